This design comes from an exercise in tuning for small area on the open sky130 flow, not from production work.
At most, simulation tests tie the RTL to the original design; equivalence was not proved.
Runs are listed by start time; runs that overlapped did not see each other's results, and the first one shown may already differ from the original design.
Some runs may be left out. An edit can pass the tests and still lose a function that they never use.
For runs 2 to 8, 13 to 17, 21 to 24, 33 to 42, 47, 49 to 51, 53 to 57, 61 to 64 and 66, only the layout was checked, not whether the RTL still works.
The clock port is modelled as an ideal driver; clocking choices that lean on that would not hold on a real chip.

==> design/flow/design.v <==
module clockDivider (
    input clk,
    input rst,
    output reg clk_1kHz,
    output reg clk_400Hz,
    output reg clk_500Hz,
    output wire tick_500Hz
);
    reg [26:0] ctr_1kHz;
    reg [26:0] ctr_400Hz;
    reg [26:0] ctr_500Hz;
    assign tick_500Hz = (ctr_500Hz >= 99) && !clk_500Hz;
    always @(posedge clk) begin
        if (rst) begin
            clk_1kHz <= 0;
            clk_400Hz <= 0;
            clk_500Hz <= 0;
            ctr_1kHz <= 0;
            ctr_400Hz <= 0;
            ctr_500Hz <= 0;
        end else begin
        if(ctr_1kHz >= 49) begin
            clk_1kHz <= ~clk_1kHz;
            ctr_1kHz <= 0;
        end else begin
            ctr_1kHz <= ctr_1kHz + 1;
        end if (ctr_400Hz >= 124) begin
            clk_400Hz <= ~clk_400Hz;
            ctr_400Hz <= 0;
        end else begin
            ctr_400Hz <= ctr_400Hz + 1;
        end if (ctr_500Hz >= 99) begin
            clk_500Hz <= ~clk_500Hz;
            ctr_500Hz <= 0;
        end else begin
            ctr_500Hz <= ctr_500Hz + 1;
        end
        end
    end
endmodule
module keypadDecode(
    input wire clk,
    input wire rst,
    input wire tick_500Hz,
    input wire [3:0] JC_cols,
    input wire [1:0] status,
    output reg [3:0] JC_rows,
    output reg [15:0] userPin,
    output reg validPin,
    output reg [3:0] pin0,
    output reg [3:0] pin1,
    output reg [3:0] pin2,
    output reg [3:0] pin3
);
    reg [3:0] currentPin [0:3];
    reg [3:0] currentInput;
    reg [2:0] inputCtr;
    reg keyPressedPrev;
    reg [1:0] rowSel;
    reg [15:0] debounce_timer;
    reg stable_keyPressed;
    always @(posedge clk) begin
        if (rst) begin
            currentPin[0] <= 0;
            currentPin[1] <= 0;
            currentPin[2] <= 0;
            currentPin[3] <= 0;
            inputCtr <= 0;
            keyPressedPrev <= 0;
            rowSel <= 0;
            debounce_timer <= 0;
            stable_keyPressed <= 0;
            JC_rows <= 0;
            userPin <= 0;
            validPin <= 0;
            pin0 <= 0;
            pin1 <= 0;
            pin2 <= 0;
            pin3 <= 0;
        end else if (tick_500Hz && status != 1) begin
            if (JC_cols != 4'b1111) begin
                if (debounce_timer < 20) begin
                    debounce_timer <= debounce_timer + 1;
                    stable_keyPressed <= 0;
                end else
                    stable_keyPressed <= 1;
            end else begin
                debounce_timer <= 0;
                stable_keyPressed <= 0;
                rowSel <= rowSel + 1;
                case(rowSel)
                    2'b00: JC_rows <= 4'b1110;
                    2'b01: JC_rows <= 4'b1101;
                    2'b10: JC_rows <= 4'b1011;
                    2'b11: JC_rows <= 4'b0111;
                endcase
            end
            keyPressedPrev <= stable_keyPressed;
            if (stable_keyPressed && !keyPressedPrev) begin
                if (currentInput < 4'b1010) begin
                    if (inputCtr < 4) begin
                        currentPin[inputCtr] <= currentInput;
                        inputCtr <= inputCtr + 1;
                    end
                    validPin <= 0;
                end else if (currentInput == 4'b1010) begin
                    inputCtr <= 0;
                    validPin <= 0;
                    pin0 <= 15;
                    pin1 <= 15;
                    pin2 <= 15;
                    pin3 <= 15;
                end
                else if (currentInput == 4'b1011 && inputCtr >= 4) begin
                    userPin <= {currentPin[0], currentPin[1], currentPin[2], currentPin[3]};
                    inputCtr <= 0;
                    validPin <= 1;
                    pin0 <= 15;
                    pin1 <= 15;
                    pin2 <= 15;
                    pin3 <= 15;
                end else if (currentInput == 4'b1100) 
                    inputCtr <= inputCtr - 1;
            end else begin
                validPin <= 0;
            end
            pin0 <= (inputCtr >= 1) ? currentPin[0] : 15;
            pin1 <= (inputCtr >= 2) ? currentPin[1] : 15;
            pin2 <= (inputCtr >= 3) ? currentPin[2] : 15;
            pin3 <= (inputCtr >= 4) ? currentPin[3] : 15;
        end
    end
    always @(*) begin
            case ({JC_rows, JC_cols})
                8'b11100111: currentInput = 4'b0000;  
                8'b11101110: currentInput = 4'b0001;  
                8'b11011110: currentInput = 4'b0010;  
                8'b10111110: currentInput = 4'b0011;  
                8'b11101101: currentInput = 4'b0100;  
                8'b11011101: currentInput = 4'b0101;  
                8'b10111101: currentInput = 4'b0110;  
                8'b11101011: currentInput = 4'b0111;  
                8'b11011011: currentInput = 4'b1000;  
                8'b10111011: currentInput = 4'b1001;  
                8'b01111011: currentInput = 4'b1010;  
                8'b10110111: currentInput = 4'b1011;  
                8'b01110111: currentInput = 4'b1100;  
                default: currentInput = 4'b1111;
            endcase
        end
endmodule
module outputs(
    input clk,
    input rst,
    input tick_500Hz,
    input wire [3:0] pin0,
    input wire [3:0] pin1,
    input wire [3:0] pin2,
    input wire [3:0] pin3,
    input wire [1:0] status,
    input wire       validPin,
    output reg [3:0] an,
    output reg [6:0] seg
);
    reg [4:0] LED_display;  
    reg [1:0] LEDActivationCtr;  
    reg       adj_set;           
  always @(posedge clk) begin
    if (rst) begin
        LED_display <= 0;
        LEDActivationCtr <= 0;
        adj_set <= 0;
        an <= 0;
    end else if (tick_500Hz) begin
        if (status != 2'b10)
            adj_set <= 1'b0;
        else if (validPin)
            adj_set <= 1'b1;
        case (LEDActivationCtr)
        2'b00: begin
            an <= 4'b0111;
            if (status == 2'b00) begin  
                if (pin0 != 15)
                    LED_display <= pin0;        
                else
                    LED_display <= 5'b01010;    
            end else if (status == 2'b01) begin  
                LED_display <= 5'b00000;        
            end else begin  
                if (adj_set)
                    LED_display <= 5'b10101;    
                else if (pin0 != 15)
                    LED_display <= pin0;        
                else
                    LED_display <= 5'b10100;    
            end
        end
        2'b01: begin
            an <= 4'b1011;
            if (status == 2'b00) begin  
                if (pin1 != 15)
                    LED_display <= pin1;
                else if (pin0 != 15)
                    LED_display <= 5'b01111;    
                else
                    LED_display <= 5'b00000;    
            end else if (status == 2'b01) begin  
                LED_display <= 5'b01100;        
            end else begin  
                if (adj_set)
                    LED_display <= 5'b01101;    
                else if (pin1 != 15)
                    LED_display <= pin1;
                else if (pin0 != 15)
                    LED_display <= 5'b01111;    
                else
                    LED_display <= 5'b01011;    
            end
        end
        2'b10: begin
            an <= 4'b1101;
            if (status == 2'b00) begin  
                if (pin2 != 15)
                    LED_display <= pin2;
                else if (pin0 != 15)
                    LED_display <= 5'b01111;    
                else
                    LED_display <= 5'b10000;    
            end else if (status == 2'b01) begin  
                LED_display <= 5'b01101;        
            end else begin  
                if (adj_set)
                    LED_display <= 5'b10110;    
                else if (pin2 != 15)
                    LED_display <= pin2;
                else if (pin0 != 15)
                    LED_display <= 5'b01111;    
                else
                    LED_display <= 5'b10111;    
            end
        end
        2'b11: begin
            an <= 4'b1110;
            if (status == 2'b00) begin  
                if (pin3 != 15)
                    LED_display <= pin3;
                else if (pin0 != 15)
                    LED_display <= 5'b01111;    
                else
                    LED_display <= 5'b01011;    
            end else if (status == 2'b01) begin  
                LED_display <= 5'b01110;        
            end else begin  
                if (adj_set)
                    LED_display <= 5'b10111;    
                else if (pin3 != 15)
                    LED_display <= pin3;
                else if (pin0 != 15)
                    LED_display <= 5'b01111;    
                else
                    LED_display <= 5'b10111;    
            end
        end
        endcase
        if (LEDActivationCtr >= 2'b11) begin
            LEDActivationCtr <= 0;
        end else begin
            LEDActivationCtr <= LEDActivationCtr + 1;
        end
    end
  end
    always @(*) begin
        case(LED_display)
            5'b00000: seg = 7'b0000001;  
            5'b00001: seg = 7'b1001111;  
            5'b00010: seg = 7'b0010010;  
            5'b00011: seg = 7'b0000110;  
            5'b00100: seg = 7'b1001100;  
            5'b00101: seg = 7'b0100100;  
            5'b00110: seg = 7'b0100000;  
            5'b00111: seg = 7'b0001111;  
            5'b01000: seg = 7'b0000000;  
            5'b01001: seg = 7'b0000100;  
            5'b01010: seg = 7'b1110001;  
            5'b10000: seg = 7'b0110001;  
            5'b01011: seg = 7'b1000010;  
            5'b01100: seg = 7'b0011000;  
            5'b01101: seg = 7'b0110000;  
            5'b01110: seg = 7'b1101010;  
            5'b01111: seg = 7'b1111110;  
            5'b10100: seg = 7'b0001000;  
            5'b10101: seg = 7'b0100100;  
            5'b10110: seg = 7'b1110000;  
            5'b10111: seg = 7'b1111111;  
            default: seg = 7'b0000001;  
        endcase
    end
endmodule
module pinVerify(
    input wire clk,
    input wire rst,
    input wire tick_500Hz,
    input wire clk_400Hz,
    input wire clk_1kHz,
    input wire [15:0] storedPin,
    input wire [15:0] userPin,
    input wire validPin,
    input wire [1:0] sw,
    input btnL,
    output wire audio_out,
    output reg [1:0] status
);
    reg [11:0] tone_timer;  
    reg play_enable;
    reg [1:0] pinStatus;  
    reg [15:0] lastEnteredPin;
    reg [3:0] rst_debounce_reg;
    reg clean_rst;
    always @(posedge clk) begin
      if (rst) begin
        tone_timer <= 0;
        play_enable <= 0;
        pinStatus <= 0;
        lastEnteredPin <= 0;
        rst_debounce_reg <= 0;
        clean_rst <= 0;
        status <= 0;
      end else if (tick_500Hz) begin
        if (status == 1 && sw[0] == 1) begin
            status <= 2;
        end
        if (play_enable) begin
            if (tone_timer <= 2499)
                tone_timer <= tone_timer + 1;
            else begin
                play_enable <= 0;
                tone_timer <= 0;
            end
        end
        if (clean_rst) begin
            status <= 0; 
        end else begin
            case (status)
                0: begin  
                    if (validPin) begin
                        if (userPin == storedPin) begin
                            status <= 1;
                            pinStatus <= 2;
                            play_enable <= 1;
                            tone_timer <= 0;
                        end
                        else begin
                            if (userPin != lastEnteredPin) begin
                                lastEnteredPin <= userPin;  
                                status <= 0;
                                pinStatus <= 1;
                                play_enable <= 1;
                                tone_timer <= 0;
                            end 
                        end
                    end 
                end
                1: begin  
                    if (sw[0] == 1) status <= 2;  
                end
                2: begin  
                    if (validPin) status <= 0;  
                end
            endcase
        end
        rst_debounce_reg <= {rst_debounce_reg[2:0], btnL};
        if (rst_debounce_reg == 4'b1111) 
            clean_rst <= 1;
        else if (rst_debounce_reg == 4'b0000)
            clean_rst <= 0;
      end
    end
    assign audio_out = (play_enable) ? ((pinStatus == 1) ? clk_400Hz : clk_1kHz) : 1'b0;
endmodule
module adjustment(
    input wire clk,
    input wire rst,
    input wire tick_500Hz,
    input wire [1:0] status,
    input wire [15:0] userPin,
    input wire validPin,
    output reg [15:0] storedPin
);
    always @(posedge clk) begin
        if (rst) begin
            storedPin <= 16'b0100_0011_0010_0001;   
        end else if (tick_500Hz) begin
            if (status == 2 && validPin) begin
                storedPin <= userPin;
            end
        end
    end
endmodule
module topModule (
    input clk,
    input rst,
    input btnL,
    input [1:0] sw,
    input [3:0] JC_cols,
    input btnR,
    output audio_gain,
    output audio_shutdown,
    output audio_out,
    output [3:0] JC_rows,
    output [3:0] an,
    output [6:0] seg
);
    wire clk_1kHz;
    wire clk_400Hz;
    wire clk_500Hz;
    wire tick_500Hz;
    wire [15:0] userPin;
    wire validPin;
    wire [3:0] pin0;
    wire [3:0] pin1;
    wire [3:0] pin2;
    wire [3:0] pin3;
    wire [1:0] status;  
    wire [15:0] storedPin;
    assign audio_shutdown = 1'b1;
    assign audio_gain = 1'b1;
    clockDivider u1(
        .clk(clk),
        .rst(rst),
        .tick_500Hz(tick_500Hz),
        .clk_1kHz(clk_1kHz),
        .clk_400Hz(clk_400Hz),
        .clk_500Hz(clk_500Hz)
    );
    keypadDecode u2(
        .clk(clk),
        .rst(rst),
        .tick_500Hz(tick_500Hz),
        .JC_rows(JC_rows),
        .JC_cols(JC_cols),
        .userPin(userPin),
        .validPin(validPin),
        .status(status),
        .pin0(pin0),
        .pin1(pin1),
        .pin2(pin2),
        .pin3(pin3)
    );
    outputs u3(
        .pin0(pin0),
        .pin1(pin1),
        .pin2(pin2),
        .pin3(pin3),
        .clk(clk),
        .rst(rst),
        .tick_500Hz(tick_500Hz),
        .validPin(validPin),
        .an(an),
        .seg(seg),
        .status(status)
    );
    pinVerify u4(
        .clk_400Hz(clk_400Hz),
        .clk_1kHz(clk_1kHz),
        .audio_out(audio_out),
        .clk(clk),
        .rst(rst),
        .tick_500Hz(tick_500Hz),
        .storedPin(storedPin),
        .userPin(userPin),
        .validPin(validPin),
        .status(status),
        .btnL(btnL),
        .sw(sw)
    );
    adjustment u5(
        .status(status),
        .clk(clk),
        .rst(rst),
        .tick_500Hz(tick_500Hz),
        .userPin(userPin),
        .validPin(validPin),
        .storedPin(storedPin)
    );
endmodule
==> design/flow/run.sh <==
#!/bin/bash
# synth_recipe.tcl (not shown) runs the flow's synth.tcl, then flattens the netlist and writes it again
# the make line also repeats each setting of config.mk as NAME=value (left out here)
make -C /OpenROAD-flow-scripts/flow DESIGN_CONFIG=/design/flow/config.mk WORK_HOME=/design/flow/orfs CLKGATE_MAP_FILE= SYNTH_SCRIPT=/design/flow/synth_recipe.tcl finish
==> design/flow/config.mk <==
export PLATFORM = sky130hd
export DESIGN_NAME = topModule
export DESIGN_NICKNAME = topModule
export VERILOG_FILES = /design/flow/design.v
export SDC_FILE = /design/flow/constraint.sdc
export NUM_CORES = 4
export LEC_CHECK = 0
export CAP_MARGIN = 20
export CORE_MARGIN = 2
export CORE_UTILIZATION = 40
export SLEW_MARGIN = 20
==> design/flow/constraint.sdc <==
create_clock -name core_clock -period 10.0 [get_ports {clk}]
set_input_delay 2.0000 -clock core_clock [delete_from_list [all_inputs] [get_ports {clk}]]
set_output_delay 2.0000 -clock core_clock [all_outputs]
set_load 0.01 [all_outputs]
==> run notes, run 1 <==
Area contributors post-synth dfxtp_1 (45%), nor2_1 (5.8%), edfxtp_1 (5.0%); largest area contributor in the netlist dfxtp_1; Ys Warns 5; Reg2Reg Depth 10; Worst R2R End seg[5]$_DFF_P_; Buf/Inv on CP 1; Resize count post-CTS 0; Worst-path clk slew 0.05 ns; Final period util 41.7%; ys flop type dfxtp_1; Die ar. 25,400 um2; crit-path max FO 16; Top cell by count, worst path nor2_1; status no timing/DRC/antenna violations; Fin Hold WS 0.456 ns; DRC Markers 0; Worst Skew 0.00826 ns; post-layout util 47.1%; FP Rows 56; Post-Syn Area 9660 um2; detailed-router iteration count before antenna repair 4; GR met1 Demand/Resource 19.8%; die width 159 um; routability cong. 0.817; max-slew violations 0; share of cells above drive strength 1 6.75%; slowest stage delay, CP 0.80 ns; H-tree Lvls 1; synth unique cells 75; commonest cells in the netlist dfxtp_1 (217), nor2_1 (149), nand2_1 (85); Layout area overhead 15.2%; max_cap viols 0; fin nets 1,132; Top delay family on crit path simple AND/OR/NAND/NOR gates; post-route minimum period 4.17 ns; Remaining Overflow, GRT 0; Num CTS Buffers 25; GR peak layer met2; Worst Hold Depth 2; GR Util met3 2.06%; Starting Density 40.9%; DR WL/cell 12.8 um; DIE HEIGHT 159 um; Mean Syn Cell Area 9.44 um2; Worst R2R Start u4.status[1]$_SDFFE_PP0N_; top-count cell post-synth dfxtp_1; first-pass GRT wire length 31,100 um; Max-slew headroom 35.0%; biggest regs u1.ctr_1kHz: 27 flops, u1.ctr_400Hz: 27 flops, u1.ctr_500Hz: 27 flops; Antenna Nets Post-Route 0; reg2reg setup slack 6.39 ns; met2 GRT Util 23.5%; RSZ-0062 raised after global routing false; hpwl dp 12,400 um; post-CTS setup buffer count 0; FF+latch count, synth 233; post-synthesis async set-or-reset flop share 0%; Ant. Diodes 0; Worst Tran Pin Value 0.973 ns; Hold Fails Final Rpt 0; vias per inst 4.86; largest net degree at the start of global routing 65; Root Buffer clkbuf_16; HP Start u2.keyPressedPrev$_SDFFE_PP0P_; sequential share of the synthesized area 49.9%; initial antenna violation count 0; Req. time, crit path 10.37 ns; Port Buffers 23; startpoint type of the worst setup path input pin; Hold Buf Count CTS 0; Total Routing Usage GR 14.3%; clock tree buffer depth 3; # setup viols final 0; HP Class flip-flop to flip-flop; DR vias 6,954; CTS tree yes; Crit Path Class input pin to flip-flop; Clock Latency Late Sink 0.51 ns; Synth top area share 45.0%; drt total wl 18,300 um; Place WS 5.34 ns; vias in the first global route 6,401; setup_tns 0 ns; cell count after synthesis 1,023; Post-synth EDFFs 16; WHS Endpoint u2.keyPressedPrev$_SDFFE_PP0P_; core area 23,600 um2; post-layout worst setup margin 5.83 ns; I/O Pins 28; TritonCTS sink count 233; fillers 2,274; critical path cell sequence clkdlybuf4s50_1 -> nand4b_1 -> nor2_1 -> nor3_1 -> a211oi_2 -> nor3_4 -> mux2i_1 -> nor2_1; crit path capture type flip-flop; Slowest cell on crit path nor3_4; initial DRC count 374; fmax 240 MHz; Worst EP arrival 4.54 ns
==> cell type report <==
class / count / area [um2] / area share [%]
clock buffers: 38 / 714 / 6.42
clock inverters: 6 / 83.8 / 0.754
inverters: 27 / 101 / 0.911
multi-input cells: 779 / 4740 / 42.6
flip-flops and latches: 233 / 4820 / 43.4
well taps: 319 / 399 / 3.59
repair buffers: 28 / 265 / 2.38
==> how the worst max path moves through the flow <==
stage | end | from | cells after the start | slack (ns)
floorplan | u2.currentPin[0][0]$_SDFFCE_PN0P_ | JC_cols[2] | 8 | 6.12
global placement | u2.userPin[13]$_SDFFE_PP0P_ | JC_cols[2] | 8 | 5.36
detailed placement | u2.currentPin[1][1]$_SDFFCE_PN0P_ | JC_cols[2] | 8 | 5.34
CTS | u2.userPin[0]$_SDFFE_PP0P_ | JC_cols[3] | 8 | 5.82
global route | u2.userPin[13]$_SDFFE_PP0P_ | JC_cols[2] | 8 | 5.56
finish | u2.userPin[0]$_SDFFE_PP0P_ | JC_cols[3] | 8 | 5.83
==> layout by cell type (no fill, tap or decap), types with 8 or more instances in the layout <==
master and n:
a211oi_1 15, a21oi_1 47, clkbuf_16 25, conb_1 63, xnor2_1 25, inv_1 25, nand3_1 28, xor2_1 36
nor4_1 22, nand2_1 85, clkdlybuf4s50_1 22, nor2_1 148, and2_1 8, nand3b_1 10, a31oi_1 11, clkbuf_1 9
o21ai_0 28, nor3_1 48, and3_1 8, nand4_1 14, ha_1 28, mux2i_1 41, edfxtp_1 16, dfxtp_1 217
==> tightest hold or removal path: cells and delay by family, from the launching register on <==
family          cells  cell delay (ns)
simple gates        1             0.05
flops               1             0.30
compound gates      1             0.05
==> metal layers <==
layer	share of wire, %	wire length (um)
met1	50	9190
met2	46	8360
met3	2.8	509
met4	1.6	288
met5	0	0
==> per-stage QoR <==
stage / instance area [um2] / cells
after detailed placement: 10300 / 1386
after global placement: 10300 / 1386
after floorplan: 9890 / 1084
final: 11100 / 1430
after global routing: 11100 / 1430
after CTS: 11100 / 1430
==> kinds of logic after synthesis <==
kind of cell / Yosys count / share of synthesized area (%)
other: 2 / 0.0777
adders and majority gates: 28 / 3.63
xor gates and xnor gates: 61 / 5.53
AOI/OAI and AO/OA: 163 / 11.2
muxes: 45 / 4.71
buffers and inverters: 72 / 3.56
and+or+nand+nor: 419 / 21.3
DFF: 233 / 49.9
Power of run 1 is not shown: the default activity estimate is doubtful for this run.
==> run 2: changes to the inputs <==
==> design/flow/design.v (replaced) <==
module topModule (
    input clk,
    input rst,
    input btnL,
    input [1:0] sw,
    input [3:0] JC_cols,
    input btnR,
    output audio_gain,
    output audio_shutdown,
    output audio_out,
    output reg [3:0] JC_rows,
    output reg [3:0] an,
    output reg [6:0] seg
);
    assign audio_shutdown = 1'b1;
    assign audio_gain = 1'b1;
    reg [5:0] c50;
    reg       k1, q1;
    reg [6:0] c125;
    reg       k4;
    wire w50  = c50[5] & c50[4] & c50[0];       
    wire w125 = &c125[6:2];                     
    wire tick = w50 & k1 & ~q1;                 
    always @(posedge clk) begin
        if (rst) begin
            c50 <= 0; k1 <= 0; q1 <= 0; c125 <= 0; k4 <= 0;
        end else begin
            c50 <= w50 ? 6'd0 : c50 + 6'd1;
            if (w50) k1 <= ~k1;
            if (w50 & k1) q1 <= ~q1;
            c125 <= w125 ? 7'd0 : c125 + 7'd1;
            if (w125) k4 <= ~k4;
        end
    end
    reg [1:0]  status;       
    reg [3:0]  cp0, cp1, cp2, cp3;    
    reg [2:0]  ctr;          
    reg [2:0]  pctr;         
    reg [4:0]  db;           
    reg        validPin;
    reg [15:0] storedPin;
    reg [15:0] lastPin;
    reg        play, fail;
    reg [11:0] timer;
    reg [3:0]  bl;
    reg        clean;
    reg [4:0]  led;
    reg        adj_set;
    wire [15:0] userPin = {cp0, cp1, cp2, cp3};
    wire en = tick & (status != 2'd1);
    wire pressed = (JC_cols != 4'b1111);
    wire edge_ = db[4] & db[2] & db[0];         
    wire dbmax = db[4] & db[2] & db[1];         
    reg [3:0] ci;
    always @(*) begin
        case ({JC_rows, JC_cols})
            8'b11100111: ci = 4'd0;
            8'b11101110: ci = 4'd1;
            8'b11011110: ci = 4'd2;
            8'b10111110: ci = 4'd3;
            8'b11101101: ci = 4'd4;
            8'b11011101: ci = 4'd5;
            8'b10111101: ci = 4'd6;
            8'b11101011: ci = 4'd7;
            8'b11011011: ci = 4'd8;
            8'b10111011: ci = 4'd9;
            8'b01111011: ci = 4'd10;
            8'b10110111: ci = 4'd11;
            8'b01110111: ci = 4'd12;
            default:     ci = 4'd15;
        endcase
    end
    wire isdig = (ci < 4'd10);
    wire kev = en & edge_;
    always @(posedge clk) begin
        if (rst) begin
            JC_rows <= 4'b0000;
            db <= 0;
            ctr <= 0;
            pctr <= 3'd7;
            validPin <= 0;
            cp0 <= 0; cp1 <= 0; cp2 <= 0; cp3 <= 0;
        end else begin
            if (en) begin
                db <= !pressed ? 5'd0 : (dbmax ? db : db + 5'd1);
                if (!pressed)
                    JC_rows <= {JC_rows[2] | ~JC_rows[3], JC_rows[1] | ~JC_rows[3],
                                JC_rows[0] | ~JC_rows[3], JC_rows[3]};
                pctr <= ctr;
                validPin <= edge_ & (ci == 4'd11) & ctr[2];
            end
            if (kev) begin
                if (isdig) begin
                    if (!ctr[2]) ctr <= ctr + 3'd1;
                end else if (ci == 4'd10) ctr <= 0;
                else if (ci == 4'd11) begin
                    if (ctr[2]) ctr <= 0;
                end else if (ci == 4'd12) ctr <= ctr - 3'd1;
            end
            if (kev & isdig & ~ctr[2]) begin
                case (ctr[1:0])
                    2'd0: cp0 <= ci;
                    2'd1: cp1 <= ci;
                    2'd2: cp2 <= ci;
                    2'd3: cp3 <= ci;
                endcase
            end
        end
    end
    wire match = (userPin == storedPin);
    wire newfail = (userPin != lastPin);
    always @(posedge clk) begin
        if (rst) begin
            status <= 0;
            storedPin <= 16'h4321;
            lastPin <= 0;
            play <= 0;
            fail <= 0;
            timer <= 0;
            bl <= 0;
            clean <= 0;
        end else if (tick) begin
            if (play) begin
                if (timer[11] & timer[8] & timer[7] & timer[6] & timer[2]) begin  
                    play <= 0;
                    timer <= 0;
                end else
                    timer <= timer + 12'd1;
            end
            if (clean)
                status <= 0;
            else begin
                case (status)
                    2'd0: if (validPin) begin
                        if (match) begin
                            status <= 1; fail <= 0; play <= 1; timer <= 0;
                        end else if (newfail) begin
                            lastPin <= userPin; fail <= 1; play <= 1; timer <= 0;
                        end
                    end
                    2'd1: if (sw[0]) status <= 2;
                    2'd2: if (validPin) status <= 0;
                    default: ;
                endcase
            end
            if (status == 2'd2 && validPin) storedPin <= userPin;
            bl <= {bl[2:0], btnL};
            if (bl == 4'b1111) clean <= 1;
            else if (bl == 4'b0000) clean <= 0;
        end
    end
    assign audio_out = play & (fail ? k4 : k1);
    wire [1:0] slot = (an == 4'b0111) ? 2'd1 : (an == 4'b1011) ? 2'd2 :
                      (an == 4'b1101) ? 2'd3 : 2'd0;
    reg [3:0] dig;
    always @(*) begin
        case (slot)
            2'd0: dig = cp0;
            2'd1: dig = cp1;
            2'd2: dig = cp2;
            default: dig = cp3;
        endcase
    end
    wire has  = (pctr > {1'b0, slot});    
    wire has0 = (pctr != 3'd0);
    reg [4:0] nled;
    always @(*) begin
        if (status == 2'd1) begin
            case (slot)
                2'd0: nled = 5'b00000;
                2'd1: nled = 5'b01100;
                2'd2: nled = 5'b01101;
                default: nled = 5'b01110;
            endcase
        end else if (status == 2'd2 && adj_set) begin
            case (slot)
                2'd0: nled = 5'b10101;
                2'd1: nled = 5'b01101;
                2'd2: nled = 5'b10110;
                default: nled = 5'b10111;
            endcase
        end else if (has)
            nled = {1'b0, dig};
        else if (has0)
            nled = 5'b01111;
        else if (status == 2'd0) begin
            case (slot)
                2'd0: nled = 5'b01010;
                2'd1: nled = 5'b00000;
                2'd2: nled = 5'b10000;
                default: nled = 5'b01011;
            endcase
        end else begin
            case (slot)
                2'd0: nled = 5'b10100;
                2'd1: nled = 5'b01011;
                default: nled = 5'b10111;
            endcase
        end
    end
    always @(posedge clk) begin
        if (rst) begin
            an <= 4'b0000;
            led <= 0;
            adj_set <= 0;
        end else if (tick) begin
            if (status != 2'd2) adj_set <= 0;
            else if (validPin) adj_set <= 1;
            an <= {an[0], an[3] | ~an[0], an[2] | ~an[0], an[1] | ~an[0]};
            led <= nled;
        end
    end
    always @(*) begin
        case (led)
            5'b00000: seg = 7'b0000001;
            5'b00001: seg = 7'b1001111;
            5'b00010: seg = 7'b0010010;
            5'b00011: seg = 7'b0000110;
            5'b00100: seg = 7'b1001100;
            5'b00101: seg = 7'b0100100;
            5'b00110: seg = 7'b0100000;
            5'b00111: seg = 7'b0001111;
            5'b01000: seg = 7'b0000000;
            5'b01001: seg = 7'b0000100;
            5'b01010: seg = 7'b1110001;
            5'b10000: seg = 7'b0110001;
            5'b01011: seg = 7'b1000010;
            5'b01100: seg = 7'b0011000;
            5'b01101: seg = 7'b0110000;
            5'b01110: seg = 7'b1101010;
            5'b01111: seg = 7'b1111110;
            5'b10100: seg = 7'b0001000;
            5'b10101: seg = 7'b0100100;
            5'b10110: seg = 7'b1110000;
            5'b10111: seg = 7'b1111111;
            default:  seg = 7'b0000001;
        endcase
    end
endmodule
--- a/design/flow/config.mk
+++ b/design/flow/config.mk
@@ -8,4 +8,6 @@
 export CAP_MARGIN = 20
 export CORE_MARGIN = 2
 export CORE_UTILIZATION = 40
+export CTS_BUF_LIST = sky130_fd_sc_hd__clkbuf_4
+export CTS_CLUSTER_SIZE = 40
 export SLEW_MARGIN = 20
==> run 2 against run 1 <==
Non-clock buffer count unchanged. Highest routed layer unchanged. First-iteration DRC count decreased by 10%. Utilization decreased by 2.2 points.
==> run notes, run 2 <==
FP Rows 46; FF+latch count, synth 118; TritonCTS sink count 118; max_cap viols 0; post-route minimum period 4.19 ns; DRC Markers 0; commonest non-fill, non-tap cells in the layout dfxtp_1 (118), nor2_1 (107), nand2_1 (65); commonest cells in the netlist dfxtp_1 (118), nor2_1 (108), nand2_1 (65); Antenna Nets Post-Route 0; CTS tree yes; Port Buffers 23; Post-synth EDFFs 0; DR vias 5,561; GR peak layer met2; RSZ-0062 raised after global routing false; post-synthesis async set-or-reset flop share 0%; detailed-router iteration count before antenna repair 7; Worst Skew 0.0201 ns; met2 GRT Util 28.6%; biggest regs lastPin: 16 flops, storedPin: 16 flops, timer: 12 flops; startpoint type of the worst setup path input pin; core area 15,900 um2; routability cong. 0.855; Top Metal Used met4; Worst R2R Start an[1]$_SDFFE_PP0P_; setup_tns 0 ns; GR met1 Demand/Resource 22.8%; ys flop type dfxtp_1; synth unique cells 79; I/O Pins 28; reg2reg setup slack 6.02 ns; met2 WL 6970 um; fmax 239 MHz; vias per inst 5.48; Hold Fails Final Rpt 0; met3 wire len 552 um; Root Buffer clkbuf_4; Layout area overhead 9.94%; vias in the first global route 5,235; fin nets 820; Worst-path clk slew 0.10 ns; critical path cell sequence clkdlybuf4s50_1 -> nand4_1 -> or3_1 -> o41ai_1 -> a222oi_1 -> buf_4 -> nor2_2 -> mux2_2; drt total wl 14,700 um; Fin Hold WS 0.481 ns; Post-Syn Area 6500 um2; Num CTS Buffers 17; Hold Buf Count CTS 0; largest net degree at the start of global routing 58; max-slew violations 0; slowest stage delay, CP 0.77 ns; Worst Tran Pin Value 0.936 ns; Buf/Inv on CP 2; Slowest cell on crit path clkdlybuf4s50_1; crit-path max FO 15; initial DRC count 335; top-count cell post-synth dfxtp_1; Clock Latency Late Sink 0.52 ns; first-pass GRT wire length 25,100 um; GR Util met3 3.94%; Req. time, crit path 10.42 ns; Reg2Reg Depth 14; commonest non-fill, non-tap cell in the layout dfxtp_1; Max-slew headroom 37.4%; Top delay family on crit path buffers and inverters; crit path capture type flip-flop; Worst Hold Depth 1; die width 131 um; share of cells above drive strength 1 6.78%; # setup viols final 0; cell count after synthesis 781; Area contributors post-synth dfxtp_1 (36%), mux2i_1 (6.6%), nor2_1 (6.2%); initial antenna violation count 1; Mean Syn Cell Area 8.32 um2; DIE HEIGHT 131 um; WHS Endpoint c125[0]$_SDFF_PP0_; HP Class flip-flop to flip-flop; post-layout util 45.0%; post-CTS setup buffer count 0; Worst EP arrival 4.60 ns; status no timing/DRC/antenna violations; HP Start c125[0]$_SDFF_PP0_; Remaining Overflow, GRT 0; Resize count post-CTS 0; Crit Path Class input pin to flip-flop; clock tree buffer depth 2; Ys Warns 1; Final period util 41.9%; Synth top area share 36.4%; hpwl dp 10,200 um; largest area contributor in the netlist dfxtp_1; Worst R2R End seg[2]$_DFF_P_; sequential share of the synthesized area 36.4%; Die ar. 17,300 um2; H-tree Lvls 4; Total Routing Usage GR 17.6%; Starting Density 40.9%; DR WL/cell 14.5 um; M1 WL 7000 um
## run 2: cell count changes after synthesis, sizes merged, moves of 11 or more
cell and change:
edfxtp -16, nor3 -30, nand2 -20, nor4 -14, nor2 -37, nand2b +11
o21ai -12, dfxtp -99
## run 2: area by class of cell
type	instances	area, um2
Antenna cell	1	2.50
Clock buffer	19	143
Clock inverter	12	160
Fill cell	1615	8740
Inverter	27	101
Multi-Input combinational cell	593	3840
Sequential cell	118	2360
Tap cell	216	270
Timing Repair Buffer	28	265
## run 2: cell families after synthesis
logic type                 share of synthesized area, %
muxes                                              6.80
buffers and inverters                              4.66
AOI/OAI and AO/OA                                  16.5
adders and majority gates                          4.82
other                                            0.0577
DFF                                                36.4
xor gates and xnor gates                           6.88
and+or+nand+nor                                    23.9
## run 2: stage by stage
| step | setup slack (ns) | instance area [um2] | std cells |
|---|---|---|---|
| after floorplan | 6.35 | 6500 | 782 |
| after global placement | 5.33 | 6840 | 982 |
| after detailed placement | 5.32 | 6840 | 982 |
| after CTS | 5.87 | 7140 | 1013 |
| after global routing | 5.68 | 7140 | 1014 |
| final | 5.81 | 7140 | 1014 |
## run 2: how the worst max path moves through the flow
| stage | slack (ns) | startpoint | end | cells past startpoint |
|---|---|---|---|---|
| 5_1_grt | 5.68 | an[1]$_SDFFE_PP0P_ | seg[2]$_DFF_P_ | 14 |
| 2_1_floorplan | 6.35 | JC_cols[0] | cp3[2]$_SDFFE_PP0P_ | 7 |
| 3_5_place_dp | 5.32 | JC_cols[1] | cp3[2]$_SDFFE_PP0P_ | 8 |
| 4_1_cts | 5.87 | play$_SDFFE_PP0P_ | audio_out | 3 |
| 3_3_place_gp | 5.33 | JC_cols[1] | cp3[2]$_SDFFE_PP0P_ | 8 |
| 6_report | 5.81 | JC_cols[1] | cp3[2]$_SDFFE_PP0P_ | 8 |
Power of run 2 is not shown: the default activity estimate is doubtful for this run.
==> run 3: changes to the inputs <==
--- a/design/flow/config.mk
+++ b/design/flow/config.mk
@@ -8,6 +8,4 @@
 export CAP_MARGIN = 20
 export CORE_MARGIN = 2
 export CORE_UTILIZATION = 40
-export CTS_BUF_LIST = sky130_fd_sc_hd__clkbuf_4
-export CTS_CLUSTER_SIZE = 40
 export SLEW_MARGIN = 20
==> run 3 against run 2 <==
Via count is 0.50% lower. Fmax fell by 2.8%. Clock skew decreased by 0.011 ns. Register-to-register slack is essentially flat.
==> run notes, run 3 <==
status no timing/DRC/antenna violations; Crit Path Class input pin to flip-flop; crit-path max FO 15; clock tree buffer depth 2; Worst EP arrival 4.61 ns; vias in the first global route 5,289; first-pass GRT wire length 25,200 um; HP Start c125[0]$_SDFF_PP0_; core area 15,900 um2; largest area contributor in the netlist dfxtp_1; Total Routing Usage GR 17.7%; fmax 232 MHz; Fin Hold WS 0.473 ns; post-CTS setup buffer count 0; fin nets 820; Synth top area share 36.4%; Max-slew headroom 36.6%; DP Cell Count 982; Remaining Overflow, GRT 0; Port Buffers 23; Worst Hold Depth 1; Layout Cells excl Fill 1,013; Die ar. 17,300 um2; FF+latch count, synth 118; Starting Density 40.9%; Hold Fails Final Rpt 0; FP Rows 46; Clock Latency Late Sink 0.42 ns; share of cells above drive strength 1 6.90%; vias per inst 5.46; DR vias 5,533; Placed Area 6840 um2; # setup viols final 0; cell count after synthesis 781; Worst-path clk slew 0.05 ns; Area contributors post-synth dfxtp_1 (36%), mux2i_1 (6.6%), nor2_1 (6.2%); Resize count post-CTS 0; initial DRC count 314; RSZ-0062 raised after global routing false; Worst R2R Start an[1]$_SDFFE_PP0P_; fin area 7460 um2; sequential share of the synthesized area 36.4%; Mean Syn Cell Area 8.32 um2; post-synthesis async set-or-reset flop share 0%; TritonCTS sink count 118; Post-Syn Area 6500 um2; post-layout worst setup margin 5.69 ns; synth unique cells 79; routability cong. 0.855; detailed-router iteration count before antenna repair 7; biggest regs lastPin: 16 flops, storedPin: 16 flops, timer: 12 flops; commonest cells in the netlist dfxtp_1 (118), nor2_1 (108), nand2_1 (65); I/O Pins 28; Layout area overhead 14.8%; DRC Markers 0; initial antenna violation count 0; Reg2Reg Depth 14; hpwl dp 10,200 um; DR WL/cell 14.6 um; post-route minimum period 4.31 ns; Post-synth EDFFs 0; DIE HEIGHT 131 um; Hold Buf Count CTS 0; post-layout util 47.0%; setup_tns 0 ns; max-slew violations 0; ys flop type dfxtp_1; Ys Warns 1; HP Class flip-flop to flip-flop; largest net degree at the start of global routing 58; startpoint type of the worst setup path input pin; CTS tree yes; Worst R2R End seg[2]$_DFF_P_; Worst Skew 0.00873 ns; Final period util 43.1%; Place WS 5.32 ns; commonest non-fill, non-tap cell in the layout dfxtp_1; top-count cell post-synth dfxtp_1; die width 131 um; Num CTS Buffers 17; Worst Tran Pin Value 0.948 ns; Root Buffer clkbuf_16; Req. time, crit path 10.31 ns; Antenna Nets Post-Route 0; Ant. Diodes 0; max_cap viols 0; WHS Endpoint c125[0]$_SDFF_PP0_; H-tree Lvls 4; commonest non-fill, non-tap cells in the layout dfxtp_1 (118), nor2_1 (107), nand2_1 (65); drt total wl 14,800 um; reg2reg setup slack 6.03 ns; crit path capture type flip-flop
-- run 3: cell counts after synthesis --
Identical to the previous run, type by type.
-- run 3: worst max-delay path by stage --
stage	start	cells after the start	slack (ns)	to
3_5_place_dp	JC_cols[1]	8	5.32	cp3[2]$_SDFFE_PP0P_
2_1_floorplan	JC_cols[0]	7	6.35	cp3[2]$_SDFFE_PP0P_
3_3_place_gp	JC_cols[1]	8	5.33	cp3[2]$_SDFFE_PP0P_
6_report	JC_cols[1]	8	5.69	cp3[2]$_SDFFE_PP0P_
5_1_grt	JC_cols[1]	8	5.54	cp3[2]$_SDFFE_PP0P_
4_1_cts	JC_cols[1]	8	5.76	cp3[2]$_SDFFE_PP0P_
-- run 3: routing by layer --
layer / GRT usage [%] / vias to the layer above / share of wire, %
met3: 4.05 / 15 / 4.0
met5: 0 / - / 0
met1: 22.5 / 2648 / 48
li1: - / 2769 / -
met2: 29.0 / 101 / 47
met4: 6.88 / 0 / 1.3
-- run 3: kinds of logic (layout without fill, tap and decap cells) --
group                      Yosys count  after routing  synth area share (%)
DFF                                118            118                  36.4
AOI/OAI and AO/OA                  156            156                  16.5
other                                1              2                0.0577
buffers and inverters               71             86                  4.66
and+or+nand+nor                    315            315                  23.9
muxes                               44             44                  6.80
xor gates and xnor gates            51             51                  6.88
adders and majority gates           25             25                  4.82
-- run 3: cell type report --
class	count	area, um2
fillers	1580	8430
multi-input cells	593	3840
flip-flops and latches	118	2360
clock buffers	22	474
well taps	216	270
repair buffers	28	265
clock inverters	9	149
inverters	27	101
-- run 3: critical path: stages --
cell,delay (ns)
clkdlybuf4s50_1,0.78
nand4_1,0.21
or3_1,0.43
o41ai_1,0.12
a222oi_1,0.17
buf_4,0.22
nor2_2,0.30
mux2_2,0.38
Power of run 3 is not shown: the default activity estimate is doubtful for this run.
==> run 4: changes to the inputs <==
--- a/design/flow/config.mk
+++ b/design/flow/config.mk
@@ -8,4 +8,6 @@
 export CAP_MARGIN = 20
 export CORE_MARGIN = 2
 export CORE_UTILIZATION = 40
+export CTS_BUF_LIST = sky130_fd_sc_hd__clkbuf_8
+export CTS_CLUSTER_SIZE = 60
 export SLEW_MARGIN = 20
==> run 4 against run 3 <==
Utilization shrank 1.2 points. Flip-flop and latch count did not move. First-iteration DRC count is 7.6% higher. Non-clock buffer count stayed put. Final cell count is the same. Routed wire length shrank 0.73%. Fmax increased by 1.1%.
==> run notes, run 4 <==
status no timing/DRC/antenna violations; Worst Hold Depth 1; largest area contributor in the netlist dfxtp_1; H-tree Lvls 4; slowest stage delay, CP 0.77 ns; Ys Warns 1; Num CTS Buffers 17; Final period util 42.6%; post-synthesis async set-or-reset flop share 0%; DIE HEIGHT 131 um; critical path cell sequence clkdlybuf4s50_1 -> nand4_1 -> or3_1 -> o41ai_1 -> a222oi_1 -> buf_4 -> nor2_2 -> mux2_2; die width 131 um; Crit Path Class input pin to flip-flop; DP Cell Count 982; Root Buffer clkbuf_8; Worst EP arrival 4.60 ns; FF+latch count, synth 118; Req. time, crit path 10.34 ns; startpoint type of the worst setup path input pin; RSZ-0062 raised after global routing false; commonest non-fill, non-tap cell in the layout dfxtp_1; fin area 7270 um2; DR vias 5,530; vias in the first global route 5,249; Die ar. 17,300 um2; post-layout worst setup margin 5.74 ns; Area contributors post-synth dfxtp_1 (36%), mux2i_1 (6.6%), nor2_1 (6.2%); ys flop type dfxtp_1; initial antenna violation count 0; TritonCTS sink count 118; share of cells above drive strength 1 6.90%; biggest regs lastPin: 16 flops, storedPin: 16 flops, timer: 12 flops; Worst R2R Start an[1]$_SDFFE_PP0P_; Layout area overhead 11.9%; post-route minimum period 4.26 ns; Port Buffers 23; post-CTS setup buffer count 0; drt total wl 14,700 um; HP Class flip-flop to flip-flop; Worst Skew 0.0107 ns; Ant. Diodes 0; first-pass GRT wire length 25,000 um; multi-input logic area 3840 um2; Antenna Nets Post-Route 0; DR WL/cell 14.5 um; Synth top area share 36.4%; fillers 1,601; Placed Area 6840 um2; synth unique cells 79; fin nets 820; Worst-path clk slew 0.07 ns; Worst Tran Pin Value 0.931 ns; clock tree buffer depth 2; Slowest cell on crit path clkdlybuf4s50_1; core area 15,900 um2; Post-Syn Area 6500 um2; Resize count post-CTS 0; HP Start c125[0]$_SDFF_PP0_; sequential share of the synthesized area 36.4%; cell count after synthesis 781; max-slew violations 0; initial DRC count 338; CP Launch Point JC_cols[1]; Layout Cells excl Fill 1,013; I/O Pins 28; Reg2Reg Depth 14; detailed-router iteration count before antenna repair 5; vias per inst 5.46; Remaining Overflow, GRT 0; # setup viols final 0; Worst R2R End seg[2]$_DFF_P_; Post-synth EDFFs 0; Starting Density 40.9%; commonest cells in the netlist dfxtp_1 (118), nor2_1 (108), nand2_1 (65); WHS Endpoint c125[0]$_SDFF_PP0_; setup_tns 0 ns; Total Routing Usage GR 17.6%; reg2reg setup slack 6.04 ns; Place WS 5.32 ns; top-count cell post-synth dfxtp_1; fmax 235 MHz; Hold Buf Count CTS 0; DRC Markers 0; Hold Fails Final Rpt 0; routability cong. 0.855; commonest non-fill, non-tap cells in the layout dfxtp_1 (118), nor2_1 (107), nand2_1 (65); CTS tree yes; Max-slew headroom 37.7%; Register Area 2360 um2; crit path capture type flip-flop; max_cap viols 0; hpwl dp 10,200 um; Mean Syn Cell Area 8.32 um2; FP Rows 46; CP endpoint cp3[2]$_SDFFE_PP0P_; crit-path max FO 15; Clock Latency Late Sink 0.45 ns; largest net degree at the start of global routing 58
==> run 4: cell count changes in the layout (fill, tap and decap cells not counted) <==
cell	previous run	this run
clkbuf_16	17	0
clkbuf_8	3	20
clkbuf_1	2	0
inv_1	26	28
==> run 4: worst max-delay path, delay by kind of cell <==
kind                   cells  cell delay [ns]
and+or+nand+nor            3             0.93
buffers and inverters      2             0.99
AOI/OAI and AO/OA          2             0.29
muxes                      1             0.38
==> run 4: through the flow <==
| stage | hold slack, ns | util (%) |
|---|---|---|
| 5_1_grt | 0.499 | 45.8 |
| 4_1_cts | 0.482 | 45.8 |
| 2_1_floorplan | 0.418 | - |
| 3_3_place_gp | 0.434 | 43.0 |
| 3_5_place_dp | 0.465 | 43.0 |
| 6_report | 0.475 | 45.8 |
==> run 4: area by class of cell <==
type,count,area share [%]
clock inverters,11,2.15
inverters,27,1.39
multi-input cells,593,52.8
well taps,216,3.72
flip-flops and latches,118,32.5
repair buffers,28,3.65
clock buffers,20,3.79
==> run 4: cell families (layout without fill, tap and decap cells) <==
| family | Yosys count | after routing | share of synthesized area, % |
|---|---|---|---|
| other | 1 | 2 | 0.0577 |
| XOR/XNOR | 51 | 51 | 6.88 |
| adder cells (fa/ha/maj) | 25 | 25 | 4.82 |
| buffers and inverters | 71 | 86 | 4.66 |
| multiplexers | 44 | 44 | 6.80 |
| flip-flops | 118 | 118 | 36.4 |
| AO/OA/AOI/OAI | 156 | 156 | 16.5 |
| AND/OR/NAND/NOR | 315 | 315 | 23.9 |
==> run 4: metal layers <==
metal	vias up	global-route usage [%]	part of all wire [%]	wire length, um
met5	-	0	0	0
met4	0	6.94	1.4	205
met3	18	4.28	4.4	642
met2	118	28.5	47	6910
met1	2627	22.6	47	6970
li1	2767	-	-	-
Power of run 4 is not shown: the default activity estimate is doubtful for this run.
==> run 5: changes to the inputs <==
--- a/design/flow/config.mk
+++ b/design/flow/config.mk
@@ -8,6 +8,6 @@
 export CAP_MARGIN = 20
 export CORE_MARGIN = 2
 export CORE_UTILIZATION = 40
-export CTS_BUF_LIST = sky130_fd_sc_hd__clkbuf_8
-export CTS_CLUSTER_SIZE = 60
+export CTS_BUF_LIST = sky130_fd_sc_hd__clkbuf_4
+export CTS_CLUSTER_SIZE = 80
 export SLEW_MARGIN = 20
==> run 5 against run 4 <==
Die area unchanged. Register-to-register slack lost 0.02 ns. Critical path type unchanged. Clock skew is 0.0094 ns higher. Utilization is 0.80 points lower. Highest routed layer unchanged. Flip-flop and latch count unchanged. Non-clock buffer count did not move. Sequential share of layout area is 0.58 points higher. Still clean on timing, DRC and antenna. Final cell count is essentially flat. Routed wire length decreased by 0.29%.
==> run notes, run 5 <==
Req. time, crit path 10.42 ns; commonest cells in the netlist dfxtp_1 (118), nor2_1 (108), nand2_1 (65); routability cong. 0.855; GR met1 Demand/Resource 22.8%; critical path cell sequence clkdlybuf4s50_1 -> nand4_1 -> or3_1 -> o41ai_1 -> a222oi_1 -> buf_4 -> nor2_2 -> mux2_2; Root Buffer clkbuf_4; clock tree buffer depth 2; detailed-router iteration count before antenna repair 7; Worst Skew 0.0201 ns; fmax 239 MHz; GR peak layer met2; sequential share of the synthesized area 36.4%; Worst Tran Pin Value 0.936 ns; RSZ-0062 raised after global routing false; die width 131 um; Remaining Overflow, GRT 0; Hold Fails Final Rpt 0; top-count cell post-synth dfxtp_1; Antenna Nets Post-Route 0; drt total wl 14,700 um; crit path capture type flip-flop; Final period util 41.9%; Max-slew headroom 37.4%; met2 GRT Util 28.6%; Ys Warns 1; post-synthesis async set-or-reset flop share 0%; CTS tree yes; slowest stage delay, CP 0.77 ns; share of cells above drive strength 1 6.78%; Total Routing Usage GR 17.6%; Num CTS Buffers 17; Port Buffers 23; startpoint type of the worst setup path input pin; Post-synth EDFFs 0; hpwl dp 10,200 um; cell count after synthesis 781; initial antenna violation count 1; HP Class flip-flop to flip-flop; initial DRC count 335; DIE HEIGHT 131 um; Area contributors post-synth dfxtp_1 (36%), mux2i_1 (6.6%), nor2_1 (6.2%); post-route minimum period 4.19 ns; synth unique cells 79; # setup viols final 0; FF+latch count, synth 118; status no timing/DRC/antenna violations; Slowest cell on crit path clkdlybuf4s50_1; Resize count post-CTS 0; Top delay family on crit path buffers and inverters; TritonCTS sink count 118; Clock Latency Late Sink 0.52 ns; max_cap viols 0; Buf/Inv on CP 2; FP Rows 46; DRC Markers 0; Die ar. 17,300 um2; post-CTS setup buffer count 0; setup_tns 0 ns; biggest regs lastPin: 16 flops, storedPin: 16 flops, timer: 12 flops; Crit Path Class input pin to flip-flop; Hold Buf Count CTS 0; Worst EP arrival 4.60 ns; commonest non-fill, non-tap cell in the layout dfxtp_1; Worst-path clk slew 0.10 ns; DR vias 5,561; H-tree Lvls 4; core area 15,900 um2; Mean Syn Cell Area 8.32 um2; GR Util met3 3.94%; Synth top area share 36.4%; first-pass GRT wire length 25,100 um; max-slew violations 0; largest net degree at the start of global routing 58; crit-path max FO 15; largest area contributor in the netlist dfxtp_1; commonest non-fill, non-tap cells in the layout dfxtp_1 (118), nor2_1 (107), nand2_1 (65); DR WL/cell 14.5 um; Layout area overhead 9.94%; vias in the first global route 5,235; ys flop type dfxtp_1; Fin Hold WS 0.481 ns; I/O Pins 28; fin nets 820; Post-Syn Area 6500 um2; fin area 7140 um2; Starting Density 40.9%; Placed Area 6840 um2; vias per inst 5.48
-- run 5: layout make-up --
class / count / area (um2)
fill: 1615 / 8740
multi-input combinational: 593 / 3840
sequential: 118 / 2360
tap: 216 / 270
timing repair buffer: 28 / 265
clock inverter: 12 / 160
clock buffer: 19 / 143
inverter: 27 / 101
antenna: 1 / 2.50
-- run 5: cells by family after synthesis --
logic type	count (synthesis)	synth area share, %
flops	118	36.4
fa+ha+maj	25	4.82
xor+xnor	51	6.88
compound gates	156	16.5
mux	44	6.80
simple gates	315	23.9
buf+inv	71	4.66
other cells	1	0.0577
-- run 5: layer usage --
| metal | vias up | routed length, um |
|---|---|---|
| met5 | - | 0 |
| met4 | 0 | 161 |
| met3 | 13 | 552 |
| met2 | 110 | 6970 |
| met1 | 2669 | 7000 |
| li1 | 2769 | - |
-- run 5: final timing paths --
kind | start | to | slack, ns | depth (start not counted)
setup / recovery | JC_cols[1] | cp3[2]$_SDFFE_PP0P_ | 5.81 | 8
hold / removal | c125[0]$_SDFF_PP0_ | c125[0]$_SDFF_PP0_ | 0.48 | 1
setup reg to reg | an[1]$_SDFFE_PP0P_ | seg[2]$_DFF_P_ | 6.02 | 14
hold reg to reg | c125[0]$_SDFF_PP0_ | c125[0]$_SDFF_PP0_ | 0.48 | 1
-- run 5: per-stage QoR --
step / worst slack, ns / utilization [%] / std cells
after detailed placement: 5.32 / 43.0 / 982
after CTS: 5.87 / 44.9 / 1013
after global placement: 5.33 / 43.0 / 982
final: 5.81 / 45.0 / 1014
after floorplan: 6.35 / - / 782
after global routing: 5.68 / 45.0 / 1014
Power of run 5 is not shown: the default activity estimate is doubtful for this run.
==> run 6: changes to the inputs <==
--- a/design/flow/config.mk
+++ b/design/flow/config.mk
@@ -7,7 +7,6 @@
 export LEC_CHECK = 0
 export CAP_MARGIN = 20
 export CORE_MARGIN = 2
-export CORE_UTILIZATION = 40
+export CORE_UTILIZATION = 70
 export CTS_BUF_LIST = sky130_fd_sc_hd__clkbuf_4
-export CTS_CLUSTER_SIZE = 80
 export SLEW_MARGIN = 20
==> run 6 against run 5 <==
Still clean on timing, DRC and antenna. Setup slack better by 0.035 ns. Clock skew fell by 0.00073 ns. Global-route usage is 12 points higher. Register-to-register slack worse by 0.08 ns. Critical path depth is 5 lower. Cell area decreased by 2.1%. Flip-flop and latch count stayed put. Largest cell class unchanged.
==> run notes, run 6 <==
Total Routing Usage GR 29.2%; fin nets 821; Worst R2R End seg[2]$_DFF_P_; DR vias 5,615; DIE HEIGHT 100 um; reg2reg setup slack 5.94 ns; RSZ-0062 raised after global routing false; post-route minimum period 4.15 ns; detailed-router iteration count before antenna repair 8; commonest cells in the netlist dfxtp_1 (118), nor2_1 (108), nand2_1 (65); multi-input logic area 3840 um2; routability cong. 0.913; HP Class flip-flop to flip-flop; Area contributors post-synth dfxtp_1 (36%), mux2i_1 (6.6%), nor2_1 (6.2%); initial DRC count 257; Num CTS Buffers 17; vias per inst 6.17; FP Rows 35; Post-Syn Area 6500 um2; Reg2Reg Depth 13; Final period util 41.5%; vias in the first global route 5,251; Starting Density 71.3%; Antenna Nets Post-Route 0; biggest regs lastPin: 16 flops, storedPin: 16 flops, timer: 12 flops; crit path capture type output pin; Layout area overhead 7.67%; post-layout util 76.8%; commonest non-fill, non-tap cell in the layout dfxtp_1; fmax 241 MHz; max-slew violations 0; Worst-path clk slew 0.12 ns; crit-path max FO 15; Clock Latency Late Sink 0.52 ns; fillers 709; Worst EP arrival 2.15 ns; hpwl dp 9820 um; Worst Skew 0.0194 ns; startpoint type of the worst setup path flip-flop; H-tree Lvls 4; CP Launch Point play$_SDFFE_PP0P_; post-synthesis async set-or-reset flop share 0%; fin area 6990 um2; TritonCTS sink count 118; Placed Area 6710 um2; initial antenna violation count 0; CTS tree yes; largest area contributor in the netlist dfxtp_1; commonest non-fill, non-tap cells in the layout dfxtp_1 (118), nor2_1 (107), nand2_1 (65); cell count after synthesis 781; CP endpoint audio_out; sequential share of the synthesized area 36.4%; post-layout worst setup margin 5.85 ns; Mean Syn Cell Area 8.32 um2; largest net degree at the start of global routing 84; Place WS 5.34 ns; drt total wl 14,300 um; share of cells above drive strength 1 7.13%; Post-synth EDFFs 0; Crit Path Class flip-flop to output pin; post-CTS setup buffer count 0; max_cap viols 0; clock tree buffer depth 2; DRC Markers 0; synth unique cells 79; first-pass GRT wire length 24,000 um; Register Area 2360 um2; core area 9110 um2; die width 100 um; Ant. Diodes 0; DR WL/cell 15.7 um; FF+latch count, synth 118; setup_tns 0 ns; DP Cell Count 878; Hold Buf Count CTS 0; Root Buffer clkbuf_4; Ys Warns 1; Fin Hold WS 0.455 ns; I/O Pins 28; Worst R2R Start an[1]$_SDFFE_PP0P_; # setup viols final 0; Layout Cells excl Fill 910; Req. time, crit path 8.00 ns; Hold Fails Final Rpt 0; Synth top area share 36.4%; top-count cell post-synth dfxtp_1; Die ar. 10,100 um2; Resize count post-CTS 0; ys flop type dfxtp_1; Port Buffers 23; Remaining Overflow, GRT 0; Max-slew headroom 34.5%; status no timing/DRC/antenna violations; Worst Tran Pin Value 0.979 ns
==> run 6: logic make-up after synthesis <==
family                   after synthesis  share of synthesized area [%]
AO/OA/AOI/OAI                        156                           16.5
XOR/XNOR                              51                           6.88
adder cells (fa/ha/maj)               25                           4.82
buffers and inverters                 71                           4.66
flip-flops                           118                           36.4
multiplexers                          44                           6.80
other                                  1                         0.0577
AND/OR/NAND/NOR                      315                           23.9
==> run 6: area by class of cell <==
| cell class | instances | area share (%) |
|---|---|---|
| inverters | 27 | 1.45 |
| repair buffers | 29 | 3.90 |
| flip-flops and latches | 118 | 33.8 |
| clock buffers | 17 | 1.82 |
| well taps | 111 | 1.99 |
| multi-input cells | 593 | 54.9 |
| clock inverters | 15 | 2.20 |
==> run 6: worst max-delay path, stage by stage, from the launching register on <==
cell and delay (ns):
dfxtp_1 0.65, inv_1 0.21, nor2_1 0.20, clkdlybuf4s50_1 0.57
==> run 6: worst min-delay path by stage <==
stage / start / to / slack, ns / cells past startpoint
floorplan: c125[0]$_SDFF_PP0_ / c125[0]$_SDFF_PP0_ / 0.42 / 1
global placement: c125[0]$_SDFF_PP0_ / c125[0]$_SDFF_PP0_ / 0.43 / 1
detailed placement: c125[0]$_SDFF_PP0_ / c125[0]$_SDFF_PP0_ / 0.44 / 1
CTS: c125[0]$_SDFF_PP0_ / c125[0]$_SDFF_PP0_ / 0.46 / 1
global route: c125[0]$_SDFF_PP0_ / c125[0]$_SDFF_PP0_ / 0.50 / 1
finish: c125[0]$_SDFF_PP0_ / c125[0]$_SDFF_PP0_ / 0.46 / 1
==> run 6: per-layer routing <==
metal / GRT usage, % / vias up / wire length (um)
li1: - / 2784 / -
met1: 37.3 / 2638 / 6250
met2: 48.9 / 161 / 7030
met3: 5.71 / 32 / 723
met4: 11.3 / 0 / 254
met5: 0 / - / 0
Power of run 6 is not shown: the default activity estimate is doubtful for this run.
==> run 7: changes to the inputs <==
--- a/design/flow/config.mk
+++ b/design/flow/config.mk
@@ -8,5 +8,6 @@
 export CAP_MARGIN = 20
 export CORE_MARGIN = 2
 export CORE_UTILIZATION = 70
-export CTS_BUF_LIST = sky130_fd_sc_hd__clkbuf_4
+export CTS_BUF_LIST = sky130_fd_sc_hd__clkbuf_2 sky130_fd_sc_hd__clkbuf_4
+export CTS_CLUSTER_DIAMETER = 60
 export SLEW_MARGIN = 20
==> run 7 against run 6 <==
Highest routed layer unchanged. Final cell count stayed put. Setup slack stayed put. Synthesized area stayed put. Cell area stayed put.
==> run notes, run 7 <==
share of cells above drive strength 1 7.13%; Final period util 41.5%; largest area contributor in the netlist dfxtp_1; biggest regs lastPin: 16 flops, storedPin: 16 flops, timer: 12 flops; Ant. Diodes 0; max-slew violations 0; Synth Area in Adders 4.82%; Post-Syn Area 6500 um2; post-CTS setup buffer count 0; hpwl dp 9820 um; post-synthesis async set-or-reset flop share 0%; Post-synth EDFFs 0; Synth Area in Compound Gates 16.5%; Clock Latency Late Sink 0.52 ns; detailed-router iteration count before antenna repair 8; Remaining Overflow, GRT 0; mux share of post-synthesis cell area 6.80%; FP Rows 35; TritonCTS sink count 118; first-pass GRT wire length 24,000 um; Req. time, crit path 8.00 ns; crit path capture type output pin; vias in the first global route 5,251; post-route minimum period 4.15 ns; ys flop type dfxtp_1; fmax 241 MHz; vias per inst 6.17; Num CTS Buffers 17; routability cong. 0.913; synth unique cells 79; initial DRC count 257; FF+latch count, synth 118; Resize count post-CTS 0; status no timing/DRC/antenna violations; Area contributors post-synth dfxtp_1 (36%), mux2i_1 (6.6%), nor2_1 (6.2%); commonest non-fill, non-tap cells in the layout dfxtp_1 (118), nor2_1 (107), nand2_1 (65); sequential share of the synthesized area 36.4%; largest net degree at the start of global routing 84; reg2reg setup slack 5.94 ns; CTS tree yes; Synth Area in XOR/XNOR 6.88%; cell count after synthesis 781; DR vias 5,615; Hold Buf Count CTS 0; setup_tns 0 ns; commonest non-fill, non-tap cell in the layout dfxtp_1; # setup viols final 0; Worst Tran Pin Value 0.979 ns; Ys Warns 1; RSZ-0062 raised after global routing false; H-tree Lvls 4; DRC Markers 0; HP Class flip-flop to flip-flop; Crit Path Class flip-flop to output pin; Antenna Nets Post-Route 0; die width 100 um; crit-path max FO 15; Port Buffers 23; largest family of logic cells by synthesized area simple AND/OR/NAND/NOR gates; Layout area overhead 7.67%; commonest cells in the netlist dfxtp_1 (118), nor2_1 (108), nand2_1 (65); Worst EP arrival 2.15 ns; core area 9110 um2; Root Buffer clkbuf_4; drt total wl 14,300 um; startpoint type of the worst setup path flip-flop; Die ar. 10,100 um2; clock tree buffer depth 2; DR WL/cell 15.7 um; Worst-path clk slew 0.12 ns; Max-slew headroom 34.5%; Starting Density 71.3%; Simple-Gate Fraction of Synth Area 23.9%; Total Routing Usage GR 29.2%; Hold Fails Final Rpt 0; I/O Pins 28; initial antenna violation count 0; Mean Syn Cell Area 8.32 um2; DIE HEIGHT 100 um; max_cap viols 0; Synth top area share 36.4%; Worst Skew 0.0194 ns; top-count cell post-synth dfxtp_1; fin nets 821
## run 7: cell counts in the layout (fill, tap and decap cells not counted)
No cell type changed its count.
## run 7: metrics by stage
stage                     util, %  hold WS (ns)  worst slack [ns]  cells  cell area (um2)
after floorplan                 -         0.418              6.35    782             6500
after global placement       73.7         0.431              5.41    878             6710
after detailed placement     73.7         0.435              5.34    878             6710
after CTS                    76.8         0.459              5.85    910             6990
after global routing         76.8         0.504              5.63    910             6990
final                        76.8         0.455              5.85    910             6990
## run 7: area by class of cell
type                       instances  area [um2]
fill                             709        2110
sequential                       118        2360
clock inverter                    15         154
clock buffer                      17         128
inverter                          27         101
tap                              111         139
timing repair buffer              29         273
multi-input combinational        593        3840
## run 7: worst paths after layout
kind                   endpoint  depth (start not counted)          startpoint
max                   audio_out                          3   play$_SDFFE_PP0P_
min          c125[0]$_SDFF_PP0_                          1  c125[0]$_SDFF_PP0_
max reg2reg      seg[2]$_DFF_P_                         13  an[1]$_SDFFE_PP0P_
min reg2reg  c125[0]$_SDFF_PP0_                          1  c125[0]$_SDFF_PP0_
## run 7: per-layer routing
layer  GRT usage, %  part of all wire, %  vias to the layer above
met3           5.71                  5.1                       32
met4           11.3                  1.8                        0
met2           48.9                   49                      161
met1           37.3                   44                     2638
met5              0                    0                        -
li1               -                    -                     2784
## run 7: critical path, cell delays in order, from the launching register on
cell and delay, ns:
dfxtp_1 0.65, inv_1 0.21, nor2_1 0.20, clkdlybuf4s50_1 0.57
Power of run 7 is not shown: the default activity estimate is doubtful for this run.
==> run 8: changes to the inputs <==
==> design/flow/config.mk (replaced) <==
export PLATFORM = sky130hd
export DESIGN_NAME = topModule
export DESIGN_NICKNAME = topModule
export VERILOG_FILES = /design/flow/design.v
export SDC_FILE = /design/flow/constraint.sdc
export NUM_CORES = 4
export LEC_CHECK = 0
export CAP_MARGIN = 20
export CORE_MARGIN = 2
export CORE_UTILIZATION = 55
export CTS_BUF_LIST = sky130_fd_sc_hd__clkbuf_4
export CTS_CLUSTER_DIAMETER = 100
export CTS_CLUSTER_SIZE = 30
export SLEW_MARGIN = 20
==> run 8 against run 7 <==
Count of clock-buffer cells in the layout up 4. Critical path type is now input pin to flip-flop. Register-to-register slack better by 0.12 ns. Clock skew down 0.0024 ns. Flip-flop and latch count unchanged. Routed wire length up 0.90%. Sequential share of layout area decreased by 0.23 points. Fmax shrank 0.19%. Worst hold slack improved by 0.0070 ns. Cell area up 0.70%. First-iteration DRC count up 15%. Highest routed layer unchanged. Non-clock buffer count stayed put. Synthesized cell count did not move. Still clean.
==> run notes, run 8 <==
ys flop type dfxtp_1; Starting Density 56.7%; Ys Warns 1; Placed Area 6750 um2; die width 113 um; Clock Latency Late Sink 0.54 ns; # setup viols final 0; post-route minimum period 4.16 ns; drt total wl 14,400 um; crit path capture type flip-flop; RSZ-0062 raised after global routing false; biggest regs lastPin: 16 flops, storedPin: 16 flops, timer: 12 flops; DRC Markers 0; Synth top area share 36.4%; Num CTS Buffers 17; Area contributors post-synth dfxtp_1 (36%), mux2i_1 (6.6%), nor2_1 (6.2%); I/O Pins 28; startpoint type of the worst setup path input pin; post-CTS setup buffer count 0; max_cap viols 0; synth unique cells 79; Mean Syn Cell Area 8.32 um2; Crit Path Class input pin to flip-flop; Worst Hold Depth 1; initial antenna violation count 0; Layout Cells excl Fill 942; fin nets 821; hpwl dp 9840 um; fmax 240 MHz; Total Routing Usage GR 23.5%; Antenna Nets Post-Route 0; Worst Skew 0.0170 ns; initial DRC count 296; vias per inst 5.83; Die ar. 12,700 um2; Worst EP arrival 4.60 ns; max-slew violations 0; Synth Area in XOR/XNOR 6.88%; fin area 7040 um2; TritonCTS sink count 118; Final period util 41.6%; CTS tree yes; crit-path max FO 15; mux share of post-synthesis cell area 6.80%; Remaining Overflow, GRT 0; first-pass GRT wire length 24,400 um; Root Buffer clkbuf_4; share of cells above drive strength 1 7.01%; status no timing/DRC/antenna violations; cell count after synthesis 781; FF+latch count, synth 118; Worst-path clk slew 0.10 ns; Simple-Gate Fraction of Synth Area 23.9%; DIE HEIGHT 113 um; Place WS 5.33 ns; Ant. Diodes 0; largest family of logic cells by synthesized area simple AND/OR/NAND/NOR gates; Layout area overhead 8.42%; top-count cell post-synth dfxtp_1; commonest cells in the netlist dfxtp_1 (118), nor2_1 (108), nand2_1 (65); Hold Fails Final Rpt 0; Resize count post-CTS 0; Synth Area in Adders 4.82%; FP Rows 39; detailed-router iteration count before antenna repair 7; DR WL/cell 15.3 um; Req. time, crit path 10.44 ns; clock tree buffer depth 2; core area 11,500 um2; Post-Syn Area 6500 um2; setup_tns 0 ns; Worst Tran Pin Value 0.965 ns; largest area contributor in the netlist dfxtp_1; H-tree Lvls 4; Port Buffers 23; commonest non-fill, non-tap cells in the layout dfxtp_1 (118), nor2_1 (107), nand2_1 (65); Max-slew headroom 35.5%; commonest non-fill, non-tap cell in the layout dfxtp_1; sequential share of the synthesized area 36.4%; Synth Area in Compound Gates 16.5%; Post-synth EDFFs 0; Hold Buf Count CTS 0; largest net degree at the start of global routing 76; HP Class flip-flop to flip-flop; routability cong. 0.855; post-layout worst setup margin 5.84 ns; DR vias 5,491; vias in the first global route 5,201; post-synthesis async set-or-reset flop share 0%; DP Cell Count 910; Reg2Reg Depth 14
run 8: cell counts after synthesis:
Identical to the previous run, type by type.
run 8: critical path: stages:
cell	delay [ns]
clkdlybuf4s50_1	0.79
nand4_1	0.22
or3_1	0.42
o41ai_1	0.12
a222oi_1	0.18
buf_4	0.22
nor2_2	0.27
mux2_2	0.37
run 8: layer usage:
layer	vias up	GRT usage, %	part of all wire (%)
met2	122	38.2	47
li1	2777	-	-
met1	2576	30.8	48
met3	16	5.72	3.9
met4	0	7.80	1.3
met5	-	0	0
run 8: metrics by stage:
stage               utilization, %  hold WS (ns)
floorplan                        -         0.418
global placement              58.9         0.431
detailed placement            58.9         0.454
CTS                           61.4         0.467
global route                  61.4         0.495
finish                        61.4         0.462
run 8: final timing paths:
check,start,to,slack (ns)
max,JC_cols[1],cp3[2]$_SDFFE_PP0P_,5.84
min,c125[0]$_SDFF_PP0_,c125[0]$_SDFF_PP0_,0.46
max reg2reg,an[1]$_SDFFE_PP0P_,seg[2]$_DFF_P_,6.06
min reg2reg,c125[0]$_SDFF_PP0_,c125[0]$_SDFF_PP0_,0.46
run 8: kinds of logic after synthesis:
group / count (synthesis)
mux: 44
buf+inv: 71
simple gates: 315
fa+ha+maj: 25
xor+xnor: 51
other cells: 1
compound gates: 156
flops: 118
run 8: area by class of cell:
class                   instances  area, um2
clock buffers                  21        158
clock inverters                11        133
fillers                      1046       4420
inverters                      27        101
multi-input cells             593       3840
flip-flops and latches        118       2360
well taps                     143        179
repair buffers                 29        273
Power of run 8 is not shown: the default activity estimate is doubtful for this run.
==> run 9: changes to the inputs <==
--- a/design/flow/design.v
+++ b/design/flow/design.v
@@ -32,46 +32,50 @@
             if (w125) k4 <= ~k4;
         end
     end
+    reg rl;
+    always @(posedge clk) begin
+        if (rst) rl <= 1'b1;
+        else if (w50) rl <= 1'b0;
+    end
     reg [1:0]  status;       
-    reg [3:0]  cp0, cp1, cp2, cp3;    
     reg [2:0]  ctr;          
     reg [2:0]  pctr;         
     reg [4:0]  db;           
     reg        validPin;
-    reg [15:0] storedPin;
-    reg [15:0] lastPin;
     reg        play, fail;
     reg [11:0] timer;
     reg [3:0]  bl;
     reg        clean;
     reg [4:0]  led;
     reg        adj_set;
-    wire [15:0] userPin = {cp0, cp1, cp2, cp3};
+    reg [7:0]  cpH, cpL;     
+    reg [7:0]  stH, stL;     
+    reg [7:0]  lpH, lpL;     
+    reg        accS, accL;   
     wire en = tick & (status != 2'd1);
     wire pressed = (JC_cols != 4'b1111);
     wire edge_ = db[4] & db[2] & db[0];         
     wire dbmax = db[4] & db[2] & db[1];         
-    reg [3:0] ci;
-    always @(*) begin
-        case ({JC_rows, JC_cols})
-            8'b11100111: ci = 4'd0;
-            8'b11101110: ci = 4'd1;
-            8'b11011110: ci = 4'd2;
-            8'b10111110: ci = 4'd3;
-            8'b11101101: ci = 4'd4;
-            8'b11011101: ci = 4'd5;
-            8'b10111101: ci = 4'd6;
-            8'b11101011: ci = 4'd7;
-            8'b11011011: ci = 4'd8;
-            8'b10111011: ci = 4'd9;
-            8'b01111011: ci = 4'd10;
-            8'b10110111: ci = 4'd11;
-            8'b01110111: ci = 4'd12;
-            default:     ci = 4'd15;
-        endcase
-    end
-    wire isdig = (ci < 4'd10);
+    wire R0 = ~JC_rows[0] & JC_rows[1];
+    wire R1 = ~JC_rows[1] & JC_rows[0];
+    wire R2 = ~JC_rows[2] & JC_rows[0];
+    wire R3 = ~JC_rows[3] & JC_rows[0];
+    wire K0 = (JC_cols == 4'b1110);
+    wire K1 = (JC_cols == 4'b1101);
+    wire K2 = (JC_cols == 4'b1011);
+    wire K3 = (JC_cols == 4'b0111);
+    wire isdig = (R0 & K3) | ((R0 | R1 | R2) & (K0 | K1 | K2));
+    wire isC = R3 & K2;
+    wire isE = R2 & K3;
+    wire isD = R3 & K3;
+    wire [3:0] dv = {K2 & ~R0, K1 | (K2 & R0), (K0 & (R1 | R2)) | (K1 & R2) | (K2 & R0),
+                     ((K0 | K2) & ~R1) | (K1 & R1)};
     wire kev = en & edge_;
+    wire wr = kev & isdig & ~ctr[2];
+    wire wr0 = wr & (ctr[1:0] == 2'd0);
+    wire wr1 = wr & (ctr[1:0] == 2'd1);
+    wire wr2 = wr & (ctr[1:0] == 2'd2);
+    wire wr3 = wr & (ctr[1:0] == 2'd3);
     always @(posedge clk) begin
         if (rst) begin
             JC_rows <= 4'b0000;
@@ -79,7 +83,6 @@
             ctr <= 0;
             pctr <= 3'd7;
             validPin <= 0;
-            cp0 <= 0; cp1 <= 0; cp2 <= 0; cp3 <= 0;
         end else begin
             if (en) begin
                 db <= !pressed ? 5'd0 : (dbmax ? db : db + 5'd1);
@@ -87,33 +90,47 @@
                     JC_rows <= {JC_rows[2] | ~JC_rows[3], JC_rows[1] | ~JC_rows[3],
                                 JC_rows[0] | ~JC_rows[3], JC_rows[3]};
                 pctr <= ctr;
-                validPin <= edge_ & (ci == 4'd11) & ctr[2];
+                validPin <= edge_ & isE & ctr[2];
             end
             if (kev) begin
                 if (isdig) begin
                     if (!ctr[2]) ctr <= ctr + 3'd1;
-                end else if (ci == 4'd10) ctr <= 0;
-                else if (ci == 4'd11) begin
-                    if (ctr[2]) ctr <= 0;
-                end else if (ci == 4'd12) ctr <= ctr - 3'd1;
-            end
-            if (kev & isdig & ~ctr[2]) begin
-                case (ctr[1:0])
-                    2'd0: cp0 <= ci;
-                    2'd1: cp1 <= ci;
-                    2'd2: cp2 <= ci;
-                    2'd3: cp3 <= ci;
-                endcase
-            end
-        end
-    end
-    wire match = (userPin == storedPin);
-    wire newfail = (userPin != lastPin);
+                end else if (isC | (isE & ctr[2])) ctr <= 0;
+                else if (isD) ctr <= ctr - 3'd1;
+            end
+        end
+    end
+    wire [7:0] cpH_rot = {cpH[6:0], cpH[7] & ~rl};
+    wire [7:0] cpL_rot = {cpL[6:0], cpL[7] & ~rl};
+    wire [7:0] cpH_wr = {dv[2:0], dv[3], dv[2:0], dv[3]};   
+    wire [7:0] wmH = {{3{wr0}}, wr1, {3{wr1}}, wr0};
+    wire [7:0] wmL = {{3{wr2}}, wr3, {3{wr3}}, wr2};
+    always @(posedge clk) begin
+        cpH <= (wmH & cpH_wr) | (~wmH & cpH_rot);
+        cpL <= (wmL & cpH_wr) | (~wmL & cpL_rot);
+    end
+    wire [2:0] rb = 3'd2 - c50[2:0];
+    wire kH = rl & (8'h43 >> rb);
+    wire kL = rl & (8'h21 >> rb);
+    wire ldS = adj_set;                                
+    wire ldL = play & fail & (timer == 12'd0);         
+    always @(posedge clk) begin
+        stH <= {stH[6:0], ldS ? cpH[7] : (rl ? kH : stH[7])};
+        stL <= {stL[6:0], ldS ? cpL[7] : (rl ? kL : stL[7])};
+        lpH <= {lpH[6:0], ldL ? cpH[7] : (lpH[7] & ~rl)};
+        lpL <= {lpL[6:0], ldL ? cpL[7] : (lpL[7] & ~rl)};
+    end
+    wire eqS = (cpH[7] == stH[7]) & (cpL[7] == stL[7]);
+    wire eqL = (cpH[7] == lpH[7]) & (cpL[7] == lpL[7]);
+    always @(posedge clk) begin
+        accS <= w50 | (accS & eqS);
+        accL <= w50 | (accL & eqL);
+    end
+    wire match = accS & eqS;           
+    wire newfail = ~(accL & eqL);
     always @(posedge clk) begin
         if (rst) begin
             status <= 0;
-            storedPin <= 16'h4321;
-            lastPin <= 0;
             play <= 0;
             fail <= 0;
             timer <= 0;
@@ -135,7 +152,7 @@
                         if (match) begin
                             status <= 1; fail <= 0; play <= 1; timer <= 0;
                         end else if (newfail) begin
-                            lastPin <= userPin; fail <= 1; play <= 1; timer <= 0;
+                            fail <= 1; play <= 1; timer <= 0;
                         end
                     end
                     2'd1: if (sw[0]) status <= 2;
@@ -143,7 +160,6 @@
                     default: ;
                 endcase
             end
-            if (status == 2'd2 && validPin) storedPin <= userPin;
             bl <= {bl[2:0], btnL};
             if (bl == 4'b1111) clean <= 1;
             else if (bl == 4'b0000) clean <= 0;
@@ -155,10 +171,10 @@
     reg [3:0] dig;
     always @(*) begin
         case (slot)
-            2'd0: dig = cp0;
-            2'd1: dig = cp1;
-            2'd2: dig = cp2;
-            default: dig = cp3;
+            2'd0: dig = cpH[7:4];
+            2'd1: dig = cpH[3:0];
+            2'd2: dig = cpL[7:4];
+            default: dig = cpL[3:0];
         endcase
     end
     wire has  = (pctr > {1'b0, slot});    
@@ -211,29 +227,26 @@
         end
     end
     always @(*) begin
-        case (led)
-            5'b00000: seg = 7'b0000001;
-            5'b00001: seg = 7'b1001111;
-            5'b00010: seg = 7'b0010010;
-            5'b00011: seg = 7'b0000110;
-            5'b00100: seg = 7'b1001100;
-            5'b00101: seg = 7'b0100100;
-            5'b00110: seg = 7'b0100000;
-            5'b00111: seg = 7'b0001111;
-            5'b01000: seg = 7'b0000000;
-            5'b01001: seg = 7'b0000100;
-            5'b01010: seg = 7'b1110001;
-            5'b10000: seg = 7'b0110001;
-            5'b01011: seg = 7'b1000010;
-            5'b01100: seg = 7'b0011000;
-            5'b01101: seg = 7'b0110000;
-            5'b01110: seg = 7'b1101010;
-            5'b01111: seg = 7'b1111110;
-            5'b10100: seg = 7'b0001000;
-            5'b10101: seg = 7'b0100100;
-            5'b10110: seg = 7'b1110000;
-            5'b10111: seg = 7'b1111111;
-            default:  seg = 7'b0000001;
-        endcase
+        seg = 7'b0000001;
+        if (led == 5'b00001) seg = 7'b1001111;
+        if (led == 5'b00010) seg = 7'b0010010;
+        if (led == 5'b00011) seg = 7'b0000110;
+        if (led == 5'b00100) seg = 7'b1001100;
+        if (led == 5'b00101) seg = 7'b0100100;
+        if (led == 5'b00110) seg = 7'b0100000;
+        if (led == 5'b00111) seg = 7'b0001111;
+        if (led == 5'b01000) seg = 7'b0000000;
+        if (led == 5'b01001) seg = 7'b0000100;
+        if (led == 5'b01010) seg = 7'b1110001;
+        if (led == 5'b10000) seg = 7'b0110001;
+        if (led == 5'b01011) seg = 7'b1000010;
+        if (led == 5'b01100) seg = 7'b0011000;
+        if (led == 5'b01101) seg = 7'b0110000;
+        if (led == 5'b01110) seg = 7'b1101010;
+        if (led == 5'b01111) seg = 7'b1111110;
+        if (led == 5'b10100) seg = 7'b0001000;
+        if (led == 5'b10101) seg = 7'b0100100;
+        if (led == 5'b10110) seg = 7'b1110000;
+        if (led == 5'b10111) seg = 7'b1111111;
     end
 endmodule
--- a/design/flow/config.mk
+++ b/design/flow/config.mk
@@ -7,8 +7,6 @@
 export LEC_CHECK = 0
 export CAP_MARGIN = 20
 export CORE_MARGIN = 2
-export CORE_UTILIZATION = 55
+export CORE_UTILIZATION = 40
 export CTS_BUF_LIST = sky130_fd_sc_hd__clkbuf_4
-export CTS_CLUSTER_DIAMETER = 100
-export CTS_CLUSTER_SIZE = 30
 export SLEW_MARGIN = 20
==> run 9 against run 8 <==
Synthesized area fell by 18%. Global-route usage decreased by 7.5 points. Critical path depth decreased by 4. Die area is 12% higher. Cell area decreased by 15%. Utilization shrank 16 points. Sequential share of layout area is 4.8 points higher. Clock skew decreased by 0.0027 ns. Non-clock buffer count down 5. Register-to-register slack improved by 1.3 ns. First-iteration DRC count fell by 26%. Critical path type is now flip-flop to output pin. Routed wire length decreased by 24%.
==> run notes, run 9 <==
commonest non-fill, non-tap cells in the layout dfxtp_1 (114), nand2_1 (69), nor2_1 (51); multi-input logic area 2780 um2; TritonCTS sink count 114; max_cap viols 0; initial antenna violation count 1; top-count cell post-synth dfxtp_1; largest net degree at the start of global routing 51; Layout area overhead 11.7%; Post-Syn Area 5330 um2; die width 119 um; fin area 5950 um2; FP Rows 42; Worst Skew 0.0143 ns; startpoint type of the worst setup path flip-flop; share of cells above drive strength 1 7.64%; CLK BUF 17; cell count after synthesis 602; drt total wl 11,000 um; sequential share of the synthesized area 42.8%; H-tree Lvls 4; vias in the first global route 3,937; setup_tns 0 ns; DR vias 4,251; Crit Path Class flip-flop to output pin; clock tree buffer depth 2; Total Routing Usage GR 16.1%; Die ar. 14,300 um2; # setup viols final 0; Top class by area multi-input combinational cells; Starting Density 40.6%; inverters 32; Resize count post-CTS 0; routability cong. 0.869; Antenna Nets Post-Route 0; detailed-router iteration count before antenna repair 4; fillers 1,290; most flop-heavy register timer; FFs & Latches 114; M1 WL 5390 um; Worst-path clk slew 0.10 ns; I/O Pins 28; post-route minimum period 4.31 ns; Mean Syn Cell Area 8.85 um2; Fin Hold WS 0.332 ns; fmax 232 MHz; commonest non-fill, non-tap cell in the layout dfxtp_1; Worst EP arrival 2.31 ns; Num CTS Buffers 17; Hold Fails Final Rpt 0; multi-input combinational cell count 426; Ant. Diodes 1; DRC Markers 0; post-synthesis async set-or-reset flop share 0%; non-clk buf share 3.91%; synth unique cells 66; fin nets 650; max-slew violations 0; max FFs per register 12; status no timing/DRC/antenna violations; DR WL/cell 13.6 um; met3 wire len 487 um; Post-synth EDFFs 0; vias per inst 5.28; crit-path max FO 15; Worst Tran Pin Value 0.833 ns; Ys Warns 1; Req. time, crit path 8.00 ns; Top Metal Used met4; Hold Buf Count CTS 0; RSZ-0062 raised after global routing false; Signal buffers 24; crit path capture type output pin; CTS tree yes; Area contributors post-synth dfxtp_1 (43%), ha_1 (5.9%), nand2_1 (4.9%); Port Buffers 23; reg2reg setup slack 7.40 ns; FF+latch count, synth 114; ys flop type dfxtp_1; largest area contributor in the netlist dfxtp_1; share of cell area taken by multi-input logic gates 46.6%; Placed Area 5630 um2; Max-slew headroom 43.1%; core area 13,100 um2; initial DRC count 218; Final period util 43.1%; met2 WL 4850 um; post-CTS setup buffer count 0; Clock Latency Late Sink 0.53 ns; hpwl dp 7680 um; # Taps 176; commonest cells in the netlist dfxtp_1 (114), nand2_1 (69), nor2_1 (51); Synth top area share 42.8%; HP Class flip-flop to flip-flop; Seq area share 38.3%; DIE HEIGHT 119 um; Root Buffer clkbuf_4; first-pass GRT wire length 18,500 um; clock-cell share of area 5.36%; Register Area 2280 um2; Remaining Overflow, GRT 0
[run 9: changes by cell type in the layout (fill, tap and decap cells not counted), sizes merged, moves of 7 or more]
cell / before / now
a21oi: 45 / 31
nor3: 19 / 26
mux2: 1 / 15
nor2: 112 / 51
xor2: 28 / 14
nand2: 65 / 73
mux2i: 43 / 17
nand2b: 19 / 10
[run 9: logic make-up (layout without fill, tap and decap cells)]
family	count (synthesis)	count (layout)	synth area share [%]
adders and majority gates	25	25	5.87
buffers and inverters	63	88	5.12
AOI/OAI and AO/OA	97	97	12.6
other	1	3	0.0704
DFF	114	114	42.8
muxes	32	32	6.36
and+or+nand+nor	239	239	22.1
xor gates and xnor gates	31	31	5.10
[run 9: worst max-delay path, stage by stage (launching register included)]
cell and delay, ns:
dfxtp_1 0.66, nand2b_1 0.16, a22o_1 0.26, a22o_1 0.23
clkdlybuf4s50_1 0.47
[run 9: layer usage]
metal / up-vias / global-route usage (%)
met5: - / 0
met4: 0 / 6.99
met2: 104 / 25.3
met3: 22 / 3.83
met1: 1995 / 21.0
li1: 2130 / -
[run 9: per-stage QoR]
| stage | worst slack [ns] | util, % | std cells |
|---|---|---|---|
| global route | 5.49 | 45.3 | 805 |
| floorplan | 6.43 | - | 603 |
| global placement | 5.72 | 42.9 | 772 |
| detailed placement | 5.67 | 42.9 | 772 |
| finish | 5.69 | 45.3 | 805 |
| CTS | 5.63 | 45.3 | 804 |
[run 9: worst paths after layout]
check / startpoint / endpoint / cells after the start
max reg2reg: an[1]$_SDFFE_PP0P_ / led[1]$_SDFFE_PP0P_ / 8
max: led[1]$_SDFFE_PP0P_ / seg[4] / 4
min: stL[3]$_DFF_P_ / stL[4]$_DFF_P_ / 0
min reg2reg: stL[3]$_DFF_P_ / stL[4]$_DFF_P_ / 0
Power of run 9 is not shown: the default activity estimate is doubtful for this run.
==> run 10: changes to the inputs <==
--- a/design/flow/config.mk
+++ b/design/flow/config.mk
@@ -9,4 +9,5 @@
 export CORE_MARGIN = 2
 export CORE_UTILIZATION = 40
 export CTS_BUF_LIST = sky130_fd_sc_hd__clkbuf_4
+export CTS_CLUSTER_SIZE = 20
 export SLEW_MARGIN = 20
==> run 10 against run 9 <==
Sequential share of layout area unchanged. Cell area unchanged. Die area unchanged. Global-route usage unchanged.
==> run notes, run 10 <==
Post-Syn Area 5330 um2; core area 13,100 um2; Hold Buf Count CTS 0; max-slew violations 0; Resize count post-CTS 0; Worst-path clk slew 0.10 ns; most flop-heavy register timer; detailed-router iteration count before antenna repair 4; Remaining Overflow, GRT 0; Req. time, crit path 8.00 ns; Seq area share 38.3%; Ys Warns 1; Clock Latency Late Sink 0.53 ns; post-CTS setup buffer count 0; Area contributors post-synth dfxtp_1 (43%), ha_1 (5.9%), nand2_1 (4.9%); RSZ-0062 raised after global routing false; # Taps 176; Slowest cell on crit path dfxtp_1; H-tree Lvls 4; Ant. Diodes 1; Antenna Nets Post-Route 0; commonest cells in the netlist dfxtp_1 (114), nand2_1 (69), nor2_1 (51); Hold Fails Final Rpt 0; Top class by area multi-input combinational cells; DR WL/cell 13.6 um; post-route minimum period 4.31 ns; startpoint type of the worst setup path flip-flop; post-synthesis async set-or-reset flop share 0%; FF+latch count, synth 114; vias in the first global route 3,937; sequential share of the synthesized area 42.8%; share of cell area taken by multi-input logic gates 46.6%; die width 119 um; Post-synth EDFFs 0; max_cap viols 0; CLK BUF 17; HP Class flip-flop to flip-flop; critical path cell sequence nand2b_1 -> a22o_1 -> a22o_1 -> clkdlybuf4s50_1; Worst Skew 0.0143 ns; Die ar. 14,300 um2; multi-input logic area 2780 um2; top-count cell post-synth dfxtp_1; FFs & Latches 114; Signal buffers 24; cell count after synthesis 602; crit path capture type output pin; Port Buffers 23; Worst Tran Pin Value 0.833 ns; initial DRC count 218; inverters 32; synth unique cells 66; # setup viols final 0; first-pass GRT wire length 18,500 um; Total Routing Usage GR 16.1%; Root Buffer clkbuf_4; clock-cell share of area 5.36%; routability cong. 0.869; DR vias 4,251; max FFs per register 12; Num CTS Buffers 17; multi-input combinational cell count 426; share of cells above drive strength 1 7.64%; drt total wl 11,000 um; Layout area overhead 11.7%; hpwl dp 7680 um; slowest stage delay, CP 0.66 ns; CTS tree yes; Max-slew headroom 43.1%; Top cell by count, worst path a22o_1; I/O Pins 28; DRC Markers 0; status no timing/DRC/antenna violations; Crit Path Class flip-flop to output pin; largest net degree at the start of global routing 51; FP Rows 42; Register Area 2280 um2; Mean Syn Cell Area 8.85 um2; Starting Density 40.6%; Synth top area share 42.8%; largest area contributor in the netlist dfxtp_1; non-clk buf share 3.91%; Final period util 43.1%; fillers 1,290; vias per inst 5.28; ys flop type dfxtp_1; setup_tns 0 ns; fin nets 650; commonest non-fill, non-tap cell in the layout dfxtp_1; fmax 232 MHz; initial antenna violation count 1; crit-path max FO 15; commonest non-fill, non-tap cells in the layout dfxtp_1 (114), nand2_1 (69), nor2_1 (51); Worst EP arrival 2.31 ns; clock tree buffer depth 2; DIE HEIGHT 119 um; TritonCTS sink count 114
-- run 10: cell counts after synthesis --
No cell type changed its count.
-- run 10: stage by stage --
stage / utilization [%] / cells / worst slack (ns) / hold WS [ns] / area [um2]
after global routing: 45.3 / 805 / 5.49 / 0.338 / 5950
after CTS: 45.3 / 804 / 5.63 / 0.331 / 5950
final: 45.3 / 805 / 5.69 / 0.332 / 5950
after floorplan: - / 603 / 6.43 / 0.310 / 5330
after detailed placement: 42.9 / 772 / 5.67 / 0.312 / 5630
after global placement: 42.9 / 772 / 5.72 / 0.310 / 5630
-- run 10: metal layers --
metal  wire length (um)  global-route usage [%]  part of all wire (%)
met3                487                    3.83                   4.4
met2               4850                    25.3                    44
met5                  0                       0                     0
met4                234                    6.99                   2.1
met1               5390                    21.0                    49
-- run 10: worst paths after layout --
kind,startpoint,endpoint,slack (ns),depth (start not counted)
worst max register to register,an[1]$_SDFFE_PP0P_,led[1]$_SDFFE_PP0P_,7.40,8
worst max-delay path,led[1]$_SDFFE_PP0P_,seg[4],5.69,4
worst min-delay path,stL[3]$_DFF_P_,stL[4]$_DFF_P_,0.33,0
worst min register to register,stL[3]$_DFF_P_,stL[4]$_DFF_P_,0.33,0
-- run 10: logic make-up after synthesis --
group / after synthesis / synth area share, %
AND/OR/NAND/NOR: 239 / 22.1
flip-flops: 114 / 42.8
AO/OA/AOI/OAI: 97 / 12.6
buffers and inverters: 63 / 5.12
multiplexers: 32 / 6.36
XOR/XNOR: 31 / 5.10
adder cells (fa/ha/maj): 25 / 5.87
other: 1 / 0.0704
-- run 10: critical path: cells and delay by family, from the launching register on --
kind	cells	cell delay, ns
compound gates	2	0.49
buf+inv	1	0.47
flops	1	0.66
simple gates	1	0.16
Power of run 10 is not shown: the default activity estimate is doubtful for this run.
==> run 11: changes to the inputs <==
--- a/design/flow/config.mk
+++ b/design/flow/config.mk
@@ -9,5 +9,6 @@
 export CORE_MARGIN = 2
 export CORE_UTILIZATION = 40
 export CTS_BUF_LIST = sky130_fd_sc_hd__clkbuf_4
-export CTS_CLUSTER_SIZE = 20
+export CTS_CLUSTER_DIAMETER = 200
+export CTS_CLUSTER_SIZE = 30
 export SLEW_MARGIN = 20
==> run 11 against run 10 <==
Still clean. Setup slack unchanged. Synthesized area unchanged. Final cell count stayed put. Cell area unchanged. Critical path depth unchanged. Register-to-register slack about the same. Worst hold slack is the same.
==> run notes, run 11 <==
status no timing/DRC/antenna violations; Remaining Overflow, GRT 0; DR vias 4,251; Resize count post-CTS 0; TritonCTS sink count 114; Root Buffer clkbuf_4; Post-Syn Area 5330 um2; Slowest cell on crit path dfxtp_1; first-pass GRT wire length 18,500 um; slowest stage delay, CP 0.66 ns; Worst Tran Pin Value 0.833 ns; Port Buffers 23; RSZ-0062 raised after global routing false; synth unique cells 66; multi-input logic area 2780 um2; Req. time, crit path 8.00 ns; Final period util 43.1%; Simple-Gate Fraction of Synth Area 22.1%; Total Routing Usage GR 16.1%; DP Cell Count 772; Num CTS Buffers 17; fmax 232 MHz; routability cong. 0.869; FF+latch count, synth 114; Mean Syn Cell Area 8.85 um2; DR WL/cell 13.6 um; initial DRC count 218; Post-synth EDFFs 0; CTS tree yes; setup_tns 0 ns; Starting Density 40.6%; post-synthesis async set-or-reset flop share 0%; drt total wl 11,000 um; mux share of post-synthesis cell area 6.36%; # setup viols final 0; Area contributors post-synth dfxtp_1 (43%), ha_1 (5.9%), nand2_1 (4.9%); crit path capture type output pin; post-CTS setup buffer count 0; Worst Skew 0.0143 ns; sequential share of the synthesized area 42.8%; Synth Area in Compound Gates 12.6%; hpwl dp 7680 um; DRC Markers 0; Synth Area in XOR/XNOR 5.10%; startpoint type of the worst setup path flip-flop; Die ar. 14,300 um2; I/O Pins 28; most flop-heavy register timer; cell count after synthesis 602; Register Area 2280 um2; Clock Latency Late Sink 0.53 ns; Layout area overhead 11.7%; Top cell by count, worst path a22o_1; crit-path max FO 15; core area 13,100 um2; Layout Cells excl Fill 805; DIE HEIGHT 119 um; largest family of logic cells by synthesized area simple AND/OR/NAND/NOR gates; post-layout util 45.3%; Worst-path clk slew 0.10 ns; initial antenna violation count 1; commonest non-fill, non-tap cells in the layout dfxtp_1 (114), nand2_1 (69), nor2_1 (51); Crit Path Class flip-flop to output pin; Synth top area share 42.8%; die width 119 um; clock tree buffer depth 2; Reg2Reg Depth 8; H-tree Lvls 4; HP Class flip-flop to flip-flop; vias in the first global route 3,937; fin nets 650; Max-slew headroom 43.1%; top-count cell post-synth dfxtp_1; max-slew violations 0; largest area contributor in the netlist dfxtp_1; Synth Area in Adders 5.87%; detailed-router iteration count before antenna repair 4; largest net degree at the start of global routing 51; critical path cell sequence nand2b_1 -> a22o_1 -> a22o_1 -> clkdlybuf4s50_1; ys flop type dfxtp_1; post-route minimum period 4.31 ns; fillers 1,290; Hold Fails Final Rpt 0; vias per inst 5.28; share of cells above drive strength 1 7.64%; Antenna Nets Post-Route 0; Ys Warns 1; Worst EP arrival 2.31 ns; max FFs per register 12; FP Rows 42; Worst Hold Depth 0; Hold Buf Count CTS 0; commonest cells in the netlist dfxtp_1 (114), nand2_1 (69), nor2_1 (51); max_cap viols 0; commonest non-fill, non-tap cell in the layout dfxtp_1
run 11: cell counts after synthesis:
Identical to the previous run, type by type.
run 11: final cells by class:
type,count,share of cell area [%]
flip-flops and latches,114,38.3
well taps,176,3.70
multi-input cells,426,46.6
inverters,32,2.02
clock buffers,17,2.14
diodes,1,0.0420
repair buffers,24,3.91
clock inverters,15,3.22
run 11: final timing paths:
kind / start / end / slack [ns]
worst min register to register: stL[3]$_DFF_P_ / stL[4]$_DFF_P_ / 0.33
worst min-delay path: stL[3]$_DFF_P_ / stL[4]$_DFF_P_ / 0.33
worst max register to register: an[1]$_SDFFE_PP0P_ / led[1]$_SDFFE_PP0P_ / 7.40
worst max-delay path: led[1]$_SDFFE_PP0P_ / seg[4] / 5.69
run 11: metrics by stage:
stage	worst slack, ns	instance area, um2	hold WS [ns]
finish	5.69	5950	0.332
floorplan	6.43	5330	0.310
detailed placement	5.67	5630	0.312
global placement	5.72	5630	0.310
global route	5.49	5950	0.338
CTS	5.63	5950	0.331
run 11: routing by layer:
layer | part of all wire, % | vias to the layer above | routed length (um) | GRT usage (%)
met4 | 2.1 | 0 | 234 | 6.99
li1 | - | 2130 | - | -
met2 | 44 | 104 | 4850 | 25.3
met1 | 49 | 1995 | 5390 | 21.0
met3 | 4.4 | 22 | 487 | 3.83
met5 | 0 | - | 0 | 0
run 11: cell families (layout without fill, tap and decap cells):
group	Yosys count	in the layout
xor gates and xnor gates	31	31
other	1	3
DFF	114	114
adders and majority gates	25	25
buffers and inverters	63	88
and+or+nand+nor	239	239
AOI/OAI and AO/OA	97	97
muxes	32	32
run 11: critical path: cells and delay by family (launching register included):
family                 cells  cell delay, ns
AOI/OAI and AO/OA          2            0.49
buffers and inverters      1            0.47
DFF                        1            0.66
and+or+nand+nor            1            0.16
Power of run 11 is not shown: the default activity estimate is doubtful for this run.
==> run 12: changes to the inputs <==
--- a/design/flow/config.mk
+++ b/design/flow/config.mk
@@ -8,7 +8,5 @@
 export CAP_MARGIN = 20
 export CORE_MARGIN = 2
 export CORE_UTILIZATION = 40
-export CTS_BUF_LIST = sky130_fd_sc_hd__clkbuf_4
-export CTS_CLUSTER_DIAMETER = 200
-export CTS_CLUSTER_SIZE = 30
+export CTS_BUF_LIST = sky130_fd_sc_hd__clkbuf_8
 export SLEW_MARGIN = 20
==> run 12 against run 11 <==
Still clean. Via count fell by 1.1%. Final cell count fell by 0.12%. Cell area rose by 2.1%. Count of clock-buffer cells in the layout rose by 2. Fmax rose by 2.3%. Worst hold slack got worse by 0.0070 ns. Setup slack improved by 0.097 ns.
==> run notes, run 12 <==
post-layout worst setup margin 5.78 ns; Slowest cell on crit path dfxtp_1; initial antenna violation count 0; CTS tree yes; post-route minimum period 4.22 ns; synth unique cells 66; Reg2Reg Depth 8; most flop-heavy register timer; post-synthesis async set-or-reset flop share 0%; critical path cell sequence nand2b_1 -> a22o_1 -> a22o_1 -> clkdlybuf4s50_1; DRC Markers 0; vias per inst 5.23; Layout Cells excl Fill 804; Synth top area share 42.8%; RSZ-0062 raised after global routing false; setup_tns 0 ns; drt total wl 11,000 um; Antenna Nets Post-Route 0; # setup viols final 0; commonest non-fill, non-tap cell in the layout dfxtp_1; Post-synth EDFFs 0; clock tree buffer depth 2; vias in the first global route 3,935; Total Routing Usage GR 16.1%; first-pass GRT wire length 18,600 um; Clock Latency Late Sink 0.43 ns; share of cells above drive strength 1 7.96%; largest area contributor in the netlist dfxtp_1; commonest cells in the netlist dfxtp_1 (114), nand2_1 (69), nor2_1 (51); Area contributors post-synth dfxtp_1 (43%), ha_1 (5.9%), nand2_1 (4.9%); Worst EP arrival 2.22 ns; ys flop type dfxtp_1; Mean Syn Cell Area 8.85 um2; crit-path max FO 15; H-tree Lvls 4; fin area 6080 um2; Ant. Diodes 0; TritonCTS sink count 114; Worst-path clk slew 0.07 ns; HP Class flip-flop to flip-flop; Num CTS Buffers 17; Worst Tran Pin Value 0.877 ns; commonest non-fill, non-tap cells in the layout dfxtp_1 (114), nand2_1 (69), nor2_1 (51); FP Rows 42; fmax 237 MHz; Top delay family on crit path flip-flops; max_cap viols 0; Resize count post-CTS 0; Fin Hold WS 0.325 ns; Req. time, crit path 8.00 ns; crit path capture type output pin; Remaining Overflow, GRT 0; reg2reg setup slack 7.43 ns; Root Buffer clkbuf_8; critical path depth 4; core area 13,100 um2; initial DRC count 253; post-layout util 46.3%; DR WL/cell 13.7 um; CP endpoint seg[4]; Buf/Inv on CP 1; max FFs per register 12; status no timing/DRC/antenna violations; Place WS 5.67 ns; Worst R2R End led[1]$_SDFFE_PP0P_; routability cong. 0.869; I/O Pins 28; Crit Path Class flip-flop to output pin; startpoint type of the worst setup path flip-flop; Worst R2R Start an[1]$_SDFFE_PP0P_; Final period util 42.2%; detailed-router iteration count before antenna repair 4; max-slew violations 0; CP Launch Point led[1]$_SDFFE_PP0P_; Starting Density 40.6%; Max-slew headroom 41.5%; Port Buffers 23; DR vias 4,203; Worst Skew 0.00822 ns; Layout area overhead 14.1%; top-count cell post-synth dfxtp_1; cell count after synthesis 602; Die ar. 14,300 um2; Ys Warns 1; DP Cell Count 772; Hold Buf Count CTS 0; sequential share of the synthesized area 42.8%; fin nets 650; DIE HEIGHT 119 um; slowest stage delay, CP 0.65 ns; Hold Fails Final Rpt 0; Post-Syn Area 5330 um2; die width 119 um; Placed Area 5630 um2; largest net degree at the start of global routing 51; post-CTS setup buffer count 0; FF+latch count, synth 114; hpwl dp 7680 um; Top cell by count, worst path a22o_1
## run 12: cell counts after synthesis
Identical to the previous run, type by type.
## run 12: cell families after synthesis
group                      after synthesis  share of synthesized area [%]
xor gates and xnor gates                31                           5.10
buffers and inverters                   63                           5.12
AOI/OAI and AO/OA                       97                           12.6
adders and majority gates               25                           5.87
other                                    1                         0.0704
muxes                                   32                           6.36
DFF                                    114                           42.8
and+or+nand+nor                        239                           22.1
## run 12: per-layer routing
layer  vias to the layer above  track usage [%]  routed length (um)
met3                        13             4.26                 377
met4                         0             6.10                 157
li1                       2121                -                   -
met2                        78             25.2                4920
met1                      1991             21.2                5560
met5                         -                0                   0
## run 12: worst min path at each step
| stage | startpoint | to | slack (ns) | cells after the start |
|---|---|---|---|---|
| 2_1_floorplan | lpH[0]$_DFF_P_ | lpH[1]$_DFF_P_ | 0.31 | 0 |
| 3_3_place_gp | lpL[4]$_DFF_P_ | lpL[5]$_DFF_P_ | 0.31 | 0 |
| 3_5_place_dp | lpH[4]$_DFF_P_ | lpH[5]$_DFF_P_ | 0.31 | 0 |
| 4_1_cts | stL[3]$_DFF_P_ | stL[4]$_DFF_P_ | 0.33 | 0 |
| 5_1_grt | lpL[2]$_DFF_P_ | lpL[3]$_DFF_P_ | 0.33 | 0 |
| 6_report | stL[3]$_DFF_P_ | stL[4]$_DFF_P_ | 0.32 | 0 |
## run 12: area by class of cell
class	count	area [um2]
clock buffers	19	262
repair buffers	24	233
well taps	176	220
multi-input cells	426	2780
inverters	32	120
clock inverters	13	184
flip-flops and latches	114	2280
fillers	1271	7060
Power of run 12 is not shown: the default activity estimate is doubtful for this run.
==> run 13: changes to the inputs <==
--- a/design/flow/design.v
+++ b/design/flow/design.v
@@ -9,33 +9,33 @@
     output audio_shutdown,
     output audio_out,
     output reg [3:0] JC_rows,
-    output reg [3:0] an,
+    output [3:0] an,
     output reg [6:0] seg
 );
     assign audio_shutdown = 1'b1;
     assign audio_gain = 1'b1;
     reg [5:0] c50;
-    reg       k1, q1;
-    reg [6:0] c125;
-    reg       k4;
+    reg       k1;
+    reg [3:0] d;
     wire w50  = c50[5] & c50[4] & c50[0];       
-    wire w125 = &c125[6:2];                     
-    wire tick = w50 & k1 & ~q1;                 
-    always @(posedge clk) begin
-        if (rst) begin
-            c50 <= 0; k1 <= 0; q1 <= 0; c125 <= 0; k4 <= 0;
+    wire w100 = w50 & k1;                       
+    wire tick = w100 & ~d[0];                   
+    wire ge25 = c50 >= 6'd25;
+    wire k4 = ((d == 4'd1 || d == 4'd6) & (k1 | ge25)) | ((d == 4'd2 || d == 4'd7) & ~k1) |
+              ((d == 4'd3 || d == 4'd8) & k1 & ge25) | (d == 4'd4) | (d == 4'd9);
+    always @(posedge clk) begin
+        if (rst) begin
+            c50 <= 0; k1 <= 0; d <= 0;
         end else begin
             c50 <= w50 ? 6'd0 : c50 + 6'd1;
             if (w50) k1 <= ~k1;
-            if (w50 & k1) q1 <= ~q1;
-            c125 <= w125 ? 7'd0 : c125 + 7'd1;
-            if (w125) k4 <= ~k4;
+            if (w100) d <= (d[3] & d[0]) ? 4'd0 : d + 4'd1;
         end
     end
     reg rl;
     always @(posedge clk) begin
         if (rst) rl <= 1'b1;
-        else if (w50) rl <= 1'b0;
+        else if (tick) rl <= 1'b0;
     end
     reg [1:0]  status;       
     reg [2:0]  ctr;          
@@ -110,13 +110,14 @@
         cpL <= (wmL & cpH_wr) | (~wmL & cpL_rot);
     end
     wire [2:0] rb = 3'd2 - c50[2:0];
-    wire kH = rl & (8'h43 >> rb);
-    wire kL = rl & (8'h21 >> rb);
+    wire rs = rl & ~k1;
+    wire kH = (8'h43 >> rb);
+    wire kL = (8'h21 >> rb);
     wire ldS = adj_set;                                
     wire ldL = play & fail & (timer == 12'd0);         
     always @(posedge clk) begin
-        stH <= {stH[6:0], ldS ? cpH[7] : (rl ? kH : stH[7])};
-        stL <= {stL[6:0], ldS ? cpL[7] : (rl ? kL : stL[7])};
+        stH <= {stH[6:0], ldS ? cpH[7] : (rs ? kH : stH[7])};
+        stL <= {stL[6:0], ldS ? cpL[7] : (rs ? kL : stL[7])};
         lpH <= {lpH[6:0], ldL ? cpH[7] : (lpH[7] & ~rl)};
         lpL <= {lpL[6:0], ldL ? cpL[7] : (lpL[7] & ~rl)};
     end
@@ -166,8 +167,9 @@
         end
     end
     assign audio_out = play & (fail ? k4 : k1);
-    wire [1:0] slot = (an == 4'b0111) ? 2'd1 : (an == 4'b1011) ? 2'd2 :
-                      (an == 4'b1101) ? 2'd3 : 2'd0;
+    reg [1:0] slot;
+    assign an = {~(rl | (slot == 2'd1)), ~(rl | (slot == 2'd2)),
+                 ~(rl | (slot == 2'd3)), ~(rl | (slot == 2'd0))};
     reg [3:0] dig;
     always @(*) begin
         case (slot)
@@ -216,37 +218,23 @@
     end
     always @(posedge clk) begin
         if (rst) begin
-            an <= 4'b0000;
+            slot <= 2'd0;
             led <= 0;
             adj_set <= 0;
         end else if (tick) begin
             if (status != 2'd2) adj_set <= 0;
             else if (validPin) adj_set <= 1;
-            an <= {an[0], an[3] | ~an[0], an[2] | ~an[0], an[1] | ~an[0]};
+            slot <= slot + 2'd1;
             led <= nled;
         end
     end
     always @(*) begin
-        seg = 7'b0000001;
-        if (led == 5'b00001) seg = 7'b1001111;
-        if (led == 5'b00010) seg = 7'b0010010;
-        if (led == 5'b00011) seg = 7'b0000110;
-        if (led == 5'b00100) seg = 7'b1001100;
-        if (led == 5'b00101) seg = 7'b0100100;
-        if (led == 5'b00110) seg = 7'b0100000;
-        if (led == 5'b00111) seg = 7'b0001111;
-        if (led == 5'b01000) seg = 7'b0000000;
-        if (led == 5'b01001) seg = 7'b0000100;
-        if (led == 5'b01010) seg = 7'b1110001;
-        if (led == 5'b10000) seg = 7'b0110001;
-        if (led == 5'b01011) seg = 7'b1000010;
-        if (led == 5'b01100) seg = 7'b0011000;
-        if (led == 5'b01101) seg = 7'b0110000;
-        if (led == 5'b01110) seg = 7'b1101010;
-        if (led == 5'b01111) seg = 7'b1111110;
-        if (led == 5'b10100) seg = 7'b0001000;
-        if (led == 5'b10101) seg = 7'b0100100;
-        if (led == 5'b10110) seg = 7'b1110000;
-        if (led == 5'b10111) seg = 7'b1111111;
+        seg[6] = (led[3] & led[1]) | (led[4] & led[1]) | (~led[3] & ~led[2] & ~led[1] & led[0]) | (~led[4] & ~led[3] & led[2] & ~led[1] & ~led[0]);
+        seg[5] = ~((~led[2] & led[0]) | (~led[4] & ~led[1] & ~led[0]) | (~led[4] & ~led[3] & ~led[2]) | (led[4] & led[2] & ~led[1]) | (~led[4] & ~led[3] & led[1] & led[0]));
+        seg[4] = (led[4] & led[1]) | (led[3] & led[2] & ~led[1]) | (~led[2] & led[1] & ~led[0]) | (led[4] & ~led[2]) | (led[3] & led[2] & led[0]);
+        seg[3] = (led[2] & ~led[1] & ~led[0]) | (led[2] & led[1] & led[0]) | (led[3] & led[2] & led[1]) | (~led[3] & ~led[2] & ~led[1] & led[0]);
+        seg[2] = (~led[3] & led[0]) | (~led[2] & ~led[1] & led[0]) | (led[2] & led[1] & led[0]) | (~led[4] & ~led[3] & led[2] & ~led[1]);
+        seg[1] = (led[1] & led[0]) | (~led[3] & ~led[2] & led[1]) | (~led[3] & ~led[2] & led[0]) | (led[3] & led[2] & led[1]);
+        seg[0] = (~led[3] & ~led[2] & ~led[1]) | (~led[3] & led[2] & led[1] & led[0]) | (led[3] & ~led[2] & led[1] & ~led[0]);
     end
 endmodule
==> run 13 against run 12 <==
Sequential share of layout area fell by 0.89 points. Worst hold slack improved by 0.011 ns. Clock skew rose by 0.00066 ns. Synthesized cell count fell by 2.8%. Setup slack got worse by 0.43 ns. Synthesized area fell by 0.54%. Utilization fell by 1.6 points. Non-clock buffer count did not move. Critical endpoint is now audio_out. Die area fell by 0.53%. Still clean on timing, DRC and antenna. Flip-flop and latch count fell by 7.
==> run notes, run 13 <==
status no timing/DRC/antenna violations; top-count cell post-synth dfxtp_1; Top delay family on crit path buffers and inverters; largest family of logic cells by synthesized area simple AND/OR/NAND/NOR gates; WHS Endpoint stL[3]$_DFF_P_; routability cong. 0.860; Starting Density 40.5%; Placed Area 5630 um2; Req. time, crit path 8.00 ns; DR WL/cell 14.2 um; # setup viols final 0; Worst R2R End timer[11]$_SDFFE_PP0N_; Synth top area share 40.4%; Simple-Gate Fraction of Synth Area 21.2%; vias per inst 5.26; core area 13,100 um2; setup_tns 0 ns; Slowest cell on crit path clkdlybuf4s50_1; max_cap viols 0; synth unique cells 68; Worst-path clk slew 0.10 ns; HP Start stL[2]$_DFF_P_; Clock Latency Late Sink 0.39 ns; max FFs per register 12; vias in the first global route 3,734; Total Routing Usage GR 16.0%; GR peak layer met2; RSZ-0062 raised after global routing false; Resize count post-CTS 0; Port Buffers 23; Buf/Inv on CP 2; DIE HEIGHT 119 um; post-CTS setup buffer count 0; met2 WL 4840 um; Fin Hold WS 0.336 ns; Worst R2R Start c50[0]$_SDFF_PP0_; Ant. Diodes 0; HP Class flip-flop to flip-flop; reg2reg setup slack 7.50 ns; Die ar. 14,200 um2; initial DRC count 231; GR met1 Demand/Resource 22.5%; cell count after synthesis 585; Post-synth EDFFs 0; Ys Warns 1; Num CTS Buffers 9; die width 119 um; Mean Syn Cell Area 9.06 um2; crit-path max FO 10; Remaining Overflow, GRT 0; Antenna Nets Post-Route 0; Synth Area in XOR/XNOR 3.80%; sequential share of the synthesized area 40.4%; post-route minimum period 4.64 ns; fmax 215 MHz; commonest non-fill, non-tap cells in the layout dfxtp_1 (107), nor2_1 (56), nand2_1 (43); Worst EP arrival 2.64 ns; M1 WL 5540 um; Hold Buf Count CTS 0; Crit Path Class flip-flop to output pin; share of cells above drive strength 1 7.37%; Reg2Reg Depth 4; slowest stage delay, CP 0.57 ns; H-tree Lvls 3; fin area 5840 um2; Hold Fails Final Rpt 0; drt total wl 11,000 um; CTS tree yes; Post-Syn Area 5300 um2; max-slew violations 0; crit path capture type output pin; Final period util 46.4%; most flop-heavy register timer; Layout area overhead 10.2%; post-synthesis async set-or-reset flop share 0%; Synth Area in Adders 7.56%; Area contributors post-synth dfxtp_1 (40%), ha_1 (7.6%), mux2_4 (4.0%); DR vias 4,064; fin nets 634; first-pass GRT wire length 18,500 um; met3 wire len 406 um; Max-slew headroom 30.9%; hpwl dp 7710 um; met2 GRT Util 24.5%; Worst Tran Pin Value 1.04 ns; critical path cell sequence inv_1 -> ha_1 -> nor3b_1 -> o21bai_1 -> a21o_1 -> nand2_1 -> a41oi_1 -> clkdlybuf4s50_1; Synth Area in Compound Gates 15.7%; startpoint type of the worst setup path flip-flop; Root Buffer clkbuf_8; largest net degree at the start of global routing 57; DRC Markers 0; TritonCTS sink count 107; FF+latch count, synth 107; Top Metal Used met4; detailed-router iteration count before antenna repair 4; FP Rows 42; mux share of post-synthesis cell area 6.80%; Worst Hold Depth 0; Worst Skew 0.00888 ns; I/O Pins 28; initial antenna violation count 0; ys flop type dfxtp_1; commonest cells in the netlist dfxtp_1 (107), nor2_1 (56), nand2_1 (43); commonest non-fill, non-tap cell in the layout dfxtp_1; fillers 1,287; clock tree buffer depth 2; largest area contributor in the netlist dfxtp_1; GR Util met3 3.35%
-- run 13: cell count changes after synthesis, moves of 6 or more --
cell | before | now
and3_1 | 10 | 3
dfxtp_1 | 114 | 107
ha_1 | 25 | 32
mux2_1 | 12 | 0
mux2_4 | 0 | 14
nand2_1 | 69 | 43
nand3_1 | 21 | 13
o21ai_0 | 16 | 25
xnor2_1 | 17 | 11
-- run 13: logic make-up after synthesis --
group / count (synthesis)
simple gates: 213
compound gates: 122
flops: 107
buf+inv: 58
fa+ha+maj: 32
mux: 29
xor+xnor: 23
other cells: 1
-- run 13: how the worst max path moves through the flow --
stage / startpoint / endpoint / cells past startpoint
3_5_place_dp: c50[0]$_SDFF_PP0_ / audio_out / 8
6_report: c50[0]$_SDFF_PP0_ / audio_out / 8
2_1_floorplan: JC_cols[0] / cpL[1]$_DFF_P_ / 6
4_1_cts: c50[0]$_SDFF_PP0_ / audio_out / 8
5_1_grt: c50[0]$_SDFF_PP0_ / audio_out / 8
3_3_place_gp: c50[0]$_SDFF_PP0_ / audio_out / 8
-- run 13: final cells by class --
class / instances / area (um2) / share of cell area [%]
repair buffers: 24 / 233 / 3.98
multi-input cells: 421 / 2920 / 50.1
inverters: 29 / 109 / 1.86
flip-flops and latches: 107 / 2140 / 36.7
clock inverters: 7 / 90.1 / 1.54
clock buffers: 9 / 124 / 2.12
well taps: 176 / 220 / 3.77
-- run 13: per-stage QoR --
stage	instances	util (%)	worst slack [ns]
final	773	44.6	5.36
after global routing	773	44.6	5.17
after CTS	773	44.6	5.30
after detailed placement	757	43.0	5.78
after global placement	757	43.0	5.85
after floorplan	586	-	6.52
Power of run 13 is not shown: the default activity estimate is doubtful for this run.
==> run 14: changes to the inputs <==
--- a/design/flow/config.mk
+++ b/design/flow/config.mk
@@ -8,5 +8,4 @@
 export CAP_MARGIN = 20
 export CORE_MARGIN = 2
 export CORE_UTILIZATION = 40
-export CTS_BUF_LIST = sky130_fd_sc_hd__clkbuf_8
 export SLEW_MARGIN = 20
==> run 14 against run 13 <==
Worst hold slack lost 0.0073 ns. Highest routed layer unchanged. Register-to-register slack is essentially flat. Utilization grew 0.77 points. Flip-flop and latch count is the same. First-iteration DRC count grew 8.7%. Critical path type unchanged. Final cell count is the same. Global-route usage is essentially flat. Clock skew shrank 0.0047 ns. Synthesized cell count is the same.
==> run notes, run 14 <==
first-pass GRT wire length 18,600 um; Post-Syn Area 5300 um2; reg2reg setup slack 7.50 ns; DR WL/cell 14.2 um; slowest stage delay, CP 0.57 ns; DIE HEIGHT 119 um; clock tree buffer depth 2; critical path cell sequence inv_1 -> ha_1 -> nor3b_1 -> o21bai_1 -> a21o_1 -> nand2_1 -> a41oi_1 -> clkdlybuf4s50_1; largest net degree at the start of global routing 57; Buf/Inv on CP 2; share of cells above drive strength 1 7.37%; met2 WL 4930 um; FF+latch count, synth 107; GR met1 Demand/Resource 22.4%; Hold Buf Count CTS 0; Die ar. 14,200 um2; Root Buffer clkbuf_16; GR Util met3 3.21%; hpwl dp 7710 um; Worst R2R Start k1$_SDFFE_PP0P_; commonest non-fill, non-tap cell in the layout dfxtp_1; drt total wl 10,900 um; Antenna Nets Post-Route 0; CP endpoint audio_out; FP Rows 42; HP Class flip-flop to flip-flop; M1 WL 5500 um; Worst Tran Pin Value 1.02 ns; Port Buffers 23; Max-slew headroom 32.3%; Reg2Reg Depth 4; fin nets 634; H-tree Lvls 3; most flop-heavy register timer; I/O Pins 28; post-route minimum period 4.61 ns; vias in the first global route 3,745; fillers 1,268; routability cong. 0.860; Num CTS Buffers 9; cell count after synthesis 585; Slowest cell on crit path clkdlybuf4s50_1; synth unique cells 68; Crit Path Class flip-flop to output pin; Post-synth EDFFs 0; CTS tree yes; crit-path max FO 10; critical path depth 8; Worst-path clk slew 0.07 ns; DR vias 4,075; Layout area overhead 12.2%; Synth top area share 40.4%; core area 13,100 um2; Req. time, crit path 8.00 ns; Final period util 46.1%; setup_tns 0 ns; Worst EP arrival 2.61 ns; post-layout worst setup margin 5.39 ns; Resize count post-CTS 0; Worst Skew 0.00414 ns; Top delay family on crit path buffers and inverters; largest area contributor in the netlist dfxtp_1; Ys Warns 1; startpoint type of the worst setup path flip-flop; Place WS 5.78 ns; commonest non-fill, non-tap cells in the layout dfxtp_1 (107), nor2_1 (56), nand2_1 (43); Worst R2R End timer[11]$_SDFFE_PP0N_; post-CTS setup buffer count 0; Clock Latency Late Sink 0.35 ns; multi-input logic area 2920 um2; TritonCTS sink count 107; Area contributors post-synth dfxtp_1 (40%), ha_1 (7.6%), mux2_4 (4.0%); DRC Markers 0; commonest cells in the netlist dfxtp_1 (107), nor2_1 (56), nand2_1 (43); Total Routing Usage GR 16.0%; max FFs per register 12; top-count cell post-synth dfxtp_1; Starting Density 40.5%; met3 wire len 374 um; Ant. Diodes 0; Mean Syn Cell Area 9.06 um2; Register Area 2140 um2; CP Launch Point c50[0]$_SDFF_PP0_; ys flop type dfxtp_1; vias per inst 5.27; status no timing/DRC/antenna violations; die width 119 um; initial DRC count 251; Hold Fails Final Rpt 0; sequential share of the synthesized area 40.4%; max-slew violations 0; GR peak layer met2; Top Metal Used met4; detailed-router iteration count before antenna repair 4; Remaining Overflow, GRT 0; met2 GRT Util 24.7%; fmax 217 MHz; initial antenna violation count 0; crit path capture type output pin; post-synthesis async set-or-reset flop share 0%; RSZ-0062 raised after global routing false; max_cap viols 0; # setup viols final 0
-- run 14: changes by cell type in the layout (fill, tap and decap cells not counted) --
cell / previous run / this run
clkbuf_16: 0 / 9
clkbuf_8: 9 / 0
-- run 14: final cells by class --
class | count | area share [%]
Timing Repair Buffer | 24 | 3.92
Clock inverter | 7 | 1.52
Sequential cell | 107 | 36.0
Multi-Input combinational cell | 421 | 49.2
Clock buffer | 9 | 3.79
Inverter | 29 | 1.83
Tap cell | 176 | 3.71
-- run 14: logic make-up (layout without fill, tap and decap cells) --
kind of cell | count (synthesis) | in the layout | synth area share [%]
buf+inv | 58 | 69 | 4.46
fa+ha+maj | 32 | 32 | 7.56
compound gates | 122 | 122 | 15.7
simple gates | 213 | 213 | 21.2
other cells | 1 | 2 | 0.0708
flops | 107 | 107 | 40.4
xor+xnor | 23 | 23 | 3.80
mux | 29 | 29 | 6.80
-- run 14: worst min path at each step --
stage	start	endpoint	slack, ns	cells after the start
final	lpH[4]$_DFF_P_	lpH[5]$_DFF_P_	0.33	0
after global routing	stL[2]$_DFF_P_	stL[3]$_DFF_P_	0.33	0
after CTS	stH[6]$_DFF_P_	stH[7]$_DFF_P_	0.33	0
after detailed placement	stH[1]$_DFF_P_	stH[2]$_DFF_P_	0.31	0
after global placement	stH[1]$_DFF_P_	stH[2]$_DFF_P_	0.31	0
after floorplan	lpH[0]$_DFF_P_	lpH[1]$_DFF_P_	0.31	0
-- run 14: through the flow --
step	utilization, %	std cells	instance area [um2]	hold slack [ns]
4_1_cts	45.4	773	5940	0.330
5_1_grt	45.4	773	5940	0.332
6_report	45.4	773	5940	0.328
2_1_floorplan	-	586	5300	0.310
3_3_place_gp	43.0	757	5630	0.311
3_5_place_dp	43.0	757	5630	0.312
Power of run 14 is not shown: the default activity estimate is doubtful for this run.
==> run 15: changes to the inputs <==
--- a/design/flow/config.mk
+++ b/design/flow/config.mk
@@ -8,4 +8,5 @@
 export CAP_MARGIN = 20
 export CORE_MARGIN = 2
 export CORE_UTILIZATION = 40
+export CTS_BUF_LIST = sky130_fd_sc_hd__clkbuf_4 sky130_fd_sc_hd__clkbuf_8
 export SLEW_MARGIN = 20
==> run 15 against run 14 <==
Flip-flop and latch count unchanged. Global-route usage is essentially flat. Non-clock buffer count stayed put. Cell area decreased by 1.7%. Worst hold slack better by 0.0073 ns. First-iteration DRC count is 8.0% lower. Clock skew is 0.0047 ns higher. Utilization fell by 0.77 points. Register-to-register slack hardly changed. Highest routed layer unchanged.
==> run notes, run 15 <==
crit-path max FO 10; Worst R2R End timer[11]$_SDFFE_PP0N_; Slowest cell on crit path clkdlybuf4s50_1; fillers 1,287; critical path depth 8; CP endpoint audio_out; met3 wire len 406 um; I/O Pins 28; drt total wl 11,000 um; # setup viols final 0; share of cells above drive strength 1 7.37%; Crit Path Class flip-flop to output pin; post-synthesis async set-or-reset flop share 0%; Antenna Nets Post-Route 0; Root Buffer clkbuf_8; TritonCTS sink count 107; Resize count post-CTS 0; Hold Buf Count CTS 0; Signal buffers 24; hpwl dp 7710 um; FFs & Latches 107; Worst R2R Start c50[0]$_SDFF_PP0_; Ant. Diodes 0; initial DRC count 231; critical path cell sequence inv_1 -> ha_1 -> nor3b_1 -> o21bai_1 -> a21o_1 -> nand2_1 -> a41oi_1 -> clkdlybuf4s50_1; commonest non-fill, non-tap cells in the layout dfxtp_1 (107), nor2_1 (56), nand2_1 (43); reg2reg setup slack 7.50 ns; fmax 215 MHz; Seq area share 36.7%; initial antenna violation count 0; CTS tree yes; Mean Syn Cell Area 9.06 um2; DP Cell Count 757; Post-synth EDFFs 0; Post-Syn Area 5300 um2; DR vias 4,064; Reg2Reg Depth 4; commonest cells in the netlist dfxtp_1 (107), nor2_1 (56), nand2_1 (43); fin nets 634; crit path capture type output pin; top-count cell post-synth dfxtp_1; H-tree Lvls 3; Starting Density 40.5%; die width 119 um; CP Launch Point c50[0]$_SDFF_PP0_; Num CTS Buffers 9; Worst Skew 0.00888 ns; share of cell area taken by multi-input logic gates 50.1%; Req. time, crit path 8.00 ns; routability cong. 0.860; Clock Latency Late Sink 0.39 ns; Top delay family on crit path buffers and inverters; Final period util 46.4%; Worst-path clk slew 0.10 ns; Remaining Overflow, GRT 0; cell count after synthesis 585; largest net degree at the start of global routing 57; HP Class flip-flop to flip-flop; FP Rows 42; CLK BUF 9; DIE HEIGHT 119 um; slowest stage delay, CP 0.57 ns; DRC Markers 0; status no timing/DRC/antenna violations; Buf/Inv on CP 2; multi-input combinational cell count 421; post-CTS setup buffer count 0; Layout area overhead 10.2%; Register Area 2140 um2; Worst EP arrival 2.64 ns; Port Buffers 23; max_cap viols 0; vias in the first global route 3,734; Ys Warns 1; Hold Fails Final Rpt 0; clock-cell share of area 3.66%; first-pass GRT wire length 18,500 um; FF+latch count, synth 107; max-slew violations 0; sequential share of the synthesized area 40.4%; non-clk buf share 3.98%; ys flop type dfxtp_1; post-route minimum period 4.64 ns; commonest non-fill, non-tap cell in the layout dfxtp_1; # Taps 176; Layout Cells excl Fill 773; inverters 29; max FFs per register 12; Area contributors post-synth dfxtp_1 (40%), ha_1 (7.6%), mux2_4 (4.0%); met2 WL 4840 um; RSZ-0062 raised after global routing false; multi-input logic area 2920 um2; vias per inst 5.26; most flop-heavy register timer; setup_tns 0 ns; Die ar. 14,200 um2; Synth top area share 40.4%; largest area contributor in the netlist dfxtp_1; synth unique cells 68; clock tree buffer depth 2; HP Start stL[2]$_DFF_P_; core area 13,100 um2; Total Routing Usage GR 16.0%; Top class by area multi-input combinational cells; Max-slew headroom 30.9%; DR WL/cell 14.2 um; Worst Tran Pin Value 1.04 ns; startpoint type of the worst setup path flip-flop; M1 WL 5540 um; detailed-router iteration count before antenna repair 4; Top Metal Used met4
run 15: cell count changes in the layout (fill, tap and decap cells not counted):
| cell | change |
|---|---|
| clkbuf_16 | -9 |
| clkbuf_8 | +9 |
run 15: how the worst min path moves through the flow:
stage	end	slack [ns]	cells past startpoint
after floorplan	lpH[1]$_DFF_P_	0.31	0
after global placement	stH[2]$_DFF_P_	0.31	0
after detailed placement	stH[2]$_DFF_P_	0.31	0
after CTS	stL[3]$_DFF_P_	0.34	0
after global routing	lpH[5]$_DFF_P_	0.34	0
final	stL[3]$_DFF_P_	0.34	0
run 15: stage by stage:
step | cell area, um2 | hold WS [ns] | utilization (%) | setup slack, ns
2_1_floorplan | 5300 | 0.310 | - | 6.52
3_3_place_gp | 5630 | 0.311 | 43.0 | 5.85
3_5_place_dp | 5630 | 0.312 | 43.0 | 5.78
4_1_cts | 5840 | 0.338 | 44.6 | 5.30
5_1_grt | 5840 | 0.341 | 44.6 | 5.17
6_report | 5840 | 0.336 | 44.6 | 5.36
run 15: routing by layer:
| layer | vias up | global-route usage, % |
|---|---|---|
| li1 | 2077 | - |
| met1 | 1913 | 22.5 |
| met2 | 61 | 24.5 |
| met3 | 13 | 3.35 |
| met4 | 0 | 5.28 |
| met5 | - | 0 |
run 15: kinds of logic (layout without fill, tap and decap cells):
family                   after synthesis  after routing  synth area share [%]
buffers and inverters                 58             69                  4.46
other                                  1              2                0.0708
AO/OA/AOI/OAI                        122            122                  15.7
AND/OR/NAND/NOR                      213            213                  21.2
XOR/XNOR                              23             23                  3.80
multiplexers                          29             29                  6.80
flip-flops                           107            107                  40.4
adder cells (fa/ha/maj)               32             32                  7.56
Power of run 15 is not shown: the default activity estimate is doubtful for this run.
==> run 16: changes to the inputs <==
==> design/flow/flow/run.sh (new file) <==
#!/bin/bash
# Own layout flow: the standard layout (standard.sh), with three changes:
#  - synthesis runs the standard flow's synthesis script (synth_recipe.tcl) unchanged, except that the final
#    ABC technology mapping uses flow/abc.script (area mapping, no buffering or upsizing)
#    instead of ORFS's speed script; registers and their names are not affected;
#  - buffer_ports puts a sky130_fd_sc_hd__buf_1 on every input and output port;
#  - clock tree synthesis uses clkbuf cells from CTS_BUFS and inserts no dummy loads.
# Each tool's output is in orfs/logs/; make's full output is in own_flow.log.
set -euo pipefail
W=$(pwd)
CTS_BUFS="sky130_fd_sc_hd__clkbuf_8"
CTS_EXTRA=""
{
  printf 'proc abc {args} {\n'
  printf '  set i [lsearch -exact $args -script]\n'
  printf '  if {$i >= 0} { lset args [expr {$i + 1}] {%s/flow/abc.script} }\n' "$W"
  printf '  puts "own flow: abc $args"\n'
  printf '  yosys abc {*}$args\n'
  printf '}\n'
  cat synth_recipe.tcl
} > own_synth.tcl
sed -E "s#SYNTH_SCRIPT=[^ ]*#SYNTH_SCRIPT=$W/own_synth.tcl#" standard.sh > own_standard.sh
grep -q "SYNTH_SCRIPT=$W/own_synth.tcl" own_standard.sh
export BUFFER_PORTS_ARGS="-buffer_cell sky130_fd_sc_hd__buf_1"
export CTS_ARGS="-sink_clustering_enable -repair_clock_nets -buf_list $CTS_BUFS -dont_use_dummy_load $CTS_EXTRA"
bash own_standard.sh > own_flow.log 2>&1
==> design/flow/flow/abc.script (new file) <==
strash
&get -n
&st
&syn2
&dch
&nf
&put
strash
dch
map -a
==> design/flow/standard.sh (new file) <==
#!/bin/bash
# synth_recipe.tcl (not shown) runs the flow's synth.tcl, then flattens the netlist and writes it again
# the make line also repeats each setting of config.mk as NAME=value (left out here)
make -C /OpenROAD-flow-scripts/flow DESIGN_CONFIG=/design/flow/config.mk WORK_HOME=/design/flow/orfs CLKGATE_MAP_FILE= SYNTH_SCRIPT=/design/flow/synth_recipe.tcl "${@:-finish}"
--- a/design/flow/config.mk
+++ b/design/flow/config.mk
@@ -8,5 +8,4 @@
 export CAP_MARGIN = 20
 export CORE_MARGIN = 2
 export CORE_UTILIZATION = 40
-export CTS_BUF_LIST = sky130_fd_sc_hd__clkbuf_4 sky130_fd_sc_hd__clkbuf_8
 export SLEW_MARGIN = 20
removed: design/flow/run.sh
==> run 16 against run 15 <==
Non-clock buffer count grew 1. Setup slack gained 0.32 ns. Via count grew 2.6%. Cell area shrank 11%. Die area shrank 9.0%. Count of clock-buffer cells in the layout is the same. Worst hold slack lost 0.022 ns. Global-route usage grew 0.94 points. Synthesized area shrank 9.3%. Routed wire length shrank 4.9%. Synthesized cell count grew 5.8%. Critical path type is now flip-flop to flip-flop.
==> run notes, run 16 <==
Register Area 2140 um2; fillers 1,178; Ys Warns 1; Remaining Overflow, GRT 0; Worst EP arrival 4.63 ns; share of cells above drive strength 1 2.30%; startpoint type of the worst setup path flip-flop; Max-slew headroom 59.4%; post-route minimum period 4.32 ns; # Taps 147; Reg2Reg Depth 15; die width 114 um; Crit Path Class flip-flop to flip-flop; cell count after synthesis 619; Synth top area share 44.5%; Root Buffer clkbuf_8; CTS tree yes; Layout area overhead 8.27%; multi-input combinational cell count 423; vias per inst 5.22; critical path cell sequence clkinv_1 -> nor3_1 -> clkinv_1 -> nor2_1 -> clkinv_1 -> nor2_1 -> buf_4 -> clkinv_1 -> nor2_1 -> clkinv_1 -> a21oi_1 -> clkinv_1 -> nor2_1 -> a31oi_1 -> nor3_1; Worst Tran Pin Value 0.606 ns; Starting Density 40.5%; DR vias 4,170; DIE HEIGHT 114 um; commonest cells in the netlist dfxtp_1 (107), clkinv_1 (88), nor2_1 (83); Top cell by count, worst path clkinv_1; setup_tns 0 ns; Clock Latency Late Sink 0.38 ns; Port Buffers 23; share of cell area taken by multi-input logic gates 44.7%; Worst-path clk slew 0.11 ns; fin nets 696; routability cong. 0.868; crit path capture type flip-flop; CP Launch Point c50[0]$_SDFF_PP0_; max-slew violations 0; Worst Skew 0.0382 ns; Req. time, crit path 10.31 ns; vias in the first global route 3,897; clock tree buffer depth 2; slowest stage delay, CP 0.58 ns; DR WL/cell 13.0 um; status no timing/DRC/antenna violations; Buf/Inv on CP 7; commonest non-fill, non-tap cell in the layout dfxtp_1; Post-Syn Area 4810 um2; inverters 88; largest area contributor in the netlist dfxtp_1; Resize count post-CTS 0; # setup viols final 0; Layout Cells excl Fill 799; Top delay family on crit path buffers and inverters; most flop-heavy register timer; crit-path max FO 23; synth unique cells 32; Die ar. 12,900 um2; top-count cell post-synth dfxtp_1; FP Rows 40; Signal buffers 25; CLK BUF 9; initial DRC count 338; critical path depth 15; initial antenna violation count 0; RSZ-0062 raised after global routing false; detailed-router iteration count before antenna repair 7; Ant. Diodes 0; commonest non-fill, non-tap cells in the layout dfxtp_1 (107), clkinv_1 (88), nor2_1 (83); Place WS 5.37 ns; Hold Buf Count CTS 0; HP Start stL[2]$_DFF_P_; I/O Pins 28; Area contributors post-synth dfxtp_1 (45%), ha_1 (8.3%), clkinv_1 (6.9%); Worst R2R Start c50[0]$_SDFF_PP0_; Worst R2R End db[4]$_SDFFE_PP0P_; Antenna Nets Post-Route 0; multi-input logic area 2320 um2; post-CTS setup buffer count 0; core area 11,900 um2; first-pass GRT wire length 17,900 um; Slowest cell on crit path nor2_1; Total Routing Usage GR 17.0%; FFs & Latches 107; post-layout worst setup margin 5.68 ns; Top class by area multi-input combinational cells; clock-cell share of area 2.38%; WHS Endpoint stL[3]$_DFF_P_; FF+latch count, synth 107; DP Cell Count 790; TritonCTS sink count 107; sequential share of the synthesized area 44.5%; largest net degree at the start of global routing 27; ys flop type dfxtp_1; Final period util 43.2%; hpwl dp 7640 um; reg2reg setup slack 5.68 ns; max_cap viols 0; Num CTS Buffers 9; Worst Hold Depth 0; Seq area share 41.1%; Mean Syn Cell Area 7.77 um2; fmax 231 MHz
-- run 16: cell types whose count changed in the layout (fill, tap and decap cells not counted), sizes merged, moves of 15 or more --
cell | before | now
clkdlybuf4s50 | 22 | 0
buf | 2 | 25
inv | 33 | 0
o21ai | 28 | 56
clkinv | 2 | 88
a21oi | 33 | 60
mux2i | 15 | 0
nand2 | 47 | 72
nor2 | 56 | 83
-- run 16: worst max-delay path by stage --
| stage | slack, ns | to |
|---|---|---|
| 2_1_floorplan | 6.01 | db[4]$_SDFFE_PP0P_ |
| 3_3_place_gp | 5.53 | cpL[0]$_DFF_P_ |
| 3_5_place_dp | 5.37 | cpL[0]$_DFF_P_ |
| 4_1_cts | 5.65 | db[4]$_SDFFE_PP0P_ |
| 5_1_grt | 5.00 | db[0]$_SDFFE_PP0P_ |
| 6_report | 5.68 | db[4]$_SDFFE_PP0P_ |
-- run 16: through the flow --
step / hold WS (ns) / util [%] / instance area (um2)
final: 0.313 / 43.9 / 5210
after global routing: 0.326 / 43.9 / 5210
after CTS: 0.321 / 43.9 / 5210
after detailed placement: 0.312 / 42.8 / 5080
after global placement: 0.311 / 42.8 / 5080
after floorplan: 0.310 / - / 4810
-- run 16: cell families after synthesis --
group | Yosys count | share of synthesized area (%)
compound gates | 164 | 19.5
xor+xnor | 7 | 1.28
fa+ha+maj | 32 | 8.33
buf+inv | 90 | 7.18
flops | 107 | 44.5
other cells | 1 | 0.0780
simple gates | 218 | 19.0
-- run 16: routing by layer --
metal | part of all wire (%) | wire length (um) | global-route usage [%] | vias up
met4 | 0.64 | 67 | 4.15 | 0
met1 | 47 | 4880 | 20.9 | 1911
li1 | - | - | - | 2173
met2 | 49 | 5120 | 29.7 | 79
met5 | 0 | 0 | 0 | -
met3 | 3.4 | 350 | 4.30 | 7
Power of run 16 is not shown: the default activity estimate is doubtful for this run.
==> run 17: changes to the inputs <==
--- a/design/flow/flow/run.sh
+++ b/design/flow/flow/run.sh
@@ -8,7 +8,7 @@
 # Each tool's output is in orfs/logs/; make's full output is in own_flow.log.
 set -euo pipefail
 W=$(pwd)
-CTS_BUFS="sky130_fd_sc_hd__clkbuf_8"
+CTS_BUFS="sky130_fd_sc_hd__clkbuf_2 sky130_fd_sc_hd__clkbuf_4 sky130_fd_sc_hd__clkbuf_8"
 CTS_EXTRA=""
 {
   printf 'proc abc {args} {\n'
==> run 17 against run 16 <==
The flow now stops in clock tree synthesis. Synthesized cell count did not move. Synthesized area did not move.
==> run notes, run 17 <==
FF+latch count, synth 107; ys flop type dfxtp_1; Placed Area 5080 um2; top-count cell post-synth dfxtp_1; stage where the run ended clock tree synthesis; hpwl dp 7640 um; largest area contributor in the netlist dfxtp_1; Port Buffers 23; die width 114 um; cell count after synthesis 619; Synth top area share 44.5%; routability cong. 0.868; DIE HEIGHT 114 um; sequential share of the synthesized area 44.5%; Mean Syn Cell Area 7.77 um2; Starting Density 40.5%; commonest cells in the netlist dfxtp_1 (107), clkinv_1 (88), nor2_1 (83); Area contributors post-synth dfxtp_1 (45%), ha_1 (8.3%), clkinv_1 (6.9%); status aborted with a tool error; Post-Syn Area 4810 um2; FP Rows 40; Run Error [ERROR STA-0564] clock_tree_synthesis positional arguments not supported.; I/O Pins 28; Ys Warns 1; synth unique cells 32; Post-synth EDFFs 0; DP Cell Count 790; post-synthesis async set-or-reset flop share 0%
==> run 17: cell counts after synthesis <==
Identical to the previous run, type by type.
==> run 17: through the flow <==
step	utilization [%]	setup slack, ns
global placement	42.8	5.53
floorplan	-	6.01
detailed placement	42.8	5.37
==> run 17: cell families after synthesis <==
group | count (synthesis) | synth area share [%]
adders and majority gates | 32 | 8.33
AOI/OAI and AO/OA | 164 | 19.5
and+or+nand+nor | 218 | 19.0
DFF | 107 | 44.5
buffers and inverters | 90 | 7.18
xor gates and xnor gates | 7 | 1.28
other | 1 | 0.0780
==> run 17: worst max path at each step <==
stage,to,depth (start not counted),start,slack (ns)
2_1_floorplan,db[4]$_SDFFE_PP0P_,14,c50[0]$_SDFF_PP0_,6.01
3_3_place_gp,cpL[0]$_DFF_P_,14,JC_cols[0],5.53
3_5_place_dp,cpL[0]$_DFF_P_,14,JC_cols[0],5.37
==> run 18: changes to the inputs <==
--- a/design/flow/design.v
+++ b/design/flow/design.v
@@ -43,7 +43,8 @@
     reg [4:0]  db;           
     reg        validPin;
     reg        play, fail;
-    reg [11:0] timer;
+    reg [2:0]  tp0, tp1, tp2, tp3;
+    reg        tc;
     reg [3:0]  bl;
     reg        clean;
     reg [4:0]  led;
@@ -114,7 +115,8 @@
     wire kH = (8'h43 >> rb);
     wire kL = (8'h21 >> rb);
     wire ldS = adj_set;                                
-    wire ldL = play & fail & (timer == 12'd0);         
+    wire tz = ~|{tp0, tp1, tp2, tp3, tc};               
+    wire ldL = play & fail & tz;                        
     always @(posedge clk) begin
         stH <= {stH[6:0], ldS ? cpH[7] : (rs ? kH : stH[7])};
         stL <= {stL[6:0], ldS ? cpL[7] : (rs ? kL : stL[7])};
@@ -129,33 +131,35 @@
     end
     wire match = accS & eqS;           
     wire newfail = ~(accL & eqL);
+    wire tend = tp3[2] & tp1[0] & tp1[1] & tp1[2] & tp0[2];    
+    wire start = tick & ~clean & (status == 2'd0) & validPin & (match | newfail);
+    wire cin = (tick & play & ~tend) | tc;
+    wire [3:0] tsum = {1'b0, tp3} + {3'b000, cin};
+    always @(posedge clk) begin
+        if (rst | start) begin
+            tp0 <= 0; tp1 <= 0; tp2 <= 0; tp3 <= 0; tc <= 0;
+        end else begin
+            tp0 <= tsum[2:0]; tp1 <= tp0; tp2 <= tp1; tp3 <= tp2; tc <= tsum[3];
+        end
+    end
     always @(posedge clk) begin
         if (rst) begin
             status <= 0;
             play <= 0;
             fail <= 0;
-            timer <= 0;
             bl <= 0;
             clean <= 0;
         end else if (tick) begin
-            if (play) begin
-                if (timer[11] & timer[8] & timer[7] & timer[6] & timer[2]) begin  
-                    play <= 0;
-                    timer <= 0;
-                end else
-                    timer <= timer + 12'd1;
+            if (play & tend) play <= 0;
+            if (start) begin
+                play <= 1;
+                fail <= ~match;
             end
             if (clean)
                 status <= 0;
             else begin
                 case (status)
-                    2'd0: if (validPin) begin
-                        if (match) begin
-                            status <= 1; fail <= 0; play <= 1; timer <= 0;
-                        end else if (newfail) begin
-                            fail <= 1; play <= 1; timer <= 0;
-                        end
-                    end
+                    2'd0: if (validPin & match) status <= 1;
                     2'd1: if (sw[0]) status <= 2;
                     2'd2: if (validPin) status <= 0;
                     default: ;
--- a/design/flow/flow/run.sh
+++ b/design/flow/flow/run.sh
@@ -8,7 +8,7 @@
 # Each tool's output is in orfs/logs/; make's full output is in own_flow.log.
 set -euo pipefail
 W=$(pwd)
-CTS_BUFS="sky130_fd_sc_hd__clkbuf_2 sky130_fd_sc_hd__clkbuf_4 sky130_fd_sc_hd__clkbuf_8"
+CTS_BUFS="sky130_fd_sc_hd__clkbuf_4 sky130_fd_sc_hd__clkbuf_8"
 CTS_EXTRA=""
 {
   printf 'proc abc {args} {\n'
@@ -22,5 +22,5 @@
 sed -E "s#SYNTH_SCRIPT=[^ ]*#SYNTH_SCRIPT=$W/own_synth.tcl#" standard.sh > own_standard.sh
 grep -q "SYNTH_SCRIPT=$W/own_synth.tcl" own_standard.sh
 export BUFFER_PORTS_ARGS="-buffer_cell sky130_fd_sc_hd__buf_1"
-export CTS_ARGS="-sink_clustering_enable -repair_clock_nets -buf_list $CTS_BUFS -dont_use_dummy_load $CTS_EXTRA"
+export CTS_ARGS="-sink_clustering_enable -repair_clock_nets -buf_list {$CTS_BUFS} -dont_use_dummy_load $CTS_EXTRA"
 bash own_standard.sh > own_flow.log 2>&1
==> run 18 against run 17 <==
Synthesized cell count down 8.2%. Synthesized area down 3.8%. Now clean on timing, DRC and antenna.
==> run notes, run 18 <==
H-tree Lvls 3; sequential share of the synthesized area 46.8%; Starting Density 40.7%; die width 112 um; Top cell by count, worst path a21oi_1; TritonCTS sink count 108; cell count after synthesis 568; met3 wire len 413 um; Post-Syn Area 4620 um2; Top Metal Used met4; post-route minimum period 4.17 ns; DIE HEIGHT 112 um; Top delay family on crit path compound AO/OA/AOI/OAI gates; Num CTS Buffers 9; CP Launch Point c50[0]$_SDFF_PP0_; fmax 240 MHz; first-pass GRT wire length 16,500 um; Worst Skew 0.0313 ns; commonest non-fill, non-tap cell in the layout dfxtp_1; Worst Tran Pin Value 0.582 ns; vias per inst 5.24; Root Buffer clkbuf_8; Max-slew headroom 60.8%; FP Rows 39; Synth Area in Compound Gates 20.9%; Hold Buf Count CTS 0; Port Buffers 23; Synth Area in XOR/XNOR 0.758%; Worst R2R Start c50[0]$_SDFF_PP0_; commonest cells in the netlist dfxtp_1 (108), clkinv_1 (84), nand2_1 (66), nor2_1 (66), o21ai_0 (63); synth unique cells 34; Simple-Gate Fraction of Synth Area 15.5%; Final period util 41.7%; Synth top area share 46.8%; Reg2Reg Depth 15; Hold Fails Final Rpt 0; reg2reg setup slack 5.83 ns; Slowest cell on crit path dfxtp_1; Crit Path Class flip-flop to output pin; met2 WL 4440 um; CTS tree yes; drt total wl 9590 um; Mean Syn Cell Area 8.14 um2; Resize count post-CTS 0; # setup viols final 0; WHS Endpoint stH[2]$_DFF_P_; critical path depth 7; DRC Markers 0; Post-synth EDFFs 0; post-CTS setup buffer count 0; crit path capture type output pin; detailed-router iteration count before antenna repair 5; commonest non-fill, non-tap cells in the layout dfxtp_1 (108), clkinv_1 (84), nor2_1 (66), nand2_1 (66), o21ai_0 (63); hpwl dp 7030 um; RSZ-0062 raised after global routing false; setup_tns 0 ns; fin nets 645; clock tree buffer depth 2; slowest stage delay, CP 0.46 ns; post-layout util 44.1%; HP Start stH[1]$_DFF_P_; Worst R2R End db[4]$_SDFFE_PP0P_; Clock Latency Late Sink 0.37 ns; max_cap viols 0; Worst-path clk slew 0.10 ns; DR vias 3,895; Req. time, crit path 8.00 ns; fillers 1,129; vias in the first global route 3,643; I/O Pins 28; largest family of logic cells by synthesized area compound AO/OA/AOI/OAI gates; routability cong. 0.910; Total Routing Usage GR 16.0%; initial antenna violation count 0; Worst Hold Depth 0; post-synthesis async set-or-reset flop share 0%; Antenna Nets Post-Route 0; critical path cell sequence clkinv_1 -> ha_1 -> a21oi_1 -> a21oi_1 -> o311a_2 -> o22ai_1 -> buf_1; Area contributors post-synth dfxtp_1 (47%), ha_1 (8.7%), o21ai_0 (6.8%); Synth Area in Adders 8.66%; M1 WL 4580 um; crit-path max FO 7; Die ar. 12,400 um2; Worst EP arrival 2.17 ns; initial DRC count 280; Ant. Diodes 0; largest area contributor in the netlist dfxtp_1; HP Class flip-flop to flip-flop; ys flop type dfxtp_1; Remaining Overflow, GRT 0; Layout area overhead 8.50%; max-slew violations 0; largest net degree at the start of global routing 26; status no timing/DRC/antenna violations; DR WL/cell 12.9 um; mux share of post-synthesis cell area 0.216%; FF+latch count, synth 108; core area 11,400 um2; Buf/Inv on CP 2; top-count cell post-synth dfxtp_1; share of cells above drive strength 1 2.66%; Ys Warns 1; startpoint type of the worst setup path flip-flop
==> run 18: changes by cell type after synthesis, sizes merged, moves of 6 or more <==
cell,delta
nand3,-8
nor3,-14
o211ai,+6
a21oi,-15
o21ai,+7
nor2,-17
nand2,-6
==> run 18: worst max path at each step <==
stage,to,slack (ns)
CTS,audio_out,5.80
floorplan,db[4]$_SDFFE_PP0P_,6.34
detailed placement,db[4]$_SDFFE_PP0P_,5.92
global route,db[4]$_SDFFE_PP0P_,5.20
global placement,db[4]$_SDFFE_PP0P_,5.97
finish,audio_out,5.83
==> run 18: cell families after synthesis <==
logic type | count (synthesis)
AOI/OAI and AO/OA | 163
xor gates and xnor gates | 4
adders and majority gates | 32
buffers and inverters | 86
DFF | 108
muxes | 1
other | 1
and+or+nand+nor | 173
==> run 18: layout make-up <==
| class | instances | area (um2) | area share, % |
|---|---|---|---|
| Multi-Input combinational cell | 375 | 2140 | 42.6 |
| Timing Repair Buffer | 25 | 101 | 2.02 |
| Sequential cell | 108 | 2160 | 43.1 |
| Inverter | 84 | 315 | 6.28 |
| Tap cell | 143 | 179 | 3.57 |
| Clock buffer | 9 | 124 | 2.47 |
==> run 18: metal layers <==
layer	up-vias	track usage, %
met3	16	3.76
li1	2014	-
met4	0	5.43
met5	-	0
met1	1771	21.1
met2	94	26.0
==> run 18: metrics by stage <==
| stage | area (um2) | setup slack (ns) | hold WS (ns) | instances |
|---|---|---|---|---|
| floorplan | 4630 | 6.34 | 0.310 | 569 |
| global placement | 4890 | 5.97 | 0.311 | 735 |
| detailed placement | 4890 | 5.92 | 0.312 | 735 |
| CTS | 5020 | 5.80 | 0.318 | 744 |
| global route | 5020 | 5.20 | 0.323 | 744 |
| finish | 5020 | 5.83 | 0.321 | 744 |
Power of run 18 is not shown: the default activity estimate is doubtful for this run.
==> run 19: changes to the inputs <==
--- a/design/flow/flow/run.sh
+++ b/design/flow/flow/run.sh
@@ -8,7 +8,7 @@
 # Each tool's output is in orfs/logs/; make's full output is in own_flow.log.
 set -euo pipefail
 W=$(pwd)
-CTS_BUFS="sky130_fd_sc_hd__clkbuf_4 sky130_fd_sc_hd__clkbuf_8"
+CTS_BUFS="sky130_fd_sc_hd__clkbuf_8"
 CTS_EXTRA=""
 {
   printf 'proc abc {args} {\n'
==> run 19 against run 18 <==
Critical path depth unchanged. Cell area unchanged. Via count is the same. Register-to-register slack is essentially flat. Count of clock-buffer cells in the layout unchanged. Non-clock buffer count is the same. Fmax stayed put. Setup slack did not move. First-iteration DRC count unchanged. Critical path type unchanged. Highest routed layer unchanged.
==> run notes, run 19 <==
status no timing/DRC/antenna violations; max_cap viols 0; Max-slew headroom 60.8%; routability cong. 0.910; Worst-path clk slew 0.10 ns; critical path cell sequence clkinv_1 -> ha_1 -> a21oi_1 -> a21oi_1 -> o311a_2 -> o22ai_1 -> buf_1; Remaining Overflow, GRT 0; vias per inst 5.24; largest net degree at the start of global routing 26; commonest cells in the netlist dfxtp_1 (108), clkinv_1 (84), nand2_1 (66), nor2_1 (66), o21ai_0 (63); RSZ-0062 raised after global routing false; Layout area overhead 8.50%; top-count cell post-synth dfxtp_1; fin nets 645; DR vias 3,895; initial antenna violation count 0; Buf/Inv on CP 2; core area 11,400 um2; Die ar. 12,400 um2; sequential share of the synthesized area 46.8%; startpoint type of the worst setup path flip-flop; Mean Syn Cell Area 8.14 um2; Post-Syn Area 4620 um2; Resize count post-CTS 0; setup_tns 0 ns; Antenna Nets Post-Route 0; H-tree Lvls 3; Final period util 41.7%; post-layout worst setup margin 5.83 ns; Placed Area 4890 um2; post-CTS setup buffer count 0; slowest stage delay, CP 0.46 ns; Synth top area share 46.8%; ys flop type dfxtp_1; fmax 240 MHz; Starting Density 40.7%; Hold Fails Final Rpt 0; Slowest cell on crit path dfxtp_1; TritonCTS sink count 108; FP Rows 39; Top cell by count, worst path a21oi_1; synth unique cells 34; FF+latch count, synth 108; commonest non-fill, non-tap cell in the layout dfxtp_1; DR WL/cell 12.9 um; largest area contributor in the netlist dfxtp_1; Clock Latency Late Sink 0.37 ns; Top delay family on crit path compound AO/OA/AOI/OAI gates; Hold Buf Count CTS 0; Ant. Diodes 0; crit-path max FO 7; DP Cell Count 735; Worst Skew 0.0313 ns; Worst EP arrival 2.17 ns; Layout Cells excl Fill 744; Worst Tran Pin Value 0.582 ns; die width 112 um; I/O Pins 28; Fin Hold WS 0.321 ns; initial DRC count 280; vias in the first global route 3,643; first-pass GRT wire length 16,500 um; fin area 5020 um2; drt total wl 9590 um; Crit Path Class flip-flop to output pin; Post-synth EDFFs 0; Num CTS Buffers 9; Ys Warns 1; detailed-router iteration count before antenna repair 5; cell count after synthesis 568; HP Class flip-flop to flip-flop; clock tree buffer depth 2; Total Routing Usage GR 16.0%; share of cells above drive strength 1 2.66%; post-synthesis async set-or-reset flop share 0%; Place WS 5.92 ns; crit path capture type output pin; max-slew violations 0; Area contributors post-synth dfxtp_1 (47%), ha_1 (8.7%), o21ai_0 (6.8%); post-layout util 44.1%; DIE HEIGHT 112 um; DRC Markers 0; Port Buffers 23; # setup viols final 0; Root Buffer clkbuf_8; hpwl dp 7030 um; CTS tree yes; commonest non-fill, non-tap cells in the layout dfxtp_1 (108), clkinv_1 (84), nor2_1 (66), nand2_1 (66), o21ai_0 (63); post-route minimum period 4.17 ns; Req. time, crit path 8.00 ns
[run 19: cell counts in the layout (fill, tap and decap cells not counted)]
No cell type changed its count.
[run 19: cell families after synthesis]
logic type,synth area share (%)
multiplexers,0.216
buffers and inverters,7.14
other,0.0811
adder cells (fa/ha/maj),8.66
AO/OA/AOI/OAI,20.9
XOR/XNOR,0.758
flip-flops,46.8
AND/OR/NAND/NOR,15.5
[run 19: area by class of cell]
type                            instances  area [um2]
Tap cell                              143         179
Inverter                               84         315
Fill cell                            1129        6350
Clock buffer                            9         124
Sequential cell                       108        2160
Timing Repair Buffer                   25         101
Multi-Input combinational cell        375        2140
[run 19: worst register-to-register path, stage by stage (launching register included)]
cell,delay [ns]
dfxtp_1,0.46
clkinv_1,0.19
nor3_1,0.33
clkinv_1,0.19
nor2_1,0.21
clkinv_1,0.16
nor2_1,0.12
buf_4,0.23
clkinv_1,0.34
nor2_1,0.48
clkinv_1,0.30
a31oi_1,0.27
clkinv_1,0.17
nor2_1,0.29
a31oi_1,0.12
a311oi_1,0.19
[run 19: worst paths after layout]
path | startpoint | cells past startpoint | slack [ns] | to
worst max-delay path | c50[0]$_SDFF_PP0_ | 7 | 5.83 | audio_out
worst min-delay path | stH[1]$_DFF_P_ | 0 | 0.32 | stH[2]$_DFF_P_
worst max register to register | c50[0]$_SDFF_PP0_ | 15 | 5.83 | db[4]$_SDFFE_PP0P_
worst min register to register | stH[1]$_DFF_P_ | 0 | 0.32 | stH[2]$_DFF_P_
[run 19: routing by layer]
metal	wire length (um)	up-vias	part of all wire [%]	GRT usage (%)
met1	4580	1771	48	21.1
li1	-	2014	-	-
met3	413	16	4.3	3.76
met2	4440	94	46	26.0
met5	0	-	0	0
met4	156	0	1.6	5.43
Power of run 19 is not shown: the default activity estimate is doubtful for this run.
==> run 20: changes to the inputs <==
--- a/design/flow/flow/run.sh
+++ b/design/flow/flow/run.sh
@@ -8,8 +8,8 @@
 # Each tool's output is in orfs/logs/; make's full output is in own_flow.log.
 set -euo pipefail
 W=$(pwd)
-CTS_BUFS="sky130_fd_sc_hd__clkbuf_8"
-CTS_EXTRA=""
+CTS_BUFS=${CTS_BUFS:-sky130_fd_sc_hd__clkbuf_4 sky130_fd_sc_hd__clkbuf_8}
+CTS_EXTRA=${CTS_EXTRA:-}
 {
   printf 'proc abc {args} {\n'
   printf '  set i [lsearch -exact $args -script]\n'
==> run 20 against run 19 <==
Cell area did not move. Utilization unchanged. Synthesized area unchanged. Still clean. Routed wire length is the same. Die area unchanged. Non-clock buffer count stayed put.
==> run notes, run 20 <==
status no timing/DRC/antenna violations; Simple-Gate Fraction of Synth Area 15.5%; initial antenna violation count 0; Total Routing Usage GR 16.0%; sequential share of the synthesized area 46.8%; Num CTS Buffers 9; Remaining Overflow, GRT 0; Worst R2R Start c50[0]$_SDFF_PP0_; Antenna Nets Post-Route 0; Final period util 41.7%; Top cell by count, worst path a21oi_1; Resize count post-CTS 0; fmax 240 MHz; Synth Area in Compound Gates 20.9%; Max-slew headroom 60.8%; Mean Syn Cell Area 8.14 um2; clock tree buffer depth 2; post-synthesis async set-or-reset flop share 0%; initial DRC count 280; I/O Pins 28; Ys Warns 1; largest net degree at the start of global routing 26; Worst Tran Pin Value 0.582 ns; post-route minimum period 4.17 ns; Worst EP arrival 2.17 ns; share of cells above drive strength 1 2.66%; HP Class flip-flop to flip-flop; Synth top area share 46.8%; largest family of logic cells by synthesized area compound AO/OA/AOI/OAI gates; Post-Syn Area 4620 um2; Port Buffers 23; die width 112 um; detailed-router iteration count before antenna repair 5; post-layout util 44.1%; top-count cell post-synth dfxtp_1; RSZ-0062 raised after global routing false; Worst-path clk slew 0.10 ns; DR vias 3,895; Worst Hold Depth 0; DP Cell Count 735; Worst Skew 0.0313 ns; FP Rows 39; max-slew violations 0; vias in the first global route 3,643; multi-input logic area 2140 um2; core area 11,400 um2; Die ar. 12,400 um2; Root Buffer clkbuf_8; Synth Area in XOR/XNOR 0.758%; largest area contributor in the netlist dfxtp_1; commonest non-fill, non-tap cell in the layout dfxtp_1; DRC Markers 0; crit-path max FO 7; fin nets 645; Ant. Diodes 0; WHS Endpoint stH[2]$_DFF_P_; Worst R2R End db[4]$_SDFFE_PP0P_; critical path cell sequence clkinv_1 -> ha_1 -> a21oi_1 -> a21oi_1 -> o311a_2 -> o22ai_1 -> buf_1; Area contributors post-synth dfxtp_1 (47%), ha_1 (8.7%), o21ai_0 (6.8%); Starting Density 40.7%; CTS tree yes; # setup viols final 0; Hold Buf Count CTS 0; DR WL/cell 12.9 um; TritonCTS sink count 108; Register Area 2160 um2; Slowest cell on crit path dfxtp_1; drt total wl 9590 um; synth unique cells 34; slowest stage delay, CP 0.46 ns; fillers 1,129; hpwl dp 7030 um; setup_tns 0 ns; commonest cells in the netlist dfxtp_1 (108), clkinv_1 (84), nand2_1 (66), nor2_1 (66), o21ai_0 (63); Layout Cells excl Fill 744; ys flop type dfxtp_1; first-pass GRT wire length 16,500 um; max_cap viols 0; routability cong. 0.910; Synth Area in Adders 8.66%; Crit Path Class flip-flop to output pin; H-tree Lvls 3; Clock Latency Late Sink 0.37 ns; Buf/Inv on CP 2; Top delay family on crit path compound AO/OA/AOI/OAI gates; DIE HEIGHT 112 um; HP Start stH[1]$_DFF_P_; vias per inst 5.24; startpoint type of the worst setup path flip-flop; Reg2Reg Depth 15; Layout area overhead 8.50%; Req. time, crit path 8.00 ns; crit path capture type output pin; post-CTS setup buffer count 0; Post-synth EDFFs 0; FF+latch count, synth 108; commonest non-fill, non-tap cells in the layout dfxtp_1 (108), clkinv_1 (84), nor2_1 (66), nand2_1 (66), o21ai_0 (63); reg2reg setup slack 5.83 ns; Hold Fails Final Rpt 0; cell count after synthesis 568; mux share of post-synthesis cell area 0.216%
run 20: logic make-up after synthesis:
logic type                 count (synthesis)
muxes                                      1
AOI/OAI and AO/OA                        163
and+or+nand+nor                          173
DFF                                      108
other                                      1
xor gates and xnor gates                   4
buffers and inverters                     86
adders and majority gates                 32
run 20: final cells by class:
cell class,count,share of cell area (%)
tap,143,3.57
clock buffer,9,2.47
timing repair buffer,25,2.02
multi-input combinational,375,42.6
inverter,84,6.28
sequential,108,43.1
run 20: worst max path at each step:
stage / endpoint / slack (ns) / from / cells past startpoint
floorplan: db[4]$_SDFFE_PP0P_ / 6.34 / c50[0]$_SDFF_PP0_ / 14
global placement: db[4]$_SDFFE_PP0P_ / 5.97 / c50[0]$_SDFF_PP0_ / 15
detailed placement: db[4]$_SDFFE_PP0P_ / 5.92 / c50[0]$_SDFF_PP0_ / 15
CTS: audio_out / 5.80 / c50[0]$_SDFF_PP0_ / 7
global route: db[4]$_SDFFE_PP0P_ / 5.20 / c50[0]$_SDFF_PP0_ / 15
finish: audio_out / 5.83 / c50[0]$_SDFF_PP0_ / 7
run 20: metal layers:
metal / GRT usage, % / part of all wire [%] / wire length (um) / vias to the layer above
li1: - / - / - / 2014
met5: 0 / 0 / 0 / -
met1: 21.1 / 48 / 4580 / 1771
met4: 5.43 / 1.6 / 156 / 0
met3: 3.76 / 4.3 / 413 / 16
met2: 26.0 / 46 / 4440 / 94
run 20: metrics by stage:
step,hold WS (ns),setup slack [ns],cell area (um2)
after floorplan,0.310,6.34,4630
after global placement,0.311,5.97,4890
after detailed placement,0.312,5.92,4890
after CTS,0.318,5.80,5020
after global routing,0.323,5.20,5020
final,0.321,5.83,5020
Power of run 20 is not shown: the default activity estimate is doubtful for this run.
==> run 21: changes to the inputs <==
--- a/design/flow/design.v
+++ b/design/flow/design.v
@@ -185,41 +185,9 @@
     end
     wire has  = (pctr > {1'b0, slot});    
     wire has0 = (pctr != 3'd0);
-    reg [4:0] nled;
-    always @(*) begin
-        if (status == 2'd1) begin
-            case (slot)
-                2'd0: nled = 5'b00000;
-                2'd1: nled = 5'b01100;
-                2'd2: nled = 5'b01101;
-                default: nled = 5'b01110;
-            endcase
-        end else if (status == 2'd2 && adj_set) begin
-            case (slot)
-                2'd0: nled = 5'b10101;
-                2'd1: nled = 5'b01101;
-                2'd2: nled = 5'b10110;
-                default: nled = 5'b10111;
-            endcase
-        end else if (has)
-            nled = {1'b0, dig};
-        else if (has0)
-            nled = 5'b01111;
-        else if (status == 2'd0) begin
-            case (slot)
-                2'd0: nled = 5'b01010;
-                2'd1: nled = 5'b00000;
-                2'd2: nled = 5'b10000;
-                default: nled = 5'b01011;
-            endcase
-        end else begin
-            case (slot)
-                2'd0: nled = 5'b10100;
-                2'd1: nled = 5'b01011;
-                default: nled = 5'b10111;
-            endcase
-        end
-    end
+    wire isword = (status == 2'd1) | ((status == 2'd2) & adj_set) | ~has0;
+    wire [1:0] wcode = {status[1], (status == 2'd0) | (status[1] & ~adj_set)};
+    wire [4:0] nled = isword ? {1'b1, slot, wcode} : (has ? {1'b0, dig} : 5'b01111);
     always @(posedge clk) begin
         if (rst) begin
             slot <= 2'd0;
@@ -233,12 +201,12 @@
         end
     end
     always @(*) begin
-        seg[6] = (led[3] & led[1]) | (led[4] & led[1]) | (~led[3] & ~led[2] & ~led[1] & led[0]) | (~led[4] & ~led[3] & led[2] & ~led[1] & ~led[0]);
-        seg[5] = ~((~led[2] & led[0]) | (~led[4] & ~led[1] & ~led[0]) | (~led[4] & ~led[3] & ~led[2]) | (led[4] & led[2] & ~led[1]) | (~led[4] & ~led[3] & led[1] & led[0]));
-        seg[4] = (led[4] & led[1]) | (led[3] & led[2] & ~led[1]) | (~led[2] & led[1] & ~led[0]) | (led[4] & ~led[2]) | (led[3] & led[2] & led[0]);
-        seg[3] = (led[2] & ~led[1] & ~led[0]) | (led[2] & led[1] & led[0]) | (led[3] & led[2] & led[1]) | (~led[3] & ~led[2] & ~led[1] & led[0]);
-        seg[2] = (~led[3] & led[0]) | (~led[2] & ~led[1] & led[0]) | (led[2] & led[1] & led[0]) | (~led[4] & ~led[3] & led[2] & ~led[1]);
-        seg[1] = (led[1] & led[0]) | (~led[3] & ~led[2] & led[1]) | (~led[3] & ~led[2] & led[0]) | (led[3] & led[2] & led[1]);
-        seg[0] = (~led[3] & ~led[2] & ~led[1]) | (~led[3] & led[2] & led[1] & led[0]) | (led[3] & ~led[2] & led[1] & ~led[0]);
+        seg[6] = (led[3] & led[2]) | (led[3] & led[1]) | (~led[3] & ~led[2] & ~led[1] & led[0]) | (~led[4] & led[2] & ~led[1] & ~led[0]) | (led[4] & led[2] & led[1] & led[0]);
+        seg[5] = ~((~led[4] & ~led[2]) | (~led[3] & ~led[1] & ~led[0]) | (~led[3] & led[1] & led[0]) | (led[4] & led[2] & ~led[1] & led[0]));
+        seg[4] = (led[3] & led[1]) | (led[4] & led[3] & ~led[2]) | (led[4] & ~led[3] & led[2] & ~led[0]) | (~led[4] & ~led[2] & led[1] & ~led[0]) | (led[4] & ~led[2] & ~led[1] & led[0]);
+        seg[3] = (led[3] & led[2] & led[1]) | (led[2] & ~led[1] & ~led[0]) | (led[4] & ~led[2] & led[1] & led[0]) | (~led[4] & led[2] & led[1] & led[0]) | (~led[4] & ~led[3] & ~led[2] & ~led[1] & led[0]);
+        seg[2] = (~led[4] & led[0]) | (led[3] & led[2] & led[1]) | (~led[4] & led[2] & ~led[1]) | (led[3] & led[1] & led[0]) | (led[4] & ~led[3] & ~led[2] & led[1] & ~led[0]);
+        seg[1] = (led[3] & led[2]) | (~led[4] & ~led[2] & led[1]) | (led[2] & led[1] & led[0]) | (led[3] & led[1] & led[0]) | (~led[4] & ~led[3] & ~led[2] & led[0]);
+        seg[0] = (~led[3] & ~led[2] & ~led[1]) | (led[4] & led[3] & ~led[2] & led[0]) | (led[4] & led[3] & led[2] & led[1]) | (led[4] & ~led[3] & ~led[1] & led[0]) | (~led[4] & ~led[3] & led[2] & led[1] & led[0]);
     end
 endmodule
--- a/design/flow/flow/run.sh
+++ b/design/flow/flow/run.sh
@@ -8,8 +8,8 @@
 # Each tool's output is in orfs/logs/; make's full output is in own_flow.log.
 set -euo pipefail
 W=$(pwd)
-CTS_BUFS=${CTS_BUFS:-sky130_fd_sc_hd__clkbuf_4 sky130_fd_sc_hd__clkbuf_8}
-CTS_EXTRA=${CTS_EXTRA:-}
+CTS_BUFS="sky130_fd_sc_hd__clkbuf_4 sky130_fd_sc_hd__clkbuf_8"
+CTS_EXTRA=""
 {
   printf 'proc abc {args} {\n'
   printf '  set i [lsearch -exact $args -script]\n'
==> run 21 against run 20 <==
Non-clock buffer count is the same. Count of clock-buffer cells in the layout unchanged. Synthesized area is 1.0% lower. Flip-flop and latch count did not move. Clock skew up 0.0037 ns. First-iteration DRC count is 18% lower. Fmax decreased by 12%.
==> run notes, run 21 <==
Ant. Diodes 0; commonest non-fill, non-tap cells in the layout dfxtp_1 (108), clkinv_1 (88), nor2_1 (85); Die ar. 12,300 um2; initial antenna violation count 0; largest area contributor in the netlist dfxtp_1; Placed Area 4850 um2; Fin Hold WS 0.302 ns; post-synthesis async set-or-reset flop share 0%; Worst EP arrival 4.98 ns; Crit Path Class input pin to flip-flop; Num CTS Buffers 9; cell count after synthesis 564; status no timing/DRC/antenna violations; Layout area overhead 8.58%; Worst Skew 0.0351 ns; fin nets 638; # setup viols final 0; Worst-path clk slew 0.11 ns; Clock Latency Late Sink 0.38 ns; sequential share of the synthesized area 47.2%; share of cells above drive strength 1 3.18%; Mean Syn Cell Area 8.12 um2; Ys Warns 1; Slowest cell on crit path mux2_2; max_cap viols 0; I/O Pins 28; first-pass GRT wire length 16,000 um; synth unique cells 35; startpoint type of the worst setup path input pin; drt total wl 9450 um; Hold Buf Count CTS 0; DIE HEIGHT 111 um; Starting Density 40.6%; Port Buffers 23; commonest cells in the netlist dfxtp_1 (108), clkinv_1 (88), nor2_1 (85); Final period util 47.3%; H-tree Lvls 3; Buf/Inv on CP 7; post-route minimum period 4.73 ns; Hold Fails Final Rpt 0; Post-Syn Area 4580 um2; die width 111 um; Top cell by count, worst path clkinv_1; routability cong. 0.877; Max-slew headroom 42.3%; FP Rows 39; fin area 4970 um2; core area 11,300 um2; hpwl dp 6980 um; Top delay family on crit path simple AND/OR/NAND/NOR gates; initial DRC count 229; CTS tree yes; Req. time, crit path 10.25 ns; vias per inst 5.07; max-slew violations 0; crit path capture type flip-flop; Area contributors post-synth dfxtp_1 (47%), ha_1 (7.9%), clkinv_1 (7.2%); largest net degree at the start of global routing 26; Post-synth EDFFs 0; post-CTS setup buffer count 0; Root Buffer clkbuf_8; Synth top area share 47.2%; HP Class flip-flop to flip-flop; Resize count post-CTS 0; clock tree buffer depth 2; ys flop type dfxtp_1; Antenna Nets Post-Route 0; DR WL/cell 12.8 um; top-count cell post-synth dfxtp_1; DRC Markers 0; vias in the first global route 3,618; Worst Tran Pin Value 0.854 ns; TritonCTS sink count 108; RSZ-0062 raised after global routing false; detailed-router iteration count before antenna repair 5; Total Routing Usage GR 15.7%; commonest non-fill, non-tap cell in the layout dfxtp_1; Remaining Overflow, GRT 0; setup_tns 0 ns; DR vias 3,751; crit-path max FO 6; slowest stage delay, CP 0.39 ns; critical path cell sequence buf_1 -> clkinv_1 -> nor2_1 -> clkinv_1 -> nor3_1 -> clkinv_1 -> o21ai_0 -> clkinv_1 -> nor2_1 -> clkinv_1 -> nor2_1 -> clkinv_1 -> nor2_1 -> mux2_2; fmax 211 MHz; FF+latch count, synth 108
-- run 21: changes by cell type after synthesis, moves of 3 or more --
cell / previous run / this run
a31oi_1: 7 / 11
clkinv_1: 84 / 88
ha_1: 32 / 29
mux2_2: 0 / 4
nand2_1: 66 / 59
nand3_1: 11 / 14
nor2_1: 66 / 85
o21ai_0: 63 / 43
-- run 21: final timing paths --
check,from,slack (ns),cells after the start,to
min,lpL[5]$_DFF_P_,0.30,0,lpL[6]$_DFF_P_
max,JC_cols[0],5.27,14,cpH[1]$_DFF_P_
max reg2reg,c50[0]$_SDFF_PP0_,5.32,16,cpH[1]$_DFF_P_
min reg2reg,lpL[5]$_DFF_P_,0.30,0,lpL[6]$_DFF_P_
-- run 21: per-layer routing --
layer  GRT usage [%]  wire length [um]
met5               0                 0
met4            4.00                40
met3            4.37               350
met2            27.3              4450
met1            19.3              4610
-- run 21: cell families after synthesis --
family	after synthesis	share of synthesized area, %
other cells	1	0.0819
buf+inv	90	7.55
compound gates	142	18.6
mux	5	1.20
flops	108	47.2
simple gates	184	16.4
xor+xnor	5	0.957
fa+ha+maj	29	7.93
-- run 21: per-stage QoR --
step	cells	setup slack, ns	util, %
after floorplan	565	5.63	-
after global placement	731	5.04	43.0
after global routing	740	4.68	44.1
after detailed placement	731	4.91	43.0
final	740	5.27	44.1
after CTS	740	5.31	44.1
-- run 21: cell type report --
cell class	instances	area, um2
fillers	1136	6300
flip-flops and latches	108	2160
multi-input cells	367	2070
inverters	88	330
well taps	143	179
clock buffers	9	124
repair buffers	25	101
Power of run 21 is not shown: the default activity estimate is doubtful for this run.
==> run 22: changes to the inputs <==
--- a/design/flow/flow/run.sh
+++ b/design/flow/flow/run.sh
@@ -8,8 +8,8 @@
 # Each tool's output is in orfs/logs/; make's full output is in own_flow.log.
 set -euo pipefail
 W=$(pwd)
-CTS_BUFS="sky130_fd_sc_hd__clkbuf_4 sky130_fd_sc_hd__clkbuf_8"
-CTS_EXTRA=""
+CTS_BUFS="sky130_fd_sc_hd__clkbuf_16"
+CTS_EXTRA="-sink_clustering_size 60 -sink_clustering_max_diameter 400"
 {
   printf 'proc abc {args} {\n'
   printf '  set i [lsearch -exact $args -script]\n'
==> run 22 against run 21 <==
Still clean on timing, DRC and antenna. Worst hold slack improved by 0.0065 ns. Utilization rose by 0.90 points. Via count rose by 0.27%. Highest routed layer unchanged.
==> run notes, run 22 <==
largest net degree at the start of global routing 26; Post-synth EDFFs 0; post-layout util 45.0%; Ant. Diodes 0; slowest stage delay, CP 0.38 ns; top-count cell post-synth dfxtp_1; Starting Density 40.6%; Worst R2R End cpL[1]$_DFF_P_; Total Routing Usage GR 15.8%; detailed-router iteration count before antenna repair 4; cell count after synthesis 564; post-CTS setup buffer count 0; reg2reg setup slack 5.33 ns; Slowest cell on crit path o21ai_0; Antenna Nets Post-Route 0; status no timing/DRC/antenna violations; commonest cells in the netlist dfxtp_1 (108), clkinv_1 (88), nor2_1 (85); core area 11,300 um2; FF+latch count, synth 108; commonest non-fill, non-tap cell in the layout dfxtp_1; Crit Path Class input pin to flip-flop; Hold Buf Count CTS 0; Port Buffers 23; FP Rows 39; Reg2Reg Depth 16; Fin Hold WS 0.308 ns; fin nets 638; crit-path max FO 6; Resize count post-CTS 0; I/O Pins 28; Layout area overhead 10.8%; Area contributors post-synth dfxtp_1 (47%), ha_1 (7.9%), clkinv_1 (7.2%); max-slew violations 0; Mean Syn Cell Area 8.12 um2; TritonCTS sink count 108; Worst Tran Pin Value 0.830 ns; drt total wl 9520 um; die width 111 um; fillers 1,131; synth unique cells 35; DR WL/cell 12.9 um; H-tree Lvls 3; WHS Endpoint lpL[6]$_DFF_P_; post-route minimum period 4.73 ns; first-pass GRT wire length 16,100 um; Worst EP arrival 4.96 ns; # setup viols final 0; Top delay family on crit path simple AND/OR/NAND/NOR gates; max_cap viols 0; RSZ-0062 raised after global routing false; CTS tree yes; hpwl dp 6980 um; Worst Skew 0.0218 ns; Final period util 47.3%; HP Class flip-flop to flip-flop; vias per inst 5.08; Root Buffer clkbuf_16; DRC Markers 0; post-synthesis async set-or-reset flop share 0%; Worst R2R Start c50[0]$_SDFF_PP0_; routability cong. 0.877; ys flop type dfxtp_1; Hold Fails Final Rpt 0; initial DRC count 245; Remaining Overflow, GRT 0; initial antenna violation count 0; Clock Latency Late Sink 0.35 ns; setup_tns 0 ns; Worst Hold Depth 0; crit path capture type flip-flop; Max-slew headroom 44.0%; commonest non-fill, non-tap cells in the layout dfxtp_1 (108), clkinv_1 (88), nor2_1 (85); largest area contributor in the netlist dfxtp_1; Die ar. 12,300 um2; Req. time, crit path 10.23 ns; Worst-path clk slew 0.08 ns; DR vias 3,761; startpoint type of the worst setup path input pin; clock tree buffer depth 2; critical path cell sequence buf_1 -> clkinv_1 -> nor2_1 -> clkinv_1 -> nor3_1 -> clkinv_1 -> o21ai_0 -> clkinv_1 -> nor2_1 -> clkinv_1 -> nor2_1 -> clkinv_1 -> nor2_1 -> mux2_2; sequential share of the synthesized area 47.2%; HP Start lpL[5]$_DFF_P_; Num CTS Buffers 9; DIE HEIGHT 111 um; Synth top area share 47.2%; Top cell by count, worst path clkinv_1; vias in the first global route 3,631; Post-Syn Area 4580 um2; Ys Warns 1; share of cells above drive strength 1 3.18%; fmax 211 MHz; Buf/Inv on CP 7
## run 22: worst reg2reg max path: cells and delay by family (launching register included)
kind	cells	cell delay, ns
simple gates	7	1.97
buf+inv	8	1.72
flops	1	0.49
mux	1	0.38
## run 22: worst max-delay path by stage
stage	start	endpoint	cells after the start
floorplan	JC_cols[0]	cpL[1]$_DFF_P_	13
global placement	JC_cols[0]	cpL[1]$_DFF_P_	14
detailed placement	JC_cols[0]	cpL[1]$_DFF_P_	14
CTS	JC_cols[0]	cpL[1]$_DFF_P_	14
global route	c50[0]$_SDFF_PP0_	cpL[1]$_DFF_P_	16
finish	JC_cols[0]	cpL[1]$_DFF_P_	14
## run 22: per-layer routing
metal  wire (um)  track usage (%)  vias up
met5           0                0        -
met4          91             4.67        0
met3         323             4.05       17
met2        4480             27.4       76
met1        4620             19.4     1692
li1            -                -     1976
## run 22: metrics by stage
step / worst slack, ns / area, um2 / std cells
2_1_floorplan: 5.63 / 4580 / 565
3_3_place_gp: 5.04 / 4850 / 731
3_5_place_dp: 4.91 / 4850 / 731
4_1_cts: 5.27 / 5070 / 740
5_1_grt: 4.68 / 5070 / 740
6_report: 5.27 / 5070 / 740
## run 22: cell families after synthesis
kind of cell	Yosys count	share of synthesized area, %
compound gates	142	18.6
xor+xnor	5	0.957
fa+ha+maj	29	7.93
buf+inv	90	7.55
flops	108	47.2
mux	5	1.20
other cells	1	0.0819
simple gates	184	16.4
## run 22: layout make-up
cell class | instances | area, um2 | area share, %
inverter | 88 | 330 | 6.51
sequential | 108 | 2160 | 42.6
clock buffer | 9 | 225 | 4.44
tap | 143 | 179 | 3.53
timing repair buffer | 25 | 101 | 2.00
multi-input combinational | 367 | 2070 | 40.9
Power of run 22 is not shown: the default activity estimate is doubtful for this run.
==> run 23: changes to the inputs <==
--- a/design/flow/flow/run.sh
+++ b/design/flow/flow/run.sh
@@ -8,8 +8,8 @@
 # Each tool's output is in orfs/logs/; make's full output is in own_flow.log.
 set -euo pipefail
 W=$(pwd)
-CTS_BUFS="sky130_fd_sc_hd__clkbuf_16"
-CTS_EXTRA="-sink_clustering_size 60 -sink_clustering_max_diameter 400"
+CTS_BUFS="sky130_fd_sc_hd__clkbuf_8 sky130_fd_sc_hd__clkbuf_16"
+CTS_EXTRA="-sink_clustering_size 30 -sink_clustering_max_diameter 300"
 {
   printf 'proc abc {args} {\n'
   printf '  set i [lsearch -exact $args -script]\n'
==> run 23 against run 22 <==
Register-to-register slack is essentially flat. Setup slack stayed put. Highest routed layer unchanged. Synthesized cell count unchanged. Sequential share of layout area unchanged. First-iteration DRC count stayed put. Critical endpoint unchanged.
==> run notes, run 23 <==
status no timing/DRC/antenna violations; DRC Markers 0; die width 111 um; GR peak layer met2; initial DRC count 245; startpoint type of the worst setup path input pin; H-tree Lvls 3; FF+latch count, synth 108; first-pass GRT wire length 16,100 um; max-slew violations 0; multi-input logic area 2070 um2; Worst EP arrival 4.96 ns; Post-Syn Area 4580 um2; Port Buffers 23; Max-slew headroom 44.0%; Hold Buf Count CTS 0; core area 11,300 um2; HP Class flip-flop to flip-flop; FP Rows 39; crit-path max FO 6; Root Buffer clkbuf_16; cell count after synthesis 564; fmax 211 MHz; Req. time, crit path 10.23 ns; Crit Path Class input pin to flip-flop; I/O Pins 28; vias per inst 5.08; sequential share of the synthesized area 47.2%; setup_tns 0 ns; Total Routing Usage GR 15.8%; Layout area overhead 10.8%; Fin Hold WS 0.308 ns; routability cong. 0.877; Worst-path clk slew 0.08 ns; Worst Tran Pin Value 0.830 ns; commonest non-fill, non-tap cells in the layout dfxtp_1 (108), clkinv_1 (88), nor2_1 (85); drt total wl 9520 um; Ys Warns 1; Register Area 2160 um2; RSZ-0062 raised after global routing false; # setup viols final 0; TritonCTS sink count 108; share of cells above drive strength 1 3.18%; GR met1 Demand/Resource 19.4%; Hold Fails Final Rpt 0; M1 WL 4620 um; largest area contributor in the netlist dfxtp_1; Mean Syn Cell Area 8.12 um2; detailed-router iteration count before antenna repair 4; top-count cell post-synth dfxtp_1; DR vias 3,761; crit path capture type flip-flop; post-CTS setup buffer count 0; Area contributors post-synth dfxtp_1 (47%), ha_1 (7.9%), clkinv_1 (7.2%); met2 WL 4480 um; Ant. Diodes 0; Resize count post-CTS 0; CTS tree yes; hpwl dp 6980 um; Starting Density 40.6%; post-synthesis async set-or-reset flop share 0%; DR WL/cell 12.9 um; synth unique cells 35; Die ar. 12,300 um2; ys flop type dfxtp_1; GR Util met3 4.05%; met2 GRT Util 27.4%; Num CTS Buffers 9; met3 wire len 323 um; Top Metal Used met4; Final period util 47.3%; Post-synth EDFFs 0; fillers 1,131; commonest non-fill, non-tap cell in the layout dfxtp_1; Clock Latency Late Sink 0.35 ns; Remaining Overflow, GRT 0; clock tree buffer depth 2; initial antenna violation count 0; max_cap viols 0; Synth top area share 47.2%; vias in the first global route 3,631; fin nets 638; DIE HEIGHT 111 um; largest net degree at the start of global routing 26; Antenna Nets Post-Route 0; Worst Skew 0.0218 ns; post-route minimum period 4.73 ns; commonest cells in the netlist dfxtp_1 (108), clkinv_1 (88), nor2_1 (85)
[run 23: cell counts after synthesis]
No cell type changed its count.
[run 23: logic make-up (layout without fill, tap and decap cells)]
logic type,after synthesis,count (layout),share of synthesized area [%]
buffers and inverters,90,122,7.55
muxes,5,5,1.20
adders and majority gates,29,29,7.93
and+or+nand+nor,184,184,16.4
other,1,2,0.0819
xor gates and xnor gates,5,5,0.957
AOI/OAI and AO/OA,142,142,18.6
DFF,108,108,47.2
[run 23: through the flow]
step	util (%)	worst slack [ns]	cell area (um2)	instances
floorplan	-	5.63	4580	565
global placement	43.0	5.04	4850	731
detailed placement	43.0	4.91	4850	731
CTS	45.0	5.27	5070	740
global route	45.0	4.68	5070	740
finish	45.0	5.27	5070	740
[run 23: final timing paths]
check / from / to / slack, ns / cells after the start
worst max-delay path: JC_cols[0] / cpL[1]$_DFF_P_ / 5.27 / 14
worst min-delay path: lpL[5]$_DFF_P_ / lpL[6]$_DFF_P_ / 0.31 / 0
worst max register to register: c50[0]$_SDFF_PP0_ / cpL[1]$_DFF_P_ / 5.33 / 16
worst min register to register: lpL[5]$_DFF_P_ / lpL[6]$_DFF_P_ / 0.31 / 0
[run 23: layout make-up]
type	instances	share of cell area, %
repair buffers	25	2.00
well taps	143	3.53
inverters	88	6.51
flip-flops and latches	108	42.6
multi-input cells	367	40.9
clock buffers	9	4.44
[run 23: worst max-delay path: stages]
cell and delay (ns):
buf_1 0.18, clkinv_1 0.16, nor2_1 0.18, clkinv_1 0.10, nor3_1 0.31, clkinv_1 0.10, o21ai_0 0.38, clkinv_1 0.15
nor2_1 0.19, clkinv_1 0.10, nor2_1 0.23, clkinv_1 0.12, nor2_1 0.35, mux2_2 0.38
Power of run 23 is not shown: the default activity estimate is doubtful for this run.
==> run 24: changes to the inputs <==
--- a/design/flow/flow/run.sh
+++ b/design/flow/flow/run.sh
@@ -8,8 +8,8 @@
 # Each tool's output is in orfs/logs/; make's full output is in own_flow.log.
 set -euo pipefail
 W=$(pwd)
-CTS_BUFS="sky130_fd_sc_hd__clkbuf_8 sky130_fd_sc_hd__clkbuf_16"
-CTS_EXTRA="-sink_clustering_size 30 -sink_clustering_max_diameter 300"
+CTS_BUFS="sky130_fd_sc_hd__clkbuf_16"
+CTS_EXTRA=""
 {
   printf 'proc abc {args} {\n'
   printf '  set i [lsearch -exact $args -script]\n'
==> run 24 against run 23 <==
Clock skew did not move. Die area is the same. Synthesized cell count is the same. Critical path depth unchanged. Flip-flop and latch count unchanged. Critical path type unchanged.
==> run notes, run 24 <==
clock tree buffer depth 2; largest net degree at the start of global routing 26; GR Util met3 4.05%; HP Start lpL[5]$_DFF_P_; CTS tree yes; fin area 5070 um2; commonest non-fill, non-tap cells in the layout dfxtp_1 (108), clkinv_1 (88), nor2_1 (85); fin nets 638; crit path capture type flip-flop; Fin Hold WS 0.308 ns; Starting Density 40.6%; Max-slew headroom 44.0%; H-tree Lvls 3; Worst Hold Depth 0; Req. time, crit path 10.23 ns; Num CTS Buffers 9; Area contributors post-synth dfxtp_1 (47%), ha_1 (7.9%), clkinv_1 (7.2%); die width 111 um; Post-synth EDFFs 0; TritonCTS sink count 108; WHS Endpoint lpL[6]$_DFF_P_; # setup viols final 0; synth unique cells 35; post-layout util 45.0%; max-slew violations 0; crit-path max FO 6; Clock Latency Late Sink 0.35 ns; Worst Tran Pin Value 0.830 ns; Layout Cells excl Fill 740; Port Buffers 23; GR peak layer met2; RSZ-0062 raised after global routing false; Worst R2R End cpL[1]$_DFF_P_; cell count after synthesis 564; post-CTS setup buffer count 0; Resize count post-CTS 0; Hold Buf Count CTS 0; commonest cells in the netlist dfxtp_1 (108), clkinv_1 (88), nor2_1 (85); hpwl dp 6980 um; Crit Path Class input pin to flip-flop; Ys Warns 1; initial DRC count 245; Synth top area share 47.2%; DR WL/cell 12.9 um; Worst Skew 0.0218 ns; Ant. Diodes 0; routability cong. 0.877; sequential share of the synthesized area 47.2%; drt total wl 9520 um; Hold Fails Final Rpt 0; FP Rows 39; GR met1 Demand/Resource 19.4%; DR vias 3,761; first-pass GRT wire length 16,100 um; vias in the first global route 3,631; max_cap viols 0; DP Cell Count 731; post-layout worst setup margin 5.27 ns; Post-Syn Area 4580 um2; initial antenna violation count 0; DIE HEIGHT 111 um; core area 11,300 um2; fillers 1,131; Mean Syn Cell Area 8.12 um2; DRC Markers 0; Layout area overhead 10.8%; Worst-path clk slew 0.08 ns; detailed-router iteration count before antenna repair 4; startpoint type of the worst setup path input pin; commonest non-fill, non-tap cell in the layout dfxtp_1; Reg2Reg Depth 16; Total Routing Usage GR 15.8%; Worst EP arrival 4.96 ns; FF+latch count, synth 108; status no timing/DRC/antenna violations; I/O Pins 28; Placed Area 4850 um2; Antenna Nets Post-Route 0; Final period util 47.3%; Place WS 4.91 ns; largest area contributor in the netlist dfxtp_1; ys flop type dfxtp_1; top-count cell post-synth dfxtp_1; fmax 211 MHz; HP Class flip-flop to flip-flop; Remaining Overflow, GRT 0; setup_tns 0 ns; Root Buffer clkbuf_16; share of cells above drive strength 1 3.18%; post-route minimum period 4.73 ns; Die ar. 12,300 um2; vias per inst 5.08; reg2reg setup slack 5.33 ns; met2 GRT Util 27.4%; post-synthesis async set-or-reset flop share 0%; Worst R2R Start c50[0]$_SDFF_PP0_
-- run 24: metal layers --
layer	routed length (um)	up-vias
met3	323	17
met4	91	0
li1	-	1976
met1	4620	1692
met5	0	-
met2	4480	76
-- run 24: worst max-delay path, cell delays in order --
cell,delay (ns)
buf_1,0.18
clkinv_1,0.16
nor2_1,0.18
clkinv_1,0.10
nor3_1,0.31
clkinv_1,0.10
o21ai_0,0.38
clkinv_1,0.15
nor2_1,0.19
clkinv_1,0.10
nor2_1,0.23
clkinv_1,0.12
nor2_1,0.35
mux2_2,0.38
-- run 24: worst max-delay path by stage --
stage                       from  cells past startpoint        endpoint
2_1_floorplan         JC_cols[0]                     13  cpL[1]$_DFF_P_
3_3_place_gp          JC_cols[0]                     14  cpL[1]$_DFF_P_
3_5_place_dp          JC_cols[0]                     14  cpL[1]$_DFF_P_
4_1_cts               JC_cols[0]                     14  cpL[1]$_DFF_P_
5_1_grt        c50[0]$_SDFF_PP0_                     16  cpL[1]$_DFF_P_
6_report              JC_cols[0]                     14  cpL[1]$_DFF_P_
-- run 24: cell families (layout without fill, tap and decap cells) --
kind of cell    Yosys count  after routing  share of synthesized area [%]
compound gates          142            142                           18.6
fa+ha+maj                29             29                           7.93
buf+inv                  90            122                           7.55
xor+xnor                  5              5                          0.957
other cells               1              2                         0.0819
mux                       5              5                           1.20
simple gates            184            184                           16.4
flops                   108            108                           47.2
-- run 24: layout make-up --
class / instances / area (um2) / area share [%]
clock buffers: 9 / 225 / 4.44
flip-flops and latches: 108 / 2160 / 42.6
repair buffers: 25 / 101 / 2.00
inverters: 88 / 330 / 6.51
multi-input cells: 367 / 2070 / 40.9
well taps: 143 / 179 / 3.53
Power of run 24 is not shown: the default activity estimate is doubtful for this run.
==> run 25: changes to the inputs <==
--- a/design/flow/design.v
+++ b/design/flow/design.v
@@ -16,20 +16,24 @@
     assign audio_gain = 1'b1;
     reg [5:0] c50;
     reg       k1;
-    reg [3:0] d;
+    reg [2:0] d5;
+    reg       dp;
     wire w50  = c50[5] & c50[4] & c50[0];       
     wire w100 = w50 & k1;                       
-    wire tick = w100 & ~d[0];                   
+    wire tick = w100 & ~dp;                     
     wire ge25 = c50 >= 6'd25;
-    wire k4 = ((d == 4'd1 || d == 4'd6) & (k1 | ge25)) | ((d == 4'd2 || d == 4'd7) & ~k1) |
-              ((d == 4'd3 || d == 4'd8) & k1 & ge25) | (d == 4'd4) | (d == 4'd9);
-    always @(posedge clk) begin
-        if (rst) begin
-            c50 <= 0; k1 <= 0; d <= 0;
+    wire k4 = ((d5 == 3'd1) & (k1 | ge25)) | ((d5 == 3'd2) & ~k1) |
+              ((d5 == 3'd3) & k1 & ge25) | (d5 == 3'd4);
+    always @(posedge clk) begin
+        if (rst) begin
+            c50 <= 0; k1 <= 0; d5 <= 0; dp <= 0;
         end else begin
             c50 <= w50 ? 6'd0 : c50 + 6'd1;
             if (w50) k1 <= ~k1;
-            if (w100) d <= (d[3] & d[0]) ? 4'd0 : d + 4'd1;
+            if (w100) begin
+                d5 <= d5[2] ? 3'd0 : d5 + 3'd1;
+                dp <= ~dp;
+            end
         end
     end
     reg rl;
@@ -40,7 +44,7 @@
     reg [1:0]  status;       
     reg [2:0]  ctr;          
     reg [2:0]  pctr;         
-    reg [4:0]  db;           
+    reg [4:0]  db;
     reg        validPin;
     reg        play, fail;
     reg [2:0]  tp0, tp1, tp2, tp3;
@@ -55,8 +59,8 @@
     reg        accS, accL;   
     wire en = tick & (status != 2'd1);
     wire pressed = (JC_cols != 4'b1111);
-    wire edge_ = db[4] & db[2] & db[0];         
-    wire dbmax = db[4] & db[2] & db[1];         
+    wire edge_ = ~db[4] & ~db[2] & ~db[1];      
+    wire dbmax = ~db[3] & ~db[2] & ~db[0];      
     wire R0 = ~JC_rows[0] & JC_rows[1];
     wire R1 = ~JC_rows[1] & JC_rows[0];
     wire R2 = ~JC_rows[2] & JC_rows[0];
@@ -80,13 +84,13 @@
     always @(posedge clk) begin
         if (rst) begin
             JC_rows <= 4'b0000;
-            db <= 0;
+            db <= 5'b01011;
             ctr <= 0;
             pctr <= 3'd7;
             validPin <= 0;
         end else begin
             if (en) begin
-                db <= !pressed ? 5'd0 : (dbmax ? db : db + 5'd1);
+                db <= !pressed ? 5'b01011 : (dbmax ? db : {db[3:0], db[4] ^ db[1]});
                 if (!pressed)
                     JC_rows <= {JC_rows[2] | ~JC_rows[3], JC_rows[1] | ~JC_rows[3],
                                 JC_rows[0] | ~JC_rows[3], JC_rows[3]};
--- a/design/flow/flow/run.sh
+++ b/design/flow/flow/run.sh
@@ -8,8 +8,8 @@
 # Each tool's output is in orfs/logs/; make's full output is in own_flow.log.
 set -euo pipefail
 W=$(pwd)
-CTS_BUFS="sky130_fd_sc_hd__clkbuf_16"
-CTS_EXTRA=""
+CTS_BUFS=${CTS_BUFS:-sky130_fd_sc_hd__clkbuf_4 sky130_fd_sc_hd__clkbuf_8}
+CTS_EXTRA=${CTS_EXTRA:-}
 {
   printf 'proc abc {args} {\n'
   printf '  set i [lsearch -exact $args -script]\n'
==> run 25 against run 24 <==
Non-clock buffer count is the same. Count of clock-buffer cells in the layout is the same. First-iteration DRC count shrank 19%. Still clean. Critical path type is now flip-flop to flip-flop. Synthesized cell count shrank 3.5%. Critical endpoint is now cpH[1]$_DFF_P_. Routed wire length shrank 3.6%. Global-route usage grew 0.51 points.
==> run notes, run 25 <==
Top cell by count, worst path clkinv_1; Worst R2R End cpH[1]$_DFF_P_; CP endpoint cpH[1]$_DFF_P_; Top Metal Used met4; setup_tns 0 ns; fillers 1,060; core area 10,900 um2; Reg2Reg Depth 16; met2 GRT Util 26.7%; crit-path max FO 17; Slowest cell on crit path nor2_1; Placed Area 4760 um2; DIE HEIGHT 110 um; Mean Syn Cell Area 8.27 um2; M1 WL 4420 um; Synth top area share 48.1%; DR WL/cell 12.8 um; max-slew violations 0; sequential share of the synthesized area 48.1%; DR vias 3,642; Post-synth EDFFs 0; TritonCTS sink count 108; CTS tree yes; I/O Pins 28; cell count after synthesis 544; RSZ-0062 raised after global routing false; Clock Latency Late Sink 0.37 ns; met3 wire len 378 um; fmax 189 MHz; top-count cell post-synth dfxtp_1; Total Routing Usage GR 16.3%; HP Class flip-flop to flip-flop; fin nets 617; post-CTS setup buffer count 0; post-route minimum period 5.29 ns; vias per inst 5.08; Worst Hold Depth 0; Antenna Nets Post-Route 0; largest net degree at the start of global routing 28; Layout Cells excl Fill 717; drt total wl 9170 um; # setup viols final 0; routability cong. 0.801; hpwl dp 6740 um; critical path cell sequence clkinv_1 -> nor3_1 -> clkinv_1 -> nor2_1 -> clkinv_1 -> nor2_1 -> buf_4 -> clkinv_1 -> nor2_1 -> clkinv_1 -> nor4_1 -> clkinv_1 -> nor2_1 -> clkinv_1 -> nor2_1 -> mux2_2; fin area 4890 um2; vias in the first global route 3,427; commonest non-fill, non-tap cell in the layout dfxtp_1; slowest stage delay, CP 0.56 ns; Post-Syn Area 4500 um2; Die ar. 12,100 um2; share of cells above drive strength 1 3.81%; startpoint type of the worst setup path flip-flop; Worst Tran Pin Value 0.643 ns; max_cap viols 0; Worst R2R Start c50[0]$_SDFF_PP0_; Fin Hold WS 0.306 ns; ys flop type dfxtp_1; die width 110 um; GR Util met3 3.88%; synth unique cells 35; DRC Markers 0; Worst EP arrival 5.55 ns; Layout area overhead 8.65%; largest area contributor in the netlist dfxtp_1; GR met1 Demand/Resource 21.2%; Num CTS Buffers 9; FP Rows 38; clock tree buffer depth 2; Hold Fails Final Rpt 0; Remaining Overflow, GRT 0; DP Cell Count 708; Root Buffer clkbuf_8; Crit Path Class flip-flop to flip-flop; Starting Density 41.3%; Final period util 52.9%; Worst-path clk slew 0.10 ns; Ys Warns 1; status no timing/DRC/antenna violations; initial DRC count 198; Resize count post-CTS 0; first-pass GRT wire length 15,500 um; GR peak layer met2; Req. time, crit path 10.26 ns; detailed-router iteration count before antenna repair 5; reg2reg setup slack 4.71 ns; post-synthesis async set-or-reset flop share 0%; Port Buffers 23; Max-slew headroom 56.8%; crit path capture type flip-flop; commonest non-fill, non-tap cells in the layout dfxtp_1 (108), clkinv_1 (87), nor2_1 (76); met2 WL 4320 um; Worst Skew 0.0216 ns; FF+latch count, synth 108; H-tree Lvls 3; Register Area 2160 um2; multi-input logic area 2000 um2; initial antenna violation count 0; Hold Buf Count CTS 0; commonest cells in the netlist dfxtp_1 (108), clkinv_1 (87), nor2_1 (76); CP Launch Point c50[0]$_SDFF_PP0_; Area contributors post-synth dfxtp_1 (48%), ha_1 (7.8%), clkinv_1 (7.3%); Ant. Diodes 0
[run 25: final cells by class]
| class | count | share of cell area, % |
|---|---|---|
| Clock buffer | 9 | 2.53 |
| Inverter | 87 | 6.68 |
| Tap cell | 140 | 3.58 |
| Sequential cell | 108 | 44.2 |
| Multi-Input combinational cell | 348 | 40.9 |
| Timing Repair Buffer | 25 | 2.07 |
[run 25: logic make-up (layout without fill, tap and decap cells)]
| group | count (synthesis) | after routing | synth area share (%) |
|---|---|---|---|
| compound gates | 138 | 138 | 18.4 |
| xor+xnor | 5 | 5 | 0.974 |
| mux | 6 | 6 | 1.50 |
| flops | 108 | 108 | 48.1 |
| simple gates | 169 | 169 | 15.6 |
| buf+inv | 89 | 121 | 7.59 |
| fa+ha+maj | 28 | 28 | 7.79 |
| other cells | 1 | 2 | 0.0834 |
[run 25: how the worst min path moves through the flow]
stage / from / endpoint
floorplan: lpH[0]$_DFF_P_ / lpH[1]$_DFF_P_
global placement: stL[5]$_DFF_P_ / stL[6]$_DFF_P_
detailed placement: lpL[3]$_DFF_P_ / lpL[4]$_DFF_P_
CTS: stH[1]$_DFF_P_ / stH[2]$_DFF_P_
global route: stH[1]$_DFF_P_ / stH[2]$_DFF_P_
finish: stH[1]$_DFF_P_ / stH[2]$_DFF_P_
[run 25: worst max-delay path: cells and delay by family (launching register included)]
| kind | cells | cell delay (ns) |
|---|---|---|
| muxes | 1 | 0.39 |
| buffers and inverters | 8 | 1.96 |
| and+or+nand+nor | 7 | 2.36 |
| DFF | 1 | 0.46 |
[run 25: through the flow]
step / worst slack [ns] / utilization (%)
3_3_place_gp: 4.81 / 43.7
2_1_floorplan: 5.48 / -
6_report: 4.71 / 44.9
5_1_grt: 3.99 / 44.9
4_1_cts: 4.68 / 44.9
3_5_place_dp: 4.67 / 43.7
Power of run 25 is not shown: the default activity estimate is doubtful for this run.
==> run 26: changes to the inputs <==
==> design/flow/flow/abc.script (replaced) <==
strash
&get -n
&st
&syn2
&syn3
&dch
&nf
&put
strash
dch
map -a
==> run 26 against run 25 <==
Still clean on timing, DRC and antenna. Synthesized area is 0.75% lower. Clock skew rose by 0.010 ns. Fmax decreased by 8.8%. Critical endpoint is now cpL[4]$_DFF_P_. Largest cell class unchanged.
==> run notes, run 26 <==
Ant. Diodes 0; Die ar. 12,000 um2; ys flop type dfxtp_1; max-slew violations 0; detailed-router iteration count before antenna repair 4; post-CTS setup buffer count 0; Layout Cells excl Fill 723; initial antenna violation count 0; max_cap viols 0; first-pass GRT wire length 15,100 um; Layout area overhead 8.55%; DR vias 3,627; clock tree buffer depth 2; Hold Buf Count CTS 0; Hold Fails Final Rpt 0; critical path depth 16; Clock Latency Late Sink 0.37 ns; DP Cell Count 714; critical path cell sequence clkinv_1 -> nor3_1 -> clkinv_1 -> nor2_1 -> clkinv_1 -> nor2_1 -> clkinv_1 -> nor2_1 -> clkinv_1 -> nor4_1 -> clkinv_1 -> nor2_1 -> clkinv_1 -> nor2_1 -> nor2_1 -> a21oi_1; Buf/Inv on CP 7; Top delay family on crit path simple AND/OR/NAND/NOR gates; GR Util met3 4.09%; startpoint type of the worst setup path flip-flop; Fin Hold WS 0.291 ns; post-route minimum period 5.80 ns; Port Buffers 23; Ys Warns 1; commonest cells in the netlist dfxtp_1 (108), clkinv_1 (88), nor2_1 (81); HP Class flip-flop to flip-flop; CTS tree yes; Max-slew headroom 36.2%; cell count after synthesis 551; share of cells above drive strength 1 2.40%; met2 GRT Util 25.2%; crit-path max FO 18; vias per inst 5.02; Total Routing Usage GR 16.1%; Antenna Nets Post-Route 0; commonest non-fill, non-tap cell in the layout dfxtp_1; Post-Syn Area 4460 um2; Worst Skew 0.0319 ns; fmax 173 MHz; TritonCTS sink count 108; # setup viols final 0; RSZ-0062 raised after global routing false; Worst-path clk slew 0.11 ns; Register Area 2160 um2; Crit Path Class flip-flop to flip-flop; FP Rows 38; DIE HEIGHT 110 um; fin nets 623; vias in the first global route 3,415; DR WL/cell 12.1 um; Worst EP arrival 6.08 ns; hpwl dp 6560 um; synth unique cells 29; H-tree Lvls 3; Resize count post-CTS 0; Final period util 58.0%; Worst Hold Depth 0; post-layout util 44.5%; Slowest cell on crit path nor2_1; commonest non-fill, non-tap cells in the layout dfxtp_1 (108), clkinv_1 (88), nor2_1 (81); die width 110 um; Remaining Overflow, GRT 0; largest net degree at the start of global routing 32; Top cell by count, worst path clkinv_1; Starting Density 41.0%; Reg2Reg Depth 16; GR peak layer met2; DRC Markers 0; setup_tns 0 ns; drt total wl 8740 um; initial DRC count 150; largest area contributor in the netlist dfxtp_1; routability cong. 0.813; core area 10,900 um2; status no timing/DRC/antenna violations; slowest stage delay, CP 0.78 ns; top-count cell post-synth dfxtp_1; Root Buffer clkbuf_8; post-synthesis async set-or-reset flop share 0%; Worst Tran Pin Value 0.953 ns; I/O Pins 28; Post-synth EDFFs 0; multi-input logic area 1960 um2; FF+latch count, synth 108; crit path capture type flip-flop; GR met1 Demand/Resource 21.2%; sequential share of the synthesized area 48.4%; Num CTS Buffers 9; Synth top area share 48.4%; Req. time, crit path 10.28 ns; Area contributors post-synth dfxtp_1 (48%), ha_1 (7.8%), clkinv_1 (7.4%); fillers 1,106; Mean Syn Cell Area 8.10 um2
-- run 26: worst paths after layout --
kind,to,from,slack (ns)
min,lpH[1]$_DFF_P_,lpH[0]$_DFF_P_,0.29
min reg2reg,lpH[1]$_DFF_P_,lpH[0]$_DFF_P_,0.29
max,cpL[4]$_DFF_P_,c50[0]$_SDFF_PP0_,4.20
max reg2reg,cpL[4]$_DFF_P_,c50[0]$_SDFF_PP0_,4.20
-- run 26: cell families after synthesis --
group | count (synthesis) | synth area share (%)
compound gates | 142 | 18.5
xor+xnor | 3 | 0.589
fa+ha+maj | 28 | 7.85
buf+inv | 90 | 7.74
flops | 108 | 48.4
other cells | 1 | 0.0840
simple gates | 179 | 16.8
-- run 26: final cells by class --
| type | count | share of cell area, % |
|---|---|---|
| inverter | 88 | 6.82 |
| tap | 140 | 3.61 |
| timing repair buffer | 24 | 1.94 |
| sequential | 108 | 44.6 |
| multi-input combinational | 354 | 40.5 |
| clock buffer | 9 | 2.56 |
-- run 26: metal layers --
metal,vias to the layer above,routed length [um]
li1,1934,-
met1,1630,4430
met2,45,3770
met3,18,322
met4,0,218
met5,-,0
-- run 26: per-stage QoR --
step	instance area, um2	worst slack (ns)
6_report	4850	4.20
5_1_grt	4850	3.24
4_1_cts	4850	4.18
3_5_place_dp	4720	4.23
3_3_place_gp	4720	4.34
2_1_floorplan	4470	5.74
Power of run 26 is not shown: the default activity estimate is doubtful for this run.
==> run 27: changes to the inputs <==
==> design/flow/flow/abc.script (replaced) <==
strash
dch
map -a
topo
dnsize -c
==> run 27 against run 26 <==
Still clean. Critical path depth down 1. Clock skew up 0.0023 ns. Count of clock-buffer cells in the layout unchanged. Flip-flop and latch count unchanged. Global-route usage down 0.11 points. Register-to-register slack better by 0.31 ns. Synthesized cell count down 2.4%. Critical path type unchanged.
==> run notes, run 27 <==
Top cell by count, worst path clkinv_1; RSZ-0062 raised after global routing false; Num CTS Buffers 9; Worst Skew 0.0342 ns; CTS tree yes; Ys Warns 1; status no timing/DRC/antenna violations; Area contributors post-synth dfxtp_1 (49%), ha_1 (7.9%), clkinv_1 (6.9%); Post-Syn Area 4430 um2; Req. time, crit path 10.23 ns; TritonCTS sink count 108; Slowest cell on crit path clkinv_1; clock tree buffer depth 2; Antenna Nets Post-Route 0; Reg2Reg Depth 15; Mean Syn Cell Area 8.23 um2; I/O Pins 28; vias in the first global route 3,341; core area 10,800 um2; slowest stage delay, CP 0.72 ns; Ant. Diodes 0; vias per inst 5.09; Die ar. 11,900 um2; fmax 182 MHz; ys flop type dfxtp_1; # setup viols final 0; fillers 1,099; crit path capture type flip-flop; crit-path max FO 23; Synth top area share 48.8%; max-slew violations 0; cell count after synthesis 538; hpwl dp 6530 um; reg2reg setup slack 4.52 ns; largest family of logic cells by synthesized area compound AO/OA/AOI/OAI gates; Hold Buf Count CTS 0; fin nets 610; largest net degree at the start of global routing 28; mux share of post-synthesis cell area 0%; detailed-router iteration count before antenna repair 5; initial antenna violation count 0; Post-synth EDFFs 0; H-tree Lvls 3; first-pass GRT wire length 15,100 um; Clock Latency Late Sink 0.37 ns; share of cells above drive strength 1 2.63%; sequential share of the synthesized area 48.8%; Worst EP arrival 5.71 ns; Hold Fails Final Rpt 0; synth unique cells 32; Worst Tran Pin Value 0.734 ns; Starting Density 40.8%; Final period util 54.8%; FP Rows 38; die width 109 um; commonest non-fill, non-tap cell in the layout dfxtp_1; DIE HEIGHT 109 um; Remaining Overflow, GRT 0; Total Routing Usage GR 16.0%; Worst Hold Depth 0; Port Buffers 23; FF+latch count, synth 108; DR vias 3,617; multi-input logic area 1950 um2; max_cap viols 0; Resize count post-CTS 0; drt total wl 8720 um; Buf/Inv on CP 6; critical path depth 15; commonest non-fill, non-tap cells in the layout dfxtp_1 (108), clkinv_1 (81), nor2_1 (59); DRC Markers 0; Synth Area in Adders 7.91%; setup_tns 0 ns; top-count cell post-synth dfxtp_1; critical path cell sequence clkinv_1 -> nor3_1 -> clkinv_1 -> nor2_1 -> clkinv_1 -> nor2_1 -> clkinv_1 -> nor2_1 -> clkinv_1 -> nor4_1 -> clkinv_1 -> nor2_1 -> nand3_1 -> nand3_1 -> o21ai_0; post-route minimum period 5.48 ns; DR WL/cell 12.3 um; post-synthesis async set-or-reset flop share 0%; routability cong. 0.860; Synth Area in XOR/XNOR 0.989%; HP Class flip-flop to flip-flop; largest area contributor in the netlist dfxtp_1; Crit Path Class flip-flop to flip-flop; Synth Area in Compound Gates 18.5%; startpoint type of the worst setup path flip-flop; Top delay family on crit path simple AND/OR/NAND/NOR gates; initial DRC count 217; post-CTS setup buffer count 0; Simple-Gate Fraction of Synth Area 16.5%; Root Buffer clkbuf_8; Layout area overhead 8.62%; Max-slew headroom 50.9%; Worst-path clk slew 0.11 ns; commonest cells in the netlist dfxtp_1 (108), clkinv_1 (81), nor2_1 (59); Register Area 2160 um2
run 27: layout make-up:
| cell class | instances | area share [%] |
|---|---|---|
| sequential | 108 | 45.0 |
| timing repair buffer | 24 | 1.95 |
| inverter | 81 | 6.32 |
| clock buffer | 9 | 2.58 |
| multi-input combinational | 348 | 40.6 |
| tap | 140 | 3.64 |
run 27: per-stage QoR:
stage / utilization [%] / cells / hold WS [ns] / area, um2 / worst slack, ns
5_1_grt: 44.4 / 710 / 0.304 / 4810 / 3.69
3_5_place_dp: 43.2 / 701 / 0.312 / 4690 / 4.58
4_1_cts: 44.4 / 710 / 0.304 / 4810 / 4.56
3_3_place_gp: 43.2 / 701 / 0.311 / 4690 / 4.59
2_1_floorplan: - / 539 / 0.310 / 4430 / 6.10
6_report: 44.4 / 710 / 0.301 / 4810 / 4.52
run 27: metal layers:
metal | up-vias | track usage, % | share of wire [%]
li1 | 1883 | - | -
met1 | 1659 | 22.4 | 52
met2 | 61 | 24.9 | 44
met3 | 14 | 3.11 | 2.8
met4 | 0 | 5.15 | 1.4
met5 | - | 0 | 0
run 27: worst paths after layout:
path,start,endpoint
worst max-delay path,c50[0]$_SDFF_PP0_,cpL[0]$_DFF_P_
worst min-delay path,lpL[0]$_DFF_P_,lpL[1]$_DFF_P_
worst max register to register,c50[0]$_SDFF_PP0_,cpL[0]$_DFF_P_
worst min register to register,lpL[0]$_DFF_P_,lpL[1]$_DFF_P_
run 27: cell families (layout without fill, tap and decap cells):
logic type / Yosys count / after routing
DFF: 108 / 108
and+or+nand+nor: 172 / 172
xor gates and xnor gates: 5 / 5
adders and majority gates: 28 / 28
AOI/OAI and AO/OA: 141 / 141
buffers and inverters: 83 / 114
other: 1 / 2
Power of run 27 is not shown: the default activity estimate is doubtful for this run.
==> run 28: changes to the inputs <==
==> design/flow/flow/abc.script (replaced) <==
strash
dch
amap
topo
==> run 28 against run 27 <==
Synthesized cell count down 8.4%. Still clean on timing, DRC and antenna. Register-to-register slack improved by 0.99 ns. First-iteration DRC count shrank 4.1%. Critical endpoint is now cpH[5]$_DFF_P_.
==> run notes, run 28 <==
status no timing/DRC/antenna violations; Max-slew headroom 40.8%; startpoint type of the worst setup path flip-flop; WHS Endpoint lpL[1]$_DFF_P_; Starting Density 40.7%; setup_tns 0 ns; top-count cell post-synth dfxtp_1; initial DRC count 208; RSZ-0062 raised after global routing false; DIE HEIGHT 109 um; sequential share of the synthesized area 49.4%; routability cong. 0.865; critical path cell sequence and3_1 -> nand2_1 -> nor2_1 -> clkinv_1 -> nor2_1 -> nand4_1 -> or3_1 -> nor2b_1 -> clkinv_1 -> nand2_1 -> o21ai_0; commonest non-fill, non-tap cells in the layout dfxtp_1 (108), clkinv_1 (66), nor2_1 (66); hpwl dp 6350 um; Req. time, crit path 10.22 ns; # setup viols final 0; HP Start lpL[0]$_DFF_P_; core area 10,700 um2; Area contributors post-synth dfxtp_1 (49%), ha_1 (8.0%), clkinv_1 (5.7%); Hold Buf Count CTS 0; fmax 223 MHz; largest net degree at the start of global routing 26; Mean Syn Cell Area 8.87 um2; Ys Warns 1; detailed-router iteration count before antenna repair 7; Die ar. 11,800 um2; Num CTS Buffers 9; commonest non-fill, non-tap cell in the layout dfxtp_1; FF+latch count, synth 108; Worst Tran Pin Value 0.885 ns; share of cells above drive strength 1 1.90%; synth unique cells 40; commonest cells in the netlist dfxtp_1 (108), clkinv_1 (66), nor2_1 (66); fin nets 565; clock tree buffer depth 2; Hold Fails Final Rpt 0; FP Rows 38; Synth top area share 49.4%; first-pass GRT wire length 14,700 um; DR WL/cell 13.0 um; Resize count post-CTS 0; Worst R2R End cpH[5]$_DFF_P_; TritonCTS sink count 108; CTS tree yes; Ant. Diodes 0; Worst R2R Start c50[0]$_SDFF_PP0_; Buf/Inv on CP 2; Worst-path clk slew 0.11 ns; post-CTS setup buffer count 0; Crit Path Class flip-flop to flip-flop; Worst EP arrival 4.71 ns; slowest stage delay, CP 0.75 ns; crit path capture type flip-flop; Top delay family on crit path simple AND/OR/NAND/NOR gates; ys flop type dfxtp_1; vias in the first global route 3,209; DR vias 3,504; Root Buffer clkbuf_8; HP Class flip-flop to flip-flop; drt total wl 8630 um; initial antenna violation count 0; cell count after synthesis 493; Post-Syn Area 4370 um2; I/O Pins 28; Slowest cell on crit path clkinv_1; Worst Skew 0.0386 ns; die width 109 um; Antenna Nets Post-Route 0; Layout area overhead 8.72%; largest area contributor in the netlist dfxtp_1; CP Launch Point c50[0]$_SDFF_PP0_; Post-synth EDFFs 0; reg2reg setup slack 5.51 ns; Clock Latency Late Sink 0.38 ns; max-slew violations 0; vias per inst 5.27; Total Routing Usage GR 15.8%; Remaining Overflow, GRT 0; DRC Markers 0; Reg2Reg Depth 11; Port Buffers 23; Worst Hold Depth 0; H-tree Lvls 3; post-synthesis async set-or-reset flop share 0%; max_cap viols 0; crit-path max FO 20; Final period util 44.9%; post-route minimum period 4.49 ns
==> run 28: cell types whose count changed after synthesis, sizes merged, moves of 5 or more <==
cell	previous run	this run
o221a	1	7
nor2	59	66
o21ai	52	32
a21oi	50	26
nand2	57	37
nor2b	0	12
clkinv	81	66
nand3	25	6
a211oi	7	18
o221ai	0	6
o22ai	2	7
==> run 28: kinds of logic after synthesis <==
family                     synth area share [%]
DFF                                        49.4
buffers and inverters                      6.01
and+or+nand+nor                            15.6
AOI/OAI and AO/OA                          20.9
other                                    0.0857
adders and majority gates                  8.01
==> run 28: cell type report <==
cell class	instances	area, um2
sequential	108	2160
tap	140	175
inverter	66	248
clock buffer	9	124
timing repair buffer	24	93.8
multi-input combinational	318	1950
fill	1083	5990
==> run 28: through the flow <==
step	utilization, %	area (um2)	setup slack, ns	instances	hold slack [ns]
final	44.3	4760	5.51	665	0.283
after CTS	44.3	4760	5.48	665	0.282
after global placement	43.1	4630	5.48	656	0.311
after detailed placement	43.1	4630	5.41	656	0.313
after global routing	44.3	4760	5.10	665	0.281
after floorplan	-	4380	5.93	494	0.310
==> run 28: worst max path at each step <==
stage | cells past startpoint | to | slack [ns]
2_1_floorplan | 11 | cpL[1]$_DFF_P_ | 5.93
3_3_place_gp | 12 | cpH[5]$_DFF_P_ | 5.48
3_5_place_dp | 12 | cpH[5]$_DFF_P_ | 5.41
4_1_cts | 11 | cpH[5]$_DFF_P_ | 5.48
5_1_grt | 11 | cpH[6]$_DFF_P_ | 5.10
6_report | 11 | cpH[5]$_DFF_P_ | 5.51
==> run 28: per-layer routing <==
metal | track usage (%) | wire (um)
met3 | 2.95 | 350
met2 | 25.0 | 3940
met4 | 6.59 | 131
met1 | 21.1 | 4210
met5 | 0 | 0
Power of run 28 is not shown: the default activity estimate is doubtful for this run.
==> run 29: changes to the inputs <==
==> design/flow/flow/abc.script (replaced) <==
strash
dch
amap
strash
dch
amap
topo
==> run 29 against run 28 <==
Flip-flop and latch count stayed put. Non-clock buffer count unchanged. Critical path depth unchanged. Still clean on timing, DRC and antenna. Count of clock-buffer cells in the layout is the same. Critical endpoint is now ctr[1]$_SDFFE_PP0P_. Routed wire length increased by 3.2%.
==> run notes, run 29 <==
top-count cell post-synth dfxtp_1; Die ar. 11,800 um2; WHS Endpoint lpL[4]$_DFF_P_; RSZ-0062 raised after global routing false; post-layout util 44.2%; Root Buffer clkbuf_8; CTS tree yes; cell count after synthesis 499; Worst Tran Pin Value 0.996 ns; detailed-router iteration count before antenna repair 4; post-synthesis async set-or-reset flop share 0%; TritonCTS sink count 108; Mean Syn Cell Area 8.79 um2; Resize count post-CTS 0; die width 109 um; FP Rows 38; post-CTS setup buffer count 0; DRC Markers 0; clock tree buffer depth 2; HP Start lpL[3]$_DFF_P_; Synth top area share 49.3%; slowest stage delay, CP 0.81 ns; fin nets 571; Hold Fails Final Rpt 0; largest area contributor in the netlist dfxtp_1; Worst R2R End ctr[1]$_SDFFE_PP0P_; Req. time, crit path 10.21 ns; fin area 4770 um2; startpoint type of the worst setup path flip-flop; reg2reg setup slack 5.00 ns; vias per inst 5.21; ys flop type dfxtp_1; Layout area overhead 8.70%; Worst EP arrival 5.22 ns; max_cap viols 0; Clock Latency Late Sink 0.38 ns; status no timing/DRC/antenna violations; Worst R2R Start c50[0]$_SDFF_PP0_; share of cells above drive strength 1 1.88%; fmax 200 MHz; max-slew violations 0; Post-Syn Area 4390 um2; Hold Buf Count CTS 0; commonest non-fill, non-tap cell in the layout dfxtp_1; I/O Pins 28; Max-slew headroom 32.9%; commonest non-fill, non-tap cells in the layout dfxtp_1 (108), nor2_1 (75), clkinv_1 (68); Total Routing Usage GR 16.4%; critical path depth 11; DR vias 3,496; commonest cells in the netlist dfxtp_1 (108), nor2_1 (75), clkinv_1 (68); first-pass GRT wire length 15,100 um; post-route minimum period 5.00 ns; Post-synth EDFFs 0; critical path cell sequence and3_1 -> nand2_1 -> nor2_1 -> clkinv_1 -> nor2_1 -> clkinv_1 -> nor4_1 -> o31a_1 -> o21ai_0 -> a311oi_1 -> a211oi_1; Final period util 50.0%; Placed Area 4640 um2; Crit Path Class flip-flop to flip-flop; H-tree Lvls 3; Antenna Nets Post-Route 0; DIE HEIGHT 109 um; DR WL/cell 13.3 um; # setup viols final 0; Ys Warns 1; CP Launch Point c50[0]$_SDFF_PP0_; Port Buffers 23; Buf/Inv on CP 2; initial antenna violation count 0; Starting Density 40.6%; crit path capture type flip-flop; sequential share of the synthesized area 49.3%; drt total wl 8900 um; Worst-path clk slew 0.11 ns; largest net degree at the start of global routing 34; vias in the first global route 3,321; Ant. Diodes 0; core area 10,800 um2; Num CTS Buffers 9; initial DRC count 217; Area contributors post-synth dfxtp_1 (49%), ha_1 (8.0%), nor2_1 (6.4%); Remaining Overflow, GRT 0; Worst Hold Depth 0; synth unique cells 43; setup_tns 0 ns; CP endpoint ctr[1]$_SDFFE_PP0P_; Reg2Reg Depth 11; FF+latch count, synth 108; crit-path max FO 21; Slowest cell on crit path nor4_1; routability cong. 0.808; Top delay family on crit path simple AND/OR/NAND/NOR gates; hpwl dp 6550 um; Worst Skew 0.0344 ns; HP Class flip-flop to flip-flop
run 29: changes by cell type in the layout (fill, tap and decap cells not counted), moves of 4 or more:
cell      change
nor2_1        +9
a221oi_1      -5
o21ai_0       -6
o221a_1       -7
nor3_1        +5
and3_1        +8
o22ai_1      +10
a211oi_1      -5
nand2_1       -6
nor2b_1      -10
o21a_1        +4
run 29: worst register-to-register path: stages, from the launching register on:
cell	delay (ns)
dfxtp_1	0.49
and3_1	0.28
nand2_1	0.17
nor2_1	0.62
clkinv_1	0.71
nor2_1	0.56
clkinv_1	0.35
nor4_1	0.81
o31a_1	0.28
o21ai_0	0.19
a311oi_1	0.30
a211oi_1	0.08
run 29: layout make-up:
class	instances	area (um2)
multi-input combinational	322	1960
fill	1063	6020
timing repair buffer	24	93.8
sequential	108	2160
clock buffer	9	124
tap	140	175
inverter	68	255
run 29: cells by family (layout without fill, tap and decap cells):
logic type      after synthesis  count (layout)  synth area share, %
buf+inv                      70             101                 6.16
compound gates              130             130                 20.0
simple gates                162             162                 16.5
flops                       108             108                 49.3
fa+ha+maj                    28              28                 7.99
other cells                   1               2               0.0855
run 29: metal layers:
metal / GRT usage [%] / vias up / share of wire [%]
li1: - / 1828 / -
met1: 20.5 / 1615 / 49
met2: 27.3 / 43 / 47
met3: 5.02 / 10 / 2.9
met4: 4.76 / 0 / 1.1
met5: 0 / - / 0
run 29: metrics by stage:
stage | hold WS (ns) | cells | setup WS [ns]
2_1_floorplan | 0.310 | 500 | 6.01
3_3_place_gp | 0.310 | 662 | 5.09
3_5_place_dp | 0.313 | 662 | 5.00
4_1_cts | 0.334 | 671 | 4.92
5_1_grt | 0.338 | 671 | 4.45
6_report | 0.320 | 671 | 5.00
Power of run 29 is not shown: the default activity estimate is doubtful for this run.
==> run 30: changes to the inputs <==
==> design/flow/flow/abc.script (replaced) <==
strash
dch -f
amap
topo
==> run 30 against run 29 <==
Flip-flop and latch count unchanged. Critical endpoint is now cpL[5]$_DFF_P_. Non-clock buffer count up 1. Cell area up 0.73%. Fmax up 17%. Final cell count up 0.45%. Sequential share of layout area down 0.33 points. Synthesized cell count up 0.40%. Synthesized area up 0.63%. Utilization up 0.32 points.
==> run notes, run 30 <==
DP Cell Count 665; Hold Fails Final Rpt 0; commonest cells in the netlist dfxtp_1 (108), nor2_1 (76), clkinv_1 (75); clock tree buffer depth 2; fin nets 574; DIE HEIGHT 109 um; largest net degree at the start of global routing 30; ys flop type dfxtp_1; H-tree Lvls 3; vias in the first global route 3,367; post-route minimum period 4.26 ns; routability cong. 0.843; Layout Cells excl Fill 674; DRC Markers 0; largest area contributor in the netlist dfxtp_1; status no timing/DRC/antenna violations; Worst-path clk slew 0.10 ns; Port Buffers 23; FP Rows 38; Post-Syn Area 4410 um2; post-layout worst setup margin 5.74 ns; FF+latch count, synth 108; DR vias 3,522; initial antenna violation count 0; Mean Syn Cell Area 8.81 um2; max_cap viols 0; Layout area overhead 8.82%; Clock Latency Late Sink 0.38 ns; post-layout util 44.5%; Place WS 5.37 ns; Hold Buf Count CTS 0; top-count cell post-synth dfxtp_1; Crit Path Class input pin to flip-flop; Area contributors post-synth dfxtp_1 (49%), ha_1 (7.9%), nor2_1 (6.5%); Max-slew headroom 55.8%; max-slew violations 0; Starting Density 40.9%; Root Buffer clkbuf_8; post-CTS setup buffer count 0; Fin Hold WS 0.329 ns; Worst EP arrival 4.51 ns; detailed-router iteration count before antenna repair 4; drt total wl 8930 um; I/O Pins 28; fin area 4800 um2; critical path cell sequence buf_1 -> nand2_1 -> nor3_1 -> clkinv_1 -> a22o_1 -> o21ai_0 -> clkinv_1 -> or3_1 -> nor2b_1 -> clkinv_1 -> o22a_1; Top delay family on crit path simple AND/OR/NAND/NOR gates; Buf/Inv on CP 4; DR WL/cell 13.2 um; Antenna Nets Post-Route 0; Ys Warns 1; RSZ-0062 raised after global routing false; Synth top area share 49.0%; initial DRC count 241; cell count after synthesis 501; commonest non-fill, non-tap cell in the layout dfxtp_1; hpwl dp 6590 um; Worst Skew 0.0307 ns; Placed Area 4680 um2; core area 10,800 um2; Req. time, crit path 10.25 ns; startpoint type of the worst setup path input pin; sequential share of the synthesized area 49.0%; vias per inst 5.23; fillers 1,086; Resize count post-CTS 0; first-pass GRT wire length 15,400 um; # setup viols final 0; Top cell by count, worst path clkinv_1; Post-synth EDFFs 0; Slowest cell on crit path or3_1; slowest stage delay, CP 0.47 ns; share of cells above drive strength 1 2.06%; commonest non-fill, non-tap cells in the layout dfxtp_1 (108), nor2_1 (76), clkinv_1 (75); crit path capture type flip-flop; Num CTS Buffers 9; Worst Tran Pin Value 0.664 ns; setup_tns 0 ns; HP Class flip-flop to flip-flop; synth unique cells 39; fmax 235 MHz; die width 109 um; Ant. Diodes 0; crit-path max FO 5; Die ar. 11,900 um2; CTS tree yes; multi-input logic area 1960 um2; Register Area 2160 um2; Remaining Overflow, GRT 0; TritonCTS sink count 108; Final period util 42.6%; post-synthesis async set-or-reset flop share 0%; Total Routing Usage GR 16.4%
run 30: changes by cell type after synthesis, sizes merged, moves of 6 or more:
cell / change
nand2: -11
a21oi: +10
nor2b: +10
o22ai: -10
and3: -8
clkinv: +7
o22a: +7
a221oi: +6
run 30: final timing paths:
check                                        from        endpoint  slack (ns)  depth (start not counted)
worst min register to register     stL[1]$_DFF_P_  stL[2]$_DFF_P_        0.33                          0
worst min-delay path               stL[1]$_DFF_P_  stL[2]$_DFF_P_        0.33                          0
worst max-delay path                   JC_cols[1]  cpL[5]$_DFF_P_        5.74                         11
worst max register to register  c50[0]$_SDFF_PP0_  cpL[5]$_DFF_P_        6.40                         10
run 30: cell families after synthesis:
| logic type | after synthesis | share of synthesized area [%] |
|---|---|---|
| AO/OA/AOI/OAI | 135 | 20.8 |
| adder cells (fa/ha/maj) | 28 | 7.94 |
| buffers and inverters | 77 | 6.72 |
| flip-flops | 108 | 49.0 |
| other | 1 | 0.0850 |
| AND/OR/NAND/NOR | 152 | 15.4 |
run 30: area by class of cell:
type                       count  share of cell area [%]
sequential                   108                    45.0
multi-input combinational    317                    40.8
inverter                      75                    5.86
tap                          140                    3.65
clock buffer                   9                    2.58
timing repair buffer          25                    2.11
run 30: per-layer routing:
layer	part of all wire [%]	global-route usage [%]
met3	3.3	4.00
met4	1.6	5.77
met1	48	20.5
met2	47	27.3
met5	0	0
Power of run 30 is not shown: the default activity estimate is doubtful for this run.
==> run 31: changes to the inputs <==
==> design/flow/flow/abc.script (replaced) <==
strash
resyn2rs
dch -f
amap
topo
==> run 31 against run 30 <==
The run now fails in synthesis.
==> run notes, run 31 <==
status aborted with a tool error; stage where the run ended synthesis; Run Error ERROR: ABC script did not complete successfully; Ys Warns 1
==> run 32: changes to the inputs <==
==> design/flow/flow/abc.script (replaced) <==
strash
&get -n
&st
&synch2
&put
dch
amap
topo
==> run 32 against run 31 <==
The run now finishes clean.
==> run notes, run 32 <==
status no timing/DRC/antenna violations; HP Start lpH[1]$_DFF_P_; Hold Buf Count CTS 0; post-synthesis async set-or-reset flop share 0%; initial antenna violation count 0; WHS Endpoint lpH[2]$_DFF_P_; Worst Skew 0.0315 ns; Mean Syn Cell Area 8.79 um2; Port Buffers 23; Worst R2R End cpL[3]$_DFF_P_; Max-slew headroom 46.4%; Num CTS Buffers 9; fin nets 573; startpoint type of the worst setup path flip-flop; Remaining Overflow, GRT 0; max_cap viols 0; RSZ-0062 raised after global routing false; met2 WL 3910 um; fmax 212 MHz; DR WL/cell 12.9 um; Total Routing Usage GR 15.5%; critical path cell sequence nand3_1 -> nor2_1 -> clkinv_1 -> nor2_1 -> clkinv_1 -> nor2_1 -> nand4_1 -> or3_1 -> nor2b_1 -> clkinv_1 -> o22ai_1; reg2reg setup slack 5.28 ns; largest area contributor in the netlist dfxtp_1; Ant. Diodes 0; GR Util met3 2.39%; vias per inst 5.14; # setup viols final 0; CTS tree yes; vias in the first global route 3,208; Post-Syn Area 4400 um2; max-slew violations 0; DRC Markers 0; Post-synth EDFFs 0; FF+latch count, synth 108; multi-input logic area 1960 um2; Placed Area 4660 um2; commonest non-fill, non-tap cells in the layout dfxtp_1 (108), nor2_1 (76), clkinv_1 (72); GR met1 Demand/Resource 20.6%; Synth top area share 49.1%; core area 10,800 um2; commonest non-fill, non-tap cell in the layout dfxtp_1; met3 wire len 263 um; Resize count post-CTS 0; Top delay family on crit path simple AND/OR/NAND/NOR gates; Req. time, crit path 10.28 ns; Ys Warns 1; detailed-router iteration count before antenna repair 6; ys flop type dfxtp_1; routability cong. 0.896; DR vias 3,458; Hold Fails Final Rpt 0; DIE HEIGHT 109 um; first-pass GRT wire length 14,500 um; Worst R2R Start c50[0]$_SDFF_PP0_; Worst-path clk slew 0.10 ns; Worst Tran Pin Value 0.801 ns; Place WS 5.25 ns; Root Buffer clkbuf_8; FP Rows 38; Register Area 2160 um2; Reg2Reg Depth 11; crit path capture type flip-flop; Crit Path Class flip-flop to flip-flop; post-route minimum period 4.72 ns; GR peak layer met2; clock tree buffer depth 2; setup_tns 0 ns; fillers 1,063; Buf/Inv on CP 3; HP Class flip-flop to flip-flop; I/O Pins 28; Worst EP arrival 5.00 ns; initial DRC count 180; Die ar. 11,900 um2; Slowest cell on crit path clkinv_1; slowest stage delay, CP 0.74 ns; Final period util 47.2%; die width 109 um; Top Metal Used met4; Area contributors post-synth dfxtp_1 (49%), ha_1 (8.0%), nor2_1 (6.5%); sequential share of the synthesized area 49.1%; Clock Latency Late Sink 0.37 ns; fin area 4780 um2; post-CTS setup buffer count 0; Starting Density 40.8%; TritonCTS sink count 108; crit-path max FO 22; largest net degree at the start of global routing 31; Layout area overhead 8.67%; post-layout util 44.3%; drt total wl 8700 um; commonest cells in the netlist dfxtp_1 (108), nor2_1 (76), clkinv_1 (72); share of cells above drive strength 1 1.88%; met2 GRT Util 24.1%; hpwl dp 6380 um; Worst Hold Depth 0; post-layout worst setup margin 5.28 ns; M1 WL 4380 um; Antenna Nets Post-Route 0; H-tree Lvls 3; cell count after synthesis 501; synth unique cells 36; top-count cell post-synth dfxtp_1
## run 32: metrics by stage
| step | hold WS, ns | std cells |
|---|---|---|
| floorplan | 0.310 | 502 |
| global placement | 0.312 | 664 |
| detailed placement | 0.313 | 664 |
| CTS | 0.329 | 673 |
| global route | 0.329 | 673 |
| finish | 0.324 | 673 |
## run 32: worst register-to-register path: cells and delay by family, from the launching register on
| kind | cells | cell delay (ns) |
|---|---|---|
| buffers and inverters | 3 | 1.16 |
| AO/OA/AOI/OAI | 1 | 0.19 |
| flip-flops | 1 | 0.48 |
| AND/OR/NAND/NOR | 7 | 2.80 |
## run 32: area by class of cell
class,count,share of cell area [%]
well taps,140,3.66
flip-flops and latches,108,45.2
clock buffers,9,2.59
multi-input cells,320,41.0
repair buffers,24,1.96
inverters,72,5.65
## run 32: worst max path at each step
stage / start / slack, ns / depth (start not counted) / end
detailed placement: c50[0]$_SDFF_PP0_ / 5.25 / 11 / cpL[3]$_DFF_P_
finish: c50[0]$_SDFF_PP0_ / 5.28 / 11 / cpL[3]$_DFF_P_
floorplan: JC_cols[3] / 6.33 / 9 / ctr[0]$_SDFFE_PP0P_
global route: c50[0]$_SDFF_PP0_ / 4.64 / 11 / cpL[1]$_DFF_P_
global placement: c50[0]$_SDFF_PP0_ / 5.30 / 11 / cpL[4]$_DFF_P_
CTS: c50[0]$_SDFF_PP0_ / 5.18 / 11 / cpL[3]$_DFF_P_
## run 32: logic make-up (layout without fill, tap and decap cells)
logic type	Yosys count	count (layout)	synth area share, %
and+or+nand+nor	149	149	14.8
AOI/OAI and AO/OA	141	141	21.6
DFF	108	108	49.1
buffers and inverters	74	105	6.48
adders and majority gates	28	28	7.96
other	1	2	0.0852
Power of run 32 is not shown: the default activity estimate is doubtful for this run.
==> run 33: changes to the inputs <==
--- a/design/flow/design.v
+++ b/design/flow/design.v
@@ -49,7 +49,8 @@
     reg        play, fail;
     reg [2:0]  tp0, tp1, tp2, tp3;
     reg        tc;
-    reg [3:0]  bl;
+    reg        blv;          
+    reg [1:0]  blr;          
     reg        clean;
     reg [4:0]  led;
     reg        adj_set;
@@ -151,7 +152,8 @@
             status <= 0;
             play <= 0;
             fail <= 0;
-            bl <= 0;
+            blv <= 0;
+            blr <= 2'd3;
             clean <= 0;
         end else if (tick) begin
             if (play & tend) play <= 0;
@@ -169,9 +171,12 @@
                     default: ;
                 endcase
             end
-            bl <= {bl[2:0], btnL};
-            if (bl == 4'b1111) clean <= 1;
-            else if (bl == 4'b0000) clean <= 0;
+            if (btnL != blv) begin
+                blv <= btnL;
+                blr <= 2'd0;
+            end else if (blr != 2'd3)
+                blr <= blr + 2'd1;
+            if (blr == 2'd3) clean <= blv;    
         end
     end
     assign audio_out = play & (fail ? k4 : k1);
@@ -190,7 +195,7 @@
     wire has  = (pctr > {1'b0, slot});    
     wire has0 = (pctr != 3'd0);
     wire isword = (status == 2'd1) | ((status == 2'd2) & adj_set) | ~has0;
-    wire [1:0] wcode = {status[1], (status == 2'd0) | (status[1] & ~adj_set)};
+    wire [1:0] wcode = {(status == 2'd0) | (status[1] & ~adj_set), status[1]};
     wire [4:0] nled = isword ? {1'b1, slot, wcode} : (has ? {1'b0, dig} : 5'b01111);
     always @(posedge clk) begin
         if (rst) begin
@@ -205,12 +210,12 @@
         end
     end
     always @(*) begin
-        seg[6] = (led[3] & led[2]) | (led[3] & led[1]) | (~led[3] & ~led[2] & ~led[1] & led[0]) | (~led[4] & led[2] & ~led[1] & ~led[0]) | (led[4] & led[2] & led[1] & led[0]);
-        seg[5] = ~((~led[4] & ~led[2]) | (~led[3] & ~led[1] & ~led[0]) | (~led[3] & led[1] & led[0]) | (led[4] & led[2] & ~led[1] & led[0]));
-        seg[4] = (led[3] & led[1]) | (led[4] & led[3] & ~led[2]) | (led[4] & ~led[3] & led[2] & ~led[0]) | (~led[4] & ~led[2] & led[1] & ~led[0]) | (led[4] & ~led[2] & ~led[1] & led[0]);
-        seg[3] = (led[3] & led[2] & led[1]) | (led[2] & ~led[1] & ~led[0]) | (led[4] & ~led[2] & led[1] & led[0]) | (~led[4] & led[2] & led[1] & led[0]) | (~led[4] & ~led[3] & ~led[2] & ~led[1] & led[0]);
-        seg[2] = (~led[4] & led[0]) | (led[3] & led[2] & led[1]) | (~led[4] & led[2] & ~led[1]) | (led[3] & led[1] & led[0]) | (led[4] & ~led[3] & ~led[2] & led[1] & ~led[0]);
+        seg[6] = (led[3] & led[2]) | (led[4] & led[3] & led[0]) | (~led[4] & led[2] & ~led[1] & ~led[0]) | (led[4] & led[2] & led[1] & led[0]) | (~led[4] & ~led[3] & ~led[2] & ~led[1] & led[0]) | (led[4] & ~led[3] & ~led[2] & led[1] & ~led[0]);
+        seg[5] = ~((~led[4] & ~led[2]) | (~led[3] & ~led[1] & ~led[0]) | (~led[3] & led[1] & led[0]) | (led[4] & led[2] & led[1] & ~led[0]));
+        seg[4] = (led[4] & led[3] & ~led[2]) | (led[3] & led[2] & led[0]) | (~led[2] & led[1] & ~led[0]) | (led[4] & ~led[3] & led[2] & ~led[1]);
+        seg[3] = (led[3] & led[2] & led[0]) | (led[2] & ~led[1] & ~led[0]) | (led[4] & ~led[2] & led[1] & led[0]) | (~led[4] & led[2] & led[1] & led[0]) | (~led[4] & ~led[3] & ~led[2] & ~led[1] & led[0]);
+        seg[2] = (~led[4] & led[0]) | (led[3] & led[2] & led[0]) | (~led[4] & led[2] & ~led[1]) | (led[3] & led[1] & led[0]) | (~led[3] & ~led[2] & ~led[1] & led[0]);
         seg[1] = (led[3] & led[2]) | (~led[4] & ~led[2] & led[1]) | (led[2] & led[1] & led[0]) | (led[3] & led[1] & led[0]) | (~led[4] & ~led[3] & ~led[2] & led[0]);
-        seg[0] = (~led[3] & ~led[2] & ~led[1]) | (led[4] & led[3] & ~led[2] & led[0]) | (led[4] & led[3] & led[2] & led[1]) | (led[4] & ~led[3] & ~led[1] & led[0]) | (~led[4] & ~led[3] & led[2] & led[1] & led[0]);
+        seg[0] = ~((led[4] & ~led[3] & led[0]) | (led[3] & ~led[2] & ~led[1]) | (~led[3] & led[2] & ~led[1]) | (~led[4] & ~led[2] & led[1]) | (led[3] & led[2] & ~led[0]) | (~led[4] & led[3]) | (~led[4] & led[2] & ~led[0]));
     end
 endmodule
==> design/flow/flow/abc.script (replaced) <==
strash
dch
amap
topo
==> run 33 against run 32 <==
Still clean on timing, DRC and antenna. Synthesized cell count decreased by 0.40%. Flip-flop and latch count decreased by 1. Clock skew up 0.0045 ns. Routed wire length up 3.0%. Setup slack worse by 0.17 ns. Critical path type unchanged.
==> run notes, run 33 <==
status no timing/DRC/antenna violations; drt total wl 8970 um; initial DRC count 221; mux share of post-synthesis cell area 0%; FP Rows 38; TritonCTS sink count 107; Num CTS Buffers 9; CTS tree yes; DR WL/cell 13.4 um; Worst EP arrival 5.10 ns; post-layout util 44.3%; Post-synth EDFFs 0; largest family of logic cells by synthesized area compound AO/OA/AOI/OAI gates; post-CTS setup buffer count 0; Post-Syn Area 4380 um2; max_cap viols 0; Total Routing Usage GR 16.3%; Root Buffer clkbuf_8; commonest cells in the netlist dfxtp_1 (107), nor2_1 (72), clkinv_1 (65); Clock Latency Late Sink 0.36 ns; vias per inst 5.25; Simple-Gate Fraction of Synth Area 15.9%; # setup viols final 0; fin nets 572; sequential share of the synthesized area 48.9%; Ys Warns 1; Mean Syn Cell Area 8.77 um2; Port Buffers 23; Worst Skew 0.0361 ns; Synth Area in Adders 8.29%; core area 10,700 um2; post-synthesis async set-or-reset flop share 0%; Final period util 49.0%; startpoint type of the worst setup path flip-flop; Layout area overhead 8.72%; fmax 204 MHz; DRC Markers 0; Req. time, crit path 10.20 ns; RSZ-0062 raised after global routing false; post-route minimum period 4.90 ns; vias in the first global route 3,335; fin area 4760 um2; setup_tns 0 ns; Starting Density 40.7%; top-count cell post-synth dfxtp_1; Fin Hold WS 0.316 ns; Remaining Overflow, GRT 0; Synth Area in Compound Gates 20.9%; post-layout worst setup margin 5.10 ns; routability cong. 0.845; Synth top area share 48.9%; crit path capture type flip-flop; first-pass GRT wire length 15,200 um; Hold Fails Final Rpt 0; detailed-router iteration count before antenna repair 5; commonest non-fill, non-tap cells in the layout dfxtp_1 (107), nor2_1 (72), clkinv_1 (65); Placed Area 4640 um2; Hold Buf Count CTS 0; FF+latch count, synth 107; ys flop type dfxtp_1; Register Area 2140 um2; synth unique cells 40; largest area contributor in the netlist dfxtp_1; Layout Cells excl Fill 671; max-slew violations 0; fillers 1,081; H-tree Lvls 3; clock tree buffer depth 2; die width 109 um; Synth Area in XOR/XNOR 0%; Ant. Diodes 0; crit-path max FO 18; Place WS 5.19 ns; DR vias 3,520; Worst Tran Pin Value 0.990 ns; Worst-path clk slew 0.09 ns; commonest non-fill, non-tap cell in the layout dfxtp_1; share of cells above drive strength 1 1.88%; largest net degree at the start of global routing 25; I/O Pins 28; Max-slew headroom 33.4%; DIE HEIGHT 109 um; Area contributors post-synth dfxtp_1 (49%), ha_1 (8.3%), nor2_1 (6.2%); DP Cell Count 662; Crit Path Class flip-flop to flip-flop; initial antenna violation count 0; Antenna Nets Post-Route 0; multi-input logic area 1980 um2; cell count after synthesis 499; hpwl dp 6650 um; Resize count post-CTS 0; Die ar. 11,800 um2; HP Class flip-flop to flip-flop
==> run 33: cell count changes in the layout (fill, tap and decap cells not counted), sizes merged, moves of 4 or more <==
cell / before / now
nor2b: 14 / 10
a211oi: 11 / 20
o21ai: 29 / 36
o22ai: 13 / 4
clkinv: 72 / 65
a21oi: 33 / 25
nor2: 76 / 72
nor3: 14 / 18
a22oi: 8 / 3
nand2: 26 / 36
==> run 33: kinds of logic (layout without fill, tap and decap cells) <==
group                      Yosys count  count (layout)
AOI/OAI and AO/OA                  136             136
adders and majority gates           29              29
buffers and inverters               67              98
DFF                                107             107
other                                1               2
and+or+nand+nor                    159             159
==> run 33: worst paths after layout <==
path	cells after the start	startpoint	endpoint	slack, ns
max reg2reg	10	c50[0]$_SDFF_PP0_	cpH[1]$_DFF_P_	5.10
max	10	c50[0]$_SDFF_PP0_	cpH[1]$_DFF_P_	5.10
min	0	stL[2]$_DFF_P_	stL[3]$_DFF_P_	0.32
min reg2reg	0	stL[2]$_DFF_P_	stL[3]$_DFF_P_	0.32
==> run 33: final cells by class <==
cell class | instances | share of cell area, %
timing repair buffer | 24 | 1.97
clock buffer | 9 | 2.60
sequential | 107 | 45.0
tap | 140 | 3.68
inverter | 65 | 5.13
multi-input combinational | 326 | 41.6
==> run 33: worst max-delay path, stage by stage, from the launching register on <==
cell and delay [ns]:
dfxtp_1 0.47, and3_1 0.29, nand2_1 0.17, nor2_1 0.62
clkinv_1 0.68, nor2_1 0.59, clkinv_1 0.33, nor4_1 0.82
nand4_1 0.50, nand2_1 0.18, o21ai_0 0.12
==> run 33: routing by layer <==
layer,track usage [%],share of wire [%],vias up
met3,3.17,4.1,20
met1,21.3,50,1611
met2,25.8,43,72
met4,8.15,2.7,0
li1,-,-,1817
met5,0,0,-
Power of run 33 is not shown: the default activity estimate is doubtful for this run.
==> run 34: changes to the inputs <==
==> design/flow/flow/abc.script (replaced) <==
strash
dch
amap -A 0.9
topo
==> run 34 against run 33 <==
Critical path depth is 8 higher. Synthesized area rose by 18%. Die area up 17%.
==> run notes, run 34 <==
synth unique cells 16; Fin Hold WS 0.329 ns; I/O Pins 28; startpoint type of the worst setup path flip-flop; first-pass GRT wire length 17,000 um; largest net degree at the start of global routing 32; largest area contributor in the netlist dfxtp_1; post-route minimum period 5.37 ns; Placed Area 5450 um2; max-slew violations 0; fin area 5570 um2; Clock Latency Late Sink 0.38 ns; Hold Buf Count CTS 0; Resize count post-CTS 0; Top cell by count, worst path clkinv_1; Synth top area share 41.6%; status no timing/DRC/antenna violations; setup_tns 0 ns; share of cells above drive strength 1 1.28%; drt total wl 9570 um; # setup viols final 0; critical path cell sequence clkinv_1 -> nor3_1 -> clkinv_1 -> nor2_1 -> clkinv_1 -> nor2_1 -> clkinv_1 -> nor2_1 -> clkinv_1 -> nor2_1 -> clkinv_1 -> nor2_1 -> clkinv_1 -> nor2_1 -> clkinv_1 -> nor2_1 -> clkinv_1 -> o21ai_0; H-tree Lvls 3; DP Cell Count 947; Final period util 53.7%; hpwl dp 7370 um; core area 12,600 um2; Ys Warns 1; FP Rows 41; Req. time, crit path 10.31 ns; Root Buffer clkbuf_8; Post-synth EDFFs 0; Layout area overhead 8.19%; post-layout util 44.2%; clock tree buffer depth 2; post-CTS setup buffer count 0; routability cong. 0.852; Antenna Nets Post-Route 0; DRC Markers 0; fmax 186 MHz; commonest non-fill, non-tap cell in the layout clkinv_1; initial antenna violation count 0; Worst EP arrival 5.67 ns; Crit Path Class flip-flop to flip-flop; DIE HEIGHT 117 um; Worst Skew 0.0156 ns; max_cap viols 0; Ant. Diodes 0; sequential share of the synthesized area 41.6%; commonest cells in the netlist clkinv_1 (287), nor2_1 (174), dfxtp_1 (107); Port Buffers 23; Post-Syn Area 5150 um2; Die ar. 13,800 um2; post-synthesis async set-or-reset flop share 0%; CTS tree yes; fin nets 825; RSZ-0062 raised after global routing false; crit path capture type flip-flop; Starting Density 40.8%; detailed-router iteration count before antenna repair 4; ys flop type dfxtp_1; Max-slew headroom 45.3%; DR WL/cell 10.0 um; Top delay family on crit path simple AND/OR/NAND/NOR gates; crit-path max FO 16; commonest non-fill, non-tap cells in the layout clkinv_1 (287), nor2_1 (174), dfxtp_1 (107); post-layout worst setup margin 4.63 ns; FF+latch count, synth 107; Area contributors post-synth dfxtp_1 (42%), clkinv_1 (21%), nor2_1 (13%); Num CTS Buffers 9; vias per inst 4.37; Layout Cells excl Fill 956; DR vias 4,178; Mean Syn Cell Area 6.85 um2; HP Class flip-flop to flip-flop; Hold Fails Final Rpt 0; Slowest cell on crit path nor2_1; Remaining Overflow, GRT 0; Place WS 4.48 ns; Worst-path clk slew 0.09 ns; Total Routing Usage GR 15.1%; Buf/Inv on CP 9; die width 117 um; top-count cell post-synth clkinv_1; Worst Tran Pin Value 0.817 ns; initial DRC count 154; slowest stage delay, CP 0.65 ns; vias in the first global route 3,828; cell count after synthesis 752; TritonCTS sink count 107
-- run 34: cell types whose count changed after synthesis, sizes merged, moves of 7 or more --
cell	before	now
clkinv	65	287
a211oi	20	0
nor3	18	48
nand2	36	0
nor2b	10	0
nor4	1	9
a21oi	25	0
nand3	7	0
nor2	72	174
o22ai	4	29
-- run 34: routing by layer --
layer | up-vias | part of all wire (%) | GRT usage (%)
met5 | - | 0 | 0
li1 | 2325 | - | -
met4 | 0 | 1.2 | 4.14
met1 | 1806 | 51 | 19.2
met2 | 39 | 44 | 24.5
met3 | 8 | 3.4 | 5.14
-- run 34: area by class of cell --
class | count | area (um2)
Fill cell | 1371 | 7050
Clock buffer | 9 | 124
Sequential cell | 107 | 2140
Inverter | 287 | 1080
Multi-Input combinational cell | 357 | 1920
Tap cell | 172 | 215
Timing Repair Buffer | 24 | 93.8
-- run 34: kinds of logic after synthesis --
family / share of synthesized area, %
AO/OA/AOI/OAI: 11.6
adder cells (fa/ha/maj): 7.05
buffers and inverters: 21.2
flip-flops: 41.6
other: 0.0728
AND/OR/NAND/NOR: 18.4
-- run 34: worst paths after layout --
check / start / endpoint / cells past startpoint / slack (ns)
max reg2reg: c50[0]$_SDFF_PP0_ / cpH[0]$_DFF_P_ / 18 / 4.63
min: lpL[4]$_DFF_P_ / lpL[5]$_DFF_P_ / 0 / 0.33
min reg2reg: lpL[4]$_DFF_P_ / lpL[5]$_DFF_P_ / 0 / 0.33
max: c50[0]$_SDFF_PP0_ / cpH[0]$_DFF_P_ / 18 / 4.63
Power of run 34 is not shown: the default activity estimate is doubtful for this run.
==> run 35: changes to the inputs <==
==> design/flow/flow/abc.script (replaced) <==
strash
balance
rewrite
refactor
balance
rewrite -z
refactor -z
balance
dch
amap
topo
==> run 35 against run 34 <==
Die area is 15% lower. Still clean on timing, DRC and antenna. Synthesized area is 16% lower. Largest cell class unchanged. Critical path depth is 9 lower.
==> run notes, run 35 <==
Die ar. 11,700 um2; fin nets 563; clock tree buffer depth 2; Post-synth EDFFs 0; Buf/Inv on CP 2; max_cap viols 0; Worst EP arrival 2.15 ns; Layout Cells excl Fill 662; share of cells above drive strength 1 2.30%; post-CTS setup buffer count 0; Remaining Overflow, GRT 0; Resize count post-CTS 0; Area contributors post-synth dfxtp_1 (49%), ha_1 (8.3%), nor2_1 (6.0%); TritonCTS sink count 107; Port Buffers 23; Place WS 5.57 ns; commonest non-fill, non-tap cell in the layout dfxtp_1; status no timing/DRC/antenna violations; Crit Path Class flip-flop to output pin; FP Rows 38; commonest non-fill, non-tap cells in the layout dfxtp_1 (107), nor2_1 (69), clkinv_1 (64); Hold Buf Count CTS 0; post-layout util 44.1%; max-slew violations 0; Placed Area 4610 um2; largest net degree at the start of global routing 32; H-tree Lvls 3; Synth top area share 49.3%; I/O Pins 28; startpoint type of the worst setup path flip-flop; HP Class flip-flop to flip-flop; Top cell by count, worst path a21oi_1; Ys Warns 1; synth unique cells 45; Clock Latency Late Sink 0.36 ns; crit path capture type output pin; DIE HEIGHT 108 um; core area 10,700 um2; CTS tree yes; RSZ-0062 raised after global routing false; vias in the first global route 3,241; post-layout worst setup margin 5.85 ns; Starting Density 40.5%; Layout area overhead 9.09%; Max-slew headroom 48.0%; setup_tns 0 ns; post-route minimum period 4.15 ns; Ant. Diodes 0; DP Cell Count 653; Final period util 41.5%; Antenna Nets Post-Route 0; slowest stage delay, CP 0.41 ns; fin area 4740 um2; sequential share of the synthesized area 49.3%; largest area contributor in the netlist dfxtp_1; Root Buffer clkbuf_8; top-count cell post-synth dfxtp_1; # setup viols final 0; Fin Hold WS 0.329 ns; Req. time, crit path 8.00 ns; Worst Tran Pin Value 0.780 ns; Slowest cell on crit path dfxtp_1; commonest cells in the netlist dfxtp_1 (107), nor2_1 (69), clkinv_1 (64); Post-Syn Area 4350 um2; detailed-router iteration count before antenna repair 5; DR WL/cell 13.3 um; Worst Skew 0.0292 ns; ys flop type dfxtp_1; vias per inst 5.25; Num CTS Buffers 9; Total Routing Usage GR 15.9%; cell count after synthesis 489; hpwl dp 6550 um; FF+latch count, synth 107; Top delay family on crit path compound AO/OA/AOI/OAI gates; first-pass GRT wire length 14,900 um; initial antenna violation count 0; Mean Syn Cell Area 8.89 um2; Worst-path clk slew 0.10 ns; DR vias 3,475; fmax 241 MHz; critical path cell sequence clkinv_1 -> ha_1 -> o311a_1 -> o22a_1 -> o21ai_0 -> a21oi_1 -> a21oi_1 -> nor2_1 -> buf_1; DRC Markers 0; routability cong. 0.904; post-synthesis async set-or-reset flop share 0%; die width 108 um; Hold Fails Final Rpt 0; initial DRC count 192; crit-path max FO 5; drt total wl 8790 um
-- run 35: cell count changes after synthesis, moves of 11 or more --
cell,delta
nand2_1,+30
nor2_1,-105
nand3_1,+12
o22ai_1,-23
a21oi_1,+28
clkinv_1,-223
and3_1,+11
nor3_1,-32
-- run 35: final timing paths --
kind | startpoint | end | slack [ns] | cells after the start
setup / recovery | c50[1]$_SDFF_PP0_ | audio_out | 5.85 | 9
setup reg to reg | c50[0]$_SDFF_PP0_ | ctr[2]$_SDFFE_PP0P_ | 5.87 | 12
hold / removal | lpH[2]$_DFF_P_ | lpH[3]$_DFF_P_ | 0.33 | 0
hold reg to reg | lpH[2]$_DFF_P_ | lpH[3]$_DFF_P_ | 0.33 | 0
-- run 35: cells by family after synthesis --
family / synth area share, %
and+or+nand+nor: 15.7
AOI/OAI and AO/OA: 20.8
DFF: 49.3
buffers and inverters: 5.87
adders and majority gates: 8.35
other: 0.0862
-- run 35: metal layers --
metal	routed length, um	vias to the layer above	part of all wire (%)	global-route usage [%]
met5	0	-	0	0
met4	91	0	1.0	5.77
met3	326	8	3.7	3.13
met2	4010	67	46	25.5
met1	4360	1598	50	21.3
li1	-	1802	-	-
-- run 35: area by class of cell --
class / count / area (um2)
clock buffer: 9 / 124
fill: 1069 / 6000
inverter: 64 / 240
multi-input combinational: 317 / 1960
sequential: 107 / 2140
tap: 140 / 175
timing repair buffer: 25 / 101
Power of run 35 is not shown: the default activity estimate is doubtful for this run.
==> run 36: changes to the inputs <==
==> design/flow/flow/abc.script (replaced) <==
strash
fraig
dch
amap
topo
==> run 36 against run 35 <==
Final cell count rose by 1.4%. Flip-flop and latch count did not move. Count of clock-buffer cells in the layout is the same. Fmax down 15%. Synthesized area is 0.69% higher. Routed wire length grew 2.0%. Sequential share of layout area fell by 0.15 points. Worst hold slack got worse by 0.014 ns. Die area is 0.66% higher. Critical path depth up 1. Critical path type is now flip-flop to flip-flop. Highest routed layer unchanged.
==> run notes, run 36 <==
status no timing/DRC/antenna violations; Worst R2R Start c50[0]$_SDFF_PP0_; post-route minimum period 4.90 ns; fmax 204 MHz; fin nets 572; Root Buffer clkbuf_8; Area contributors post-synth dfxtp_1 (49%), ha_1 (8.3%), nor2_1 (6.2%); Port Buffers 23; fin area 4760 um2; commonest cells in the netlist dfxtp_1 (107), nor2_1 (72), clkinv_1 (65); max-slew violations 0; Worst-path clk slew 0.09 ns; vias in the first global route 3,335; core area 10,700 um2; Synth top area share 48.9%; Starting Density 40.7%; Post-synth EDFFs 0; drt total wl 8970 um; Worst R2R End cpH[1]$_DFF_P_; Hold Fails Final Rpt 0; detailed-router iteration count before antenna repair 5; FP Rows 38; sequential share of the synthesized area 48.9%; commonest non-fill, non-tap cell in the layout dfxtp_1; HP Class flip-flop to flip-flop; commonest non-fill, non-tap cells in the layout dfxtp_1 (107), nor2_1 (72), clkinv_1 (65); Worst EP arrival 5.10 ns; HP Start stL[2]$_DFF_P_; Reg2Reg Depth 10; Req. time, crit path 10.20 ns; Post-Syn Area 4380 um2; post-CTS setup buffer count 0; CTS tree yes; I/O Pins 28; Final period util 49.0%; largest net degree at the start of global routing 25; Placed Area 4640 um2; reg2reg setup slack 5.10 ns; top-count cell post-synth dfxtp_1; Hold Buf Count CTS 0; H-tree Lvls 3; TritonCTS sink count 107; post-layout util 44.3%; first-pass GRT wire length 15,200 um; Worst Tran Pin Value 0.990 ns; Max-slew headroom 33.4%; setup_tns 0 ns; initial antenna violation count 0; Clock Latency Late Sink 0.36 ns; post-synthesis async set-or-reset flop share 0%; DR vias 3,520; RSZ-0062 raised after global routing false; FF+latch count, synth 107; Layout Cells excl Fill 671; largest area contributor in the netlist dfxtp_1; # setup viols final 0; Die ar. 11,800 um2; post-layout worst setup margin 5.10 ns; Remaining Overflow, GRT 0; Worst Skew 0.0361 ns; cell count after synthesis 499; Antenna Nets Post-Route 0; CP Launch Point c50[0]$_SDFF_PP0_; Total Routing Usage GR 16.3%; startpoint type of the worst setup path flip-flop; CP endpoint cpH[1]$_DFF_P_; clock tree buffer depth 2; DRC Markers 0; Ys Warns 1; DIE HEIGHT 109 um; ys flop type dfxtp_1; Resize count post-CTS 0; hpwl dp 6650 um; DR WL/cell 13.4 um; initial DRC count 221; DP Cell Count 662; crit path capture type flip-flop; Layout area overhead 8.72%; Fin Hold WS 0.316 ns; crit-path max FO 18; Place WS 5.19 ns; Crit Path Class flip-flop to flip-flop; Num CTS Buffers 9; Mean Syn Cell Area 8.77 um2; synth unique cells 40; fillers 1,081; routability cong. 0.845; Ant. Diodes 0; die width 109 um; max_cap viols 0; vias per inst 5.25; share of cells above drive strength 1 1.88%
run 36: changes by cell type after synthesis, moves of 4 or more:
cell and delta:
a211oi_1 +10, a221oi_1 -5, a31oi_1 +5, and3_1 -9, nand2_1 +6, nand3_1 -5
nor2b_1 +7, o22a_1 -4, or2_0 +4
run 36: worst max-delay path, cell delays in order (launching register included):
cell,delay [ns]
dfxtp_1,0.47
and3_1,0.29
nand2_1,0.17
nor2_1,0.62
clkinv_1,0.68
nor2_1,0.59
clkinv_1,0.33
nor4_1,0.82
nand4_1,0.50
nand2_1,0.18
o21ai_0,0.12
run 36: logic make-up after synthesis:
family,after synthesis,share of synthesized area [%]
AND/OR/NAND/NOR,159,15.9
AO/OA/AOI/OAI,136,20.9
flip-flops,107,48.9
buffers and inverters,67,5.92
adder cells (fa/ha/maj),29,8.29
other,1,0.0857
run 36: how the worst min path moves through the flow:
stage | end | slack (ns) | cells after the start
after global placement | lpH[5]$_DFF_P_ | 0.31 | 0
after floorplan | lpH[1]$_DFF_P_ | 0.31 | 0
after global routing | lpL[6]$_DFF_P_ | 0.32 | 0
final | stL[3]$_DFF_P_ | 0.32 | 0
after CTS | stL[3]$_DFF_P_ | 0.32 | 0
after detailed placement | lpH[7]$_DFF_P_ | 0.31 | 0
run 36: per-layer routing:
layer	GRT usage, %	wire length (um)	vias up
li1	-	-	1817
met1	21.3	4500	1611
met2	25.8	3850	72
met3	3.17	369	20
met4	8.15	244	0
met5	0	0	-
run 36: layout make-up:
class	instances	area, um2	share of cell area [%]
clock buffer	9	124	2.60
inverter	65	244	5.13
multi-input combinational	326	1980	41.6
sequential	107	2140	45.0
tap	140	175	3.68
timing repair buffer	24	93.8	1.97
Power of run 36 is not shown: the default activity estimate is doubtful for this run.
==> run 37: changes to the inputs <==
==> design/flow/flow/abc.script (replaced) <==
strash
dch
amap -m
topo
==> run 37 against run 36 <==
First-iteration DRC count fell by 18%. Flip-flop and latch count unchanged. Synthesized area is 0.80% higher. Setup slack worse by 0.19 ns. Highest routed layer unchanged. Non-clock buffer count is the same. Via count increased by 1.4%. Critical path depth increased by 1. Critical endpoint is now cpL[3]$_DFF_P_. Fmax is 3.7% lower. Clock skew rose by 0.0092 ns. Register-to-register slack got worse by 0.19 ns. Sequential share of layout area down 0.33 points.
==> run notes, run 37 <==
CP endpoint cpL[3]$_DFF_P_; # setup viols final 0; startpoint type of the worst setup path flip-flop; RSZ-0062 raised after global routing false; Port Buffers 23; critical path depth 11; Slowest cell on crit path nor2_1; Synth top area share 48.5%; first-pass GRT wire length 14,900 um; H-tree Lvls 3; max-slew violations 0; Worst EP arrival 5.34 ns; synth unique cells 39; post-layout worst setup margin 4.91 ns; critical path cell sequence and3_1 -> nand2_1 -> nor2_1 -> clkinv_1 -> nor2_1 -> clkinv_1 -> or4_1 -> or3_1 -> nor2b_1 -> clkinv_1 -> o22ai_1; TritonCTS sink count 107; Hold Fails Final Rpt 0; top-count cell post-synth dfxtp_1; largest area contributor in the netlist dfxtp_1; DRC Markers 0; Total Routing Usage GR 15.8%; die width 109 um; status no timing/DRC/antenna violations; Worst-path clk slew 0.12 ns; Hold Buf Count CTS 0; commonest non-fill, non-tap cell in the layout dfxtp_1; fin nets 580; FP Rows 38; hpwl dp 6460 um; Layout area overhead 8.65%; detailed-router iteration count before antenna repair 5; fin area 4790 um2; fmax 197 MHz; Fin Hold WS 0.305 ns; Ant. Diodes 0; DR WL/cell 12.8 um; Starting Density 40.9%; Max-slew headroom 43.1%; Worst R2R Start c50[0]$_SDFF_PP0_; slowest stage delay, CP 0.69 ns; Req. time, crit path 10.26 ns; initial antenna violation count 0; Mean Syn Cell Area 8.70 um2; Layout Cells excl Fill 679; routability cong. 0.883; Worst Skew 0.0453 ns; Remaining Overflow, GRT 0; I/O Pins 28; Placed Area 4670 um2; cell count after synthesis 507; crit path capture type flip-flop; Resize count post-CTS 0; Place WS 4.94 ns; ys flop type dfxtp_1; reg2reg setup slack 4.91 ns; vias in the first global route 3,305; share of cells above drive strength 1 1.86%; largest net degree at the start of global routing 28; vias per inst 5.25; Buf/Inv on CP 3; Worst R2R End cpL[3]$_DFF_P_; HP Class flip-flop to flip-flop; Num CTS Buffers 9; Area contributors post-synth dfxtp_1 (49%), ha_1 (8.2%), nor2_1 (7.5%); Final period util 50.9%; Top cell by count, worst path clkinv_1; Ys Warns 1; Clock Latency Late Sink 0.37 ns; DIE HEIGHT 109 um; DR vias 3,568; FF+latch count, synth 107; post-CTS setup buffer count 0; crit-path max FO 16; core area 10,800 um2; Worst Tran Pin Value 0.851 ns; post-layout util 44.4%; post-synthesis async set-or-reset flop share 0%; commonest cells in the netlist dfxtp_1 (107), nor2_1 (88), clkinv_1 (68); Post-Syn Area 4410 um2; CP Launch Point c50[0]$_SDFF_PP0_; Top delay family on crit path simple AND/OR/NAND/NOR gates; Root Buffer clkbuf_8; Antenna Nets Post-Route 0; Reg2Reg Depth 11; Die ar. 11,900 um2; max_cap viols 0; sequential share of the synthesized area 48.5%; initial DRC count 181; DP Cell Count 670; Crit Path Class flip-flop to flip-flop; commonest non-fill, non-tap cells in the layout dfxtp_1 (107), nor2_1 (88), clkinv_1 (68); setup_tns 0 ns; drt total wl 8670 um; post-route minimum period 5.09 ns; Post-synth EDFFs 0; CTS tree yes; clock tree buffer depth 2
-- run 37: changes by cell type after synthesis, sizes merged, moves of 3 or more --
cell and change:
nor2 +16, o21ai -12, o22ai +9, nand2 -7
a211oi -5, a21oi +3, a31oi -3, clkinv +3
o21a -3
-- run 37: cell type report --
class / instances / area, um2
fill: 1085 / 6000
sequential: 107 / 2140
multi-input combinational: 331 / 2000
inverter: 68 / 255
tap: 140 / 175
clock buffer: 9 / 124
timing repair buffer: 24 / 93.8
-- run 37: per-layer routing --
layer | wire length, um | vias to the layer above | global-route usage, %
met2 | 3730 | 78 | 24.8
met1 | 4430 | 1633 | 21.3
met4 | 244 | 0 | 7.88
met3 | 260 | 21 | 2.45
li1 | - | 1836 | -
met5 | 0 | - | 0
-- run 37: how the worst min path moves through the flow --
stage                        start              to  slack (ns)  cells past startpoint
finish              lpL[4]$_DFF_P_  lpL[5]$_DFF_P_        0.31                      0
global route        lpH[3]$_DFF_P_  lpH[4]$_DFF_P_        0.32                      0
CTS                 lpL[4]$_DFF_P_  lpL[5]$_DFF_P_        0.31                      0
detailed placement  lpH[0]$_DFF_P_  lpH[1]$_DFF_P_        0.31                      0
global placement    stL[0]$_DFF_P_  stL[1]$_DFF_P_        0.31                      0
floorplan           lpH[0]$_DFF_P_  lpH[1]$_DFF_P_        0.31                      0
-- run 37: cells by family after synthesis --
family / after synthesis / share of synthesized area [%]
other: 1 / 0.0850
flip-flops: 107 / 48.5
AND/OR/NAND/NOR: 172 / 17.1
adder cells (fa/ha/maj): 29 / 8.22
buffers and inverters: 70 / 6.12
AO/OA/AOI/OAI: 128 / 19.9
Power of run 37 is not shown: the default activity estimate is doubtful for this run.
==> run 38: changes to the inputs <==
==> design/flow/flow/abc.script (replaced) <==
strash
dc2
dch
amap
topo
==> run 38 against run 37 <==
First-iteration DRC count up 50%. Sequential share of layout area is essentially flat. Highest routed layer unchanged. Worst hold slack better by 0.0085 ns. Critical endpoint is now ctr[0]$_SDFFE_PP0P_. Setup slack better by 0.28 ns. Global-route usage increased by 0.30 points. Cell area about the same. Non-clock buffer count unchanged. Via count is 0.28% lower. Final cell count shrank 0.88%.
==> run notes, run 38 <==
RSZ-0062 raised after global routing false; Worst Hold Depth 0; crit path capture type flip-flop; vias in the first global route 3,306; Num CTS Buffers 9; Place WS 5.13 ns; TritonCTS sink count 107; slowest stage delay, CP 0.76 ns; Synth Area in Compound Gates 21.3%; Port Buffers 23; Worst Tran Pin Value 0.894 ns; initial antenna violation count 0; Root Buffer clkbuf_8; M1 WL 4360 um; fillers 1,090; commonest non-fill, non-tap cells in the layout dfxtp_1 (107), nor2_1 (86), clkinv_1 (77); Hold Fails Final Rpt 0; # setup viols final 0; DR WL/cell 13.3 um; Layout area overhead 8.65%; Clock Latency Late Sink 0.37 ns; vias per inst 5.29; startpoint type of the worst setup path flip-flop; max-slew violations 0; CTS tree yes; met3 wire len 278 um; crit-path max FO 19; Total Routing Usage GR 16.1%; Layout Cells excl Fill 673; clock tree buffer depth 2; Ant. Diodes 0; post-synthesis async set-or-reset flop share 0%; synth unique cells 44; met2 WL 4170 um; Area contributors post-synth dfxtp_1 (49%), ha_1 (8.2%), nor2_1 (7.3%); detailed-router iteration count before antenna repair 4; Die ar. 11,900 um2; first-pass GRT wire length 15,200 um; Hold Buf Count CTS 0; FP Rows 38; Post-synth EDFFs 0; DRC Markers 0; post-layout util 44.4%; Simple-Gate Fraction of Synth Area 15.0%; Starting Density 40.9%; drt total wl 8950 um; die width 109 um; fin nets 574; top-count cell post-synth dfxtp_1; cell count after synthesis 501; Antenna Nets Post-Route 0; Crit Path Class flip-flop to flip-flop; Synth Area in XOR/XNOR 0%; Worst-path clk slew 0.10 ns; largest family of logic cells by synthesized area compound AO/OA/AOI/OAI gates; critical path cell sequence nand3_1 -> nor2_1 -> clkinv_1 -> nor2_1 -> clkinv_1 -> nor2_1 -> clkinv_1 -> nor4_1 -> o21ai_0 -> o21bai_1 -> o21ai_0 -> a21oi_1; ys flop type dfxtp_1; mux share of post-synthesis cell area 0%; Synth Area in Adders 8.23%; Register Area 2140 um2; Post-Syn Area 4410 um2; Top Metal Used met4; commonest cells in the netlist dfxtp_1 (107), nor2_1 (86), clkinv_1 (77); HP Class flip-flop to flip-flop; I/O Pins 28; Slowest cell on crit path nor4_1; Remaining Overflow, GRT 0; post-layout worst setup margin 5.19 ns; setup_tns 0 ns; DP Cell Count 664; post-route minimum period 4.81 ns; Mean Syn Cell Area 8.80 um2; FF+latch count, synth 107; Max-slew headroom 39.9%; multi-input logic area 1970 um2; DIE HEIGHT 109 um; commonest non-fill, non-tap cell in the layout dfxtp_1; sequential share of the synthesized area 48.6%; share of cells above drive strength 1 1.88%; status no timing/DRC/antenna violations; largest area contributor in the netlist dfxtp_1; Reg2Reg Depth 12; Worst EP arrival 5.04 ns; core area 10,800 um2; Synth top area share 48.6%; fmax 208 MHz; initial DRC count 272; Final period util 48.1%; Resize count post-CTS 0; Ys Warns 1; H-tree Lvls 3; post-CTS setup buffer count 0; Req. time, crit path 10.24 ns; largest net degree at the start of global routing 27; hpwl dp 6630 um; DR vias 3,558; max_cap viols 0; Worst Skew 0.0188 ns; routability cong. 0.884
run 38: area by class of cell:
type / instances / area share (%)
flip-flops and latches: 107 / 44.7
multi-input cells: 316 / 41.1
inverters: 77 / 6.03
well taps: 140 / 3.66
clock buffers: 9 / 2.59
repair buffers: 24 / 1.96
run 38: metal layers:
| metal | vias up | track usage, % |
|---|---|---|
| met2 | 62 | 26.9 |
| met4 | 0 | 5.04 |
| met1 | 1660 | 20.7 |
| li1 | 1820 | - |
| met5 | - | 0 |
| met3 | 16 | 3.59 |
run 38: stage by stage:
stage | instance area [um2] | hold WS, ns
4_1_cts | 4790 | 0.314
2_1_floorplan | 4410 | 0.310
3_3_place_gp | 4670 | 0.311
6_report | 4790 | 0.314
5_1_grt | 4790 | 0.329
3_5_place_dp | 4670 | 0.312
run 38: path summary, 6_finish.rpt:
check,startpoint,end,slack [ns]
max,c50[0]$_SDFF_PP0_,ctr[0]$_SDFFE_PP0P_,5.19
min,stH[3]$_DFF_P_,stH[4]$_DFF_P_,0.31
max reg2reg,c50[0]$_SDFF_PP0_,ctr[0]$_SDFFE_PP0P_,5.19
min reg2reg,stH[3]$_DFF_P_,stH[4]$_DFF_P_,0.31
run 38: logic make-up (layout without fill, tap and decap cells):
family	Yosys count	count (layout)
AND/OR/NAND/NOR	153	153
AO/OA/AOI/OAI	132	132
flip-flops	107	107
buffers and inverters	79	110
adder cells (fa/ha/maj)	29	29
other	1	2
run 38: worst max-delay path: cells and delay by family (launching register included):
kind / cells / cell delay [ns]
AO/OA/AOI/OAI: 4 / 0.80
buffers and inverters: 3 / 1.15
flip-flops: 1 / 0.49
AND/OR/NAND/NOR: 5 / 2.24
Power of run 38 is not shown: the default activity estimate is doubtful for this run.
==> run 39: changes to the inputs <==
==> design/flow/flow/abc.script (replaced) <==
strash
rewrite
refactor
resub
dch
amap
topo
==> run 39 against run 38 <==
Setup slack improved by 0.62 ns. Non-clock buffer count increased by 1. Die area decreased by 1.6%. Count of clock-buffer cells in the layout unchanged. Utilization decreased by 0.23 points. Synthesized cell count decreased by 2.0%. Clock skew increased by 0.015 ns. Highest routed layer unchanged.
==> run notes, run 39 <==
Starting Density 40.5%; ys flop type dfxtp_1; I/O Pins 28; RSZ-0062 raised after global routing false; TritonCTS sink count 107; Num CTS Buffers 9; detailed-router iteration count before antenna repair 4; core area 10,700 um2; Req. time, crit path 10.22 ns; startpoint type of the worst setup path flip-flop; post-route minimum period 4.19 ns; post-layout worst setup margin 5.81 ns; Port Buffers 23; Hold Buf Count CTS 0; commonest non-fill, non-tap cell in the layout dfxtp_1; Fin Hold WS 0.299 ns; Area contributors post-synth dfxtp_1 (49%), ha_1 (8.4%), nor2_1 (6.1%); DR vias 3,483; commonest cells in the netlist dfxtp_1 (107), nor2_1 (70), clkinv_1 (64); CTS tree yes; Hold Fails Final Rpt 0; Resize count post-CTS 0; HP Class flip-flop to flip-flop; Worst-path clk slew 0.10 ns; share of cells above drive strength 1 2.10%; Mean Syn Cell Area 8.83 um2; synth unique cells 40; Post-Syn Area 4340 um2; DRC Markers 0; top-count cell post-synth dfxtp_1; largest net degree at the start of global routing 23; clock tree buffer depth 2; Remaining Overflow, GRT 0; Worst EP arrival 4.41 ns; Final period util 41.9%; status no timing/DRC/antenna violations; crit path capture type flip-flop; vias per inst 5.25; FF+latch count, synth 107; crit-path max FO 17; fmax 239 MHz; die width 108 um; Post-synth EDFFs 0; Die ar. 11,700 um2; Max-slew headroom 36.3%; drt total wl 8660 um; setup_tns 0 ns; DR WL/cell 13.0 um; first-pass GRT wire length 14,600 um; Total Routing Usage GR 15.7%; largest area contributor in the netlist dfxtp_1; # setup viols final 0; Ys Warns 1; routability cong. 0.809; Synth top area share 49.4%; hpwl dp 6400 um; commonest non-fill, non-tap cells in the layout dfxtp_1 (107), nor2_1 (70), clkinv_1 (64); Layout area overhead 8.98%; cell count after synthesis 491; max-slew violations 0; Root Buffer clkbuf_8; post-layout util 44.2%; sequential share of the synthesized area 49.4%; vias in the first global route 3,224; FP Rows 38; Ant. Diodes 0; initial DRC count 214; Antenna Nets Post-Route 0; Worst Skew 0.0337 ns; Crit Path Class flip-flop to flip-flop; post-CTS setup buffer count 0; post-synthesis async set-or-reset flop share 0%; H-tree Lvls 3; max_cap viols 0; Worst Tran Pin Value 0.947 ns; fin nets 565; Place WS 5.63 ns; Clock Latency Late Sink 0.37 ns; initial antenna violation count 0; DIE HEIGHT 108 um
[run 39: worst paths after layout]
check	endpoint	cells after the start	startpoint	slack (ns)
hold reg to reg	lpL[5]$_DFF_P_	0	lpL[4]$_DFF_P_	0.30
setup reg to reg	cpH[1]$_DFF_P_	11	c50[0]$_SDFF_PP0_	5.81
setup / recovery	cpH[1]$_DFF_P_	11	c50[0]$_SDFF_PP0_	5.81
hold / removal	lpL[5]$_DFF_P_	0	lpL[4]$_DFF_P_	0.30
[run 39: layer usage]
layer	track usage (%)	routed length [um]
met1	20.1	4190
met2	26.5	4040
met3	2.35	280
met4	6.68	144
met5	0	0
[run 39: cells by family (layout without fill, tap and decap cells)]
group | count (synthesis) | count (layout) | synth area share, %
AOI/OAI and AO/OA | 131 | 131 | 20.5
buffers and inverters | 66 | 98 | 5.89
and+or+nand+nor | 157 | 157 | 15.8
DFF | 107 | 107 | 49.4
adders and majority gates | 29 | 29 | 8.37
other | 1 | 2 | 0.0865
[run 39: metrics by stage]
stage | instances | cell area [um2]
4_1_cts | 664 | 4720
5_1_grt | 664 | 4720
2_1_floorplan | 492 | 4340
6_report | 664 | 4720
3_5_place_dp | 655 | 4600
3_3_place_gp | 655 | 4600
[run 39: critical path: stages, from the launching register on]
cell and delay [ns]:
dfxtp_1 0.48, nand3_1 0.26, nor2_1 0.22, clkinv_1 0.15
nor2_1 0.15, clkinv_1 0.41, nor2_1 0.48, clkinv_1 0.32
nor4_1 0.78, nand4_1 0.50, nand2_1 0.19, o21ai_0 0.11
[run 39: final cells by class]
cell class | instances | area, um2
repair buffers | 25 | 101
fillers | 1075 | 5970
flip-flops and latches | 107 | 2140
multi-input cells | 319 | 1940
inverters | 64 | 240
clock buffers | 9 | 124
well taps | 140 | 175
Power of run 39 is not shown: the default activity estimate is doubtful for this run.
==> run 40: changes to the inputs <==
--- a/design/flow/flow/run.sh
+++ b/design/flow/flow/run.sh
@@ -8,7 +8,7 @@
 # Each tool's output is in orfs/logs/; make's full output is in own_flow.log.
 set -euo pipefail
 W=$(pwd)
-CTS_BUFS=${CTS_BUFS:-sky130_fd_sc_hd__clkbuf_4 sky130_fd_sc_hd__clkbuf_8}
+CTS_BUFS="sky130_fd_sc_hd__clkbuf_4 sky130_fd_sc_hd__clkbuf_8"
 CTS_EXTRA=${CTS_EXTRA:-}
 {
   printf 'proc abc {args} {\n'
@@ -22,5 +22,6 @@
 sed -E "s#SYNTH_SCRIPT=[^ ]*#SYNTH_SCRIPT=$W/own_synth.tcl#" standard.sh > own_standard.sh
 grep -q "SYNTH_SCRIPT=$W/own_synth.tcl" own_standard.sh
 export BUFFER_PORTS_ARGS="-buffer_cell sky130_fd_sc_hd__buf_1"
+if [[ -f flow/pre_cts.tcl ]]; then export PRE_CTS_TCL=$W/flow/pre_cts.tcl; fi
 export CTS_ARGS="-sink_clustering_enable -repair_clock_nets -buf_list {$CTS_BUFS} -dont_use_dummy_load $CTS_EXTRA"
 bash own_standard.sh > own_flow.log 2>&1
==> design/flow/flow/abc.script (replaced) <==
strash
dch
amap
topo
==> design/flow/flow/pre_cts.tcl (new file) <==
configure_cts_characterization -max_slew 0.1
==> run 40 against run 39 <==
Register-to-register slack worse by 0.71 ns. Setup slack worse by 0.71 ns. Utilization up 0.13 points. Sequential share of layout area down 0.33 points. Critical path type unchanged. Synthesized cell count up 1.6%. Non-clock buffer count down 1. Synthesized area up 0.98%. Die area up 0.94%. Critical path depth down 1.
==> run notes, run 40 <==
hpwl dp 6650 um; synth unique cells 40; initial DRC count 221; Fin Hold WS 0.316 ns; Crit Path Class flip-flop to flip-flop; Slowest cell on crit path nor4_1; DR WL/cell 13.4 um; vias per inst 5.25; GR met1 Demand/Resource 21.3%; top-count cell post-synth dfxtp_1; max-slew violations 0; FF+latch count, synth 107; Hold Buf Count CTS 0; post-CTS setup buffer count 0; detailed-router iteration count before antenna repair 5; DR vias 3,520; max_cap viols 0; Final period util 49.0%; Layout area overhead 8.72%; Port Buffers 23; Max-slew headroom 33.4%; Ys Warns 1; Layout Cells excl Fill 671; core area 10,700 um2; slowest stage delay, CP 0.82 ns; fmax 204 MHz; met2 GRT Util 25.8%; GR peak layer met2; Die ar. 11,800 um2; Remaining Overflow, GRT 0; FP Rows 38; post-synthesis async set-or-reset flop share 0%; startpoint type of the worst setup path flip-flop; initial antenna violation count 0; Hold Fails Final Rpt 0; sequential share of the synthesized area 48.9%; largest area contributor in the netlist dfxtp_1; crit path capture type flip-flop; setup_tns 0 ns; Post-Syn Area 4380 um2; Worst Skew 0.0361 ns; Total Routing Usage GR 16.3%; status no timing/DRC/antenna violations; Area contributors post-synth dfxtp_1 (49%), ha_1 (8.3%), nor2_1 (6.2%); first-pass GRT wire length 15,200 um; die width 109 um; Worst-path clk slew 0.09 ns; Starting Density 40.7%; I/O Pins 28; critical path cell sequence and3_1 -> nand2_1 -> nor2_1 -> clkinv_1 -> nor2_1 -> clkinv_1 -> nor4_1 -> nand4_1 -> nand2_1 -> o21ai_0; commonest non-fill, non-tap cells in the layout dfxtp_1 (107), nor2_1 (72), clkinv_1 (65); largest net degree at the start of global routing 25; Worst Tran Pin Value 0.990 ns; Clock Latency Late Sink 0.36 ns; share of cells above drive strength 1 1.88%; fin nets 572; drt total wl 8970 um; ys flop type dfxtp_1; TritonCTS sink count 107; commonest non-fill, non-tap cell in the layout dfxtp_1; Post-synth EDFFs 0; Synth top area share 48.9%; Ant. Diodes 0; Mean Syn Cell Area 8.77 um2; cell count after synthesis 499; crit-path max FO 18; HP Class flip-flop to flip-flop; commonest cells in the netlist dfxtp_1 (107), nor2_1 (72), clkinv_1 (65); Resize count post-CTS 0; DIE HEIGHT 109 um; Req. time, crit path 10.20 ns; fin area 4760 um2; CTS tree yes; routability cong. 0.845; Num CTS Buffers 9; DP Cell Count 662; vias in the first global route 3,335; Register Area 2140 um2; RSZ-0062 raised after global routing false; post-route minimum period 4.90 ns; DRC Markers 0; # setup viols final 0; fillers 1,081; multi-input logic area 1980 um2; GR Util met3 3.17%; Placed Area 4640 um2; Antenna Nets Post-Route 0; Worst EP arrival 5.10 ns
-- run 40: layer usage --
metal | up-vias | part of all wire (%)
met5 | - | 0
met2 | 72 | 43
met3 | 20 | 4.1
li1 | 1817 | -
met4 | 0 | 2.7
met1 | 1611 | 50
-- run 40: final timing paths --
check | from | end | slack, ns | cells after the start
max | c50[0]$_SDFF_PP0_ | cpH[1]$_DFF_P_ | 5.10 | 10
min | stL[2]$_DFF_P_ | stL[3]$_DFF_P_ | 0.32 | 0
max reg2reg | c50[0]$_SDFF_PP0_ | cpH[1]$_DFF_P_ | 5.10 | 10
min reg2reg | stL[2]$_DFF_P_ | stL[3]$_DFF_P_ | 0.32 | 0
-- run 40: layout make-up --
class                   instances  area share [%]
flip-flops and latches        107            45.0
repair buffers                 24            1.97
multi-input cells             326            41.6
clock buffers                   9            2.60
well taps                     140            3.68
inverters                      65            5.13
-- run 40: stage by stage --
step,util [%],setup slack (ns)
3_5_place_dp,43.1,5.19
6_report,44.3,5.10
2_1_floorplan,-,6.14
3_3_place_gp,43.1,5.20
4_1_cts,44.3,5.18
5_1_grt,44.3,4.46
-- run 40: worst max-delay path, delay by kind of cell (launching register included) --
family	cells	cell delay, ns
simple gates	7	3.17
buf+inv	2	1.01
flops	1	0.47
compound gates	1	0.12
-- run 40: kinds of logic (layout without fill, tap and decap cells) --
group / count (synthesis) / count (layout) / synth area share (%)
simple gates: 159 / 159 / 15.9
compound gates: 136 / 136 / 20.9
buf+inv: 67 / 98 / 5.92
fa+ha+maj: 29 / 29 / 8.29
other cells: 1 / 2 / 0.0857
flops: 107 / 107 / 48.9
Power of run 40 is not shown: the default activity estimate is doubtful for this run.
==> run 41: changes to the inputs <==
--- a/design/flow/flow/run.sh
+++ b/design/flow/flow/run.sh
@@ -8,7 +8,7 @@
 # Each tool's output is in orfs/logs/; make's full output is in own_flow.log.
 set -euo pipefail
 W=$(pwd)
-CTS_BUFS="sky130_fd_sc_hd__clkbuf_4 sky130_fd_sc_hd__clkbuf_8"
+CTS_BUFS="sky130_fd_sc_hd__clkbuf_8"
 CTS_EXTRA=${CTS_EXTRA:-}
 {
   printf 'proc abc {args} {\n'
==> design/flow/flow/pre_cts.tcl (replaced) <==
configure_cts_characterization -max_slew 0.1 -max_cap 0.08
==> run 41 against run 40 <==
Still clean on timing, DRC and antenna. Routed wire length unchanged. First-iteration DRC count unchanged. Non-clock buffer count unchanged. Clock skew unchanged. Via count unchanged. Cell area unchanged. Largest cell class unchanged. Highest routed layer unchanged.
==> run notes, run 41 <==
CP Launch Point c50[0]$_SDFF_PP0_; routability cong. 0.845; slowest stage delay, CP 0.82 ns; vias in the first global route 3,335; DRC Markers 0; Port Buffers 23; sequential share of the synthesized area 48.9%; Post-Syn Area 4380 um2; Final period util 49.0%; max-slew violations 0; hpwl dp 6650 um; share of cells above drive strength 1 1.88%; startpoint type of the worst setup path flip-flop; Simple-Gate Fraction of Synth Area 15.9%; WHS Endpoint stL[3]$_DFF_P_; Worst R2R Start c50[0]$_SDFF_PP0_; Layout Cells excl Fill 671; Hold Fails Final Rpt 0; max_cap viols 0; vias per inst 5.25; FF+latch count, synth 107; FP Rows 38; Worst Hold Depth 0; initial antenna violation count 0; Starting Density 40.7%; die width 109 um; CTS tree yes; commonest cells in the netlist dfxtp_1 (107), nor2_1 (72), clkinv_1 (65); Crit Path Class flip-flop to flip-flop; Ant. Diodes 0; Max-slew headroom 33.4%; Clock Latency Late Sink 0.36 ns; critical path cell sequence and3_1 -> nand2_1 -> nor2_1 -> clkinv_1 -> nor2_1 -> clkinv_1 -> nor4_1 -> nand4_1 -> nand2_1 -> o21ai_0; Antenna Nets Post-Route 0; Remaining Overflow, GRT 0; ys flop type dfxtp_1; DR vias 3,520; Mean Syn Cell Area 8.77 um2; Synth top area share 48.9%; status no timing/DRC/antenna violations; Worst EP arrival 5.10 ns; post-CTS setup buffer count 0; Register Area 2140 um2; Slowest cell on crit path nor4_1; commonest non-fill, non-tap cell in the layout dfxtp_1; Worst Skew 0.0361 ns; Reg2Reg Depth 10; top-count cell post-synth dfxtp_1; post-route minimum period 4.90 ns; TritonCTS sink count 107; Worst-path clk slew 0.09 ns; fillers 1,081; drt total wl 8970 um; Worst Tran Pin Value 0.990 ns; Synth Area in XOR/XNOR 0%; Top delay family on crit path simple AND/OR/NAND/NOR gates; DP Cell Count 662; post-synthesis async set-or-reset flop share 0%; crit path capture type flip-flop; commonest non-fill, non-tap cells in the layout dfxtp_1 (107), nor2_1 (72), clkinv_1 (65); Num CTS Buffers 9; Total Routing Usage GR 16.3%; Ys Warns 1; reg2reg setup slack 5.10 ns; fin nets 572; setup_tns 0 ns; Synth Area in Adders 8.29%; mux share of post-synthesis cell area 0%; DIE HEIGHT 109 um; RSZ-0062 raised after global routing false; Area contributors post-synth dfxtp_1 (49%), ha_1 (8.3%), nor2_1 (6.2%); Resize count post-CTS 0; DR WL/cell 13.4 um; Req. time, crit path 10.20 ns; Synth Area in Compound Gates 20.9%; HP Class flip-flop to flip-flop; largest area contributor in the netlist dfxtp_1; initial DRC count 221; multi-input logic area 1980 um2; largest net degree at the start of global routing 25; cell count after synthesis 499; core area 10,700 um2; first-pass GRT wire length 15,200 um; Hold Buf Count CTS 0; fmax 204 MHz; Worst R2R End cpH[1]$_DFF_P_; largest family of logic cells by synthesized area compound AO/OA/AOI/OAI gates; HP Start stL[2]$_DFF_P_; Buf/Inv on CP 2; crit-path max FO 18; # setup viols final 0; detailed-router iteration count before antenna repair 5; Die ar. 11,800 um2; synth unique cells 40; I/O Pins 28; Post-synth EDFFs 0; Layout area overhead 8.72%
## run 41: worst max-delay path by stage
stage,depth (start not counted),to,slack [ns]
final,10,cpH[1]$_DFF_P_,5.10
after global routing,10,cpH[1]$_DFF_P_,4.46
after CTS,11,ctr[0]$_SDFFE_PP0P_,5.18
after detailed placement,10,cpH[1]$_DFF_P_,5.19
after global placement,10,cpH[5]$_DFF_P_,5.20
after floorplan,9,ctr[0]$_SDFFE_PP0P_,6.14
## run 41: layer usage
layer	vias up	part of all wire (%)	global-route usage, %
met5	-	0	0
met4	0	2.7	8.15
met3	20	4.1	3.17
met2	72	43	25.8
met1	1611	50	21.3
li1	1817	-	-
## run 41: cell families (layout without fill, tap and decap cells)
| logic type | after synthesis | after routing |
|---|---|---|
| simple gates | 159 | 159 |
| compound gates | 136 | 136 |
| other cells | 1 | 2 |
| buf+inv | 67 | 98 |
| flops | 107 | 107 |
| fa+ha+maj | 29 | 29 |
## run 41: cell type report
type                       count  area share (%)
sequential                   107            45.0
multi-input combinational    326            41.6
inverter                      65            5.13
tap                          140            3.68
clock buffer                   9            2.60
timing repair buffer          24            1.97
## run 41: stage by stage
| stage | worst slack, ns | area (um2) | hold WS, ns | util [%] |
|---|---|---|---|---|
| 2_1_floorplan | 6.14 | 4380 | 0.310 | - |
| 3_3_place_gp | 5.20 | 4640 | 0.311 | 43.1 |
| 3_5_place_dp | 5.19 | 4640 | 0.312 | 43.1 |
| 4_1_cts | 5.18 | 4760 | 0.321 | 44.3 |
| 5_1_grt | 4.46 | 4760 | 0.325 | 44.3 |
| 6_report | 5.10 | 4760 | 0.316 | 44.3 |
Power of run 41 is not shown: the default activity estimate is doubtful for this run.
==> run 42: changes to the inputs <==
--- a/design/flow/flow/run.sh
+++ b/design/flow/flow/run.sh
@@ -8,7 +8,7 @@
 # Each tool's output is in orfs/logs/; make's full output is in own_flow.log.
 set -euo pipefail
 W=$(pwd)
-CTS_BUFS="sky130_fd_sc_hd__clkbuf_8"
+CTS_BUFS="sky130_fd_sc_hd__clkbuf_16"
 CTS_EXTRA=${CTS_EXTRA:-}
 {
   printf 'proc abc {args} {\n'
==> design/flow/flow/pre_cts.tcl (replaced) <==
configure_cts_characterization -max_slew 0.12
==> run 42 against run 41 <==
Still clean. Register-to-register slack lost 0.02 ns. Synthesized cell count is the same. Count of clock-buffer cells in the layout is the same. Final cell count is the same. Flip-flop and latch count unchanged. Routed wire length up 0.98%. Cell area increased by 2.1%. Critical path type unchanged.
==> run notes, run 42 <==
DRC Markers 0; Post-synth EDFFs 0; FF+latch count, synth 107; Area contributors post-synth dfxtp_1 (49%), ha_1 (8.3%), nor2_1 (6.2%); Worst Hold Depth 0; Worst R2R Start c50[0]$_SDFF_PP0_; Worst R2R End cpH[1]$_DFF_P_; Num CTS Buffers 9; DR WL/cell 13.5 um; Worst Tran Pin Value 0.990 ns; Buf/Inv on CP 2; largest net degree at the start of global routing 25; Total Routing Usage GR 16.4%; Worst Skew 0.0239 ns; crit path capture type flip-flop; Req. time, crit path 10.24 ns; Remaining Overflow, GRT 0; Layout area overhead 11.0%; critical path cell sequence and3_1 -> nand2_1 -> nor2_1 -> clkinv_1 -> nor2_1 -> clkinv_1 -> nor4_1 -> nand4_1 -> o21ai_0; I/O Pins 28; Post-Syn Area 4380 um2; Hold Fails Final Rpt 0; Synth top area share 48.9%; vias in the first global route 3,359; status no timing/DRC/antenna violations; RSZ-0062 raised after global routing false; post-layout util 45.2%; commonest non-fill, non-tap cells in the layout dfxtp_1 (107), nor2_1 (72), clkinv_1 (65); # setup viols final 0; slowest stage delay, CP 0.82 ns; die width 109 um; HP Start stL[2]$_DFF_P_; commonest non-fill, non-tap cell in the layout dfxtp_1; Die ar. 11,800 um2; synth unique cells 40; DP Cell Count 662; Ant. Diodes 0; Antenna Nets Post-Route 0; vias per inst 5.29; Mean Syn Cell Area 8.77 um2; Placed Area 4640 um2; Clock Latency Late Sink 0.34 ns; Final period util 49.1%; Crit Path Class flip-flop to flip-flop; Hold Buf Count CTS 0; post-route minimum period 4.91 ns; setup_tns 0 ns; Layout Cells excl Fill 671; initial DRC count 167; core area 10,700 um2; sequential share of the synthesized area 48.9%; Starting Density 40.7%; commonest cells in the netlist dfxtp_1 (107), nor2_1 (72), clkinv_1 (65); max_cap viols 0; fin nets 572; DIE HEIGHT 109 um; post-CTS setup buffer count 0; post-synthesis async set-or-reset flop share 0%; largest area contributor in the netlist dfxtp_1; Worst EP arrival 5.15 ns; post-layout worst setup margin 5.09 ns; Worst-path clk slew 0.06 ns; cell count after synthesis 499; Ys Warns 1; share of cells above drive strength 1 1.88%; Slowest cell on crit path nor4_1; Fin Hold WS 0.319 ns; CP Launch Point c50[0]$_SDFF_PP0_; fin area 4860 um2; initial antenna violation count 0; detailed-router iteration count before antenna repair 5; WHS Endpoint stL[3]$_DFF_P_; DR vias 3,552; TritonCTS sink count 107; startpoint type of the worst setup path flip-flop; Resize count post-CTS 0; HP Class flip-flop to flip-flop; Reg2Reg Depth 9; reg2reg setup slack 5.09 ns; Max-slew headroom 33.4%; CTS tree yes; first-pass GRT wire length 15,400 um; drt total wl 9050 um; critical path depth 9; max-slew violations 0; hpwl dp 6650 um; Place WS 5.19 ns; FP Rows 38; ys flop type dfxtp_1; routability cong. 0.845; crit-path max FO 18; Port Buffers 23; fmax 204 MHz; top-count cell post-synth dfxtp_1; Top delay family on crit path simple AND/OR/NAND/NOR gates
==> run 42: cell counts after synthesis <==
No cell type changed its count.
==> run 42: cells by family (layout without fill, tap and decap cells) <==
group | after synthesis | count (layout) | synth area share, %
fa+ha+maj | 29 | 29 | 8.29
buf+inv | 67 | 98 | 5.92
simple gates | 159 | 159 | 15.9
other cells | 1 | 2 | 0.0857
flops | 107 | 107 | 48.9
compound gates | 136 | 136 | 20.9
==> run 42: how the worst max path moves through the flow <==
stage / to / slack (ns)
3_5_place_dp: cpH[1]$_DFF_P_ / 5.19
3_3_place_gp: cpH[5]$_DFF_P_ / 5.20
6_report: cpH[1]$_DFF_P_ / 5.09
2_1_floorplan: ctr[0]$_SDFFE_PP0P_ / 6.14
4_1_cts: ctr[0]$_SDFFE_PP0P_ / 5.18
5_1_grt: cpH[1]$_DFF_P_ / 4.46
==> run 42: worst reg2reg max path, cell delays in order, from the launching register on <==
cell and delay, ns:
dfxtp_1 0.45, and3_1 0.29, nand2_1 0.17, nor2_1 0.63, clkinv_1 0.69, nor2_1 0.59, clkinv_1 0.33, nor4_1 0.82
nand4_1 0.50, o21ai_0 0.36
==> run 42: metal layers <==
metal | vias to the layer above | track usage, % | part of all wire, %
li1 | 1822 | - | -
met1 | 1637 | 21.6 | 50
met2 | 71 | 25.8 | 43
met3 | 22 | 4.00 | 4.4
met4 | 0 | 6.32 | 2.6
met5 | - | 0 | 0
==> run 42: layout make-up <==
type	instances	area, um2
clock buffers	9	225
repair buffers	24	93.8
fillers	1056	5880
well taps	140	175
flip-flops and latches	107	2140
multi-input cells	326	1980
inverters	65	244
Power of run 42 is not shown: the default activity estimate is doubtful for this run.
==> run 43: changes to the inputs <==
--- a/design/flow/design.v
+++ b/design/flow/design.v
@@ -42,8 +42,8 @@
         else if (tick) rl <= 1'b0;
     end
     reg [1:0]  status;       
-    reg [2:0]  ctr;          
-    reg [2:0]  pctr;         
+    reg [2:0]  ctr;
+    reg [1:0]  pend;         
     reg [4:0]  db;
     reg        validPin;
     reg        play, fail;
@@ -86,8 +86,8 @@
         if (rst) begin
             JC_rows <= 4'b0000;
             db <= 5'b01011;
-            ctr <= 0;
-            pctr <= 3'd7;
+            ctr <= 3'd7;             
+            pend <= 2'd3;
             validPin <= 0;
         end else begin
             if (en) begin
@@ -95,14 +95,17 @@
                 if (!pressed)
                     JC_rows <= {JC_rows[2] | ~JC_rows[3], JC_rows[1] | ~JC_rows[3],
                                 JC_rows[0] | ~JC_rows[3], JC_rows[3]};
-                pctr <= ctr;
                 validPin <= edge_ & isE & ctr[2];
             end
-            if (kev) begin
-                if (isdig) begin
-                    if (!ctr[2]) ctr <= ctr + 3'd1;
-                end else if (isC | (isE & ctr[2])) ctr <= 0;
-                else if (isD) ctr <= ctr - 3'd1;
+            if (tick) begin
+                case (pend)
+                    2'd1: ctr <= ctr + 3'd1;
+                    2'd2: ctr <= ctr - 3'd1;
+                    2'd3: ctr <= 3'd0;
+                    default: ;
+                endcase
+                pend <= ~kev ? 2'd0 : (isdig & ~ctr[2]) ? 2'd1 : (isC | (isE & ctr[2])) ? 2'd3 :
+                        isD ? 2'd2 : 2'd0;
             end
         end
     end
@@ -192,8 +195,8 @@
             default: dig = cpL[3:0];
         endcase
     end
-    wire has  = (pctr > {1'b0, slot});    
-    wire has0 = (pctr != 3'd0);
+    wire has  = (ctr > {1'b0, slot});     
+    wire has0 = (ctr != 3'd0);
     wire isword = (status == 2'd1) | ((status == 2'd2) & adj_set) | ~has0;
     wire [1:0] wcode = {(status == 2'd0) | (status[1] & ~adj_set), status[1]};
     wire [4:0] nled = isword ? {1'b1, slot, wcode} : (has ? {1'b0, dig} : 5'b01111);
--- a/design/flow/flow/run.sh
+++ b/design/flow/flow/run.sh
@@ -8,7 +8,7 @@
 # Each tool's output is in orfs/logs/; make's full output is in own_flow.log.
 set -euo pipefail
 W=$(pwd)
-CTS_BUFS="sky130_fd_sc_hd__clkbuf_16"
+CTS_BUFS="sky130_fd_sc_hd__clkbuf_4 sky130_fd_sc_hd__clkbuf_8"
 CTS_EXTRA=${CTS_EXTRA:-}
 {
   printf 'proc abc {args} {\n'
==> design/flow/flow/abc.script (replaced) <==
strash
rewrite
refactor
resub
dch
amap
topo
removed: design/flow/flow/pre_cts.tcl
==> run 43 against run 42 <==
Setup slack better by 0.67 ns. Non-clock buffer count up 1. Via count down 2.6%. Register-to-register slack better by 0.69 ns. Sequential share of layout area up 1.4 points. First-iteration DRC count up 20%. Critical path type is now flip-flop to output pin. Critical endpoint is now audio_out. Largest cell class unchanged.
==> run notes, run 43 <==
status no timing/DRC/antenna violations; core area 10,400 um2; commonest non-fill, non-tap cell in the layout dfxtp_1; Port Buffers 23; post-route minimum period 4.24 ns; share of cells above drive strength 1 2.11%; post-CTS setup buffer count 0; Post-Syn Area 4280 um2; DRC Markers 0; crit-path max FO 4; Layout area overhead 8.97%; Die ar. 11,500 um2; GR Util met3 3.81%; die width 107 um; Starting Density 41.3%; Worst Tran Pin Value 0.829 ns; routability cong. 0.824; first-pass GRT wire length 14,900 um; GR met1 Demand/Resource 20.4%; Place WS 5.86 ns; largest net degree at the start of global routing 29; TritonCTS sink count 106; largest area contributor in the netlist dfxtp_1; met2 GRT Util 26.7%; crit path capture type output pin; max-slew violations 0; Post-synth EDFFs 0; commonest non-fill, non-tap cells in the layout dfxtp_1 (106), clkinv_1 (72), nor2_1 (71); synth unique cells 41; Worst Skew 0.0358 ns; top-count cell post-synth dfxtp_1; FP Rows 37; HP Class flip-flop to flip-flop; Crit Path Class flip-flop to output pin; Final period util 42.4%; Ant. Diodes 0; Remaining Overflow, GRT 0; GR peak layer met2; Worst EP arrival 2.24 ns; CTS tree yes; Hold Buf Count CTS 0; DIE HEIGHT 107 um; initial DRC count 201; vias per inst 5.26; drt total wl 8680 um; ys flop type dfxtp_1; Max-slew headroom 44.4%; Hold Fails Final Rpt 0; vias in the first global route 3,296; fmax 236 MHz; post-layout util 45.0%; Antenna Nets Post-Route 0; setup_tns 0 ns; DR vias 3,460; Num CTS Buffers 9; initial antenna violation count 0; Layout Cells excl Fill 658; Total Routing Usage GR 15.9%; Worst-path clk slew 0.11 ns; Resize count post-CTS 0; FF+latch count, synth 106; Synth top area share 49.6%; Req. time, crit path 8.00 ns; DP Cell Count 649; post-layout worst setup margin 5.76 ns; DR WL/cell 13.2 um; hpwl dp 6400 um; sequential share of the synthesized area 49.6%; Area contributors post-synth dfxtp_1 (50%), ha_1 (7.0%), clkinv_1 (6.3%); I/O Pins 28; startpoint type of the worst setup path flip-flop; commonest cells in the netlist dfxtp_1 (106), clkinv_1 (72), nor2_1 (71); post-synthesis async set-or-reset flop share 0%; # setup viols final 0; Mean Syn Cell Area 8.75 um2; Ys Warns 1; max_cap viols 0; fin nets 559; RSZ-0062 raised after global routing false; Clock Latency Late Sink 0.37 ns; detailed-router iteration count before antenna repair 5; cell count after synthesis 489
-- run 43: cell count changes after synthesis, sizes merged, moves of 4 or more --
cell and delta:
o21ai -4, a211oi -8, ha -5, and3 +8, nor2b -8, a31oi -5
o22ai +5, clkinv +7
-- run 43: metrics by stage --
step                hold slack [ns]  instance area, um2
floorplan                     0.310                4280
global placement              0.310                4540
finish                        0.307                4660
global route                  0.313                4660
detailed placement            0.312                4540
CTS                           0.309                4660
-- run 43: layout make-up --
cell class / instances / area [um2]
multi-input combinational: 310 / 1880
fill: 1033 / 5710
timing repair buffer: 25 / 101
tap: 136 / 170
clock buffer: 9 / 124
inverter: 72 / 270
sequential: 106 / 2120
-- run 43: routing by layer --
layer / share of wire [%] / routed length, um
met5: 0 / 0
met4: 1.5 / 127
met3: 3.8 / 332
met2: 46 / 4030
met1: 48 / 4190
-- run 43: worst paths after layout --
kind | start | to | slack [ns] | depth (start not counted)
setup / recovery | c50[1]$_SDFF_PP0_ | audio_out | 5.76 | 9
hold / removal | lpL[6]$_DFF_P_ | lpL[7]$_DFF_P_ | 0.31 | 0
setup reg to reg | c50[0]$_SDFF_PP0_ | cpH[5]$_DFF_P_ | 5.78 | 13
hold reg to reg | lpL[6]$_DFF_P_ | lpL[7]$_DFF_P_ | 0.31 | 0
-- run 43: cells by family after synthesis --
group	Yosys count	share of synthesized area, %
AOI/OAI and AO/OA	129	20.5
adders and majority gates	25	7.48
DFF	106	49.6
other	1	0.0876
buffers and inverters	74	6.66
and+or+nand+nor	154	15.7
-- run 43: critical path, cell delays in order (launching register included) --
cell and delay [ns]:
dfxtp_1 0.39, clkinv_1 0.16, ha_1 0.21, o311a_1 0.35
o22a_1 0.16, a221oi_1 0.22, nor2_1 0.06, a21oi_1 0.12
a21oi_1 0.09, buf_1 0.14
Power of run 43 is not shown: the default activity estimate is doubtful for this run.
==> run 44: changes to the inputs <==
--- a/design/flow/config.mk
+++ b/design/flow/config.mk
@@ -7,5 +7,5 @@
 export LEC_CHECK = 0
 export CAP_MARGIN = 20
 export CORE_MARGIN = 2
-export CORE_UTILIZATION = 40
+export CORE_UTILIZATION = 65
 export SLEW_MARGIN = 20
==> run 44 against run 43 <==
First-iteration DRC count increased by 61%. Setup slack better by 0.015 ns. Final cell count is 9.0% lower. Critical path depth did not move. Critical path type unchanged. Largest cell class unchanged.
==> run notes, run 44 <==
fin nets 559; commonest non-fill, non-tap cell in the layout dfxtp_1; Remaining Overflow, GRT 0; Die ar. 7250 um2; Worst Tran Pin Value 0.840 ns; startpoint type of the worst setup path flip-flop; Worst-path clk slew 0.10 ns; Crit Path Class flip-flop to output pin; die width 85.2 um; DP Cell Count 590; post-layout worst setup margin 5.77 ns; Layout area overhead 7.25%; Max-slew headroom 42.5%; Fin Hold WS 0.315 ns; Post-Syn Area 4280 um2; largest area contributor in the netlist dfxtp_1; hpwl dp 6120 um; Mean Syn Cell Area 8.75 um2; I/O Pins 28; ys flop type dfxtp_1; post-synthesis async set-or-reset flop share 0%; fin area 4590 um2; Starting Density 67.4%; post-CTS setup buffer count 0; Placed Area 4470 um2; first-pass GRT wire length 14,200 um; top-count cell post-synth dfxtp_1; Synth top area share 49.6%; share of cells above drive strength 1 2.11%; initial antenna violation count 0; post-route minimum period 4.23 ns; vias per inst 5.78; Port Buffers 23; Worst EP arrival 2.23 ns; setup_tns 0 ns; initial DRC count 324; DR WL/cell 13.9 um; DR vias 3,463; FF+latch count, synth 106; fmax 236 MHz; Worst Skew 0.0253 ns; Total Routing Usage GR 24.4%; HP Class flip-flop to flip-flop; synth unique cells 41; Place WS 6.04 ns; sequential share of the synthesized area 49.6%; Hold Buf Count CTS 0; vias in the first global route 3,072; Hold Fails Final Rpt 0; Clock Latency Late Sink 0.37 ns; cell count after synthesis 489; post-layout util 72.3%; largest net degree at the start of global routing 29; # setup viols final 0; fillers 493; CTS tree yes; commonest cells in the netlist dfxtp_1 (106), clkinv_1 (72), nor2_1 (71); TritonCTS sink count 106; Resize count post-CTS 0; Final period util 42.3%; crit-path max FO 4; FP Rows 29; Ant. Diodes 0; Antenna Nets Post-Route 0; drt total wl 8310 um; core area 6350 um2; DRC Markers 0; status no timing/DRC/antenna violations; max_cap viols 0; max-slew violations 0; Post-synth EDFFs 0; DIE HEIGHT 85.2 um; Layout Cells excl Fill 599; Num CTS Buffers 9; commonest non-fill, non-tap cells in the layout dfxtp_1 (106), clkinv_1 (72), nor2_1 (71); routability cong. 0.882; RSZ-0062 raised after global routing false; Area contributors post-synth dfxtp_1 (50%), ha_1 (7.0%), clkinv_1 (6.3%); detailed-router iteration count before antenna repair 5; Req. time, crit path 8.00 ns; Ys Warns 1; crit path capture type output pin
[run 44: cell counts after synthesis]
No cell type changed its count.
[run 44: routing by layer]
metal  track usage [%]  wire (um)  share of wire (%)
met4              5.48         83                1.0
met1              33.1       4030                 49
met2              39.3       3870                 47
met5                 0          0                  0
met3              6.71        322                3.9
[run 44: critical path, cell delays in order (launching register included)]
cell      delay [ns]
dfxtp_1         0.39
clkinv_1        0.15
ha_1            0.21
o311a_1         0.34
o22a_1          0.15
a221oi_1        0.22
nor2_1          0.07
a21oi_1         0.12
a21oi_1         0.08
buf_1           0.13
[run 44: layout make-up]
type | count | area [um2] | area share (%)
inverters | 72 | 270 | 5.89
clock buffers | 9 | 124 | 2.70
flip-flops and latches | 106 | 2120 | 46.2
well taps | 77 | 96.3 | 2.10
repair buffers | 25 | 101 | 2.21
multi-input cells | 310 | 1880 | 40.9
[run 44: final timing paths]
path	start	end	slack (ns)	cells after the start
max	c50[1]$_SDFF_PP0_	audio_out	5.77	9
min	lpH[5]$_DFF_P_	lpH[6]$_DFF_P_	0.31	0
max reg2reg	c50[0]$_SDFF_PP0_	cpL[2]$_DFF_P_	5.96	13
min reg2reg	lpH[5]$_DFF_P_	lpH[6]$_DFF_P_	0.31	0
[run 44: kinds of logic after synthesis]
| kind of cell | count (synthesis) | synth area share (%) |
|---|---|---|
| AND/OR/NAND/NOR | 154 | 15.7 |
| flip-flops | 106 | 49.6 |
| AO/OA/AOI/OAI | 129 | 20.5 |
| buffers and inverters | 74 | 6.66 |
| adder cells (fa/ha/maj) | 25 | 7.48 |
| other | 1 | 0.0876 |
Power of run 44 is not shown: the default activity estimate is doubtful for this run.
==> run 45: changes to the inputs <==
--- a/design/flow/flow/run.sh
+++ b/design/flow/flow/run.sh
@@ -8,7 +8,7 @@
 # Each tool's output is in orfs/logs/; make's full output is in own_flow.log.
 set -euo pipefail
 W=$(pwd)
-CTS_BUFS="sky130_fd_sc_hd__clkbuf_4 sky130_fd_sc_hd__clkbuf_8"
+CTS_BUFS=${CTS_BUFS:-sky130_fd_sc_hd__clkbuf_4 sky130_fd_sc_hd__clkbuf_8}
 CTS_EXTRA=${CTS_EXTRA:-}
 {
   printf 'proc abc {args} {\n'
--- a/design/flow/config.mk
+++ b/design/flow/config.mk
@@ -7,5 +7,5 @@
 export LEC_CHECK = 0
 export CAP_MARGIN = 20
 export CORE_MARGIN = 2
-export CORE_UTILIZATION = 65
+export CORE_UTILIZATION = 40
 export SLEW_MARGIN = 20
==> run 45 against run 44 <==
Sequential share of layout area down 0.73 points. Routed wire length up 4.5%. Synthesized cell count unchanged. Critical path type unchanged. Largest cell class unchanged. Highest routed layer unchanged.
==> run notes, run 45 <==
Starting Density 41.3%; vias per inst 5.26; Mean Syn Cell Area 8.75 um2; I/O Pins 28; Worst Skew 0.0358 ns; startpoint type of the worst setup path flip-flop; TritonCTS sink count 106; # setup viols final 0; slowest stage delay, CP 0.39 ns; initial DRC count 201; detailed-router iteration count before antenna repair 5; fin nets 559; HP Start lpL[6]$_DFF_P_; Req. time, crit path 8.00 ns; Max-slew headroom 44.4%; vias in the first global route 3,296; fmax 236 MHz; Layout Cells excl Fill 658; DR WL/cell 13.2 um; Worst-path clk slew 0.11 ns; largest area contributor in the netlist dfxtp_1; sequential share of the synthesized area 49.6%; Slowest cell on crit path dfxtp_1; Layout area overhead 8.97%; largest net degree at the start of global routing 29; routability cong. 0.824; fillers 1,033; Resize count post-CTS 0; Final period util 42.4%; Post-synth EDFFs 0; Worst EP arrival 2.24 ns; post-route minimum period 4.24 ns; Crit Path Class flip-flop to output pin; drt total wl 8680 um; status no timing/DRC/antenna violations; synth unique cells 41; cell count after synthesis 489; DIE HEIGHT 107 um; crit-path max FO 4; DP Cell Count 649; Hold Buf Count CTS 0; share of cells above drive strength 1 2.11%; crit path capture type output pin; DRC Markers 0; Remaining Overflow, GRT 0; commonest non-fill, non-tap cell in the layout dfxtp_1; post-synthesis async set-or-reset flop share 0%; max_cap viols 0; RSZ-0062 raised after global routing false; DR vias 3,460; post-CTS setup buffer count 0; Area contributors post-synth dfxtp_1 (50%), ha_1 (7.0%), clkinv_1 (6.3%); Ys Warns 1; top-count cell post-synth dfxtp_1; Port Buffers 23; FF+latch count, synth 106; ys flop type dfxtp_1; FP Rows 37; Worst Tran Pin Value 0.829 ns; core area 10,400 um2; Ant. Diodes 0; initial antenna violation count 0; setup_tns 0 ns; CTS tree yes; Hold Fails Final Rpt 0; max-slew violations 0; Die ar. 11,500 um2; hpwl dp 6400 um; Total Routing Usage GR 15.9%; HP Class flip-flop to flip-flop; Clock Latency Late Sink 0.37 ns; Worst R2R Start c50[0]$_SDFF_PP0_; commonest non-fill, non-tap cells in the layout dfxtp_1 (106), clkinv_1 (72), nor2_1 (71); Synth top area share 49.6%; Antenna Nets Post-Route 0; Post-Syn Area 4280 um2; critical path cell sequence clkinv_1 -> ha_1 -> o311a_1 -> o22a_1 -> a221oi_1 -> nor2_1 -> a21oi_1 -> a21oi_1 -> buf_1; die width 107 um; CP Launch Point c50[1]$_SDFF_PP0_; commonest cells in the netlist dfxtp_1 (106), clkinv_1 (72), nor2_1 (71); Top cell by count, worst path a21oi_1; Num CTS Buffers 9; first-pass GRT wire length 14,900 um
## run 45: cell counts after synthesis
Identical to the previous run, type by type.
## run 45: final cells by class
class / count / area (um2) / share of cell area (%)
clock buffer: 9 / 124 / 2.66
inverter: 72 / 270 / 5.79
multi-input combinational: 310 / 1880 / 40.2
sequential: 106 / 2120 / 45.5
tap: 136 / 170 / 3.65
timing repair buffer: 25 / 101 / 2.17
## run 45: critical path: cells and delay by family, from the launching register on
kind	cells	cell delay (ns)
fa+ha+maj	1	0.21
flops	1	0.39
simple gates	1	0.06
buf+inv	2	0.30
compound gates	5	0.94
## run 45: per-layer routing
layer	share of wire [%]	up-vias	global-route usage, %	routed length [um]
met5	0	-	0	0
met4	1.5	0	4.76	127
met3	3.8	14	3.81	332
met2	46	75	26.7	4030
met1	48	1584	20.4	4190
li1	-	1787	-	-
## run 45: final timing paths
kind | end | slack [ns] | cells after the start
max | audio_out | 5.76 | 9
max reg2reg | cpH[5]$_DFF_P_ | 5.78 | 13
min | lpL[7]$_DFF_P_ | 0.31 | 0
min reg2reg | lpL[7]$_DFF_P_ | 0.31 | 0
## run 45: kinds of logic (layout without fill, tap and decap cells)
logic type	Yosys count	in the layout	synth area share (%)
AND/OR/NAND/NOR	154	154	15.7
AO/OA/AOI/OAI	129	129	20.5
flip-flops	106	106	49.6
buffers and inverters	74	106	6.66
adder cells (fa/ha/maj)	25	25	7.48
other	1	2	0.0876
## run 45: per-stage QoR
step	cell area [um2]	worst slack [ns]	hold slack [ns]	util (%)
finish	4660	5.76	0.307	45.0
global route	4660	5.25	0.313	45.0
global placement	4540	6.02	0.310	43.8
CTS	4660	5.71	0.309	45.0
floorplan	4280	6.34	0.310	-
detailed placement	4540	5.86	0.312	43.8
Power of run 45 is not shown: the default activity estimate is doubtful for this run.
==> run 46: changes to the inputs <==
--- a/design/flow/flow/run.sh
+++ b/design/flow/flow/run.sh
@@ -1,8 +1,9 @@
 #!/bin/bash
 # Own layout flow: the standard layout (standard.sh), with three changes:
 #  - synthesis runs the standard flow's synthesis script (synth_recipe.tcl) unchanged, except that the final
-#    ABC technology mapping uses flow/abc.script (area mapping, no buffering or upsizing)
-#    instead of ORFS's speed script; registers and their names are not affected;
+#    ABC technology mapping tries each flow/abc_*.script (area mappings, no buffering or
+#    upsizing) instead of ORFS's speed script and keeps the smallest result; registers and
+#    their names are not affected;
 #  - buffer_ports puts a sky130_fd_sc_hd__buf_1 on every input and output port;
 #  - clock tree synthesis uses clkbuf cells from CTS_BUFS and inserts no dummy loads.
 # Each tool's output is in orfs/logs/; make's full output is in own_flow.log.
@@ -11,9 +12,28 @@
 CTS_BUFS=${CTS_BUFS:-sky130_fd_sc_hd__clkbuf_4 sky130_fd_sc_hd__clkbuf_8}
 CTS_EXTRA=${CTS_EXTRA:-}
 {
+  # ABC maps the logic with each of flow/abc_*.script in turn; the smallest result is kept.
   printf 'proc abc {args} {\n'
   printf '  set i [lsearch -exact $args -script]\n'
-  printf '  if {$i >= 0} { lset args [expr {$i + 1}] {%s/flow/abc.script} }\n' "$W"
+  printf '  set lib [lindex $args [expr {[lsearch -exact $args -liberty] + 1}]]\n'
+  printf '  yosys design -save own_pre_abc\n'
+  printf '  set best ""\n'
+  printf '  set best_area 1e30\n'
+  printf '  foreach s [lsort [glob {%s/flow/abc_*.script}]] {\n' "$W"
+  printf '    yosys design -load own_pre_abc\n'
+  printf '    set a $args\n'
+  printf '    if {$i >= 0} { lset a [expr {$i + 1}] $s }\n'
+  printf '    yosys abc {*}$a\n'
+  printf '    yosys tee -q -o {%s/own_area.txt} stat -liberty $lib\n' "$W"
+  printf '    set f [open {%s/own_area.txt}]\n' "$W"
+  printf '    set t [read $f]\n'
+  printf '    close $f\n'
+  printf '    regexp {Chip area for module [^:]*: +([0-9.]+)} $t -> area\n'
+  printf '    puts "own flow: abc script $s gives area $area"\n'
+  printf '    if {$area < $best_area} { set best_area $area; set best $s }\n'
+  printf '  }\n'
+  printf '  yosys design -load own_pre_abc\n'
+  printf '  if {$i >= 0} { lset args [expr {$i + 1}] $best }\n'
   printf '  puts "own flow: abc $args"\n'
   printf '  yosys abc {*}$args\n'
   printf '}\n'
==> design/flow/flow/abc_a3.script (new file) <==
strash
dch
amap
topo
==> design/flow/flow/abc_a6.script (new file) <==
strash
&get -n
&st
&syn2
&dch
&nf
&put
strash
dch
map -a
==> design/flow/flow/abc_b4.script (new file) <==
strash
dch
amap
strash
dch
amap
topo
==> design/flow/flow/abc_c4.script (new file) <==
strash
balance
rewrite
refactor
balance
rewrite -z
refactor -z
balance
dch
amap
topo
==> design/flow/flow/abc_c6.script (new file) <==
strash
rewrite
refactor
resub
dch
amap
topo
removed: design/flow/flow/abc.script
==> run 46 against run 45 <==
Die area about the same. Critical path type is now flip-flop to flip-flop. Still clean. Utilization about the same. Non-clock buffer count unchanged. Worst hold slack worse by 0.0027 ns. Synthesized area about the same. Global-route usage up 0.76 points. Highest routed layer unchanged. Cell area about the same. Critical endpoint is now cpL[7]$_DFF_P_.
==> run notes, run 46 <==
post-synthesis async set-or-reset flop share 0%; Crit Path Class flip-flop to flip-flop; reg2reg setup slack 5.78 ns; Layout Cells excl Fill 653; Worst Skew 0.0390 ns; vias in the first global route 3,255; post-route minimum period 4.22 ns; fin nets 554; hpwl dp 6500 um; Worst-path clk slew 0.11 ns; post-layout util 45.0%; largest area contributor in the netlist dfxtp_1; met2 GRT Util 26.6%; RSZ-0062 raised after global routing false; share of cells above drive strength 1 2.13%; Slowest cell on crit path nor4_1; Post-Syn Area 4280 um2; DR WL/cell 13.5 um; WHS Endpoint lpL[1]$_DFF_P_; Worst EP arrival 4.45 ns; M1 WL 4380 um; I/O Pins 28; sequential share of the synthesized area 49.6%; Top Metal Used met4; Num CTS Buffers 9; GR peak layer met2; max_cap viols 0; Mean Syn Cell Area 8.84 um2; DP Cell Count 644; first-pass GRT wire length 15,300 um; commonest non-fill, non-tap cell in the layout dfxtp_1; TritonCTS sink count 106; Top cell by count, worst path clkinv_1; CTS tree yes; Placed Area 4540 um2; post-layout worst setup margin 5.78 ns; Worst Tran Pin Value 0.704 ns; Fin Hold WS 0.304 ns; fmax 237 MHz; Starting Density 41.3%; ys flop type dfxtp_1; vias per inst 5.33; Die ar. 11,500 um2; GR met1 Demand/Resource 22.5%; Total Routing Usage GR 16.7%; initial antenna violation count 0; fin area 4660 um2; DRC Markers 0; Layout area overhead 8.98%; Post-synth EDFFs 0; Area contributors post-synth dfxtp_1 (50%), ha_1 (7.0%), nor2_1 (6.6%); HP Start lpL[0]$_DFF_P_; Resize count post-CTS 0; top-count cell post-synth dfxtp_1; synth unique cells 45; Hold Buf Count CTS 0; DR vias 3,481; FP Rows 37; detailed-router iteration count before antenna repair 5; status no timing/DRC/antenna violations; GR Util met3 3.69%; core area 10,400 um2; Clock Latency Late Sink 0.37 ns; die width 107 um; Place WS 5.78 ns; met3 wire len 314 um; commonest non-fill, non-tap cells in the layout dfxtp_1 (106), nor2_1 (75), clkinv_1 (66); critical path cell sequence and3_1 -> nand2_1 -> nor2_1 -> clkinv_1 -> nor2_1 -> clkinv_1 -> nor4_1 -> clkinv_1 -> nor2_1 -> clkinv_1 -> nor3_1 -> clkinv_1 -> o22a_1; DIE HEIGHT 107 um; post-CTS setup buffer count 0; drt total wl 8810 um; routability cong. 0.859; Antenna Nets Post-Route 0; largest net degree at the start of global routing 29; Worst Hold Depth 0; Remaining Overflow, GRT 0; initial DRC count 144; max-slew violations 0; CP Launch Point c50[0]$_SDFF_PP0_; Synth top area share 49.6%; Max-slew headroom 53.0%; met2 WL 4010 um; Final period util 42.2%; crit path capture type flip-flop; startpoint type of the worst setup path flip-flop; cell count after synthesis 484; Hold Fails Final Rpt 0; crit-path max FO 17; # setup viols final 0; Port Buffers 23; Ys Warns 1; slowest stage delay, CP 0.51 ns; Ant. Diodes 0; Reg2Reg Depth 13; commonest cells in the netlist dfxtp_1 (106), nor2_1 (75), clkinv_1 (66); FF+latch count, synth 106; setup_tns 0 ns; Req. time, crit path 10.23 ns; Worst R2R End cpL[7]$_DFF_P_; Worst R2R Start c50[0]$_SDFF_PP0_; HP Class flip-flop to flip-flop
run 46: cell count changes after synthesis, sizes merged, moves of 3 or more:
cell / before / now
a211oi: 12 / 7
nand3: 4 / 7
nor2: 71 / 75
o311ai: 4 / 1
o21ai: 32 / 27
nor3: 18 / 21
nand2: 36 / 28
clkinv: 72 / 66
o22a: 1 / 8
o32ai: 5 / 2
run 46: cell families (layout without fill, tap and decap cells):
logic type                 count (synthesis)  after routing  synth area share (%)
buffers and inverters                     68            100                  6.14
adders and majority gates                 25             25                  7.49
DFF                                      106            106                  49.6
AOI/OAI and AO/OA                        127            127                  20.4
other                                      1              2                0.0877
and+or+nand+nor                          157            157                  16.2
run 46: worst max path at each step:
| stage | endpoint | slack (ns) | cells past startpoint |
|---|---|---|---|
| 2_1_floorplan | cpL[6]$_DFF_P_ | 6.24 | 13 |
| 3_3_place_gp | cpL[7]$_DFF_P_ | 5.82 | 12 |
| 3_5_place_dp | cpL[7]$_DFF_P_ | 5.78 | 12 |
| 4_1_cts | cpL[7]$_DFF_P_ | 5.86 | 13 |
| 5_1_grt | cpH[1]$_DFF_P_ | 5.29 | 14 |
| 6_report | cpL[7]$_DFF_P_ | 5.78 | 13 |
run 46: cell type report:
| type | instances | area, um2 |
|---|---|---|
| Sequential cell | 106 | 2120 |
| Timing Repair Buffer | 25 | 101 |
| Tap cell | 136 | 170 |
| Multi-Input combinational cell | 311 | 1900 |
| Inverter | 66 | 248 |
| Clock buffer | 9 | 124 |
| Fill cell | 1041 | 5710 |
run 46: critical path: cells and delay by family (launching register included):
family	cells	cell delay, ns
simple gates	7	2.09
compound gates	1	0.23
buf+inv	5	1.28
flops	1	0.49
Power of run 46 is not shown: the default activity estimate is doubtful for this run.
==> run 47: changes to the inputs <==
--- a/design/flow/design.v
+++ b/design/flow/design.v
@@ -8,7 +8,7 @@
     output audio_gain,
     output audio_shutdown,
     output audio_out,
-    output reg [3:0] JC_rows,
+    output [3:0] JC_rows,
     output [3:0] an,
     output reg [6:0] seg
 );
@@ -62,10 +62,13 @@
     wire pressed = (JC_cols != 4'b1111);
     wire edge_ = ~db[4] & ~db[2] & ~db[1];      
     wire dbmax = ~db[3] & ~db[2] & ~db[0];      
-    wire R0 = ~JC_rows[0] & JC_rows[1];
-    wire R1 = ~JC_rows[1] & JC_rows[0];
-    wire R2 = ~JC_rows[2] & JC_rows[0];
-    wire R3 = ~JC_rows[3] & JC_rows[0];
+    reg       scan;
+    reg [1:0] rr;
+    wire R0 = scan & (rr == 2'd0);
+    wire R1 = scan & (rr == 2'd1);
+    wire R2 = scan & (rr == 2'd2);
+    wire R3 = scan & (rr == 2'd3);
+    assign JC_rows = {~R3, ~R2, ~R1, ~R0};
     wire K0 = (JC_cols == 4'b1110);
     wire K1 = (JC_cols == 4'b1101);
     wire K2 = (JC_cols == 4'b1011);
@@ -84,7 +87,8 @@
     wire wr3 = wr & (ctr[1:0] == 2'd3);
     always @(posedge clk) begin
         if (rst) begin
-            JC_rows <= 4'b0000;
+            scan <= 1'b0;
+            rr <= 2'd0;
             db <= 5'b01011;
             ctr <= 3'd7;             
             pend <= 2'd3;
@@ -93,8 +97,10 @@
             if (en) begin
                 db <= !pressed ? 5'b01011 : (dbmax ? db : {db[3:0], db[4] ^ db[1]});
                 if (!pressed)
-                    JC_rows <= {JC_rows[2] | ~JC_rows[3], JC_rows[1] | ~JC_rows[3],
-                                JC_rows[0] | ~JC_rows[3], JC_rows[3]};
+                begin
+                    scan <= 1'b1;
+                    rr <= rr + {1'b0, scan};
+                end
                 validPin <= edge_ & isE & ctr[2];
             end
             if (tick) begin
==> run 47 against run 46 <==
Still clean. Setup slack got worse by 0.10 ns. Critical path depth decreased by 4. Non-clock buffer count unchanged. Synthesized cell count unchanged. Cell area decreased by 0.89%. Sequential share of layout area about the same. First-iteration DRC count increased by 4.2%. Routed wire length decreased by 1.9%. Synthesized area decreased by 0.97%. Count of clock-buffer cells in the layout unchanged. Via count decreased by 1.5%. Worst hold slack improved by 0.0044 ns.
==> run notes, run 47 <==
Mean Syn Cell Area 8.75 um2; max_cap viols 0; sequential share of the synthesized area 49.6%; Layout area overhead 9.07%; FF+latch count, synth 105; Num CTS Buffers 9; Worst Hold Depth 0; WHS Endpoint stH[1]$_DFF_P_; Synth top area share 49.6%; DR vias 3,428; commonest cells in the netlist dfxtp_1 (105), nor2_1 (78), clkinv_1 (61); Placed Area 4500 um2; Worst Skew 0.0232 ns; FP Rows 37; largest area contributor in the netlist dfxtp_1; Clock Latency Late Sink 0.36 ns; reg2reg setup slack 6.18 ns; share of cells above drive strength 1 2.13%; post-CTS setup buffer count 0; Post-synth EDFFs 0; Reg2Reg Depth 11; Hold Buf Count CTS 0; vias per inst 5.25; Post-Syn Area 4240 um2; fin nets 553; RSZ-0062 raised after global routing false; crit-path max FO 7; core area 10,300 um2; Worst R2R End cpH[1]$_DFF_P_; routability cong. 0.784; drt total wl 8640 um; CTS tree yes; Starting Density 41.0%; post-layout worst setup margin 5.68 ns; Top Metal Used met4; commonest non-fill, non-tap cell in the layout dfxtp_1; HP Class flip-flop to flip-flop; Port Buffers 23; Die ar. 11,400 um2; Final period util 43.2%; fmax 231 MHz; post-route minimum period 4.32 ns; initial DRC count 150; max-slew violations 0; commonest non-fill, non-tap cells in the layout dfxtp_1 (105), nor2_1 (78), clkinv_1 (61); Total Routing Usage GR 16.3%; crit path capture type output pin; # setup viols final 0; Layout Cells excl Fill 653; Max-slew headroom 38.7%; initial antenna violation count 0; DIE HEIGHT 107 um; Hold Fails Final Rpt 0; Worst-path clk slew 0.10 ns; Worst EP arrival 2.32 ns; hpwl dp 6480 um; DR WL/cell 13.2 um; ys flop type dfxtp_1; Place WS 5.70 ns; top-count cell post-synth dfxtp_1; status no timing/DRC/antenna violations; met2 WL 3940 um; DRC Markers 0; M1 WL 4210 um; detailed-router iteration count before antenna repair 4; I/O Pins 28; Resize count post-CTS 0; synth unique cells 41; cell count after synthesis 484; post-layout util 44.8%; DP Cell Count 644; Antenna Nets Post-Route 0; setup_tns 0 ns; Worst R2R Start c50[0]$_SDFF_PP0_; first-pass GRT wire length 14,900 um; Fin Hold WS 0.309 ns; Remaining Overflow, GRT 0; largest net degree at the start of global routing 29; fin area 4620 um2; Area contributors post-synth dfxtp_1 (50%), nor2_1 (6.9%), ha_1 (6.8%); die width 107 um; HP Start stH[0]$_DFF_P_; Req. time, crit path 8.00 ns; TritonCTS sink count 105; met3 wire len 361 um; Ys Warns 1; startpoint type of the worst setup path flip-flop; Ant. Diodes 0; Crit Path Class flip-flop to output pin; Worst Tran Pin Value 0.897 ns; vias in the first global route 3,267; post-synthesis async set-or-reset flop share 0%
run 47: cell types whose count changed in the layout (fill, tap and decap cells not counted), sizes merged, moves of 4 or more:
cell    before  now
a221oi       6    2
a22oi        6    2
o22a         8    0
a31oi        3    7
a211oi       7   12
clkinv      66   61
o21a         2    6
and3         9    1
nand3        7   11
a21oi       27   35
nor2b        3   10
run 47: how the worst max path moves through the flow:
| stage | end | cells after the start | startpoint |
|---|---|---|---|
| floorplan | cpL[1]$_DFF_P_ | 7 | JC_cols[3] |
| global placement | cpH[2]$_DFF_P_ | 8 | JC_cols[1] |
| detailed placement | cpH[2]$_DFF_P_ | 9 | JC_cols[2] |
| CTS | audio_out | 9 | c50[0]$_SDFF_PP0_ |
| global route | audio_out | 9 | c50[0]$_SDFF_PP0_ |
| finish | audio_out | 9 | c50[0]$_SDFF_PP0_ |
run 47: layer usage:
metal	up-vias	track usage (%)
li1	1783	-
met1	1586	21.1
met2	48	26.5
met3	11	4.19
met4	0	5.47
met5	-	0
run 47: layout make-up:
class | instances | area [um2]
sequential | 105 | 2100
multi-input combinational | 317 | 1890
tap | 136 | 170
fill | 1015 | 5700
inverter | 61 | 229
timing repair buffer | 25 | 101
clock buffer | 9 | 124
run 47: logic make-up (layout without fill, tap and decap cells):
logic type      count (synthesis)  count (layout)  synth area share [%]
compound gates                128             128                  20.1
fa+ha+maj                      24              24                  7.27
buf+inv                        63              95                  5.76
flops                         105             105                  49.6
other cells                     1               2                0.0885
simple gates                  163             163                  17.2
run 47: worst max-delay path, stage by stage, from the launching register on:
cell and delay (ns):
dfxtp_1 0.49, clkinv_1 0.17, ha_1 0.24, nand3b_1 0.09, a31oi_1 0.10, nor2_1 0.12
a221oi_1 0.05, or2_0 0.21, a31oi_1 0.31, buf_1 0.20
Power of run 47 is not shown: the default activity estimate is doubtful for this run.
==> run 48: changes to the inputs <==
--- a/design/flow/design.v
+++ b/design/flow/design.v
@@ -68,7 +68,7 @@
     wire R1 = scan & (rr == 2'd1);
     wire R2 = scan & (rr == 2'd2);
     wire R3 = scan & (rr == 2'd3);
-    assign JC_rows = {~R3, ~R2, ~R1, ~R0};
+    assign JC_rows = {4{scan}} & {~R3, ~R2, ~R1, ~R0};
     wire K0 = (JC_cols == 4'b1110);
     wire K1 = (JC_cols == 4'b1101);
     wire K2 = (JC_cols == 4'b1011);
==> run 48 against run 47 <==
Still clean on timing, DRC and antenna. Critical path depth grew 4. Critical path type is now flip-flop to flip-flop. Clock skew is essentially flat. Sequential share of layout area shrank 0.086 points. Critical endpoint is now cpH[2]$_DFF_P_. Non-clock buffer count is the same. Fmax shrank 0.96%.
==> run notes, run 48 <==
initial DRC count 184; Starting Density 41.1%; post-CTS setup buffer count 0; FF+latch count, synth 105; Worst-path clk slew 0.10 ns; max_cap viols 0; Synth top area share 49.5%; ys flop type dfxtp_1; commonest non-fill, non-tap cell in the layout dfxtp_1; DR vias 3,430; hpwl dp 6350 um; critical path cell sequence and3_1 -> nand2_1 -> nor2_1 -> buf_4 -> clkinv_1 -> nor2_1 -> clkinv_1 -> or4_1 -> nor3_1 -> clkinv_1 -> nor3_1 -> clkinv_1 -> o22a_1; commonest cells in the netlist dfxtp_1 (105), nor2_1 (69), clkinv_1 (68); fin nets 548; commonest non-fill, non-tap cells in the layout dfxtp_1 (105), nor2_1 (69), clkinv_1 (68); cell count after synthesis 479; Resize count post-CTS 0; first-pass GRT wire length 14,500 um; Worst Tran Pin Value 0.786 ns; CTS tree yes; largest area contributor in the netlist dfxtp_1; DIE HEIGHT 107 um; Hold Buf Count CTS 0; vias per inst 5.29; setup_tns 0 ns; die width 107 um; Worst Skew 0.0228 ns; Total Routing Usage GR 15.7%; Worst EP arrival 4.60 ns; Mean Syn Cell Area 8.86 um2; Layout area overhead 9.05%; core area 10,300 um2; Post-Syn Area 4250 um2; DR WL/cell 13.0 um; synth unique cells 42; Top cell by count, worst path clkinv_1; FP Rows 37; Clock Latency Late Sink 0.35 ns; HP Class flip-flop to flip-flop; drt total wl 8430 um; post-synthesis async set-or-reset flop share 0%; Final period util 43.6%; Remaining Overflow, GRT 0; Area contributors post-synth dfxtp_1 (50%), ha_1 (6.8%), nor2_1 (6.1%); crit path capture type flip-flop; vias in the first global route 3,153; Hold Fails Final Rpt 0; max-slew violations 0; Buf/Inv on CP 5; Top delay family on crit path simple AND/OR/NAND/NOR gates; initial antenna violation count 0; top-count cell post-synth dfxtp_1; Req. time, crit path 10.24 ns; largest net degree at the start of global routing 29; status no timing/DRC/antenna violations; # setup viols final 0; DRC Markers 0; Ant. Diodes 0; startpoint type of the worst setup path flip-flop; Antenna Nets Post-Route 0; Ys Warns 1; Post-synth EDFFs 0; TritonCTS sink count 105; RSZ-0062 raised after global routing false; post-route minimum period 4.36 ns; crit-path max FO 18; Fin Hold WS 0.317 ns; Num CTS Buffers 9; Max-slew headroom 47.0%; detailed-router iteration count before antenna repair 5; Port Buffers 23; Slowest cell on crit path or4_1; sequential share of the synthesized area 49.5%; share of cells above drive strength 1 2.15%; slowest stage delay, CP 0.54 ns; routability cong. 0.855; Die ar. 11,500 um2; I/O Pins 28; fmax 229 MHz; Crit Path Class flip-flop to flip-flop
==> run 48: final timing paths <==
kind,start,to,slack (ns),cells past startpoint
worst min register to register,lpL[1]$_DFF_P_,lpL[2]$_DFF_P_,0.32,0
worst min-delay path,lpL[1]$_DFF_P_,lpL[2]$_DFF_P_,0.32,0
worst max register to register,c50[0]$_SDFF_PP0_,cpH[2]$_DFF_P_,5.64,13
worst max-delay path,c50[0]$_SDFF_PP0_,cpH[2]$_DFF_P_,5.64,13
==> run 48: kinds of logic after synthesis <==
| logic type | share of synthesized area, % |
|---|---|
| other | 0.0883 |
| AND/OR/NAND/NOR | 15.1 |
| adder cells (fa/ha/maj) | 7.25 |
| buffers and inverters | 6.37 |
| flip-flops | 49.5 |
| AO/OA/AOI/OAI | 21.7 |
==> run 48: layout make-up <==
cell class                 count  area, um2
sequential                   105       2100
clock buffer                   9        124
inverter                      68        255
timing repair buffer          25        101
fill                         980       5690
tap                          136        170
multi-input combinational    305       1880
==> run 48: per-stage QoR <==
stage / cells / util, % / worst slack, ns / cell area [um2]
after global placement: 639 / 43.6 / 5.54 / 4510
after floorplan: 480 / - / 6.04 / 4250
final: 648 / 44.8 / 5.64 / 4630
after detailed placement: 639 / 43.6 / 5.51 / 4510
after global routing: 648 / 44.8 / 5.07 / 4630
after CTS: 648 / 44.8 / 5.56 / 4630
==> run 48: per-layer routing <==
metal,global-route usage [%],vias up,share of wire [%]
met4,5.10,0,1.6
met3,3.47,13,4.3
met5,0,-,0
met1,22.0,1585,51
met2,23.9,66,43
li1,-,1766,-
Power of run 48 is not shown: the default activity estimate is doubtful for this run.
==> run 49: changes to the inputs <==
--- a/design/flow/design.v
+++ b/design/flow/design.v
@@ -58,7 +58,7 @@
     reg [7:0]  stH, stL;     
     reg [7:0]  lpH, lpL;     
     reg        accS, accL;   
-    wire en = tick & (status != 2'd1);
+    wire en = tick & (status != 2'd0);
     wire pressed = (JC_cols != 4'b1111);
     wire edge_ = ~db[4] & ~db[2] & ~db[1];      
     wire dbmax = ~db[3] & ~db[2] & ~db[0];      
@@ -146,7 +146,7 @@
     wire match = accS & eqS;           
     wire newfail = ~(accL & eqL);
     wire tend = tp3[2] & tp1[0] & tp1[1] & tp1[2] & tp0[2];    
-    wire start = tick & ~clean & (status == 2'd0) & validPin & (match | newfail);
+    wire start = tick & ~clean & (status == 2'd1) & validPin & (match | newfail);
     wire cin = (tick & play & ~tend) | tc;
     wire [3:0] tsum = {1'b0, tp3} + {3'b000, cin};
     always @(posedge clk) begin
@@ -158,7 +158,7 @@
     end
     always @(posedge clk) begin
         if (rst) begin
-            status <= 0;
+            status <= 2'd1;
             play <= 0;
             fail <= 0;
             blv <= 0;
@@ -171,12 +171,12 @@
                 fail <= ~match;
             end
             if (clean)
-                status <= 0;
+                status <= 2'd1;
             else begin
                 case (status)
-                    2'd0: if (validPin & match) status <= 1;
-                    2'd1: if (sw[0]) status <= 2;
-                    2'd2: if (validPin) status <= 0;
+                    2'd1: if (validPin & match) status <= 2'd0;
+                    2'd0: if (sw[0]) status <= 2'd2;
+                    2'd2: if (validPin) status <= 2'd1;
                     default: ;
                 endcase
             end
@@ -203,8 +203,8 @@
     end
     wire has  = (ctr > {1'b0, slot});     
     wire has0 = (ctr != 3'd0);
-    wire isword = (status == 2'd1) | ((status == 2'd2) & adj_set) | ~has0;
-    wire [1:0] wcode = {(status == 2'd0) | (status[1] & ~adj_set), status[1]};
+    wire isword = (status == 2'd0) | ((status == 2'd2) & adj_set) | ~has0;
+    wire [1:0] wcode = {(status == 2'd1) | ((status == 2'd2) & ~adj_set), (status == 2'd2)};
     wire [4:0] nled = isword ? {1'b1, slot, wcode} : (has ? {1'b0, dig} : 5'b01111);
     always @(posedge clk) begin
         if (rst) begin
==> run 49 against run 48 <==
Synthesized cell count is 0.84% lower. Worst hold slack better by 0.0050 ns. Via count is 1.0% lower. Critical path type unchanged. Critical endpoint is now cpH[7]$_DFF_P_.
==> run notes, run 49 <==
status no timing/DRC/antenna violations; largest net degree at the start of global routing 29; DR WL/cell 13.2 um; Synth Area in Compound Gates 21.9%; FF+latch count, synth 105; RSZ-0062 raised after global routing false; Total Routing Usage GR 15.8%; Buf/Inv on CP 5; largest area contributor in the netlist dfxtp_1; routability cong. 0.862; sequential share of the synthesized area 50.0%; vias per inst 5.27; commonest non-fill, non-tap cells in the layout dfxtp_1 (105), nor2_1 (71), clkinv_1 (65); DIE HEIGHT 107 um; post-synthesis async set-or-reset flop share 0%; Layout Cells excl Fill 644; share of cells above drive strength 1 2.17%; HP Class flip-flop to flip-flop; initial DRC count 160; Max-slew headroom 50.7%; cell count after synthesis 475; I/O Pins 28; synth unique cells 42; Antenna Nets Post-Route 0; Simple-Gate Fraction of Synth Area 15.4%; CTS tree yes; Resize count post-CTS 0; Register Area 2100 um2; Num CTS Buffers 9; Synth top area share 50.0%; fmax 225 MHz; Ys Warns 1; Worst Skew 0.0186 ns; Worst Tran Pin Value 0.739 ns; post-route minimum period 4.45 ns; core area 10,300 um2; Slowest cell on crit path or4_1; Crit Path Class flip-flop to flip-flop; setup_tns 0 ns; commonest non-fill, non-tap cell in the layout dfxtp_1; hpwl dp 6280 um; TritonCTS sink count 105; commonest cells in the netlist dfxtp_1 (105), nor2_1 (71), clkinv_1 (65); Clock Latency Late Sink 0.36 ns; FP Rows 37; post-CTS setup buffer count 0; max-slew violations 0; Layout area overhead 9.14%; Ant. Diodes 0; Synth Area in Adders 6.43%; top-count cell post-synth dfxtp_1; Port Buffers 23; die width 107 um; DP Cell Count 635; Remaining Overflow, GRT 0; initial antenna violation count 0; multi-input logic area 1850 um2; Die ar. 11,300 um2; detailed-router iteration count before antenna repair 4; vias in the first global route 3,148; Post-Syn Area 4200 um2; DRC Markers 0; crit-path max FO 17; Fin Hold WS 0.322 ns; first-pass GRT wire length 14,400 um; drt total wl 8480 um; Mean Syn Cell Area 8.85 um2; mux share of post-synthesis cell area 0%; max_cap viols 0; Worst EP arrival 4.69 ns; Final period util 44.5%; fillers 1,038; Worst-path clk slew 0.10 ns; DR vias 3,395; ys flop type dfxtp_1; Top delay family on crit path simple AND/OR/NAND/NOR gates; Post-synth EDFFs 0; startpoint type of the worst setup path flip-flop; crit path capture type flip-flop; Top cell by count, worst path clkinv_1; critical path cell sequence nand3_1 -> nor2_1 -> clkinv_1 -> nor2_1 -> clkinv_1 -> nor2_1 -> clkinv_1 -> or4_1 -> nor3_1 -> clkinv_1 -> nor3_1 -> clkinv_1 -> o22a_1; Synth Area in XOR/XNOR 0%; Area contributors post-synth dfxtp_1 (50%), nor2_1 (6.3%), ha_1 (6.0%); Hold Fails Final Rpt 0; Hold Buf Count CTS 0; # setup viols final 0; fin nets 541; largest family of logic cells by synthesized area compound AO/OA/AOI/OAI gates; Req. time, crit path 10.24 ns; slowest stage delay, CP 0.53 ns; Starting Density 40.9%
run 49: cell count changes in the layout (fill, tap and decap cells not counted), moves of 3 or more:
| cell | previous run | this run |
|---|---|---|
| a211oi_1 | 6 | 11 |
| a21oi_1 | 30 | 26 |
| and3_1 | 7 | 11 |
| nand2_1 | 26 | 30 |
| nand3_1 | 6 | 10 |
| nor3_1 | 21 | 17 |
| a211o_1 | 3 | 0 |
| clkinv_1 | 68 | 65 |
| ha_1 | 23 | 20 |
| o2111ai_1 | 1 | 4 |
| o21ai_0 | 34 | 31 |
run 49: area by class of cell:
class,count,area share (%)
flip-flops and latches,105,45.8
inverters,65,5.32
multi-input cells,304,40.3
well taps,136,3.71
repair buffers,25,2.21
clock buffers,9,2.70
run 49: routing by layer:
layer  GRT usage [%]  vias up  part of all wire, %
li1                -     1772                    -
met1            20.6     1540                   50
met2            25.7       73                   45
met3            3.92       10                  3.9
met4            5.10        0                  1.4
met5               0        -                    0
run 49: cells by family after synthesis:
family | after synthesis
other cells | 1
simple gates | 149
buf+inv | 67
fa+ha+maj | 21
flops | 105
compound gates | 132
run 49: worst paths after layout:
kind                    endpoint  slack, ns         startpoint  depth (start not counted)
hold / removal    stL[5]$_DFF_P_       0.32     stL[4]$_DFF_P_                          0
hold reg to reg   stL[5]$_DFF_P_       0.32     stL[4]$_DFF_P_                          0
setup / recovery  cpH[7]$_DFF_P_       5.55  c50[0]$_SDFF_PP0_                         13
setup reg to reg  cpH[7]$_DFF_P_       5.55  c50[0]$_SDFF_PP0_                         13
run 49: metrics by stage:
stage	instance area (um2)	util (%)	setup slack, ns
after floorplan	4210	-	5.91
after global placement	4460	43.4	5.62
after detailed placement	4460	43.4	5.53
after CTS	4590	44.6	5.55
after global routing	4590	44.6	4.93
final	4590	44.6	5.55
Power of run 49 is not shown: the default activity estimate is doubtful for this run.
==> run 50: changes to the inputs <==
--- a/design/flow/design.v
+++ b/design/flow/design.v
@@ -58,7 +58,7 @@
     reg [7:0]  stH, stL;     
     reg [7:0]  lpH, lpL;     
     reg        accS, accL;   
-    wire en = tick & (status != 2'd0);
+    wire en = tick & (status != 2'd2);
     wire pressed = (JC_cols != 4'b1111);
     wire edge_ = ~db[4] & ~db[2] & ~db[1];      
     wire dbmax = ~db[3] & ~db[2] & ~db[0];      
@@ -146,7 +146,7 @@
     wire match = accS & eqS;           
     wire newfail = ~(accL & eqL);
     wire tend = tp3[2] & tp1[0] & tp1[1] & tp1[2] & tp0[2];    
-    wire start = tick & ~clean & (status == 2'd1) & validPin & (match | newfail);
+    wire start = tick & ~clean & (status == 2'd0) & validPin & (match | newfail);
     wire cin = (tick & play & ~tend) | tc;
     wire [3:0] tsum = {1'b0, tp3} + {3'b000, cin};
     always @(posedge clk) begin
@@ -158,7 +158,7 @@
     end
     always @(posedge clk) begin
         if (rst) begin
-            status <= 2'd1;
+            status <= 2'd0;
             play <= 0;
             fail <= 0;
             blv <= 0;
@@ -171,12 +171,12 @@
                 fail <= ~match;
             end
             if (clean)
-                status <= 2'd1;
+                status <= 2'd0;
             else begin
                 case (status)
-                    2'd1: if (validPin & match) status <= 2'd0;
-                    2'd0: if (sw[0]) status <= 2'd2;
-                    2'd2: if (validPin) status <= 2'd1;
+                    2'd0: if (validPin & match) status <= 2'd2;
+                    2'd2: if (sw[0]) status <= 2'd1;
+                    2'd1: if (validPin) status <= 2'd0;
                     default: ;
                 endcase
             end
@@ -203,8 +203,8 @@
     end
     wire has  = (ctr > {1'b0, slot});     
     wire has0 = (ctr != 3'd0);
-    wire isword = (status == 2'd0) | ((status == 2'd2) & adj_set) | ~has0;
-    wire [1:0] wcode = {(status == 2'd1) | ((status == 2'd2) & ~adj_set), (status == 2'd2)};
+    wire isword = (status == 2'd2) | ((status == 2'd1) & adj_set) | ~has0;
+    wire [1:0] wcode = {(status == 2'd0) | ((status == 2'd1) & ~adj_set), (status == 2'd1)};
     wire [4:0] nled = isword ? {1'b1, slot, wcode} : (has ? {1'b0, dig} : 5'b01111);
     always @(posedge clk) begin
         if (rst) begin
@@ -212,7 +212,7 @@
             led <= 0;
             adj_set <= 0;
         end else if (tick) begin
-            if (status != 2'd2) adj_set <= 0;
+            if (status != 2'd1) adj_set <= 0;
             else if (validPin) adj_set <= 1;
             slot <= slot + 2'd1;
             led <= nled;
==> run 50 against run 49 <==
Routed wire length is 3.4% higher. Non-clock buffer count unchanged. Critical path type unchanged. Sequential share of layout area shrank 0.51 points. Count of clock-buffer cells in the layout unchanged. Utilization grew 0.30 points. Synthesized area increased by 1.2%. Still clean. Global-route usage is 0.44 points higher. Die area is 1.2% higher. Clock skew rose by 0.016 ns. First-iteration DRC count is 12% higher. Register-to-register slack got worse by 0.12 ns. Largest cell class unchanged.
==> run notes, run 50 <==
reg2reg setup slack 5.44 ns; Layout area overhead 9.03%; post-CTS setup buffer count 0; post-synthesis async set-or-reset flop share 0%; crit path capture type flip-flop; fin nets 553; crit-path max FO 17; top-count cell post-synth dfxtp_1; Remaining Overflow, GRT 0; max-slew violations 0; share of cells above drive strength 1 2.13%; Total Routing Usage GR 16.2%; Starting Density 41.2%; setup_tns 0 ns; Ys Warns 1; Top cell by count, worst path clkinv_1; Hold Fails Final Rpt 0; Worst EP arrival 4.77 ns; DR vias 3,456; DIE HEIGHT 107 um; status no timing/DRC/antenna violations; commonest non-fill, non-tap cell in the layout dfxtp_1; Worst-path clk slew 0.09 ns; # setup viols final 0; Antenna Nets Post-Route 0; vias per inst 5.29; post-route minimum period 4.56 ns; Top delay family on crit path simple AND/OR/NAND/NOR gates; initial antenna violation count 0; first-pass GRT wire length 14,800 um; fmax 219 MHz; synth unique cells 41; FF+latch count, synth 105; vias in the first global route 3,093; met2 GRT Util 25.8%; WHS Endpoint stL[3]$_DFF_P_; Crit Path Class flip-flop to flip-flop; Final period util 45.6%; Req. time, crit path 10.21 ns; commonest non-fill, non-tap cells in the layout dfxtp_1 (105), nor2_1 (72), clkinv_1 (71); post-layout worst setup margin 5.44 ns; Post-synth EDFFs 0; HP Class flip-flop to flip-flop; Clock Latency Late Sink 0.36 ns; Die ar. 11,500 um2; Buf/Inv on CP 5; Mean Syn Cell Area 8.79 um2; Worst Tran Pin Value 0.673 ns; Port Buffers 23; drt total wl 8770 um; DRC Markers 0; Ant. Diodes 0; slowest stage delay, CP 0.52 ns; sequential share of the synthesized area 49.4%; FP Rows 37; die width 107 um; cell count after synthesis 484; TritonCTS sink count 105; met2 WL 4020 um; detailed-router iteration count before antenna repair 4; fillers 1,019; Area contributors post-synth dfxtp_1 (49%), ha_1 (6.8%), nor2_1 (6.4%); Max-slew headroom 55.1%; ys flop type dfxtp_1; GR met1 Demand/Resource 22.1%; GR Util met3 4.19%; RSZ-0062 raised after global routing false; Top Metal Used met4; largest area contributor in the netlist dfxtp_1; initial DRC count 179; post-layout util 44.9%; DR WL/cell 13.4 um; Place WS 5.45 ns; core area 10,300 um2; Worst Hold Depth 0; Synth top area share 49.4%; HP Start stL[2]$_DFF_P_; largest net degree at the start of global routing 27; M1 WL 4400 um; Resize count post-CTS 0; I/O Pins 28; Worst R2R Start c50[0]$_SDFF_PP0_; critical path cell sequence nand3_1 -> nor2_1 -> clkinv_1 -> nor2_1 -> clkinv_1 -> nor2_1 -> clkinv_1 -> or4_1 -> nor3_1 -> clkinv_1 -> nor3_1 -> clkinv_1 -> nand2_1 -> o21ai_0; Num CTS Buffers 9; max_cap viols 0; CTS tree yes; startpoint type of the worst setup path flip-flop; met3 wire len 262 um; hpwl dp 6470 um; routability cong. 0.852; Post-Syn Area 4260 um2; Hold Buf Count CTS 0; Worst R2R End cpL[5]$_DFF_P_; Reg2Reg Depth 14; Worst Skew 0.0342 ns; GR peak layer met2; Slowest cell on crit path or4_1; commonest cells in the netlist dfxtp_1 (105), nor2_1 (72), clkinv_1 (71)
==> run 50: changes by cell type after synthesis, moves of 4 or more <==
cell / before / now
clkinv_1: 65 / 71
a21oi_1: 26 / 31
nand2_1: 30 / 26
o22ai_1: 6 / 10
==> run 50: per-stage QoR <==
stage               cells  cell area [um2]  hold slack, ns
floorplan             485             4260           0.310
global placement      644             4520           0.311
detailed placement    644             4520           0.312
CTS                   653             4640           0.312
global route          653             4640           0.329
finish                653             4640           0.316
==> run 50: cell families after synthesis <==
group	after synthesis	synth area share (%)
adders and majority gates	24	7.23
AOI/OAI and AO/OA	136	21.8
DFF	105	49.4
buffers and inverters	73	6.62
other	1	0.0881
and+or+nand+nor	145	14.8
==> run 50: how the worst max path moves through the flow <==
| stage | slack (ns) | endpoint | depth (start not counted) | from |
|---|---|---|---|---|
| 6_report | 5.44 | cpL[5]$_DFF_P_ | 14 | c50[0]$_SDFF_PP0_ |
| 5_1_grt | 4.83 | cpL[5]$_DFF_P_ | 14 | c50[0]$_SDFF_PP0_ |
| 4_1_cts | 5.42 | cpL[5]$_DFF_P_ | 14 | c50[0]$_SDFF_PP0_ |
| 3_5_place_dp | 5.45 | cpL[7]$_DFF_P_ | 12 | JC_cols[3] |
| 3_3_place_gp | 5.52 | cpL[7]$_DFF_P_ | 13 | c50[0]$_SDFF_PP0_ |
| 2_1_floorplan | 5.92 | cpL[6]$_DFF_P_ | 13 | c50[0]$_SDFF_PP0_ |
==> run 50: final cells by class <==
type / count / area, um2 / share of cell area, %
tap: 136 / 170 / 3.67
multi-input combinational: 307 / 1880 / 40.4
clock buffer: 9 / 124 / 2.67
sequential: 105 / 2100 / 45.3
inverter: 71 / 267 / 5.74
timing repair buffer: 25 / 101 / 2.18
Power of run 50 is not shown: the default activity estimate is doubtful for this run.
==> run 51: changes to the inputs <==
--- a/design/flow/design.v
+++ b/design/flow/design.v
@@ -58,7 +58,7 @@
     reg [7:0]  stH, stL;     
     reg [7:0]  lpH, lpL;     
     reg        accS, accL;   
-    wire en = tick & (status != 2'd2);
+    wire en = tick & (status != 2'd3);
     wire pressed = (JC_cols != 4'b1111);
     wire edge_ = ~db[4] & ~db[2] & ~db[1];      
     wire dbmax = ~db[3] & ~db[2] & ~db[0];      
@@ -174,9 +174,9 @@
                 status <= 2'd0;
             else begin
                 case (status)
-                    2'd0: if (validPin & match) status <= 2'd2;
-                    2'd2: if (sw[0]) status <= 2'd1;
-                    2'd1: if (validPin) status <= 2'd0;
+                    2'd0: if (validPin & match) status <= 2'd3;
+                    2'd3: if (sw[0]) status <= 2'd2;
+                    2'd2: if (validPin) status <= 2'd0;
                     default: ;
                 endcase
             end
@@ -203,8 +203,8 @@
     end
     wire has  = (ctr > {1'b0, slot});     
     wire has0 = (ctr != 3'd0);
-    wire isword = (status == 2'd2) | ((status == 2'd1) & adj_set) | ~has0;
-    wire [1:0] wcode = {(status == 2'd0) | ((status == 2'd1) & ~adj_set), (status == 2'd1)};
+    wire isword = (status == 2'd3) | ((status == 2'd2) & adj_set) | ~has0;
+    wire [1:0] wcode = {(status == 2'd0) | ((status == 2'd2) & ~adj_set), (status == 2'd2)};
     wire [4:0] nled = isword ? {1'b1, slot, wcode} : (has ? {1'b0, dig} : 5'b01111);
     always @(posedge clk) begin
         if (rst) begin
@@ -212,7 +212,7 @@
             led <= 0;
             adj_set <= 0;
         end else if (tick) begin
-            if (status != 2'd1) adj_set <= 0;
+            if (status != 2'd2) adj_set <= 0;
             else if (validPin) adj_set <= 1;
             slot <= slot + 2'd1;
             led <= nled;
==> run 51 against run 50 <==
Fmax grew 8.2%. Utilization did not move. Non-clock buffer count is the same. Routed wire length fell by 4.1%. Register-to-register slack gained 0.84 ns. Critical path type is now flip-flop to output pin. Count of clock-buffer cells in the layout stayed put.
==> run notes, run 51 <==
crit-path max FO 4; setup_tns 0 ns; Die ar. 11,500 um2; fmax 237 MHz; commonest non-fill, non-tap cells in the layout dfxtp_1 (105), nor2_1 (64), clkinv_1 (62); RSZ-0062 raised after global routing false; DIE HEIGHT 107 um; sequential share of the synthesized area 49.4%; Antenna Nets Post-Route 0; crit path capture type output pin; post-CTS setup buffer count 0; max-slew violations 0; Area contributors post-synth dfxtp_1 (49%), ha_1 (6.8%), nor2_1 (5.6%); Ys Warns 1; DR vias 3,450; Num CTS Buffers 9; startpoint type of the worst setup path flip-flop; Post-synth EDFFs 0; largest area contributor in the netlist dfxtp_1; GR peak layer met2; vias per inst 5.24; Worst EP arrival 2.22 ns; Max-slew headroom 52.3%; Clock Latency Late Sink 0.38 ns; Synth Area in Compound Gates 21.0%; Hold Buf Count CTS 0; Worst Tran Pin Value 0.711 ns; initial DRC count 194; Hold Fails Final Rpt 0; core area 10,300 um2; critical path cell sequence clkinv_1 -> ha_1 -> nand3b_1 -> a31oi_1 -> nor2_1 -> a221oi_1 -> nor2_1 -> a21oi_1 -> a21oi_1 -> buf_1; cell count after synthesis 489; Final period util 42.2%; share of cells above drive strength 1 2.11%; Post-Syn Area 4260 um2; first-pass GRT wire length 14,400 um; met2 GRT Util 24.5%; Total Routing Usage GR 15.7%; Top delay family on crit path compound AO/OA/AOI/OAI gates; Req. time, crit path 8.00 ns; Layout area overhead 9.03%; routability cong. 0.840; Synth Area in XOR/XNOR 0.206%; hpwl dp 6180 um; FP Rows 37; die width 107 um; vias in the first global route 3,184; Starting Density 41.2%; TritonCTS sink count 105; top-count cell post-synth dfxtp_1; Synth top area share 49.4%; post-route minimum period 4.22 ns; Ant. Diodes 0; detailed-router iteration count before antenna repair 4; Simple-Gate Fraction of Synth Area 16.3%; CTS tree yes; post-synthesis async set-or-reset flop share 0%; status no timing/DRC/antenna violations; slowest stage delay, CP 0.42 ns; Buf/Inv on CP 2; commonest non-fill, non-tap cell in the layout dfxtp_1; Slowest cell on crit path dfxtp_1; Crit Path Class flip-flop to output pin; largest net degree at the start of global routing 27; ys flop type dfxtp_1; # setup viols final 0; fin nets 558; synth unique cells 38; FF+latch count, synth 105; initial antenna violation count 0; Worst-path clk slew 0.12 ns; max_cap viols 0; DRC Markers 0; Mean Syn Cell Area 8.70 um2; largest family of logic cells by synthesized area compound AO/OA/AOI/OAI gates; HP Class flip-flop to flip-flop; Resize count post-CTS 0; DR WL/cell 12.8 um; Remaining Overflow, GRT 0; Synth Area in Adders 7.23%; Port Buffers 23; commonest cells in the netlist dfxtp_1 (105), nor2_1 (64), clkinv_1 (62); GR met1 Demand/Resource 21.5%; GR Util met3 2.98%; Worst Skew 0.0458 ns; I/O Pins 28; drt total wl 8410 um; mux share of post-synthesis cell area 0%
==> run 51: changes by cell type after synthesis, sizes merged, moves of 4 or more <==
| cell | delta |
|---|---|
| nand2 | +14 |
| o32a | -4 |
| a211oi | +7 |
| a31oi | +4 |
| o21ai | +4 |
| o22a | -8 |
| clkinv | -9 |
| nand3 | +6 |
| o22ai | -7 |
| nor3 | -4 |
| nor2 | -8 |
==> run 51: worst paths after layout <==
check	start	to	slack, ns	cells after the start
max	c50[1]$_SDFF_PP0_	audio_out	5.78	10
min	lpH[3]$_DFF_P_	lpH[4]$_DFF_P_	0.30	0
max reg2reg	c50[0]$_SDFF_PP0_	cpL[2]$_DFF_P_	6.28	13
min reg2reg	lpH[3]$_DFF_P_	lpH[4]$_DFF_P_	0.30	0
==> run 51: routing by layer <==
metal	up-vias	wire (um)
met5	-	0
met4	0	155
met3	13	466
met2	68	3720
met1	1574	4070
li1	1795	-
==> run 51: kinds of logic after synthesis <==
group,after synthesis
and+or+nand+nor,157
AOI/OAI and AO/OA,137
DFF,105
buffers and inverters,64
adders and majority gates,24
xor gates and xnor gates,1
other,1
==> run 51: metrics by stage <==
step / util [%] / cell area [um2] / cells / hold WS [ns] / worst slack (ns)
after floorplan: - / 4260 / 490 / 0.310 / 6.24
after global placement: 43.7 / 4520 / 649 / 0.310 / 5.83
after detailed placement: 43.7 / 4520 / 649 / 0.312 / 5.78
after CTS: 44.9 / 4640 / 658 / 0.302 / 5.73
after global routing: 44.9 / 4640 / 658 / 0.303 / 5.49
final: 44.9 / 4640 / 658 / 0.302 / 5.78
==> run 51: cell type report <==
class	instances	area, um2
fill	1021	5680
sequential	105	2100
multi-input combinational	321	1910
inverter	62	233
tap	136	170
clock buffer	9	124
timing repair buffer	25	101
Power of run 51 is not shown: the default activity estimate is doubtful for this run.
==> run 52: changes to the inputs <==
--- a/design/flow/design.v
+++ b/design/flow/design.v
@@ -58,7 +58,7 @@
     reg [7:0]  stH, stL;     
     reg [7:0]  lpH, lpL;     
     reg        accS, accL;   
-    wire en = tick & (status != 2'd3);
+    wire en = tick & (status != 2'd1);
     wire pressed = (JC_cols != 4'b1111);
     wire edge_ = ~db[4] & ~db[2] & ~db[1];      
     wire dbmax = ~db[3] & ~db[2] & ~db[0];      
@@ -174,9 +174,9 @@
                 status <= 2'd0;
             else begin
                 case (status)
-                    2'd0: if (validPin & match) status <= 2'd3;
-                    2'd3: if (sw[0]) status <= 2'd2;
-                    2'd2: if (validPin) status <= 2'd0;
+                    2'd0: if (validPin & match) status <= 2'd1;
+                    2'd1: if (sw[0]) status <= 2'd3;
+                    2'd3: if (validPin) status <= 2'd0;
                     default: ;
                 endcase
             end
@@ -203,8 +203,8 @@
     end
     wire has  = (ctr > {1'b0, slot});     
     wire has0 = (ctr != 3'd0);
-    wire isword = (status == 2'd3) | ((status == 2'd2) & adj_set) | ~has0;
-    wire [1:0] wcode = {(status == 2'd0) | ((status == 2'd2) & ~adj_set), (status == 2'd2)};
+    wire isword = (status == 2'd1) | ((status == 2'd3) & adj_set) | ~has0;
+    wire [1:0] wcode = {(status == 2'd0) | ((status == 2'd3) & ~adj_set), (status == 2'd3)};
     wire [4:0] nled = isword ? {1'b1, slot, wcode} : (has ? {1'b0, dig} : 5'b01111);
     always @(posedge clk) begin
         if (rst) begin
@@ -212,7 +212,7 @@
             led <= 0;
             adj_set <= 0;
         end else if (tick) begin
-            if (status != 2'd2) adj_set <= 0;
+            if (status != 2'd3) adj_set <= 0;
             else if (validPin) adj_set <= 1;
             slot <= slot + 2'd1;
             led <= nled;
==> run 52 against run 51 <==
Synthesized cell count down 1.8%. First-iteration DRC count down 35%. Synthesized area down 1.2%. Critical path type unchanged. Routed wire length up 0.87%. Count of clock-buffer cells in the layout unchanged. Cell area down 1.1%. Flip-flop and latch count unchanged. Global-route usage about the same.
==> run notes, run 52 <==
status no timing/DRC/antenna violations; DIE HEIGHT 107 um; CTS tree yes; cell count after synthesis 480; Num CTS Buffers 9; TritonCTS sink count 105; GR met1 Demand/Resource 20.6%; fillers 1,057; Slowest cell on crit path dfxtp_1; critical path cell sequence clkinv_1 -> ha_1 -> nand3b_1 -> a31oi_1 -> nor2_1 -> a221oi_1 -> nor2_1 -> a21oi_1 -> a21oi_1 -> buf_1; Buf/Inv on CP 2; largest area contributor in the netlist dfxtp_1; sequential share of the synthesized area 50.0%; commonest cells in the netlist dfxtp_1 (105), nor2_1 (75), clkinv_1 (59); setup_tns 0 ns; Hold Buf Count CTS 0; Worst EP arrival 2.15 ns; Area contributors post-synth dfxtp_1 (50%), nor2_1 (6.7%), ha_1 (6.0%); max-slew violations 0; GR peak layer met2; largest net degree at the start of global routing 26; Synth Area in XOR/XNOR 0.208%; largest family of logic cells by synthesized area compound AO/OA/AOI/OAI gates; Starting Density 40.9%; core area 10,300 um2; Worst Tran Pin Value 0.941 ns; initial antenna violation count 0; RSZ-0062 raised after global routing false; crit path capture type output pin; Top delay family on crit path compound AO/OA/AOI/OAI gates; Crit Path Class flip-flop to output pin; commonest non-fill, non-tap cell in the layout dfxtp_1; Max-slew headroom 36.8%; initial DRC count 126; Synth Area in Adders 6.43%; Post-Syn Area 4200 um2; detailed-router iteration count before antenna repair 6; DR WL/cell 13.1 um; Port Buffers 23; fmax 241 MHz; first-pass GRT wire length 14,400 um; I/O Pins 28; vias in the first global route 3,228; post-CTS setup buffer count 0; Layout area overhead 9.14%; FP Rows 37; Remaining Overflow, GRT 0; Synth top area share 50.0%; Antenna Nets Post-Route 0; Final period util 41.5%; slowest stage delay, CP 0.41 ns; Req. time, crit path 8.00 ns; synth unique cells 42; max_cap viols 0; post-synthesis async set-or-reset flop share 0%; drt total wl 8490 um; share of cells above drive strength 1 2.14%; Die ar. 11,300 um2; vias per inst 5.37; ys flop type dfxtp_1; multi-input logic area 1870 um2; Resize count post-CTS 0; FF+latch count, synth 105; Worst-path clk slew 0.10 ns; HP Class flip-flop to flip-flop; Total Routing Usage GR 15.7%; mux share of post-synthesis cell area 0%; # setup viols final 0; DR vias 3,482; met2 GRT Util 25.0%; routability cong. 0.834; crit-path max FO 4; post-route minimum period 4.15 ns; commonest non-fill, non-tap cells in the layout dfxtp_1 (105), nor2_1 (75), clkinv_1 (59); GR Util met3 3.86%; DRC Markers 0; Simple-Gate Fraction of Synth Area 16.2%; Post-synth EDFFs 0; Worst Skew 0.0241 ns; Ant. Diodes 0; Mean Syn Cell Area 8.76 um2; Clock Latency Late Sink 0.36 ns; startpoint type of the worst setup path flip-flop; hpwl dp 6350 um; Synth Area in Compound Gates 21.4%; Register Area 2100 um2; Ys Warns 1; top-count cell post-synth dfxtp_1; fin nets 546; Hold Fails Final Rpt 0; die width 107 um
[run 52: changes by cell type after synthesis, moves of 5 or more]
cell     previous run  this run
a31oi_1             8         3
nand2_1            40        26
a21oi_1            33        42
o21ai_0            35        28
nand3_1            14         8
nor2_1             64        75
nor3_1             15        21
[run 52: metrics by stage]
step / worst slack (ns) / cell area, um2 / cells / utilization [%] / hold slack [ns]
6_report: 5.85 / 4590 / 649 / 44.6 / 0.315
5_1_grt: 5.64 / 4590 / 649 / 44.6 / 0.321
4_1_cts: 5.82 / 4590 / 649 / 44.6 / 0.319
3_5_place_dp: 5.75 / 4460 / 640 / 43.4 / 0.314
3_3_place_gp: 5.83 / 4460 / 640 / 43.4 / 0.310
2_1_floorplan: 6.31 / 4210 / 481 / - / 0.310
[run 52: path summary, 6_finish.rpt]
kind | from | endpoint | slack, ns | depth (start not counted)
setup / recovery | c50[1]$_SDFF_PP0_ | audio_out | 5.85 | 10
hold / removal | lpL[3]$_DFF_P_ | lpL[4]$_DFF_P_ | 0.32 | 0
setup reg to reg | c50[0]$_SDFF_PP0_ | cpH[1]$_DFF_P_ | 6.36 | 11
hold reg to reg | lpL[3]$_DFF_P_ | lpL[4]$_DFF_P_ | 0.32 | 0
[run 52: routing by layer]
metal / vias up / share of wire [%]
met3: 14 / 3.9
li1: 1772 / -
met2: 60 / 46
met1: 1636 / 48
met4: 0 / 2.0
met5: - / 0
[run 52: layout make-up]
type / instances / area share (%)
flip-flops and latches: 105 / 45.8
multi-input cells: 315 / 40.7
inverters: 59 / 4.83
well taps: 136 / 3.71
clock buffers: 9 / 2.70
repair buffers: 25 / 2.21
Power of run 52 is not shown: the default activity estimate is doubtful for this run.
==> run 53: changes to the inputs <==
--- a/design/flow/design.v
+++ b/design/flow/design.v
@@ -26,12 +26,19 @@
               ((d5 == 3'd3) & k1 & ge25) | (d5 == 3'd4);
     always @(posedge clk) begin
         if (rst) begin
-            c50 <= 0; k1 <= 0; d5 <= 0; dp <= 0;
+            c50 <= 0; k1 <= 0; d5 <= 3'd0; dp <= 0;
         end else begin
             c50 <= w50 ? 6'd0 : c50 + 6'd1;
             if (w50) k1 <= ~k1;
             if (w100) begin
-                d5 <= d5[2] ? 3'd0 : d5 + 3'd1;
+                case (d5)
+                    3'd0: d5 <= 3'd1;
+                    3'd1: d5 <= 3'd2;
+                    3'd2: d5 <= 3'd3;
+                    3'd3: d5 <= 3'd4;
+                    3'd4: d5 <= 3'd0;
+                    default: d5 <= 3'd0;
+                endcase
                 dp <= ~dp;
             end
         end
@@ -91,7 +98,7 @@
             rr <= 2'd0;
             db <= 5'b01011;
             ctr <= 3'd7;             
-            pend <= 2'd3;
+            pend <= 2'd1;
             validPin <= 0;
         end else begin
             if (en) begin
@@ -105,13 +112,13 @@
             end
             if (tick) begin
                 case (pend)
-                    2'd1: ctr <= ctr + 3'd1;
-                    2'd2: ctr <= ctr - 3'd1;
-                    2'd3: ctr <= 3'd0;
+                    2'd2: ctr <= ctr + 3'd1;
+                    2'd3: ctr <= ctr - 3'd1;
+                    2'd1: ctr <= 3'd0;
                     default: ;
                 endcase
-                pend <= ~kev ? 2'd0 : (isdig & ~ctr[2]) ? 2'd1 : (isC | (isE & ctr[2])) ? 2'd3 :
-                        isD ? 2'd2 : 2'd0;
+                pend <= ~kev ? 2'd0 : (isdig & ~ctr[2]) ? 2'd2 : (isC | (isE & ctr[2])) ? 2'd1 :
+                        isD ? 2'd3 : 2'd0;
             end
         end
     end
==> run 53 against run 52 <==
Critical endpoint unchanged. Critical path type unchanged. Highest routed layer unchanged. Sequential share of layout area rose by 0.49 points. Synthesized cell count rose by 0.42%. Utilization fell by 0.073 points. Register-to-register slack got worse by 0.24 ns. Count of clock-buffer cells in the layout did not move.
==> run notes, run 53 <==
Die ar. 11,200 um2; initial DRC count 159; post-CTS setup buffer count 0; share of cells above drive strength 1 2.14%; DIE HEIGHT 106 um; Resize count post-CTS 0; Worst-path clk slew 0.10 ns; ys flop type dfxtp_1; Req. time, crit path 8.00 ns; status no timing/DRC/antenna violations; Hold Fails Final Rpt 0; I/O Pins 28; largest family of logic cells by synthesized area compound AO/OA/AOI/OAI gates; post-layout worst setup margin 5.77 ns; CP Launch Point c50[0]$_SDFF_PP0_; detailed-router iteration count before antenna repair 6; Simple-Gate Fraction of Synth Area 16.4%; Fin Hold WS 0.318 ns; commonest non-fill, non-tap cell in the layout dfxtp_1; post-synthesis async set-or-reset flop share 0%; sequential share of the synthesized area 50.6%; Placed Area 4410 um2; Ys Warns 1; CTS tree yes; Area contributors post-synth dfxtp_1 (51%), nor2_1 (6.7%), clkinv_1 (6.0%); hpwl dp 6320 um; max-slew violations 0; crit path capture type output pin; Top Metal Used met4; Crit Path Class flip-flop to output pin; Mean Syn Cell Area 8.62 um2; max_cap viols 0; Remaining Overflow, GRT 0; DR WL/cell 13.3 um; initial antenna violation count 0; post-route minimum period 4.23 ns; mux share of post-synthesis cell area 0%; Max-slew headroom 49.2%; Worst Skew 0.0258 ns; fin area 4540 um2; Place WS 5.70 ns; post-layout util 44.6%; Starting Density 40.8%; DP Cell Count 642; Synth Area in Adders 5.30%; Worst R2R Start c50[0]$_SDFF_PP0_; HP Class flip-flop to flip-flop; RSZ-0062 raised after global routing false; Antenna Nets Post-Route 0; reg2reg setup slack 6.12 ns; vias per inst 5.35; FP Rows 37; Post-synth EDFFs 0; vias in the first global route 3,260; met3 wire len 346 um; fin nets 544; synth unique cells 39; commonest cells in the netlist dfxtp_1 (105), nor2_1 (74), clkinv_1 (66); Worst Tran Pin Value 0.754 ns; crit-path max FO 7; Layout Cells excl Fill 651; Synth Area in Compound Gates 21.2%; Port Buffers 23; commonest non-fill, non-tap cells in the layout dfxtp_1 (105), nor2_1 (74), clkinv_1 (66); met2 GRT Util 28.1%; Worst EP arrival 2.23 ns; Clock Latency Late Sink 0.36 ns; startpoint type of the worst setup path flip-flop; drt total wl 8630 um; Synth top area share 50.6%; Synth Area in XOR/XNOR 0%; Total Routing Usage GR 16.4%; CP endpoint audio_out; die width 106 um; DR vias 3,482; first-pass GRT wire length 14,800 um; core area 10,200 um2; fmax 237 MHz; GR peak layer met2; # setup viols final 0; Reg2Reg Depth 14; Final period util 42.3%; FF+latch count, synth 105; Worst R2R End cpL[2]$_DFF_P_; Ant. Diodes 0; largest net degree at the start of global routing 26; Post-Syn Area 4150 um2; largest area contributor in the netlist dfxtp_1; top-count cell post-synth dfxtp_1; met2 WL 4140 um; M1 WL 3980 um; Hold Buf Count CTS 0; TritonCTS sink count 105; routability cong. 0.856; setup_tns 0 ns; cell count after synthesis 482; Num CTS Buffers 9; Layout area overhead 9.25%; DRC Markers 0; GR Util met3 4.11%; GR met1 Demand/Resource 19.9%; fillers 1,023
-- run 53: changes by cell type after synthesis, sizes merged, moves of 3 or more --
cell / previous run / this run
nand2: 26 / 39
clkinv: 59 / 66
a211oi: 17 / 20
nor4: 0 / 3
nor3: 21 / 13
o21a: 5 / 0
a21oi: 42 / 37
ha: 20 / 16
-- run 53: area by class of cell --
type	instances	area [um2]	area share [%]
well taps	136	170	3.75
multi-input cells	310	1790	39.5
clock buffers	9	124	2.73
inverters	66	248	5.46
flip-flops and latches	105	2100	46.3
repair buffers	25	101	2.23
-- run 53: worst max-delay path: stages (launching register included) --
cell,delay (ns)
dfxtp_1,0.46
clkinv_1,0.16
ha_1,0.23
clkinv_1,0.06
o311a_1,0.16
o22a_1,0.11
nor2_1,0.04
o32a_1,0.15
a211oi_1,0.30
buf_1,0.19
-- run 53: cells by family (layout without fill, tap and decap cells) --
family	Yosys count	count (layout)
AOI/OAI and AO/OA	133	133
adders and majority gates	17	17
buffers and inverters	68	100
DFF	105	105
other	1	2
and+or+nand+nor	158	158
-- run 53: how the worst min path moves through the flow --
| stage | startpoint | endpoint | cells after the start |
|---|---|---|---|
| final | stH[5]$_DFF_P_ | stH[6]$_DFF_P_ | 0 |
| after global routing | stH[5]$_DFF_P_ | stH[6]$_DFF_P_ | 0 |
| after CTS | stH[5]$_DFF_P_ | stH[6]$_DFF_P_ | 0 |
| after detailed placement | stH[3]$_DFF_P_ | stH[4]$_DFF_P_ | 0 |
| after global placement | stH[3]$_DFF_P_ | stH[4]$_DFF_P_ | 0 |
| after floorplan | lpH[0]$_DFF_P_ | lpH[1]$_DFF_P_ | 0 |
Power of run 53 is not shown: the default activity estimate is doubtful for this run.
==> run 54: changes to the inputs <==
--- a/design/flow/design.v
+++ b/design/flow/design.v
@@ -98,7 +98,7 @@
             rr <= 2'd0;
             db <= 5'b01011;
             ctr <= 3'd7;             
-            pend <= 2'd1;
+            pend <= 2'd0;
             validPin <= 0;
         end else begin
             if (en) begin
@@ -112,13 +112,13 @@
             end
             if (tick) begin
                 case (pend)
-                    2'd2: ctr <= ctr + 3'd1;
-                    2'd3: ctr <= ctr - 3'd1;
-                    2'd1: ctr <= 3'd0;
+                    2'd1: ctr <= ctr + 3'd1;
+                    2'd2: ctr <= ctr - 3'd1;
+                    2'd0: ctr <= 3'd0;
                     default: ;
                 endcase
-                pend <= ~kev ? 2'd0 : (isdig & ~ctr[2]) ? 2'd2 : (isC | (isE & ctr[2])) ? 2'd1 :
-                        isD ? 2'd3 : 2'd0;
+                pend <= ~kev ? 2'd3 : (isdig & ~ctr[2]) ? 2'd1 : (isC | (isE & ctr[2])) ? 2'd0 :
+                        isD ? 2'd2 : 2'd3;
             end
         end
     end
==> run 54 against run 53 <==
Still clean on timing, DRC and antenna. Register-to-register slack got worse by 0.88 ns. Global-route usage fell by 0.30 points. Setup slack worse by 0.54 ns. First-iteration DRC count up 30%. Synthesized area increased by 0.33%. Fmax fell by 11%. Worst hold slack worse by 0.018 ns. Utilization shrank 0.067 points. Cell area grew 0.30%. Synthesized cell count grew 1.0%. Flip-flop and latch count did not move. Critical endpoint is now cpL[5]$_DFF_P_.
==> run notes, run 54 <==
Synth top area share 50.4%; vias in the first global route 3,118; TritonCTS sink count 105; synth unique cells 42; drt total wl 8530 um; Worst-path clk slew 0.09 ns; Seq area share 46.2%; RSZ-0062 raised after global routing false; core area 10,200 um2; fin nets 549; Mean Syn Cell Area 8.56 um2; multi-input logic area 1810 um2; Total Routing Usage GR 16.1%; Top delay family on crit path simple AND/OR/NAND/NOR gates; status no timing/DRC/antenna violations; share of cell area taken by multi-input logic gates 39.8%; Buf/Inv on CP 6; non-clk buf share 2.23%; DR WL/cell 13.0 um; largest net degree at the start of global routing 29; multi-input combinational cell count 316; Layout area overhead 9.22%; HP Class flip-flop to flip-flop; Ys Warns 1; routability cong. 0.845; commonest non-fill, non-tap cell in the layout dfxtp_1; fmax 210 MHz; FP Rows 37; post-route minimum period 4.76 ns; max_cap viols 0; Area contributors post-synth dfxtp_1 (50%), nor2_1 (8.6%), clkinv_1 (5.9%); WHS Endpoint lpL[4]$_DFF_P_; Ant. Diodes 0; largest area contributor in the netlist dfxtp_1; Req. time, crit path 10.21 ns; Port Buffers 23; commonest cells in the netlist dfxtp_1 (105), nor2_1 (95), clkinv_1 (65); cell count after synthesis 487; Worst EP arrival 4.98 ns; Top class by area sequential cells; ys flop type dfxtp_1; Num CTS Buffers 9; setup_tns 0 ns; Worst R2R Start c50[0]$_SDFF_PP0_; post-CTS setup buffer count 0; CTS tree yes; max-slew violations 0; Signal buffers 25; detailed-router iteration count before antenna repair 6; inverters 65; post-synthesis async set-or-reset flop share 0%; vias per inst 5.33; fillers 1,022; Starting Density 40.7%; DIE HEIGHT 106 um; initial DRC count 207; Clock Latency Late Sink 0.35 ns; Worst Hold Depth 0; share of cells above drive strength 1 2.12%; Hold Fails Final Rpt 0; sequential share of the synthesized area 50.4%; DRC Markers 0; hpwl dp 6320 um; Register Area 2100 um2; slowest stage delay, CP 0.52 ns; HP Start lpL[3]$_DFF_P_; startpoint type of the worst setup path flip-flop; Top cell by count, worst path clkinv_1; Remaining Overflow, GRT 0; FF+latch count, synth 105; critical path cell sequence nand3_1 -> nor2_1 -> clkinv_1 -> nor2_1 -> buf_4 -> clkinv_1 -> nor2_1 -> clkinv_1 -> or4_1 -> nor3_1 -> clkinv_1 -> nor3_1 -> clkinv_1 -> nand2_1 -> o21ai_0; die width 106 um; Hold Buf Count CTS 0; clock-cell share of area 2.72%; top-count cell post-synth dfxtp_1; Reg2Reg Depth 15; commonest non-fill, non-tap cells in the layout dfxtp_1 (105), nor2_1 (95), clkinv_1 (65); Crit Path Class flip-flop to flip-flop; Max-slew headroom 40.4%; DR vias 3,496; # Taps 136; CLK BUF 9; Die ar. 11,300 um2; crit path capture type flip-flop; Worst Skew 0.0264 ns; Resize count post-CTS 0; Worst Tran Pin Value 0.889 ns; Post-synth EDFFs 0; crit-path max FO 18; FFs & Latches 105; Final period util 47.6%; Post-Syn Area 4170 um2; I/O Pins 28; initial antenna violation count 0; Slowest cell on crit path or4_1; # setup viols final 0; first-pass GRT wire length 14,500 um; Worst R2R End cpL[5]$_DFF_P_; reg2reg setup slack 5.24 ns; Antenna Nets Post-Route 0
[run 54: layer usage]
metal | track usage, % | vias to the layer above | wire [um]
met5 | 0 | - | 0
met4 | 5.36 | 0 | 125
met3 | 3.68 | 12 | 420
met2 | 24.3 | 87 | 3690
met1 | 22.6 | 1602 | 4290
li1 | - | 1795 | -
[run 54: kinds of logic after synthesis]
family,count (synthesis),synth area share [%]
DFF,105,50.4
adders and majority gates,17,5.28
other,1,0.0900
and+or+nand+nor,168,17.1
AOI/OAI and AO/OA,129,20.8
buffers and inverters,67,6.21
[run 54: through the flow]
stage | utilization, % | hold WS, ns | setup WS [ns] | cell area [um2] | instances
after floorplan | - | 0.310 | 5.92 | 4170 | 488
after global placement | 43.3 | 0.310 | 5.28 | 4430 | 647
after detailed placement | 43.3 | 0.312 | 5.26 | 4430 | 647
after CTS | 44.5 | 0.303 | 5.25 | 4550 | 656
after global routing | 44.5 | 0.306 | 4.62 | 4550 | 656
final | 44.5 | 0.300 | 5.24 | 4550 | 656
[run 54: worst max path at each step]
| stage | startpoint | end | slack, ns | cells after the start |
|---|---|---|---|---|
| finish | c50[0]$_SDFF_PP0_ | cpL[5]$_DFF_P_ | 5.24 | 15 |
| floorplan | c50[0]$_SDFF_PP0_ | cpL[6]$_DFF_P_ | 5.92 | 13 |
| global placement | c50[0]$_SDFF_PP0_ | cpL[6]$_DFF_P_ | 5.28 | 14 |
| global route | c50[0]$_SDFF_PP0_ | cpL[5]$_DFF_P_ | 4.62 | 15 |
| detailed placement | c50[0]$_SDFF_PP0_ | cpL[5]$_DFF_P_ | 5.26 | 15 |
| CTS | c50[0]$_SDFF_PP0_ | cpL[5]$_DFF_P_ | 5.25 | 15 |
Power of run 54 is not shown: the default activity estimate is doubtful for this run.
==> run 55: changes to the inputs <==
--- a/design/flow/design.v
+++ b/design/flow/design.v
@@ -112,13 +112,13 @@
             end
             if (tick) begin
                 case (pend)
-                    2'd1: ctr <= ctr + 3'd1;
+                    2'd3: ctr <= ctr + 3'd1;
                     2'd2: ctr <= ctr - 3'd1;
                     2'd0: ctr <= 3'd0;
                     default: ;
                 endcase
-                pend <= ~kev ? 2'd3 : (isdig & ~ctr[2]) ? 2'd1 : (isC | (isE & ctr[2])) ? 2'd0 :
-                        isD ? 2'd2 : 2'd3;
+                pend <= ~kev ? 2'd1 : (isdig & ~ctr[2]) ? 2'd3 : (isC | (isE & ctr[2])) ? 2'd0 :
+                        isD ? 2'd2 : 2'd1;
             end
         end
     end
==> run 55 against run 54 <==
Still clean. Fmax is 12% higher. Flip-flop and latch count stayed put. Via count is 2.4% lower. Worst hold slack worse by 0.010 ns.
==> run notes, run 55 <==
mux share of post-synthesis cell area 0%; Synth Area in Adders 5.31%; commonest non-fill, non-tap cells in the layout dfxtp_1 (105), nor2_1 (92), clkinv_1 (53); Resize count post-CTS 0; die width 106 um; DRC Markers 0; ys flop type dfxtp_1; sequential share of the synthesized area 50.7%; setup_tns 0 ns; Fin Hold WS 0.290 ns; Crit Path Class flip-flop to output pin; detailed-router iteration count before antenna repair 7; Placed Area 4420 um2; DIE HEIGHT 106 um; multi-input logic area 1840 um2; top-count cell post-synth dfxtp_1; Mean Syn Cell Area 8.61 um2; DR vias 3,411; share of cells above drive strength 1 2.33%; Post-Syn Area 4150 um2; Synth Area in XOR/XNOR 0%; status no timing/DRC/antenna violations; Num CTS Buffers 9; commonest cells in the netlist dfxtp_1 (105), nor2_1 (92), clkinv_1 (53); Port Buffers 23; cell count after synthesis 482; fillers 1,033; Worst EP arrival 2.23 ns; Worst-path clk slew 0.11 ns; initial DRC count 156; drt total wl 8510 um; Ys Warns 1; synth unique cells 40; max_cap viols 0; largest area contributor in the netlist dfxtp_1; Hold Fails Final Rpt 0; Total Routing Usage GR 16.2%; startpoint type of the worst setup path flip-flop; fmax 236 MHz; Synth Area in Compound Gates 20.5%; FF+latch count, synth 105; Area contributors post-synth dfxtp_1 (51%), nor2_1 (8.3%), ha_1 (4.8%); Antenna Nets Post-Route 0; largest net degree at the start of global routing 27; Hold Buf Count CTS 0; fin nets 545; routability cong. 0.914; first-pass GRT wire length 14,600 um; Worst Tran Pin Value 0.772 ns; Post-synth EDFFs 0; TritonCTS sink count 105; commonest non-fill, non-tap cell in the layout dfxtp_1; # setup viols final 0; crit-path max FO 5; post-route minimum period 4.23 ns; Die ar. 11,200 um2; I/O Pins 28; Simple-Gate Fraction of Synth Area 18.3%; initial antenna violation count 0; largest family of logic cells by synthesized area compound AO/OA/AOI/OAI gates; Ant. Diodes 0; Starting Density 40.7%; Final period util 42.3%; Register Area 2100 um2; Synth top area share 50.7%; crit path capture type output pin; HP Class flip-flop to flip-flop; Req. time, crit path 8.00 ns; DR WL/cell 13.1 um; Worst Skew 0.0337 ns; Layout area overhead 9.44%; post-synthesis async set-or-reset flop share 0%; core area 10,200 um2; vias in the first global route 3,163; RSZ-0062 raised after global routing false; hpwl dp 6230 um; CTS tree yes; post-CTS setup buffer count 0; Clock Latency Late Sink 0.37 ns; Remaining Overflow, GRT 0; max-slew violations 0; FP Rows 37; vias per inst 5.23; fin area 4540 um2; Max-slew headroom 48.2%
run 55: cell types whose count changed after synthesis, moves of 4 or more:
cell | before | now
nor2b_1 | 3 | 7
nor3_1 | 18 | 24
o22a_1 | 4 | 0
and3_1 | 6 | 2
o21a_1 | 1 | 7
clkinv_1 | 65 | 53
a221oi_1 | 7 | 3
o21ai_0 | 28 | 21
run 55: cell type report:
cell class / instances / area share [%]
sequential: 105 / 46.3
multi-input combinational: 323 / 40.4
inverter: 53 / 4.38
tap: 136 / 3.75
clock buffer: 9 / 2.73
timing repair buffer: 26 / 2.40
run 55: critical path, cell delays in order, from the launching register on:
cell	delay [ns]
dfxtp_1	0.40
clkinv_1	0.15
ha_1	0.20
nor2_1	0.09
nand2_1	0.06
a31oi_1	0.22
a21boi_0	0.12
a2111oi_0	0.37
a21oi_1	0.14
buf_1	0.14
run 55: worst paths after layout:
kind                          start        endpoint  slack (ns)  cells past startpoint
hold reg to reg      lpL[5]$_DFF_P_  lpL[6]$_DFF_P_        0.29                      0
setup / recovery  c50[1]$_SDFF_PP0_       audio_out        5.77                      9
setup reg to reg  c50[0]$_SDFF_PP0_  cpL[4]$_DFF_P_        6.02                     12
hold / removal       lpL[5]$_DFF_P_  lpL[6]$_DFF_P_        0.29                      0
run 55: layer usage:
metal / global-route usage (%) / up-vias / wire [um]
met2: 26.5 / 61 / 3930
met4: 4.98 / 0 / 107
met5: 0 / - / 0
met3: 3.71 / 11 / 288
met1: 21.3 / 1565 / 4190
li1: - / 1774 / -
run 55: metrics by stage:
stage | utilization [%] | worst slack (ns) | instances
after floorplan | - | 6.32 | 483
after global placement | 43.4 | 5.94 | 643
after detailed placement | 43.4 | 5.84 | 643
after CTS | 44.6 | 5.72 | 652
after global routing | 44.6 | 5.28 | 652
final | 44.6 | 5.77 | 652
Power of run 55 is not shown: the default activity estimate is doubtful for this run.
==> run 56: changes to the inputs <==
--- a/design/flow/design.v
+++ b/design/flow/design.v
@@ -22,8 +22,8 @@
     wire w100 = w50 & k1;                       
     wire tick = w100 & ~dp;                     
     wire ge25 = c50 >= 6'd25;
-    wire k4 = ((d5 == 3'd1) & (k1 | ge25)) | ((d5 == 3'd2) & ~k1) |
-              ((d5 == 3'd3) & k1 & ge25) | (d5 == 3'd4);
+    wire k4 = ((d5 == 3'd1) & (k1 | ge25)) | ((d5 == 3'd3) & ~k1) |
+              ((d5 == 3'd2) & k1 & ge25) | (d5 == 3'd4);
     always @(posedge clk) begin
         if (rst) begin
             c50 <= 0; k1 <= 0; d5 <= 3'd0; dp <= 0;
@@ -33,9 +33,9 @@
             if (w100) begin
                 case (d5)
                     3'd0: d5 <= 3'd1;
-                    3'd1: d5 <= 3'd2;
-                    3'd2: d5 <= 3'd3;
-                    3'd3: d5 <= 3'd4;
+                    3'd1: d5 <= 3'd3;
+                    3'd3: d5 <= 3'd2;
+                    3'd2: d5 <= 3'd4;
                     3'd4: d5 <= 3'd0;
                     default: d5 <= 3'd0;
                 endcase
@@ -112,13 +112,13 @@
             end
             if (tick) begin
                 case (pend)
-                    2'd3: ctr <= ctr + 3'd1;
+                    2'd1: ctr <= ctr + 3'd1;
                     2'd2: ctr <= ctr - 3'd1;
                     2'd0: ctr <= 3'd0;
                     default: ;
                 endcase
-                pend <= ~kev ? 2'd1 : (isdig & ~ctr[2]) ? 2'd3 : (isC | (isE & ctr[2])) ? 2'd0 :
-                        isD ? 2'd2 : 2'd1;
+                pend <= ~kev ? 2'd3 : (isdig & ~ctr[2]) ? 2'd1 : (isC | (isE & ctr[2])) ? 2'd0 :
+                        isD ? 2'd2 : 2'd3;
             end
         end
     end
==> run 56 against run 55 <==
Still clean. Clock skew increased by 0.013 ns. Via count decreased by 0.21%. Global-route usage decreased by 0.30 points. Synthesized area increased by 0.15%. First-iteration DRC count decreased by 10%. Setup slack got worse by 0.26 ns. Sequential share of layout area about the same. Critical path type is now flip-flop to flip-flop.
==> run notes, run 56 <==
share of cells above drive strength 1 2.13%; HP Start lpH[0]$_DFF_P_; multi-input logic area 1830 um2; Ant. Diodes 0; Antenna Nets Post-Route 0; ys flop type dfxtp_1; die width 106 um; max-slew violations 0; initial DRC count 140; I/O Pins 28; post-synthesis async set-or-reset flop share 0%; Synth Area in Compound Gates 20.8%; FP Rows 37; Die ar. 11,200 um2; HP Class flip-flop to flip-flop; core area 10,200 um2; Synth Area in XOR/XNOR 0%; initial antenna violation count 0; fin nets 545; Layout area overhead 9.25%; reg2reg setup slack 5.51 ns; first-pass GRT wire length 14,500 um; Resize count post-CTS 0; Synth top area share 50.6%; routability cong. 0.863; crit-path max FO 18; DIE HEIGHT 106 um; Worst-path clk slew 0.11 ns; Worst Hold Depth 0; Worst EP arrival 4.70 ns; # setup viols final 0; sequential share of the synthesized area 50.6%; Reg2Reg Depth 14; CP Launch Point c50[0]$_SDFF_PP0_; Total Routing Usage GR 15.9%; Post-synth EDFFs 0; crit path capture type flip-flop; cell count after synthesis 483; Starting Density 40.8%; Req. time, crit path 10.21 ns; DR WL/cell 13.0 um; DR vias 3,404; Port Buffers 23; TritonCTS sink count 105; status no timing/DRC/antenna violations; Worst R2R Start c50[0]$_SDFF_PP0_; fillers 1,053; post-CTS setup buffer count 0; mux share of post-synthesis cell area 0%; commonest cells in the netlist dfxtp_1 (105), nor2_1 (87), clkinv_1 (57); largest area contributor in the netlist dfxtp_1; setup_tns 0 ns; commonest non-fill, non-tap cells in the layout dfxtp_1 (105), nor2_1 (87), clkinv_1 (57); Remaining Overflow, GRT 0; Num CTS Buffers 9; startpoint type of the worst setup path flip-flop; WHS Endpoint lpH[1]$_DFF_P_; CTS tree yes; Area contributors post-synth dfxtp_1 (51%), nor2_1 (7.9%), clkinv_1 (5.2%); top-count cell post-synth dfxtp_1; commonest non-fill, non-tap cell in the layout dfxtp_1; Max-slew headroom 40.2%; RSZ-0062 raised after global routing false; Clock Latency Late Sink 0.37 ns; largest net degree at the start of global routing 28; Hold Fails Final Rpt 0; detailed-router iteration count before antenna repair 5; largest family of logic cells by synthesized area compound AO/OA/AOI/OAI gates; Worst R2R End cpL[5]$_DFF_P_; Worst Skew 0.0463 ns; synth unique cells 41; drt total wl 8450 um; Ys Warns 1; Hold Buf Count CTS 0; Register Area 2100 um2; post-route minimum period 4.49 ns; Post-Syn Area 4150 um2; vias in the first global route 3,142; FF+latch count, synth 105; Crit Path Class flip-flop to flip-flop; Synth Area in Adders 5.30%; DRC Markers 0; Final period util 44.9%; CP endpoint cpL[5]$_DFF_P_; vias per inst 5.22; fmax 223 MHz; Worst Tran Pin Value 0.892 ns; hpwl dp 6290 um; max_cap viols 0; Mean Syn Cell Area 8.60 um2; Simple-Gate Fraction of Synth Area 17.7%
## run 56: cell types whose count changed after synthesis, moves of 4 or more
cell | previous run | this run
o22a_1 | 0 | 4
clkinv_1 | 53 | 57
nor3_1 | 24 | 18
o21a_1 | 7 | 2
and3_1 | 2 | 9
a211oi_1 | 14 | 8
nor2b_1 | 7 | 3
nor2_1 | 92 | 87
o21ai_0 | 21 | 31
## run 56: area by class of cell
type	instances	area share (%)
repair buffers	25	2.23
flip-flops and latches	105	46.3
well taps	136	3.75
clock buffers	9	2.73
multi-input cells	320	40.3
inverters	57	4.71
## run 56: critical path, cell delays in order, from the launching register on
cell	delay (ns)
dfxtp_1	0.48
nand3_1	0.22
nor2_1	0.28
clkinv_1	0.22
nor2_1	0.18
clkinv_1	0.42
nor2_1	0.35
clkinv_1	0.24
or4_1	0.52
nor3_1	0.36
clkinv_1	0.15
nor3_1	0.48
clkinv_1	0.25
nand2_1	0.11
o21ai_0	0.09
## run 56: per-stage QoR
step / setup WS [ns] / util (%) / hold WS, ns / area, um2 / cells
after floorplan: 5.91 / - / 0.310 / 4160 / 484
final: 5.51 / 44.6 / 0.301 / 4540 / 652
after CTS: 5.44 / 44.6 / 0.304 / 4540 / 652
after detailed placement: 5.41 / 43.3 / 0.312 / 4410 / 643
after global placement: 5.57 / 43.3 / 0.311 / 4410 / 643
after global routing: 4.81 / 44.6 / 0.304 / 4540 / 652
## run 56: cell families after synthesis
logic type	after synthesis
AOI/OAI and AO/OA	131
DFF	105
buffers and inverters	59
adders and majority gates	17
other	1
and+or+nand+nor	170
## run 56: per-layer routing
metal  wire length [um]  track usage, %  vias up
li1                   -               -     1779
met1               4290            21.9     1570
met2               3800            24.8       46
met3                231            2.94        9
met4                123            6.20        0
met5                  0               0        -
Power of run 56 is not shown: the default activity estimate is doubtful for this run.
==> run 57: changes to the inputs <==
--- a/design/flow/design.v
+++ b/design/flow/design.v
@@ -98,7 +98,7 @@
             rr <= 2'd0;
             db <= 5'b01011;
             ctr <= 3'd7;             
-            pend <= 2'd0;
+            pend <= 2'd1;
             validPin <= 0;
         end else begin
             if (en) begin
@@ -112,13 +112,13 @@
             end
             if (tick) begin
                 case (pend)
-                    2'd1: ctr <= ctr + 3'd1;
-                    2'd2: ctr <= ctr - 3'd1;
-                    2'd0: ctr <= 3'd0;
+                    2'd2: ctr <= ctr + 3'd1;
+                    2'd3: ctr <= ctr - 3'd1;
+                    2'd1: ctr <= 3'd0;
                     default: ;
                 endcase
-                pend <= ~kev ? 2'd3 : (isdig & ~ctr[2]) ? 2'd1 : (isC | (isE & ctr[2])) ? 2'd0 :
-                        isD ? 2'd2 : 2'd3;
+                pend <= ~kev ? 2'd0 : (isdig & ~ctr[2]) ? 2'd2 : (isC | (isE & ctr[2])) ? 2'd1 :
+                        isD ? 2'd3 : 2'd0;
             end
         end
     end
==> run 57 against run 56 <==
Still clean. Register-to-register slack improved by 1.1 ns. Synthesized cell count rose by 0.21%. Final cell count increased by 0.15%. Flip-flop and latch count stayed put. Worst hold slack better by 0.018 ns. Sequential share of layout area about the same. Setup slack improved by 0.26 ns. Fmax is 6.2% higher. Highest routed layer unchanged.
==> run notes, run 57 <==
routability cong. 0.924; Remaining Overflow, GRT 0; ys flop type dfxtp_1; detailed-router iteration count before antenna repair 4; DP Cell Count 644; Place WS 5.60 ns; Synth top area share 50.6%; DR WL/cell 12.9 um; synth unique cells 34; TritonCTS sink count 105; CTS tree yes; DR vias 3,413; Num CTS Buffers 9; drt total wl 8410 um; I/O Pins 28; sequential share of the synthesized area 50.6%; Ys Warns 1; max-slew violations 0; Worst R2R End cpL[5]$_DFF_P_; max_cap viols 0; Hold Fails Final Rpt 0; Port Buffers 23; Worst Skew 0.0314 ns; Fin Hold WS 0.319 ns; post-CTS setup buffer count 0; fin nets 546; post-layout worst setup margin 5.77 ns; WHS Endpoint stH[6]$_DFF_P_; crit path capture type output pin; Clock Latency Late Sink 0.37 ns; HP Class flip-flop to flip-flop; post-route minimum period 4.23 ns; largest area contributor in the netlist dfxtp_1; vias per inst 5.23; largest net degree at the start of global routing 25; vias in the first global route 3,173; Worst Hold Depth 0; die width 106 um; Resize count post-CTS 0; HP Start stH[5]$_DFF_P_; Worst-path clk slew 0.09 ns; Crit Path Class flip-flop to output pin; Post-Syn Area 4150 um2; Post-synth EDFFs 0; status no timing/DRC/antenna violations; commonest cells in the netlist dfxtp_1 (105), nor2_1 (69), clkinv_1 (68); commonest non-fill, non-tap cell in the layout dfxtp_1; post-layout util 44.5%; Final period util 42.3%; reg2reg setup slack 6.59 ns; FP Rows 37; Worst EP arrival 2.23 ns; Layout area overhead 9.26%; crit-path max FO 7; fillers 1,015; cell count after synthesis 484; initial antenna violation count 0; Req. time, crit path 8.00 ns; DRC Markers 0; Starting Density 40.7%; Worst R2R Start c50[0]$_SDFF_PP0_; Reg2Reg Depth 12; top-count cell post-synth dfxtp_1; multi-input logic area 1780 um2; Register Area 2100 um2; Antenna Nets Post-Route 0; Max-slew headroom 60.6%; Ant. Diodes 0; # setup viols final 0; initial DRC count 176; Total Routing Usage GR 15.8%; first-pass GRT wire length 14,200 um; startpoint type of the worst setup path flip-flop; hpwl dp 6220 um; Layout Cells excl Fill 653; Area contributors post-synth dfxtp_1 (51%), nor2_1 (6.2%), clkinv_1 (6.2%); Worst Tran Pin Value 0.587 ns; fin area 4530 um2; Mean Syn Cell Area 8.57 um2; Die ar. 11,200 um2; Placed Area 4410 um2; FF+latch count, synth 105; post-synthesis async set-or-reset flop share 0%; core area 10,200 um2; setup_tns 0 ns; fmax 237 MHz; Hold Buf Count CTS 0; RSZ-0062 raised after global routing false; DIE HEIGHT 106 um; commonest non-fill, non-tap cells in the layout dfxtp_1 (105), nor2_1 (69), clkinv_1 (68); share of cells above drive strength 1 2.13%
==> run 57: cell types whose count changed after synthesis, moves of 4 or more <==
cell,change
nor2_1,-18
a211oi_1,+11
clkinv_1,+11
nand2_1,+7
nor3_1,-6
o22ai_1,+5
o32ai_1,+5
o22a_1,-4
==> run 57: worst max-delay path: stages (launching register included) <==
cell	delay, ns
dfxtp_1	0.46
clkinv_1	0.16
ha_1	0.24
clkinv_1	0.05
o311ai_0	0.12
a311oi_1	0.29
a31oi_1	0.08
a211oi_1	0.29
buf_1	0.19
==> run 57: logic make-up after synthesis <==
kind of cell | synth area share, %
AND/OR/NAND/NOR | 16.3
AO/OA/AOI/OAI | 21.2
flip-flops | 50.6
buffers and inverters | 6.51
adder cells (fa/ha/maj) | 5.31
other | 0.0904
==> run 57: layout make-up <==
| type | count | area share, % |
|---|---|---|
| sequential | 105 | 46.4 |
| multi-input combinational | 310 | 39.3 |
| inverter | 68 | 5.63 |
| tap | 136 | 3.75 |
| clock buffer | 9 | 2.73 |
| timing repair buffer | 25 | 2.24 |
==> run 57: worst max path at each step <==
stage,startpoint,to
3_5_place_dp,JC_cols[0],cpL[6]$_DFF_P_
3_3_place_gp,JC_cols[0],cpL[2]$_DFF_P_
2_1_floorplan,JC_cols[3],cpL[2]$_DFF_P_
6_report,c50[0]$_SDFF_PP0_,audio_out
5_1_grt,c50[0]$_SDFF_PP0_,audio_out
4_1_cts,c50[0]$_SDFF_PP0_,audio_out
==> run 57: layer usage <==
layer  up-vias  track usage, %  part of all wire [%]
li1       1767               -                     -
met1      1566            20.1                    48
met2        68            25.4                    46
met3        12            3.53                   4.4
met4         0            7.80                   1.9
met5         -               0                     0
Power of run 57 is not shown: the default activity estimate is doubtful for this run.
==> run 58: changes to the inputs <==
--- a/design/flow/design.v
+++ b/design/flow/design.v
@@ -98,7 +98,7 @@
             rr <= 2'd0;
             db <= 5'b01011;
             ctr <= 3'd7;             
-            pend <= 2'd1;
+            pend <= 2'd3;
             validPin <= 0;
         end else begin
             if (en) begin
@@ -112,13 +112,13 @@
             end
             if (tick) begin
                 case (pend)
-                    2'd2: ctr <= ctr + 3'd1;
-                    2'd3: ctr <= ctr - 3'd1;
-                    2'd1: ctr <= 3'd0;
+                    2'd1: ctr <= ctr + 3'd1;
+                    2'd2: ctr <= ctr - 3'd1;
+                    2'd3: ctr <= 3'd0;
                     default: ;
                 endcase
-                pend <= ~kev ? 2'd0 : (isdig & ~ctr[2]) ? 2'd2 : (isC | (isE & ctr[2])) ? 2'd1 :
-                        isD ? 2'd3 : 2'd0;
+                pend <= ~kev ? 2'd0 : (isdig & ~ctr[2]) ? 2'd1 : (isC | (isE & ctr[2])) ? 2'd3 :
+                        isD ? 2'd2 : 2'd0;
             end
         end
     end
==> run 58 against run 57 <==
Non-clock buffer count down 1. First-iteration DRC count down 16%. Flip-flop and latch count unchanged. Largest cell class unchanged. Setup slack got worse by 0.41 ns. Cell area is 0.14% lower. Critical endpoint is now cpH[3]$_DFF_P_. Global-route usage shrank 0.21 points.
==> run notes, run 58 <==
CTS tree yes; # setup viols final 0; Placed Area 4400 um2; largest net degree at the start of global routing 27; hpwl dp 6120 um; detailed-router iteration count before antenna repair 7; Total Routing Usage GR 15.6%; Ys Warns 1; Resize count post-CTS 0; Starting Density 40.8%; Post-Syn Area 4150 um2; Post-synth EDFFs 0; I/O Pins 28; Area contributors post-synth dfxtp_1 (51%), nor2_1 (7.2%), clkinv_1 (5.7%); Worst Skew 0.0345 ns; die width 106 um; first-pass GRT wire length 14,200 um; Worst-path clk slew 0.10 ns; fillers 1,030; Register Area 2100 um2; top-count cell post-synth dfxtp_1; initial DRC count 147; DIE HEIGHT 106 um; Synth top area share 50.6%; Req. time, crit path 10.22 ns; DP Cell Count 646; ys flop type dfxtp_1; critical path cell sequence nand3_1 -> nor2_1 -> clkinv_1 -> nor2_1 -> clkinv_1 -> nor2_1 -> nand4_1 -> or3_1 -> nor3_1 -> a21oi_1; vias per inst 5.19; critical path depth 10; routability cong. 0.865; DR vias 3,402; DRC Markers 0; RSZ-0062 raised after global routing false; post-layout worst setup margin 5.36 ns; Final period util 46.4%; commonest non-fill, non-tap cells in the layout dfxtp_1 (105), nor2_1 (80), clkinv_1 (63); Layout area overhead 9.07%; FF+latch count, synth 105; Top delay family on crit path simple AND/OR/NAND/NOR gates; crit-path max FO 16; status no timing/DRC/antenna violations; Num CTS Buffers 9; Die ar. 11,200 um2; Layout Cells excl Fill 655; cell count after synthesis 487; Hold Fails Final Rpt 0; Reg2Reg Depth 10; Antenna Nets Post-Route 0; fmax 216 MHz; crit path capture type flip-flop; drt total wl 8180 um; setup_tns 0 ns; CP endpoint cpH[3]$_DFF_P_; Worst R2R End cpH[3]$_DFF_P_; core area 10,200 um2; Crit Path Class flip-flop to flip-flop; reg2reg setup slack 5.36 ns; Slowest cell on crit path nor2_1; multi-input logic area 1800 um2; HP Class flip-flop to flip-flop; fin nets 548; Mean Syn Cell Area 8.52 um2; commonest cells in the netlist dfxtp_1 (105), nor2_1 (80), clkinv_1 (63); Worst EP arrival 4.86 ns; Max-slew headroom 35.8%; post-synthesis async set-or-reset flop share 0%; Ant. Diodes 0; TritonCTS sink count 105; share of cells above drive strength 1 1.93%; post-route minimum period 4.64 ns; largest area contributor in the netlist dfxtp_1; commonest non-fill, non-tap cell in the layout dfxtp_1; post-CTS setup buffer count 0; Top cell by count, worst path nor2_1; Clock Latency Late Sink 0.36 ns; sequential share of the synthesized area 50.6%; slowest stage delay, CP 0.77 ns; Port Buffers 23; CP Launch Point c50[0]$_SDFF_PP0_; Place WS 5.39 ns; Worst Tran Pin Value 0.959 ns; FP Rows 37; vias in the first global route 3,192; Remaining Overflow, GRT 0; synth unique cells 37; initial antenna violation count 0; Buf/Inv on CP 2; max_cap viols 0; Worst R2R Start c50[0]$_SDFF_PP0_; startpoint type of the worst setup path flip-flop; Hold Buf Count CTS 0; max-slew violations 0; DR WL/cell 12.5 um; fin area 4530 um2
==> run 58: cell type report <==
type                            instances  share of cell area, %
Clock buffer                            9                   2.74
Multi-Input combinational cell        318                   39.8
Timing Repair Buffer                   24                   2.07
Inverter                               63                   5.22
Sequential cell                       105                   46.4
Tap cell                              136                   3.76
==> run 58: routing by layer <==
layer | vias up | part of all wire, % | track usage (%) | wire, um
li1 | 1780 | - | - | -
met1 | 1545 | 51 | 21.4 | 4210
met2 | 62 | 44 | 24.6 | 3580
met3 | 15 | 3.0 | 2.66 | 246
met4 | 0 | 1.8 | 6.11 | 148
met5 | - | 0 | 0 | 0
==> run 58: how the worst min path moves through the flow <==
stage | from | end | cells past startpoint
floorplan | lpH[0]$_DFF_P_ | lpH[1]$_DFF_P_ | 0
global placement | stL[0]$_DFF_P_ | stL[1]$_DFF_P_ | 0
detailed placement | lpL[1]$_DFF_P_ | lpL[2]$_DFF_P_ | 0
CTS | stL[0]$_DFF_P_ | stL[1]$_DFF_P_ | 0
global route | stL[0]$_DFF_P_ | stL[1]$_DFF_P_ | 0
finish | stL[0]$_DFF_P_ | stL[1]$_DFF_P_ | 0
==> run 58: through the flow <==
stage | utilization [%] | hold slack [ns]
2_1_floorplan | - | 0.310
3_3_place_gp | 43.2 | 0.311
3_5_place_dp | 43.2 | 0.312
4_1_cts | 44.5 | 0.310
5_1_grt | 44.5 | 0.308
6_report | 44.5 | 0.308
==> run 58: kinds of logic after synthesis <==
family,after synthesis,synth area share [%]
xor gates and xnor gates,1,0.211
and+or+nand+nor,162,16.6
other,1,0.0903
DFF,105,50.6
adders and majority gates,17,5.30
buffers and inverters,65,6.06
AOI/OAI and AO/OA,136,21.1
Power of run 58 is not shown: the default activity estimate is doubtful for this run.
==> run 59: changes to the inputs <==
--- a/design/flow/flow/run.sh
+++ b/design/flow/flow/run.sh
@@ -43,5 +43,5 @@
 grep -q "SYNTH_SCRIPT=$W/own_synth.tcl" own_standard.sh
 export BUFFER_PORTS_ARGS="-buffer_cell sky130_fd_sc_hd__buf_1"
 if [[ -f flow/pre_cts.tcl ]]; then export PRE_CTS_TCL=$W/flow/pre_cts.tcl; fi
-export CTS_ARGS="-sink_clustering_enable -repair_clock_nets -buf_list {$CTS_BUFS} -dont_use_dummy_load $CTS_EXTRA"
+export CTS_ARGS="-repair_clock_nets -buf_list {$CTS_BUFS} -dont_use_dummy_load $CTS_EXTRA"
 bash own_standard.sh > own_flow.log 2>&1
==> run 59 against run 58 <==
Still clean. Synthesized cell count unchanged. Via count unchanged. Die area unchanged. Critical path depth unchanged. Sequential share of layout area unchanged. Global-route usage unchanged. Non-clock buffer count unchanged. Utilization unchanged. Largest cell class unchanged.
==> run notes, run 59 <==
status no timing/DRC/antenna violations; setup_tns 0 ns; initial DRC count 147; Hold Buf Count CTS 0; ys flop type dfxtp_1; post-synthesis async set-or-reset flop share 0%; reg2reg setup slack 5.36 ns; commonest non-fill, non-tap cells in the layout dfxtp_1 (105), nor2_1 (80), clkinv_1 (63); Mean Syn Cell Area 8.52 um2; I/O Pins 28; startpoint type of the worst setup path flip-flop; met2 GRT Util 24.6%; Port Buffers 23; Ys Warns 1; DR vias 3,402; routability cong. 0.865; fin area 4530 um2; Placed Area 4400 um2; die width 106 um; Num CTS Buffers 9; GR met1 Demand/Resource 21.4%; Synth top area share 50.6%; fmax 216 MHz; Remaining Overflow, GRT 0; TritonCTS sink count 105; DR WL/cell 12.5 um; initial antenna violation count 0; Antenna Nets Post-Route 0; Ant. Diodes 0; crit-path max FO 16; Req. time, crit path 10.22 ns; Final period util 46.4%; max-slew violations 0; FP Rows 37; Resize count post-CTS 0; detailed-router iteration count before antenna repair 7; vias in the first global route 3,192; GR peak layer met2; Total Routing Usage GR 15.6%; CTS tree yes; largest area contributor in the netlist dfxtp_1; first-pass GRT wire length 14,200 um; Worst EP arrival 4.86 ns; Worst Skew 0.0345 ns; fin nets 548; HP Class flip-flop to flip-flop; Clock Latency Late Sink 0.36 ns; Worst Tran Pin Value 0.959 ns; Worst-path clk slew 0.10 ns; share of cells above drive strength 1 1.93%; # setup viols final 0; synth unique cells 37; Post-Syn Area 4150 um2; commonest cells in the netlist dfxtp_1 (105), nor2_1 (80), clkinv_1 (63); max_cap viols 0; Starting Density 40.8%; Max-slew headroom 35.8%; GR Util met3 2.66%; DP Cell Count 646; DIE HEIGHT 106 um; DRC Markers 0; Layout Cells excl Fill 655; largest net degree at the start of global routing 27; core area 10,200 um2; crit path capture type flip-flop; RSZ-0062 raised after global routing false; Layout area overhead 9.07%; sequential share of the synthesized area 50.6%; post-route minimum period 4.64 ns; commonest non-fill, non-tap cell in the layout dfxtp_1; Area contributors post-synth dfxtp_1 (51%), nor2_1 (7.2%), clkinv_1 (5.7%); Die ar. 11,200 um2; vias per inst 5.19; cell count after synthesis 487; top-count cell post-synth dfxtp_1; FF+latch count, synth 105; Crit Path Class flip-flop to flip-flop; Hold Fails Final Rpt 0; Post-synth EDFFs 0; hpwl dp 6120 um; drt total wl 8180 um; post-CTS setup buffer count 0
run 59: logic make-up after synthesis:
group	share of synthesized area [%]
other	0.0903
adders and majority gates	5.30
buffers and inverters	6.06
and+or+nand+nor	16.6
xor gates and xnor gates	0.211
DFF	50.6
AOI/OAI and AO/OA	21.1
run 59: layout make-up:
cell class	instances	area [um2]
well taps	136	170
inverters	63	236
flip-flops and latches	105	2100
fillers	1030	5660
multi-input cells	318	1800
clock buffers	9	124
repair buffers	24	93.8
run 59: stage by stage:
stage               worst slack (ns)  utilization (%)  hold WS (ns)
finish                          5.36             44.5         0.308
global route                    4.82             44.5         0.308
CTS                             5.37             44.5         0.310
detailed placement              5.39             43.2         0.312
global placement                5.45             43.2         0.311
floorplan                       6.24                -         0.310
run 59: path summary, 6_finish.rpt:
kind,to,start,cells past startpoint
worst max-delay path,cpH[3]$_DFF_P_,c50[0]$_SDFF_PP0_,10
worst min-delay path,stL[1]$_DFF_P_,stL[0]$_DFF_P_,0
worst max register to register,cpH[3]$_DFF_P_,c50[0]$_SDFF_PP0_,10
worst min register to register,stL[1]$_DFF_P_,stL[0]$_DFF_P_,0
run 59: worst max-delay path, cell delays in order, from the launching register on:
cell,delay (ns)
dfxtp_1,0.47
nand3_1,0.22
nor2_1,0.23
clkinv_1,0.21
nor2_1,0.77
clkinv_1,0.69
nor2_1,0.37
nand4_1,0.23
or3_1,0.44
nor3_1,0.70
a21oi_1,0.17
run 59: per-layer routing:
| metal | share of wire (%) | up-vias |
|---|---|---|
| li1 | - | 1780 |
| met1 | 51 | 1545 |
| met2 | 44 | 62 |
| met3 | 3.0 | 15 |
| met4 | 1.8 | 0 |
| met5 | 0 | - |
Power of run 59 is not shown: the default activity estimate is doubtful for this run.
==> run 60: changes to the inputs <==
--- a/design/flow/flow/run.sh
+++ b/design/flow/flow/run.sh
@@ -10,7 +10,7 @@
 set -euo pipefail
 W=$(pwd)
 CTS_BUFS=${CTS_BUFS:-sky130_fd_sc_hd__clkbuf_4 sky130_fd_sc_hd__clkbuf_8}
-CTS_EXTRA=${CTS_EXTRA:-}
+CTS_EXTRA="-sink_clustering_size 100 -sink_clustering_max_diameter 1000 -sink_clustering_levels 1"
 {
   # ABC maps the logic with each of flow/abc_*.script in turn; the smallest result is kept.
   printf 'proc abc {args} {\n'
@@ -43,5 +43,5 @@
 grep -q "SYNTH_SCRIPT=$W/own_synth.tcl" own_standard.sh
 export BUFFER_PORTS_ARGS="-buffer_cell sky130_fd_sc_hd__buf_1"
 if [[ -f flow/pre_cts.tcl ]]; then export PRE_CTS_TCL=$W/flow/pre_cts.tcl; fi
-export CTS_ARGS="-repair_clock_nets -buf_list {$CTS_BUFS} -dont_use_dummy_load $CTS_EXTRA"
+export CTS_ARGS="-sink_clustering_enable -repair_clock_nets -buf_list {$CTS_BUFS} -dont_use_dummy_load $CTS_EXTRA"
 bash own_standard.sh > own_flow.log 2>&1
==> run 60 against run 59 <==
Cell area unchanged. Global-route usage did not move. Critical path type unchanged. Clock skew is the same. Via count is the same. Flip-flop and latch count is the same. Register-to-register slack is essentially flat. Synthesized cell count unchanged.
==> run notes, run 60 <==
initial DRC count 147; top-count cell post-synth dfxtp_1; DR WL/cell 12.5 um; Place WS 5.39 ns; vias in the first global route 3,192; DR vias 3,402; Slowest cell on crit path nor2_1; startpoint type of the worst setup path flip-flop; Mean Syn Cell Area 8.52 um2; Ys Warns 1; Resize count post-CTS 0; post-CTS setup buffer count 0; # setup viols final 0; Max-slew headroom 35.8%; post-layout util 44.5%; Worst EP arrival 4.86 ns; Remaining Overflow, GRT 0; HP Class flip-flop to flip-flop; fin nets 548; Layout area overhead 9.07%; commonest non-fill, non-tap cell in the layout dfxtp_1; mux share of post-synthesis cell area 0%; cell count after synthesis 487; Num CTS Buffers 9; I/O Pins 28; Req. time, crit path 10.22 ns; Crit Path Class flip-flop to flip-flop; Simple-Gate Fraction of Synth Area 16.6%; TritonCTS sink count 105; crit path capture type flip-flop; Clock Latency Late Sink 0.36 ns; Port Buffers 23; fillers 1,030; Placed Area 4400 um2; max_cap viols 0; fin area 4530 um2; sequential share of the synthesized area 50.6%; initial antenna violation count 0; RSZ-0062 raised after global routing false; largest family of logic cells by synthesized area compound AO/OA/AOI/OAI gates; fmax 216 MHz; commonest non-fill, non-tap cells in the layout dfxtp_1 (105), nor2_1 (80), clkinv_1 (63); Antenna Nets Post-Route 0; share of cells above drive strength 1 1.93%; DIE HEIGHT 106 um; first-pass GRT wire length 14,200 um; Synth top area share 50.6%; core area 10,200 um2; setup_tns 0 ns; Area contributors post-synth dfxtp_1 (51%), nor2_1 (7.2%), clkinv_1 (5.7%); synth unique cells 37; Post-Syn Area 4150 um2; hpwl dp 6120 um; Top cell by count, worst path nor2_1; routability cong. 0.865; Synth Area in Adders 5.30%; max-slew violations 0; Worst Tran Pin Value 0.959 ns; detailed-router iteration count before antenna repair 7; Total Routing Usage GR 15.6%; post-route minimum period 4.64 ns; largest area contributor in the netlist dfxtp_1; drt total wl 8180 um; ys flop type dfxtp_1; Final period util 46.4%; Post-synth EDFFs 0; post-layout worst setup margin 5.36 ns; Ant. Diodes 0; FF+latch count, synth 105; Hold Buf Count CTS 0; CTS tree yes; die width 106 um; post-synthesis async set-or-reset flop share 0%; FP Rows 37; crit-path max FO 16; status no timing/DRC/antenna violations; commonest cells in the netlist dfxtp_1 (105), nor2_1 (80), clkinv_1 (63); Hold Fails Final Rpt 0; largest net degree at the start of global routing 27; Worst Skew 0.0345 ns; DRC Markers 0; Die ar. 11,200 um2; Synth Area in XOR/XNOR 0.211%; Worst-path clk slew 0.10 ns; Synth Area in Compound Gates 21.1%; vias per inst 5.19; slowest stage delay, CP 0.77 ns; critical path cell sequence nand3_1 -> nor2_1 -> clkinv_1 -> nor2_1 -> clkinv_1 -> nor2_1 -> nand4_1 -> or3_1 -> nor3_1 -> a21oi_1; Starting Density 40.8%
[run 60: path summary, 6_finish.rpt]
path / from / end / slack [ns] / depth (start not counted)
setup reg to reg: c50[0]$_SDFF_PP0_ / cpH[3]$_DFF_P_ / 5.36 / 10
hold reg to reg: stL[0]$_DFF_P_ / stL[1]$_DFF_P_ / 0.31 / 0
setup / recovery: c50[0]$_SDFF_PP0_ / cpH[3]$_DFF_P_ / 5.36 / 10
hold / removal: stL[0]$_DFF_P_ / stL[1]$_DFF_P_ / 0.31 / 0
[run 60: cell families after synthesis]
family          count (synthesis)
compound gates                136
buf+inv                        65
other cells                     1
simple gates                  162
xor+xnor                        1
fa+ha+maj                      17
flops                         105
[run 60: final cells by class]
type,count,area (um2),share of cell area [%]
clock buffers,9,124,2.74
inverters,63,236,5.22
multi-input cells,318,1800,39.8
flip-flops and latches,105,2100,46.4
well taps,136,170,3.76
repair buffers,24,93.8,2.07
[run 60: worst max-delay path, delay by kind of cell, from the launching register on]
kind / cells / cell delay [ns]
buffers and inverters: 2 / 0.90
DFF: 1 / 0.47
and+or+nand+nor: 7 / 2.96
AOI/OAI and AO/OA: 1 / 0.17
[run 60: routing by layer]
metal	global-route usage [%]	wire [um]	share of wire, %
met5	0	0	0
met4	6.11	148	1.8
met3	2.66	246	3.0
met2	24.6	3580	44
met1	21.4	4210	51
[run 60: through the flow]
stage / hold slack [ns] / cells
6_report: 0.308 / 655
4_1_cts: 0.310 / 655
2_1_floorplan: 0.310 / 488
3_5_place_dp: 0.312 / 646
3_3_place_gp: 0.311 / 646
5_1_grt: 0.308 / 655
Power of run 60 is not shown: the default activity estimate is doubtful for this run.
==> run 61: changes to the inputs <==
--- a/design/flow/design.v
+++ b/design/flow/design.v
@@ -211,8 +211,8 @@
     wire has  = (ctr > {1'b0, slot});     
     wire has0 = (ctr != 3'd0);
     wire isword = (status == 2'd1) | ((status == 2'd3) & adj_set) | ~has0;
-    wire [1:0] wcode = {(status == 2'd0) | ((status == 2'd3) & ~adj_set), (status == 2'd3)};
-    wire [4:0] nled = isword ? {1'b1, slot, wcode} : (has ? {1'b0, dig} : 5'b01111);
+    wire [1:0] wcode = ((status == 2'd1) ? 2'd0 : ((status == 2'd3) & adj_set) ? 2'd1 : (status == 2'd0) ? 2'd2 : 2'd3);
+    wire [4:0] nled = isword ? {1'b1, wcode, slot} : (has ? {1'b0, dig} : 5'd13);
     always @(posedge clk) begin
         if (rst) begin
             slot <= 2'd0;
@@ -226,12 +226,12 @@
         end
     end
     always @(*) begin
-        seg[6] = (led[3] & led[2]) | (led[4] & led[3] & led[0]) | (~led[4] & led[2] & ~led[1] & ~led[0]) | (led[4] & led[2] & led[1] & led[0]) | (~led[4] & ~led[3] & ~led[2] & ~led[1] & led[0]) | (led[4] & ~led[3] & ~led[2] & led[1] & ~led[0]);
-        seg[5] = ~((~led[4] & ~led[2]) | (~led[3] & ~led[1] & ~led[0]) | (~led[3] & led[1] & led[0]) | (led[4] & led[2] & led[1] & ~led[0]));
-        seg[4] = (led[4] & led[3] & ~led[2]) | (led[3] & led[2] & led[0]) | (~led[2] & led[1] & ~led[0]) | (led[4] & ~led[3] & led[2] & ~led[1]);
-        seg[3] = (led[3] & led[2] & led[0]) | (led[2] & ~led[1] & ~led[0]) | (led[4] & ~led[2] & led[1] & led[0]) | (~led[4] & led[2] & led[1] & led[0]) | (~led[4] & ~led[3] & ~led[2] & ~led[1] & led[0]);
-        seg[2] = (~led[4] & led[0]) | (led[3] & led[2] & led[0]) | (~led[4] & led[2] & ~led[1]) | (led[3] & led[1] & led[0]) | (~led[3] & ~led[2] & ~led[1] & led[0]);
-        seg[1] = (led[3] & led[2]) | (~led[4] & ~led[2] & led[1]) | (led[2] & led[1] & led[0]) | (led[3] & led[1] & led[0]) | (~led[4] & ~led[3] & ~led[2] & led[0]);
-        seg[0] = ~((led[4] & ~led[3] & led[0]) | (led[3] & ~led[2] & ~led[1]) | (~led[3] & led[2] & ~led[1]) | (~led[4] & ~led[2] & led[1]) | (led[3] & led[2] & ~led[0]) | (~led[4] & led[3]) | (~led[4] & led[2] & ~led[0]));
+        seg[6] = (led[4] & led[2] & led[1]) | (led[4] & led[1] & led[0]) | (led[3] & led[2] & led[0]) | (~led[4] & led[2] & ~led[1] & ~led[0]) | (~led[4] & ~led[3] & ~led[2] & ~led[1] & led[0]) | (led[4] & led[3] & ~led[2] & ~led[1] & ~led[0]);
+        seg[5] = ~((~led[4] & ~led[2]) | (~led[3] & ~led[2] & ~led[1]) | (led[3] & ~led[2] & led[0]) | (led[4] & led[3] & led[2] & ~led[1]) | (~led[4] & ~led[1] & ~led[0]) | (~led[4] & led[1] & led[0]));
+        seg[4] = (led[4] & led[2] & led[1]) | (~led[2] & led[1] & ~led[0]) | (led[4] & ~led[3] & ~led[1] & led[0]) | (~led[4] & led[3] & led[2]) | (led[4] & led[3] & ~led[2] & ~led[0]);
+        seg[3] = (led[2] & led[1] & led[0]) | (led[3] & led[2] & ~led[0]) | (led[4] & ~led[3] & ~led[2] & led[0]) | (~led[4] & led[3] & led[2]) | (~led[4] & led[2] & ~led[1] & ~led[0]) | (~led[3] & ~led[2] & ~led[1] & led[0]);
+        seg[2] = (~led[4] & led[0]) | (led[3] & led[2] & led[1]) | (~led[3] & led[2] & ~led[1] & ~led[0]) | (led[2] & led[1] & led[0]);
+        seg[1] = (led[1] & led[0]) | (led[3] & led[2] & led[0]) | (~led[4] & ~led[2] & led[1]) | (led[3] & led[2] & led[1]) | (~led[4] & ~led[3] & ~led[2] & led[0]);
+        seg[0] = (led[2] & led[1] & led[0]) | (led[3] & led[1] & ~led[0]) | (~led[4] & ~led[3] & ~led[2] & ~led[1]) | (led[4] & led[3] & ~led[2] & ~led[1]) | (led[4] & ~led[2] & ~led[1] & ~led[0]);
     end
 endmodule
--- a/design/flow/flow/run.sh
+++ b/design/flow/flow/run.sh
@@ -10,7 +10,7 @@
 set -euo pipefail
 W=$(pwd)
 CTS_BUFS=${CTS_BUFS:-sky130_fd_sc_hd__clkbuf_4 sky130_fd_sc_hd__clkbuf_8}
-CTS_EXTRA="-sink_clustering_size 100 -sink_clustering_max_diameter 1000 -sink_clustering_levels 1"
+CTS_EXTRA=${CTS_EXTRA:-}
 {
   # ABC maps the logic with each of flow/abc_*.script in turn; the smallest result is kept.
   printf 'proc abc {args} {\n'
==> run 61 against run 60 <==
Count of clock-buffer cells in the layout unchanged. Non-clock buffer count up 1. Sequential share of layout area down 0.19 points. Register-to-register slack better by 1.4 ns. Critical endpoint is now audio_out. Highest routed layer unchanged.
==> run notes, run 61 <==
status no timing/DRC/antenna violations; post-CTS setup buffer count 0; DIE HEIGHT 106 um; Final period util 42.4%; fin nets 548; hpwl dp 6030 um; CTS tree yes; Antenna Nets Post-Route 0; max_cap viols 0; initial antenna violation count 0; Top Metal Used met4; Hold Fails Final Rpt 0; CP endpoint audio_out; Worst EP arrival 2.24 ns; startpoint type of the worst setup path flip-flop; Resize count post-CTS 0; routability cong. 0.894; HP Start lpH[4]$_DFF_P_; TritonCTS sink count 105; initial DRC count 171; ys flop type dfxtp_1; fmax 236 MHz; Starting Density 40.7%; Register Area 2100 um2; Hold Buf Count CTS 0; DR WL/cell 12.5 um; Ant. Diodes 0; multi-input logic area 1810 um2; first-pass GRT wire length 13,700 um; Crit Path Class flip-flop to output pin; FF+latch count, synth 105; I/O Pins 28; fin area 4550 um2; Worst Skew 0.0367 ns; max-slew violations 0; Post-synth EDFFs 0; largest area contributor in the netlist dfxtp_1; Remaining Overflow, GRT 0; Post-Syn Area 4160 um2; synth unique cells 41; Req. time, crit path 8.00 ns; met3 wire len 310 um; Reg2Reg Depth 12; commonest cells in the netlist dfxtp_1 (105), nor2_1 (69), clkinv_1 (64); M1 WL 4200 um; fillers 1,017; post-layout util 44.4%; largest net degree at the start of global routing 27; FP Rows 37; slowest stage delay, CP 0.45 ns; Area contributors post-synth dfxtp_1 (50%), nor2_1 (6.2%), clkinv_1 (5.8%); RSZ-0062 raised after global routing false; die width 106 um; top-count cell post-synth dfxtp_1; core area 10,200 um2; vias per inst 5.27; Max-slew headroom 44.9%; sequential share of the synthesized area 50.5%; drt total wl 8160 um; CP Launch Point c50[0]$_SDFF_PP0_; Ys Warns 1; Top cell by count, worst path clkinv_1; setup_tns 0 ns; Placed Area 4420 um2; Synth top area share 50.5%; Worst R2R Start c50[0]$_SDFF_PP0_; Mean Syn Cell Area 8.57 um2; detailed-router iteration count before antenna repair 6; Worst R2R End cpL[2]$_DFF_P_; Layout area overhead 9.23%; Worst Tran Pin Value 0.806 ns; post-layout worst setup margin 5.76 ns; critical path cell sequence clkinv_1 -> ha_1 -> clkinv_1 -> o311ai_0 -> a311oi_1 -> a31oi_1 -> a22oi_1 -> buf_1; post-synthesis async set-or-reset flop share 0%; crit-path max FO 7; post-route minimum period 4.24 ns; commonest non-fill, non-tap cells in the layout dfxtp_1 (105), nor2_1 (69), clkinv_1 (64); Port Buffers 23; crit path capture type output pin; HP Class flip-flop to flip-flop; share of cells above drive strength 1 2.12%; Place WS 5.88 ns; Slowest cell on crit path dfxtp_1; vias in the first global route 3,032; DR vias 3,451; WHS Endpoint lpH[5]$_DFF_P_; commonest non-fill, non-tap cell in the layout dfxtp_1; DRC Markers 0; Clock Latency Late Sink 0.37 ns; Total Routing Usage GR 15.1%; Worst-path clk slew 0.11 ns; cell count after synthesis 486; reg2reg setup slack 6.74 ns; Worst Hold Depth 0; Die ar. 11,200 um2; # setup viols final 0; met2 WL 3460 um; Num CTS Buffers 9
[run 61: critical path: cells and delay by family, from the launching register on]
family | cells | cell delay (ns)
DFF | 1 | 0.45
adders and majority gates | 1 | 0.22
buffers and inverters | 3 | 0.41
AOI/OAI and AO/OA | 4 | 0.80
[run 61: metrics by stage]
stage	hold WS, ns	cells
after floorplan	0.310	487
after global placement	0.311	646
after detailed placement	0.312	646
after CTS	0.308	655
after global routing	0.315	655
final	0.306	655
[run 61: cell families (layout without fill, tap and decap cells)]
group | Yosys count | count (layout) | synth area share [%]
AOI/OAI and AO/OA | 139 | 139 | 21.6
adders and majority gates | 17 | 17 | 5.29
buffers and inverters | 66 | 98 | 6.13
DFF | 105 | 105 | 50.5
other | 1 | 2 | 0.0901
and+or+nand+nor | 158 | 158 | 16.4
[run 61: metal layers]
layer | GRT usage (%) | vias up
met1 | 20.8 | 1573
met2 | 22.8 | 78
li1 | - | 1785
met4 | 6.58 | 0
met5 | 0 | -
met3 | 3.00 | 15
[run 61: final cells by class]
class                      instances  share of cell area [%]
multi-input combinational        316                    39.8
clock buffer                       9                    2.72
timing repair buffer              25                    2.23
sequential                       105                    46.2
tap                              136                    3.74
inverter                          64                    5.28
Power of run 61 is not shown: the default activity estimate is doubtful for this run.
==> run 62: changes to the inputs <==
--- a/design/flow/design.v
+++ b/design/flow/design.v
@@ -211,8 +211,8 @@
     wire has  = (ctr > {1'b0, slot});     
     wire has0 = (ctr != 3'd0);
     wire isword = (status == 2'd1) | ((status == 2'd3) & adj_set) | ~has0;
-    wire [1:0] wcode = ((status == 2'd1) ? 2'd0 : ((status == 2'd3) & adj_set) ? 2'd1 : (status == 2'd0) ? 2'd2 : 2'd3);
-    wire [4:0] nled = isword ? {1'b1, wcode, slot} : (has ? {1'b0, dig} : 5'd13);
+    wire [1:0] wcode = ((status == 2'd1) ? 2'd0 : ((status == 2'd3) & adj_set) ? 2'd2 : (status == 2'd0) ? 2'd1 : 2'd3);
+    wire [4:0] nled = isword ? {1'b1, slot, wcode} : (has ? {1'b0, dig} : 5'd11);
     always @(posedge clk) begin
         if (rst) begin
             slot <= 2'd0;
@@ -226,12 +226,12 @@
         end
     end
     always @(*) begin
-        seg[6] = (led[4] & led[2] & led[1]) | (led[4] & led[1] & led[0]) | (led[3] & led[2] & led[0]) | (~led[4] & led[2] & ~led[1] & ~led[0]) | (~led[4] & ~led[3] & ~led[2] & ~led[1] & led[0]) | (led[4] & led[3] & ~led[2] & ~led[1] & ~led[0]);
-        seg[5] = ~((~led[4] & ~led[2]) | (~led[3] & ~led[2] & ~led[1]) | (led[3] & ~led[2] & led[0]) | (led[4] & led[3] & led[2] & ~led[1]) | (~led[4] & ~led[1] & ~led[0]) | (~led[4] & led[1] & led[0]));
-        seg[4] = (led[4] & led[2] & led[1]) | (~led[2] & led[1] & ~led[0]) | (led[4] & ~led[3] & ~led[1] & led[0]) | (~led[4] & led[3] & led[2]) | (led[4] & led[3] & ~led[2] & ~led[0]);
-        seg[3] = (led[2] & led[1] & led[0]) | (led[3] & led[2] & ~led[0]) | (led[4] & ~led[3] & ~led[2] & led[0]) | (~led[4] & led[3] & led[2]) | (~led[4] & led[2] & ~led[1] & ~led[0]) | (~led[3] & ~led[2] & ~led[1] & led[0]);
-        seg[2] = (~led[4] & led[0]) | (led[3] & led[2] & led[1]) | (~led[3] & led[2] & ~led[1] & ~led[0]) | (led[2] & led[1] & led[0]);
-        seg[1] = (led[1] & led[0]) | (led[3] & led[2] & led[0]) | (~led[4] & ~led[2] & led[1]) | (led[3] & led[2] & led[1]) | (~led[4] & ~led[3] & ~led[2] & led[0]);
-        seg[0] = (led[2] & led[1] & led[0]) | (led[3] & led[1] & ~led[0]) | (~led[4] & ~led[3] & ~led[2] & ~led[1]) | (led[4] & led[3] & ~led[2] & ~led[1]) | (led[4] & ~led[2] & ~led[1] & ~led[0]);
+        seg[6] = (led[3] & led[1]) | (led[3] & led[2]) | (~led[3] & ~led[2] & ~led[1] & led[0]) | (~led[4] & led[2] & ~led[1] & ~led[0]) | (led[4] & led[2] & led[1] & led[0]);
+        seg[5] = ~((~led[4] & ~led[3] & ~led[2]) | (~led[3] & ~led[1] & ~led[0]) | (~led[3] & led[1] & led[0]) | (~led[4] & led[3] & ~led[1]) | (led[4] & led[2] & ~led[1] & led[0]));
+        seg[4] = (led[3] & led[1]) | (led[4] & led[3] & ~led[2]) | (led[4] & ~led[3] & led[2] & ~led[0]) | (~led[4] & ~led[2] & led[1] & ~led[0]) | (led[4] & ~led[2] & ~led[1] & led[0]);
+        seg[3] = (led[3] & led[1] & led[0]) | (led[2] & ~led[1] & ~led[0]) | (led[3] & led[2] & led[1]) | (~led[4] & led[2] & led[1] & led[0]) | (led[4] & ~led[2] & led[1] & led[0]) | (~led[4] & ~led[3] & ~led[2] & ~led[1] & led[0]);
+        seg[2] = (~led[4] & led[0]) | (led[3] & led[2] & led[1]) | (~led[4] & led[2] & ~led[1]) | (led[3] & led[1] & led[0]) | (led[4] & ~led[3] & ~led[2] & led[1] & ~led[0]);
+        seg[1] = (led[3] & led[2]) | (~led[4] & ~led[2] & led[1]) | (led[2] & led[1] & led[0]) | (led[3] & led[1] & led[0]) | (~led[4] & ~led[3] & ~led[2] & led[0]);
+        seg[0] = (~led[3] & ~led[2] & ~led[1]) | (led[3] & led[2] & led[1]) | (led[4] & led[3] & ~led[2] & led[0]) | (~led[4] & led[2] & led[1] & led[0]) | (led[4] & ~led[3] & ~led[1] & led[0]);
     end
 endmodule
==> run 62 against run 61 <==
Critical endpoint is now cpH[3]$_DFF_P_. Sequential share of layout area is essentially flat. Synthesized area is essentially flat. Via count grew 0.26%. Setup slack gained 0.092 ns. Worst hold slack is essentially flat. Critical path depth grew 3. Still clean. Cell area is essentially flat.
==> run notes, run 62 <==
status no timing/DRC/antenna violations; commonest non-fill, non-tap cells in the layout dfxtp_1 (105), nor2_1 (90), clkinv_1 (63); CTS tree yes; fin nets 546; FF+latch count, synth 105; Clock Latency Late Sink 0.37 ns; Ant. Diodes 0; FP Rows 37; Req. time, crit path 10.25 ns; DIE HEIGHT 106 um; Layout area overhead 9.35%; DP Cell Count 643; TritonCTS sink count 105; Worst R2R Start c50[0]$_SDFF_PP0_; share of cells above drive strength 1 2.32%; Top cell by count, worst path clkinv_1; Die ar. 11,200 um2; max_cap viols 0; cell count after synthesis 483; fmax 241 MHz; HP Class flip-flop to flip-flop; core area 10,200 um2; DR WL/cell 13.3 um; Starting Density 40.7%; setup_tns 0 ns; commonest non-fill, non-tap cell in the layout dfxtp_1; Fin Hold WS 0.307 ns; Total Routing Usage GR 16.4%; first-pass GRT wire length 15,000 um; Crit Path Class input pin to flip-flop; post-synthesis async set-or-reset flop share 0%; synth unique cells 42; die width 106 um; top-count cell post-synth dfxtp_1; Max-slew headroom 58.0%; Worst Tran Pin Value 0.624 ns; Final period util 41.5%; Remaining Overflow, GRT 0; Post-Syn Area 4160 um2; post-route minimum period 4.15 ns; initial antenna violation count 0; ys flop type dfxtp_1; Port Buffers 23; Slowest cell on crit path or3_1; DRC Markers 0; RSZ-0062 raised after global routing false; # setup viols final 0; crit-path max FO 6; Worst Skew 0.0321 ns; crit path capture type flip-flop; fillers 1,040; commonest cells in the netlist dfxtp_1 (105), nor2_1 (90), clkinv_1 (63); post-CTS setup buffer count 0; I/O Pins 28; Register Area 2100 um2; Area contributors post-synth dfxtp_1 (51%), nor2_1 (8.1%), clkinv_1 (5.7%); Mean Syn Cell Area 8.62 um2; Antenna Nets Post-Route 0; multi-input logic area 1810 um2; Hold Buf Count CTS 0; Place WS 5.57 ns; CP Launch Point JC_cols[3]; vias per inst 5.30; drt total wl 8690 um; HP Start lpL[3]$_DFF_P_; Resize count post-CTS 0; post-layout worst setup margin 5.85 ns; largest net degree at the start of global routing 27; Synth top area share 50.5%; slowest stage delay, CP 0.43 ns; detailed-router iteration count before antenna repair 5; critical path cell sequence buf_1 -> clkinv_1 -> nor3_1 -> clkinv_1 -> nand2_1 -> nor2_1 -> o22a_1 -> or3_1 -> nor3_1 -> clkinv_1 -> o22a_1; max-slew violations 0; Hold Fails Final Rpt 0; Layout Cells excl Fill 653; Worst EP arrival 4.40 ns; initial DRC count 148; DR vias 3,460; largest area contributor in the netlist dfxtp_1; vias in the first global route 3,215; Post-synth EDFFs 0; routability cong. 0.921; reg2reg setup slack 6.16 ns; Num CTS Buffers 9; sequential share of the synthesized area 50.5%; startpoint type of the worst setup path input pin; hpwl dp 6340 um; Worst-path clk slew 0.11 ns; Ys Warns 1
[run 62: changes by cell type after synthesis, sizes merged, moves of 3 or more]
cell / previous run / this run
nor2: 69 / 90
nand2: 38 / 27
o22a: 0 / 7
a21oi: 36 / 31
nor3: 21 / 17
o22ai: 10 / 6
o221ai: 4 / 7
[run 62: cells by family after synthesis]
group,synth area share (%)
and+or+nand+nor,16.4
buffers and inverters,6.04
adders and majority gates,5.29
DFF,50.5
AOI/OAI and AO/OA,21.6
other,0.0901
[run 62: routing by layer]
metal / wire, um / share of wire [%] / vias to the layer above / global-route usage (%)
li1: - / - / 1780 / -
met1: 4310 / 50 / 1590 / 22.3
met2: 3860 / 44 / 80 / 26.2
met3: 403 / 4.6 / 10 / 3.43
met4: 114 / 1.3 / 0 / 5.45
met5: 0 / 0 / - / 0
[run 62: worst paths after layout]
| path | endpoint | depth (start not counted) |
|---|---|---|
| setup / recovery | cpH[3]$_DFF_P_ | 11 |
| hold / removal | lpL[4]$_DFF_P_ | 0 |
| setup reg to reg | cpH[3]$_DFF_P_ | 12 |
| hold reg to reg | lpL[4]$_DFF_P_ | 0 |
[run 62: area by class of cell]
type	count	area share [%]
flip-flops and latches	105	46.2
multi-input cells	314	39.8
inverters	63	5.20
well taps	136	3.74
clock buffers	9	2.72
repair buffers	26	2.34
[run 62: worst max-delay path, delay by kind of cell]
kind / cells / cell delay [ns]
AND/OR/NAND/NOR: 5 / 1.30
buffers and inverters: 4 / 0.68
AO/OA/AOI/OAI: 2 / 0.40
[run 62: through the flow]
| stage | util (%) | area [um2] |
|---|---|---|
| after CTS | 44.4 | 4550 |
| after global routing | 44.5 | 4550 |
| after floorplan | - | 4170 |
| final | 44.5 | 4550 |
| after global placement | 43.2 | 4420 |
| after detailed placement | 43.2 | 4420 |
Power of run 62 is not shown: the default activity estimate is doubtful for this run.
==> run 63: changes to the inputs <==
--- a/design/flow/design.v
+++ b/design/flow/design.v
@@ -211,8 +211,8 @@
     wire has  = (ctr > {1'b0, slot});     
     wire has0 = (ctr != 3'd0);
     wire isword = (status == 2'd1) | ((status == 2'd3) & adj_set) | ~has0;
-    wire [1:0] wcode = ((status == 2'd1) ? 2'd0 : ((status == 2'd3) & adj_set) ? 2'd2 : (status == 2'd0) ? 2'd1 : 2'd3);
-    wire [4:0] nled = isword ? {1'b1, slot, wcode} : (has ? {1'b0, dig} : 5'd11);
+    wire [1:0] wcode = ((status == 2'd1) ? 2'd0 : ((status == 2'd3) & adj_set) ? 2'd1 : (status == 2'd0) ? 2'd2 : 2'd3);
+    wire [4:0] nled = isword ? {1'b1, wcode, slot} : (has ? {1'b0, dig} : 5'd14);
     always @(posedge clk) begin
         if (rst) begin
             slot <= 2'd0;
@@ -226,12 +226,12 @@
         end
     end
     always @(*) begin
-        seg[6] = (led[3] & led[1]) | (led[3] & led[2]) | (~led[3] & ~led[2] & ~led[1] & led[0]) | (~led[4] & led[2] & ~led[1] & ~led[0]) | (led[4] & led[2] & led[1] & led[0]);
-        seg[5] = ~((~led[4] & ~led[3] & ~led[2]) | (~led[3] & ~led[1] & ~led[0]) | (~led[3] & led[1] & led[0]) | (~led[4] & led[3] & ~led[1]) | (led[4] & led[2] & ~led[1] & led[0]));
-        seg[4] = (led[3] & led[1]) | (led[4] & led[3] & ~led[2]) | (led[4] & ~led[3] & led[2] & ~led[0]) | (~led[4] & ~led[2] & led[1] & ~led[0]) | (led[4] & ~led[2] & ~led[1] & led[0]);
-        seg[3] = (led[3] & led[1] & led[0]) | (led[2] & ~led[1] & ~led[0]) | (led[3] & led[2] & led[1]) | (~led[4] & led[2] & led[1] & led[0]) | (led[4] & ~led[2] & led[1] & led[0]) | (~led[4] & ~led[3] & ~led[2] & ~led[1] & led[0]);
-        seg[2] = (~led[4] & led[0]) | (led[3] & led[2] & led[1]) | (~led[4] & led[2] & ~led[1]) | (led[3] & led[1] & led[0]) | (led[4] & ~led[3] & ~led[2] & led[1] & ~led[0]);
-        seg[1] = (led[3] & led[2]) | (~led[4] & ~led[2] & led[1]) | (led[2] & led[1] & led[0]) | (led[3] & led[1] & led[0]) | (~led[4] & ~led[3] & ~led[2] & led[0]);
-        seg[0] = (~led[3] & ~led[2] & ~led[1]) | (led[3] & led[2] & led[1]) | (led[4] & led[3] & ~led[2] & led[0]) | (~led[4] & led[2] & led[1] & led[0]) | (led[4] & ~led[3] & ~led[1] & led[0]);
+        seg[6] = (led[4] & led[2] & led[1]) | (led[4] & led[1] & led[0]) | (~led[4] & led[3] & led[2]) | (led[3] & led[2] & led[0]) | (~led[4] & led[2] & ~led[1] & ~led[0]) | (~led[4] & ~led[3] & ~led[2] & ~led[1] & led[0]) | (led[4] & led[3] & ~led[2] & ~led[1] & ~led[0]);
+        seg[5] = ~((~led[4] & ~led[2]) | (~led[3] & ~led[2] & ~led[1]) | (led[3] & ~led[2] & led[0]) | (led[3] & led[2] & ~led[1]) | (~led[4] & ~led[1] & ~led[0]) | (~led[4] & led[1] & led[0]));
+        seg[4] = (led[4] & led[2] & led[1]) | (~led[2] & led[1] & ~led[0]) | (led[4] & ~led[3] & ~led[1] & led[0]) | (~led[4] & led[3] & led[2]) | (led[4] & led[3] & ~led[2] & ~led[0]);
+        seg[3] = ~((~led[2] & ~led[0]) | (led[3] & ~led[2]) | (led[2] & ~led[1] & led[0]) | (led[4] & ~led[3] & ~led[0]) | (~led[4] & ~led[2] & led[1]) | (~led[3] & led[1] & ~led[0]));
+        seg[2] = (~led[4] & led[0]) | (led[3] & led[2] & led[1]) | (~led[3] & led[2] & ~led[1] & ~led[0]) | (led[2] & led[1] & led[0]);
+        seg[1] = (led[1] & led[0]) | (led[3] & led[2] & led[1]) | (~led[4] & ~led[2] & led[1]) | (led[3] & led[2] & led[0]) | (~led[4] & ~led[3] & ~led[2] & led[0]);
+        seg[0] = (led[2] & led[1] & led[0]) | (~led[4] & ~led[3] & ~led[2] & ~led[1]) | (led[4] & led[3] & ~led[2] & ~led[1]) | (led[4] & led[3] & led[1] & ~led[0]) | (led[4] & ~led[2] & ~led[1] & ~led[0]);
     end
 endmodule
==> run 63 against run 62 <==
Die area is 0.20% higher. Global-route usage is 0.37 points lower. Critical endpoint is now audio_out. Utilization hardly changed. Critical path depth is 3 lower. Worst hold slack better by 0.022 ns. Synthesized cell count is 1.9% higher. Via count is 0.92% higher. Sequential share of layout area hardly changed. Register-to-register slack better by 0.39 ns. Clock skew is 0.0070 ns lower. Flip-flop and latch count stayed put.
==> run notes, run 63 <==
status no timing/DRC/antenna violations; # setup viols final 0; Reg2Reg Depth 12; HP Class flip-flop to flip-flop; Post-Syn Area 4170 um2; vias per inst 5.28; crit-path max FO 7; Synth top area share 50.4%; Num CTS Buffers 9; Ys Warns 1; RSZ-0062 raised after global routing false; ys flop type dfxtp_1; reg2reg setup slack 6.55 ns; Synth Area in Compound Gates 21.1%; initial antenna violation count 0; sequential share of the synthesized area 50.4%; Remaining Overflow, GRT 0; Area contributors post-synth dfxtp_1 (50%), nor2_1 (7.6%), clkinv_1 (5.9%); fin nets 554; Layout Cells excl Fill 661; top-count cell post-synth dfxtp_1; Total Routing Usage GR 16.1%; core area 10,200 um2; commonest cells in the netlist dfxtp_1 (105), nor2_1 (84), clkinv_1 (65); Mean Syn Cell Area 8.48 um2; Worst Skew 0.0252 ns; Crit Path Class flip-flop to output pin; fillers 1,044; startpoint type of the worst setup path flip-flop; Starting Density 40.8%; largest family of logic cells by synthesized area compound AO/OA/AOI/OAI gates; fin area 4550 um2; largest area contributor in the netlist dfxtp_1; Placed Area 4430 um2; Simple-Gate Fraction of Synth Area 17.0%; max-slew violations 0; routability cong. 0.872; DRC Markers 0; Req. time, crit path 8.00 ns; Antenna Nets Post-Route 0; Worst Hold Depth 0; Final period util 41.8%; Worst R2R Start c50[0]$_SDFF_PP0_; Layout area overhead 9.21%; hpwl dp 6330 um; commonest non-fill, non-tap cell in the layout dfxtp_1; Port Buffers 23; Worst Tran Pin Value 0.703 ns; Worst R2R End cpL[5]$_DFF_P_; Ant. Diodes 0; post-CTS setup buffer count 0; TritonCTS sink count 105; drt total wl 8470 um; detailed-router iteration count before antenna repair 4; Worst-path clk slew 0.09 ns; Worst EP arrival 2.18 ns; Synth Area in XOR/XNOR 0%; vias in the first global route 3,178; HP Start lpL[3]$_DFF_P_; crit path capture type output pin; Post-synth EDFFs 0; DR vias 3,492; die width 106 um; CP Launch Point c50[0]$_SDFF_PP0_; commonest non-fill, non-tap cells in the layout dfxtp_1 (105), nor2_1 (84), clkinv_1 (65); DP Cell Count 652; fmax 239 MHz; Hold Buf Count CTS 0; post-layout util 44.5%; setup_tns 0 ns; CTS tree yes; Die ar. 11,300 um2; initial DRC count 191; I/O Pins 28; FF+latch count, synth 105; Resize count post-CTS 0; largest net degree at the start of global routing 27; DIE HEIGHT 106 um; Max-slew headroom 52.7%; DR WL/cell 12.8 um; Clock Latency Late Sink 0.37 ns; first-pass GRT wire length 14,500 um; FP Rows 37; post-synthesis async set-or-reset flop share 0%; WHS Endpoint lpL[4]$_DFF_P_; Hold Fails Final Rpt 0; cell count after synthesis 492; max_cap viols 0; mux share of post-synthesis cell area 0%; CP endpoint audio_out; post-route minimum period 4.18 ns; share of cells above drive strength 1 2.10%; synth unique cells 38; Synth Area in Adders 5.28%
## run 63: cell types whose count changed in the layout (fill, tap and decap cells not counted), sizes merged, moves of 3 or more
cell	change
a211oi	+3
a21oi	+7
nand2	+9
nor2	-6
nor4	+4
o22a	-7
## run 63: area by class of cell
| type | count | area (um2) | share of cell area [%] |
|---|---|---|---|
| Sequential cell | 105 | 2100 | 46.2 |
| Multi-Input combinational cell | 321 | 1810 | 39.8 |
| Inverter | 65 | 244 | 5.36 |
| Tap cell | 136 | 170 | 3.74 |
| Clock buffer | 9 | 124 | 2.72 |
| Timing Repair Buffer | 25 | 101 | 2.23 |
## run 63: through the flow
| step | setup slack (ns) | hold slack, ns |
|---|---|---|
| 2_1_floorplan | 6.27 | 0.310 |
| 3_3_place_gp | 5.88 | 0.310 |
| 3_5_place_dp | 5.81 | 0.312 |
| 4_1_cts | 5.77 | 0.332 |
| 5_1_grt | 5.65 | 0.340 |
| 6_report | 5.82 | 0.329 |
## run 63: logic make-up (layout without fill, tap and decap cells)
family | Yosys count | in the layout
AOI/OAI and AO/OA | 136 | 136
adders and majority gates | 17 | 17
other | 1 | 2
buffers and inverters | 67 | 99
DFF | 105 | 105
and+or+nand+nor | 166 | 166
## run 63: layer usage
layer  routed length, um  track usage (%)  vias to the layer above
li1                    -                -                     1802
met1                4140             20.9                     1607
met2                3760             25.1                       68
met3                 358             4.29                       15
met4                 205             6.95                        0
met5                   0                0                        -
## run 63: critical path, stage by stage, from the launching register on
cell and delay [ns]:
dfxtp_1 0.47, clkinv_1 0.18, ha_1 0.24, nand2_1 0.07, o211ai_1 0.08, a31oi_1 0.19, a31oi_1 0.07, a221oi_1 0.32
buf_1 0.18
Power of run 63 is not shown: the default activity estimate is doubtful for this run.
==> run 64: changes to the inputs <==
--- a/design/flow/design.v
+++ b/design/flow/design.v
@@ -211,7 +211,7 @@
     wire has  = (ctr > {1'b0, slot});     
     wire has0 = (ctr != 3'd0);
     wire isword = (status == 2'd1) | ((status == 2'd3) & adj_set) | ~has0;
-    wire [1:0] wcode = ((status == 2'd1) ? 2'd0 : ((status == 2'd3) & adj_set) ? 2'd1 : (status == 2'd0) ? 2'd2 : 2'd3);
+    wire [1:0] wcode = ((status == 2'd1) ? 2'd0 : ((status == 2'd3) & adj_set) ? 2'd2 : (status == 2'd0) ? 2'd1 : 2'd3);
     wire [4:0] nled = isword ? {1'b1, wcode, slot} : (has ? {1'b0, dig} : 5'd14);
     always @(posedge clk) begin
         if (rst) begin
@@ -226,12 +226,12 @@
         end
     end
     always @(*) begin
-        seg[6] = (led[4] & led[2] & led[1]) | (led[4] & led[1] & led[0]) | (~led[4] & led[3] & led[2]) | (led[3] & led[2] & led[0]) | (~led[4] & led[2] & ~led[1] & ~led[0]) | (~led[4] & ~led[3] & ~led[2] & ~led[1] & led[0]) | (led[4] & led[3] & ~led[2] & ~led[1] & ~led[0]);
-        seg[5] = ~((~led[4] & ~led[2]) | (~led[3] & ~led[2] & ~led[1]) | (led[3] & ~led[2] & led[0]) | (led[3] & led[2] & ~led[1]) | (~led[4] & ~led[1] & ~led[0]) | (~led[4] & led[1] & led[0]));
-        seg[4] = (led[4] & led[2] & led[1]) | (~led[2] & led[1] & ~led[0]) | (led[4] & ~led[3] & ~led[1] & led[0]) | (~led[4] & led[3] & led[2]) | (led[4] & led[3] & ~led[2] & ~led[0]);
-        seg[3] = ~((~led[2] & ~led[0]) | (led[3] & ~led[2]) | (led[2] & ~led[1] & led[0]) | (led[4] & ~led[3] & ~led[0]) | (~led[4] & ~led[2] & led[1]) | (~led[3] & led[1] & ~led[0]));
-        seg[2] = (~led[4] & led[0]) | (led[3] & led[2] & led[1]) | (~led[3] & led[2] & ~led[1] & ~led[0]) | (led[2] & led[1] & led[0]);
+        seg[6] = (led[3] & led[1]) | (led[4] & led[1] & led[0]) | (~led[3] & led[2] & ~led[1] & ~led[0]) | (led[3] & led[2] & led[0]) | (~led[4] & ~led[3] & ~led[2] & ~led[1] & led[0]);
+        seg[5] = (led[3] & led[1]) | (led[4] & led[3] & ~led[2]) | (led[4] & ~led[2] & led[1]) | (led[2] & led[1] & ~led[0]) | (~led[4] & led[2] & ~led[1] & led[0]) | (led[4] & ~led[3] & led[2] & ~led[0]);
+        seg[4] = (led[3] & led[1]) | (led[4] & led[1] & ~led[0]) | (led[4] & ~led[2] & ~led[1] & led[0]) | (~led[2] & led[1] & ~led[0]) | (led[4] & ~led[3] & led[2] & ~led[0]);
+        seg[3] = ~((~led[2] & ~led[0]) | (led[4] & ~led[3] & led[2]) | (led[3] & ~led[1] & led[0]) | (~led[4] & ~led[2] & led[1]) | (~led[3] & led[1] & ~led[0]) | (led[2] & ~led[1] & led[0]));
+        seg[2] = (~led[4] & led[0]) | (led[3] & led[2] & led[1]) | (~led[4] & led[2] & ~led[1]) | (led[3] & led[1] & led[0]) | (led[4] & led[3] & ~led[2] & ~led[1] & ~led[0]);
         seg[1] = (led[1] & led[0]) | (led[3] & led[2] & led[1]) | (~led[4] & ~led[2] & led[1]) | (led[3] & led[2] & led[0]) | (~led[4] & ~led[3] & ~led[2] & led[0]);
-        seg[0] = (led[2] & led[1] & led[0]) | (~led[4] & ~led[3] & ~led[2] & ~led[1]) | (led[4] & led[3] & ~led[2] & ~led[1]) | (led[4] & led[3] & led[1] & ~led[0]) | (led[4] & ~led[2] & ~led[1] & ~led[0]);
+        seg[0] = (led[3] & led[1] & led[0]) | (~led[4] & ~led[3] & ~led[2] & ~led[1]) | (led[4] & ~led[3] & led[2] & ~led[1]) | (led[4] & led[2] & led[1] & ~led[0]) | (~led[4] & led[2] & led[1] & led[0]) | (led[4] & ~led[3] & ~led[1] & ~led[0]);
     end
 endmodule
==> run 64 against run 63 <==
Fmax decreased by 8.5%. Via count unchanged. Non-clock buffer count decreased by 1. Still clean. Worst hold slack got worse by 0.016 ns.
==> run notes, run 64 <==
Placed Area 4410 um2; startpoint type of the worst setup path flip-flop; DR WL/cell 12.9 um; Hold Fails Final Rpt 0; Max-slew headroom 41.7%; initial DRC count 286; Post-Syn Area 4160 um2; detailed-router iteration count before antenna repair 5; core area 10,200 um2; Ant. Diodes 0; I/O Pins 28; synth unique cells 40; Antenna Nets Post-Route 0; commonest non-fill, non-tap cell in the layout dfxtp_1; Hold Buf Count CTS 0; Total Routing Usage GR 16.2%; RSZ-0062 raised after global routing false; Mean Syn Cell Area 8.41 um2; DRC Markers 0; DP Cell Count 654; DR vias 3,492; FF+latch count, synth 105; fmax 219 MHz; first-pass GRT wire length 14,700 um; Buf/Inv on CP 2; drt total wl 8580 um; Resize count post-CTS 0; commonest cells in the netlist dfxtp_1 (105), nor2_1 (97), clkinv_1 (58); Worst EP arrival 4.77 ns; critical path cell sequence nand3_1 -> clkinv_1 -> nand2_1 -> nor2_1 -> clkinv_1 -> nor2_1 -> nand3b_1 -> or3_1 -> nor3_1 -> a21oi_1; crit-path max FO 21; status no timing/DRC/antenna violations; Area contributors post-synth dfxtp_1 (51%), nor2_1 (8.7%), clkinv_1 (5.2%); # setup viols final 0; Port Buffers 23; Num CTS Buffers 9; Req. time, crit path 10.20 ns; CP Launch Point c50[0]$_SDFF_PP0_; post-CTS setup buffer count 0; Remaining Overflow, GRT 0; Worst Hold Depth 0; initial antenna violation count 0; slowest stage delay, CP 0.76 ns; setup_tns 0 ns; hpwl dp 6330 um; CP endpoint cpL[2]$_DFF_P_; critical path depth 10; Die ar. 11,200 um2; Worst R2R Start c50[0]$_SDFF_PP0_; TritonCTS sink count 105; Final period util 45.7%; largest area contributor in the netlist dfxtp_1; Worst Skew 0.0241 ns; vias in the first global route 3,238; top-count cell post-synth dfxtp_1; post-layout util 44.4%; max-slew violations 0; cell count after synthesis 495; DIE HEIGHT 106 um; Slowest cell on crit path clkinv_1; Starting Density 40.7%; fin nets 556; Clock Latency Late Sink 0.36 ns; share of cells above drive strength 1 1.90%; post-route minimum period 4.57 ns; Layout area overhead 9.05%; Crit Path Class flip-flop to flip-flop; vias per inst 5.27; Post-synth EDFFs 0; ys flop type dfxtp_1; Synth top area share 50.5%; fin area 4540 um2; commonest non-fill, non-tap cells in the layout dfxtp_1 (105), nor2_1 (97), clkinv_1 (58); largest net degree at the start of global routing 22; CTS tree yes; Ys Warns 1; HP Class flip-flop to flip-flop; FP Rows 37; Worst Tran Pin Value 0.868 ns; die width 106 um; Worst R2R End cpL[2]$_DFF_P_; crit path capture type flip-flop; Layout Cells excl Fill 663; Reg2Reg Depth 10; post-synthesis async set-or-reset flop share 0%; routability cong. 0.873; Top delay family on crit path simple AND/OR/NAND/NOR gates; sequential share of the synthesized area 50.5%; reg2reg setup slack 5.43 ns; max_cap viols 0; Worst-path clk slew 0.09 ns
## run 64: changes by cell type in the layout (fill, tap and decap cells not counted), sizes merged, moves of 6 or more
| cell | before | now |
|---|---|---|
| a211oi | 13 | 7 |
| clkinv | 65 | 58 |
| nor2 | 84 | 97 |
| nor2b | 0 | 8 |
| nor3 | 18 | 25 |
| o21ai | 32 | 26 |
## run 64: stage by stage
stage | worst slack (ns) | hold slack, ns
final | 5.43 | 0.313
after CTS | 5.42 | 0.318
after detailed placement | 5.41 | 0.312
after global routing | 4.90 | 0.318
after floorplan | 6.26 | 0.310
after global placement | 5.58 | 0.310
## run 64: logic make-up after synthesis
logic type	count (synthesis)	synth area share (%)
simple gates	193	20.1
compound gates	119	18.4
flops	105	50.5
buf+inv	60	5.59
fa+ha+maj	17	5.29
other cells	1	0.0901
## run 64: worst min path at each step
stage                         startpoint              to  slack (ns)
after floorplan           lpH[0]$_DFF_P_  lpH[1]$_DFF_P_        0.31
after global placement    stL[0]$_DFF_P_  stL[1]$_DFF_P_        0.31
after detailed placement  lpH[5]$_DFF_P_  lpH[6]$_DFF_P_        0.31
after CTS                 stH[5]$_DFF_P_  stH[6]$_DFF_P_        0.32
after global routing      stH[5]$_DFF_P_  stH[6]$_DFF_P_        0.32
final                     stH[5]$_DFF_P_  stH[6]$_DFF_P_        0.31
## run 64: cell type report
class / count / area, um2
clock buffer: 9 / 124
fill: 1011 / 5690
inverter: 58 / 218
multi-input combinational: 331 / 1830
sequential: 105 / 2100
tap: 136 / 170
timing repair buffer: 24 / 93.8
## run 64: per-layer routing
layer | track usage, % | part of all wire, %
met5 | 0 | 0
met4 | 4.79 | 1.3
met3 | 4.41 | 4.6
met2 | 26.2 | 45
met1 | 21.4 | 49
Power of run 64 is not shown: the default activity estimate is doubtful for this run.
==> run 65: changes to the inputs <==
--- a/design/flow/design.v
+++ b/design/flow/design.v
@@ -212,7 +212,7 @@
     wire has0 = (ctr != 3'd0);
     wire isword = (status == 2'd1) | ((status == 2'd3) & adj_set) | ~has0;
     wire [1:0] wcode = ((status == 2'd1) ? 2'd0 : ((status == 2'd3) & adj_set) ? 2'd2 : (status == 2'd0) ? 2'd1 : 2'd3);
-    wire [4:0] nled = isword ? {1'b1, wcode, slot} : (has ? {1'b0, dig} : 5'd14);
+    wire [4:0] nled = isword ? {1'b1, slot, wcode} : (has ? {1'b0, dig} : 5'd15);
     always @(posedge clk) begin
         if (rst) begin
             slot <= 2'd0;
@@ -226,12 +226,12 @@
         end
     end
     always @(*) begin
-        seg[6] = (led[3] & led[1]) | (led[4] & led[1] & led[0]) | (~led[3] & led[2] & ~led[1] & ~led[0]) | (led[3] & led[2] & led[0]) | (~led[4] & ~led[3] & ~led[2] & ~led[1] & led[0]);
-        seg[5] = (led[3] & led[1]) | (led[4] & led[3] & ~led[2]) | (led[4] & ~led[2] & led[1]) | (led[2] & led[1] & ~led[0]) | (~led[4] & led[2] & ~led[1] & led[0]) | (led[4] & ~led[3] & led[2] & ~led[0]);
-        seg[4] = (led[3] & led[1]) | (led[4] & led[1] & ~led[0]) | (led[4] & ~led[2] & ~led[1] & led[0]) | (~led[2] & led[1] & ~led[0]) | (led[4] & ~led[3] & led[2] & ~led[0]);
-        seg[3] = ~((~led[2] & ~led[0]) | (led[4] & ~led[3] & led[2]) | (led[3] & ~led[1] & led[0]) | (~led[4] & ~led[2] & led[1]) | (~led[3] & led[1] & ~led[0]) | (led[2] & ~led[1] & led[0]));
-        seg[2] = (~led[4] & led[0]) | (led[3] & led[2] & led[1]) | (~led[4] & led[2] & ~led[1]) | (led[3] & led[1] & led[0]) | (led[4] & led[3] & ~led[2] & ~led[1] & ~led[0]);
-        seg[1] = (led[1] & led[0]) | (led[3] & led[2] & led[1]) | (~led[4] & ~led[2] & led[1]) | (led[3] & led[2] & led[0]) | (~led[4] & ~led[3] & ~led[2] & led[0]);
-        seg[0] = (led[3] & led[1] & led[0]) | (~led[4] & ~led[3] & ~led[2] & ~led[1]) | (led[4] & ~led[3] & led[2] & ~led[1]) | (led[4] & led[2] & led[1] & ~led[0]) | (~led[4] & led[2] & led[1] & led[0]) | (led[4] & ~led[3] & ~led[1] & ~led[0]);
+        seg[6] = (led[3] & led[2]) | (led[3] & led[1]) | (~led[3] & ~led[2] & ~led[1] & led[0]) | (~led[4] & led[2] & ~led[1] & ~led[0]) | (led[4] & led[2] & led[1] & led[0]);
+        seg[5] = ~((~led[4] & ~led[2]) | (~led[3] & ~led[1] & ~led[0]) | (~led[3] & led[1] & led[0]) | (led[4] & led[2] & ~led[1] & led[0]));
+        seg[4] = (led[3] & led[1]) | (led[4] & led[3] & ~led[2]) | (led[4] & ~led[3] & led[2] & ~led[0]) | (~led[4] & ~led[2] & led[1] & ~led[0]) | (led[4] & ~led[2] & ~led[1] & led[0]);
+        seg[3] = (led[3] & led[2] & led[1]) | (led[2] & ~led[1] & ~led[0]) | (led[4] & ~led[2] & led[1] & led[0]) | (~led[4] & led[2] & led[1] & led[0]) | (~led[4] & ~led[3] & ~led[2] & ~led[1] & led[0]);
+        seg[2] = (~led[4] & led[0]) | (led[3] & led[2] & led[1]) | (~led[4] & led[2] & ~led[1]) | (led[3] & led[1] & led[0]) | (led[4] & ~led[3] & ~led[2] & led[1] & ~led[0]);
+        seg[1] = (led[3] & led[2]) | (~led[4] & ~led[2] & led[1]) | (led[2] & led[1] & led[0]) | (led[3] & led[1] & led[0]) | (~led[4] & ~led[3] & ~led[2] & led[0]);
+        seg[0] = (~led[3] & ~led[2] & ~led[1]) | (led[4] & led[3] & ~led[2] & led[0]) | (led[4] & led[3] & led[2] & led[1]) | (led[4] & ~led[3] & ~led[1] & led[0]) | (~led[4] & ~led[3] & led[2] & led[1] & led[0]);
     end
 endmodule
==> run 65 against run 64 <==
Setup slack improved by 0.082 ns. Global-route usage increased by 0.051 points. Cell area decreased by 0.52%. Critical path depth unchanged. Fmax increased by 1.8%. Synthesized cell count decreased by 3.4%. Still clean. Die area decreased by 0.56%. Utilization about the same. First-iteration DRC count decreased by 14%. Synthesized area decreased by 0.57%. Clock skew increased by 0.0035 ns.
==> run notes, run 65 <==
Clock Latency Late Sink 0.37 ns; fin nets 539; DRC Markers 0; max_cap viols 0; Port Buffers 23; Worst EP arrival 4.70 ns; ys flop type dfxtp_1; vias in the first global route 3,139; Hold Fails Final Rpt 0; core area 10,200 um2; routability cong. 0.907; commonest non-fill, non-tap cells in the layout dfxtp_1 (105), nor2_1 (75), clkinv_1 (57); Worst-path clk slew 0.10 ns; FP Rows 37; Worst Tran Pin Value 0.867 ns; Post-Syn Area 4140 um2; status no timing/DRC/antenna violations; HP Start lpH[2]$_DFF_P_; Final period util 44.8%; Mean Syn Cell Area 8.66 um2; Resize count post-CTS 0; # setup viols final 0; cell count after synthesis 478; Slowest cell on crit path clkinv_1; Remaining Overflow, GRT 0; Worst R2R Start c50[0]$_SDFF_PP0_; TritonCTS sink count 105; Hold Buf Count CTS 0; Synth top area share 50.8%; sequential share of the synthesized area 50.8%; Worst Skew 0.0276 ns; Req. time, crit path 10.22 ns; detailed-router iteration count before antenna repair 4; Layout area overhead 9.10%; Ant. Diodes 0; crit-path max FO 18; DR WL/cell 13.2 um; die width 106 um; Die ar. 11,200 um2; synth unique cells 37; drt total wl 8500 um; hpwl dp 6200 um; commonest cells in the netlist dfxtp_1 (105), nor2_1 (75), clkinv_1 (57); Crit Path Class flip-flop to flip-flop; DR vias 3,407; DIE HEIGHT 106 um; RSZ-0062 raised after global routing false; setup_tns 0 ns; crit path capture type flip-flop; largest area contributor in the netlist dfxtp_1; Antenna Nets Post-Route 0; Starting Density 40.6%; Total Routing Usage GR 16.3%; top-count cell post-synth dfxtp_1; max-slew violations 0; CTS tree yes; initial DRC count 245; initial antenna violation count 0; fmax 223 MHz; HP Class flip-flop to flip-flop; slowest stage delay, CP 0.72 ns; Ys Warns 1; commonest non-fill, non-tap cell in the layout dfxtp_1; Num CTS Buffers 9; post-CTS setup buffer count 0; critical path cell sequence nand3_1 -> clkinv_1 -> nand2_1 -> nor2_1 -> clkinv_1 -> nor2_1 -> nand4_1 -> or3_1 -> nor3_1 -> a21oi_1; Post-synth EDFFs 0; vias per inst 5.27; share of cells above drive strength 1 1.96%; first-pass GRT wire length 14,600 um; post-synthesis async set-or-reset flop share 0%; I/O Pins 28; CP Launch Point c50[0]$_SDFF_PP0_; Max-slew headroom 41.8%; post-route minimum period 4.48 ns; FF+latch count, synth 105; startpoint type of the worst setup path flip-flop; Area contributors post-synth dfxtp_1 (51%), nor2_1 (6.8%), clkinv_1 (5.2%); largest net degree at the start of global routing 24
run 65: worst paths after layout:
kind,depth (start not counted),end,slack [ns]
worst max register to register,10,cpH[2]$_DFF_P_,5.52
worst min register to register,0,lpH[3]$_DFF_P_,0.30
worst max-delay path,10,cpH[2]$_DFF_P_,5.52
worst min-delay path,0,lpH[3]$_DFF_P_,0.30
run 65: cells by family after synthesis:
family	after synthesis	synth area share, %
and+or+nand+nor	166	17.6
other	1	0.0906
DFF	105	50.8
buffers and inverters	59	5.53
adders and majority gates	17	5.32
AOI/OAI and AO/OA	130	20.6
run 65: cell type report:
class                           instances  area [um2]
Sequential cell                       105        2100
Clock buffer                            9         124
Fill cell                            1053        5670
Tap cell                              136         170
Inverter                               57         214
Multi-Input combinational cell        315        1810
Timing Repair Buffer                   24        93.8
run 65: worst max-delay path: cells and delay by family (launching register included):
family / cells / cell delay, ns
buffers and inverters: 2 / 0.83
AO/OA/AOI/OAI: 1 / 0.16
flip-flops: 1 / 0.47
AND/OR/NAND/NOR: 7 / 2.88
run 65: metal layers:
layer	vias to the layer above	GRT usage (%)	wire, um	part of all wire (%)
li1	1749	-	-	-
met1	1557	21.9	4200	49
met2	81	24.7	3670	43
met3	20	4.51	415	4.9
met4	0	6.58	215	2.5
met5	-	0	0	0
run 65: through the flow:
stage	utilization [%]	area [um2]	setup slack (ns)	cells	hold WS (ns)
after floorplan	-	4140	6.20	479	0.310
final	44.3	4510	5.52	646	0.297
after detailed placement	43.1	4390	5.47	637	0.312
after global placement	43.1	4390	5.46	637	0.310
after CTS	44.3	4510	5.46	646	0.300
after global routing	44.3	4510	4.88	646	0.293
Power of run 65 is not shown: the default activity estimate is doubtful for this run.
==> run 66: changes to the inputs <==
--- a/design/flow/design.v
+++ b/design/flow/design.v
@@ -95,7 +95,6 @@
     always @(posedge clk) begin
         if (rst) begin
             scan <= 1'b0;
-            rr <= 2'd0;
             db <= 5'b01011;
             ctr <= 3'd7;             
             pend <= 2'd3;
@@ -106,7 +105,7 @@
                 if (!pressed)
                 begin
                     scan <= 1'b1;
-                    rr <= rr + {1'b0, scan};
+                    rr <= scan ? rr + 2'd1 : 2'd0;
                 end
                 validPin <= edge_ & isE & ctr[2];
             end
@@ -157,7 +156,7 @@
     wire cin = (tick & play & ~tend) | tc;
     wire [3:0] tsum = {1'b0, tp3} + {3'b000, cin};
     always @(posedge clk) begin
-        if (rst | start) begin
+        if (start) begin                 
             tp0 <= 0; tp1 <= 0; tp2 <= 0; tp3 <= 0; tc <= 0;
         end else begin
             tp0 <= tsum[2:0]; tp1 <= tp0; tp2 <= tp1; tp3 <= tp2; tc <= tsum[3];
@@ -167,10 +166,8 @@
         if (rst) begin
             status <= 2'd0;
             play <= 0;
-            fail <= 0;
             blv <= 0;
             blr <= 2'd3;
-            clean <= 0;
         end else if (tick) begin
             if (play & tend) play <= 0;
             if (start) begin
==> run 66 against run 65 <==
Still clean. Critical path depth is 1 lower. Worst hold slack worse by 0.0049 ns. First-iteration DRC count is 5.7% lower. Clock skew is 0.0069 ns higher. Count of clock-buffer cells in the layout stayed put. Critical path type is now flip-flop to output pin.
==> run notes, run 66 <==
initial DRC count 231; critical path depth 9; largest area contributor in the netlist dfxtp_1; fillers 1,034; routability cong. 0.867; Num CTS Buffers 9; I/O Pins 28; Worst-path clk slew 0.10 ns; startpoint type of the worst setup path flip-flop; FF+latch count, synth 105; slowest stage delay, CP 0.41 ns; Final period util 43.2%; Antenna Nets Post-Route 0; Crit Path Class flip-flop to output pin; Worst Hold Depth 0; Synth top area share 48.2%; Resize count post-CTS 0; Hold Fails Final Rpt 0; Mean Syn Cell Area 8.62 um2; Die ar. 11,300 um2; post-route minimum period 4.32 ns; Post-Syn Area 4200 um2; max_cap viols 0; Worst Skew 0.0345 ns; setup_tns 0 ns; fin nets 553; Hold Buf Count CTS 0; synth unique cells 40; Reg2Reg Depth 12; core area 10,300 um2; initial antenna violation count 0; top-count cell post-synth dfxtp_1; drt total wl 8470 um; FP Rows 37; crit path capture type output pin; Ant. Diodes 0; Layout Cells excl Fill 657; crit-path max FO 4; TritonCTS sink count 105; largest net degree at the start of global routing 26; share of cells above drive strength 1 2.50%; detailed-router iteration count before antenna repair 5; Slowest cell on crit path a2111oi_0; critical path cell sequence clkinv_1 -> ha_1 -> nor2_1 -> nand2_1 -> a31oi_1 -> a31oi_1 -> a2111oi_0 -> a211oi_1 -> buf_1; max-slew violations 0; post-CTS setup buffer count 0; Worst EP arrival 2.32 ns; # setup viols final 0; Ys Warns 1; Place WS 5.82 ns; Remaining Overflow, GRT 0; Total Routing Usage GR 16.2%; post-layout util 44.7%; post-synthesis async set-or-reset flop share 0%; Buf/Inv on CP 2; sequential share of the synthesized area 51.0%; Worst Tran Pin Value 0.862 ns; Post-synth EDFFs 4; hpwl dp 6250 um; commonest non-fill, non-tap cell in the layout dfxtp_1; ys flop type dfxtp_1; DR WL/cell 12.9 um; Req. time, crit path 8.00 ns; DR vias 3,444; status no timing/DRC/antenna violations; Layout area overhead 9.48%; Port Buffers 23; vias per inst 5.24; DIE HEIGHT 106 um; CTS tree yes; first-pass GRT wire length 14,700 um; Clock Latency Late Sink 0.37 ns; commonest non-fill, non-tap cells in the layout dfxtp_1 (101), nor2_1 (84), clkinv_1 (64); Top cell by count, worst path a31oi_1; post-layout worst setup margin 5.68 ns; vias in the first global route 3,215; fmax 232 MHz; Top delay family on crit path compound AO/OA/AOI/OAI gates; Starting Density 40.8%; Max-slew headroom 42.1%; commonest cells in the netlist dfxtp_1 (101), nor2_1 (84), clkinv_1 (64); Area contributors post-synth dfxtp_1 (48%), nor2_1 (7.5%), clkinv_1 (5.7%); DRC Markers 0; cell count after synthesis 487; HP Class flip-flop to flip-flop; RSZ-0062 raised after global routing false; DP Cell Count 648; die width 106 um
-- run 66: cell families (layout without fill, tap and decap cells) --
| family | Yosys count | count (layout) | share of synthesized area, % |
|---|---|---|---|
| adder cells (fa/ha/maj) | 20 | 20 | 6.14 |
| other | 1 | 2 | 0.0893 |
| AND/OR/NAND/NOR | 168 | 168 | 17.1 |
| AO/OA/AOI/OAI | 127 | 127 | 19.6 |
| buffers and inverters | 66 | 99 | 6.08 |
| flip-flops | 105 | 105 | 51.0 |
-- run 66: through the flow --
step           hold slack [ns]  area (um2)
2_1_floorplan            0.310        4200
3_3_place_gp             0.311        4470
3_5_place_dp             0.312        4470
4_1_cts                  0.298        4600
5_1_grt                  0.289        4600
6_report                 0.292        4600
-- run 66: final timing paths --
path / to / start / slack (ns)
max reg2reg: cpH[4]$_DFF_P_ / c50[0]$_SDFF_PP0_ / 6.04
min: lpH[2]$_DFF_P_ / lpH[1]$_DFF_P_ / 0.29
max: audio_out / c50[1]$_SDFF_PP0_ / 5.68
min reg2reg: lpH[2]$_DFF_P_ / lpH[1]$_DFF_P_ / 0.29
-- run 66: layer usage --
layer	part of all wire, %	GRT usage (%)	vias up
li1	-	-	1772
met1	50	22.0	1600
met3	3.2	3.49	6
met2	45	25.4	66
met5	0	0	-
met4	1.2	6.12	0
-- run 66: area by class of cell --
cell class | instances | area (um2) | share of cell area (%)
clock buffers | 9 | 124 | 2.70
inverters | 64 | 240 | 5.23
repair buffers | 26 | 109 | 2.37
well taps | 136 | 170 | 3.70
flip-flops and latches | 105 | 2140 | 46.6
multi-input cells | 317 | 1810 | 39.4
Power of run 66 is not shown: the default activity estimate is doubtful for this run.

==> what the ideal ports hide <==
The results above use ideal ports. As a check the final layouts listed here were re-extracted and re-timed, cells and wires unchanged. Step 1: set_driving_cell puts a clkbuf_16 on clk and a buf_2 on each other input, an assumption about the parent block. Step 2 adds t to the input delays and takes it off the output delays; t is the mean of the earliest and latest rising clock arrival at the registers after step 1. Input paths then give back, and output paths get back, about the clock's delay inside the block. a / b / c = ideal ports / drivers / drivers and shift; a / b = the first two.
run	shift t [ns]	setup slack, ns	worst data-port slew with drivers (ns)
run 1	0.552	5.825 / 5.842 / 5.290	0.03
run 2	0.549	5.814 / 5.825 / 5.276	0.03
run 3	0.456	5.694 / 5.713 / 5.258	0.04
run 4	0.484	5.742 / 5.756 / 5.272	0.04
run 5	0.549	5.814 / 5.825 / 5.276	0.03
run 6	0.550	5.849 / 5.814 / 5.332	0.03
run 7	0.550	5.849 / 5.814 / 5.332	0.03
run 8	0.569	5.841 / 5.851 / 5.286	0.04
run 9	0.554	5.687 / 5.652 / 5.644	0.03
run 10	0.554	5.687 / 5.652 / 5.644	0.03
run 11	0.554	5.687 / 5.652 / 5.644	0.03
run 12	0.462	5.784 / 5.752 / 5.637	0.03
run 13	0.417	5.357 / 5.322 / 5.739	0.03
run 14	0.388	5.395 / 5.354 / 5.742	0.03
run 15	0.417	5.357 / 5.322 / 5.739	0.03
run 16	0.392	5.676 / 5.676 / 5.320	0.03
run 18	0.387	5.832 / 5.801 / 5.834	0.03
run 19	0.387	5.832 / 5.801 / 5.834	0.03
run 20	0.387	5.832 / 5.801 / 5.834	0.03
run 21	0.390	5.267 / 5.275 / 4.884	0.03
run 22	0.372	5.268 / 5.280 / 4.908	0.03
run 23	0.372	5.268 / 5.280 / 4.908	0.03
run 24	0.372	5.268 / 5.280 / 4.908	0.03
run 25	0.390	4.712 / 4.712 / 4.712	0.03
run 26	0.389	4.204 / 4.204 / 4.204	0.04
run 27	0.389	4.516 / 4.516 / 4.516	0.03
run 28	0.389	5.508 / 5.508 / 5.381	0.03
run 29	0.394	4.998 / 4.998 / 4.998	0.05
run 30	0.393	5.741 / 5.750 / 5.357	0.03
run 32	0.389	5.277 / 5.277 / 5.277	0.03
run 33	0.380	5.102 / 5.102 / 5.102	0.04
run 34	0.407	4.633 / 4.633 / 4.633	0.03
run 35	0.369	5.854 / 5.826 / 5.779	0.03
run 36	0.380	5.102 / 5.102 / 5.102	0.04
run 37	0.383	4.913 / 4.913 / 4.913	0.04
run 38	0.388	5.195 / 5.195 / 5.195	0.04
run 39	0.386	5.810 / 5.810 / 5.592	0.03
run 40	0.380	5.102 / 5.102 / 5.102	0.04
run 41	0.380	5.102 / 5.102 / 5.102	0.04
run 42	0.370	5.086 / 5.086 / 5.086	0.04
run 43	0.385	5.755 / 5.722 / 5.782	0.03
run 44	0.386	5.771 / 5.738 / 5.959	0.03
run 45	0.385	5.755 / 5.722 / 5.782	0.03
run 46	0.381	5.780 / 5.780 / 5.704	0.04
run 47	0.382	5.677 / 5.645 / 5.652	0.03
run 48	0.371	5.635 / 5.635 / 5.506	0.04
run 49	0.385	5.552 / 5.552 / 5.483	0.03
run 50	0.381	5.435 / 5.435 / 5.408	0.03
run 51	0.386	5.780 / 5.747 / 5.767	0.03
run 52	0.382	5.850 / 5.817 / 5.602	0.04
run 53	0.381	5.774 / 5.742 / 5.618	0.03
run 54	0.375	5.236 / 5.236 / 5.236	0.03
run 55	0.383	5.765 / 5.733 / 5.835	0.03
run 56	0.375	5.510 / 5.510 / 5.368	0.04
run 57	0.388	5.772 / 5.739 / 5.621	0.03
run 58	0.373	5.363 / 5.363 / 5.363	0.03
run 59	0.373	5.363 / 5.363 / 5.363	0.03
run 60	0.373	5.363 / 5.363 / 5.363	0.03
run 61	0.380	5.762 / 5.730 / 5.852	0.04
run 62	0.384	5.854 / 5.852 / 5.479	0.03
run 63	0.386	5.822 / 5.790 / 5.818	0.03
run 64	0.386	5.435 / 5.435 / 5.435	0.03
run 65	0.392	5.517 / 5.517 / 5.517	0.04
run 66	0.386	5.682 / 5.646 / 5.776	0.03
After both steps every run listed still meets setup and hold. For run 8, which loses most, drivers alone change the setup slack by +0.010 ns; drivers and shift together by -0.555 ns.
